Background: an optimization exercise with open tools, aiming at small area and a short achievable clock period. Do not read the settings as production practice. Function was checked by simulation only, so behaviour that the tests miss may differ from the original. Order is by start time. A run may have started before the one above it ended, and the first run may already hold edits. Some runs may be left out. An edit can pass the tests and still lose a function that they never use.

==> flow/design.v <==
`timescale 1ns / 1ps
module diverge_sq16(
	input  [15:0] a,
	output [27:0] p
	);
	wire signed [15:0] s = a;
	wire signed [31:0] q = s * s;
	assign p = q[27:0];
endmodule
module diverge_sq15(
	input  [14:0] a,
	output [26:0] p
	);
	wire signed [14:0] s = a;
	wire signed [29:0] q = s * s;
	assign p = q[26:0];
endmodule
`timescale 1ns / 1ps
module fractal(
input Clk_100M, reset,
input [15:0]startX,  
input [15:0]startY,
input [15:0]stepX,  
input [15:0]stepY,
output [7:0] divOut,
output [18:0] addr_w,
output wire display,
output wire wea
    );
reg [2:0]  cc;
reg [9:0]  colCount;
reg [8:0]  rowCount;
reg        tempGo;
reg [15:0] xRegTemp;
reg [15:0] yRegTemp;
reg [15:0] xReg1;
reg [15:0] yReg1;
reg [18:0] currAddr;
wire load = (cc == 3'd5);
always @(posedge Clk_100M) begin
	if (reset) begin
		cc       <= 3'd0;
		colCount <= 10'd0;
		rowCount <= 9'd0;
		tempGo   <= 1'b0;
		xRegTemp <= 16'd0;
		yRegTemp <= 16'd0;
		xReg1    <= 16'd0;
		yReg1    <= 16'd0;
		currAddr <= 19'd0;
	end else begin
		cc <= load ? 3'd0 : cc + 3'd1;
		if (load) begin
			xRegTemp <= stepX * colCount;
			yRegTemp <= stepY * rowCount;
			xReg1    <= startX + xRegTemp;
			yReg1    <= startY + yRegTemp;
			currAddr <= {rowCount, 9'd0} + {2'd0, rowCount, 7'd0} + {9'd0, colCount};
			if (colCount == 10'd639) begin
				colCount <= 10'd0;
				tempGo   <= 1'b1;
				rowCount <= (rowCount == 9'd479) ? 9'd0 : rowCount + 9'd1;
			end else begin
				colCount <= colCount + 10'd1;
			end
		end
	end
end
assign addr_w  = currAddr;
assign display = tempGo;
assign wea     = 1'b1;
function inrange;
	input [15:0] v;
	inrange = (v[15:13] == 3'b000) | (v[15:13] == 3'b111) | (v == 16'h2000);
endfunction
reg [15:0] mx, my;
reg        mEsc;
reg [2:0]  mIdx;
wire        first = (cc == 3'd0);
wire [15:0] ux = first ? xReg1 : mx;
wire [15:0] uy = first ? yReg1 : my;
wire        uEsc = first ? 1'b0 : mEsc;
wire [14:0] uX = ux[14:0];
wire [14:0] uY = uy[14:0];
wire [15:0] uT = {uX[14], uX} + {uY[14], uY};
wire [26:0] uX2, uY2;
wire [27:0] uT2;
diverge_sq15 sqx(.a(uX), .p(uX2));
diverge_sq15 sqy(.a(uY), .p(uY2));
diverge_sq16 sqt(.a(uT), .p(uT2));
wire [27:0] uS  = {1'b0, uX2} + {1'b0, uY2};
wire        uOut = ~inrange(ux) | ~inrange(uy) | (uS > 28'h400_0000);
wire [27:0] uDx = {1'b0, uX2} - {1'b0, uY2} + {xReg1, 12'd0};
wire [27:0] uDy = uT2 - uS + {yReg1, 12'd0};
always @(posedge Clk_100M) begin
	mx <= uDx[27:12];
	my <= uDy[27:12];
	if (!uEsc) mIdx <= cc;
	mEsc <= uEsc | uOut;
end
reg [15:0] cxT, cyT;      
reg [15:0] tA;            
reg [15:0] tB;            
reg [15:0] tX;            
reg [27:0] acc;           
reg        tEsc;
reg [2:0]  tIdx;
reg        resEsc;
reg [2:0]  resIdx;
reg        outEsc;
reg [2:0]  outIdx;
reg [15:0] sIn;
always @(*) begin
	case (cc)
		3'd0:    sIn = {mx[14], mx[14:0]};
		3'd1:    sIn = {tA[14], tA[14:0]};
		3'd2:    sIn = tB;
		3'd3:    sIn = {tX[14], tX[14:0]};
		default: sIn = {tA[14], tA[14:0]};
	endcase
end
wire [27:0] sq;
diverge_sq16 sqtail(.a(sIn), .p(sq));
wire [27:0] tS  = acc + sq;                        
wire        tBig = tS > 28'h400_0000;
wire [27:0] tDx = acc - sq + {cxT, 12'd0};         
wire [27:0] tDy = acc + sq;                        
always @(posedge Clk_100M) begin
	if (load) begin
		cxT <= xReg1;
		cyT <= yReg1;
	end
	case (cc)
		3'd0: begin
			acc  <= {1'b0, sq[26:0]};
			tA   <= my;
			tB   <= {mx[14], mx[14:0]} + {my[14], my[14:0]};
			tEsc <= mEsc | ~inrange(mx) | ~inrange(my);
			tIdx <= mEsc ? mIdx : 3'd6;
		end
		3'd1: begin
			tX   <= tDx[27:12];
			acc  <= {cyT, 12'd0} - tS;
			tEsc <= tEsc | tBig;
		end
		3'd2: begin
			tA   <= tDy[27:12];
		end
		3'd3: begin
			acc  <= {1'b0, sq[26:0]};
			if (!tEsc) tIdx <= 3'd7;
			tEsc <= tEsc | ~inrange(tX) | ~inrange(tA);
		end
		3'd4: begin
			resEsc <= tEsc | tBig;
			resIdx <= tIdx;
		end
		default: ;
	endcase
	if (cc == 3'd3) begin
		outEsc <= resEsc;
		outIdx <= resIdx;
	end
end
assign divOut = outEsc ? {5'd0, outIdx} : 8'd100;
endmodule
==> flow/run.sh <==
#!/bin/bash
# synth_recipe.tcl (not shown) runs the flow's synth.tcl, then flattens the netlist and writes it again
# the make line also repeats each setting of config.mk as NAME=value (left out here)
make -C /OpenROAD-flow-scripts/flow DESIGN_CONFIG=/design/flow/config.mk WORK_HOME=/design/flow/orfs CLKGATE_MAP_FILE= SYNTH_SCRIPT=/design/flow/synth_recipe.tcl finish
==> flow/config.mk <==
export PLATFORM = sky130hd
export DESIGN_NAME = fractal
export DESIGN_NICKNAME = fractal
export VERILOG_FILES = /design/flow/design.v
export SDC_FILE = /design/flow/constraint.sdc
export NUM_CORES = 4
export LEC_CHECK = 0
export CAP_MARGIN = 20
export CORE_MARGIN = 2
export CORE_UTILIZATION = 45
export SLEW_MARGIN = 20
==> flow/constraint.sdc <==
create_clock -name core_clock -period 11.0 [get_ports {Clk_100M}]
set_input_delay 2.2000 -clock core_clock [delete_from_list [all_inputs] [get_ports {Clk_100M}]]
set_output_delay 2.2000 -clock core_clock [all_outputs]
set_load 0.01 [all_outputs]
==> run_results.csv, run 1 <==
group,metric,value,unit
outcome,status,"failed layout checks",
outcome,so.violations,"negative setup slack",
timing,period_needed,12.18,ns
timing,whs,0.428,ns
route,wl_per_cell,18.5,µm
finish,multi_input_area,44200,µm²
finish,drive_gt1_share,18.0,%
worst_setup_path,critical_path.top_delay_family,"adder cells",
synth,ys_ff_latch,262,
timing,finalHoldViolCount,0,
worst_setup_path,worst-path-buf-inv,12,
timing,rsz0062_at_grt,"true",
global_route,grt_max_degree,64,
worst_setup_path,path_class,"flip-flop to flip-flop",
timing,finalSetupViolations,10,
synth,yosys.area.top_type,"fa_1",
synth,syn_area,55200,µm²
job,cap_violations,0,
route,drc,0,
clocking,clock_latency,0.62,ns
synth,synth_xor_area_share,5.97,%
synth,synth_edf_count,123,
finish,postLayoutCoreUtil,55.2,%
hold_path,worstHoldPathType,"flip-flop to flip-flop",
route,dr_wl_met2,75.3,mm
timing,drv_slew,0,
clocking,postCtsHoldBufs,0,
clocking,max-clock-path-buffers,3,
timing,fin_tns_setup,-6.67,ns
worst_setup_path,r2r_start,"cc[1]",
timing,fmax,0.0821,GHz
synth,synthAdderAreaFrac,49.4,%
route,wl_met1,71.4,mm
synth,async_flop_share,0,%
clocking,path_clk_slew,0.08,ns
worst_setup_path,critical-path-max-stage-delay,0.52,ns
floorplanning,core.rowCount,128,
worst_setup_path,cp.required,11.55,ns
synth,muxShareOfSynthArea,0.637,%
worst_setup_path,crit_arrival,12.73,ns
worst_setup_path,crit_slowest_cell,"fa_1",
synth,postSynthCellCount,6138,
hold_path,hold_path_end,"outIdx[1]",
floorplanning,pin_count,95,
clocking,clock_tree.root_cell,"clkbuf_16",
worst_setup_path,r2r-end,"my[15]",
finish,n_antenna_cell,0,
timing,post-route-period-util,111,%
timing,worstMarginPinSlew,1.05,ns
worst_setup_path,start_kind,"flip-flop",
clocking,cts-buffers-inserted,29,
route,antenna_left,0,
finish,nFillCells,11200,
finish,nNetsFinal,8640,
synth,synth.distinct_cells,96,
timing,setup_ws,-1.18,ns
timing,clock_skew,0.0299,ns
route,dr.pass1.iters,6,
finish,ff_latch_area,6480,µm²
global_route,antenna_found_initial,5,
synth,synthFlopType,"dfxtp_1",
synth,synth_top_cells_by_area,"fa_1 36%, ha_1 13%, inv_1 9.5%",
route,via_per_inst,5.08,
placement,gp_congestion,0.939,
clocking,cts.sinks,262,
timing,slew_headroom,29.2,%
synth,yosys.area.top_type_share,35.9,%
clocking,cts_tree,"yes",
hold_path,holdCritStartpoint,"resIdx[1]",
floorplanning,die-height,354,µm
route,vias,43900,
floorplanning,start_util,45.4,%
synth,yosysMostFrequentCell,"inv_1",
synth,synth_top_family_by_area,"adder cells",
floorplanning,die_x,354,µm
synth,synthSimpleGateAreaFrac,12.4,%
hold_path,holdPathStages,0,
worst_setup_path,cp-end-kind,"flip-flop",
global_route,grt_usage,25.9,%
route,drt_iter0_markers,2892,
synth,yosysSeqAreaShare,11.7,%
global_route,grt.overflow.total,0,
clocking,htreeDepth,1,
worst_setup_path,ff2ff_path_depth,52,
worst_setup_path,worst_path_most_repeated_cell,"fa_1",
worst_setup_path,worstPathMaxFanout,9,
synth,synth_compound_area_share,8.97,%
route,drt-total-wl,160,mm
synth,synth.avg_cell_area,8.99,µm²
finish,syn2layout_area_growth,21.7,%
route,maxUsedRoutingLayer,"met5",
floorplanning,core_area,122000,µm²
placement,dp_hpwl,136,mm
synth,yosys-top-cells-count,"1400 x inv_1, 991 x fa_1, 667 x nand2_1, 594 x ha_1, 393 x nor2_1",
placement,portBuffers,90,
route,met3_length,9.89,mm
global_route,grt_pass1_vias,46200,
floorplanning,die_area,125000,µm²
global_route,grt_pass1_wl,254,mm
worst_setup_path,r2r_slack,-1.18,ns
placement,place_ws,-1.74,ns
synth,synthesis.yosys.warnings,1,
==> per-stage QoR <==
stage | area [µm²] | instances
floorplan | 55600 | 6140
global placement | 64300 | 8533
detailed placement | 64300 | 8533
CTS | 66400 | 8615
global route | 67200 | 8637
finish | 67200 | 8637
==> cells by family after synthesis <==
| kind of cell | after synthesis |
|---|---|
| other | 2 |
| and+or+nand+nor | 1524 |
| adders and majority gates | 1585 |
| DFF | 262 |
| muxes | 35 |
| xor gates and xnor gates | 370 |
| buffers and inverters | 1596 |
| AOI/OAI and AO/OA | 764 |
==> per-layer routing <==
metal	GRT usage, %	vias to the layer above
li1	-	20700
met1	36.1	22000
met2	42.9	1033
met3	3.90	188
met4	4.93	10
met5	0	-
==> area by class of cell <==
type / count / area share (%)
timing repair inverter: 1 / 0.0242
inverter: 1432 / 8.06
sequential: 262 / 9.64
clock buffer: 37 / 1.22
multi-input combinational: 4282 / 65.8
timing repair buffer: 981 / 11.9
tap: 1625 / 3.03
clock inverter: 17 / 0.303
==> how the worst max path moves through the flow <==
stage,startpoint,endpoint,slack [ns],depth (start not counted)
finish,cc[1],my[15],-1.18,52
global route,cc[1],my[15],-1.66,53
CTS,cc[1],my[15],-1.15,52
detailed placement,cc[0],my[15],-1.74,48
global placement,cc[0],my[15],-1.72,51
floorplan,cc[0],my[15],-0.72,54
==> cells in the final DEF (no fill, tap or decap), types with 121 or more instances in the layout <==
| cell type | instances |
|---|---|
| inv_1 | 1376 |
| fa_1 | 985 |
| buf_4 | 849 |
| nand2_1 | 642 |
| ha_1 | 561 |
| nor2_1 | 373 |
| xnor2_1 | 244 |
| a21oi_1 | 222 |
| dfxtp_1 | 137 |
| and2_1 | 135 |
| edfxtp_1 | 123 |
| o21ai_0 | 121 |
==> state kept, by name, indices dropped and copies added (netlist names), 9 cells and up <==
signal / flops
acc: 28
currAddr: 19
cxT: 16
cyT: 16
mx: 16
my: 16
tA: 16
tB: 16
tX: 16
xReg1: 16
xRegTemp: 16
yReg1: 16
yRegTemp: 16
colCount: 10
rowCount: 9
==> repair_timing <==
| item | 4_1_cts | 5_1_grt |
|---|---|---|
| resized for setup | 159 | 142 |
| endpoints found under the setup margin | 24 | 23 |
| pin swaps | 58 | 78 |
| setup buffers | 24 | 22 |
| cloned | 4 | 1 |
| endpoints found under the hold margin | 0 | 0 |
Power of run 1 is not shown: default switching activity piles up to over one toggle a cycle in this logic, so the estimate is an artifact.
## Run 2: large edit since run 1, in outline
flow/design.v: 166 -> 1761 lines; modules unchanged: 0
  diverge_pipe: new, 1151 lines, shown in part
  diverge_tail: new, 469 lines, not shown
  fractal: edited, 148 -> 139 lines
  removed: diverge_sq16, diverge_sq15
==> module diverge_pipe as of run 2, first 32 of 1151 lines <==
module diverge_pipe(
	input  [14:0] X,
	input  [14:0] Y,
	input  [15:0] cx,
	input  [15:0] cy,
	output        big,
	output [15:0] nx,
	output [15:0] ny
	);
wire [15:0] U = {X[14], X} - {Y[14], Y};
wire s1 = (X[0] & X[11]) ^ (X[1] & X[10]);
wire c2 = (X[0] & X[11]) & (X[1] & X[10]);
wire s3 = (X[0] & X[12]) ^ (X[1] & X[11]);
wire c4 = (X[0] & X[12]) & (X[1] & X[11]);
wire s5 = (X[0] & X[13]) ^ (X[1] & X[12]) ^ (X[2] & X[11]);
wire c6 = ((X[0] & X[13]) & (X[1] & X[12])) | ((X[0] & X[13]) & (X[2] & X[11])) | ((X[1] & X[12]) & (X[2] & X[11]));
wire s7 = (X[3] & X[10]) ^ (X[4] & X[9]);
wire c8 = (X[3] & X[10]) & (X[4] & X[9]);
wire s9 = ~(X[14] & X[0]) ^ (X[1] & X[13]) ^ (X[2] & X[12]);
wire c10 = (~(X[14] & X[0]) & (X[1] & X[13])) | (~(X[14] & X[0]) & (X[2] & X[12])) | ((X[1] & X[13]) & (X[2] & X[12]));
wire s11 = (X[3] & X[11]) ^ (X[4] & X[10]) ^ (X[5] & X[9]);
wire c12 = ((X[3] & X[11]) & (X[4] & X[10])) | ((X[3] & X[11]) & (X[5] & X[9])) | ((X[4] & X[10]) & (X[5] & X[9]));
wire s13 = ~(X[14] & X[1]) ^ (X[2] & X[13]) ^ (X[3] & X[12]);
wire c14 = (~(X[14] & X[1]) & (X[2] & X[13])) | (~(X[14] & X[1]) & (X[3] & X[12])) | ((X[2] & X[13]) & (X[3] & X[12]));
wire s15 = (X[4] & X[11]) ^ (X[5] & X[10]) ^ (X[6] & X[9]);
wire c16 = ((X[4] & X[11]) & (X[5] & X[10])) | ((X[4] & X[11]) & (X[6] & X[9])) | ((X[5] & X[10]) & (X[6] & X[9]));
wire s17 = ~(X[14] & X[2]) ^ (X[3] & X[13]) ^ (X[4] & X[12]);
wire c18 = (~(X[14] & X[2]) & (X[3] & X[13])) | (~(X[14] & X[2]) & (X[4] & X[12])) | ((X[3] & X[13]) & (X[4] & X[12]));
wire s19 = ~(X[14] & X[3]) ^ (X[4] & X[13]) ^ (X[5] & X[12]);
wire c20 = (~(X[14] & X[3]) & (X[4] & X[13])) | (~(X[14] & X[3]) & (X[5] & X[12])) | ((X[4] & X[13]) & (X[5] & X[12]));
wire s21 = (X[0] & X[7]) ^ (X[1] & X[6]);
wire c22 = (X[0] & X[7]) & (X[1] & X[6]);
==> module fractal as of run 2 <==
module fractal(
input Clk_100M, reset,
input [15:0]startX,  
input [15:0]startY,
input [15:0]stepX,  
input [15:0]stepY,
output [7:0] divOut,
output [18:0] addr_w,
output wire display,
output wire wea
    );
reg [2:0]  cc;
reg [9:0]  colCount;
reg [8:0]  rowCount;
reg        tempGo;
reg [15:0] xRegTemp;
reg [15:0] yRegTemp;
reg [15:0] xReg1;
reg [15:0] yReg1;
reg [18:0] currAddr;
wire load = (cc == 3'd5);
always @(posedge Clk_100M) begin
	if (reset) begin
		cc       <= 3'd0;
		colCount <= 10'd0;
		rowCount <= 9'd0;
		tempGo   <= 1'b0;
		xRegTemp <= 16'd0;
		yRegTemp <= 16'd0;
		xReg1    <= 16'd0;
		yReg1    <= 16'd0;
		currAddr <= 19'd0;
	end else begin
		cc <= load ? 3'd0 : cc + 3'd1;
		if (load) begin
			xRegTemp <= stepX * colCount;
			yRegTemp <= stepY * rowCount;
			xReg1    <= startX + xRegTemp;
			yReg1    <= startY + yRegTemp;
			currAddr <= {rowCount, 9'd0} + {2'd0, rowCount, 7'd0} + {9'd0, colCount};
			if (colCount == 10'd639) begin
				colCount <= 10'd0;
				tempGo   <= 1'b1;
				rowCount <= (rowCount == 9'd479) ? 9'd0 : rowCount + 9'd1;
			end else begin
				colCount <= colCount + 10'd1;
			end
		end
	end
end
assign addr_w  = currAddr;
assign display = tempGo;
assign wea     = 1'b1;
function inrange;
	input [15:0] v;
	inrange = (v[15:13] == 3'b000) | (v[15:13] == 3'b111) | (v == 16'h2000);
endfunction
reg [15:0] mx, my;
reg        mEsc;
reg [2:0]  mIdx;
wire        first = (cc == 3'd0);
wire [15:0] ux = first ? xReg1 : mx;
wire [15:0] uy = first ? yReg1 : my;
wire        uEsc = first ? 1'b0 : mEsc;
wire        uBig;
wire [15:0] unx, uny;
diverge_pipe step(.X(ux[14:0]), .Y(uy[14:0]), .cx(xReg1), .cy(yReg1),
	.big(uBig), .nx(unx), .ny(uny));
always @(posedge Clk_100M) begin
	mx <= unx;
	my <= uny;
	if (!uEsc) mIdx <= cc;
	mEsc <= uEsc | uBig | ~inrange(ux) | ~inrange(uy);
end
reg [15:0] cxT, cyT;      
reg [15:0] tA;            
reg [15:0] tB;            
reg [15:0] tX;            
reg [27:0] acc;
reg        tEsc;
reg [2:0]  tIdx;
reg        resEsc;
reg [2:0]  resIdx;
reg        outEsc;
reg [2:0]  outIdx;
reg [15:0] sIn;
always @(*) begin
	case (cc)
		3'd0:    sIn = {mx[14], mx[14:0]};
		3'd2:    sIn = tB;
		3'd3:    sIn = {tX[14], tX[14:0]};
		default: sIn = {tA[14], tA[14:0]};
	endcase
end
wire        accOn = (cc == 3'd1) | (cc == 3'd4);
wire [27:0] e1;
wire [15:0] e2;
diverge_tail tail(.a(sIn), .acc1(accOn ? acc : 28'd0), .acc2(acc),
	.c((cc == 3'd1) ? cxT : cyT), .e1(e1), .e2(e2));
wire        tBig = e1 > 28'h400_0000;
always @(posedge Clk_100M) begin
	if (load) begin
		cxT <= xReg1;
		cyT <= yReg1;
	end
	case (cc)
		3'd0: begin
			acc  <= e1;
			tA   <= my;
			tB   <= {mx[14], mx[14:0]} - {my[14], my[14:0]};
			tEsc <= mEsc | ~inrange(mx) | ~inrange(my);
			tIdx <= mEsc ? mIdx : 3'd6;
		end
		3'd1: begin
			tX   <= e2;
			acc  <= e1;
			tEsc <= tEsc | tBig;
		end
		3'd2: begin
			tA   <= e2;
		end
		3'd3: begin
			acc  <= e1;
			if (!tEsc) tIdx <= 3'd7;
			tEsc <= tEsc | ~inrange(tX) | ~inrange(tA);
		end
		3'd4: begin
			resEsc <= tEsc | tBig;
			resIdx <= tIdx;
		end
		default: ;
	endcase
	if (cc == 3'd3) begin
		outEsc <= resEsc;
		outIdx <= resIdx;
	end
end
assign divOut = outEsc ? {5'd0, outIdx} : 8'd100;
endmodule
==> run 2 against run 1 <==
Now clean on timing, DRC and antenna. Setup slack better by 1.9 ns. Synthesized cell count down 25%. Register-to-register slack better by 1.9 ns. Non-clock buffer count decreased by 808. Worst hold slack got worse by 0.012 ns. Global-route usage is 0.62 points lower. Routed wire length down 28%. Final cell count shrank 32%. Area after synthesis shrank 26%. Fmax is 19% higher. Core utilization shrank 5.9 points.
==> run_results.csv, run 2 <==
group,metric,value,unit
outcome,status,"complete, no violations",
timing,finalSetupViolations,0,
timing,fin_tns_setup,0,ns
synth,syn_area,40800,µm²
synth,synth.distinct_cells,93,
synth,yosys-top-cells-count,"906 x inv_1, 628 x fa_1, 542 x nand2_1, 414 x nor2_1, 372 x ha_1",
route,drc,0,
synth,yosysSeqAreaShare,15.9,%
floorplanning,die-height,305,µm
route,antenna_left,0,
synth,synthesis.yosys.warnings,1,
worst_setup_path,critical-path-max-stage-delay,0.54,ns
synth,synthSimpleGateAreaFrac,15.2,%
synth,synthFlopType,"dfxtp_1",
clocking,clock_tree.root_cell,"clkbuf_16",
route,drt_iter0_markers,2404,
clocking,max-clock-path-buffers,3,
finish,largest_registers,"acc: 28 flops, currAddr: 19 flops",
worst_setup_path,path_class,"flip-flop to flip-flop",
timing,drv_slew,0,
synth,synth.avg_cell_area,8.82,µm²
route,vias,31400,
global_route,antenna_found_initial,7,
clocking,cts-buffers-inserted,34,
global_route,grt_pass1_vias,32200,
clocking,path_clk_slew,0.08,ns
route,dr.pass1.iters,8,
finish,final_cell_mix,"906 x inv_1, 628 x fa_1, 541 x nand2_1",
finish,drive_gt1_share,4.68,%
clocking,postCtsHoldBufs,0,
route,via_per_inst,5.33,
floorplanning,start_util,45.4,%
route,drt-total-wl,115,mm
finish,largest_reg_flops,28,
worst_setup_path,worst_path_most_repeated_cell,"fa_1",
synth,yosys.area.top_type_share,30.8,%
synth,ys_ff_latch,262,
synth,muxShareOfSynthArea,1.35,%
synth,synth_edf_count,123,
worst_setup_path,r2r_start,"cc[0]",
finish,regMostFlops,"acc",
timing,fmax,0.0975,GHz
timing,rsz0062_at_grt,"false",
finish,nFillCells,8779,
timing,finalHoldViolCount,0,
clocking,post_cts_buffers,0,
global_route,grt_usage,25.2,%
clocking,cts.sinks,262,
synth,yosysMostFrequentCell,"inv_1",
timing,clock_skew,0.0214,ns
global_route,grt.overflow.total,0,
synth,synthAdderAreaFrac,42.2,%
finish,multi_input_area,30300,µm²
synth,synth_top_cells_by_area,"fa_1 31%, ha_1 11%, edfxtp_1 9.0%",
floorplanning,core.rowCount,110,
worst_setup_path,endpoint,"my[15]",
timing,slew_headroom,23.1,%
synth,synth_top_family_by_area,"adder cells",
floorplanning,pin_count,95,
worst_setup_path,start_kind,"flip-flop",
placement,gp_congestion,1.01,
timing,worstMarginPinSlew,1.15,ns
worst_setup_path,crit_start,"cc[0]",
worst_setup_path,r2r_slack,0.75,ns
timing,post-route-period-util,93.2,%
worst_setup_path,r2r-end,"my[15]",
synth,postSynthCellCount,4630,
worst_setup_path,cp-end-kind,"flip-flop",
floorplanning,die_x,305,µm
floorplanning,core_area,90000,µm²
hold_path,worstHoldPathType,"flip-flop to flip-flop",
job,cap_violations,0,
finish,syn2layout_area_growth,8.83,%
finish,nNetsFinal,5763,
route,wl_per_cell,19.4,µm
worst_setup_path,worstPathMaxFanout,25,
synth,yosys.area.top_type,"fa_1",
clocking,cts_tree,"yes",
synth,synth_xor_area_share,5.54,%
worst_setup_path,crit_arrival,10.70,ns
worst_setup_path,cp.required,11.45,ns
timing,period_needed,10.25,ns
global_route,grt_pass1_wl,183,mm
clocking,clock_latency,0.56,ns
worst_setup_path,crit_slowest_cell,"fa_1",
finish,ff_latch_area,6480,µm²
synth,async_flop_share,0,%
synth,synth_compound_area_share,9.79,%
clocking,htreeDepth,2,
placement,portBuffers,90,
floorplanning,die_area,93100,µm²
worst_setup_path,ff2ff_path_depth,41,
placement,dp_hpwl,94.9,mm
global_route,grt_max_degree,83,
finish,final_common_cell,"inv_1",
## run 2: changes by cell type after synthesis, sizes merged, moves of 17 or more
cell and change:
a21o -31, a21oi -70, and2 +17, clkbuf -32, fa -363, ha -222, inv -496, mux2 +23
nand2 -123, nor2 +22, nor3 -31, o21ai -27, xnor2 -92, xor2 -26
## run 2: cells by family after synthesis
family | after synthesis
muxes | 49
and+or+nand+nor | 1384
DFF | 262
AOI/OAI and AO/OA | 611
other | 2
xor gates and xnor gates | 252
adders and majority gates | 1000
buffers and inverters | 1070
## run 2: how the worst min path moves through the flow
stage	endpoint	startpoint	slack, ns	cells past startpoint
final	outIdx[0]	resIdx[0]	0.42	0
after floorplan	outEsc	resEsc	0.40	0
after CTS	outIdx[0]	resIdx[0]	0.42	0
after global placement	outIdx[1]	resIdx[1]	0.40	0
after global routing	outIdx[2]	resIdx[2]	0.43	0
after detailed placement	resIdx[1]	tIdx[1]	0.40	0
## run 2: per-stage QoR
step | util [%] | std cells | area, µm² | setup WS, ns | hold WS [ns]
2_1_floorplan | - | 4632 | 40800 | 0.374 | 0.400
3_3_place_gp | 48.0 | 5837 | 43200 | 0.805 | 0.405
3_5_place_dp | 48.0 | 5837 | 43200 | 0.571 | 0.405
4_1_cts | 49.3 | 5899 | 44400 | 0.550 | 0.419
5_1_grt | 49.4 | 5899 | 44400 | 0.0553 | 0.427
6_report | 49.4 | 5900 | 44400 | 0.747 | 0.417
## run 2: worst max-delay path: cells and delay by family, from the launching register on
family / cells / cell delay [ns]
buf+inv: 8 / 0.76
flops: 1 / 0.42
xor+xnor: 2 / 0.50
compound gates: 12 / 2.67
simple gates: 9 / 1.38
fa+ha+maj: 10 / 4.40
## run 2: cell type report
cell class,count,share of cell area (%)
Antenna cell,1,0.00563
Clock buffer,44,2.19
Clock inverter,18,0.434
Inverter,926,7.83
Multi-Input combinational cell,3300,68.2
Sequential cell,262,14.6
Tap cell,1176,3.31
Timing Repair Buffer,173,3.42
## run 2: timing repair
item	4_1_cts	5_1_grt
endpoints found under the setup margin	0	3
resized for setup	0	3
endpoints found under the hold margin	0	0
## run 2: routing by layer
metal	GRT usage [%]	wire length, µm	vias to the layer above
met1	34.4	49300	15600
met2	42.0	54200	992
met5	0	89	-
li1	-	-	14700
met4	6.06	3100	14
met3	4.32	7960	180
Power of run 2 is left out for the same reason.
==> run 3: too many edits to list; what changed since run 2 <==
flow/design.v: 1761 -> 1779 lines; modules unchanged: 0
  diverge_pipe: edited, 1151 -> 1165 lines, shown in part
  diverge_tail: edited, 469 -> 445 lines, not shown
  fractal: edited, 139 -> 167 lines
==> module diverge_pipe as of run 3, first 35 of 1165 lines <==
module diverge_pipe(
	input  [14:0] X,
	input  [14:0] Y,
	input  [15:0] cx,
	input  [15:0] cy,
	output        big,
	output [15:0] nx,
	output [15:0] ny
	);
wire s1 = X[2] ^ (X[0] & X[3]) ^ (X[1] & X[2]);
wire c2 = (X[2] & (X[0] & X[3])) | (X[2] & (X[1] & X[2])) | ((X[0] & X[3]) & (X[1] & X[2]));
wire s3 = (X[0] & X[4]) ^ (X[1] & X[3]) ^ c2;
wire c4 = ((X[0] & X[4]) & (X[1] & X[3])) | ((X[0] & X[4]) & c2) | ((X[1] & X[3]) & c2);
wire s5 = X[3] ^ (X[0] & X[5]) ^ (X[1] & X[4]);
wire c6 = (X[3] & (X[0] & X[5])) | (X[3] & (X[1] & X[4])) | ((X[0] & X[5]) & (X[1] & X[4]));
wire s7 = (X[2] & X[3]) ^ s5 ^ c4;
wire c8 = ((X[2] & X[3]) & s5) | ((X[2] & X[3]) & c4) | (s5 & c4);
wire s9 = (X[0] & X[6]) ^ (X[1] & X[5]) ^ (X[2] & X[4]);
wire c10 = ((X[0] & X[6]) & (X[1] & X[5])) | ((X[0] & X[6]) & (X[2] & X[4])) | ((X[1] & X[5]) & (X[2] & X[4]));
wire s11 = c6 ^ s9 ^ c8;
wire c12 = (c6 & s9) | (c6 & c8) | (s9 & c8);
wire s13 = X[4] ^ (X[0] & X[7]) ^ (X[1] & X[6]);
wire c14 = (X[4] & (X[0] & X[7])) | (X[4] & (X[1] & X[6])) | ((X[0] & X[7]) & (X[1] & X[6]));
wire s15 = (X[2] & X[5]) ^ (X[3] & X[4]) ^ c10;
wire c16 = ((X[2] & X[5]) & (X[3] & X[4])) | ((X[2] & X[5]) & c10) | ((X[3] & X[4]) & c10);
wire s17 = s13 ^ s15 ^ c12;
wire c18 = (s13 & s15) | (s13 & c12) | (s15 & c12);
wire s19 = (X[0] & X[8]) ^ (X[1] & X[7]) ^ (X[2] & X[6]);
wire c20 = ((X[0] & X[8]) & (X[1] & X[7])) | ((X[0] & X[8]) & (X[2] & X[6])) | ((X[1] & X[7]) & (X[2] & X[6]));
wire s21 = (X[3] & X[5]) ^ c14 ^ s19;
wire c22 = ((X[3] & X[5]) & c14) | ((X[3] & X[5]) & s19) | (c14 & s19);
wire s23 = c16 ^ s21 ^ c18;
wire c24 = (c16 & s21) | (c16 & c18) | (s21 & c18);
wire s25 = X[5] ^ (X[0] & X[9]) ^ (X[1] & X[8]);
wire c26 = (X[5] & (X[0] & X[9])) | (X[5] & (X[1] & X[8])) | ((X[0] & X[9]) & (X[1] & X[8]));
==> module fractal as of run 3 <==
module fractal(
input Clk_100M, reset,
input [15:0]startX,  
input [15:0]startY,
input [15:0]stepX,  
input [15:0]stepY,
output [7:0] divOut,
output [18:0] addr_w,
output wire display,
output wire wea
    );
reg [2:0]  cc;
reg [9:0]  colCount;
reg [8:0]  rowCount;
reg        tempGo;
reg [15:0] xRegTemp;      
reg [15:0] yRegTemp;      
reg [15:0] sX, sY;        
reg [15:0] xReg1;         
reg [15:0] yReg1;
reg [18:0] currAddr;
wire load = (cc == 3'd5);
reg [1:0] colBits, rowBits;
always @(*) begin
	case (cc[1:0])
		2'd0:    begin colBits = colCount[3:2]; rowBits = rowCount[3:2]; end
		2'd1:    begin colBits = colCount[5:4]; rowBits = rowCount[5:4]; end
		2'd2:    begin colBits = colCount[7:6]; rowBits = rowCount[7:6]; end
		default: begin colBits = colCount[9:8]; rowBits = {1'b0, rowCount[8]}; end
	endcase
end
wire [15:0] newX = startX + xRegTemp;
wire [15:0] newY = startY + yRegTemp;
always @(posedge Clk_100M) begin
	if (reset) begin
		cc       <= 3'd0;
		colCount <= 10'h3ff;
		rowCount <= 9'd0;
		tempGo   <= 1'b0;
		xRegTemp <= 16'd0;
		yRegTemp <= 16'd0;
		xReg1    <= 16'd0;
		yReg1    <= 16'd0;
		currAddr <= 19'd0;
	end else begin
		cc <= load ? 3'd0 : cc + 3'd1;
		if (load) begin
			xReg1    <= newX;
			yReg1    <= newY;
			xRegTemp <= stepX * colCount[1:0];
			yRegTemp <= stepY * rowCount[1:0];
			currAddr <= (colCount == 10'd0 && rowCount == 9'd0) ? 19'd0 : currAddr + 19'd1;
			if (colCount == 10'd639)
				tempGo <= 1'b1;
		end else if (!cc[2]) begin
			xRegTemp <= xRegTemp + sX * colBits;
			yRegTemp <= yRegTemp + sY * rowBits;
		end
		if (cc == 3'd4) begin
			if (colCount == 10'd639) begin
				colCount <= 10'd0;
				rowCount <= (rowCount == 9'd479) ? 9'd0 : rowCount + 9'd1;
			end else begin
				colCount <= colCount + 10'd1;
			end
		end
	end
end
always @(posedge Clk_100M) begin
	if (reset) begin
		sX <= 16'd0;
		sY <= 16'd0;
	end else begin
		sX <= load ? {stepX[13:0], 2'b00} : {sX[13:0], 2'b00};
		sY <= load ? {stepY[13:0], 2'b00} : {sY[13:0], 2'b00};
	end
end
assign addr_w  = currAddr;
assign display = tempGo;
assign wea     = 1'b1;
function inrange;
	input [15:0] v;
	inrange = (v[15:13] == 3'b000) | (v[15:13] == 3'b111) | (v == 16'h2000);
endfunction
reg [15:0] mx, my;
reg        mEsc;          
reg [2:0]  mIdx;          
wire        uBig;
wire [15:0] unx, uny;
diverge_pipe step(.X(mx[14:0]), .Y(my[14:0]), .cx(xReg1), .cy(yReg1),
	.big(uBig), .nx(unx), .ny(uny));
wire        uOut = uBig | ~inrange(mx) | ~inrange(my);
always @(posedge Clk_100M) begin
	if (load) begin
		mx   <= newX;
		my   <= newY;
		mEsc <= 1'b0;
	end else begin
		mx   <= unx;
		my   <= uny;
		mEsc <= mEsc | uOut;
		if (!mEsc) mIdx <= cc;
	end
end
reg [15:0] cxT, cyT;      
reg [15:0] dIn;
reg [15:0] tA;            
reg [15:0] tX;            
reg [27:0] acc;
reg        tEsc;
reg [2:0]  tIdx;
reg        resEsc;
reg [2:0]  resIdx;
reg        outEsc;
reg [2:0]  outIdx;
wire        accOn = (cc == 3'd1) | (cc == 3'd4);
wire [15:0] sqIn  = {(cc == 3'd2) ? dIn[15] : dIn[14], dIn[14:0]};
wire [27:0] e1;
wire [15:0] e2;
diverge_tail tail(.a(sqIn), .acc1(accOn ? acc : 28'd0), .acc2(acc),
	.c((cc == 3'd1) ? cxT : cyT), .e1(e1), .e2(e2));
wire        tBig = e1 > 28'h400_0000;
always @(posedge Clk_100M) begin
	case (cc)
		3'd5: begin
			cxT  <= xReg1;
			cyT  <= yReg1;
			dIn  <= unx;
			tA   <= uny;
			tEsc <= mEsc | uOut;
			tIdx <= mEsc ? mIdx : 3'd5;
		end
		3'd0: begin
			acc  <= e1;
			dIn  <= tA;
			tA   <= {dIn[14], dIn[14:0]} - {tA[14], tA[14:0]};
			if (!tEsc) tIdx <= 3'd6;
			tEsc <= tEsc | ~inrange(dIn) | ~inrange(tA);
		end
		3'd1: begin
			acc  <= e1;
			dIn  <= tA;
			tX   <= e2;
			tEsc <= tEsc | tBig;
		end
		3'd2: begin
			dIn  <= tX;
			tA   <= e2;
		end
		3'd3: begin
			acc  <= e1;
			dIn  <= tA;
			if (!tEsc) tIdx <= 3'd7;
			tEsc <= tEsc | ~inrange(dIn) | ~inrange(tA);
		end
		default: begin
			resEsc <= tEsc | tBig;
			resIdx <= tIdx;
		end
	endcase
	if (cc == 3'd3) begin
		outEsc <= resEsc;
		outIdx <= resIdx;
	end
end
assign divOut = outEsc ? {5'd0, outIdx} : 8'd100;
endmodule
--- a/flow/config.mk
+++ b/flow/config.mk
@@ -5,7 +5,9 @@
 export SDC_FILE = /design/flow/constraint.sdc
 export NUM_CORES = 4
 export LEC_CHECK = 0
+export ABC_CLOCK_PERIOD_IN_PS = 6000
 export CAP_MARGIN = 20
 export CORE_MARGIN = 2
 export CORE_UTILIZATION = 45
+export SETUP_SLACK_MARGIN = 4.0
 export SLEW_MARGIN = 20
==> run 3 against run 2 <==
Still clean. Synthesized cell count down 6.7%. Register-to-register slack better by 2.6 ns. Routed wire length fell by 7.3%. Critical path depth shrank 8. Global-route usage is 0.47 points lower. Non-clock buffer count is 50 higher. Cell area is 2.5% lower. Clock skew up 0.016 ns.
==> run_results.csv, run 3 <==
group,metric,value,unit
synth,synth.distinct_cells,74,
timing,period_needed,7.64,ns
timing,drv_slew,0,
finish,largest_reg_flops,28,
floorplanning,pin_count,95,
global_route,grt_pass1_vias,30200,
route,drt_iter0_markers,1915,
clocking,cts-buffers-inserted,38,
placement,portBuffers,90,
route,drc,0,
synth,synthesis.yosys.warnings,1,
timing,post-route-period-util,69.5,%
clocking,clock_latency,0.59,ns
clocking,htreeDepth,2,
finish,nFillCells,8102,
synth,postSynthCellCount,4320,
finish,syn2layout_area_growth,12.9,%
hold_path,worstHoldPathType,"flip-flop to flip-flop",
finish,final_common_cell,"inv_1",
outcome,status,"complete, no violations",
synth,yosys.area.top_type,"fa_1",
global_route,grt.overflow.total,0,
synth,yosys.area.top_type_share,30.9,%
floorplanning,die_area,87600,µm²
clocking,max-clock-path-buffers,3,
finish,regMostFlops,"acc",
synth,ys_ff_latch,290,
clocking,clock_tree.root_cell,"clkbuf_16",
job,cap_violations,0,
worst_setup_path,worst_path_most_repeated_cell,"fa_2",
worst_setup_path,start_kind,"flip-flop",
global_route,antenna_found_initial,3,
timing,slew_headroom,28.7,%
floorplanning,die-height,296,µm
clocking,cts_tree,"yes",
global_route,grt_pass1_wl,168,mm
floorplanning,start_util,45.2,%
floorplanning,core.rowCount,107,
synth,synth.avg_cell_area,8.88,µm²
worst_setup_path,crit_slowest_cell,"edfxtp_1",
synth,yosysMostFrequentCell,"inv_1",
synth,synth_top_cells_by_area,"fa_1 31%, edfxtp_1 9.6%, dfxtp_1 8.7%",
synth,synth_edf_count,123,
timing,fmax,0.131,GHz
worst_setup_path,crit_arrival,7.98,ns
worst_setup_path,cp.required,11.34,ns
synth,yosys-top-cells-count,"785 x inv_1, 593 x fa_1, 521 x nand2_1, 290 x and2_1, 266 x ha_1",
worst_setup_path,cp-end-kind,"flip-flop",
floorplanning,core_area,84900,µm²
route,dr.pass1.iters,6,
finish,drive_gt1_share,8.45,%
synth,yosysSeqAreaShare,18.3,%
synth,syn_area,38400,µm²
timing,worstMarginPinSlew,1.07,ns
route,wl_per_cell,19.0,µm
global_route,grt_max_degree,85,
finish,nNetsFinal,5332,
worst_setup_path,path_class,"flip-flop to flip-flop",
route,via_per_inst,5.32,
timing,fin_tns_setup,0,ns
global_route,grt_usage,24.8,%
route,vias,29700,
timing,finalSetupViolations,0,
synth,async_flop_share,0,%
worst_setup_path,worstPathMaxFanout,5,
clocking,cts.sinks,290,
worst_setup_path,critical-path-max-stage-delay,0.47,ns
route,drt-total-wl,106,mm
synth,synthFlopType,"dfxtp_1",
floorplanning,die_x,296,µm
finish,multi_input_area,28400,µm²
route,antenna_left,0,
placement,dp_hpwl,80.8,mm
timing,rsz0062_at_grt,"true",
finish,largest_registers,"acc: 28 flops, currAddr: 19 flops",
clocking,path_clk_slew,0.06,ns
placement,gp_congestion,0.876,
timing,finalHoldViolCount,0,
timing,clock_skew,0.0376,ns
finish,ff_latch_area,7070,µm²
finish,final_cell_mix,"763 x inv_1, 568 x fa_1, 515 x nand2_1",
==> run 3: per-stage QoR <==
step           hold slack (ns)  utilization (%)  worst slack (ns)  cells  instance area [µm²]
3_3_place_gp             0.407             47.7              2.61   5426                40500
2_1_floorplan            0.400                -              3.36   4322                38500
3_5_place_dp             0.405             47.7              2.49   5426                40500
5_1_grt                  0.428             51.0              3.12   5580                43300
6_report                 0.419             51.0              3.36   5582                43300
4_1_cts                  0.420             50.3              3.39   5552                42700
==> run 3: kinds of logic (layout without fill, tap and decap cells) <==
logic type	after synthesis	in the layout	synth area share, %
simple gates	1341	1341	16.7
mux	38	38	1.01
buf+inv	975	1089	9.62
other cells	2	6	0.0196
xor+xnor	201	201	4.59
compound gates	609	609	9.98
flops	290	290	18.3
fa+ha+maj	864	864	39.7
==> run 3: worst paths after layout <==
kind / startpoint / endpoint / slack, ns / cells past startpoint
worst max-delay path: dIn[3] / tEsc / 3.36 / 33
worst min-delay path: resIdx[1] / outIdx[1] / 0.42 / 0
worst max register to register: dIn[3] / tEsc / 3.36 / 33
worst min register to register: resIdx[1] / outIdx[1] / 0.42 / 0
==> run 3: final cells by class <==
| class | count | share of cell area [%] |
|---|---|---|
| Sequential cell | 290 | 16.3 |
| Multi-Input combinational cell | 3057 | 65.6 |
| Clock buffer | 52 | 2.44 |
| Antenna cell | 2 | 0.0116 |
| Tap cell | 1144 | 3.30 |
| Inverter | 797 | 7.06 |
| Timing Repair Buffer | 223 | 4.89 |
| Clock inverter | 17 | 0.402 |
==> run 3: critical path: cells and delay by family, from the launching register on <==
| family | cells | cell delay, ns |
|---|---|---|
| AND/OR/NAND/NOR | 6 | 1.24 |
| adder cells (fa/ha/maj) | 14 | 4.22 |
| flip-flops | 1 | 0.47 |
| AO/OA/AOI/OAI | 5 | 0.89 |
| buffers and inverters | 8 | 0.58 |
==> run 3: layer usage <==
metal	track usage [%]	routed length, µm
met5	0	38
met4	9.00	4290
met3	3.19	6280
met2	42.1	52000
met1	32.4	43700
==> run 3: timing repair <==
item | 4_1_cts | 5_1_grt
pin swaps | 40 | 38
buffers inserted | 54 | 27
cloned | 3 | 1
endpoints found under the setup margin | 74 | 55
resized for setup | 112 | 102
hold buffers | 0 | 0
Power of run 3 is left out for the same reason.
==> run 4: too many edits to list; what changed since run 3 <==
flow/design.v: 1779 -> 1775 lines; modules unchanged: 1
  diverge_pipe: edited, 1165 -> 1161 lines, shown in part
  diverge_tail: edited, 445 -> 445 lines, not shown
==> module diverge_pipe, changes in run 4, first 33 of 1294 lines <==
@@ -9,28 +9,28 @@
 	);
 wire s1 = X[2] ^ (X[0] & X[3]) ^ (X[1] & X[2]);
 wire c2 = (X[2] & (X[0] & X[3])) | (X[2] & (X[1] & X[2])) | ((X[0] & X[3]) & (X[1] & X[2]));
-wire s3 = (X[0] & X[4]) ^ (X[1] & X[3]) ^ c2;
-wire c4 = ((X[0] & X[4]) & (X[1] & X[3])) | ((X[0] & X[4]) & c2) | ((X[1] & X[3]) & c2);
+wire s3 = (X[0] & X[4]) ^ (X[1] & X[3]);
+wire c4 = (X[0] & X[4]) & (X[1] & X[3]);
 wire s5 = X[3] ^ (X[0] & X[5]) ^ (X[1] & X[4]);
 wire c6 = (X[3] & (X[0] & X[5])) | (X[3] & (X[1] & X[4])) | ((X[0] & X[5]) & (X[1] & X[4]));
-wire s7 = (X[2] & X[3]) ^ s5 ^ c4;
-wire c8 = ((X[2] & X[3]) & s5) | ((X[2] & X[3]) & c4) | (s5 & c4);
+wire s7 = (X[2] & X[3]) ^ c4;
+wire c8 = (X[2] & X[3]) & c4;
 wire s9 = (X[0] & X[6]) ^ (X[1] & X[5]) ^ (X[2] & X[4]);
 wire c10 = ((X[0] & X[6]) & (X[1] & X[5])) | ((X[0] & X[6]) & (X[2] & X[4])) | ((X[1] & X[5]) & (X[2] & X[4]));
-wire s11 = c6 ^ s9 ^ c8;
-wire c12 = (c6 & s9) | (c6 & c8) | (s9 & c8);
+wire s11 = c6 ^ c8 ^ s9;
+wire c12 = (c6 & c8) | (c6 & s9) | (c8 & s9);
 wire s13 = X[4] ^ (X[0] & X[7]) ^ (X[1] & X[6]);
 wire c14 = (X[4] & (X[0] & X[7])) | (X[4] & (X[1] & X[6])) | ((X[0] & X[7]) & (X[1] & X[6]));
 wire s15 = (X[2] & X[5]) ^ (X[3] & X[4]) ^ c10;
 wire c16 = ((X[2] & X[5]) & (X[3] & X[4])) | ((X[2] & X[5]) & c10) | ((X[3] & X[4]) & c10);
-wire s17 = s13 ^ s15 ^ c12;
-wire c18 = (s13 & s15) | (s13 & c12) | (s15 & c12);
+wire s17 = s13 ^ c12 ^ s15;
+wire c18 = (s13 & c12) | (s13 & s15) | (c12 & s15);
 wire s19 = (X[0] & X[8]) ^ (X[1] & X[7]) ^ (X[2] & X[6]);
 wire c20 = ((X[0] & X[8]) & (X[1] & X[7])) | ((X[0] & X[8]) & (X[2] & X[6])) | ((X[1] & X[7]) & (X[2] & X[6]));
 wire s21 = (X[3] & X[5]) ^ c14 ^ s19;
 wire c22 = ((X[3] & X[5]) & c14) | ((X[3] & X[5]) & s19) | (c14 & s19);
-wire s23 = c16 ^ s21 ^ c18;
--- a/flow/config.mk
+++ b/flow/config.mk
@@ -5,7 +5,6 @@
 export SDC_FILE = /design/flow/constraint.sdc
 export NUM_CORES = 4
 export LEC_CHECK = 0
-export ABC_CLOCK_PERIOD_IN_PS = 6000
 export CAP_MARGIN = 20
 export CORE_MARGIN = 2
 export CORE_UTILIZATION = 45
==> run 4 against run 3 <==
Count of clock-buffer cells in the layout shrank 7. Non-clock buffer count shrank 47. Worst hold slack gained 0.0032 ns. Critical path type unchanged.
==> run_results.csv, run 4 <==
group,metric,value,unit
outcome,status,"complete, no violations",
floorplanning,core_area,82400,µm²
route,vias,29200,
floorplanning,core.rowCount,105,
clocking,clock_latency,0.57,ns
timing,fin_tns_setup,0,ns
timing,drv_slew,0,
floorplanning,start_util,45.6,%
synth,synthFlopType,"dfxtp_1",
worst_setup_path,critical-path-max-stage-delay,0.53,ns
finish,final_cell_mix,"741 x inv_1, 511 x fa_1, 460 x nand2_1",
route,wl_met1,44.9,mm
clocking,htreeDepth,2,
placement,gp_congestion,0.887,
timing,period_needed,6.77,ns
global_route,grt_pass1_vias,30100,
finish,largest_registers,"acc: 28 flops, currAddr: 19 flops",
timing,finalHoldViolCount,0,
global_route,antenna_found_initial,0,
hold_path,holdCritStartpoint,"resIdx[2]",
clocking,path_clk_slew,0.06,ns
floorplanning,die_area,85700,µm²
worst_setup_path,cp.required,11.32,ns
route,antenna_left,0,
floorplanning,pin_count,95,
synth,synthesis.yosys.warnings,1,
clocking,clock_tree.root_cell,"clkbuf_16",
synth,yosys-top-cells-count,"746 x inv_1, 512 x fa_1, 462 x nand2_1, 295 x ha_1, 227 x nor2_1",
finish,syn2layout_area_growth,10.2,%
global_route,grt.overflow.total,0,
finish,drive_gt1_share,5.49,%
timing,rsz0062_at_grt,"true",
timing,clock_skew,0.0196,ns
clocking,postCtsHoldBufs,0,
route,drt_iter0_markers,2253,
worst_setup_path,worstPathMaxFanout,14,
route,maxUsedRoutingLayer,"met4",
global_route,grt_pass1_wl,168,mm
clocking,cts_tree,"yes",
route,wl_per_cell,19.7,µm
timing,fmax,0.148,GHz
finish,nNetsFinal,5123,
route,met3_length,5.53,mm
synth,yosys.area.top_type_share,27.3,%
job,cap_violations,0,
global_route,grt_max_degree,85,
worst_setup_path,start_kind,"flip-flop",
timing,slew_headroom,19.3,%
timing,whs,0.422,ns
synth,yosysMostFrequentCell,"inv_1",
floorplanning,die_x,293,µm
route,via_per_inst,5.45,
finish,final_common_cell,"inv_1",
synth,syn_area,37500,µm²
synth,ys_ff_latch,290,
route,dr.pass1.iters,6,
timing,finalSetupViolations,0,
clocking,max-clock-path-buffers,3,
timing,worstMarginPinSlew,1.20,ns
synth,synth_top_cells_by_area,"fa_1 27%, edfxtp_1 9.8%, ha_1 9.8%",
finish,regMostFlops,"acc",
worst_setup_path,crit_arrival,7.09,ns
synth,yosys.area.top_type,"fa_1",
worst_setup_path,cp-end-kind,"flip-flop",
route,drc,0,
finish,largest_reg_flops,28,
timing,post-route-period-util,61.6,%
finish,nFillCells,7807,
worst_setup_path,path_class,"flip-flop to flip-flop",
placement,dp_hpwl,81.6,mm
worst_setup_path,path_cells,"buf_6, clkinvlp_4, nor2_1, fa_1, fa_1, inv_1, fa_1, inv_1, ha_1, inv_1, fa_1, inv_1, ha_1, a21o_1, a311oi_4, nand2_2, xor2_1, or4_1, or4_1, nor4_2, nand3_1, a211o_1",
worst_setup_path,r2r_start,"dIn[1]",
global_route,grt_usage,25.1,%
placement,portBuffers,90,
worst_setup_path,crit_start,"dIn[1]",
synth,synth.avg_cell_area,8.89,µm²
finish,final-instance-count-excl-fill,5349,
synth,yosysSeqAreaShare,18.8,%
route,drt-total-wl,105,mm
placement,placed_cells,5244,
synth,synth.distinct_cells,74,
route,dr_wl_met2,52.5,mm
hold_path,worstHoldPathType,"flip-flop to flip-flop",
worst_setup_path,crit_slowest_cell,"fa_1",
synth,postSynthCellCount,4222,
floorplanning,die-height,293,µm
synth,synth_edf_count,123,
clocking,cts-buffers-inserted,36,
clocking,cts.sinks,290,
synth,async_flop_share,0,%
## run 4: layout make-up
type	instances	area, µm²	share of cell area [%]
Inverter	760	2890	6.98
Sequential cell	290	7050	17.1
Tap cell	1070	1340	3.24
Clock inverter	21	373	0.902
Clock buffer	45	1010	2.44
Timing Repair Buffer	176	1610	3.88
Antenna cell	1	2.50	0.00605
Multi-Input combinational cell	2986	27100	65.5
## run 4: cells by family after synthesis
family	after synthesis	synth area share, %
AO/OA/AOI/OAI	707	12.1
XOR/XNOR	308	7.19
adder cells (fa/ha/maj)	807	37.1
buffers and inverters	948	9.57
flip-flops	290	18.8
multiplexers	59	1.62
other	2	0.0200
AND/OR/NAND/NOR	1101	13.6
## run 4: timing repair
| action | 4_1_cts | 5_1_grt |
|---|---|---|
| gates resized for setup | 15 | 39 |
| hold endpoints to repair | 0 | 0 |
| cloned | 1 | 0 |
| setup endpoints to repair | 22 | 27 |
| setup buffers | 3 | 34 |
| pin swaps | 2 | 7 |
## run 4: stage by stage
stage | setup WS [ns] | util [%] | area, µm²
detailed placement | 3.41 | 47.9 | 39400
global route | 3.96 | 50.2 | 41300
finish | 4.23 | 50.2 | 41300
global placement | 3.55 | 47.9 | 39400
floorplan | 4.35 | - | 37500
CTS | 4.00 | 49.7 | 40900
## run 4: final timing paths
check | slack, ns | to | cells past startpoint
worst min register to register | 0.42 | outIdx[2] | 0
worst min-delay path | 0.42 | outIdx[2] | 0
worst max register to register | 4.23 | resEsc | 22
worst max-delay path | 4.23 | resEsc | 22
## run 4: critical path: cells and delay by family, from the launching register on
family                     cells  cell delay, ns
adders and majority gates      6            2.65
and+or+nand+nor                6            1.80
AOI/OAI and AO/OA              3            0.95
buffers and inverters          6            0.60
DFF                            1            0.34
xor gates and xnor gates       1            0.18
## run 4: routing by layer
layer	track usage, %	up-vias
li1	-	13600
met1	32.9	14600
met2	44.1	812
met3	2.88	133
met4	6.24	0
met5	0	-
Power of run 4 is left out for the same reason.
==> run 5: changes to the inputs <==
--- a/flow/design.v
+++ b/flow/design.v
@@ -1713,7 +1713,6 @@
 reg [15:0] cxT, cyT;      
 reg [15:0] dIn;
 reg [15:0] tA;            
-reg [15:0] tX;            
 reg [27:0] acc;
 reg        tEsc;
 reg [2:0]  tIdx;
@@ -1729,42 +1728,39 @@
 	.c((cc == 3'd1) ? cxT : cyT), .e1(e1), .e2(e2));
 wire        tBig = e1 > 28'h400_0000;
 always @(posedge Clk_100M) begin
+	acc <= e1;
+	dIn <= load ? unx : tA;
+	if (load)
+		tA <= uny;
+	else if (cc == 3'd0)
+		tA <= {dIn[14], dIn[14:0]} - {tA[14], tA[14:0]};
+	else
+		tA <= e2;
+	if (load) begin
+		cxT <= xReg1;
+		cyT <= yReg1;
+	end
 	case (cc)
 		3'd5: begin
-			cxT  <= xReg1;
-			cyT  <= yReg1;
-			dIn  <= unx;
-			tA   <= uny;
 			tEsc <= mEsc | uOut;
 			tIdx <= mEsc ? mIdx : 3'd5;
 		end
 		3'd0: begin
-			acc  <= e1;
-			dIn  <= tA;
-			tA   <= {dIn[14], dIn[14:0]} - {tA[14], tA[14:0]};
 			if (!tEsc) tIdx <= 3'd6;
 			tEsc <= tEsc | ~inrange(dIn) | ~inrange(tA);
 		end
 		3'd1: begin
-			acc  <= e1;
-			dIn  <= tA;
-			tX   <= e2;
 			tEsc <= tEsc | tBig;
 		end
-		3'd2: begin
-			dIn  <= tX;
-			tA   <= e2;
-		end
 		3'd3: begin
-			acc  <= e1;
-			dIn  <= tA;
 			if (!tEsc) tIdx <= 3'd7;
 			tEsc <= tEsc | ~inrange(dIn) | ~inrange(tA);
 		end
-		default: begin
+		3'd4: begin
 			resEsc <= tEsc | tBig;
 			resIdx <= tIdx;
 		end
+		default: ;
 	endcase
 	if (cc == 3'd3) begin
 		outEsc <= resEsc;
==> run 5 against run 4 <==
Count of clock-buffer cells in the layout stayed put. Largest cell class unchanged. Non-clock buffer count is 1 lower. First-iteration DRC count is 18% lower. Die area is 2.7% lower. Setup slack worse by 0.13 ns. Core utilization is 0.15 points lower. Via count is 2.2% lower. Fmax is 1.9% lower. Final cell count is 0.37% higher. Global-route usage is 1.1 points lower.
==> run_results.csv, run 5 <==
group,metric,value,unit
outcome,status,"complete, no violations",
floorplanning,die_area,83400,µm²
synth,synthesis.yosys.warnings,1,
synth,synth_edf_count,47,
clocking,clock_tree.root_cell,"clkbuf_16",
worst_setup_path,worstPathMaxFanout,4,
synth,ys_ff_latch,274,
route,dr.pass1.iters,7,
worst_setup_path,cp-end-kind,"flip-flop",
job,cap_violations,0,
synth,synth_xor_area_share,7.03,%
timing,fin_tns_setup,0,ns
synth,synth.distinct_cells,83,
worst_setup_path,crit_slowest_cell,"fa_1",
route,wl_per_cell,18.3,µm
route,via_per_inst,5.31,
worst_setup_path,cp.required,11.31,ns
timing,post-route-period-util,62.8,%
floorplanning,die_x,289,µm
clocking,max-clock-path-buffers,3,
synth,yosys-top-cells-count,"751 x inv_1, 508 x fa_1, 477 x nand2_1, 296 x ha_1, 259 x nor2_1",
worst_setup_path,start_kind,"flip-flop",
route,antenna_left,0,
hold_path,worstHoldPathType,"flip-flop to flip-flop",
timing,finalSetupViolations,0,
synth,postSynthCellCount,4258,
synth,async_flop_share,0,%
global_route,grt_max_degree,87,
placement,place_area,38400,µm²
synth,muxShareOfSynthArea,1.55,%
synth,syn_area,36500,µm²
clocking,cts-buffers-inserted,35,
timing,clock_skew,0.0210,ns
floorplanning,die-height,289,µm
finish,drive_gt1_share,5.99,%
route,drt_iter0_markers,1840,
timing,worstMarginPinSlew,0.990,ns
synth,synth.avg_cell_area,8.58,µm²
clocking,path_clk_slew,0.06,ns
finish,regMostFlops,"acc",
global_route,grt_usage,24.0,%
floorplanning,start_util,45.4,%
floorplanning,core.rowCount,104,
floorplanning,pin_count,95,
worst_setup_path,worst-path-buf-inv,6,
global_route,antenna_found_initial,2,
worst_setup_path,critical_path.top_delay_family,"adder cells",
finish,nNetsFinal,5152,
synth,yosysMostFrequentCell,"inv_1",
worst_setup_path,crit_arrival,7.22,ns
synth,synthAdderAreaFrac,38.0,%
timing,slew_headroom,33.3,%
timing,finalHoldViolCount,0,
route,drc,0,
global_route,grt.overflow.total,0,
timing,fmax,0.145,GHz
global_route,grt_pass1_vias,28600,
finish,final_cell_mix,"732 x inv_1, 506 x fa_1, 475 x nand2_1",
route,drt-total-wl,98.3,mm
clocking,htreeDepth,2,
worst_setup_path,path_class,"flip-flop to flip-flop",
finish,largest_registers,"acc: 28 flops, currAddr: 19 flops",
synth,synthFlopType,"dfxtp_1",
clocking,postCtsHoldBufs,0,
clocking,clock_latency,0.56,ns
route,vias,28500,
finish,final_common_cell,"inv_1",
finish,largest_reg_flops,28,
synth,synth_compound_area_share,12.5,%
synth,synthSimpleGateAreaFrac,14.8,%
timing,drv_slew,0,
synth,synth_top_cells_by_area,"fa_1 28%, dfxtp_1 12%, ha_1 10%",
placement,dp_hpwl,77.3,mm
worst_setup_path,critical-path-max-stage-delay,0.54,ns
finish,stdcell_area,40200,µm²
timing,period_needed,6.91,ns
worst_setup_path,worst_path_most_repeated_cell,"fa_1",
global_route,grt_pass1_wl,157,mm
clocking,cts_tree,"yes",
timing,rsz0062_at_grt,"true",
placement,portBuffers,90,
synth,yosysSeqAreaShare,16.3,%
finish,syn2layout_area_growth,10.2,%
placement,gp_congestion,0.892,
clocking,cts.sinks,274,
synth,yosys.area.top_type,"fa_1",
synth,yosys.area.top_type_share,27.8,%
synth,synth_top_family_by_area,"adder cells",
floorplanning,core_area,80400,µm²
==> run 5: cell types whose count changed after synthesis, moves of 11 or more <==
cell      delta
a22oi_1     -23
dfxtp_1     +60
a21oi_1     +28
and3_1      -13
nand2_1     +15
nor2_1      +32
o21ai_0     +11
edfxtp_1    -76
==> run 5: path summary, 6_finish.rpt <==
path	start	to	slack, ns	cells after the start
worst max-delay path	cc[0]	tEsc	4.09	27
worst min register to register	tIdx[1]	resIdx[1]	0.42	0
worst min-delay path	tIdx[1]	resIdx[1]	0.42	0
worst max register to register	cc[0]	tEsc	4.09	27
==> run 5: layout make-up <==
| class | instances | area [µm²] |
|---|---|---|
| antenna | 1 | 2.50 |
| timing repair buffer | 175 | 1600 |
| sequential | 274 | 6010 |
| clock buffer | 45 | 976 |
| fill | 7797 | 40200 |
| multi-input combinational | 3036 | 27200 |
| inverter | 760 | 2920 |
| clock inverter | 18 | 201 |
| tap | 1060 | 1330 |
==> run 5: per-layer routing <==
layer,track usage [%],vias to the layer above,part of all wire (%),routed length [µm]
met5,0,-,0.010,10
met4,7.80,2,3.5,3410
met3,2.69,134,5.1,5060
met2,40.7,745,48,47300
met1,32.0,14000,43,42400
li1,-,13700,-,-
==> run 5: what timing repair did <==
| action | CTS | global route |
|---|---|---|
| pin swaps | 0 | 20 |
| resized for setup | 23 | 98 |
| hold endpoints to repair | 0 | 0 |
| setup buffers | 1 | 34 |
| endpoints found under the setup margin | 20 | 22 |
==> run 5: cells by family after synthesis <==
kind of cell             count (synthesis)
adder cells (fa/ha/maj)                804
multiplexers                            54
XOR/XNOR                               293
flip-flops                             274
AND/OR/NAND/NOR                       1163
buffers and inverters                  950
other                                    2
AO/OA/AOI/OAI                          718
==> run 5: through the flow <==
stage	utilization [%]	std cells	setup WS (ns)	hold WS, ns
after floorplan	-	4260	4.00	0.400
after global placement	47.8	5270	3.68	0.403
after detailed placement	47.8	5270	3.55	0.408
after CTS	49.3	5334	3.83	0.423
after global routing	50.0	5368	3.90	0.432
final	50.0	5369	4.09	0.424
Power of run 5 is left out for the same reason.
==> run 6: too many edits to list; what changed since run 5 <==
flow/design.v: 1771 -> 1786 lines; modules unchanged: 0
  diverge_pipe: edited, 1161 -> 1165 lines, shown in part
  diverge_tail: edited, 445 -> 449 lines
  fractal: edited, 163 -> 170 lines
==> module diverge_pipe, changes in run 6, first 31 of 2034 lines <==
@@ -41,28 +41,28 @@
 wire c32 = (c22 & s29) | (c22 & c24) | (s29 & c24);
 wire s33 = (X[0] & X[10]) ^ (X[1] & X[9]) ^ (X[2] & X[8]);
 wire c34 = ((X[0] & X[10]) & (X[1] & X[9])) | ((X[0] & X[10]) & (X[2] & X[8])) | ((X[1] & X[9]) & (X[2] & X[8]));
-wire s35 = (X[3] & X[7]) ^ (X[4] & X[6]) ^ c26;
-wire c36 = ((X[3] & X[7]) & (X[4] & X[6])) | ((X[3] & X[7]) & c26) | ((X[4] & X[6]) & c26);
-wire s37 = c28 ^ s33 ^ c30;
-wire c38 = (c28 & s33) | (c28 & c30) | (s33 & c30);
-wire s39 = s35 ^ s37 ^ c32;
-wire c40 = (s35 & s37) | (s35 & c32) | (s37 & c32);
+wire s35 = (X[3] & X[7]) ^ (X[4] & X[6]) ^ cx[0];
+wire c36 = ((X[3] & X[7]) & (X[4] & X[6])) | ((X[3] & X[7]) & cx[0]) | ((X[4] & X[6]) & cx[0]);
+wire s37 = c26 ^ c28 ^ s33;
+wire c38 = (c26 & c28) | (c26 & s33) | (c28 & s33);
+wire s39 = s35 ^ c30 ^ s37;
+wire c40 = (s35 & c30) | (s35 & s37) | (c30 & s37);
 wire s41 = X[6] ^ (X[0] & X[11]) ^ (X[1] & X[10]);
 wire c42 = (X[6] & (X[0] & X[11])) | (X[6] & (X[1] & X[10])) | ((X[0] & X[11]) & (X[1] & X[10]));
 wire s43 = (X[2] & X[9]) ^ (X[3] & X[8]) ^ (X[4] & X[7]);
 wire c44 = ((X[2] & X[9]) & (X[3] & X[8])) | ((X[2] & X[9]) & (X[4] & X[7])) | ((X[3] & X[8]) & (X[4] & X[7]));
-wire s45 = (X[5] & X[6]) ^ cx[0] ^ c34;
-wire c46 = ((X[5] & X[6]) & cx[0]) | ((X[5] & X[6]) & c34) | (cx[0] & c34);
+wire s45 = (X[5] & X[6]) ^ cx[1] ^ c34;
+wire c46 = ((X[5] & X[6]) & cx[1]) | ((X[5] & X[6]) & c34) | (cx[1] & c34);
 wire s47 = s41 ^ s43 ^ c36;
 wire c48 = (s41 & s43) | (s41 & c36) | (s43 & c36);
-wire s49 = s45 ^ c38 ^ s47;
-wire c50 = (s45 & c38) | (s45 & s47) | (c38 & s47);
+wire s49 = c38 ^ s45 ^ s47;
+wire c50 = (c38 & s45) | (c38 & s47) | (s45 & s47);
 wire s51 = (X[0] & X[12]) ^ (X[1] & X[11]) ^ (X[2] & X[10]);
==> module diverge_tail, changes in run 6 <==
@@ -215,18 +215,18 @@
 assign qq_a[25] = c170; assign qq_b[25] = s173;
 assign qq_a[26] = s177; assign qq_b[26] = c174;
 assign qq_a[27] = c178; assign qq_b[27] = s179;
-wire s181 = qq_a[0] ^ qq_b[0] ^ acc1[0];
-wire c182 = (qq_a[0] & qq_b[0]) | (qq_a[0] & acc1[0]) | (qq_b[0] & acc1[0]);
-wire s183 = qq_a[1] ^ qq_b[1] ^ acc1[1];
-wire c184 = (qq_a[1] & qq_b[1]) | (qq_a[1] & acc1[1]) | (qq_b[1] & acc1[1]);
+wire s181 = qq_a[0] ^ qq_b[0];
+wire c182 = qq_a[0] & qq_b[0];
+wire s183 = qq_a[1] ^ qq_b[1] ^ c182;
+wire c184 = (qq_a[1] & qq_b[1]) | (qq_a[1] & c182) | (qq_b[1] & c182);
 wire s185 = qq_a[2] ^ qq_b[2] ^ acc1[2];
 wire c186 = (qq_a[2] & qq_b[2]) | (qq_a[2] & acc1[2]) | (qq_b[2] & acc1[2]);
 wire s187 = qq_b[3] ^ qq_a[3] ^ acc1[3];
 wire c188 = (qq_b[3] & qq_a[3]) | (qq_b[3] & acc1[3]) | (qq_a[3] & acc1[3]);
-wire s189 = qq_b[4] ^ acc1[4] ^ c188;
-wire c190 = (qq_b[4] & acc1[4]) | (qq_b[4] & c188) | (acc1[4] & c188);
-wire s191 = acc1[5] ^ qq_a[5] ^ qq_b[5];
-wire c192 = (acc1[5] & qq_a[5]) | (acc1[5] & qq_b[5]) | (qq_a[5] & qq_b[5]);
+wire s189 = qq_b[4] ^ acc1[4] ^ qq_a[4];
+wire c190 = (qq_b[4] & acc1[4]) | (qq_b[4] & qq_a[4]) | (acc1[4] & qq_a[4]);
+wire s191 = qq_a[5] ^ acc1[5] ^ qq_b[5];
+wire c192 = (qq_a[5] & acc1[5]) | (qq_a[5] & qq_b[5]) | (acc1[5] & qq_b[5]);
 wire s193 = acc1[6] ^ qq_a[6] ^ qq_b[6];
 wire c194 = (acc1[6] & qq_a[6]) | (acc1[6] & qq_b[6]) | (qq_a[6] & qq_b[6]);
 wire s195 = qq_b[7] ^ acc1[7] ^ c194;
@@ -272,11 +272,11 @@
 wire s235 = acc1[27] ^ qq_a[27] ^ qq_b[27];
 wire c236 = (acc1[27] & qq_a[27]) | (acc1[27] & qq_b[27]) | (qq_a[27] & qq_b[27]);
 wire [27:0] e1r_a, e1r_b;
-assign e1r_a[0] = s181; assign e1r_b[0] = 1'b0;
-assign e1r_a[1] = c182; assign e1r_b[1] = s183;
+assign e1r_a[0] = s181; assign e1r_b[0] = acc1[0];
+assign e1r_a[1] = acc1[1]; assign e1r_b[1] = s183;
 assign e1r_a[2] = c184; assign e1r_b[2] = s185;
 assign e1r_a[3] = c186; assign e1r_b[3] = s187;
-assign e1r_a[4] = qq_a[4]; assign e1r_b[4] = s189;
+assign e1r_a[4] = c188; assign e1r_b[4] = s189;
 assign e1r_a[5] = c190; assign e1r_b[5] = s191;
 assign e1r_a[6] = c192; assign e1r_b[6] = s193;
 assign e1r_a[7] = qq_a[7]; assign e1r_b[7] = s195;
@@ -301,22 +301,22 @@
 assign e1r_a[26] = c232; assign e1r_b[26] = s233;
 assign e1r_a[27] = s235; assign e1r_b[27] = c234;
 assign e1 = e1r_a + e1r_b;
-wire s237 = acc2[0] ^ ~qq_a[0] ^ ~qq_b[0];
-wire c238 = (acc2[0] & ~qq_a[0]) | (acc2[0] & ~qq_b[0]) | (~qq_a[0] & ~qq_b[0]);
-wire s239 = acc2[1] ^ ~qq_a[1] ^ ~qq_b[1];
-wire c240 = (acc2[1] & ~qq_a[1]) | (acc2[1] & ~qq_b[1]) | (~qq_a[1] & ~qq_b[1]);
-wire s241 = 1'b1 ^ c238 ^ s239;
-wire c242 = (1'b1 & c238) | (1'b1 & s239) | (c238 & s239);
-wire s243 = acc2[2] ^ ~qq_a[2] ^ ~qq_b[2];
-wire c244 = (acc2[2] & ~qq_a[2]) | (acc2[2] & ~qq_b[2]) | (~qq_a[2] & ~qq_b[2]);
+wire s237 = ~qq_a[0] ^ ~qq_b[0] ^ 1'b1;
+wire c238 = (~qq_a[0] & ~qq_b[0]) | (~qq_a[0] & 1'b1) | (~qq_b[0] & 1'b1);
+wire s239 = ~qq_a[1] ^ ~qq_b[1] ^ 1'b1;
+wire c240 = (~qq_a[1] & ~qq_b[1]) | (~qq_a[1] & 1'b1) | (~qq_b[1] & 1'b1);
+wire s241 = acc2[1] ^ c238 ^ s239;
+wire c242 = (acc2[1] & c238) | (acc2[1] & s239) | (c238 & s239);
+wire s243 = ~qq_a[2] ^ ~qq_b[2] ^ acc2[2];
+wire c244 = (~qq_a[2] & ~qq_b[2]) | (~qq_a[2] & acc2[2]) | (~qq_b[2] & acc2[2]);
 wire s245 = c240 ^ s243 ^ c242;
 wire c246 = (c240 & s243) | (c240 & c242) | (s243 & c242);
-wire s247 = acc2[3] ^ ~qq_b[3] ^ ~qq_a[3];
-wire c248 = (acc2[3] & ~qq_b[3]) | (acc2[3] & ~qq_a[3]) | (~qq_b[3] & ~qq_a[3]);
+wire s247 = ~qq_b[3] ^ ~qq_a[3] ^ acc2[3];
+wire c248 = (~qq_b[3] & ~qq_a[3]) | (~qq_b[3] & acc2[3]) | (~qq_a[3] & acc2[3]);
 wire s249 = c244 ^ s247;
 wire c250 = c244 & s247;
-wire s251 = acc2[4] ^ ~qq_b[4] ^ c248;
-wire c252 = (acc2[4] & ~qq_b[4]) | (acc2[4] & c248) | (~qq_b[4] & c248);
+wire s251 = ~qq_b[4] ^ acc2[4] ^ c248;
+wire c252 = (~qq_b[4] & acc2[4]) | (~qq_b[4] & c248) | (acc2[4] & c248);
 wire s253 = ~qq_a[4] ^ c250 ^ s251;
 wire c254 = (~qq_a[4] & c250) | (~qq_a[4] & s251) | (c250 & s251);
 wire s255 = acc2[5] ^ ~qq_a[5] ^ ~qq_b[5];
@@ -327,40 +327,40 @@
 wire c260 = (acc2[6] & ~qq_a[6]) | (acc2[6] & ~qq_b[6]) | (~qq_a[6] & ~qq_b[6]);
 wire s261 = c256 ^ s259 ^ c258;
 wire c262 = (c256 & s259) | (c256 & c258) | (s259 & c258);
-wire s263 = acc2[7] ^ ~qq_b[7] ^ c260;
-wire c264 = (acc2[7] & ~qq_b[7]) | (acc2[7] & c260) | (~qq_b[7] & c260);
+wire s263 = ~qq_b[7] ^ acc2[7] ^ c260;
+wire c264 = (~qq_b[7] & acc2[7]) | (~qq_b[7] & c260) | (acc2[7] & c260);
 wire s265 = ~qq_a[7] ^ s263 ^ c262;
 wire c266 = (~qq_a[7] & s263) | (~qq_a[7] & c262) | (s263 & c262);
-wire s267 = acc2[8] ^ ~qq_b[8] ^ c264;
-wire c268 = (acc2[8] & ~qq_b[8]) | (acc2[8] & c264) | (~qq_b[8] & c264);
+wire s267 = ~qq_b[8] ^ acc2[8] ^ c264;
+wire c268 = (~qq_b[8] & acc2[8]) | (~qq_b[8] & c264) | (acc2[8] & c264);
 wire s269 = ~qq_a[8] ^ s267 ^ c266;
 wire c270 = (~qq_a[8] & s267) | (~qq_a[8] & c266) | (s267 & c266);
 wire s271 = acc2[9] ^ ~qq_a[9] ^ ~qq_b[9];
 wire c272 = (acc2[9] & ~qq_a[9]) | (acc2[9] & ~qq_b[9]) | (~qq_a[9] & ~qq_b[9]);
 wire s273 = c268 ^ s271;
 wire c274 = c268 & s271;
-wire s275 = acc2[10] ^ ~qq_b[10] ^ ~qq_a[10];
-wire c276 = (acc2[10] & ~qq_b[10]) | (acc2[10] & ~qq_a[10]) | (~qq_b[10] & ~qq_a[10]);
+wire s275 = ~qq_b[10] ^ acc2[10] ^ ~qq_a[10];
+wire c276 = (~qq_b[10] & acc2[10]) | (~qq_b[10] & ~qq_a[10]) | (acc2[10] & ~qq_a[10]);
 wire s277 = c272 ^ c274 ^ s275;
 wire c278 = (c272 & c274) | (c272 & s275) | (c274 & s275);
-wire s279 = acc2[11] ^ ~qq_b[11] ^ ~qq_a[11];
-wire c280 = (acc2[11] & ~qq_b[11]) | (acc2[11] & ~qq_a[11]) | (~qq_b[11] & ~qq_a[11]);
+wire s279 = ~qq_b[11] ^ acc2[11] ^ ~qq_a[11];
+wire c280 = (~qq_b[11] & acc2[11]) | (~qq_b[11] & ~qq_a[11]) | (acc2[11] & ~qq_a[11]);
 wire s281 = c276 ^ c278 ^ s279;
 wire c282 = (c276 & c278) | (c276 & s279) | (c278 & s279);
 wire s283 = acc2[12] ^ c[0] ^ ~qq_a[12];
 wire c284 = (acc2[12] & c[0]) | (acc2[12] & ~qq_a[12]) | (c[0] & ~qq_a[12]);
 wire s285 = ~qq_b[12] ^ s283 ^ c280;
 wire c286 = (~qq_b[12] & s283) | (~qq_b[12] & c280) | (s283 & c280);
-wire s287 = acc2[13] ^ ~qq_b[13] ^ c[1];
-wire c288 = (acc2[13] & ~qq_b[13]) | (acc2[13] & c[1]) | (~qq_b[13] & c[1]);
+wire s287 = ~qq_b[13] ^ acc2[13] ^ c[1];
+wire c288 = (~qq_b[13] & acc2[13]) | (~qq_b[13] & c[1]) | (acc2[13] & c[1]);
 wire s289 = s287 ^ ~qq_a[13] ^ c284;
 wire c290 = (s287 & ~qq_a[13]) | (s287 & c284) | (~qq_a[13] & c284);
 wire s291 = acc2[14] ^ c[2] ^ c288;
 wire c292 = (acc2[14] & c[2]) | (acc2[14] & c288) | (c[2] & c288);
 wire s293 = s291 ^ ~qq_a[14] ^ ~qq_b[14];
 wire c294 = (s291 & ~qq_a[14]) | (s291 & ~qq_b[14]) | (~qq_a[14] & ~qq_b[14]);
-wire s295 = acc2[15] ^ ~qq_b[15] ^ c[3];
-wire c296 = (acc2[15] & ~qq_b[15]) | (acc2[15] & c[3]) | (~qq_b[15] & c[3]);
+wire s295 = ~qq_b[15] ^ acc2[15] ^ c[3];
+wire c296 = (~qq_b[15] & acc2[15]) | (~qq_b[15] & c[3]) | (acc2[15] & c[3]);
 wire s297 = s295 ^ c292 ^ ~qq_a[15];
 wire c298 = (s295 & c292) | (s295 & ~qq_a[15]) | (c292 & ~qq_a[15]);
 wire s299 = acc2[16] ^ c[4] ^ c296;
@@ -373,12 +373,12 @@
 wire c306 = (s303 & ~qq_a[17]) | (s303 & ~qq_b[17]) | (~qq_a[17] & ~qq_b[17]);
 wire s307 = acc2[18] ^ c[6] ^ c304;
 wire c308 = (acc2[18] & c[6]) | (acc2[18] & c304) | (c[6] & c304);
-wire s309 = ~qq_a[18] ^ s307 ^ ~qq_b[18];
-wire c310 = (~qq_a[18] & s307) | (~qq_a[18] & ~qq_b[18]) | (s307 & ~qq_b[18]);
-wire s311 = acc2[19] ^ c[7] ^ c308;
-wire c312 = (acc2[19] & c[7]) | (acc2[19] & c308) | (c[7] & c308);
-wire s313 = ~qq_a[19] ^ ~qq_b[19] ^ s311;
-wire c314 = (~qq_a[19] & ~qq_b[19]) | (~qq_a[19] & s311) | (~qq_b[19] & s311);
+wire s309 = ~qq_a[18] ^ ~qq_b[18] ^ s307;
+wire c310 = (~qq_a[18] & ~qq_b[18]) | (~qq_a[18] & s307) | (~qq_b[18] & s307);
+wire s311 = acc2[19] ^ c[7] ^ ~qq_a[19];
+wire c312 = (acc2[19] & c[7]) | (acc2[19] & ~qq_a[19]) | (c[7] & ~qq_a[19]);
+wire s313 = ~qq_b[19] ^ c308 ^ s311;
+wire c314 = (~qq_b[19] & c308) | (~qq_b[19] & s311) | (c308 & s311);
 wire s315 = acc2[20] ^ c[8] ^ ~qq_a[20];
 wire c316 = (acc2[20] & c[8]) | (acc2[20] & ~qq_a[20]) | (c[8] & ~qq_a[20]);
 wire s317 = ~qq_b[20] ^ c312 ^ s315;
@@ -403,16 +403,20 @@
 wire c336 = (acc2[25] & c[13]) | (acc2[25] & ~qq_a[25]) | (c[13] & ~qq_a[25]);
 wire s337 = ~qq_b[25] ^ c332 ^ s335;
 wire c338 = (~qq_b[25] & c332) | (~qq_b[25] & s335) | (c332 & s335);
-wire s339 = acc2[26] ^ c[14] ^ ~qq_a[26];
-wire c340 = (acc2[26] & c[14]) | (acc2[26] & ~qq_a[26]) | (c[14] & ~qq_a[26]);
-wire s341 = ~qq_b[26] ^ s339 ^ c336;
-wire c342 = (~qq_b[26] & s339) | (~qq_b[26] & c336) | (s339 & c336);
-wire s343 = acc2[27] ^ c[15] ^ ~qq_a[27];
-wire c344 = (acc2[27] & c[15]) | (acc2[27] & ~qq_a[27]) | (c[15] & ~qq_a[27]);
-wire s345 = ~qq_b[27] ^ c340 ^ s343;
-wire c346 = (~qq_b[27] & c340) | (~qq_b[27] & s343) | (c340 & s343);
+wire s339 = 1'b1 ^ acc2[26] ^ c[14];
+wire c340 = (1'b1 & acc2[26]) | (1'b1 & c[14]) | (acc2[26] & c[14]);
+wire s341 = s339 ^ ~qq_a[26] ^ ~qq_b[26];
+wire c342 = (s339 & ~qq_a[26]) | (s339 & ~qq_b[26]) | (~qq_a[26] & ~qq_b[26]);
+wire s343 = c336 ^ s341;
+wire c344 = c336 & s341;
+wire s345 = acc2[27] ^ c[15] ^ c340;
+wire c346 = (acc2[27] & c[15]) | (acc2[27] & c340) | (c[15] & c340);
+wire s347 = ~qq_a[27] ^ ~qq_b[27] ^ s345;
+wire c348 = (~qq_a[27] & ~qq_b[27]) | (~qq_a[27] & s345) | (~qq_b[27] & s345);
+wire s349 = c342 ^ s347 ^ c344;
+wire c350 = (c342 & s347) | (c342 & c344) | (s347 & c344);
 wire [27:0] e2r_a, e2r_b;
-assign e2r_a[0] = s237; assign e2r_b[0] = 1'b0;
+assign e2r_a[0] = acc2[0]; assign e2r_b[0] = s237;
 assign e2r_a[1] = s241; assign e2r_b[1] = 1'b0;
 assign e2r_a[2] = s245; assign e2r_b[2] = 1'b0;
 assign e2r_a[3] = s249; assign e2r_b[3] = c246;
@@ -430,7 +434,7 @@
 assign e2r_a[15] = c294; assign e2r_b[15] = s297;
 assign e2r_a[16] = c298; assign e2r_b[16] = s301;
 assign e2r_a[17] = c302; assign e2r_b[17] = s305;
-assign e2r_a[18] = s309; assign e2r_b[18] = c306;
+assign e2r_a[18] = c306; assign e2r_b[18] = s309;
 assign e2r_a[19] = c310; assign e2r_b[19] = s313;
 assign e2r_a[20] = c314; assign e2r_b[20] = s317;
 assign e2r_a[21] = c318; assign e2r_b[21] = s321;
@@ -438,8 +442,8 @@
 assign e2r_a[23] = c326; assign e2r_b[23] = s329;
 assign e2r_a[24] = s333; assign e2r_b[24] = c330;
 assign e2r_a[25] = c334; assign e2r_b[25] = s337;
-assign e2r_a[26] = c338; assign e2r_b[26] = s341;
-assign e2r_a[27] = s345; assign e2r_b[27] = c342;
+assign e2r_a[26] = s343; assign e2r_b[26] = c338;
+assign e2r_a[27] = s349; assign e2r_b[27] = 1'b0;
 wire [27:0] E2 = e2r_a + e2r_b;
 assign e2 = E2[27:12];
 endmodule
==> module fractal, changes in run 6 <==
@@ -112,13 +112,20 @@
 reg [2:0]  resIdx;
 reg        outEsc;
 reg [2:0]  outIdx;
-wire        accOn = (cc == 3'd1) | (cc == 3'd4);
-wire [15:0] sqIn  = {(cc == 3'd2) ? dIn[15] : dIn[14], dIn[14:0]};
+reg        accOn;         
+reg        selX;          
+reg        selU;          
+always @(posedge Clk_100M) begin
+	accOn <= (cc == 3'd0) | (cc == 3'd3);
+	selX  <= (cc == 3'd0);
+	selU  <= (cc == 3'd1);
+end
+wire [15:0] sqIn  = {selU ? dIn[15] : dIn[14], dIn[14:0]};
 wire [27:0] e1;
 wire [15:0] e2;
-diverge_tail tail(.a(sqIn), .acc1(accOn ? acc : 28'd0), .acc2(acc),
-	.c((cc == 3'd1) ? cxT : cyT), .e1(e1), .e2(e2));
-wire        tBig = e1 > 28'h400_0000;
+diverge_tail tail(.a(sqIn), .acc1(accOn ? acc : 28'hbff_ffff), .acc2(acc),
+	.c(selX ? cxT : cyT), .e1(e1), .e2(e2));
+wire        tBig = ~e1[27];
 always @(posedge Clk_100M) begin
 	acc <= e1;
 	dIn <= load ? unx : tA;
==> run 6 against run 5 <==
Worst hold slack worse by 0.0072 ns. Clock skew up 0.0037 ns. Largest cell class unchanged. Critical path depth shrank 6. Core utilization shrank 1.0 points. Still clean on timing, DRC and antenna. Setup slack improved by 0.20 ns. Sequential share of layout area is 0.15 points lower. Sequential cell count grew 3. Via count grew 0.22%. Count of clock-buffer cells in the layout decreased by 2.
==> run_results.csv, run 6 <==
group,metric,value,unit
finish,final_common_cell,"inv_1",
global_route,grt_use_met2,41.1,%
clocking,path_clk_slew,0.08,ns
job,cap_violations,0,
route,via_per_inst,5.26,
worst_setup_path,start_kind,"flip-flop",
clocking,max-clock-path-buffers,3,
timing,drv_slew,0,
timing,fin_tns_setup,0,ns
floorplanning,start_util,45.2,%
hold_path,hold_path_end,"outIdx[1]",
timing,worstMarginPinSlew,1.02,ns
synth,synth.distinct_cells,81,
finish,largest_reg_flops,28,
timing,finalHoldViolCount,0,
timing,rsz0062_at_grt,"true",
worst_setup_path,path_class,"flip-flop to flip-flop",
synth,async_flop_share,0,%
synth,muxShareOfSynthArea,1.15,%
global_route,met3_usage,3.03,%
synth,synth_top_cells_by_area,"fa_1 32%, dfxtp_1 12%, ha_1 9.9%",
synth,synthFlopType,"dfxtp_1",
timing,finalSetupViolations,0,
global_route,met1_usage,31.2,%
route,drt-total-wl,99.7,mm
finish,final_cell_mix,"793 x inv_1, 595 x fa_1, 529 x nand2_1",
synth,synth_compound_area_share,9.96,%
hold_path,holdPathStages,0,
synth,postSynthCellCount,4317,
global_route,antenna_found_initial,3,
global_route,grt_max_degree,71,
worst_setup_path,r2r_start,"dIn[11]",
worst_setup_path,worstPathMaxFanout,15,
synth,synth_xor_area_share,4.80,%
placement,portBuffers,90,
synth,synth_edf_count,47,
route,vias,28600,
timing,period_needed,6.70,ns
synth,yosys.area.top_type,"fa_1",
global_route,grt_busiest_layer,"met2",
synth,syn_area,37600,µm²
clocking,cts-buffers-inserted,34,
worst_setup_path,ff2ff_path_depth,21,
timing,post-route-period-util,60.9,%
synth,synthAdderAreaFrac,41.6,%
synth,yosys-top-cells-count,"795 x inv_1, 595 x fa_1, 530 x nand2_1, 297 x ha_1, 264 x and2_1",
global_route,grt_pass1_wl,161,mm
route,wl_per_cell,18.4,µm
finish,nNetsFinal,5279,
global_route,grt_usage,23.9,%
worst_setup_path,crit_arrival,7.11,ns
worst_setup_path,cp.required,11.41,ns
synth,synth.avg_cell_area,8.71,µm²
floorplanning,die_area,85900,µm²
synth,synthSimpleGateAreaFrac,16.6,%
finish,regMostFlops,"acc",
floorplanning,core.rowCount,106,
synth,synthesis.yosys.warnings,1,
outcome,status,"complete, no violations",
hold_path,holdCritStartpoint,"resIdx[1]",
finish,nFillCells,7990,
timing,clock_skew,0.0247,ns
finish,syn2layout_area_growth,8.45,%
finish,drive_gt1_share,3.96,%
global_route,grt.overflow.total,0,
clocking,clock_latency,0.56,ns
timing,slew_headroom,30.7,%
synth,yosysMostFrequentCell,"inv_1",
clocking,cts_tree,"yes",
placement,dp_hpwl,77.6,mm
synth,yosysSeqAreaShare,16.0,%
clocking,htreeDepth,2,
worst_setup_path,r2r_slack,4.30,ns
worst_setup_path,cp-end-kind,"flip-flop",
clocking,postCtsHoldBufs,0,
global_route,grt_pass1_vias,29500,
route,dr.pass1.iters,6,
timing,fmax,0.149,GHz
synth,ys_ff_latch,277,
placement,gp_congestion,0.876,
floorplanning,die_x,293,µm
clocking,clock_tree.root_cell,"clkbuf_16",
floorplanning,pin_count,95,
worst_setup_path,r2r-end,"tA[15]",
synth,synth_top_family_by_area,"adder cells",
route,drc,0,
finish,largest_registers,"acc: 28 flops, currAddr: 19 flops",
synth,yosys.area.top_type_share,31.7,%
floorplanning,die-height,293,µm
clocking,cts.sinks,277,
route,antenna_left,0,
finish,postLayoutCoreUtil,49.0,%
route,drt_iter0_markers,1873,
hold_path,worstHoldPathType,"flip-flop to flip-flop",
floorplanning,core_area,83200,µm²
==> run 6: worst max-delay path: stages (launching register included) <==
cell and delay, ns:
dfxtp_1 0.90, inv_1 0.25, nor2_1 0.20, fa_1 0.21, inv_1 0.06, fa_1 0.39
fa_1 0.49, inv_1 0.05, fa_1 0.46, fa_1 0.55, inv_1 0.07, fa_1 0.47
ha_1 0.35, a21o_1 0.18, a21o_1 0.19, a211oi_1 0.27, o21ai_2 0.18, a221o_1 0.43
a211o_1 0.32, a21o_1 0.19, xnor2_1 0.18, o221ai_1 0.13
==> run 6: what timing repair did <==
action,CTS,global route
resized for setup,5,9
endpoints found under the setup margin,17,10
buffers inserted,0,4
cloned,0,0
==> run 6: metrics by stage <==
step	instance area [µm²]	instances	hold WS (ns)	setup WS (ns)
3_3_place_gp	39500	5361	0.403	3.67
3_5_place_dp	39500	5361	0.405	3.52
6_report	40800	5427	0.417	4.30
2_1_floorplan	37600	4319	0.400	4.93
5_1_grt	40800	5426	0.428	3.98
4_1_cts	40700	5422	0.418	4.07
==> run 6: final cells by class <==
cell class	count	area (µm²)	share of cell area [%]
Antenna cell	1	2.50	0.00614
Tap cell	1080	1350	3.31
Sequential cell	277	6020	14.8
Clock buffer	43	946	2.32
Inverter	813	3070	7.53
Clock inverter	18	230	0.565
Timing Repair Buffer	137	1250	3.07
Multi-Input combinational cell	3058	27900	68.4
==> run 6: cells by family (layout without fill, tap and decap cells) <==
kind of cell | after synthesis | in the layout
AND/OR/NAND/NOR | 1313 | 1313
other | 2 | 5
flip-flops | 277 | 277
AO/OA/AOI/OAI | 602 | 602
adder cells (fa/ha/maj) | 892 | 892
multiplexers | 42 | 42
XOR/XNOR | 205 | 205
buffers and inverters | 984 | 1011
==> run 6: how the worst max path moves through the flow <==
| stage | startpoint | to | slack (ns) | cells after the start |
|---|---|---|---|---|
| 2_1_floorplan | mx[0] | mx[15] | 4.93 | 21 |
| 3_3_place_gp | mx[8] | tEsc | 3.67 | 18 |
| 3_5_place_dp | mx[8] | tEsc | 3.52 | 18 |
| 4_1_cts | my[9] | tEsc | 4.07 | 22 |
| 5_1_grt | dIn[11] | tEsc | 3.98 | 19 |
| 6_report | dIn[11] | tA[15] | 4.30 | 21 |
==> run 6: per-layer routing <==
layer	up-vias	routed length [µm]
met3	140	5680
met1	14100	42200
met4	6	3400
met2	763	48400
met5	-	40
li1	13500	-
Power of run 6 is left out for the same reason.
==> run 7: changes to the inputs <==
==> flow/flow/run.sh (new file) <==
#!/bin/bash
# Layout flow: the standard flow (standard.sh) with one change to synthesis.
# Yosys's synth normally runs "abc -fast" before ORFS extracts full adders
# (extract_fa); abc restructures the adder trees first, and the adders it
# leaves are found with mixed polarities, which puts an inverter between many
# pairs of full-adder cells. Here the adders are extracted before "abc -fast".
# Everything else (registers, flattening, renaming, the rest of ORFS) is the
# standard flow.
set -euo pipefail
cd "$(dirname "$0")/.."
{
  cat <<'TCL'
proc synth {args} {
  if {[lsearch -exact $args "fine:"] >= 0} {
    yosys synth -nofsm -noshare -noabc {*}$args
    yosys extract_fa
    yosys abc -fast
    yosys opt -fast
  } else {
    yosys synth -nofsm -noshare {*}$args
  }
}
TCL
  tail -n +2 synth_recipe.tcl
} > flow/fa_synth.tcl
sed "s#$PWD/synth_recipe.tcl#$PWD/flow/fa_synth.tcl#g" standard.sh > flow/fa_standard.sh
grep -q fa_synth.tcl flow/fa_standard.sh
bash flow/fa_standard.sh > flow_make.log 2>&1
==> flow/standard.sh (new file) <==
#!/bin/bash
# synth_recipe.tcl (not shown) runs the flow's synth.tcl, then flattens the netlist and writes it again
# the make line also repeats each setting of config.mk as NAME=value (left out here)
make -C /OpenROAD-flow-scripts/flow DESIGN_CONFIG=/design/flow/config.mk WORK_HOME=/design/flow/orfs CLKGATE_MAP_FILE= SYNTH_SCRIPT=/design/flow/synth_recipe.tcl "${@:-finish}"
removed: flow/run.sh
==> run 7 against run 6 <==
Critical path type unchanged. Sequential share of layout area grew 0.33 points. Synthesized cell count shrank 10%. Worst hold slack gained 0.0027 ns. Clock skew grew 0.0044 ns. Sequential cell count is the same. Global-route usage grew 0.26 points. Via count shrank 6.5%. Largest cell class unchanged. Core utilization grew 0.71 points. Routed wire length shrank 3.0%. Final cell count shrank 7.6%. Critical endpoint is now mx[8]. Highest routed layer is now met4.
==> run_results.csv, run 7 <==
group,metric,value,unit
clocking,max-clock-path-buffers,3,
worst_setup_path,r2r-end,"mx[8]",
synth,synth.distinct_cells,87,
worst_setup_path,start_kind,"flip-flop",
clocking,clock_tree.root_cell,"clkbuf_16",
placement,dp_hpwl,76.5,mm
route,vias,26700,
hold_path,hold_path_end,"outEsc",
route,dr.pass1.iters,7,
worst_setup_path,crit_arrival,7.11,ns
worst_setup_path,path_class,"flip-flop to flip-flop",
timing,clock_skew,0.0291,ns
outcome,status,"complete, no violations",
floorplanning,core.rowCount,104,
floorplanning,die_area,83300,µm²
clocking,cts.sinks,277,
finish,drive_gt1_share,5.64,%
synth,synthesis.yosys.warnings,1,
synth,synth.avg_cell_area,9.39,µm²
global_route,grt_pass1_wl,156,mm
global_route,grt_usage,24.2,%
floorplanning,pin_count,95,
finish,largest_registers,"acc: 28 flops, currAddr: 19 flops",
synth,syn_area,36500,µm²
floorplanning,die-height,289,µm
placement,gp_congestion,0.893,
timing,fmax,0.149,GHz
synth,yosys.area.top_type,"fa_1",
floorplanning,start_util,45.4,%
route,drt-total-wl,96.7,mm
global_route,grt.overflow.total,0,
worst_setup_path,path_cells,"buf_4, clkinvlp_4, buf_4, nor2_1, fa_1, fa_1, fa_1, fa_1, inv_1, fa_1, inv_1, fa_1, inv_1, ha_1, and4_1, and2_1, o2111ai_1, a21oi_1, o31ai_1, xnor2_1, o21ai_0",
global_route,grt_max_degree,74,
hold_path,worstHoldPathType,"flip-flop to flip-flop",
clocking,htreeDepth,2,
finish,syn2layout_area_growth,9.68,%
placement,portBuffers,90,
timing,period_needed,6.70,ns
synth,synthFlopType,"dfxtp_1",
synth,postSynthCellCount,3883,
worst_setup_path,critical_path.top_delay_family,"adder cells",
job,cap_violations,0,
hold_path,holdPathStages,0,
clocking,clock_latency,0.58,ns
global_route,grt_pass1_vias,27800,
synth,yosys-top-cells-count,"600 x fa_1, 411 x and2_1, 386 x inv_1, 333 x nand2_1, 320 x nor2_1",
finish,regMostFlops,"acc",
timing,finalSetupViolations,0,
synth,yosysMostFrequentCell,"fa_1",
hold_path,holdCritStartpoint,"resEsc",
worst_setup_path,r2r_start,"my[12]",
timing,drv_slew,0,
clocking,cts-buffers-inserted,36,
synth,async_flop_share,0,%
clocking,postCtsHoldBufs,0,
worst_setup_path,cp.required,11.42,ns
worst_setup_path,worstPathMaxFanout,18,
finish,final_common_cell,"fa_1",
floorplanning,die_x,289,µm
clocking,path_clk_slew,0.06,ns
route,wl_per_cell,19.3,µm
floorplanning,core_area,80400,µm²
worst_setup_path,ff2ff_path_depth,21,
finish,n_antenna_cell,0,
timing,fin_tns_setup,0,ns
route,drc,0,
route,antenna_left,0,
timing,worstMarginPinSlew,1.02,ns
worst_setup_path,cp-end-kind,"flip-flop",
finish,largest_reg_flops,28,
route,via_per_inst,5.33,
worst_setup_path,r2r_slack,4.30,ns
synth,synth_top_cells_by_area,"fa_1 33%, dfxtp_1 13%, ha_1 10%",
timing,rsz0062_at_grt,"false",
worst_setup_path,worst_path_most_repeated_cell,"fa_1",
synth,synth_edf_count,47,
worst_setup_path,critical-path-max-stage-delay,0.57,ns
worst_setup_path,worst-path-buf-inv,6,
synth,yosysSeqAreaShare,16.5,%
global_route,antenna_found_initial,0,
synth,yosys.area.top_type_share,32.9,%
timing,finalHoldViolCount,0,
synth,ys_ff_latch,277,
finish,nNetsFinal,4891,
timing,post-route-period-util,60.9,%
finish,final_cell_mix,"600 x fa_1, 411 x and2_1, 374 x inv_1",
route,drt_iter0_markers,1662,
timing,slew_headroom,30.0,%
clocking,cts_tree,"yes",
worst_setup_path,crit_slowest_cell,"fa_1",
run 7: cell families after synthesis:
kind of cell	synth area share, %
flip-flops	16.5
multiplexers	1.23
AND/OR/NAND/NOR	18.0
other	0.0206
adder cells (fa/ha/maj)	43.2
buffers and inverters	5.89
AO/OA/AOI/OAI	10.1
XOR/XNOR	5.11
run 7: worst max path at each step:
stage / startpoint / cells after the start / end / slack [ns]
after global placement: my[10] / 20 / tEsc / 3.58
after CTS: my[11] / 21 / dIn[14] / 4.02
final: my[12] / 21 / mx[8] / 4.30
after floorplan: mx[5] / 21 / tEsc / 4.51
after detailed placement: mx[9] / 19 / tEsc / 3.39
after global routing: mx[1] / 20 / dIn[10] / 4.01
run 7: routing by layer:
layer  wire, µm  up-vias  track usage [%]  part of all wire, %
met5          0        -                0                    0
met4       2750        0             6.57                  2.8
met3       4080      117             2.61                  4.2
met2      48500      560             42.8                   50
met1      41400    13300             31.4                   43
li1           -    12700                -                    -
run 7: timing repair:
item | in CTS | in global routing
setup endpoints to repair | 27 | 34
gates cloned | 0 | 1
gates resized for setup | 18 | 27
buffers inserted | 11 | 31
pin swaps | 1 | 0
run 7: worst register-to-register path, delay by kind of cell (launching register included):
kind,cells,cell delay [ns]
xor+xnor,1,0.55
flops,1,0.31
buf+inv,6,0.95
fa+ha+maj,7,3.28
simple gates,3,0.50
compound gates,4,0.95
run 7: layout make-up:
class                      instances  area (µm²)
clock inverter                    21         236
tap                             1060        1330
fill                            7682       40400
multi-input combinational       3044       28400
timing repair inverter             1        5.00
timing repair buffer             165        1490
inverter                         401        1570
clock buffer                      45         986
sequential                       277        6040
run 7: metrics by stage:
stage	instance area, µm²	std cells	hold slack [ns]	utilization, %	worst slack [ns]
2_1_floorplan	36500	3885	0.400	-	4.51
5_1_grt	40000	5014	0.421	49.7	4.01
3_3_place_gp	38300	4905	0.404	47.7	3.58
4_1_cts	39700	4982	0.422	49.3	4.02
6_report	40000	5014	0.419	49.7	4.30
3_5_place_dp	38300	4905	0.407	47.7	3.39
Power of run 7 is left out for the same reason.
==> run 8: changes to the inputs <==
--- a/flow/config.mk
+++ b/flow/config.mk
@@ -8,5 +8,5 @@
 export CAP_MARGIN = 20
 export CORE_MARGIN = 2
 export CORE_UTILIZATION = 45
-export SETUP_SLACK_MARGIN = 4.0
+export SETUP_SLACK_MARGIN = 3.0
 export SLEW_MARGIN = 20
==> run 8 against run 7 <==
Final cell count decreased by 0.86%. Critical endpoint is now tEsc. Sequential share of layout area increased by 0.11 points. Cell area decreased by 1.1%. Sequential cell count unchanged. Synthesized cell count unchanged. Via count decreased by 0.31%.
==> run_results.csv, run 8 <==
group,metric,value,unit
finish,postLayoutCoreUtil,49.2,%
finish,regMostFlops,"acc",
finish,largest_reg_flops,28,
timing,slew_headroom,29.9,%
timing,period_needed,7.60,ns
outcome,status,"complete, no violations",
finish,nFillCells,7719,
clocking,clock_tree.root_cell,"clkbuf_16",
finish,n_antenna_cell,0,
timing,fin_tns_setup,0,ns
floorplanning,die_x,289,µm
floorplanning,die_area,83300,µm²
finish,nNetsFinal,4848,
route,wl_per_cell,19.4,µm
timing,worstMarginPinSlew,1.02,ns
floorplanning,core_area,80400,µm²
synth,synthFlopType,"dfxtp_1",
global_route,antenna_found_initial,0,
finish,largest_registers,"acc: 28 flops, currAddr: 19 flops",
global_route,grt_pass1_wl,156,mm
finish,final_common_cell,"fa_1",
route,drt-total-wl,96.4,mm
worst_setup_path,crit_arrival,7.91,ns
clocking,path_clk_slew,0.06,ns
synth,syn_area,36500,µm²
worst_setup_path,cp-end-kind,"flip-flop",
timing,whs,0.420,ns
synth,async_flop_share,0,%
placement,gp_congestion,0.893,
global_route,grt_use_met2,42.7,%
worst_setup_path,path_class,"flip-flop to flip-flop",
synth,synthesis.yosys.warnings,1,
route,via_per_inst,5.36,
synth,yosysMostFrequentCell,"fa_1",
floorplanning,start_util,45.4,%
clocking,cts_tree,"yes",
clocking,htreeDepth,2,
finish,stdcell_area,39600,µm²
placement,dp_hpwl,76.5,mm
timing,clock_skew,0.0306,ns
floorplanning,core.rowCount,104,
hold_path,worstHoldPathType,"flip-flop to flip-flop",
global_route,grt_busiest_layer,"met2",
synth,yosys.area.top_type_share,32.9,%
finish,drive_gt1_share,3.76,%
floorplanning,die-height,289,µm
synth,postSynthCellCount,3883,
synth,synth.avg_cell_area,9.39,µm²
synth,yosys-top-cells-count,"600 x fa_1, 411 x and2_1, 386 x inv_1, 333 x nand2_1, 320 x nor2_1",
placement,portBuffers,90,
placement,place_area,38300,µm²
worst_setup_path,cp.required,11.31,ns
worst_setup_path,worstPathMaxFanout,17,
synth,synth_top_cells_by_area,"fa_1 33%, dfxtp_1 13%, ha_1 10%",
clocking,postCtsHoldBufs,0,
synth,yosysSeqAreaShare,16.5,%
synth,synth.distinct_cells,87,
global_route,grt_pass1_vias,27800,
global_route,grt_max_degree,74,
route,dr.pass1.iters,7,
route,drc,0,
timing,fmax,0.132,GHz
clocking,clock_latency,0.58,ns
finish,syn2layout_area_growth,8.45,%
job,cap_violations,0,
route,vias,26600,
finish,final_cell_mix,"600 x fa_1, 411 x and2_1, 386 x inv_1",
timing,post-route-period-util,69.1,%
synth,synth_edf_count,47,
synth,ys_ff_latch,277,
global_route,met3_usage,2.47,%
global_route,met1_usage,31.3,%
synth,yosys.area.top_type,"fa_1",
floorplanning,pin_count,95,
timing,finalSetupViolations,0,
timing,finalHoldViolCount,0,
clocking,cts.sinks,277,
worst_setup_path,start_kind,"flip-flop",
timing,drv_slew,0,
route,drt_iter0_markers,1646,
timing,rsz0062_at_grt,"false",
route,antenna_left,0,
global_route,grt_usage,24.1,%
global_route,grt.overflow.total,0,
clocking,cts-buffers-inserted,36,
clocking,max-clock-path-buffers,3,
[run 8: cell types whose count changed in the layout (fill, tap and decap cells not counted), moves of 2 or more]
cell	change
clkinv_1	+4
dfxtp_2	-12
inv_1	+12
dfxtp_4	-2
buf_6	-3
dfxtp_1	+14
inv_4	-2
buf_4	-38
clkinvlp_4	-12
[run 8: critical path, cell delays in order (launching register included)]
cell,delay [ns]
dfxtp_1,0.69
clkinv_1,0.76
fa_1,0.76
inv_1,0.05
fa_1,0.41
fa_1,0.49
fa_1,0.55
fa_1,0.53
inv_1,0.08
fa_1,0.43
ha_1,0.30
a21o_1,0.18
a21o_1,0.17
a21o_1,0.17
a21o_1,0.17
a21oi_1,0.13
o21ai_0,0.12
or4_4,0.56
a2111oi_4,0.62
o221ai_2,0.16
[run 8: worst paths after layout]
kind,slack [ns],start,end,cells after the start
worst max-delay path,3.40,mx[9],tEsc,19
worst min-delay path,0.42,resIdx[0],outIdx[0],0
worst max register to register,3.40,mx[9],tEsc,19
worst min register to register,0.42,resIdx[0],outIdx[0],0
[run 8: cell type report]
class | count | area [µm²] | area share [%]
timing repair buffer | 123 | 1150 | 2.90
inverter | 401 | 1510 | 3.82
sequential | 277 | 6020 | 15.2
tap | 1060 | 1330 | 3.35
clock buffer | 45 | 986 | 2.49
multi-input combinational | 3044 | 28300 | 71.6
clock inverter | 21 | 236 | 0.598
[run 8: cell families (layout without fill, tap and decap cells)]
| kind of cell | Yosys count | in the layout | synth area share, % |
|---|---|---|---|
| buf+inv | 564 | 590 | 5.89 |
| fa+ha+maj | 899 | 899 | 43.2 |
| mux | 43 | 43 | 1.23 |
| compound gates | 560 | 560 | 10.1 |
| simple gates | 1325 | 1325 | 18.0 |
| flops | 277 | 277 | 16.5 |
| xor+xnor | 213 | 213 | 5.11 |
| other cells | 2 | 4 | 0.0206 |
[run 8: repair_timing]
action	CTS	global route
buffers inserted	0	0
gates resized for setup	0	1
endpoints found under the setup margin	0	1
[run 8: per-layer routing]
metal  up-vias  part of all wire, %
met1     13300                   43
met5         -                    0
met3       114                  4.0
met2       546                   50
met4         0                  3.0
li1      12600                    -
[run 8: through the flow]
stage | std cells | setup slack [ns]
2_1_floorplan | 3885 | 4.51
3_3_place_gp | 4905 | 3.58
3_5_place_dp | 4905 | 3.39
4_1_cts | 4971 | 3.39
5_1_grt | 4971 | 3.06
6_report | 4971 | 3.40
Power of run 8 is left out for the same reason.
==> run 9: changes to the inputs <==
--- a/flow/config.mk
+++ b/flow/config.mk
@@ -8,5 +8,5 @@
 export CAP_MARGIN = 20
 export CORE_MARGIN = 2
 export CORE_UTILIZATION = 45
-export SETUP_SLACK_MARGIN = 3.0
+export SETUP_SLACK_MARGIN = 5.0
 export SLEW_MARGIN = 20
==> run 9 against run 8 <==
Setup slack better by 1.5 ns. Largest cell class unchanged. Global-route usage is 1.0 points higher. Sequential cell count stayed put. Critical endpoint unchanged.
==> run_results.csv, run 9 <==
group,metric,value,unit
synth,yosysSeqAreaShare,16.5,%
synth,synth_top_cells_by_area,"fa_1 33%, dfxtp_1 13%, ha_1 10%",
route,vias,27300,
clocking,postCtsHoldBufs,0,
timing,rsz0062_at_grt,"true",
worst_setup_path,worstPathMaxFanout,4,
timing,post-route-period-util,55.8,%
timing,fmax,0.163,GHz
synth,synth.distinct_cells,87,
worst_setup_path,start_kind,"flip-flop",
finish,nNetsFinal,4972,
synth,synthFlopType,"dfxtp_1",
placement,dp_hpwl,77.1,mm
clocking,path_clk_slew,0.06,ns
finish,n_antenna_cell,0,
worst_setup_path,cp.required,11.31,ns
finish,largest_reg_flops,28,
clocking,cts-buffers-inserted,37,
clocking,max-clock-path-buffers,3,
placement,gp_congestion,0.901,
finish,final_cell_mix,"570 x fa_1, 409 x and2_1, 363 x inv_1",
global_route,grt_pass1_vias,28600,
floorplanning,die_area,83300,µm²
timing,finalHoldViolCount,0,
synth,yosys.area.top_type,"fa_1",
floorplanning,die_x,289,µm
synth,yosysMostFrequentCell,"fa_1",
synth,yosys.area.top_type_share,32.9,%
finish,postLayoutCoreUtil,51.7,%
worst_setup_path,path_class,"flip-flop to flip-flop",
synth,synthesis.yosys.warnings,1,
route,antenna_left,0,
synth,ys_ff_latch,277,
timing,fin_tns_setup,0,ns
worst_setup_path,cp-end-kind,"flip-flop",
clocking,clock_tree.root_cell,"clkbuf_16",
timing,worstMarginPinSlew,1.20,ns
outcome,status,"complete, no violations",
global_route,grt_usage,25.1,%
floorplanning,pin_count,95,
route,drt_iter0_markers,1671,
hold_path,worstHoldPathType,"flip-flop to flip-flop",
finish,largest_registers,"acc: 28 flops, currAddr: 19 flops",
floorplanning,core_area,80400,µm²
floorplanning,die-height,289,µm
finish,regMostFlops,"acc",
placement,portBuffers,90,
synth,yosys-top-cells-count,"600 x fa_1, 411 x and2_1, 386 x inv_1, 333 x nand2_1, 320 x nor2_1",
route,drc,0,
floorplanning,start_util,45.4,%
synth,synth_edf_count,47,
timing,drv_slew,0,
global_route,grt.overflow.total,0,
global_route,antenna_found_initial,2,
route,wl_per_cell,19.9,µm
finish,drive_gt1_share,10.6,%
route,via_per_inst,5.37,
worst_setup_path,crit_arrival,6.45,ns
clocking,cts.sinks,277,
timing,period_needed,6.14,ns
synth,async_flop_share,0,%
floorplanning,core.rowCount,104,
finish,syn2layout_area_growth,14.0,%
clocking,cts_tree,"yes",
finish,final_common_cell,"fa_1",
global_route,grt_max_degree,79,
timing,clock_skew,0.0133,ns
timing,finalSetupViolations,0,
synth,syn_area,36500,µm²
synth,synth.avg_cell_area,9.39,µm²
job,cap_violations,0,
clocking,htreeDepth,2,
timing,slew_headroom,19.8,%
route,drt-total-wl,102,mm
synth,postSynthCellCount,3883,
global_route,grt_pass1_wl,161,mm
clocking,clock_latency,0.57,ns
route,dr.pass1.iters,7,
-- run 9: changes by cell type in the layout (fill, tap and decap cells not counted), moves of 8 or more --
cell / before / now
inv_1: 386 / 363
dfxtp_2: 2 / 10
dfxtp_1: 228 / 192
dfxtp_4: 0 / 28
fa_1: 600 / 570
nor2_2: 0 / 12
o21ai_0: 76 / 67
fa_2: 0 / 30
clkinvlp_4: 5 / 16
nor2_1: 320 / 305
buf_4: 34 / 129
buf_12: 0 / 15
-- run 9: cells by family after synthesis --
family	synth area share, %
DFF	16.5
and+or+nand+nor	18.0
adders and majority gates	43.2
buffers and inverters	5.89
xor gates and xnor gates	5.11
AOI/OAI and AO/OA	10.1
muxes	1.23
other	0.0206
-- run 9: worst paths after layout --
check	from	slack, ns	endpoint	depth (start not counted)
worst min-delay path	resIdx[1]	0.42	outIdx[1]	0
worst max register to register	my[9]	4.86	tEsc	23
worst max-delay path	my[9]	4.86	tEsc	23
worst min register to register	resIdx[1]	0.42	outIdx[1]	0
-- run 9: cell type report --
| class | instances | area [µm²] |
|---|---|---|
| clock inverters | 19 | 238 |
| multi-input cells | 3044 | 28800 |
| flip-flops and latches | 277 | 6130 |
| inverters | 401 | 1630 |
| well taps | 1060 | 1330 |
| fillers | 7503 | 38800 |
| repair buffers | 246 | 2410 |
| clock buffers | 48 | 1010 |
-- run 9: critical path, cell delays in order, from the launching register on --
cell	delay (ns)
dfxtp_2	0.35
buf_12	0.13
clkinvlp_4	0.17
buf_12	0.19
fa_1	0.53
inv_2	0.05
fa_2	0.34
fa_1	0.55
fa_2	0.25
inv_2	0.05
fa_1	0.54
inv_2	0.05
fa_1	0.47
ha_1	0.30
a21o_1	0.16
a21o_1	0.14
a21o_1	0.15
a21o_1	0.17
a21oi_2	0.16
o21ai_2	0.07
or4_4	0.50
a2111oi_4	0.31
buf_6	0.18
o221ai_2	0.08
-- run 9: per-stage QoR --
stage,setup WS [ns],instance area [µm²],hold WS (ns),cells
4_1_cts,4.82,41100,0.415,5075
2_1_floorplan,4.96,36600,0.400,3885
5_1_grt,4.67,41600,0.428,5095
6_report,4.86,41600,0.418,5095
3_3_place_gp,3.61,38300,0.403,4903
3_5_place_dp,3.41,38300,0.407,4903
-- run 9: routing by layer --
| layer | track usage [%] | routed length (µm) |
|---|---|---|
| met1 | 32.2 | 42200 |
| met2 | 42.6 | 49100 |
| met3 | 3.63 | 5360 |
| met4 | 10.6 | 4900 |
| met5 | 0 | 9 |
-- run 9: timing repair --
action                                  4_1_cts  5_1_grt
pin swaps                                    58       43
gates resized for setup                     185       71
setup buffers                               101       19
endpoints found under the hold margin         0        0
gates cloned                                  4        1
endpoints found under the setup margin       68       47
Power of run 9 is left out for the same reason.
==> run 10: changes to the inputs <==
--- a/flow/design.v
+++ b/flow/design.v
@@ -2,6 +2,8 @@
 module diverge_pipe(
 	input  [14:0] X,
 	input  [14:0] Y,
+	input  [14:0] Xp,
+	input  [14:0] Yp,
 	input  [15:0] cx,
 	input  [15:0] cy,
 	output        big,
@@ -746,54 +748,54 @@
 assign dx_a[27] = s617; assign dx_b[27] = c612;
 wire [27:0] DX = dx_a + dx_b;
 assign nx = DX[27:12];
-wire s619 = (X[0] & Y[2]) ^ (X[1] & Y[1]) ^ (X[2] & Y[0]);
-wire c620 = ((X[0] & Y[2]) & (X[1] & Y[1])) | ((X[0] & Y[2]) & (X[2] & Y[0])) | ((X[1] & Y[1]) & (X[2] & Y[0]));
-wire s621 = (X[0] & Y[3]) ^ (X[1] & Y[2]) ^ (X[2] & Y[1]);
-wire c622 = ((X[0] & Y[3]) & (X[1] & Y[2])) | ((X[0] & Y[3]) & (X[2] & Y[1])) | ((X[1] & Y[2]) & (X[2] & Y[1]));
-wire s623 = (X[3] & Y[0]) ^ c620 ^ s621;
-wire c624 = ((X[3] & Y[0]) & c620) | ((X[3] & Y[0]) & s621) | (c620 & s621);
-wire s625 = (X[0] & Y[4]) ^ (X[1] & Y[3]) ^ (X[2] & Y[2]);
-wire c626 = ((X[0] & Y[4]) & (X[1] & Y[3])) | ((X[0] & Y[4]) & (X[2] & Y[2])) | ((X[1] & Y[3]) & (X[2] & Y[2]));
-wire s627 = (X[3] & Y[1]) ^ (X[4] & Y[0]) ^ c622;
-wire c628 = ((X[3] & Y[1]) & (X[4] & Y[0])) | ((X[3] & Y[1]) & c622) | ((X[4] & Y[0]) & c622);
+wire s619 = (Xp[0] & Yp[2]) ^ (Xp[1] & Yp[1]) ^ (Xp[2] & Yp[0]);
+wire c620 = ((Xp[0] & Yp[2]) & (Xp[1] & Yp[1])) | ((Xp[0] & Yp[2]) & (Xp[2] & Yp[0])) | ((Xp[1] & Yp[1]) & (Xp[2] & Yp[0]));
+wire s621 = (Xp[0] & Yp[3]) ^ (Xp[1] & Yp[2]) ^ (Xp[2] & Yp[1]);
+wire c622 = ((Xp[0] & Yp[3]) & (Xp[1] & Yp[2])) | ((Xp[0] & Yp[3]) & (Xp[2] & Yp[1])) | ((Xp[1] & Yp[2]) & (Xp[2] & Yp[1]));
+wire s623 = (Xp[3] & Yp[0]) ^ c620 ^ s621;
+wire c624 = ((Xp[3] & Yp[0]) & c620) | ((Xp[3] & Yp[0]) & s621) | (c620 & s621);
+wire s625 = (Xp[0] & Yp[4]) ^ (Xp[1] & Yp[3]) ^ (Xp[2] & Yp[2]);
+wire c626 = ((Xp[0] & Yp[4]) & (Xp[1] & Yp[3])) | ((Xp[0] & Yp[4]) & (Xp[2] & Yp[2])) | ((Xp[1] & Yp[3]) & (Xp[2] & Yp[2]));
+wire s627 = (Xp[3] & Yp[1]) ^ (Xp[4] & Yp[0]) ^ c622;
+wire c628 = ((Xp[3] & Yp[1]) & (Xp[4] & Yp[0])) | ((Xp[3] & Yp[1]) & c622) | ((Xp[4] & Yp[0]) & c622);
 wire s629 = s625 ^ c624 ^ s627;
 wire c630 = (s625 & c624) | (s625 & s627) | (c624 & s627);
-wire s631 = (X[0] & Y[5]) ^ (X[1] & Y[4]) ^ (X[2] & Y[3]);
-wire c632 = ((X[0] & Y[5]) & (X[1] & Y[4])) | ((X[0] & Y[5]) & (X[2] & Y[3])) | ((X[1] & Y[4]) & (X[2] & Y[3]));
-wire s633 = (X[3] & Y[2]) ^ (X[4] & Y[1]) ^ (X[5] & Y[0]);
-wire c634 = ((X[3] & Y[2]) & (X[4] & Y[1])) | ((X[3] & Y[2]) & (X[5] & Y[0])) | ((X[4] & Y[1]) & (X[5] & Y[0]));
+wire s631 = (Xp[0] & Yp[5]) ^ (Xp[1] & Yp[4]) ^ (Xp[2] & Yp[3]);
+wire c632 = ((Xp[0] & Yp[5]) & (Xp[1] & Yp[4])) | ((Xp[0] & Yp[5]) & (Xp[2] & Yp[3])) | ((Xp[1] & Yp[4]) & (Xp[2] & Yp[3]));
+wire s633 = (Xp[3] & Yp[2]) ^ (Xp[4] & Yp[1]) ^ (Xp[5] & Yp[0]);
+wire c634 = ((Xp[3] & Yp[2]) & (Xp[4] & Yp[1])) | ((Xp[3] & Yp[2]) & (Xp[5] & Yp[0])) | ((Xp[4] & Yp[1]) & (Xp[5] & Yp[0]));
 wire s635 = c626 ^ s631 ^ s633;
 wire c636 = (c626 & s631) | (c626 & s633) | (s631 & s633);
 wire s637 = c628 ^ s635;
 wire c638 = c628 & s635;
-wire s639 = (X[0] & Y[6]) ^ (X[1] & Y[5]) ^ (X[2] & Y[4]);
-wire c640 = ((X[0] & Y[6]) & (X[1] & Y[5])) | ((X[0] & Y[6]) & (X[2] & Y[4])) | ((X[1] & Y[5]) & (X[2] & Y[4]));
-wire s641 = (X[3] & Y[3]) ^ (X[4] & Y[2]) ^ (X[5] & Y[1]);
-wire c642 = ((X[3] & Y[3]) & (X[4] & Y[2])) | ((X[3] & Y[3]) & (X[5] & Y[1])) | ((X[4] & Y[2]) & (X[5] & Y[1]));
-wire s643 = (X[6] & Y[0]) ^ c632 ^ c634;
-wire c644 = ((X[6] & Y[0]) & c632) | ((X[6] & Y[0]) & c634) | (c632 & c634);
+wire s639 = (Xp[0] & Yp[6]) ^ (Xp[1] & Yp[5]) ^ (Xp[2] & Yp[4]);
+wire c640 = ((Xp[0] & Yp[6]) & (Xp[1] & Yp[5])) | ((Xp[0] & Yp[6]) & (Xp[2] & Yp[4])) | ((Xp[1] & Yp[5]) & (Xp[2] & Yp[4]));
+wire s641 = (Xp[3] & Yp[3]) ^ (Xp[4] & Yp[2]) ^ (Xp[5] & Yp[1]);
+wire c642 = ((Xp[3] & Yp[3]) & (Xp[4] & Yp[2])) | ((Xp[3] & Yp[3]) & (Xp[5] & Yp[1])) | ((Xp[4] & Yp[2]) & (Xp[5] & Yp[1]));
+wire s643 = (Xp[6] & Yp[0]) ^ c632 ^ c634;
+wire c644 = ((Xp[6] & Yp[0]) & c632) | ((Xp[6] & Yp[0]) & c634) | (c632 & c634);
 wire s645 = s639 ^ s641 ^ c636;
 wire c646 = (s639 & s641) | (s639 & c636) | (s641 & c636);
 wire s647 = s643 ^ c638 ^ s645;
 wire c648 = (s643 & c638) | (s643 & s645) | (c638 & s645);
-wire s649 = (X[0] & Y[7]) ^ (X[1] & Y[6]) ^ (X[2] & Y[5]);
-wire c650 = ((X[0] & Y[7]) & (X[1] & Y[6])) | ((X[0] & Y[7]) & (X[2] & Y[5])) | ((X[1] & Y[6]) & (X[2] & Y[5]));
-wire s651 = (X[3] & Y[4]) ^ (X[4] & Y[3]) ^ (X[5] & Y[2]);
-wire c652 = ((X[3] & Y[4]) & (X[4] & Y[3])) | ((X[3] & Y[4]) & (X[5] & Y[2])) | ((X[4] & Y[3]) & (X[5] & Y[2]));
-wire s653 = (X[6] & Y[1]) ^ (X[7] & Y[0]) ^ c640;
-wire c654 = ((X[6] & Y[1]) & (X[7] & Y[0])) | ((X[6] & Y[1]) & c640) | ((X[7] & Y[0]) & c640);
+wire s649 = (Xp[0] & Yp[7]) ^ (Xp[1] & Yp[6]) ^ (Xp[2] & Yp[5]);
+wire c650 = ((Xp[0] & Yp[7]) & (Xp[1] & Yp[6])) | ((Xp[0] & Yp[7]) & (Xp[2] & Yp[5])) | ((Xp[1] & Yp[6]) & (Xp[2] & Yp[5]));
+wire s651 = (Xp[3] & Yp[4]) ^ (Xp[4] & Yp[3]) ^ (Xp[5] & Yp[2]);
+wire c652 = ((Xp[3] & Yp[4]) & (Xp[4] & Yp[3])) | ((Xp[3] & Yp[4]) & (Xp[5] & Yp[2])) | ((Xp[4] & Yp[3]) & (Xp[5] & Yp[2]));
+wire s653 = (Xp[6] & Yp[1]) ^ (Xp[7] & Yp[0]) ^ c640;
+wire c654 = ((Xp[6] & Yp[1]) & (Xp[7] & Yp[0])) | ((Xp[6] & Yp[1]) & c640) | ((Xp[7] & Yp[0]) & c640);
 wire s655 = c642 ^ s649 ^ s651;
 wire c656 = (c642 & s649) | (c642 & s651) | (s649 & s651);
 wire s657 = c644 ^ s653 ^ s655;
 wire c658 = (c644 & s653) | (c644 & s655) | (s653 & s655);
 wire s659 = c646 ^ s657;
 wire c660 = c646 & s657;
-wire s661 = (X[0] & Y[8]) ^ (X[1] & Y[7]) ^ (X[2] & Y[6]);
-wire c662 = ((X[0] & Y[8]) & (X[1] & Y[7])) | ((X[0] & Y[8]) & (X[2] & Y[6])) | ((X[1] & Y[7]) & (X[2] & Y[6]));
-wire s663 = (X[3] & Y[5]) ^ (X[4] & Y[4]) ^ (X[5] & Y[3]);
-wire c664 = ((X[3] & Y[5]) & (X[4] & Y[4])) | ((X[3] & Y[5]) & (X[5] & Y[3])) | ((X[4] & Y[4]) & (X[5] & Y[3]));
-wire s665 = (X[6] & Y[2]) ^ (X[7] & Y[1]) ^ (X[8] & Y[0]);
-wire c666 = ((X[6] & Y[2]) & (X[7] & Y[1])) | ((X[6] & Y[2]) & (X[8] & Y[0])) | ((X[7] & Y[1]) & (X[8] & Y[0]));
+wire s661 = (Xp[0] & Yp[8]) ^ (Xp[1] & Yp[7]) ^ (Xp[2] & Yp[6]);
+wire c662 = ((Xp[0] & Yp[8]) & (Xp[1] & Yp[7])) | ((Xp[0] & Yp[8]) & (Xp[2] & Yp[6])) | ((Xp[1] & Yp[7]) & (Xp[2] & Yp[6]));
+wire s663 = (Xp[3] & Yp[5]) ^ (Xp[4] & Yp[4]) ^ (Xp[5] & Yp[3]);
+wire c664 = ((Xp[3] & Yp[5]) & (Xp[4] & Yp[4])) | ((Xp[3] & Yp[5]) & (Xp[5] & Yp[3])) | ((Xp[4] & Yp[4]) & (Xp[5] & Yp[3]));
+wire s665 = (Xp[6] & Yp[2]) ^ (Xp[7] & Yp[1]) ^ (Xp[8] & Yp[0]);
+wire c666 = ((Xp[6] & Yp[2]) & (Xp[7] & Yp[1])) | ((Xp[6] & Yp[2]) & (Xp[8] & Yp[0])) | ((Xp[7] & Yp[1]) & (Xp[8] & Yp[0]));
 wire s667 = c650 ^ c652 ^ s661;
 wire c668 = (c650 & c652) | (c650 & s661) | (c652 & s661);
 wire s669 = s663 ^ s665 ^ c654;
@@ -802,14 +804,14 @@
 wire c672 = (c656 & s667) | (c656 & s669) | (s667 & s669);
 wire s673 = c658 ^ c660 ^ s671;
 wire c674 = (c658 & c660) | (c658 & s671) | (c660 & s671);
-wire s675 = (X[0] & Y[9]) ^ (X[1] & Y[8]) ^ (X[2] & Y[7]);
-wire c676 = ((X[0] & Y[9]) & (X[1] & Y[8])) | ((X[0] & Y[9]) & (X[2] & Y[7])) | ((X[1] & Y[8]) & (X[2] & Y[7]));
-wire s677 = (X[3] & Y[6]) ^ (X[4] & Y[5]) ^ (X[5] & Y[4]);
-wire c678 = ((X[3] & Y[6]) & (X[4] & Y[5])) | ((X[3] & Y[6]) & (X[5] & Y[4])) | ((X[4] & Y[5]) & (X[5] & Y[4]));
-wire s679 = (X[6] & Y[3]) ^ (X[7] & Y[2]) ^ (X[8] & Y[1]);
-wire c680 = ((X[6] & Y[3]) & (X[7] & Y[2])) | ((X[6] & Y[3]) & (X[8] & Y[1])) | ((X[7] & Y[2]) & (X[8] & Y[1]));
-wire s681 = (X[9] & Y[0]) ^ c662 ^ c664;
-wire c682 = ((X[9] & Y[0]) & c662) | ((X[9] & Y[0]) & c664) | (c662 & c664);
+wire s675 = (Xp[0] & Yp[9]) ^ (Xp[1] & Yp[8]) ^ (Xp[2] & Yp[7]);
+wire c676 = ((Xp[0] & Yp[9]) & (Xp[1] & Yp[8])) | ((Xp[0] & Yp[9]) & (Xp[2] & Yp[7])) | ((Xp[1] & Yp[8]) & (Xp[2] & Yp[7]));
+wire s677 = (Xp[3] & Yp[6]) ^ (Xp[4] & Yp[5]) ^ (Xp[5] & Yp[4]);
+wire c678 = ((Xp[3] & Yp[6]) & (Xp[4] & Yp[5])) | ((Xp[3] & Yp[6]) & (Xp[5] & Yp[4])) | ((Xp[4] & Yp[5]) & (Xp[5] & Yp[4]));
+wire s679 = (Xp[6] & Yp[3]) ^ (Xp[7] & Yp[2]) ^ (Xp[8] & Yp[1]);
+wire c680 = ((Xp[6] & Yp[3]) & (Xp[7] & Yp[2])) | ((Xp[6] & Yp[3]) & (Xp[8] & Yp[1])) | ((Xp[7] & Yp[2]) & (Xp[8] & Yp[1]));
+wire s681 = (Xp[9] & Yp[0]) ^ c662 ^ c664;
+wire c682 = ((Xp[9] & Yp[0]) & c662) | ((Xp[9] & Yp[0]) & c664) | (c662 & c664);
 wire s683 = c666 ^ s675 ^ s677;
 wire c684 = (c666 & s675) | (c666 & s677) | (s675 & s677);
 wire s685 = s679 ^ c668 ^ s681;
@@ -818,14 +820,14 @@
 wire c688 = (s683 & c670) | (s683 & s685) | (c670 & s685);
 wire s689 = c672 ^ s687;
 wire c690 = c672 & s687;
-wire s691 = (X[0] & Y[10]) ^ (X[1] & Y[9]) ^ (X[2] & Y[8]);
-wire c692 = ((X[0] & Y[10]) & (X[1] & Y[9])) | ((X[0] & Y[10]) & (X[2] & Y[8])) | ((X[1] & Y[9]) & (X[2] & Y[8]));
-wire s693 = (X[3] & Y[7]) ^ (X[4] & Y[6]) ^ (X[5] & Y[5]);
-wire c694 = ((X[3] & Y[7]) & (X[4] & Y[6])) | ((X[3] & Y[7]) & (X[5] & Y[5])) | ((X[4] & Y[6]) & (X[5] & Y[5]));
-wire s695 = (X[6] & Y[4]) ^ (X[7] & Y[3]) ^ (X[8] & Y[2]);
-wire c696 = ((X[6] & Y[4]) & (X[7] & Y[3])) | ((X[6] & Y[4]) & (X[8] & Y[2])) | ((X[7] & Y[3]) & (X[8] & Y[2]));
-wire s697 = (X[9] & Y[1]) ^ (X[10] & Y[0]) ^ c676;
-wire c698 = ((X[9] & Y[1]) & (X[10] & Y[0])) | ((X[9] & Y[1]) & c676) | ((X[10] & Y[0]) & c676);
+wire s691 = (Xp[0] & Yp[10]) ^ (Xp[1] & Yp[9]) ^ (Xp[2] & Yp[8]);
+wire c692 = ((Xp[0] & Yp[10]) & (Xp[1] & Yp[9])) | ((Xp[0] & Yp[10]) & (Xp[2] & Yp[8])) | ((Xp[1] & Yp[9]) & (Xp[2] & Yp[8]));
+wire s693 = (Xp[3] & Yp[7]) ^ (Xp[4] & Yp[6]) ^ (Xp[5] & Yp[5]);
+wire c694 = ((Xp[3] & Yp[7]) & (Xp[4] & Yp[6])) | ((Xp[3] & Yp[7]) & (Xp[5] & Yp[5])) | ((Xp[4] & Yp[6]) & (Xp[5] & Yp[5]));
+wire s695 = (Xp[6] & Yp[4]) ^ (Xp[7] & Yp[3]) ^ (Xp[8] & Yp[2]);
+wire c696 = ((Xp[6] & Yp[4]) & (Xp[7] & Yp[3])) | ((Xp[6] & Yp[4]) & (Xp[8] & Yp[2])) | ((Xp[7] & Yp[3]) & (Xp[8] & Yp[2]));
+wire s697 = (Xp[9] & Yp[1]) ^ (Xp[10] & Yp[0]) ^ c676;
+wire c698 = ((Xp[9] & Yp[1]) & (Xp[10] & Yp[0])) | ((Xp[9] & Yp[1]) & c676) | ((Xp[10] & Yp[0]) & c676);
 wire s699 = c678 ^ c680 ^ s691;
 wire c700 = (c678 & c680) | (c678 & s691) | (c680 & s691);
 wire s701 = s693 ^ s695 ^ c682;
@@ -836,14 +838,14 @@
 wire c706 = (c686 & s701) | (c686 & s703) | (s701 & s703);
 wire s707 = c688 ^ s705 ^ c690;
 wire c708 = (c688 & s705) | (c688 & c690) | (s705 & c690);
-wire s709 = (X[0] & Y[11]) ^ (X[1] & Y[10]) ^ (X[2] & Y[9]);
-wire c710 = ((X[0] & Y[11]) & (X[1] & Y[10])) | ((X[0] & Y[11]) & (X[2] & Y[9])) | ((X[1] & Y[10]) & (X[2] & Y[9]));
-wire s711 = (X[3] & Y[8]) ^ (X[4] & Y[7]) ^ (X[5] & Y[6]);
-wire c712 = ((X[3] & Y[8]) & (X[4] & Y[7])) | ((X[3] & Y[8]) & (X[5] & Y[6])) | ((X[4] & Y[7]) & (X[5] & Y[6]));
-wire s713 = (X[6] & Y[5]) ^ (X[7] & Y[4]) ^ (X[8] & Y[3]);
-wire c714 = ((X[6] & Y[5]) & (X[7] & Y[4])) | ((X[6] & Y[5]) & (X[8] & Y[3])) | ((X[7] & Y[4]) & (X[8] & Y[3]));
-wire s715 = (X[9] & Y[2]) ^ (X[10] & Y[1]) ^ (X[11] & Y[0]);
-wire c716 = ((X[9] & Y[2]) & (X[10] & Y[1])) | ((X[9] & Y[2]) & (X[11] & Y[0])) | ((X[10] & Y[1]) & (X[11] & Y[0]));
+wire s709 = (Xp[0] & Yp[11]) ^ (Xp[1] & Yp[10]) ^ (Xp[2] & Yp[9]);
+wire c710 = ((Xp[0] & Yp[11]) & (Xp[1] & Yp[10])) | ((Xp[0] & Yp[11]) & (Xp[2] & Yp[9])) | ((Xp[1] & Yp[10]) & (Xp[2] & Yp[9]));
+wire s711 = (Xp[3] & Yp[8]) ^ (Xp[4] & Yp[7]) ^ (Xp[5] & Yp[6]);
+wire c712 = ((Xp[3] & Yp[8]) & (Xp[4] & Yp[7])) | ((Xp[3] & Yp[8]) & (Xp[5] & Yp[6])) | ((Xp[4] & Yp[7]) & (Xp[5] & Yp[6]));
+wire s713 = (Xp[6] & Yp[5]) ^ (Xp[7] & Yp[4]) ^ (Xp[8] & Yp[3]);
+wire c714 = ((Xp[6] & Yp[5]) & (Xp[7] & Yp[4])) | ((Xp[6] & Yp[5]) & (Xp[8] & Yp[3])) | ((Xp[7] & Yp[4]) & (Xp[8] & Yp[3]));
+wire s715 = (Xp[9] & Yp[2]) ^ (Xp[10] & Yp[1]) ^ (Xp[11] & Yp[0]);
+wire c716 = ((Xp[9] & Yp[2]) & (Xp[10] & Yp[1])) | ((Xp[9] & Yp[2]) & (Xp[11] & Yp[0])) | ((Xp[10] & Yp[1]) & (Xp[11] & Yp[0]));
 wire s717 = cy[0] ^ c692 ^ c694;
 wire c718 = (cy[0] & c692) | (cy[0] & c694) | (c692 & c694);
 wire s719 = c696 ^ s709 ^ s711;
@@ -856,16 +858,16 @@
 wire c726 = (c702 & s721) | (c702 & c704) | (s721 & c704);
 wire s727 = s723 ^ c706 ^ s725;
 wire c728 = (s723 & c706) | (s723 & s725) | (c706 & s725);
-wire s729 = (X[0] & Y[12]) ^ (X[1] & Y[11]) ^ (X[2] & Y[10]);
-wire c730 = ((X[0] & Y[12]) & (X[1] & Y[11])) | ((X[0] & Y[12]) & (X[2] & Y[10])) | ((X[1] & Y[11]) & (X[2] & Y[10]));
-wire s731 = (X[3] & Y[9]) ^ (X[4] & Y[8]) ^ (X[5] & Y[7]);
-wire c732 = ((X[3] & Y[9]) & (X[4] & Y[8])) | ((X[3] & Y[9]) & (X[5] & Y[7])) | ((X[4] & Y[8]) & (X[5] & Y[7]));
-wire s733 = (X[6] & Y[6]) ^ (X[7] & Y[5]) ^ (X[8] & Y[4]);
-wire c734 = ((X[6] & Y[6]) & (X[7] & Y[5])) | ((X[6] & Y[6]) & (X[8] & Y[4])) | ((X[7] & Y[5]) & (X[8] & Y[4]));
-wire s735 = (X[9] & Y[3]) ^ (X[10] & Y[2]) ^ (X[11] & Y[1]);
-wire c736 = ((X[9] & Y[3]) & (X[10] & Y[2])) | ((X[9] & Y[3]) & (X[11] & Y[1])) | ((X[10] & Y[2]) & (X[11] & Y[1]));
-wire s737 = (X[12] & Y[0]) ^ cy[1] ^ c710;
-wire c738 = ((X[12] & Y[0]) & cy[1]) | ((X[12] & Y[0]) & c710) | (cy[1] & c710);
+wire s729 = (Xp[0] & Yp[12]) ^ (Xp[1] & Yp[11]) ^ (Xp[2] & Yp[10]);
+wire c730 = ((Xp[0] & Yp[12]) & (Xp[1] & Yp[11])) | ((Xp[0] & Yp[12]) & (Xp[2] & Yp[10])) | ((Xp[1] & Yp[11]) & (Xp[2] & Yp[10]));
+wire s731 = (Xp[3] & Yp[9]) ^ (Xp[4] & Yp[8]) ^ (Xp[5] & Yp[7]);
+wire c732 = ((Xp[3] & Yp[9]) & (Xp[4] & Yp[8])) | ((Xp[3] & Yp[9]) & (Xp[5] & Yp[7])) | ((Xp[4] & Yp[8]) & (Xp[5] & Yp[7]));
+wire s733 = (Xp[6] & Yp[6]) ^ (Xp[7] & Yp[5]) ^ (Xp[8] & Yp[4]);
+wire c734 = ((Xp[6] & Yp[6]) & (Xp[7] & Yp[5])) | ((Xp[6] & Yp[6]) & (Xp[8] & Yp[4])) | ((Xp[7] & Yp[5]) & (Xp[8] & Yp[4]));
+wire s735 = (Xp[9] & Yp[3]) ^ (Xp[10] & Yp[2]) ^ (Xp[11] & Yp[1]);
+wire c736 = ((Xp[9] & Yp[3]) & (Xp[10] & Yp[2])) | ((Xp[9] & Yp[3]) & (Xp[11] & Yp[1])) | ((Xp[10] & Yp[2]) & (Xp[11] & Yp[1]));
+wire s737 = (Xp[12] & Yp[0]) ^ cy[1] ^ c710;
+wire c738 = ((Xp[12] & Yp[0]) & cy[1]) | ((Xp[12] & Yp[0]) & c710) | (cy[1] & c710);
 wire s739 = c712 ^ c714 ^ c716;
 wire c740 = (c712 & c714) | (c712 & c716) | (c714 & c716);
 wire s741 = s729 ^ s731 ^ s733;
@@ -878,16 +880,16 @@
 wire c748 = (c722 & c724) | (c722 & s743) | (c724 & s743);
 wire s749 = s745 ^ c726 ^ s747;
 wire c750 = (s745 & c726) | (s745 & s747) | (c726 & s747);
-wire s751 = (X[0] & Y[13]) ^ (X[1] & Y[12]) ^ (X[2] & Y[11]);
-wire c752 = ((X[0] & Y[13]) & (X[1] & Y[12])) | ((X[0] & Y[13]) & (X[2] & Y[11])) | ((X[1] & Y[12]) & (X[2] & Y[11]));
-wire s753 = (X[3] & Y[10]) ^ (X[4] & Y[9]) ^ (X[5] & Y[8]);
-wire c754 = ((X[3] & Y[10]) & (X[4] & Y[9])) | ((X[3] & Y[10]) & (X[5] & Y[8])) | ((X[4] & Y[9]) & (X[5] & Y[8]));
-wire s755 = (X[6] & Y[7]) ^ (X[7] & Y[6]) ^ (X[8] & Y[5]);
-wire c756 = ((X[6] & Y[7]) & (X[7] & Y[6])) | ((X[6] & Y[7]) & (X[8] & Y[5])) | ((X[7] & Y[6]) & (X[8] & Y[5]));
-wire s757 = (X[9] & Y[4]) ^ (X[10] & Y[3]) ^ (X[11] & Y[2]);
-wire c758 = ((X[9] & Y[4]) & (X[10] & Y[3])) | ((X[9] & Y[4]) & (X[11] & Y[2])) | ((X[10] & Y[3]) & (X[11] & Y[2]));
-wire s759 = (X[12] & Y[1]) ^ (X[13] & Y[0]) ^ cy[2];
-wire c760 = ((X[12] & Y[1]) & (X[13] & Y[0])) | ((X[12] & Y[1]) & cy[2]) | ((X[13] & Y[0]) & cy[2]);
+wire s751 = (Xp[0] & Yp[13]) ^ (Xp[1] & Yp[12]) ^ (Xp[2] & Yp[11]);
+wire c752 = ((Xp[0] & Yp[13]) & (Xp[1] & Yp[12])) | ((Xp[0] & Yp[13]) & (Xp[2] & Yp[11])) | ((Xp[1] & Yp[12]) & (Xp[2] & Yp[11]));
+wire s753 = (Xp[3] & Yp[10]) ^ (Xp[4] & Yp[9]) ^ (Xp[5] & Yp[8]);
+wire c754 = ((Xp[3] & Yp[10]) & (Xp[4] & Yp[9])) | ((Xp[3] & Yp[10]) & (Xp[5] & Yp[8])) | ((Xp[4] & Yp[9]) & (Xp[5] & Yp[8]));
+wire s755 = (Xp[6] & Yp[7]) ^ (Xp[7] & Yp[6]) ^ (Xp[8] & Yp[5]);
+wire c756 = ((Xp[6] & Yp[7]) & (Xp[7] & Yp[6])) | ((Xp[6] & Yp[7]) & (Xp[8] & Yp[5])) | ((Xp[7] & Yp[6]) & (Xp[8] & Yp[5]));
+wire s757 = (Xp[9] & Yp[4]) ^ (Xp[10] & Yp[3]) ^ (Xp[11] & Yp[2]);
+wire c758 = ((Xp[9] & Yp[4]) & (Xp[10] & Yp[3])) | ((Xp[9] & Yp[4]) & (Xp[11] & Yp[2])) | ((Xp[10] & Yp[3]) & (Xp[11] & Yp[2]));
+wire s759 = (Xp[12] & Yp[1]) ^ (Xp[13] & Yp[0]) ^ cy[2];
+wire c760 = ((Xp[12] & Yp[1]) & (Xp[13] & Yp[0])) | ((Xp[12] & Yp[1]) & cy[2]) | ((Xp[13] & Yp[0]) & cy[2]);
 wire s761 = c730 ^ c732 ^ c734;
 wire c762 = (c730 & c732) | (c730 & c734) | (c732 & c734);
 wire s763 = c736 ^ s751 ^ s753;
@@ -902,16 +904,16 @@
 wire c772 = (c744 & c746) | (c744 & s767) | (c746 & s767);
 wire s773 = s769 ^ c748 ^ s771;
 wire c774 = (s769 & c748) | (s769 & s771) | (c748 & s771);
-wire s775 = ~(X[14] & Y[0]) ^ ~(Y[14] & X[0]) ^ (X[1] & Y[13]);
-wire c776 = (~(X[14] & Y[0]) & ~(Y[14] & X[0])) | (~(X[14] & Y[0]) & (X[1] & Y[13])) | (~(Y[14] & X[0]) & (X[1] & Y[13]));
-wire s777 = (X[2] & Y[12]) ^ (X[3] & Y[11]) ^ (X[4] & Y[10]);
-wire c778 = ((X[2] & Y[12]) & (X[3] & Y[11])) | ((X[2] & Y[12]) & (X[4] & Y[10])) | ((X[3] & Y[11]) & (X[4] & Y[10]));
-wire s779 = (X[5] & Y[9]) ^ (X[6] & Y[8]) ^ (X[7] & Y[7]);
-wire c780 = ((X[5] & Y[9]) & (X[6] & Y[8])) | ((X[5] & Y[9]) & (X[7] & Y[7])) | ((X[6] & Y[8]) & (X[7] & Y[7]));
-wire s781 = (X[8] & Y[6]) ^ (X[9] & Y[5]) ^ (X[10] & Y[4]);
-wire c782 = ((X[8] & Y[6]) & (X[9] & Y[5])) | ((X[8] & Y[6]) & (X[10] & Y[4])) | ((X[9] & Y[5]) & (X[10] & Y[4]));
-wire s783 = (X[11] & Y[3]) ^ (X[12] & Y[2]) ^ (X[13] & Y[1]);
-wire c784 = ((X[11] & Y[3]) & (X[12] & Y[2])) | ((X[11] & Y[3]) & (X[13] & Y[1])) | ((X[12] & Y[2]) & (X[13] & Y[1]));
+wire s775 = ~(Xp[14] & Yp[0]) ^ ~(Yp[14] & Xp[0]) ^ (Xp[1] & Yp[13]);
+wire c776 = (~(Xp[14] & Yp[0]) & ~(Yp[14] & Xp[0])) | (~(Xp[14] & Yp[0]) & (Xp[1] & Yp[13])) | (~(Yp[14] & Xp[0]) & (Xp[1] & Yp[13]));
+wire s777 = (Xp[2] & Yp[12]) ^ (Xp[3] & Yp[11]) ^ (Xp[4] & Yp[10]);
+wire c778 = ((Xp[2] & Yp[12]) & (Xp[3] & Yp[11])) | ((Xp[2] & Yp[12]) & (Xp[4] & Yp[10])) | ((Xp[3] & Yp[11]) & (Xp[4] & Yp[10]));
+wire s779 = (Xp[5] & Yp[9]) ^ (Xp[6] & Yp[8]) ^ (Xp[7] & Yp[7]);
+wire c780 = ((Xp[5] & Yp[9]) & (Xp[6] & Yp[8])) | ((Xp[5] & Yp[9]) & (Xp[7] & Yp[7])) | ((Xp[6] & Yp[8]) & (Xp[7] & Yp[7]));
+wire s781 = (Xp[8] & Yp[6]) ^ (Xp[9] & Yp[5]) ^ (Xp[10] & Yp[4]);
+wire c782 = ((Xp[8] & Yp[6]) & (Xp[9] & Yp[5])) | ((Xp[8] & Yp[6]) & (Xp[10] & Yp[4])) | ((Xp[9] & Yp[5]) & (Xp[10] & Yp[4]));
+wire s783 = (Xp[11] & Yp[3]) ^ (Xp[12] & Yp[2]) ^ (Xp[13] & Yp[1]);
+wire c784 = ((Xp[11] & Yp[3]) & (Xp[12] & Yp[2])) | ((Xp[11] & Yp[3]) & (Xp[13] & Yp[1])) | ((Xp[12] & Yp[2]) & (Xp[13] & Yp[1]));
 wire s785 = cy[3] ^ c752 ^ c754;
 wire c786 = (cy[3] & c752) | (cy[3] & c754) | (c752 & c754);
 wire s787 = c756 ^ c758 ^ s775;
@@ -928,16 +930,16 @@
 wire c798 = (s791 & s793) | (s791 & c770) | (s793 & c770);
 wire s799 = c772 ^ s795 ^ s797;
 wire c800 = (c772 & s795) | (c772 & s797) | (s795 & s797);
-wire s801 = 1'b1 ^ ~(X[14] & Y[1]) ^ ~(Y[14] & X[1]);
-wire c802 = (1'b1 & ~(X[14] & Y[1])) | (1'b1 & ~(Y[14] & X[1])) | (~(X[14] & Y[1]) & ~(Y[14] & X[1]));
-wire s803 = (X[2] & Y[13]) ^ (X[3] & Y[12]) ^ (X[4] & Y[11]);
-wire c804 = ((X[2] & Y[13]) & (X[3] & Y[12])) | ((X[2] & Y[13]) & (X[4] & Y[11])) | ((X[3] & Y[12]) & (X[4] & Y[11]));
-wire s805 = (X[5] & Y[10]) ^ (X[6] & Y[9]) ^ (X[7] & Y[8]);
-wire c806 = ((X[5] & Y[10]) & (X[6] & Y[9])) | ((X[5] & Y[10]) & (X[7] & Y[8])) | ((X[6] & Y[9]) & (X[7] & Y[8]));
-wire s807 = (X[8] & Y[7]) ^ (X[9] & Y[6]) ^ (X[10] & Y[5]);
-wire c808 = ((X[8] & Y[7]) & (X[9] & Y[6])) | ((X[8] & Y[7]) & (X[10] & Y[5])) | ((X[9] & Y[6]) & (X[10] & Y[5]));
-wire s809 = (X[11] & Y[4]) ^ (X[12] & Y[3]) ^ (X[13] & Y[2]);
-wire c810 = ((X[11] & Y[4]) & (X[12] & Y[3])) | ((X[11] & Y[4]) & (X[13] & Y[2])) | ((X[12] & Y[3]) & (X[13] & Y[2]));
+wire s801 = 1'b1 ^ ~(Xp[14] & Yp[1]) ^ ~(Yp[14] & Xp[1]);
+wire c802 = (1'b1 & ~(Xp[14] & Yp[1])) | (1'b1 & ~(Yp[14] & Xp[1])) | (~(Xp[14] & Yp[1]) & ~(Yp[14] & Xp[1]));
+wire s803 = (Xp[2] & Yp[13]) ^ (Xp[3] & Yp[12]) ^ (Xp[4] & Yp[11]);
+wire c804 = ((Xp[2] & Yp[13]) & (Xp[3] & Yp[12])) | ((Xp[2] & Yp[13]) & (Xp[4] & Yp[11])) | ((Xp[3] & Yp[12]) & (Xp[4] & Yp[11]));
+wire s805 = (Xp[5] & Yp[10]) ^ (Xp[6] & Yp[9]) ^ (Xp[7] & Yp[8]);
+wire c806 = ((Xp[5] & Yp[10]) & (Xp[6] & Yp[9])) | ((Xp[5] & Yp[10]) & (Xp[7] & Yp[8])) | ((Xp[6] & Yp[9]) & (Xp[7] & Yp[8]));
+wire s807 = (Xp[8] & Yp[7]) ^ (Xp[9] & Yp[6]) ^ (Xp[10] & Yp[5]);
+wire c808 = ((Xp[8] & Yp[7]) & (Xp[9] & Yp[6])) | ((Xp[8] & Yp[7]) & (Xp[10] & Yp[5])) | ((Xp[9] & Yp[6]) & (Xp[10] & Yp[5]));
+wire s809 = (Xp[11] & Yp[4]) ^ (Xp[12] & Yp[3]) ^ (Xp[13] & Yp[2]);
+wire c810 = ((Xp[11] & Yp[4]) & (Xp[12] & Yp[3])) | ((Xp[11] & Yp[4]) & (Xp[13] & Yp[2])) | ((Xp[12] & Yp[3]) & (Xp[13] & Yp[2]));
 wire s811 = cy[4] ^ c776 ^ c778;
 wire c812 = (cy[4] & c776) | (cy[4] & c778) | (c776 & c778);
 wire s813 = c780 ^ c782 ^ c784;
@@ -956,16 +958,16 @@
 wire c826 = (c796 & s821) | (c796 & s823) | (s821 & s823);
 wire s827 = c798 ^ s825 ^ c800;
 wire c828 = (c798 & s825) | (c798 & c800) | (s825 & c800);
-wire s829 = ~(X[14] & Y[2]) ^ ~(Y[14] & X[2]) ^ (X[3] & Y[13]);
-wire c830 = (~(X[14] & Y[2]) & ~(Y[14] & X[2])) | (~(X[14] & Y[2]) & (X[3] & Y[13])) | (~(Y[14] & X[2]) & (X[3] & Y[13]));
-wire s831 = (X[4] & Y[12]) ^ (X[5] & Y[11]) ^ (X[6] & Y[10]);
-wire c832 = ((X[4] & Y[12]) & (X[5] & Y[11])) | ((X[4] & Y[12]) & (X[6] & Y[10])) | ((X[5] & Y[11]) & (X[6] & Y[10]));
-wire s833 = (X[7] & Y[9]) ^ (X[8] & Y[8]) ^ (X[9] & Y[7]);
-wire c834 = ((X[7] & Y[9]) & (X[8] & Y[8])) | ((X[7] & Y[9]) & (X[9] & Y[7])) | ((X[8] & Y[8]) & (X[9] & Y[7]));
-wire s835 = (X[10] & Y[6]) ^ (X[11] & Y[5]) ^ (X[12] & Y[4]);
-wire c836 = ((X[10] & Y[6]) & (X[11] & Y[5])) | ((X[10] & Y[6]) & (X[12] & Y[4])) | ((X[11] & Y[5]) & (X[12] & Y[4]));
-wire s837 = (X[13] & Y[3]) ^ cy[5] ^ c802;
-wire c838 = ((X[13] & Y[3]) & cy[5]) | ((X[13] & Y[3]) & c802) | (cy[5] & c802);
+wire s829 = ~(Xp[14] & Yp[2]) ^ ~(Yp[14] & Xp[2]) ^ (Xp[3] & Yp[13]);
+wire c830 = (~(Xp[14] & Yp[2]) & ~(Yp[14] & Xp[2])) | (~(Xp[14] & Yp[2]) & (Xp[3] & Yp[13])) | (~(Yp[14] & Xp[2]) & (Xp[3] & Yp[13]));
+wire s831 = (Xp[4] & Yp[12]) ^ (Xp[5] & Yp[11]) ^ (Xp[6] & Yp[10]);
+wire c832 = ((Xp[4] & Yp[12]) & (Xp[5] & Yp[11])) | ((Xp[4] & Yp[12]) & (Xp[6] & Yp[10])) | ((Xp[5] & Yp[11]) & (Xp[6] & Yp[10]));
+wire s833 = (Xp[7] & Yp[9]) ^ (Xp[8] & Yp[8]) ^ (Xp[9] & Yp[7]);
+wire c834 = ((Xp[7] & Yp[9]) & (Xp[8] & Yp[8])) | ((Xp[7] & Yp[9]) & (Xp[9] & Yp[7])) | ((Xp[8] & Yp[8]) & (Xp[9] & Yp[7]));
+wire s835 = (Xp[10] & Yp[6]) ^ (Xp[11] & Yp[5]) ^ (Xp[12] & Yp[4]);
+wire c836 = ((Xp[10] & Yp[6]) & (Xp[11] & Yp[5])) | ((Xp[10] & Yp[6]) & (Xp[12] & Yp[4])) | ((Xp[11] & Yp[5]) & (Xp[12] & Yp[4]));
+wire s837 = (Xp[13] & Yp[3]) ^ cy[5] ^ c802;
+wire c838 = ((Xp[13] & Yp[3]) & cy[5]) | ((Xp[13] & Yp[3]) & c802) | (cy[5] & c802);
 wire s839 = c804 ^ c806 ^ c808;
 wire c840 = (c804 & c806) | (c804 & c808) | (c806 & c808);
 wire s841 = c810 ^ s829 ^ s831;
@@ -982,14 +984,14 @@
 wire c852 = (c822 & s847) | (c822 & c824) | (s847 & c824);
 wire s853 = s849 ^ c826 ^ s851;
 wire c854 = (s849 & c826) | (s849 & s851) | (c826 & s851);
-wire s855 = ~(X[14] & Y[3]) ^ ~(Y[14] & X[3]) ^ (X[4] & Y[13]);
-wire c856 = (~(X[14] & Y[3]) & ~(Y[14] & X[3])) | (~(X[14] & Y[3]) & (X[4] & Y[13])) | (~(Y[14] & X[3]) & (X[4] & Y[13]));
-wire s857 = (X[5] & Y[12]) ^ (X[6] & Y[11]) ^ (X[7] & Y[10]);
-wire c858 = ((X[5] & Y[12]) & (X[6] & Y[11])) | ((X[5] & Y[12]) & (X[7] & Y[10])) | ((X[6] & Y[11]) & (X[7] & Y[10]));
-wire s859 = (X[8] & Y[9]) ^ (X[9] & Y[8]) ^ (X[10] & Y[7]);
-wire c860 = ((X[8] & Y[9]) & (X[9] & Y[8])) | ((X[8] & Y[9]) & (X[10] & Y[7])) | ((X[9] & Y[8]) & (X[10] & Y[7]));
-wire s861 = (X[11] & Y[6]) ^ (X[12] & Y[5]) ^ (X[13] & Y[4]);
-wire c862 = ((X[11] & Y[6]) & (X[12] & Y[5])) | ((X[11] & Y[6]) & (X[13] & Y[4])) | ((X[12] & Y[5]) & (X[13] & Y[4]));
+wire s855 = ~(Xp[14] & Yp[3]) ^ ~(Yp[14] & Xp[3]) ^ (Xp[4] & Yp[13]);
+wire c856 = (~(Xp[14] & Yp[3]) & ~(Yp[14] & Xp[3])) | (~(Xp[14] & Yp[3]) & (Xp[4] & Yp[13])) | (~(Yp[14] & Xp[3]) & (Xp[4] & Yp[13]));
+wire s857 = (Xp[5] & Yp[12]) ^ (Xp[6] & Yp[11]) ^ (Xp[7] & Yp[10]);
+wire c858 = ((Xp[5] & Yp[12]) & (Xp[6] & Yp[11])) | ((Xp[5] & Yp[12]) & (Xp[7] & Yp[10])) | ((Xp[6] & Yp[11]) & (Xp[7] & Yp[10]));
+wire s859 = (Xp[8] & Yp[9]) ^ (Xp[9] & Yp[8]) ^ (Xp[10] & Yp[7]);
+wire c860 = ((Xp[8] & Yp[9]) & (Xp[9] & Yp[8])) | ((Xp[8] & Yp[9]) & (Xp[10] & Yp[7])) | ((Xp[9] & Yp[8]) & (Xp[10] & Yp[7]));
+wire s861 = (Xp[11] & Yp[6]) ^ (Xp[12] & Yp[5]) ^ (Xp[13] & Yp[4]);
+wire c862 = ((Xp[11] & Yp[6]) & (Xp[12] & Yp[5])) | ((Xp[11] & Yp[6]) & (Xp[13] & Yp[4])) | ((Xp[12] & Yp[5]) & (Xp[13] & Yp[4]));
 wire s863 = cy[6] ^ c830 ^ c832;
 wire c864 = (cy[6] & c830) | (cy[6] & c832) | (c830 & c832);
 wire s865 = c834 ^ c836 ^ s855;
@@ -1006,14 +1008,14 @@
 wire c876 = (s871 & c848) | (s871 & c850) | (c848 & c850);
 wire s877 = s873 ^ c852 ^ s875;
 wire c878 = (s873 & c852) | (s873 & s875) | (c852 & s875);
-wire s879 = ~(X[14] & Y[4]) ^ ~(Y[14] & X[4]) ^ (X[5] & Y[13]);
-wire c880 = (~(X[14] & Y[4]) & ~(Y[14] & X[4])) | (~(X[14] & Y[4]) & (X[5] & Y[13])) | (~(Y[14] & X[4]) & (X[5] & Y[13]));
-wire s881 = (X[6] & Y[12]) ^ (X[7] & Y[11]) ^ (X[8] & Y[10]);
-wire c882 = ((X[6] & Y[12]) & (X[7] & Y[11])) | ((X[6] & Y[12]) & (X[8] & Y[10])) | ((X[7] & Y[11]) & (X[8] & Y[10]));
-wire s883 = (X[9] & Y[9]) ^ (X[10] & Y[8]) ^ (X[11] & Y[7]);
-wire c884 = ((X[9] & Y[9]) & (X[10] & Y[8])) | ((X[9] & Y[9]) & (X[11] & Y[7])) | ((X[10] & Y[8]) & (X[11] & Y[7]));
-wire s885 = (X[12] & Y[6]) ^ (X[13] & Y[5]) ^ cy[7];
-wire c886 = ((X[12] & Y[6]) & (X[13] & Y[5])) | ((X[12] & Y[6]) & cy[7]) | ((X[13] & Y[5]) & cy[7]);
+wire s879 = ~(Xp[14] & Yp[4]) ^ ~(Yp[14] & Xp[4]) ^ (Xp[5] & Yp[13]);
+wire c880 = (~(Xp[14] & Yp[4]) & ~(Yp[14] & Xp[4])) | (~(Xp[14] & Yp[4]) & (Xp[5] & Yp[13])) | (~(Yp[14] & Xp[4]) & (Xp[5] & Yp[13]));
+wire s881 = (Xp[6] & Yp[12]) ^ (Xp[7] & Yp[11]) ^ (Xp[8] & Yp[10]);
+wire c882 = ((Xp[6] & Yp[12]) & (Xp[7] & Yp[11])) | ((Xp[6] & Yp[12]) & (Xp[8] & Yp[10])) | ((Xp[7] & Yp[11]) & (Xp[8] & Yp[10]));
+wire s883 = (Xp[9] & Yp[9]) ^ (Xp[10] & Yp[8]) ^ (Xp[11] & Yp[7]);
+wire c884 = ((Xp[9] & Yp[9]) & (Xp[10] & Yp[8])) | ((Xp[9] & Yp[9]) & (Xp[11] & Yp[7])) | ((Xp[10] & Yp[8]) & (Xp[11] & Yp[7]));
+wire s885 = (Xp[12] & Yp[6]) ^ (Xp[13] & Yp[5]) ^ cy[7];
+wire c886 = ((Xp[12] & Yp[6]) & (Xp[13] & Yp[5])) | ((Xp[12] & Yp[6]) & cy[7]) | ((Xp[13] & Yp[5]) & cy[7]);
 wire s887 = c856 ^ c858 ^ c860;
 wire c888 = (c856 & c858) | (c856 & c860) | (c858 & c860);
 wire s889 = c862 ^ s879 ^ s881;
@@ -1028,14 +1030,14 @@
 wire c898 = (c872 & s893) | (c872 & c874) | (s893 & c874);
 wire s899 = s895 ^ c876 ^ s897;
 wire c900 = (s895 & c876) | (s895 & s897) | (c876 & s897);
-wire s901 = ~(X[14] & Y[5]) ^ ~(Y[14] & X[5]) ^ (X[6] & Y[13]);
-wire c902 = (~(X[14] & Y[5]) & ~(Y[14] & X[5])) | (~(X[14] & Y[5]) & (X[6] & Y[13])) | (~(Y[14] & X[5]) & (X[6] & Y[13]));
-wire s903 = (X[7] & Y[12]) ^ (X[8] & Y[11]) ^ (X[9] & Y[10]);
-wire c904 = ((X[7] & Y[12]) & (X[8] & Y[11])) | ((X[7] & Y[12]) & (X[9] & Y[10])) | ((X[8] & Y[11]) & (X[9] & Y[10]));
-wire s905 = (X[10] & Y[9]) ^ (X[11] & Y[8]) ^ (X[12] & Y[7]);
-wire c906 = ((X[10] & Y[9]) & (X[11] & Y[8])) | ((X[10] & Y[9]) & (X[12] & Y[7])) | ((X[11] & Y[8]) & (X[12] & Y[7]));
-wire s907 = (X[13] & Y[6]) ^ cy[8] ^ c880;
-wire c908 = ((X[13] & Y[6]) & cy[8]) | ((X[13] & Y[6]) & c880) | (cy[8] & c880);
+wire s901 = ~(Xp[14] & Yp[5]) ^ ~(Yp[14] & Xp[5]) ^ (Xp[6] & Yp[13]);
+wire c902 = (~(Xp[14] & Yp[5]) & ~(Yp[14] & Xp[5])) | (~(Xp[14] & Yp[5]) & (Xp[6] & Yp[13])) | (~(Yp[14] & Xp[5]) & (Xp[6] & Yp[13]));
+wire s903 = (Xp[7] & Yp[12]) ^ (Xp[8] & Yp[11]) ^ (Xp[9] & Yp[10]);
+wire c904 = ((Xp[7] & Yp[12]) & (Xp[8] & Yp[11])) | ((Xp[7] & Yp[12]) & (Xp[9] & Yp[10])) | ((Xp[8] & Yp[11]) & (Xp[9] & Yp[10]));
+wire s905 = (Xp[10] & Yp[9]) ^ (Xp[11] & Yp[8]) ^ (Xp[12] & Yp[7]);
+wire c906 = ((Xp[10] & Yp[9]) & (Xp[11] & Yp[8])) | ((Xp[10] & Yp[9]) & (Xp[12] & Yp[7])) | ((Xp[11] & Yp[8]) & (Xp[12] & Yp[7]));
+wire s907 = (Xp[13] & Yp[6]) ^ cy[8] ^ c880;
+wire c908 = ((Xp[13] & Yp[6]) & cy[8]) | ((Xp[13] & Yp[6]) & c880) | (cy[8] & c880);
 wire s909 = c882 ^ c884 ^ s901;
 wire c910 = (c882 & c884) | (c882 & s901) | (c884 & s901);
 wire s911 = s903 ^ s905 ^ c886;
@@ -1048,12 +1050,12 @@
 wire c918 = (c894 & s913) | (c894 & c896) | (s913 & c896);
 wire s919 = s915 ^ c898 ^ s917;
 wire c920 = (s915 & c898) | (s915 & s917) | (c898 & s917);
-wire s921 = ~(X[14] & Y[6]) ^ ~(Y[14] & X[6]) ^ (X[7] & Y[13]);
-wire c922 = (~(X[14] & Y[6]) & ~(Y[14] & X[6])) | (~(X[14] & Y[6]) & (X[7] & Y[13])) | (~(Y[14] & X[6]) & (X[7] & Y[13]));
-wire s923 = (X[8] & Y[12]) ^ (X[9] & Y[11]) ^ (X[10] & Y[10]);
-wire c924 = ((X[8] & Y[12]) & (X[9] & Y[11])) | ((X[8] & Y[12]) & (X[10] & Y[10])) | ((X[9] & Y[11]) & (X[10] & Y[10]));
-wire s925 = (X[11] & Y[9]) ^ (X[12] & Y[8]) ^ (X[13] & Y[7]);
-wire c926 = ((X[11] & Y[9]) & (X[12] & Y[8])) | ((X[11] & Y[9]) & (X[13] & Y[7])) | ((X[12] & Y[8]) & (X[13] & Y[7]));
+wire s921 = ~(Xp[14] & Yp[6]) ^ ~(Yp[14] & Xp[6]) ^ (Xp[7] & Yp[13]);
+wire c922 = (~(Xp[14] & Yp[6]) & ~(Yp[14] & Xp[6])) | (~(Xp[14] & Yp[6]) & (Xp[7] & Yp[13])) | (~(Yp[14] & Xp[6]) & (Xp[7] & Yp[13]));
+wire s923 = (Xp[8] & Yp[12]) ^ (Xp[9] & Yp[11]) ^ (Xp[10] & Yp[10]);
+wire c924 = ((Xp[8] & Yp[12]) & (Xp[9] & Yp[11])) | ((Xp[8] & Yp[12]) & (Xp[10] & Yp[10])) | ((Xp[9] & Yp[11]) & (Xp[10] & Yp[10]));
+wire s925 = (Xp[11] & Yp[9]) ^ (Xp[12] & Yp[8]) ^ (Xp[13] & Yp[7]);
+wire c926 = ((Xp[11] & Yp[9]) & (Xp[12] & Yp[8])) | ((Xp[11] & Yp[9]) & (Xp[13] & Yp[7])) | ((Xp[12] & Yp[8]) & (Xp[13] & Yp[7]));
 wire s927 = cy[9] ^ c902 ^ c904;
 wire c928 = (cy[9] & c902) | (cy[9] & c904) | (c902 & c904);
 wire s929 = c906 ^ s921 ^ s923;
@@ -1066,12 +1068,12 @@
 wire c936 = (c914 & s931) | (c914 & s933) | (s931 & s933);
 wire s937 = c916 ^ s935 ^ c918;
 wire c938 = (c916 & s935) | (c916 & c918) | (s935 & c918);
-wire s939 = ~(X[14] & Y[7]) ^ ~(Y[14] & X[7]) ^ (X[8] & Y[13]);
-wire c940 = (~(X[14] & Y[7]) & ~(Y[14] & X[7])) | (~(X[14] & Y[7]) & (X[8] & Y[13])) | (~(Y[14] & X[7]) & (X[8] & Y[13]));
-wire s941 = (X[9] & Y[12]) ^ (X[10] & Y[11]) ^ (X[11] & Y[10]);
-wire c942 = ((X[9] & Y[12]) & (X[10] & Y[11])) | ((X[9] & Y[12]) & (X[11] & Y[10])) | ((X[10] & Y[11]) & (X[11] & Y[10]));
-wire s943 = (X[12] & Y[9]) ^ (X[13] & Y[8]) ^ cy[10];
-wire c944 = ((X[12] & Y[9]) & (X[13] & Y[8])) | ((X[12] & Y[9]) & cy[10]) | ((X[13] & Y[8]) & cy[10]);
+wire s939 = ~(Xp[14] & Yp[7]) ^ ~(Yp[14] & Xp[7]) ^ (Xp[8] & Yp[13]);
+wire c940 = (~(Xp[14] & Yp[7]) & ~(Yp[14] & Xp[7])) | (~(Xp[14] & Yp[7]) & (Xp[8] & Yp[13])) | (~(Yp[14] & Xp[7]) & (Xp[8] & Yp[13]));
+wire s941 = (Xp[9] & Yp[12]) ^ (Xp[10] & Yp[11]) ^ (Xp[11] & Yp[10]);
+wire c942 = ((Xp[9] & Yp[12]) & (Xp[10] & Yp[11])) | ((Xp[9] & Yp[12]) & (Xp[11] & Yp[10])) | ((Xp[10] & Yp[11]) & (Xp[11] & Yp[10]));
+wire s943 = (Xp[12] & Yp[9]) ^ (Xp[13] & Yp[8]) ^ cy[10];
+wire c944 = ((Xp[12] & Yp[9]) & (Xp[13] & Yp[8])) | ((Xp[12] & Yp[9]) & cy[10]) | ((Xp[13] & Yp[8]) & cy[10]);
 wire s945 = c922 ^ c924 ^ c926;
 wire c946 = (c922 & c924) | (c922 & c926) | (c924 & c926);
 wire s947 = s939 ^ s941 ^ s943;
@@ -1082,12 +1084,12 @@
 wire c952 = (s947 & c932) | (s947 & c934) | (c932 & c934);
 wire s953 = s949 ^ c936 ^ s951;
 wire c954 = (s949 & c936) | (s949 & s951) | (c936 & s951);
-wire s955 = ~(X[14] & Y[8]) ^ ~(Y[14] & X[8]) ^ (X[9] & Y[13]);
-wire c956 = (~(X[14] & Y[8]) & ~(Y[14] & X[8])) | (~(X[14] & Y[8]) & (X[9] & Y[13])) | (~(Y[14] & X[8]) & (X[9] & Y[13]));
-wire s957 = (X[10] & Y[12]) ^ (X[11] & Y[11]) ^ (X[12] & Y[10]);
-wire c958 = ((X[10] & Y[12]) & (X[11] & Y[11])) | ((X[10] & Y[12]) & (X[12] & Y[10])) | ((X[11] & Y[11]) & (X[12] & Y[10]));
-wire s959 = (X[13] & Y[9]) ^ cy[11] ^ c940;
-wire c960 = ((X[13] & Y[9]) & cy[11]) | ((X[13] & Y[9]) & c940) | (cy[11] & c940);
+wire s955 = ~(Xp[14] & Yp[8]) ^ ~(Yp[14] & Xp[8]) ^ (Xp[9] & Yp[13]);
+wire c956 = (~(Xp[14] & Yp[8]) & ~(Yp[14] & Xp[8])) | (~(Xp[14] & Yp[8]) & (Xp[9] & Yp[13])) | (~(Yp[14] & Xp[8]) & (Xp[9] & Yp[13]));
+wire s957 = (Xp[10] & Yp[12]) ^ (Xp[11] & Yp[11]) ^ (Xp[12] & Yp[10]);
+wire c958 = ((Xp[10] & Yp[12]) & (Xp[11] & Yp[11])) | ((Xp[10] & Yp[12]) & (Xp[12] & Yp[10])) | ((Xp[11] & Yp[11]) & (Xp[12] & Yp[10]));
+wire s959 = (Xp[13] & Yp[9]) ^ cy[11] ^ c940;
+wire c960 = ((Xp[13] & Yp[9]) & cy[11]) | ((Xp[13] & Yp[9]) & c940) | (cy[11] & c940);
 wire s961 = c942 ^ s955 ^ s957;
 wire c962 = (c942 & s955) | (c942 & s957) | (s955 & s957);
 wire s963 = c944 ^ c946 ^ s959;
@@ -1096,10 +1098,10 @@
 wire c966 = (s961 & c948) | (s961 & c950) | (c948 & c950);
 wire s967 = s963 ^ c952 ^ s965;
 wire c968 = (s963 & c952) | (s963 & s965) | (c952 & s965);
-wire s969 = ~(X[14] & Y[9]) ^ ~(Y[14] & X[9]) ^ (X[10] & Y[13]);
-wire c970 = (~(X[14] & Y[9]) & ~(Y[14] & X[9])) | (~(X[14] & Y[9]) & (X[10] & Y[13])) | (~(Y[14] & X[9]) & (X[10] & Y[13]));
-wire s971 = (X[11] & Y[12]) ^ (X[12] & Y[11]) ^ (X[13] & Y[10]);
-wire c972 = ((X[11] & Y[12]) & (X[12] & Y[11])) | ((X[11] & Y[12]) & (X[13] & Y[10])) | ((X[12] & Y[11]) & (X[13] & Y[10]));
+wire s969 = ~(Xp[14] & Yp[9]) ^ ~(Yp[14] & Xp[9]) ^ (Xp[10] & Yp[13]);
+wire c970 = (~(Xp[14] & Yp[9]) & ~(Yp[14] & Xp[9])) | (~(Xp[14] & Yp[9]) & (Xp[10] & Yp[13])) | (~(Yp[14] & Xp[9]) & (Xp[10] & Yp[13]));
+wire s971 = (Xp[11] & Yp[12]) ^ (Xp[12] & Yp[11]) ^ (Xp[13] & Yp[10]);
+wire c972 = ((Xp[11] & Yp[12]) & (Xp[12] & Yp[11])) | ((Xp[11] & Yp[12]) & (Xp[13] & Yp[10])) | ((Xp[12] & Yp[11]) & (Xp[13] & Yp[10]));
 wire s973 = cy[12] ^ c956 ^ c958;
 wire c974 = (cy[12] & c956) | (cy[12] & c958) | (c956 & c958);
 wire s975 = s969 ^ s971 ^ c960;
@@ -1108,34 +1110,34 @@
 wire c978 = (c962 & s973) | (c962 & c964) | (s973 & c964);
 wire s979 = s975 ^ c966 ^ s977;
 wire c980 = (s975 & c966) | (s975 & s977) | (c966 & s977);
-wire s981 = ~(X[14] & Y[10]) ^ ~(Y[14] & X[10]) ^ (X[11] & Y[13]);
-wire c982 = (~(X[14] & Y[10]) & ~(Y[14] & X[10])) | (~(X[14] & Y[10]) & (X[11] & Y[13])) | (~(Y[14] & X[10]) & (X[11] & Y[13]));
-wire s983 = (X[12] & Y[12]) ^ (X[13] & Y[11]) ^ cy[13];
-wire c984 = ((X[12] & Y[12]) & (X[13] & Y[11])) | ((X[12] & Y[12]) & cy[13]) | ((X[13] & Y[11]) & cy[13]);
+wire s981 = ~(Xp[14] & Yp[10]) ^ ~(Yp[14] & Xp[10]) ^ (Xp[11] & Yp[13]);
+wire c982 = (~(Xp[14] & Yp[10]) & ~(Yp[14] & Xp[10])) | (~(Xp[14] & Yp[10]) & (Xp[11] & Yp[13])) | (~(Yp[14] & Xp[10]) & (Xp[11] & Yp[13]));
+wire s983 = (Xp[12] & Yp[12]) ^ (Xp[13] & Yp[11]) ^ cy[13];
+wire c984 = ((Xp[12] & Yp[12]) & (Xp[13] & Yp[11])) | ((Xp[12] & Yp[12]) & cy[13]) | ((Xp[13] & Yp[11]) & cy[13]);
 wire s985 = c970 ^ c972 ^ s981;
 wire c986 = (c970 & c972) | (c970 & s981) | (c972 & s981);
 wire s987 = s983 ^ c974 ^ s985;
 wire c988 = (s983 & c974) | (s983 & s985) | (c974 & s985);
 wire s989 = c976 ^ s987 ^ c978;
 wire c990 = (c976 & s987) | (c976 & c978) | (s987 & c978);
-wire s991 = ~(X[14] & Y[11]) ^ ~(Y[14] & X[11]) ^ (X[12] & Y[13]);
-wire c992 = (~(X[14] & Y[11]) & ~(Y[14] & X[11])) | (~(X[14] & Y[11]) & (X[12] & Y[13])) | (~(Y[14] & X[11]) & (X[12] & Y[13]));
-wire s993 = (X[13] & Y[12]) ^ cy[14] ^ c982;
-wire c994 = ((X[13] & Y[12]) & cy[14]) | ((X[13] & Y[12]) & c982) | (cy[14] & c982);
+wire s991 = ~(Xp[14] & Yp[11]) ^ ~(Yp[14] & Xp[11]) ^ (Xp[12] & Yp[13]);
+wire c992 = (~(Xp[14] & Yp[11]) & ~(Yp[14] & Xp[11])) | (~(Xp[14] & Yp[11]) & (Xp[12] & Yp[13])) | (~(Yp[14] & Xp[11]) & (Xp[12] & Yp[13]));
+wire s993 = (Xp[13] & Yp[12]) ^ cy[14] ^ c982;
+wire c994 = ((Xp[13] & Yp[12]) & cy[14]) | ((Xp[13] & Yp[12]) & c982) | (cy[14] & c982);
 wire s995 = s991 ^ c984 ^ c986;
 wire c996 = (s991 & c984) | (s991 & c986) | (c984 & c986);
 wire s997 = s993 ^ c988 ^ s995;
 wire c998 = (s993 & c988) | (s993 & s995) | (c988 & s995);
-wire s999 = ~(X[14] & Y[12]) ^ ~(Y[14] & X[12]) ^ (X[13] & Y[13]);
-wire c1000 = (~(X[14] & Y[12]) & ~(Y[14] & X[12])) | (~(X[14] & Y[12]) & (X[13] & Y[13])) | (~(Y[14] & X[12]) & (X[13] & Y[13]));
+wire s999 = ~(Xp[14] & Yp[12]) ^ ~(Yp[14] & Xp[12]) ^ (Xp[13] & Yp[13]);
+wire c1000 = (~(Xp[14] & Yp[12]) & ~(Yp[14] & Xp[12])) | (~(Xp[14] & Yp[12]) & (Xp[13] & Yp[13])) | (~(Yp[14] & Xp[12]) & (Xp[13] & Yp[13]));
 wire s1001 = cy[15] ^ c992 ^ s999;
 wire c1002 = (cy[15] & c992) | (cy[15] & s999) | (c992 & s999);
 wire s1003 = c994 ^ s1001 ^ c996;
 wire c1004 = (c994 & s1001) | (c994 & c996) | (s1001 & c996);
 wire [27:0] dy_a, dy_b;
 assign dy_a[0] = 1'b0; assign dy_b[0] = 1'b0;
-assign dy_a[1] = (X[0] & Y[0]); assign dy_b[1] = 1'b0;
-assign dy_a[2] = (X[0] & Y[1]); assign dy_b[2] = (X[1] & Y[0]);
+assign dy_a[1] = (Xp[0] & Yp[0]); assign dy_b[1] = 1'b0;
+assign dy_a[2] = (Xp[0] & Yp[1]); assign dy_b[2] = (Xp[1] & Yp[0]);
 assign dy_a[3] = s619; assign dy_b[3] = 1'b0;
 assign dy_a[4] = s623; assign dy_b[4] = 1'b0;
 assign dy_a[5] = s629; assign dy_b[5] = 1'b0;
@@ -1699,21 +1701,26 @@
 	inrange = (v[15:13] == 3'b000) | (v[15:13] == 3'b111) | (v == 16'h2000);
 endfunction
 reg [15:0] mx, my;
+reg [14:0] pxn, pyn;      
 reg        mEsc;          
 reg [2:0]  mIdx;          
 wire        uBig;
 wire [15:0] unx, uny;
-diverge_pipe step(.X(mx[14:0]), .Y(my[14:0]), .cx(xReg1), .cy(yReg1),
+diverge_pipe step(.X(mx[14:0]), .Y(my[14:0]), .Xp(~pxn), .Yp(~pyn), .cx(xReg1), .cy(yReg1),
 	.big(uBig), .nx(unx), .ny(uny));
 wire        uOut = uBig | ~inrange(mx) | ~inrange(my);
 always @(posedge Clk_100M) begin
 	if (load) begin
 		mx   <= newX;
 		my   <= newY;
+		pxn  <= ~newX[14:0];
+		pyn  <= ~newY[14:0];
 		mEsc <= 1'b0;
 	end else begin
 		mx   <= unx;
 		my   <= uny;
+		pxn  <= ~unx[14:0];
+		pyn  <= ~uny[14:0];
 		mEsc <= mEsc | uOut;
 		if (!mEsc) mIdx <= cc;
 	end
==> run 10 against run 9 <==
Die area is 1.4% higher. Final cell count up 1.2%. Critical path depth is 3 lower. Core utilization decreased by 0.61 points. Critical endpoint unchanged. Critical path type unchanged. Still clean on timing, DRC and antenna.
==> run_results.csv, run 10 <==
group,metric,value,unit
timing,period_needed,5.91,ns
finish,postLayoutCoreUtil,51.1,%
finish,largest_registers,"acc: 28 flops, currAddr: 19 flops",
worst_setup_path,start_kind,"flip-flop",
placement,portBuffers,90,
clocking,clock_tree.root_cell,"clkbuf_16",
synth,async_flop_share,0,%
global_route,grt.overflow.total,0,
synth,synth.distinct_cells,93,
timing,clock_skew,0.0244,ns
route,antenna_left,0,
synth,postSynthCellCount,3946,
job,cap_violations,0,
outcome,status,"complete, no violations",
route,dr.pass1.iters,6,
placement,gp_congestion,0.929,
synth,yosysSeqAreaShare,17.9,%
finish,final_common_cell,"fa_1",
worst_setup_path,crit_arrival,6.21,ns
floorplanning,die-height,291,µm
timing,drv_slew,0,
placement,place_area,38900,µm²
synth,yosysMostFrequentCell,"fa_1",
floorplanning,core.rowCount,105,
clocking,htreeDepth,2,
floorplanning,die_x,291,µm
clocking,cts-buffers-inserted,38,
timing,post-route-period-util,53.8,%
synth,synthesis.yosys.warnings,1,
global_route,grt_pass1_vias,28500,
clocking,cts_tree,"yes",
route,wl_met1,43.8,mm
route,wl_per_cell,19.9,µm
route,drt-total-wl,103,mm
route,drc,0,
synth,syn_area,37000,µm²
route,met3_length,5.02,mm
global_route,grt_pass1_wl,162,mm
placement,dp_hpwl,80.7,mm
finish,final_cell_mix,"558 x fa_1, 458 x nor2_1, 387 x inv_1",
finish,n_antenna_cell,0,
finish,drive_gt1_share,10.9,%
finish,stdcell_area,41700,µm²
synth,synth_top_cells_by_area,"fa_1 32%, dfxtp_1 14%, ha_1 10%",
clocking,cts.sinks,307,
worst_setup_path,cp-end-kind,"flip-flop",
route,vias,27700,
synth,synth.avg_cell_area,9.37,µm²
worst_setup_path,path_class,"flip-flop to flip-flop",
synth,ys_ff_latch,307,
timing,fin_tns_setup,0,ns
route,maxUsedRoutingLayer,"met4",
global_route,antenna_found_initial,0,
synth,synthFlopType,"dfxtp_1",
timing,slew_headroom,24.8,%
worst_setup_path,cp.required,11.30,ns
floorplanning,die_area,84500,µm²
clocking,max-clock-path-buffers,3,
global_route,grt_usage,24.6,%
route,via_per_inst,5.38,
clocking,path_clk_slew,0.07,ns
finish,nNetsFinal,5021,
floorplanning,core_area,81700,µm²
timing,fmax,0.169,GHz
finish,regMostFlops,"acc",
timing,finalSetupViolations,0,
synth,synth_edf_count,47,
floorplanning,pin_count,95,
timing,rsz0062_at_grt,"true",
hold_path,holdPathStages,0,
global_route,grt_max_degree,93,
timing,whs,0.417,ns
worst_setup_path,worstPathMaxFanout,8,
finish,largest_reg_flops,28,
synth,yosys.area.top_type_share,32.5,%
route,dr_wl_met2,49.4,mm
clocking,clock_latency,0.58,ns
worst_setup_path,ff2ff_path_depth,20,
route,drt_iter0_markers,1813,
finish,syn2layout_area_growth,12.9,%
timing,worstMarginPinSlew,1.12,ns
finish,nFillCells,7693,
timing,finalHoldViolCount,0,
synth,yosys.area.top_type,"fa_1",
synth,yosys-top-cells-count,"600 x fa_1, 469 x nor2_1, 407 x inv_1, 305 x nand2_1, 299 x ha_1",
floorplanning,start_util,45.3,%
hold_path,worstHoldPathType,"flip-flop to flip-flop",
clocking,postCtsHoldBufs,0,
run 10: cell types whose count changed in the layout (fill, tap and decap cells not counted), moves of 18 or more:
cell	change
nor2_1	+153
and2_1	-126
nand2_1	-27
inv_1	+24
o21ai_1	-24
dfxtp_4	+21
buf_4	-18
run 10: timing repair:
action	in CTS	in global routing
gates resized for setup	162	125
pin swaps	45	84
buffers inserted	65	30
endpoints found under the setup margin	61	50
run 10: area by class of cell:
class,count,area (µm²),area share (%)
Clock buffer,48,1030,2.46
Clock inverter,21,324,0.776
Inverter,427,1700,4.08
Multi-Input combinational cell,3071,28700,68.7
Sequential cell,307,6820,16.3
Tap cell,1070,1340,3.21
Timing Repair Buffer,211,1860,4.45
run 10: routing by layer:
layer  up-vias  GRT usage (%)
li1      13000              -
met1     13800           32.7
met2       704           41.3
met3       156           2.78
met4         0           9.19
met5         -              0
run 10: worst max-delay path, stage by stage (launching register included):
cell,delay [ns]
dfxtp_4,0.38
buf_6,0.14
fa_2,0.39
inv_2,0.07
fa_2,0.18
inv_2,0.04
fa_1,0.55
fa_1,0.46
ha_4,0.29
inv_1,0.05
fa_1,0.54
inv_2,0.06
fa_1,0.50
ha_4,0.29
nand4_1,0.12
or4_1,0.52
a31o_1,0.21
a21oi_2,0.23
o21ai_2,0.11
a2111oi_4,0.38
o311ai_1,0.13
run 10: stage by stage:
| stage | cells | worst slack, ns |
|---|---|---|
| 4_1_cts | 5125 | 5.00 |
| 6_report | 5155 | 5.09 |
| 3_3_place_gp | 4991 | 4.43 |
| 5_1_grt | 5155 | 4.91 |
| 3_5_place_dp | 4991 | 4.31 |
| 2_1_floorplan | 3948 | 5.01 |
run 10: worst paths after layout:
path               endpoint       from  slack (ns)
hold / removal    outIdx[2]  resIdx[2]        0.42
setup / recovery       tEsc      my[6]        5.09
setup reg to reg       tEsc      my[6]        5.09
hold reg to reg   outIdx[2]  resIdx[2]        0.42
run 10: cells by family after synthesis:
family	share of synthesized area, %
other	0.0203
muxes	1.26
and+or+nand+nor	17.2
AOI/OAI and AO/OA	10.2
DFF	17.9
buffers and inverters	5.89
xor gates and xnor gates	4.97
adders and majority gates	42.6
Power of run 10 is left out for the same reason.
==> run 11: changes to the inputs <==
--- a/flow/config.mk
+++ b/flow/config.mk
@@ -7,6 +7,6 @@
 export LEC_CHECK = 0
 export CAP_MARGIN = 20
 export CORE_MARGIN = 2
-export CORE_UTILIZATION = 45
+export CORE_UTILIZATION = 60
 export SETUP_SLACK_MARGIN = 5.0
 export SLEW_MARGIN = 20
==> run 11 against run 10 <==
Highest routed layer is now met5. Via count grew 3.1%. Synthesized cell count is the same. Sequential share of layout area grew 0.075 points. Still clean on timing, DRC and antenna. Routed wire length grew 4.8%. Fmax shrank 0.82%. Area after synthesis is the same. Cell area shrank 0.37%. Clock skew grew 0.010 ns. Critical path type unchanged. Global-route usage grew 9.9 points. Sequential cell count is the same.
==> run_results.csv, run 11 <==
group,metric,value,unit
outcome,status,"complete, no violations",
worst_setup_path,cp-end-kind,"flip-flop",
worst_setup_path,cp.required,11.31,ns
floorplanning,start_util,60.3,%
timing,finalHoldViolCount,0,
clocking,cts.sinks,307,
finish,drive_gt1_share,11.4,%
route,vias,28600,
synth,postSynthCellCount,3946,
timing,drv_slew,0,
global_route,grt_max_degree,73,
floorplanning,die-height,252,µm
floorplanning,die_x,252,µm
synth,yosys.area.top_type,"fa_1",
job,cap_violations,0,
synth,yosysSeqAreaShare,17.9,%
route,dr.pass1.iters,6,
synth,synthesis.yosys.warnings,1,
worst_setup_path,start_kind,"flip-flop",
floorplanning,core_area,61400,µm²
finish,syn2layout_area_growth,12.5,%
route,drt-total-wl,107,mm
route,via_per_inst,5.86,
clocking,clock_tree.root_cell,"clkbuf_16",
finish,nNetsFinal,5022,
finish,final_cell_mix,"557 x fa_1, 456 x nor2_1, 390 x inv_1",
clocking,cts-buffers-inserted,39,
route,antenna_left,0,
placement,dp_hpwl,83.8,mm
route,wl_per_cell,22.0,µm
worst_setup_path,path_class,"flip-flop to flip-flop",
clocking,max-clock-path-buffers,3,
clocking,clock_latency,0.59,ns
global_route,grt_pass1_vias,29700,
timing,fmax,0.168,GHz
synth,yosysMostFrequentCell,"fa_1",
floorplanning,pin_count,95,
clocking,cts_tree,"yes",
finish,final-instance-count-excl-fill,4880,
worst_setup_path,crit_arrival,6.28,ns
placement,portBuffers,90,
synth,synth.distinct_cells,93,
floorplanning,die_area,63600,µm²
route,drc,0,
global_route,grt.overflow.total,0,
hold_path,worstHoldPathType,"flip-flop to flip-flop",
synth,ys_ff_latch,307,
timing,worstMarginPinSlew,1.11,ns
synth,syn_area,37000,µm²
global_route,grt_pass1_wl,169,mm
floorplanning,core.rowCount,91,
synth,synthFlopType,"dfxtp_1",
timing,period_needed,5.96,ns
worst_setup_path,worstPathMaxFanout,8,
synth,synth_edf_count,47,
global_route,antenna_found_initial,7,
finish,largest_registers,"acc: 28 flops, currAddr: 19 flops",
synth,yosys.area.top_type_share,32.5,%
timing,clock_skew,0.0346,ns
synth,yosys-top-cells-count,"600 x fa_1, 469 x nor2_1, 407 x inv_1, 305 x nand2_1, 299 x ha_1",
finish,largest_reg_flops,28,
worst_setup_path,r2r_slack,5.04,ns
timing,rsz0062_at_grt,"true",
synth,async_flop_share,0,%
global_route,grt_usage,34.5,%
synth,synth_top_cells_by_area,"fa_1 32%, dfxtp_1 14%, ha_1 10%",
clocking,path_clk_slew,0.06,ns
route,drt_iter0_markers,2270,
placement,placed_cells,4706,
timing,finalSetupViolations,0,
timing,slew_headroom,25.6,%
timing,post-route-period-util,54.2,%
placement,gp_congestion,1.00,
timing,fin_tns_setup,0,ns
timing,whs,0.434,ns
clocking,htreeDepth,2,
synth,synth.avg_cell_area,9.37,µm²
finish,regMostFlops,"acc",
finish,final_common_cell,"fa_1",
[run 11: cell counts after synthesis]
No cell type changed its count.
[run 11: cell families (layout without fill, tap and decap cells)]
family / after synthesis / count (layout) / synth area share (%)
AND/OR/NAND/NOR: 1339 / 1339 / 17.2
adder cells (fa/ha/maj): 899 / 899 / 42.6
AO/OA/AOI/OAI: 575 / 575 / 10.2
buffers and inverters: 570 / 708 / 5.89
flip-flops: 307 / 307 / 17.9
XOR/XNOR: 209 / 209 / 4.97
multiplexers: 45 / 45 / 1.26
other: 2 / 8 / 0.0203
[run 11: repair_timing]
item                                   4_1_cts  5_1_grt
pin swaps                                   51       58
endpoints found under the hold margin        0        0
setup endpoints to repair                   74       55
hold buffers                                 0        0
resized for setup                          184      115
setup buffers                               58       42
[run 11: stage by stage]
step | worst slack (ns) | area, µm² | util [%]
4_1_cts | 5.00 | 40800 | 66.4
3_3_place_gp | 3.91 | 38500 | 62.7
6_report | 5.04 | 41600 | 67.8
2_1_floorplan | 5.01 | 37000 | -
3_5_place_dp | 4.16 | 38500 | 62.7
5_1_grt | 4.89 | 41600 | 67.8
[run 11: worst max-delay path, cell delays in order (launching register included)]
cell and delay, ns:
dfxtp_4 0.39, and2_1 0.18, fa_1 0.57, fa_1 0.45, fa_1 0.55, fa_1 0.46, buf_4 0.17, fa_1 0.43
fa_1 0.48, ha_1 0.34, nand3_2 0.08, or4_4 0.54, a31o_1 0.22, a21oi_2 0.22, o21ai_2 0.10, a2111oi_4 0.38
o311ai_1 0.13
[run 11: path summary, 6_finish.rpt]
| check | start | end | cells after the start |
|---|---|---|---|
| setup / recovery | mx[9] | tEsc | 16 |
| hold / removal | resIdx[2] | outIdx[2] | 0 |
| setup reg to reg | mx[9] | tEsc | 16 |
| hold reg to reg | resIdx[2] | outIdx[2] | 0 |
[run 11: area by class of cell]
| class | count | area, µm² |
|---|---|---|
| antenna | 4 | 10.0 |
| clock buffer | 49 | 1060 |
| clock inverter | 21 | 330 |
| fill | 4906 | 19800 |
| inverter | 427 | 1690 |
| multi-input combinational | 3071 | 28800 |
| sequential | 307 | 6820 |
| tap | 790 | 988 |
| timing repair buffer | 211 | 1880 |
[run 11: routing by layer]
layer  global-route usage [%]  vias up  wire length, µm
li1                         -    13000                -
met1                     47.1    14300            45100
met2                     55.6      999            50200
met3                     5.79      220             7690
met4                     13.0        4             4460
met5                        0        -               30
Power of run 11 is left out for the same reason.
==> run 12: changes to the inputs <==
--- a/flow/design.v
+++ b/flow/design.v
@@ -1702,26 +1702,31 @@
 endfunction
 reg [15:0] mx, my;
 reg [14:0] pxn, pyn;      
-reg        mEsc;          
+reg        mAcc;          
+reg        eB;            
 reg [2:0]  mIdx;          
+reg        first;         
 wire        uBig;
 wire [15:0] unx, uny;
 diverge_pipe step(.X(mx[14:0]), .Y(my[14:0]), .Xp(~pxn), .Yp(~pyn), .cx(xReg1), .cy(yReg1),
 	.big(uBig), .nx(unx), .ny(uny));
-wire        uOut = uBig | ~inrange(mx) | ~inrange(my);
+wire        mEsc   = mAcc | (eB & ~first);           
+wire        mRange = ~inrange(mx) | ~inrange(my);     
 always @(posedge Clk_100M) begin
+	first <= load;
+	eB    <= uBig;
 	if (load) begin
 		mx   <= newX;
 		my   <= newY;
 		pxn  <= ~newX[14:0];
 		pyn  <= ~newY[14:0];
-		mEsc <= 1'b0;
+		mAcc <= 1'b0;
 	end else begin
 		mx   <= unx;
 		my   <= uny;
 		pxn  <= ~unx[14:0];
 		pyn  <= ~uny[14:0];
-		mEsc <= mEsc | uOut;
+		mAcc <= mEsc | mRange;
 		if (!mEsc) mIdx <= cc;
 	end
 end
@@ -1729,8 +1734,9 @@
 reg [15:0] dIn;
 reg [15:0] tA;            
 reg [27:0] acc;
-reg        tEsc;
+reg        tEsc;          
 reg [2:0]  tIdx;
+reg        bD;            
 reg        resEsc;
 reg [2:0]  resIdx;
 reg        outEsc;
@@ -1762,26 +1768,25 @@
 		cxT <= xReg1;
 		cyT <= yReg1;
 	end
+	bD <= tBig;
 	case (cc)
 		3'd5: begin
-			tEsc <= mEsc | uOut;
-			tIdx <= mEsc ? mIdx : 3'd5;
+			tEsc   <= mEsc | mRange;
+			tIdx   <= mEsc ? mIdx : 3'd5;
+			resEsc <= tEsc | bD;
+			resIdx <= tIdx;
 		end
 		3'd0: begin
-			if (!tEsc) tIdx <= 3'd6;
-			tEsc <= tEsc | ~inrange(dIn) | ~inrange(tA);
+			if (!(tEsc | eB)) tIdx <= 3'd6;
+			tEsc <= tEsc | eB | ~inrange(dIn) | ~inrange(tA);
 		end
-		3'd1: begin
-			tEsc <= tEsc | tBig;
+		3'd2: begin
+			tEsc <= tEsc | bD;
 		end
 		3'd3: begin
 			if (!tEsc) tIdx <= 3'd7;
 			tEsc <= tEsc | ~inrange(dIn) | ~inrange(tA);
 		end
-		3'd4: begin
-			resEsc <= tEsc | tBig;
-			resIdx <= tIdx;
-		end
 		default: ;
 	endcase
 	if (cc == 3'd3) begin
==> flow/flow/run.sh (replaced) <==
#!/bin/bash
set -euo pipefail
MARGIN=6.5
cd "$(dirname "$0")/.."
{
  cat <<'TCL'
proc synth {args} {
  if {[lsearch -exact $args "fine:"] >= 0} {
    yosys synth -nofsm -noshare -noabc {*}$args
    yosys extract_fa
    yosys abc -fast
    yosys opt -fast
  } else {
    yosys synth -nofsm -noshare {*}$args
  }
}
TCL
  tail -n +2 synth_recipe.tcl
} > flow/fa_synth.tcl
sed -e "s#$PWD/synth_recipe.tcl#$PWD/flow/fa_synth.tcl#g" \
    -e "s#SETUP_SLACK_MARGIN=[0-9.]*#SETUP_SLACK_MARGIN=$MARGIN#" standard.sh > flow/fa_standard.sh
grep -q fa_synth.tcl flow/fa_standard.sh
grep -q "SETUP_SLACK_MARGIN=$MARGIN" flow/fa_standard.sh
bash flow/fa_standard.sh > flow_make.log 2>&1
--- a/flow/config.mk
+++ b/flow/config.mk
@@ -7,6 +7,6 @@
 export LEC_CHECK = 0
 export CAP_MARGIN = 20
 export CORE_MARGIN = 2
-export CORE_UTILIZATION = 60
+export CORE_UTILIZATION = 45
 export SETUP_SLACK_MARGIN = 5.0
 export SLEW_MARGIN = 20
==> run 12 against run 11 <==
Clock skew fell by 0.00056 ns. Fmax grew 2.3%. First-iteration DRC count is 34% lower. Sequential cell count rose by 3. Via count shrank 1.9%. Synthesized cell count shrank 0.15%. Critical path type unchanged. Largest cell class unchanged. Highest routed layer unchanged.
==> run_results.csv, run 12 <==
group,metric,value,unit
timing,post-route-period-util,53.0,%
synth,async_flop_share,0,%
worst_setup_path,path_class,"flip-flop to flip-flop",
placement,dp_hpwl,82.2,mm
synth,synthFlopType,"dfxtp_1",
clocking,postCtsHoldBufs,0,
timing,drv_slew,0,
timing,rsz0062_at_grt,"true",
clocking,clock_latency,0.59,ns
synth,synth_top_cells_by_area,"fa_1 33%, dfxtp_1 14%, ha_1 10%",
floorplanning,die-height,290,µm
route,vias,28000,
finish,nFillCells,7213,
timing,finalSetupViolations,0,
synth,yosys.area.top_type_share,32.6,%
timing,worstMarginPinSlew,1.18,ns
finish,largest_reg_flops,28,
finish,final_cell_mix,"517 x fa_1, 427 x nor2_1, 386 x inv_1",
global_route,met3_usage,2.73,%
global_route,grt_use_met2,45.0,%
clocking,path_clk_slew,0.06,ns
timing,slew_headroom,20.9,%
worst_setup_path,cp.required,11.44,ns
outcome,status,"complete, no violations",
placement,portBuffers,90,
global_route,grt_pass1_wl,167,mm
floorplanning,die_x,290,µm
clocking,max-clock-path-buffers,3,
synth,synth.avg_cell_area,9.35,µm²
clocking,cts.sinks,310,
route,via_per_inst,5.39,
worst_setup_path,start_kind,"flip-flop",
route,drc,0,
synth,synth_edf_count,47,
finish,regMostFlops,"acc",
timing,finalHoldViolCount,0,
worst_setup_path,cp-end-kind,"flip-flop",
synth,yosys-top-cells-count,"600 x fa_1, 465 x nor2_1, 422 x inv_1, 314 x nand2_1, 299 x ha_1",
clocking,cts_tree,"yes",
route,wl_per_cell,20.7,µm
finish,largest_registers,"acc: 28 flops, currAddr: 19 flops",
route,dr.pass1.iters,5,
route,antenna_left,0,
global_route,grt.overflow.total,0,
floorplanning,core_area,80800,µm²
global_route,antenna_found_initial,1,
synth,syn_area,36800,µm²
synth,yosysSeqAreaShare,18.1,%
synth,yosys.area.top_type,"fa_1",
floorplanning,pin_count,95,
finish,nNetsFinal,5075,
timing,fmax,0.172,GHz
synth,synth.distinct_cells,80,
timing,period_needed,5.82,ns
timing,clock_skew,0.0340,ns
synth,synthesis.yosys.warnings,1,
floorplanning,die_area,84100,µm²
global_route,grt_pass1_vias,29100,
global_route,grt_busiest_layer,"met2",
clocking,cts-buffers-inserted,40,
synth,ys_ff_latch,310,
global_route,grt_usage,25.5,%
synth,postSynthCellCount,3940,
clocking,clock_tree.root_cell,"clkbuf_16",
global_route,met1_usage,33.4,%
global_route,grt_max_degree,91,
floorplanning,start_util,45.6,%
floorplanning,core.rowCount,104,
finish,drive_gt1_share,18.9,%
worst_setup_path,crit_arrival,6.27,ns
finish,syn2layout_area_growth,19.2,%
route,drt-total-wl,108,mm
job,cap_violations,0,
worst_setup_path,worstPathMaxFanout,6,
route,drt_iter0_markers,1498,
clocking,htreeDepth,2,
hold_path,worstHoldPathType,"flip-flop to flip-flop",
finish,final_common_cell,"fa_1",
synth,yosysMostFrequentCell,"fa_1",
timing,fin_tns_setup,0,ns
placement,gp_congestion,0.892,
==> run 12: what timing repair did <==
action / in CTS / in global routing
resized for setup: 270 / 183
cloned: 0 / 2
buffers inserted: 88 / 78
setup endpoints to repair: 132 / 129
pin swaps: 86 / 136
==> run 12: stage by stage <==
stage / cells / utilization (%) / worst slack (ns) / cell area [µm²] / hold slack (ns)
final: 5202 / 54.3 / 5.18 / 43900 / 0.425
after global routing: 5201 / 54.3 / 4.94 / 43900 / 0.434
after CTS: 5121 / 52.7 / 5.17 / 42600 / 0.425
after detailed placement: 4960 / 49.0 / 4.73 / 39600 / 0.412
after global placement: 4960 / 49.0 / 4.85 / 39600 / 0.410
after floorplan: 3942 / - / 5.41 / 38300 / 0.400
==> run 12: layer usage <==
metal / part of all wire [%] / wire length (µm)
met5: 0.010 / 11
met2: 50 / 54300
met4: 2.6 / 2810
met1: 42 / 45200
met3: 4.9 / 5250
==> run 12: final cells by class <==
type	instances	area [µm²]	share of cell area, %
Tap cell	1060	1330	3.02
Multi-Input combinational cell	3048	30000	68.4
Inverter	438	1810	4.11
Clock inverter	26	302	0.687
Clock buffer	47	1050	2.39
Antenna cell	1	2.50	0.00570
Sequential cell	310	6930	15.8
Timing Repair Buffer	272	2460	5.59
==> run 12: final timing paths <==
path,startpoint,to,slack (ns),cells past startpoint
min reg2reg,resIdx[1],outIdx[1],0.42,0
min,resIdx[1],outIdx[1],0.42,0
max,my[0],dIn[11],5.18,25
max reg2reg,my[0],dIn[11],5.18,25
==> run 12: kinds of logic (layout without fill, tap and decap cells) <==
kind of cell    Yosys count  count (layout)  share of synthesized area [%]
compound gates          563             563                           9.87
xor+xnor                205             205                           4.88
fa+ha+maj               899             899                           42.8
buf+inv                 584             783                           6.01
flops                   310             310                           18.1
mux                      42              42                           1.19
other cells               2               5                         0.0204
simple gates           1335            1335                           17.1
==> run 12: worst max-delay path, stage by stage, from the launching register on <==
cell        delay, ns
dfxtp_4          0.36
clkinvlp_4       0.18
nor2_4           0.13
fa_1             0.19
inv_1            0.06
fa_1             0.35
inv_1            0.08
fa_1             0.45
fa_2             0.42
ha_4             0.28
inv_2            0.04
fa_1             0.55
inv_2            0.06
fa_1             0.50
inv_2            0.05
ha_4             0.23
a21o_1           0.17
a21o_1           0.15
a221o_1          0.34
a21oi_4          0.18
o21ai_4          0.09
buf_4            0.15
a21o_1           0.17
a211o_1          0.28
nand2_1          0.13
o21ai_1          0.08
Power of run 12 is left out for the same reason.
==> run 13: changes to the inputs <==
==> flow/flow/run.sh (replaced) <==
#!/bin/bash
# Layout flow: the standard flow (standard.sh) with one change to synthesis.
# Yosys's synth normally runs "abc -fast" before ORFS extracts full adders
# (extract_fa); abc restructures the adder trees first, and the adders it
# leaves are found with mixed polarities, which puts an inverter between many
# pairs of full-adder cells. Here the adders are extracted before "abc -fast".
# Everything else (registers, flattening, renaming, the rest of ORFS) is the
# standard flow.
set -euo pipefail
cd "$(dirname "$0")/.."
{
  cat <<'TCL'
proc synth {args} {
  if {[lsearch -exact $args "fine:"] >= 0} {
    yosys synth -nofsm -noshare -noabc {*}$args
    yosys extract_fa
    yosys abc -fast
    yosys opt -fast
  } else {
    yosys synth -nofsm -noshare {*}$args
  }
}
TCL
  tail -n +2 synth_recipe.tcl
} > flow/fa_synth.tcl
sed "s#$PWD/synth_recipe.tcl#$PWD/flow/fa_synth.tcl#g" standard.sh > flow/fa_standard.sh
grep -q fa_synth.tcl flow/fa_standard.sh
bash flow/fa_standard.sh > flow_make.log 2>&1
==> run 13 against run 12 <==
Area after synthesis unchanged. Via count fell by 1.4%. Cell area down 5.1%. Critical path depth fell by 4. Die area unchanged. Fmax down 1.8%. Non-clock buffer count decreased by 69. Core utilization is 2.8 points lower. Routed wire length fell by 1.8%. Count of clock-buffer cells in the layout rose by 8. Largest cell class unchanged.
==> run_results.csv, run 13 <==
group,metric,value,unit
timing,rsz0062_at_grt,"true",
global_route,grt_pass1_vias,28800,
floorplanning,die_area,84100,µm²
route,met3_length,5.43,mm
finish,final_common_cell,"fa_1",
clocking,postCtsHoldBufs,0,
clocking,clock_tree.root_cell,"clkbuf_16",
worst_setup_path,worst-path-buf-inv,6,
timing,worstMarginPinSlew,1.01,ns
hold_path,worstHoldPathType,"flip-flop to flip-flop",
global_route,grt.overflow.total,0,
route,drc,0,
clocking,cts.sinks,310,
route,dr.pass1.iters,5,
global_route,antenna_found_initial,0,
worst_setup_path,crit_arrival,6.47,ns
clocking,cts_tree,"yes",
route,dr_wl_met2,51.5,mm
synth,async_flop_share,0,%
worst_setup_path,cp.required,11.54,ns
route,wl_per_cell,20.6,µm
finish,final_cell_mix,"578 x fa_1, 449 x nor2_1, 406 x inv_1",
route,antenna_left,0,
worst_setup_path,worstPathMaxFanout,9,
synth,syn_area,36800,µm²
finish,syn2layout_area_growth,13.2,%
finish,stdcell_area,41700,µm²
finish,largest_reg_flops,28,
finish,largest_registers,"acc: 28 flops, currAddr: 19 flops",
worst_setup_path,path_class,"flip-flop to flip-flop",
timing,period_needed,5.93,ns
placement,place_area,38700,µm²
finish,regMostFlops,"acc",
floorplanning,core.rowCount,104,
job,cap_violations,0,
worst_setup_path,crit_slowest_cell,"fa_1",
worst_setup_path,start_kind,"flip-flop",
floorplanning,pin_count,95,
synth,yosys.area.top_type,"fa_1",
synth,yosys.area.top_type_share,32.6,%
floorplanning,die-height,290,µm
placement,portBuffers,90,
clocking,htreeDepth,2,
placement,dp_hpwl,83.3,mm
synth,yosys-top-cells-count,"600 x fa_1, 465 x nor2_1, 422 x inv_1, 314 x nand2_1, 299 x ha_1",
worst_setup_path,critical_path.top_delay_family,"adder cells",
finish,drive_gt1_share,10.4,%
global_route,grt_pass1_wl,166,mm
timing,fmax,0.169,GHz
placement,gp_congestion,0.902,
outcome,status,"complete, no violations",
route,drt-total-wl,106,mm
route,maxUsedRoutingLayer,"met4",
synth,postSynthCellCount,3940,
synth,yosysSeqAreaShare,18.1,%
floorplanning,core_area,80800,µm²
worst_setup_path,critical-path-max-stage-delay,0.59,ns
timing,clock_skew,0.0294,ns
finish,postLayoutCoreUtil,51.6,%
timing,slew_headroom,32.2,%
clocking,max-clock-path-buffers,3,
synth,synth_top_cells_by_area,"fa_1 33%, dfxtp_1 14%, ha_1 10%",
timing,setup_ws,5.07,ns
clocking,clock_latency,0.61,ns
timing,finalSetupViolations,0,
route,via_per_inst,5.38,
floorplanning,start_util,45.6,%
clocking,path_clk_slew,0.06,ns
synth,synthFlopType,"dfxtp_1",
placement,place_ws,4.21,ns
synth,synth.avg_cell_area,9.35,µm²
synth,yosysMostFrequentCell,"fa_1",
finish,nNetsFinal,5007,
global_route,grt_usage,25.3,%
global_route,grt_max_degree,68,
clocking,cts-buffers-inserted,41,
worst_setup_path,cp-end-kind,"flip-flop",
floorplanning,die_x,290,µm
worst_setup_path,path_cells,"clkinv_8, nor2_2, fa_2, fa_1, fa_1, ha_4, inv_1, fa_1, inv_1, fa_1, inv_1, ha_4, a21oi_4, o21ai_1, o31a_1, a311oi_4, buf_4, xnor2_1, nand2_1, and2_1, inv_1",
synth,synth_edf_count,47,
synth,synth.distinct_cells,80,
finish,nFillCells,7358,
finish,n_antenna_cell,0,
route,wl_met1,45.7,mm
route,vias,27600,
timing,drv_slew,0,
timing,post-route-period-util,53.9,%
timing,finalHoldViolCount,0,
timing,fin_tns_setup,0,ns
route,drt_iter0_markers,1846,
synth,ys_ff_latch,310,
synth,synthesis.yosys.warnings,1,
run 13: worst register-to-register path: cells and delay by family, from the launching register on:
kind,cells,cell delay [ns]
adders and majority gates,7,3.20
DFF,1,0.38
xor gates and xnor gates,1,0.14
and+or+nand+nor,3,0.61
buffers and inverters,6,0.64
AOI/OAI and AO/OA,4,0.92
run 13: cell families (layout without fill, tap and decap cells):
family,Yosys count,in the layout,share of synthesized area [%]
mux,42,42,1.19
xor+xnor,205,205,4.88
other cells,2,4,0.0204
fa+ha+maj,899,899,42.8
flops,310,310,18.1
simple gates,1335,1335,17.1
buf+inv,584,717,6.01
compound gates,563,563,9.87
run 13: final timing paths:
| kind | endpoint | cells past startpoint | slack (ns) | startpoint |
|---|---|---|---|---|
| worst max-delay path | mx[6] | 21 | 5.07 | my[11] |
| worst max register to register | mx[6] | 21 | 5.07 | my[11] |
| worst min register to register | outEsc | 0 | 0.44 | resEsc |
| worst min-delay path | outEsc | 0 | 0.44 | resEsc |
run 13: final cells by class:
cell class / instances / area [µm²] / area share (%)
Multi-Input combinational cell: 3048 / 28500 / 68.4
Sequential cell: 310 / 6880 / 16.5
Inverter: 438 / 1780 / 4.26
Timing Repair Buffer: 203 / 1770 / 4.25
Tap cell: 1060 / 1330 / 3.18
Clock buffer: 55 / 1140 / 2.73
Clock inverter: 21 / 277 / 0.664
run 13: timing repair:
| action | 4_1_cts | 5_1_grt |
|---|---|---|
| pin swaps | 26 | 44 |
| setup buffers | 54 | 32 |
| endpoints found under the setup margin | 72 | 47 |
| gates resized for setup | 177 | 102 |
run 13: metrics by stage:
| step | hold slack [ns] | cells |
|---|---|---|
| floorplan | 0.400 | 3942 |
| global placement | 0.420 | 4973 |
| detailed placement | 0.426 | 4973 |
| CTS | 0.441 | 5103 |
| global route | 0.445 | 5135 |
| finish | 0.439 | 5135 |
run 13: layer usage:
layer	vias to the layer above	track usage (%)
li1	13000	-
met1	13800	33.7
met2	739	43.2
met3	135	3.65
met4	0	7.02
met5	-	0
Power of run 13 is left out for the same reason.
==> run 14: changes to the inputs <==
--- a/flow/design.v
+++ b/flow/design.v
@@ -1640,10 +1640,11 @@
 wire load = (cc == 3'd5);
 reg [1:0] colBits, rowBits;
 always @(*) begin
-	case (cc[1:0])
-		2'd0:    begin colBits = colCount[3:2]; rowBits = rowCount[3:2]; end
-		2'd1:    begin colBits = colCount[5:4]; rowBits = rowCount[5:4]; end
-		2'd2:    begin colBits = colCount[7:6]; rowBits = rowCount[7:6]; end
+	case (cc)
+		3'd0:    begin colBits = colCount[1:0]; rowBits = rowCount[1:0]; end
+		3'd1:    begin colBits = colCount[3:2]; rowBits = rowCount[3:2]; end
+		3'd2:    begin colBits = colCount[5:4]; rowBits = rowCount[5:4]; end
+		3'd3:    begin colBits = colCount[7:6]; rowBits = rowCount[7:6]; end
 		default: begin colBits = colCount[9:8]; rowBits = {1'b0, rowCount[8]}; end
 	endcase
 end
@@ -1665,12 +1666,12 @@
 		if (load) begin
 			xReg1    <= newX;
 			yReg1    <= newY;
-			xRegTemp <= stepX * colCount[1:0];
-			yRegTemp <= stepY * rowCount[1:0];
+			xRegTemp <= 16'd0;
+			yRegTemp <= 16'd0;
 			currAddr <= (colCount == 10'd0 && rowCount == 9'd0) ? 19'd0 : currAddr + 19'd1;
 			if (colCount == 10'd639)
 				tempGo <= 1'b1;
-		end else if (!cc[2]) begin
+		end else begin
 			xRegTemp <= xRegTemp + sX * colBits;
 			yRegTemp <= yRegTemp + sY * rowBits;
 		end
@@ -1689,8 +1690,8 @@
 		sX <= 16'd0;
 		sY <= 16'd0;
 	end else begin
-		sX <= load ? {stepX[13:0], 2'b00} : {sX[13:0], 2'b00};
-		sY <= load ? {stepY[13:0], 2'b00} : {sY[13:0], 2'b00};
+		sX <= load ? stepX : {sX[13:0], 2'b00};
+		sY <= load ? stepY : {sY[13:0], 2'b00};
 	end
 end
 assign addr_w  = currAddr;
==> run 14 against run 13 <==
Die area down 3.4%. Cell area fell by 4.1%. Fmax fell by 0.61%. Count of clock-buffer cells in the layout rose by 4. Sequential share of layout area grew 0.85 points. Sequential cell count is 4 higher. Worst hold slack got worse by 0.019 ns. Setup slack worse by 0.036 ns. Clock skew is 0.0039 ns higher. Critical endpoint is now mx[14].
==> run_results.csv, run 14 <==
group,metric,value,unit
finish,stdcell_area,40000,µm²
timing,finalSetupViolations,0,
synth,ys_ff_latch,314,
route,vias,25900,
finish,drive_gt1_share,9.56,%
synth,muxShareOfSynthArea,0.975,%
timing,slew_headroom,30.4,%
floorplanning,die-height,285,µm
synth,synth_top_cells_by_area,"fa_1 34%, dfxtp_1 15%, ha_1 9.7%",
worst_setup_path,start_kind,"flip-flop",
timing,drv_slew,0,
worst_setup_path,cp.required,11.49,ns
finish,largest_registers,"acc: 28 flops, currAddr: 19 flops",
timing,fin_tns_setup,0,ns
clocking,max-clock-path-buffers,3,
worst_setup_path,cp-end-kind,"flip-flop",
synth,postSynthCellCount,3723,
global_route,grt_pass1_vias,26900,
floorplanning,core_area,78600,µm²
synth,synthFlopType,"dfxtp_1",
floorplanning,pin_count,95,
worst_setup_path,crit_arrival,6.45,ns
synth,async_flop_share,0,%
timing,worstMarginPinSlew,1.04,ns
hold_path,worstHoldPathType,"flip-flop to flip-flop",
global_route,grt.overflow.total,0,
placement,dp_hpwl,75.9,mm
synth,yosys-top-cells-count,"602 x fa_1, 453 x nor2_1, 384 x inv_1, 314 x nand2_1, 276 x ha_1",
timing,setup_ws,5.03,ns
synth,synth_top_family_by_area,"adder cells",
synth,synth_xor_area_share,4.29,%
finish,largest_reg_flops,28,
timing,post-route-period-util,54.2,%
placement,place_area,37500,µm²
synth,synthesis.yosys.warnings,1,
synth,synthAdderAreaFrac,43.6,%
clocking,clock_tree.root_cell,"clkbuf_16",
clocking,htreeDepth,2,
hold_path,holdPathStages,0,
clocking,cts-buffers-inserted,41,
synth,synth_edf_count,47,
route,drt_iter0_markers,1526,
global_route,antenna_found_initial,2,
job,cap_violations,0,
clocking,path_clk_slew,0.06,ns
synth,yosysSeqAreaShare,19.0,%
synth,synth_compound_area_share,8.88,%
global_route,grt_max_degree,107,
placement,place_ws,4.28,ns
finish,regMostFlops,"acc",
synth,synth.distinct_cells,88,
synth,yosys.area.top_type,"fa_1",
finish,nNetsFinal,4742,
finish,final_common_cell,"fa_1",
finish,n_antenna_cell,0,
worst_setup_path,ff2ff_path_depth,22,
placement,portBuffers,90,
timing,clock_skew,0.0333,ns
placement,gp_congestion,0.907,
worst_setup_path,path_class,"flip-flop to flip-flop",
synth,synthSimpleGateAreaFrac,17.5,%
timing,rsz0062_at_grt,"true",
floorplanning,core.rowCount,103,
finish,multi_input_area,27200,µm²
route,drc,0,
finish,syn2layout_area_growth,12.4,%
global_route,grt_usage,23.8,%
timing,fmax,0.168,GHz
finish,nFillCells,7389,
synth,yosys.area.top_type_share,33.9,%
finish,ff_latch_area,6940,µm²
clocking,cts.sinks,314,
floorplanning,die_x,285,µm
timing,finalHoldViolCount,0,
route,wl_per_cell,19.6,µm
clocking,clock_latency,0.60,ns
finish,final_cell_mix,"592 x fa_1, 439 x nor2_1, 369 x inv_1",
clocking,cts_tree,"yes",
route,via_per_inst,5.31,
synth,syn_area,35500,µm²
timing,period_needed,5.97,ns
synth,yosysMostFrequentCell,"fa_1",
worst_setup_path,worstPathMaxFanout,6,
floorplanning,die_area,81200,µm²
route,antenna_left,0,
route,drt-total-wl,95.6,mm
outcome,status,"complete, no violations",
route,dr.pass1.iters,5,
global_route,grt_pass1_wl,151,mm
floorplanning,start_util,45.2,%
synth,synth.avg_cell_area,9.55,µm²
-- run 14: changes by cell type after synthesis, sizes merged, moves of 11 or more --
cell	before	now
xnor2	144	108
inv	426	390
o21a	19	30
nor2	465	453
a21o	65	50
o21ai	100	67
ha	299	276
a211oi	35	14
nor2b	24	35
clkbuf	124	109
a21oi	201	169
and2	288	259
-- run 14: metal layers --
metal,vias to the layer above,global-route usage (%),share of wire [%],wire [µm]
met5,-,0,0,0
met4,0,7.15,3.5,3310
met3,154,3.18,5.1,4910
met2,712,39.8,48,45500
met1,12900,32.4,44,41800
li1,12100,-,-,-
-- run 14: final cells by class --
type	instances	share of cell area [%]
multi-input combinational	2878	68.1
clock inverter	16	0.607
inverter	403	4.03
timing repair buffer	159	3.59
tap	1050	3.29
sequential	314	17.4
timing repair inverter	1	0.0125
clock buffer	59	2.99
-- run 14: logic make-up (layout without fill, tap and decap cells) --
| group | after synthesis | count (layout) |
|---|---|---|
| fa+ha+maj | 878 | 878 |
| flops | 314 | 314 |
| mux | 33 | 33 |
| other cells | 2 | 4 |
| buf+inv | 533 | 638 |
| compound gates | 481 | 481 |
| simple gates | 1308 | 1308 |
| xor+xnor | 174 | 174 |
-- run 14: final timing paths --
path	start	endpoint	slack [ns]
worst min-delay path	resIdx[0]	outIdx[0]	0.42
worst max register to register	my[0]	mx[14]	5.03
worst max-delay path	my[0]	mx[14]	5.03
worst min register to register	resIdx[0]	outIdx[0]	0.42
-- run 14: per-stage QoR --
step	cells	hold slack (ns)	utilization, %
3_3_place_gp	4759	0.413	47.6
5_1_grt	4880	0.435	50.8
3_5_place_dp	4759	0.418	47.6
4_1_cts	4850	0.422	50.0
2_1_floorplan	3725	0.400	-
6_report	4880	0.419	50.8
-- run 14: timing repair --
action | 4_1_cts | 5_1_grt
buffers inserted | 15 | 30
hold buffers | 0 | 0
setup endpoints to repair | 85 | 78
gates resized for setup | 119 | 121
pin swaps | 15 | 37
gates cloned | 1 | 0
-- run 14: critical path, stage by stage, from the launching register on --
cell	delay [ns]
dfxtp_4	0.36
clkinvlp_4	0.16
buf_4	0.17
nor2_2	0.09
fa_1	0.47
fa_1	0.49
fa_1	0.52
ha_4	0.29
inv_2	0.04
fa_1	0.54
inv_2	0.06
fa_1	0.59
inv_2	0.06
ha_4	0.26
a21o_1	0.18
nor3_2	0.10
o21ai_1	0.10
a31oi_2	0.28
a21oi_4	0.13
o211a_4	0.29
nor3_4	0.23
mux2i_2	0.11
or3_1	0.30
Power of run 14 is left out for the same reason.
==> run 15: changes to the inputs <==
==> flow/flow/run.sh (replaced) <==
#!/bin/bash
set -euo pipefail
MARGIN=5.5
cd "$(dirname "$0")/.."
{
  cat <<'TCL'
proc synth {args} {
  if {[lsearch -exact $args "fine:"] >= 0} {
    yosys synth -nofsm -noshare -noabc {*}$args
    yosys extract_fa
    yosys abc -fast
    yosys opt -fast
  } else {
    yosys synth -nofsm -noshare {*}$args
  }
}
TCL
  tail -n +2 synth_recipe.tcl
} > flow/fa_synth.tcl
sed -e "s#$PWD/synth_recipe.tcl#$PWD/flow/fa_synth.tcl#g" \
    -e "s#SETUP_SLACK_MARGIN=[0-9.]*#SETUP_SLACK_MARGIN=$MARGIN#" standard.sh > flow/fa_standard.sh
grep -q fa_synth.tcl flow/fa_standard.sh
grep -q "SETUP_SLACK_MARGIN=$MARGIN" flow/fa_standard.sh
bash flow/fa_standard.sh > flow_make.log 2>&1
==> run 15 against run 14 <==
Still clean on timing, DRC and antenna. Sequential share of layout area fell by 0.58 points. Cell area rose by 4.3%. Core utilization rose by 2.2 points. Worst hold slack got worse by 0.0023 ns. Non-clock buffer count rose by 96. Via count rose by 2.4%. Register-to-register slack got worse by 0.05 ns. Fmax fell by 0.91%. Area after synthesis did not move. Routed wire length rose by 3.1%. Critical path depth rose by 4.
==> run_results.csv, run 15 <==
group,metric,value,unit
synth,synth_top_cells_by_area,"fa_1 34%, dfxtp_1 15%, ha_1 9.7%",
route,dr.pass1.iters,5,
synth,postSynthCellCount,3723,
worst_setup_path,start_kind,"flip-flop",
synth,synth.distinct_cells,88,
synth,synthFlopType,"dfxtp_1",
synth,yosysSeqAreaShare,19.0,%
clocking,path_clk_slew,0.06,ns
clocking,max-clock-path-buffers,3,
finish,syn2layout_area_growth,17.2,%
synth,ys_ff_latch,314,
global_route,grt.overflow.total,0,
timing,fmax,0.166,GHz
placement,portBuffers,90,
worst_setup_path,critical_path.top_delay_family,"adder cells",
timing,post-route-period-util,54.7,%
floorplanning,start_util,45.2,%
finish,n_antenna_cell,0,
floorplanning,die-height,285,µm
worst_setup_path,crit_slowest_cell,"fa_1",
timing,finalSetupViolations,0,
outcome,status,"complete, no violations",
timing,slew_headroom,30.8,%
floorplanning,die_area,81200,µm²
clocking,postCtsHoldBufs,0,
timing,clock_skew,0.0274,ns
synth,yosys.area.top_type,"fa_1",
timing,drv_slew,0,
floorplanning,die_x,285,µm
worst_setup_path,path_class,"flip-flop to flip-flop",
global_route,grt_pass1_wl,154,mm
synth,yosys.area.top_type_share,33.9,%
route,wl_per_cell,19.8,µm
clocking,cts-buffers-inserted,41,
hold_path,holdCritStartpoint,"resEsc",
timing,whs,0.417,ns
job,cap_violations,0,
route,drc,0,
synth,async_flop_share,0,%
route,drt-total-wl,98.5,mm
worst_setup_path,crit_start,"my[0]",
floorplanning,pin_count,95,
timing,finalHoldViolCount,0,
synth,synth_edf_count,47,
route,via_per_inst,5.33,
worst_setup_path,r2r_start,"my[0]",
clocking,cts.sinks,314,
timing,worstMarginPinSlew,1.04,ns
finish,regMostFlops,"acc",
global_route,grt_pass1_vias,27400,
route,antenna_left,0,
finish,final_cell_mix,"553 x fa_1, 429 x nor2_1, 355 x inv_1",
worst_setup_path,crit_arrival,6.50,ns
timing,fin_tns_setup,0,ns
finish,drive_gt1_share,15.4,%
synth,synthesis.yosys.warnings,1,
floorplanning,core_area,78600,µm²
synth,synth.avg_cell_area,9.55,µm²
synth,yosys-top-cells-count,"602 x fa_1, 453 x nor2_1, 384 x inv_1, 314 x nand2_1, 276 x ha_1",
global_route,grt_max_degree,115,
floorplanning,core.rowCount,103,
route,vias,26500,
placement,gp_congestion,0.888,
worst_setup_path,cp-end-kind,"flip-flop",
global_route,antenna_found_initial,1,
timing,rsz0062_at_grt,"true",
finish,largest_registers,"acc: 28 flops, currAddr: 19 flops",
synth,syn_area,35500,µm²
synth,yosysMostFrequentCell,"fa_1",
worst_setup_path,critical-path-max-stage-delay,0.56,ns
clocking,htreeDepth,2,
clocking,clock_latency,0.60,ns
global_route,grt_usage,24.4,%
worst_setup_path,worst-path-buf-inv,8,
worst_setup_path,cp.required,11.47,ns
clocking,clock_tree.root_cell,"clkbuf_16",
timing,period_needed,6.02,ns
clocking,cts_tree,"yes",
worst_setup_path,worst_path_most_repeated_cell,"inv_2",
route,drt_iter0_markers,1502,
finish,nNetsFinal,4838,
finish,final_common_cell,"fa_1",
finish,largest_reg_flops,28,
worst_setup_path,worstPathMaxFanout,5,
hold_path,worstHoldPathType,"flip-flop to flip-flop",
placement,dp_hpwl,76.2,mm
==> run 15: cell counts after synthesis <==
Identical to the previous run, type by type.
==> run 15: layer usage <==
metal / up-vias / wire (µm) / GRT usage [%]
li1: 12300 / - / -
met1: 13400 / 42100 / 32.6
met2: 715 / 48000 / 41.6
met3: 137 / 4920 / 2.82
met4: 0 / 3490 / 7.75
met5: - / 0 / 0
==> run 15: worst paths after layout <==
path	endpoint	slack (ns)	cells after the start
setup / recovery	mx[11]	4.98	26
hold reg to reg	outEsc	0.42	0
setup reg to reg	mx[11]	4.98	26
hold / removal	outEsc	0.42	0
==> run 15: worst register-to-register path, stage by stage, from the launching register on <==
cell	delay, ns
dfxtp_4	0.37
clkinvlp_4	0.16
nor2_4	0.14
fa_2	0.20
inv_2	0.04
fa_2	0.33
inv_2	0.07
fa_1	0.42
fa_1	0.49
ha_4	0.30
inv_2	0.03
fa_1	0.51
inv_2	0.05
fa_1	0.56
inv_2	0.06
ha_4	0.21
a21o_1	0.18
a21o_1	0.20
a21o_4	0.24
a211oi_4	0.31
buf_6	0.16
nor3_4	0.05
or3_4	0.43
xor2_4	0.18
buf_6	0.14
nand2_2	0.05
nand2_1	0.05
==> run 15: layout make-up <==
type                       instances  area [µm²]
fill                            7226       37000
clock inverter                    19         246
sequential                       314        6990
multi-input combinational       2878       28000
clock buffer                      57        1150
inverter                         403        1660
tap                             1050        1310
timing repair inverter             1        5.00
timing repair buffer             255        2340
==> run 15: logic make-up after synthesis <==
| group | share of synthesized area, % |
|---|---|
| buffers and inverters | 5.69 |
| flip-flops | 19.0 |
| multiplexers | 0.975 |
| XOR/XNOR | 4.29 |
| AND/OR/NAND/NOR | 17.5 |
| other | 0.0211 |
| adder cells (fa/ha/maj) | 43.6 |
| AO/OA/AOI/OAI | 8.88 |
==> run 15: what timing repair did <==
item / CTS / global route
resized for setup: 226 / 220
gates cloned: 1 / 0
hold endpoints to repair: 0 / 0
buffers inserted: 81 / 61
pin swaps: 55 / 151
setup endpoints to repair: 101 / 94
==> run 15: through the flow <==
step / cell area [µm²] / setup slack, ns / instances / utilization (%)
after global placement: 37600 / 3.96 / 4758 / 47.8
after global routing: 41700 / 4.81 / 4977 / 53.0
after CTS: 40400 / 5.04 / 4916 / 51.3
after floorplan: 35800 / 5.46 / 3725 / -
final: 41700 / 4.98 / 4977 / 53.0
after detailed placement: 37600 / 3.95 / 4758 / 47.8
Power of run 15 is left out for the same reason.
==> run 16: changes to the inputs <==
==> flow/flow/run.sh (replaced) <==
#!/bin/bash
# Layout flow: the standard flow (standard.sh) with one change to synthesis.
# Yosys's synth normally runs "abc -fast" before ORFS extracts full adders
# (extract_fa); abc restructures the adder trees first, and the adders it
# leaves are found with mixed polarities, which puts an inverter between many
# pairs of full-adder cells. Here the adders are extracted before "abc -fast".
# Everything else (registers, flattening, renaming, the rest of ORFS) is the
# standard flow.
set -euo pipefail
cd "$(dirname "$0")/.."
{
  cat <<'TCL'
proc synth {args} {
  if {[lsearch -exact $args "fine:"] >= 0} {
    yosys synth -nofsm -noshare -noabc {*}$args
    yosys extract_fa
    yosys abc -fast
    yosys opt -fast
  } else {
    yosys synth -nofsm -noshare {*}$args
  }
}
TCL
  tail -n +2 synth_recipe.tcl
} > flow/fa_synth.tcl
sed "s#$PWD/synth_recipe.tcl#$PWD/flow/fa_synth.tcl#g" standard.sh > flow/fa_standard.sh
grep -q fa_synth.tcl flow/fa_standard.sh
bash flow/fa_standard.sh > flow_make.log 2>&1
--- a/flow/config.mk
+++ b/flow/config.mk
@@ -7,6 +7,6 @@
 export LEC_CHECK = 0
 export CAP_MARGIN = 20
 export CORE_MARGIN = 2
-export CORE_UTILIZATION = 45
+export CORE_UTILIZATION = 52
 export SETUP_SLACK_MARGIN = 5.0
 export SLEW_MARGIN = 20
==> run 16 against run 15 <==
Core utilization increased by 6.0 points. Critical path depth decreased by 6. Sequential cell count unchanged. Area after synthesis unchanged. Via count increased by 0.46%. Register-to-register slack improved by 0.13 ns. First-iteration DRC count increased by 0.67%. Clock skew increased by 0.034 ns. Non-clock buffer count decreased by 89. Largest cell class unchanged. Highest routed layer is now met5.
==> run_results.csv, run 16 <==
group,metric,value,unit
outcome,status,"complete, no violations",
synth,async_flop_share,0,%
floorplanning,start_util,52.7,%
synth,syn_area,35500,µm²
timing,clock_skew,0.0614,ns
timing,finalSetupViolations,0,
finish,largest_registers,"acc: 28 flops, currAddr: 19 flops",
global_route,grt.overflow.total,0,
finish,final_cell_mix,"592 x fa_1, 438 x nor2_1, 373 x inv_1",
synth,synth_top_cells_by_area,"fa_1 34%, dfxtp_1 15%, ha_1 9.7%",
timing,rsz0062_at_grt,"true",
route,drt-total-wl,102,mm
worst_setup_path,ff2ff_path_depth,20,
synth,synthFlopType,"dfxtp_1",
route,wl_per_cell,21.6,µm
finish,multi_input_area,27200,µm²
synth,synth.avg_cell_area,9.55,µm²
worst_setup_path,path_class,"flip-flop to flip-flop",
clocking,path_clk_slew,0.07,ns
worst_setup_path,r2r_slack,5.11,ns
hold_path,holdCritStartpoint,"resIdx[1]",
worst_setup_path,cp.required,11.49,ns
timing,fin_tns_setup,0,ns
global_route,met3_usage,4.23,%
floorplanning,core_area,67400,µm²
timing,fmax,0.170,GHz
worst_setup_path,r2r-end,"mx[14]",
job,cap_violations,0,
placement,gp_congestion,0.908,
timing,worstMarginPinSlew,1.08,ns
route,drt_iter0_markers,1512,
global_route,grt_busiest_layer,"met2",
global_route,met1_usage,39.2,%
clocking,cts-buffers-inserted,40,
hold_path,hold_path_end,"outIdx[1]",
clocking,cts.sinks,314,
finish,ff_latch_area,6950,µm²
timing,post-route-period-util,53.6,%
finish,syn2layout_area_growth,11.9,%
finish,n_antenna_cell,0,
synth,yosys-top-cells-count,"602 x fa_1, 453 x nor2_1, 384 x inv_1, 314 x nand2_1, 276 x ha_1",
floorplanning,core.rowCount,95,
clocking,max-clock-path-buffers,3,
worst_setup_path,r2r_start,"my[6]",
synth,yosys.area.top_type,"fa_1",
synth,ys_ff_latch,314,
finish,final_common_cell,"fa_1",
finish,nNetsFinal,4747,
worst_setup_path,worstPathMaxFanout,10,
route,dr.pass1.iters,6,
clocking,clock_tree.root_cell,"clkbuf_16",
timing,slew_headroom,27.3,%
hold_path,worstHoldPathType,"flip-flop to flip-flop",
synth,synth_edf_count,47,
finish,nFillCells,5879,
global_route,grt_pass1_wl,161,mm
global_route,grt_max_degree,105,
floorplanning,die_area,70500,µm²
clocking,htreeDepth,2,
timing,drv_slew,0,
clocking,cts_tree,"yes",
placement,dp_hpwl,80.5,mm
route,vias,26700,
route,drc,0,
finish,regMostFlops,"acc",
global_route,grt_usage,29.7,%
global_route,grt_pass1_vias,28300,
worst_setup_path,crit_arrival,6.38,ns
floorplanning,die-height,265,µm
global_route,antenna_found_initial,3,
finish,largest_reg_flops,28,
synth,yosys.area.top_type_share,33.9,%
worst_setup_path,cp-end-kind,"flip-flop",
timing,period_needed,5.89,ns
synth,yosysSeqAreaShare,19.0,%
synth,postSynthCellCount,3723,
placement,portBuffers,90,
timing,finalHoldViolCount,0,
floorplanning,die_x,265,µm
synth,synthesis.yosys.warnings,1,
finish,drive_gt1_share,9.73,%
route,antenna_left,0,
global_route,grt_use_met2,50.0,%
clocking,clock_latency,0.60,ns
hold_path,holdPathStages,0,
synth,yosysMostFrequentCell,"fa_1",
route,via_per_inst,5.66,
floorplanning,pin_count,95,
worst_setup_path,start_kind,"flip-flop",
synth,synth.distinct_cells,88,
==> run 16: cell counts after synthesis <==
Identical to the previous run, type by type.
==> run 16: area by class of cell <==
type / count / area share, %
sequential: 314 / 17.5
clock inverter: 27 / 0.855
inverter: 403 / 4.06
timing repair buffer: 166 / 3.73
tap: 873 / 2.75
clock buffer: 47 / 2.66
multi-input combinational: 2878 / 68.5
==> run 16: per-layer routing <==
metal | share of wire [%] | wire length (µm)
met5 | 0.011 | 11
met2 | 48 | 49000
met4 | 4.2 | 4270
met3 | 5.8 | 5910
met1 | 42 | 42500
==> run 16: kinds of logic after synthesis <==
| family | synth area share (%) |
|---|---|
| DFF | 19.0 |
| and+or+nand+nor | 17.5 |
| other | 0.0211 |
| AOI/OAI and AO/OA | 8.88 |
| adders and majority gates | 43.6 |
| xor gates and xnor gates | 4.29 |
| buffers and inverters | 5.69 |
| muxes | 0.975 |
==> run 16: worst max-delay path by stage <==
stage / from / endpoint / slack, ns / depth (start not counted)
after global routing: my[6] / mx[14] / 4.91 / 20
final: my[6] / mx[14] / 5.11 / 20
after detailed placement: my[5] / dIn[12] / 4.09 / 20
after global placement: my[4] / dIn[12] / 4.24 / 20
after floorplan: my[1] / mx[14] / 5.01 / 25
after CTS: pxn[5] / my[8] / 5.00 / 17
==> run 16: stage by stage <==
stage / instance area [µm²] / util, % / cells / hold slack (ns) / worst slack, ns
5_1_grt: 39800 / 59.0 / 4708 / 0.430 / 4.91
3_5_place_dp: 37200 / 55.2 / 4579 / 0.410 / 4.09
3_3_place_gp: 37200 / 55.2 / 4579 / 0.410 / 4.24
2_1_floorplan: 35600 / - / 3725 / 0.400 / 5.01
4_1_cts: 39200 / 58.1 / 4676 / 0.424 / 5.00
6_report: 39800 / 59.0 / 4708 / 0.421 / 5.11
==> run 16: what timing repair did <==
| action | in CTS | in global routing |
|---|---|---|
| setup buffers | 23 | 32 |
| setup endpoints to repair | 87 | 75 |
| pin swaps | 10 | 35 |
| resized for setup | 148 | 104 |
| hold buffers | 0 | 0 |
==> run 16: critical path, cell delays in order (launching register included) <==
cell	delay, ns
dfxtp_4	0.36
buf_12	0.14
buf_4	0.14
and2_1	0.16
fa_1	0.46
fa_1	0.46
fa_1	0.44
ha_1	0.23
fa_1	0.60
inv_1	0.08
fa_1	0.48
ha_1	0.39
a21o_1	0.22
a21oi_2	0.21
o21ai_2	0.11
a31oi_4	0.21
a21oi_4	0.11
o211a_4	0.29
nor3_4	0.24
mux2i_1	0.13
or3_1	0.34
Power of run 16 is left out for the same reason.
==> run 17: changes to the inputs <==
==> flow/flow/run.sh (replaced) <==
#!/bin/bash
set -euo pipefail
MARGIN=4.5
cd "$(dirname "$0")/.."
{
  cat <<'TCL'
proc synth {args} {
  if {[lsearch -exact $args "fine:"] >= 0} {
    yosys synth -nofsm -noshare -noabc {*}$args
    yosys extract_fa
    yosys abc -fast
    yosys opt -fast
  } else {
    yosys synth -nofsm -noshare {*}$args
  }
}
TCL
  tail -n +2 synth_recipe.tcl
} > flow/fa_synth.tcl
sed -e "s#$PWD/synth_recipe.tcl#$PWD/flow/fa_synth.tcl#g" \
    -e "s#SETUP_SLACK_MARGIN=[0-9.]*#SETUP_SLACK_MARGIN=$MARGIN#" standard.sh > flow/fa_standard.sh
grep -q fa_synth.tcl flow/fa_standard.sh
grep -q "SETUP_SLACK_MARGIN=$MARGIN" flow/fa_standard.sh
bash flow/fa_standard.sh > flow_make.log 2>&1
--- a/flow/config.mk
+++ b/flow/config.mk
@@ -7,6 +7,6 @@
 export LEC_CHECK = 0
 export CAP_MARGIN = 20
 export CORE_MARGIN = 2
-export CORE_UTILIZATION = 52
+export CORE_UTILIZATION = 45
 export SETUP_SLACK_MARGIN = 5.0
 export SLEW_MARGIN = 20
==> run 17 against run 16 <==
Setup slack worse by 0.36 ns. Still clean. Highest routed layer unchanged. Non-clock buffer count is 46 lower. Synthesized cell count stayed put. Core utilization is 9.4 points lower. Count of clock-buffer cells in the layout is 11 higher. Worst hold slack better by 0.0076 ns. Register-to-register slack worse by 0.36 ns. Die area is 15% higher. Sequential cell count stayed put. Global-route usage is 5.7 points lower. Sequential share of layout area hardly changed.
==> run_results.csv, run 17 <==
group,metric,value,unit
outcome,status,"complete, no violations",
worst_setup_path,path_class,"flip-flop to flip-flop",
synth,synth.avg_cell_area,9.55,µm²
synth,synth_top_cells_by_area,"fa_1 34%, dfxtp_1 15%, ha_1 9.7%",
clocking,cts.sinks,314,
timing,clock_skew,0.0397,ns
floorplanning,die_area,81200,µm²
floorplanning,start_util,45.2,%
finish,final_common_cell,"fa_1",
finish,regMostFlops,"acc",
clocking,clock_tree.root_cell,"clkbuf_16",
synth,synth.distinct_cells,88,
worst_setup_path,crit_slowest_cell,"fa_1",
synth,postSynthCellCount,3723,
floorplanning,core_area,78600,µm²
timing,rsz0062_at_grt,"true",
synth,yosys.area.top_type_share,33.9,%
route,drt_iter0_markers,1447,
worst_setup_path,worst_path_most_repeated_cell,"fa_1",
route,drc,0,
synth,synth_edf_count,47,
worst_setup_path,crit_arrival,6.72,ns
worst_setup_path,worst-path-buf-inv,6,
timing,period_needed,6.25,ns
placement,portBuffers,90,
worst_setup_path,critical-path-max-stage-delay,0.59,ns
finish,largest_registers,"acc: 28 flops, currAddr: 19 flops",
synth,synthesis.yosys.warnings,1,
timing,slew_headroom,25.8,%
route,wl_per_cell,19.6,µm
synth,syn_area,35500,µm²
finish,nNetsFinal,4702,
worst_setup_path,worstPathMaxFanout,7,
global_route,grt_busiest_layer,"met2",
route,dr.pass1.iters,6,
global_route,grt_max_degree,66,
global_route,grt_pass1_vias,27200,
worst_setup_path,crit_start,"my[0]",
finish,syn2layout_area_growth,9.86,%
timing,worstMarginPinSlew,1.11,ns
placement,dp_hpwl,76.3,mm
floorplanning,die_x,285,µm
global_route,grt_usage,24.0,%
global_route,antenna_found_initial,3,
global_route,grt.overflow.total,0,
synth,ys_ff_latch,314,
worst_setup_path,critical_path.top_delay_family,"adder cells",
finish,drive_gt1_share,6.07,%
clocking,path_clk_slew,0.07,ns
synth,async_flop_share,0,%
clocking,postCtsHoldBufs,0,
synth,yosys-top-cells-count,"602 x fa_1, 453 x nor2_1, 384 x inv_1, 314 x nand2_1, 276 x ha_1",
worst_setup_path,start_kind,"flip-flop",
global_route,met3_usage,3.23,%
hold_path,holdCritStartpoint,"tIdx[2]",
job,cap_violations,0,
hold_path,worstHoldPathType,"flip-flop to flip-flop",
route,antenna_left,0,
worst_setup_path,cp.required,11.47,ns
worst_setup_path,cp-end-kind,"flip-flop",
placement,gp_congestion,0.927,
clocking,clock_latency,0.61,ns
timing,fmax,0.160,GHz
synth,yosysMostFrequentCell,"fa_1",
clocking,cts-buffers-inserted,41,
worst_setup_path,path_cells,"clkinvlp_4, nor2_1, fa_1, inv_1, fa_1, inv_1, fa_1, fa_1, ha_4, inv_1, fa_1, inv_1, fa_1, inv_1, ha_1, a21o_1, nor3_1, o21ai_0, a31oi_2, a21oi_4, o211a_1, nor3_4, mux2i_1, or3_1",
timing,post-route-period-util,56.8,%
worst_setup_path,r2r_start,"my[0]",
synth,yosysSeqAreaShare,19.0,%
global_route,grt_pass1_wl,151,mm
route,vias,25700,
timing,fin_tns_setup,0,ns
timing,drv_slew,0,
timing,finalHoldViolCount,0,
floorplanning,pin_count,95,
floorplanning,core.rowCount,103,
route,drt-total-wl,95.0,mm
finish,largest_reg_flops,28,
floorplanning,die-height,285,µm
synth,synthFlopType,"dfxtp_1",
synth,yosys.area.top_type,"fa_1",
route,via_per_inst,5.30,
clocking,htreeDepth,2,
clocking,max-clock-path-buffers,3,
global_route,met1_usage,32.0,%
timing,finalSetupViolations,0,
finish,final_cell_mix,"602 x fa_1, 453 x nor2_1, 381 x inv_1",
global_route,grt_use_met2,40.2,%
clocking,cts_tree,"yes",
[run 17: final cells by class]
type                       instances  area, µm²
multi-input combinational       2878      26800
antenna                            2       5.00
fill                            7470      39600
sequential                       314       6820
clock buffer                      58       1210
clock inverter                    18        175
inverter                         403       1560
timing repair buffer             120       1120
tap                             1050       1310
[run 17: path summary, 6_finish.rpt]
| kind | to | depth (start not counted) | slack, ns |
|---|---|---|---|
| worst max-delay path | mx[14] | 24 | 4.75 |
| worst min-delay path | resIdx[2] | 0 | 0.43 |
| worst max register to register | mx[14] | 24 | 4.75 |
| worst min register to register | resIdx[2] | 0 | 0.43 |
[run 17: logic make-up after synthesis]
logic type                 synth area share, %
muxes                                    0.975
other                                   0.0211
and+or+nand+nor                           17.5
xor gates and xnor gates                  4.29
adders and majority gates                 43.6
DFF                                       19.0
buffers and inverters                     5.69
AOI/OAI and AO/OA                         8.88
[run 17: layer usage]
layer	vias up	part of all wire, %
li1	12000	-
met1	12800	43
met2	660	48
met3	156	5.1
met4	2	3.7
met5	-	0.011
[run 17: what timing repair did]
item / in CTS / in global routing
hold endpoints to repair: 0 / 0
pin swaps: 0 / 5
gates resized for setup: 13 / 60
endpoints found under the setup margin: 23 / 42
buffers inserted: 0 / 7
[run 17: stage by stage]
| stage | setup slack (ns) | instance area, µm² | hold WS, ns | instances | util, % |
|---|---|---|---|---|---|
| after global placement | 4.41 | 37400 | 0.417 | 4758 | 47.6 |
| after detailed placement | 4.23 | 37400 | 0.421 | 4758 | 47.6 |
| after CTS | 4.49 | 38800 | 0.437 | 4834 | 49.4 |
| after floorplan | 4.90 | 35500 | 0.400 | 3725 | - |
| final | 4.75 | 39000 | 0.429 | 4843 | 49.7 |
| after global routing | 4.49 | 39000 | 0.446 | 4841 | 49.7 |
Power of run 17 is left out for the same reason.
==> run 18: changes to the inputs <==
==> flow/flow/run.sh (replaced) <==
#!/bin/bash
# Layout flow: the standard flow (standard.sh) with one change to synthesis.
# Yosys's synth normally runs "abc -fast" before ORFS extracts full adders
# (extract_fa); abc restructures the adder trees first, and the adders it
# leaves are found with mixed polarities, which puts an inverter between many
# pairs of full-adder cells. Here the adders are extracted before "abc -fast".
# Everything else (registers, flattening, renaming, the rest of ORFS) is the
# standard flow.
set -euo pipefail
cd "$(dirname "$0")/.."
{
  cat <<'TCL'
proc synth {args} {
  if {[lsearch -exact $args "fine:"] >= 0} {
    yosys synth -nofsm -noshare -noabc {*}$args
    yosys extract_fa
    yosys abc -fast
    yosys opt -fast
  } else {
    yosys synth -nofsm -noshare {*}$args
  }
}
TCL
  tail -n +2 synth_recipe.tcl
} > flow/fa_synth.tcl
sed "s#$PWD/synth_recipe.tcl#$PWD/flow/fa_synth.tcl#g" standard.sh > flow/fa_standard.sh
grep -q fa_synth.tcl flow/fa_standard.sh
bash flow/fa_standard.sh > flow_make.log 2>&1
--- a/flow/config.mk
+++ b/flow/config.mk
@@ -7,6 +7,7 @@
 export LEC_CHECK = 0
 export CAP_MARGIN = 20
 export CORE_MARGIN = 2
-export CORE_UTILIZATION = 45
+export CORE_UTILIZATION = 52
+export CTS_BUF_LIST = sky130_fd_sc_hd__clkbuf_8
 export SETUP_SLACK_MARGIN = 5.0
 export SLEW_MARGIN = 20
==> run 18 against run 17 <==
Core utilization grew 9.3 points. Non-clock buffer count grew 45. Fmax grew 6.3%. Via count grew 4.0%. Worst hold slack lost 0.0079 ns. Sequential share of layout area is essentially flat. Cell area grew 1.8%. Critical path type unchanged. Critical endpoint is now my[8].
==> run_results.csv, run 18 <==
group,metric,value,unit
outcome,status,"complete, no violations",
clocking,path_clk_slew,0.07,ns
global_route,antenna_found_initial,1,
global_route,grt.overflow.total,0,
clocking,cts_tree,"yes",
floorplanning,core.rowCount,95,
finish,final_cell_mix,"589 x fa_1, 441 x nor2_1, 384 x inv_1",
clocking,htreeDepth,2,
worst_setup_path,ff2ff_path_depth,16,
timing,period_needed,5.88,ns
global_route,grt_pass1_vias,28600,
synth,async_flop_share,0,%
route,dr.pass1.iters,6,
finish,n_antenna_cell,0,
finish,ff_latch_area,6940,µm²
finish,final-instance-count-excl-fill,4743,
finish,nNetsFinal,4764,
clocking,postCtsHoldBufs,0,
clocking,clock_latency,0.72,ns
clocking,cts-buffers-inserted,58,
worst_setup_path,crit_arrival,6.39,ns
floorplanning,core_area,67400,µm²
timing,slew_headroom,38.0,%
clocking,cts.sinks,314,
global_route,grt_pass1_wl,162,mm
placement,placed_cells,4579,
finish,nFillCells,5926,
floorplanning,die_x,265,µm
worst_setup_path,r2r_start,"pxn[1]",
timing,fmax,0.170,GHz
synth,yosys-top-cells-count,"602 x fa_1, 453 x nor2_1, 384 x inv_1, 314 x nand2_1, 276 x ha_1",
synth,syn_area,35500,µm²
timing,finalHoldViolCount,0,
finish,largest_reg_flops,28,
finish,multi_input_area,27200,µm²
route,drt-total-wl,103,mm
synth,synthFlopType,"dfxtp_1",
floorplanning,die_area,70500,µm²
timing,clock_skew,0.0676,ns
placement,place_ws,4.09,ns
route,drc,0,
finish,postLayoutCoreUtil,59.0,%
placement,dp_hpwl,80.5,mm
floorplanning,start_util,52.7,%
job,cap_violations,0,
timing,worstMarginPinSlew,0.930,ns
synth,ys_ff_latch,314,
synth,yosys.area.top_type,"fa_1",
route,wl_per_cell,21.6,µm
clocking,clock_tree.root_cell,"clkbuf_8",
synth,synth_top_cells_by_area,"fa_1 34%, dfxtp_1 15%, ha_1 9.7%",
worst_setup_path,r2r_slack,5.12,ns
floorplanning,pin_count,95,
global_route,grt_max_degree,105,
synth,synth_edf_count,47,
route,vias,26700,
timing,post-route-period-util,53.4,%
worst_setup_path,cp.required,11.51,ns
synth,yosysSeqAreaShare,19.0,%
hold_path,worstHoldPathType,"flip-flop to flip-flop",
global_route,grt_usage,29.9,%
placement,portBuffers,90,
route,drt_iter0_markers,1636,
synth,postSynthCellCount,3723,
floorplanning,die-height,265,µm
route,antenna_left,0,
synth,synth.distinct_cells,88,
worst_setup_path,cp-end-kind,"flip-flop",
synth,synth.avg_cell_area,9.55,µm²
timing,fin_tns_setup,0,ns
worst_setup_path,crit_start,"pxn[1]",
finish,regMostFlops,"acc",
worst_setup_path,worstPathMaxFanout,14,
worst_setup_path,r2r-end,"my[8]",
finish,drive_gt1_share,10.4,%
placement,gp_congestion,0.908,
worst_setup_path,endpoint,"my[8]",
timing,drv_slew,0,
finish,largest_registers,"acc: 28 flops, currAddr: 19 flops",
route,via_per_inst,5.63,
synth,yosys.area.top_type_share,33.9,%
worst_setup_path,start_kind,"flip-flop",
worst_setup_path,path_class,"flip-flop to flip-flop",
timing,setup_ws,5.12,ns
timing,rsz0062_at_grt,"true",
finish,syn2layout_area_growth,11.8,%
synth,yosysMostFrequentCell,"fa_1",
clocking,max-clock-path-buffers,3,
synth,synthesis.yosys.warnings,1,
timing,finalSetupViolations,0,
finish,final_common_cell,"fa_1",
-- run 18: cell counts after synthesis --
Identical to the previous run, type by type.
-- run 18: cell families (layout without fill, tap and decap cells) --
| family | count (synthesis) | after routing | share of synthesized area, % |
|---|---|---|---|
| AOI/OAI and AO/OA | 481 | 481 | 8.88 |
| xor gates and xnor gates | 174 | 174 | 4.29 |
| and+or+nand+nor | 1308 | 1308 | 17.5 |
| other | 2 | 4 | 0.0211 |
| buffers and inverters | 533 | 678 | 5.69 |
| DFF | 314 | 314 | 19.0 |
| muxes | 33 | 33 | 0.975 |
| adders and majority gates | 878 | 878 | 43.6 |
-- run 18: stage by stage --
step	instance area, µm²	hold WS [ns]
after floorplan	35600	0.400
after global placement	37200	0.410
after detailed placement	37200	0.410
after CTS	39100	0.425
after global routing	39700	0.440
final	39700	0.421
-- run 18: final cells by class --
| cell class | instances | share of cell area [%] |
|---|---|---|
| flip-flops and latches | 314 | 17.5 |
| clock inverters | 37 | 0.910 |
| multi-input cells | 2878 | 68.6 |
| repair buffers | 165 | 3.73 |
| well taps | 873 | 2.75 |
| inverters | 403 | 4.04 |
| clock buffers | 73 | 2.53 |
-- run 18: worst min-delay path by stage --
stage               startpoint        end  slack (ns)  depth (start not counted)
CTS                  resIdx[1]  outIdx[1]        0.43                          0
detailed placement   resIdx[1]  outIdx[1]        0.41                          0
finish               resIdx[1]  outIdx[1]        0.42                          0
global placement        resEsc     outEsc        0.41                          0
global route            resEsc     outEsc        0.44                          0
floorplan               resEsc     outEsc        0.40                          0
-- run 18: routing by layer --
metal | share of wire (%) | GRT usage [%] | wire length [µm]
met1 | 42 | 39.4 | 43300
met2 | 48 | 50.1 | 49400
met3 | 5.7 | 4.55 | 5800
met4 | 4.1 | 11.3 | 4200
met5 | 0.013 | 0 | 13
-- run 18: critical path, stage by stage (launching register included) --
cell     delay [ns]
dfxtp_2        0.46
or2_2          0.37
fa_1           0.54
inv_1          0.06
fa_1           0.52
fa_1           0.53
fa_1           0.52
fa_1           0.47
fa_1           0.42
ha_1           0.37
and4_1         0.22
a21oi_1        0.14
o21ai_2        0.14
o21a_1         0.21
nor2_1         0.16
xor2_2         0.35
o21ai_1        0.21
-- run 18: repair_timing --
action                     in CTS  in global routing
pin swaps                      14                 45
gates resized for setup       148                 98
buffers inserted               21                 33
setup endpoints to repair      85                 73
Power of run 18 is left out for the same reason.
==> run 19: changes to the inputs <==
--- a/flow/config.mk
+++ b/flow/config.mk
@@ -8,6 +8,6 @@
 export CAP_MARGIN = 20
 export CORE_MARGIN = 2
 export CORE_UTILIZATION = 52
-export CTS_BUF_LIST = sky130_fd_sc_hd__clkbuf_8
+export CTS_BUF_LIST = sky130_fd_sc_hd__clkbuf_4 sky130_fd_sc_hd__clkbuf_8
 export SETUP_SLACK_MARGIN = 5.0
 export SLEW_MARGIN = 20
==> run 19 against run 18 <==
Still clean. Cell area hardly changed. Non-clock buffer count is 1 lower. Critical path depth stayed put. Clock skew is 0.0099 ns higher. Setup slack worse by 0.0095 ns. Routed wire length hardly changed. Highest routed layer unchanged.
==> run_results.csv, run 19 <==
group,metric,value,unit
timing,drv_slew,0,
clocking,max-clock-path-buffers,3,
finish,drive_gt1_share,10.6,%
timing,fmax,0.170,GHz
finish,nFillCells,5926,
synth,async_flop_share,0,%
route,drt-total-wl,103,mm
finish,final_common_cell,"fa_1",
clocking,cts_tree,"yes",
worst_setup_path,crit_start,"pxn[1]",
synth,postSynthCellCount,3723,
worst_setup_path,critical-path-max-stage-delay,0.54,ns
route,vias,26700,
synth,yosys.area.top_type_share,33.9,%
route,drc,0,
route,dr_wl_met2,49.3,mm
synth,synth.avg_cell_area,9.55,µm²
job,cap_violations,0,
clocking,clock_latency,0.73,ns
route,dr.pass1.iters,6,
worst_setup_path,path_class,"flip-flop to flip-flop",
finish,regMostFlops,"acc",
worst_setup_path,start_kind,"flip-flop",
synth,synth_top_family_by_area,"adder cells",
finish,syn2layout_area_growth,11.8,%
route,via_per_inst,5.64,
global_route,grt_pass1_vias,28600,
floorplanning,die-height,265,µm
worst_setup_path,cp-end-kind,"flip-flop",
route,wl_per_cell,21.7,µm
synth,synthesis.yosys.warnings,1,
synth,yosysMostFrequentCell,"fa_1",
timing,worstMarginPinSlew,1.00,ns
worst_setup_path,critical_path.top_delay_family,"adder cells",
synth,ys_ff_latch,314,
timing,finalHoldViolCount,0,
route,met3_length,5.51,mm
floorplanning,core_area,67400,µm²
global_route,grt_pass1_wl,162,mm
worst_setup_path,path_cells,"or2_2, fa_1, inv_1, fa_1, fa_1, fa_1, fa_1, fa_1, ha_1, and4_1, a21oi_1, o21ai_2, o21a_1, nor2_1, xor2_2, o21ai_1",
timing,clock_skew,0.0775,ns
route,antenna_left,0,
synth,synthSimpleGateAreaFrac,17.5,%
clocking,htreeDepth,2,
synth,yosys-top-cells-count,"602 x fa_1, 453 x nor2_1, 384 x inv_1, 314 x nand2_1, 276 x ha_1",
finish,n_antenna_cell,0,
route,maxUsedRoutingLayer,"met5",
floorplanning,pin_count,95,
timing,slew_headroom,32.7,%
placement,portBuffers,90,
timing,period_needed,5.89,ns
synth,muxShareOfSynthArea,0.975,%
floorplanning,die_x,265,µm
global_route,antenna_found_initial,2,
clocking,cts.sinks,314,
synth,syn_area,35500,µm²
timing,rsz0062_at_grt,"true",
synth,yosysSeqAreaShare,19.0,%
worst_setup_path,worstPathMaxFanout,14,
global_route,grt.overflow.total,0,
floorplanning,die_area,70500,µm²
worst_setup_path,r2r_start,"pxn[1]",
global_route,grt_max_degree,105,
global_route,grt_usage,29.9,%
finish,final_cell_mix,"590 x fa_1, 441 x nor2_1, 372 x inv_1",
synth,synth_top_cells_by_area,"fa_1 34%, dfxtp_1 15%, ha_1 9.7%",
hold_path,worstHoldPathType,"flip-flop to flip-flop",
worst_setup_path,worst-path-buf-inv,1,
worst_setup_path,crit_slowest_cell,"fa_1",
worst_setup_path,cp.required,11.51,ns
finish,largest_reg_flops,28,
synth,synthFlopType,"dfxtp_1",
placement,dp_hpwl,80.5,mm
floorplanning,core.rowCount,95,
clocking,cts-buffers-inserted,58,
synth,yosys.area.top_type,"fa_1",
synth,synth_compound_area_share,8.88,%
worst_setup_path,worst_path_most_repeated_cell,"fa_1",
synth,synth_xor_area_share,4.29,%
hold_path,holdCritStartpoint,"resIdx[1]",
route,wl_met1,43.6,mm
finish,nNetsFinal,4763,
finish,largest_registers,"acc: 28 flops, currAddr: 19 flops",
route,drt_iter0_markers,1653,
timing,post-route-period-util,53.5,%
synth,synth.distinct_cells,88,
outcome,status,"complete, no violations",
timing,fin_tns_setup,0,ns
synth,synthAdderAreaFrac,43.6,%
placement,gp_congestion,0.908,
timing,finalSetupViolations,0,
clocking,clock_tree.root_cell,"clkbuf_8",
floorplanning,start_util,52.7,%
synth,synth_edf_count,47,
clocking,path_clk_slew,0.07,ns
worst_setup_path,crit_arrival,6.40,ns
## run 19: changes by cell type in the layout (fill, tap and decap cells not counted), sizes merged
| cell | delta |
|---|---|
| inv | -12 |
| clkbuf | +12 |
| buf | -1 |
## run 19: area by class of cell
cell class | count | area [µm²] | area share (%)
multi-input combinational | 2878 | 27200 | 68.5
sequential | 314 | 6940 | 17.5
inverter | 403 | 1610 | 4.04
timing repair buffer | 164 | 1460 | 3.68
clock buffer | 85 | 1090 | 2.76
tap | 873 | 1090 | 2.75
clock inverter | 25 | 317 | 0.797
## run 19: stage by stage
| stage | hold slack, ns | utilization [%] | cells | setup slack (ns) | instance area (µm²) |
|---|---|---|---|---|---|
| floorplan | 0.400 | - | 3725 | 5.01 | 35600 |
| global placement | 0.410 | 55.2 | 4579 | 4.24 | 37200 |
| detailed placement | 0.410 | 55.2 | 4579 | 4.09 | 37200 |
| CTS | 0.425 | 58.1 | 4710 | 4.99 | 39200 |
| global route | 0.440 | 59.0 | 4742 | 4.94 | 39700 |
| finish | 0.421 | 59.0 | 4742 | 5.11 | 39700 |
## run 19: per-layer routing
| layer | track usage, % | vias up |
|---|---|---|
| li1 | - | 12200 |
| met1 | 39.4 | 13600 |
| met2 | 50.2 | 763 |
| met3 | 4.52 | 202 |
| met4 | 11.3 | 2 |
| met5 | 0 | - |
## run 19: what timing repair did
action / CTS / global route
resized for setup: 148 / 93
buffers inserted: 21 / 32
hold buffers: 0 / 0
setup endpoints to repair: 84 / 71
pin swaps: 14 / 47
hold endpoints to repair: 0 / 0
## run 19: cells by family after synthesis
group | Yosys count
buf+inv | 533
simple gates | 1308
xor+xnor | 174
other cells | 2
mux | 33
compound gates | 481
fa+ha+maj | 878
flops | 314
## run 19: worst paths after layout
| kind | end | cells past startpoint | slack (ns) |
|---|---|---|---|
| worst min register to register | outIdx[1] | 0 | 0.42 |
| worst max-delay path | my[8] | 16 | 5.11 |
| worst min-delay path | outIdx[1] | 0 | 0.42 |
| worst max register to register | my[8] | 16 | 5.11 |
Power of run 19 is left out for the same reason.
## Run 20: large edit since run 19, in outline
flow/design.v: 1799 -> 1725 lines; modules unchanged: 0
  diverge_pipe: edited, 1167 -> 1119 lines, shown in part
  diverge_tail: edited, 449 -> 425 lines, not shown
  fractal: edited, 181 -> 179 lines
==> module diverge_pipe as of run 20, first 38 of 1119 lines <==
module diverge_pipe(
	input  [14:0] X,
	input  [14:0] Y,
	input  [14:0] Xp,
	input  [14:0] Yp,
	input  [15:0] cx,
	input  [15:0] cy,
	output        big,
	output [15:0] nx,
	output [15:0] ny
	);
wire s1 = X[2] ^ (X[0] & X[3]) ^ (X[1] & X[2]);
wire c2 = (X[2] & (X[0] & X[3])) | (X[2] & (X[1] & X[2])) | ((X[0] & X[3]) & (X[1] & X[2]));
wire s3 = (X[0] & X[4]) ^ (X[1] & X[3]);
wire c4 = (X[0] & X[4]) & (X[1] & X[3]);
wire s5 = X[3] ^ (X[0] & X[5]) ^ (X[1] & X[4]);
wire c6 = (X[3] & (X[0] & X[5])) | (X[3] & (X[1] & X[4])) | ((X[0] & X[5]) & (X[1] & X[4]));
wire s7 = (X[2] & X[3]) ^ c4;
wire c8 = (X[2] & X[3]) & c4;
wire s9 = (X[0] & X[6]) ^ (X[1] & X[5]) ^ (X[2] & X[4]);
wire c10 = ((X[0] & X[6]) & (X[1] & X[5])) | ((X[0] & X[6]) & (X[2] & X[4])) | ((X[1] & X[5]) & (X[2] & X[4]));
wire s11 = c6 ^ c8 ^ s9;
wire c12 = (c6 & c8) | (c6 & s9) | (c8 & s9);
wire s13 = X[4] ^ (X[0] & X[7]) ^ (X[1] & X[6]);
wire c14 = (X[4] & (X[0] & X[7])) | (X[4] & (X[1] & X[6])) | ((X[0] & X[7]) & (X[1] & X[6]));
wire s15 = (X[2] & X[5]) ^ (X[3] & X[4]) ^ c10;
wire c16 = ((X[2] & X[5]) & (X[3] & X[4])) | ((X[2] & X[5]) & c10) | ((X[3] & X[4]) & c10);
wire s17 = s13 ^ c12 ^ s15;
wire c18 = (s13 & c12) | (s13 & s15) | (c12 & s15);
wire s19 = (X[0] & X[8]) ^ (X[1] & X[7]) ^ (X[2] & X[6]);
wire c20 = ((X[0] & X[8]) & (X[1] & X[7])) | ((X[0] & X[8]) & (X[2] & X[6])) | ((X[1] & X[7]) & (X[2] & X[6]));
wire s21 = (X[3] & X[5]) ^ c14 ^ s19;
wire c22 = ((X[3] & X[5]) & c14) | ((X[3] & X[5]) & s19) | (c14 & s19);
wire s23 = c16 ^ s21;
wire c24 = c16 & s21;
wire s25 = X[5] ^ (X[0] & X[9]) ^ (X[1] & X[8]);
wire c26 = (X[5] & (X[0] & X[9])) | (X[5] & (X[1] & X[8])) | ((X[0] & X[9]) & (X[1] & X[8]));
wire s27 = (X[2] & X[7]) ^ (X[3] & X[6]) ^ (X[4] & X[5]);
==> module fractal, changes in run 20 <==
@@ -126,13 +126,11 @@
 reg [2:0]  outIdx;
 reg        accOn;         
 reg        selX;          
-reg        selU;          
 always @(posedge Clk_100M) begin
 	accOn <= (cc == 3'd0) | (cc == 3'd3);
 	selX  <= (cc == 3'd0);
-	selU  <= (cc == 3'd1);
 end
-wire [15:0] sqIn  = {selU ? dIn[15] : dIn[14], dIn[14:0]};
+wire [15:0] sqIn  = dIn;
 wire [27:0] e1;
 wire [15:0] e2;
 diverge_tail tail(.a(sqIn), .acc1(accOn ? acc : 28'hbff_ffff), .acc2(acc),
--- a/flow/config.mk
+++ b/flow/config.mk
@@ -8,6 +8,5 @@
 export CAP_MARGIN = 20
 export CORE_MARGIN = 2
 export CORE_UTILIZATION = 52
-export CTS_BUF_LIST = sky130_fd_sc_hd__clkbuf_4 sky130_fd_sc_hd__clkbuf_8
 export SETUP_SLACK_MARGIN = 5.0
 export SLEW_MARGIN = 20
==> run 20 against run 19 <==
Area after synthesis fell by 3.6%. Synthesized cell count fell by 3.4%. Cell area fell by 2.4%. Critical path type unchanged. Via count fell by 3.4%. Largest cell class unchanged. Core utilization rose by 0.25 points. Die area fell by 3.6%. Still clean.
==> run_results.csv, run 20 <==
group,metric,value,unit
worst_setup_path,r2r_start,"pyn[13]",
floorplanning,die-height,261,µm
finish,nFillCells,5693,
synth,synth_edf_count,47,
worst_setup_path,ff2ff_path_depth,16,
timing,finalSetupViolations,0,
finish,syn2layout_area_growth,13.2,%
synth,postSynthCellCount,3597,
worst_setup_path,r2r-end,"tA[13]",
worst_setup_path,r2r_slack,5.14,ns
synth,yosys.area.top_type,"fa_1",
worst_setup_path,worstPathMaxFanout,5,
clocking,cts-buffers-inserted,40,
floorplanning,die_area,67900,µm²
hold_path,holdPathStages,0,
finish,largest_reg_flops,28,
global_route,grt_usage,29.6,%
hold_path,worstHoldPathType,"flip-flop to flip-flop",
synth,synthesis.yosys.warnings,1,
placement,place_area,35900,µm²
synth,yosys.area.top_type_share,33.4,%
synth,yosysSeqAreaShare,19.7,%
placement,dp_hpwl,76.2,mm
hold_path,holdCritStartpoint,"tIdx[0]",
worst_setup_path,cp-end-kind,"flip-flop",
placement,gp_congestion,0.923,
route,drt_iter0_markers,1721,
clocking,clock_latency,0.61,ns
worst_setup_path,path_class,"flip-flop to flip-flop",
global_route,grt_max_degree,79,
timing,period_needed,5.86,ns
clocking,path_clk_slew,0.06,ns
synth,yosysMostFrequentCell,"fa_1",
worst_setup_path,cp.required,11.42,ns
placement,portBuffers,90,
synth,synth_top_cells_by_area,"fa_1 33%, dfxtp_1 16%, ha_1 10%",
finish,final_common_cell,"fa_1",
timing,fmax,0.171,GHz
clocking,max-clock-path-buffers,3,
finish,final-instance-count-excl-fill,4597,
timing,post-route-period-util,53.3,%
job,cap_violations,0,
synth,yosys-top-cells-count,"571 x fa_1, 453 x nor2_1, 406 x inv_1, 295 x nand2_1, 275 x ha_1",
floorplanning,start_util,52.3,%
timing,slew_headroom,26.3,%
route,wl_per_cell,21.2,µm
finish,regMostFlops,"acc",
clocking,cts_tree,"yes",
floorplanning,die_x,261,µm
route,via_per_inst,5.62,
route,dr.pass1.iters,6,
worst_setup_path,crit_arrival,6.27,ns
synth,synthFlopType,"dfxtp_1",
worst_setup_path,crit_start,"pyn[13]",
finish,final_cell_mix,"546 x fa_1, 439 x nor2_1, 391 x inv_1",
finish,drive_gt1_share,10.6,%
floorplanning,core.rowCount,94,
route,antenna_left,0,
clocking,cts.sinks,313,
floorplanning,pin_count,95,
route,drc,0,
route,drt-total-wl,97.4,mm
finish,stdcell_area,38800,µm²
synth,synth.distinct_cells,81,
placement,placed_cells,4454,
timing,finalHoldViolCount,0,
route,vias,25800,
worst_setup_path,start_kind,"flip-flop",
synth,syn_area,34200,µm²
global_route,grt_pass1_vias,27400,
synth,async_flop_share,0,%
timing,fin_tns_setup,0,ns
clocking,htreeDepth,2,
synth,ys_ff_latch,313,
timing,drv_slew,0,
timing,clock_skew,0.0498,ns
hold_path,hold_path_end,"resIdx[0]",
global_route,grt.overflow.total,0,
finish,largest_registers,"acc: 28 flops, currAddr: 19 flops",
timing,worstMarginPinSlew,1.10,ns
outcome,status,"complete, no violations",
clocking,clock_tree.root_cell,"clkbuf_16",
floorplanning,core_area,65500,µm²
global_route,antenna_found_initial,1,
finish,nNetsFinal,4612,
global_route,grt_pass1_wl,154,mm
synth,synth.avg_cell_area,9.52,µm²
timing,rsz0062_at_grt,"true",
[run 20: through the flow]
step           utilization (%)  hold slack, ns  setup slack, ns
2_1_floorplan                -           0.400             5.13
3_3_place_gp              54.8           0.410             4.07
3_5_place_dp              54.8           0.408             4.00
4_1_cts                   58.1           0.430             4.95
5_1_grt                   59.2           0.428             4.94
6_report                  59.2           0.426             5.14
[run 20: kinds of logic after synthesis]
logic type,share of synthesized area [%]
other cells,0.0219
simple gates,16.5
fa+ha+maj,43.4
mux,0.884
compound gates,8.90
xor+xnor,4.65
flops,19.7
buf+inv,5.96
[run 20: final cells by class]
class,instances,area [µm²],share of cell area (%)
Clock buffer,43,1020,2.64
Tap cell,864,1080,2.79
Sequential cell,313,6940,17.9
Timing Repair Buffer,179,1680,4.34
Clock inverter,31,363,0.936
Multi-Input combinational cell,2748,26000,67.1
Antenna cell,1,2.50,0.00645
Inverter,418,1650,4.26
[run 20: how the worst max path moves through the flow]
stage	slack [ns]	to
after detailed placement	4.00	mx[12]
after global routing	4.94	dIn[14]
final	5.14	tA[13]
after CTS	4.95	bD
after floorplan	5.13	dIn[8]
after global placement	4.07	mx[12]
[run 20: timing repair]
item	in CTS	in global routing
hold buffers	0	0
endpoints found under the setup margin	79	56
pin swaps	21	59
setup buffers	37	31
resized for setup	169	120
[run 20: per-layer routing]
metal	vias up	part of all wire (%)	track usage [%]
li1	11700	-	-
met1	13100	42	38.5
met2	789	48	49.9
met3	198	5.6	4.32
met4	2	4.4	11.7
met5	-	0.013	0
[run 20: worst max-delay path: stages (launching register included)]
cell and delay [ns]:
dfxtp_4 0.39, or2_2 0.30, fa_1 0.53, inv_1 0.05, fa_2 0.37, fa_1 0.51, fa_2 0.42, fa_1 0.52
fa_1 0.58, ha_4 0.22, and4_1 0.15, a221o_1 0.39, o41a_1 0.41, a21o_1 0.25, a21oi_2 0.20, xor2_2 0.27
a21oi_1 0.10
Power of run 20 is left out for the same reason.
==> run 21: changes to the inputs <==
--- a/flow/design.v
+++ b/flow/design.v
@@ -832,16 +832,16 @@
 wire c700 = (c674 & c676) | (c674 & s695) | (c676 & s695);
 wire s701 = s697 ^ c678 ^ s699;
 wire c702 = (s697 & c678) | (s697 & s699) | (c678 & s699);
-wire s703 = (Xp[0] & Yp[13]) ^ (Xp[1] & Yp[12]) ^ (Xp[2] & Yp[11]);
-wire c704 = ((Xp[0] & Yp[13]) & (Xp[1] & Yp[12])) | ((Xp[0] & Yp[13]) & (Xp[2] & Yp[11])) | ((Xp[1] & Yp[12]) & (Xp[2] & Yp[11]));
-wire s705 = (Xp[3] & Yp[10]) ^ (Xp[4] & Yp[9]) ^ (Xp[5] & Yp[8]);
-wire c706 = ((Xp[3] & Yp[10]) & (Xp[4] & Yp[9])) | ((Xp[3] & Yp[10]) & (Xp[5] & Yp[8])) | ((Xp[4] & Yp[9]) & (Xp[5] & Yp[8]));
-wire s707 = (Xp[6] & Yp[7]) ^ (Xp[7] & Yp[6]) ^ (Xp[8] & Yp[5]);
-wire c708 = ((Xp[6] & Yp[7]) & (Xp[7] & Yp[6])) | ((Xp[6] & Yp[7]) & (Xp[8] & Yp[5])) | ((Xp[7] & Yp[6]) & (Xp[8] & Yp[5]));
-wire s709 = (Xp[9] & Yp[4]) ^ (Xp[10] & Yp[3]) ^ (Xp[11] & Yp[2]);
-wire c710 = ((Xp[9] & Yp[4]) & (Xp[10] & Yp[3])) | ((Xp[9] & Yp[4]) & (Xp[11] & Yp[2])) | ((Xp[10] & Yp[3]) & (Xp[11] & Yp[2]));
-wire s711 = (Xp[12] & Yp[1]) ^ (Xp[13] & Yp[0]) ^ cy[2];
-wire c712 = ((Xp[12] & Yp[1]) & (Xp[13] & Yp[0])) | ((Xp[12] & Yp[1]) & cy[2]) | ((Xp[13] & Yp[0]) & cy[2]);
+wire s703 = ~(Xp[13] & Yp[0]) ^ ~(Yp[13] & Xp[0]) ^ (Xp[1] & Yp[12]);
+wire c704 = (~(Xp[13] & Yp[0]) & ~(Yp[13] & Xp[0])) | (~(Xp[13] & Yp[0]) & (Xp[1] & Yp[12])) | (~(Yp[13] & Xp[0]) & (Xp[1] & Yp[12]));
+wire s705 = (Xp[2] & Yp[11]) ^ (Xp[3] & Yp[10]) ^ (Xp[4] & Yp[9]);
+wire c706 = ((Xp[2] & Yp[11]) & (Xp[3] & Yp[10])) | ((Xp[2] & Yp[11]) & (Xp[4] & Yp[9])) | ((Xp[3] & Yp[10]) & (Xp[4] & Yp[9]));
+wire s707 = (Xp[5] & Yp[8]) ^ (Xp[6] & Yp[7]) ^ (Xp[7] & Yp[6]);
+wire c708 = ((Xp[5] & Yp[8]) & (Xp[6] & Yp[7])) | ((Xp[5] & Yp[8]) & (Xp[7] & Yp[6])) | ((Xp[6] & Yp[7]) & (Xp[7] & Yp[6]));
+wire s709 = (Xp[8] & Yp[5]) ^ (Xp[9] & Yp[4]) ^ (Xp[10] & Yp[3]);
+wire c710 = ((Xp[8] & Yp[5]) & (Xp[9] & Yp[4])) | ((Xp[8] & Yp[5]) & (Xp[10] & Yp[3])) | ((Xp[9] & Yp[4]) & (Xp[10] & Yp[3]));
+wire s711 = (Xp[11] & Yp[2]) ^ (Xp[12] & Yp[1]) ^ cy[2];
+wire c712 = ((Xp[11] & Yp[2]) & (Xp[12] & Yp[1])) | ((Xp[11] & Yp[2]) & cy[2]) | ((Xp[12] & Yp[1]) & cy[2]);
 wire s713 = c682 ^ c684 ^ c686;
 wire c714 = (c682 & c684) | (c682 & c686) | (c684 & c686);
 wire s715 = c688 ^ s703 ^ s705;
@@ -856,236 +856,188 @@
 wire c724 = (c696 & c698) | (c696 & s719) | (c698 & s719);
 wire s725 = s721 ^ c700 ^ s723;
 wire c726 = (s721 & c700) | (s721 & s723) | (c700 & s723);
-wire s727 = ~(Xp[14] & Yp[0]) ^ ~(Yp[14] & Xp[0]) ^ (Xp[1] & Yp[13]);
-wire c728 = (~(Xp[14] & Yp[0]) & ~(Yp[14] & Xp[0])) | (~(Xp[14] & Yp[0]) & (Xp[1] & Yp[13])) | (~(Yp[14] & Xp[0]) & (Xp[1] & Yp[13]));
+wire s727 = 1'b1 ^ ~(Xp[13] & Yp[1]) ^ ~(Yp[13] & Xp[1]);
+wire c728 = (1'b1 & ~(Xp[13] & Yp[1])) | (1'b1 & ~(Yp[13] & Xp[1])) | (~(Xp[13] & Yp[1]) & ~(Yp[13] & Xp[1]));
 wire s729 = (Xp[2] & Yp[12]) ^ (Xp[3] & Yp[11]) ^ (Xp[4] & Yp[10]);
 wire c730 = ((Xp[2] & Yp[12]) & (Xp[3] & Yp[11])) | ((Xp[2] & Yp[12]) & (Xp[4] & Yp[10])) | ((Xp[3] & Yp[11]) & (Xp[4] & Yp[10]));
 wire s731 = (Xp[5] & Yp[9]) ^ (Xp[6] & Yp[8]) ^ (Xp[7] & Yp[7]);
 wire c732 = ((Xp[5] & Yp[9]) & (Xp[6] & Yp[8])) | ((Xp[5] & Yp[9]) & (Xp[7] & Yp[7])) | ((Xp[6] & Yp[8]) & (Xp[7] & Yp[7]));
 wire s733 = (Xp[8] & Yp[6]) ^ (Xp[9] & Yp[5]) ^ (Xp[10] & Yp[4]);
 wire c734 = ((Xp[8] & Yp[6]) & (Xp[9] & Yp[5])) | ((Xp[8] & Yp[6]) & (Xp[10] & Yp[4])) | ((Xp[9] & Yp[5]) & (Xp[10] & Yp[4]));
-wire s735 = (Xp[11] & Yp[3]) ^ (Xp[12] & Yp[2]) ^ (Xp[13] & Yp[1]);
-wire c736 = ((Xp[11] & Yp[3]) & (Xp[12] & Yp[2])) | ((Xp[11] & Yp[3]) & (Xp[13] & Yp[1])) | ((Xp[12] & Yp[2]) & (Xp[13] & Yp[1]));
-wire s737 = cy[3] ^ c704 ^ c706;
-wire c738 = (cy[3] & c704) | (cy[3] & c706) | (c704 & c706);
-wire s739 = c708 ^ c710 ^ s727;
-wire c740 = (c708 & c710) | (c708 & s727) | (c710 & s727);
-wire s741 = s729 ^ s731 ^ s733;
-wire c742 = (s729 & s731) | (s729 & s733) | (s731 & s733);
-wire s743 = s735 ^ c712 ^ c714;
-wire c744 = (s735 & c712) | (s735 & c714) | (c712 & c714);
-wire s745 = c716 ^ s737 ^ s739;
-wire c746 = (c716 & s737) | (c716 & s739) | (s737 & s739);
-wire s747 = s741 ^ c718 ^ c720;
-wire c748 = (s741 & c718) | (s741 & c720) | (c718 & c720);
-wire s749 = s743 ^ s745 ^ c722;
-wire c750 = (s743 & s745) | (s743 & c722) | (s745 & c722);
-wire s751 = c724 ^ s747 ^ s749;
-wire c752 = (c724 & s747) | (c724 & s749) | (s747 & s749);
-wire s753 = 1'b1 ^ ~(Xp[14] & Yp[1]) ^ ~(Yp[14] & Xp[1]);
-wire c754 = (1'b1 & ~(Xp[14] & Yp[1])) | (1'b1 & ~(Yp[14] & Xp[1])) | (~(Xp[14] & Yp[1]) & ~(Yp[14] & Xp[1]));
-wire s755 = (Xp[2] & Yp[13]) ^ (Xp[3] & Yp[12]) ^ (Xp[4] & Yp[11]);
-wire c756 = ((Xp[2] & Yp[13]) & (Xp[3] & Yp[12])) | ((Xp[2] & Yp[13]) & (Xp[4] & Yp[11])) | ((Xp[3] & Yp[12]) & (Xp[4] & Yp[11]));
-wire s757 = (Xp[5] & Yp[10]) ^ (Xp[6] & Yp[9]) ^ (Xp[7] & Yp[8]);
-wire c758 = ((Xp[5] & Yp[10]) & (Xp[6] & Yp[9])) | ((Xp[5] & Yp[10]) & (Xp[7] & Yp[8])) | ((Xp[6] & Yp[9]) & (Xp[7] & Yp[8]));
-wire s759 = (Xp[8] & Yp[7]) ^ (Xp[9] & Yp[6]) ^ (Xp[10] & Yp[5]);
-wire c760 = ((Xp[8] & Yp[7]) & (Xp[9] & Yp[6])) | ((Xp[8] & Yp[7]) & (Xp[10] & Yp[5])) | ((Xp[9] & Yp[6]) & (Xp[10] & Yp[5]));
-wire s761 = (Xp[11] & Yp[4]) ^ (Xp[12] & Yp[3]) ^ (Xp[13] & Yp[2]);
-wire c762 = ((Xp[11] & Yp[4]) & (Xp[12] & Yp[3])) | ((Xp[11] & Yp[4]) & (Xp[13] & Yp[2])) | ((Xp[12] & Yp[3]) & (Xp[13] & Yp[2]));
-wire s763 = cy[4] ^ c728 ^ c730;
-wire c764 = (cy[4] & c728) | (cy[4] & c730) | (c728 & c730);
-wire s765 = c732 ^ c734 ^ c736;
-wire c766 = (c732 & c734) | (c732 & c736) | (c734 & c736);
-wire s767 = s753 ^ s755 ^ s757;
-wire c768 = (s753 & s755) | (s753 & s757) | (s755 & s757);
-wire s769 = s759 ^ s761 ^ c738;
-wire c770 = (s759 & s761) | (s759 & c738) | (s761 & c738);
-wire s771 = c740 ^ c742 ^ s763;
-wire c772 = (c740 & c742) | (c740 & s763) | (c742 & s763);
-wire s773 = s765 ^ s767 ^ c744;
-wire c774 = (s765 & s767) | (s765 & c744) | (s767 & c744);
-wire s775 = s769 ^ c746 ^ s771;
-wire c776 = (s769 & c746) | (s769 & s771) | (c746 & s771);
-wire s777 = c748 ^ s773 ^ s775;
-wire c778 = (c748 & s773) | (c748 & s775) | (s773 & s775);
-wire s779 = c750 ^ s777 ^ c752;
-wire c780 = (c750 & s777) | (c750 & c752) | (s777 & c752);
-wire s781 = ~(Xp[14] & Yp[2]) ^ ~(Yp[14] & Xp[2]) ^ (Xp[3] & Yp[13]);
-wire c782 = (~(Xp[14] & Yp[2]) & ~(Yp[14] & Xp[2])) | (~(Xp[14] & Yp[2]) & (Xp[3] & Yp[13])) | (~(Yp[14] & Xp[2]) & (Xp[3] & Yp[13]));
-wire s783 = (Xp[4] & Yp[12]) ^ (Xp[5] & Yp[11]) ^ (Xp[6] & Yp[10]);
-wire c784 = ((Xp[4] & Yp[12]) & (Xp[5] & Yp[11])) | ((Xp[4] & Yp[12]) & (Xp[6] & Yp[10])) | ((Xp[5] & Yp[11]) & (Xp[6] & Yp[10]));
-wire s785 = (Xp[7] & Yp[9]) ^ (Xp[8] & Yp[8]) ^ (Xp[9] & Yp[7]);
-wire c786 = ((Xp[7] & Yp[9]) & (Xp[8] & Yp[8])) | ((Xp[7] & Yp[9]) & (Xp[9] & Yp[7])) | ((Xp[8] & Yp[8]) & (Xp[9] & Yp[7]));
-wire s787 = (Xp[10] & Yp[6]) ^ (Xp[11] & Yp[5]) ^ (Xp[12] & Yp[4]);
-wire c788 = ((Xp[10] & Yp[6]) & (Xp[11] & Yp[5])) | ((Xp[10] & Yp[6]) & (Xp[12] & Yp[4])) | ((Xp[11] & Yp[5]) & (Xp[12] & Yp[4]));
-wire s789 = (Xp[13] & Yp[3]) ^ cy[5] ^ c754;
-wire c790 = ((Xp[13] & Yp[3]) & cy[5]) | ((Xp[13] & Yp[3]) & c754) | (cy[5] & c754);
-wire s791 = c756 ^ c758 ^ c760;
-wire c792 = (c756 & c758) | (c756 & c760) | (c758 & c760);
-wire s793 = c762 ^ s781 ^ s783;
-wire c794 = (c762 & s781) | (c762 & s783) | (s781 & s783);
-wire s795 = s785 ^ s787 ^ c764;
-wire c796 = (s785 & s787) | (s785 & c764) | (s787 & c764);
-wire s797 = c766 ^ c768 ^ s789;
-wire c798 = (c766 & c768) | (c766 & s789) | (c768 & s789);
-wire s799 = s791 ^ s793 ^ c770;
-wire c800 = (s791 & s793) | (s791 & c770) | (s793 & c770);
-wire s801 = c772 ^ s795 ^ s797;
-wire c802 = (c772 & s795) | (c772 & s797) | (s795 & s797);
-wire s803 = c774 ^ s799 ^ c776;
-wire c804 = (c774 & s799) | (c774 & c776) | (s799 & c776);
-wire s805 = s801 ^ c778 ^ s803;
-wire c806 = (s801 & c778) | (s801 & s803) | (c778 & s803);
-wire s807 = ~(Xp[14] & Yp[3]) ^ ~(Yp[14] & Xp[3]) ^ (Xp[4] & Yp[13]);
-wire c808 = (~(Xp[14] & Yp[3]) & ~(Yp[14] & Xp[3])) | (~(Xp[14] & Yp[3]) & (Xp[4] & Yp[13])) | (~(Yp[14] & Xp[3]) & (Xp[4] & Yp[13]));
-wire s809 = (Xp[5] & Yp[12]) ^ (Xp[6] & Yp[11]) ^ (Xp[7] & Yp[10]);
-wire c810 = ((Xp[5] & Yp[12]) & (Xp[6] & Yp[11])) | ((Xp[5] & Yp[12]) & (Xp[7] & Yp[10])) | ((Xp[6] & Yp[11]) & (Xp[7] & Yp[10]));
-wire s811 = (Xp[8] & Yp[9]) ^ (Xp[9] & Yp[8]) ^ (Xp[10] & Yp[7]);
-wire c812 = ((Xp[8] & Yp[9]) & (Xp[9] & Yp[8])) | ((Xp[8] & Yp[9]) & (Xp[10] & Yp[7])) | ((Xp[9] & Yp[8]) & (Xp[10] & Yp[7]));
-wire s813 = (Xp[11] & Yp[6]) ^ (Xp[12] & Yp[5]) ^ (Xp[13] & Yp[4]);
-wire c814 = ((Xp[11] & Yp[6]) & (Xp[12] & Yp[5])) | ((Xp[11] & Yp[6]) & (Xp[13] & Yp[4])) | ((Xp[12] & Yp[5]) & (Xp[13] & Yp[4]));
-wire s815 = cy[6] ^ c782 ^ c784;
-wire c816 = (cy[6] & c782) | (cy[6] & c784) | (c782 & c784);
-wire s817 = c786 ^ c788 ^ s807;
-wire c818 = (c786 & c788) | (c786 & s807) | (c788 & s807);
-wire s819 = s809 ^ s811 ^ s813;
-wire c820 = (s809 & s811) | (s809 & s813) | (s811 & s813);
-wire s821 = c790 ^ c792 ^ c794;
-wire c822 = (c790 & c792) | (c790 & c794) | (c792 & c794);
-wire s823 = s815 ^ s817 ^ s819;
-wire c824 = (s815 & s817) | (s815 & s819) | (s817 & s819);
-wire s825 = c796 ^ c798 ^ s821;
-wire c826 = (c796 & c798) | (c796 & s821) | (c798 & s821);
-wire s827 = s823 ^ c800 ^ c802;
-wire c828 = (s823 & c800) | (s823 & c802) | (c800 & c802);
-wire s829 = s825 ^ c804 ^ s827;
-wire c830 = (s825 & c804) | (s825 & s827) | (c804 & s827);
-wire s831 = ~(Xp[14] & Yp[4]) ^ ~(Yp[14] & Xp[4]) ^ (Xp[5] & Yp[13]);
-wire c832 = (~(Xp[14] & Yp[4]) & ~(Yp[14] & Xp[4])) | (~(Xp[14] & Yp[4]) & (Xp[5] & Yp[13])) | (~(Yp[14] & Xp[4]) & (Xp[5] & Yp[13]));
-wire s833 = (Xp[6] & Yp[12]) ^ (Xp[7] & Yp[11]) ^ (Xp[8] & Yp[10]);
-wire c834 = ((Xp[6] & Yp[12]) & (Xp[7] & Yp[11])) | ((Xp[6] & Yp[12]) & (Xp[8] & Yp[10])) | ((Xp[7] & Yp[11]) & (Xp[8] & Yp[10]));
-wire s835 = (Xp[9] & Yp[9]) ^ (Xp[10] & Yp[8]) ^ (Xp[11] & Yp[7]);
-wire c836 = ((Xp[9] & Yp[9]) & (Xp[10] & Yp[8])) | ((Xp[9] & Yp[9]) & (Xp[11] & Yp[7])) | ((Xp[10] & Yp[8]) & (Xp[11] & Yp[7]));
-wire s837 = (Xp[12] & Yp[6]) ^ (Xp[13] & Yp[5]) ^ cy[7];
-wire c838 = ((Xp[12] & Yp[6]) & (Xp[13] & Yp[5])) | ((Xp[12] & Yp[6]) & cy[7]) | ((Xp[13] & Yp[5]) & cy[7]);
-wire s839 = c808 ^ c810 ^ c812;
-wire c840 = (c808 & c810) | (c808 & c812) | (c810 & c812);
-wire s841 = c814 ^ s831 ^ s833;
-wire c842 = (c814 & s831) | (c814 & s833) | (s831 & s833);
-wire s843 = s835 ^ s837 ^ c816;
-wire c844 = (s835 & s837) | (s835 & c816) | (s837 & c816);
-wire s845 = c818 ^ c820 ^ s839;
-wire c846 = (c818 & c820) | (c818 & s839) | (c820 & s839);
-wire s847 = s841 ^ c822 ^ s843;
-wire c848 = (s841 & c822) | (s841 & s843) | (c822 & s843);
-wire s849 = c824 ^ s845 ^ c826;
-wire c850 = (c824 & s845) | (c824 & c826) | (s845 & c826);
-wire s851 = s847 ^ c828 ^ s849;
-wire c852 = (s847 & c828) | (s847 & s849) | (c828 & s849);
-wire s853 = ~(Xp[14] & Yp[5]) ^ ~(Yp[14] & Xp[5]) ^ (Xp[6] & Yp[13]);
-wire c854 = (~(Xp[14] & Yp[5]) & ~(Yp[14] & Xp[5])) | (~(Xp[14] & Yp[5]) & (Xp[6] & Yp[13])) | (~(Yp[14] & Xp[5]) & (Xp[6] & Yp[13]));
-wire s855 = (Xp[7] & Yp[12]) ^ (Xp[8] & Yp[11]) ^ (Xp[9] & Yp[10]);
-wire c856 = ((Xp[7] & Yp[12]) & (Xp[8] & Yp[11])) | ((Xp[7] & Yp[12]) & (Xp[9] & Yp[10])) | ((Xp[8] & Yp[11]) & (Xp[9] & Yp[10]));
-wire s857 = (Xp[10] & Yp[9]) ^ (Xp[11] & Yp[8]) ^ (Xp[12] & Yp[7]);
-wire c858 = ((Xp[10] & Yp[9]) & (Xp[11] & Yp[8])) | ((Xp[10] & Yp[9]) & (Xp[12] & Yp[7])) | ((Xp[11] & Yp[8]) & (Xp[12] & Yp[7]));
-wire s859 = (Xp[13] & Yp[6]) ^ cy[8] ^ c832;
-wire c860 = ((Xp[13] & Yp[6]) & cy[8]) | ((Xp[13] & Yp[6]) & c832) | (cy[8] & c832);
-wire s861 = c834 ^ c836 ^ s853;
-wire c862 = (c834 & c836) | (c834 & s853) | (c836 & s853);
-wire s863 = s855 ^ s857 ^ c838;
-wire c864 = (s855 & s857) | (s855 & c838) | (s857 & c838);
-wire s865 = c840 ^ c842 ^ s859;
-wire c866 = (c840 & c842) | (c840 & s859) | (c842 & s859);
-wire s867 = s861 ^ s863 ^ c844;
-wire c868 = (s861 & s863) | (s861 & c844) | (s863 & c844);
-wire s869 = c846 ^ s865 ^ c848;
-wire c870 = (c846 & s865) | (c846 & c848) | (s865 & c848);
-wire s871 = s867 ^ c850 ^ s869;
-wire c872 = (s867 & c850) | (s867 & s869) | (c850 & s869);
-wire s873 = ~(Xp[14] & Yp[6]) ^ ~(Yp[14] & Xp[6]) ^ (Xp[7] & Yp[13]);
-wire c874 = (~(Xp[14] & Yp[6]) & ~(Yp[14] & Xp[6])) | (~(Xp[14] & Yp[6]) & (Xp[7] & Yp[13])) | (~(Yp[14] & Xp[6]) & (Xp[7] & Yp[13]));
-wire s875 = (Xp[8] & Yp[12]) ^ (Xp[9] & Yp[11]) ^ (Xp[10] & Yp[10]);
-wire c876 = ((Xp[8] & Yp[12]) & (Xp[9] & Yp[11])) | ((Xp[8] & Yp[12]) & (Xp[10] & Yp[10])) | ((Xp[9] & Yp[11]) & (Xp[10] & Yp[10]));
-wire s877 = (Xp[11] & Yp[9]) ^ (Xp[12] & Yp[8]) ^ (Xp[13] & Yp[7]);
-wire c878 = ((Xp[11] & Yp[9]) & (Xp[12] & Yp[8])) | ((Xp[11] & Yp[9]) & (Xp[13] & Yp[7])) | ((Xp[12] & Yp[8]) & (Xp[13] & Yp[7]));
-wire s879 = cy[9] ^ c854 ^ c856;
-wire c880 = (cy[9] & c854) | (cy[9] & c856) | (c854 & c856);
-wire s881 = c858 ^ s873 ^ s875;
-wire c882 = (c858 & s873) | (c858 & s875) | (s873 & s875);
-wire s883 = s877 ^ c860 ^ c862;
-wire c884 = (s877 & c860) | (s877 & c862) | (c860 & c862);
-wire s885 = s879 ^ c864 ^ s881;
-wire c886 = (s879 & c864) | (s879 & s881) | (c864 & s881);
-wire s887 = c866 ^ s883 ^ s885;
-wire c888 = (c866 & s883) | (c866 & s885) | (s883 & s885);
-wire s889 = c868 ^ s887 ^ c870;
-wire c890 = (c868 & s887) | (c868 & c870) | (s887 & c870);
-wire s891 = ~(Xp[14] & Yp[7]) ^ ~(Yp[14] & Xp[7]) ^ (Xp[8] & Yp[13]);
-wire c892 = (~(Xp[14] & Yp[7]) & ~(Yp[14] & Xp[7])) | (~(Xp[14] & Yp[7]) & (Xp[8] & Yp[13])) | (~(Yp[14] & Xp[7]) & (Xp[8] & Yp[13]));
-wire s893 = (Xp[9] & Yp[12]) ^ (Xp[10] & Yp[11]) ^ (Xp[11] & Yp[10]);
-wire c894 = ((Xp[9] & Yp[12]) & (Xp[10] & Yp[11])) | ((Xp[9] & Yp[12]) & (Xp[11] & Yp[10])) | ((Xp[10] & Yp[11]) & (Xp[11] & Yp[10]));
-wire s895 = (Xp[12] & Yp[9]) ^ (Xp[13] & Yp[8]) ^ cy[10];
-wire c896 = ((Xp[12] & Yp[9]) & (Xp[13] & Yp[8])) | ((Xp[12] & Yp[9]) & cy[10]) | ((Xp[13] & Yp[8]) & cy[10]);
-wire s897 = c874 ^ c876 ^ c878;
-wire c898 = (c874 & c876) | (c874 & c878) | (c876 & c878);
-wire s899 = s891 ^ s893 ^ s895;
-wire c900 = (s891 & s893) | (s891 & s895) | (s893 & s895);
-wire s901 = c880 ^ c882 ^ s897;
-wire c902 = (c880 & c882) | (c880 & s897) | (c882 & s897);
-wire s903 = s899 ^ c884 ^ c886;
-wire c904 = (s899 & c884) | (s899 & c886) | (c884 & c886);
-wire s905 = s901 ^ c888 ^ s903;
-wire c906 = (s901 & c888) | (s901 & s903) | (c888 & s903);
-wire s907 = ~(Xp[14] & Yp[8]) ^ ~(Yp[14] & Xp[8]) ^ (Xp[9] & Yp[13]);
-wire c908 = (~(Xp[14] & Yp[8]) & ~(Yp[14] & Xp[8])) | (~(Xp[14] & Yp[8]) & (Xp[9] & Yp[13])) | (~(Yp[14] & Xp[8]) & (Xp[9] & Yp[13]));
-wire s909 = (Xp[10] & Yp[12]) ^ (Xp[11] & Yp[11]) ^ (Xp[12] & Yp[10]);
-wire c910 = ((Xp[10] & Yp[12]) & (Xp[11] & Yp[11])) | ((Xp[10] & Yp[12]) & (Xp[12] & Yp[10])) | ((Xp[11] & Yp[11]) & (Xp[12] & Yp[10]));
-wire s911 = (Xp[13] & Yp[9]) ^ cy[11] ^ c892;
-wire c912 = ((Xp[13] & Yp[9]) & cy[11]) | ((Xp[13] & Yp[9]) & c892) | (cy[11] & c892);
-wire s913 = c894 ^ s907 ^ s909;
-wire c914 = (c894 & s907) | (c894 & s909) | (s907 & s909);
-wire s915 = c896 ^ c898 ^ s911;
-wire c916 = (c896 & c898) | (c896 & s911) | (c898 & s911);
-wire s917 = s913 ^ c900 ^ c902;
-wire c918 = (s913 & c900) | (s913 & c902) | (c900 & c902);
-wire s919 = s915 ^ c904 ^ s917;
-wire c920 = (s915 & c904) | (s915 & s917) | (c904 & s917);
-wire s921 = ~(Xp[14] & Yp[9]) ^ ~(Yp[14] & Xp[9]) ^ (Xp[10] & Yp[13]);
-wire c922 = (~(Xp[14] & Yp[9]) & ~(Yp[14] & Xp[9])) | (~(Xp[14] & Yp[9]) & (Xp[10] & Yp[13])) | (~(Yp[14] & Xp[9]) & (Xp[10] & Yp[13]));
-wire s923 = (Xp[11] & Yp[12]) ^ (Xp[12] & Yp[11]) ^ (Xp[13] & Yp[10]);
-wire c924 = ((Xp[11] & Yp[12]) & (Xp[12] & Yp[11])) | ((Xp[11] & Yp[12]) & (Xp[13] & Yp[10])) | ((Xp[12] & Yp[11]) & (Xp[13] & Yp[10]));
-wire s925 = cy[12] ^ c908 ^ c910;
-wire c926 = (cy[12] & c908) | (cy[12] & c910) | (c908 & c910);
-wire s927 = s921 ^ s923 ^ c912;
-wire c928 = (s921 & s923) | (s921 & c912) | (s923 & c912);
-wire s929 = c914 ^ s925 ^ c916;
-wire c930 = (c914 & s925) | (c914 & c916) | (s925 & c916);
-wire s931 = s927 ^ c918 ^ s929;
-wire c932 = (s927 & c918) | (s927 & s929) | (c918 & s929);
-wire s933 = ~(Xp[14] & Yp[10]) ^ ~(Yp[14] & Xp[10]) ^ (Xp[11] & Yp[13]);
-wire c934 = (~(Xp[14] & Yp[10]) & ~(Yp[14] & Xp[10])) | (~(Xp[14] & Yp[10]) & (Xp[11] & Yp[13])) | (~(Yp[14] & Xp[10]) & (Xp[11] & Yp[13]));
-wire s935 = (Xp[12] & Yp[12]) ^ (Xp[13] & Yp[11]) ^ cy[13];
-wire c936 = ((Xp[12] & Yp[12]) & (Xp[13] & Yp[11])) | ((Xp[12] & Yp[12]) & cy[13]) | ((Xp[13] & Yp[11]) & cy[13]);
-wire s937 = c922 ^ c924 ^ s933;
-wire c938 = (c922 & c924) | (c922 & s933) | (c924 & s933);
-wire s939 = s935 ^ c926 ^ s937;
-wire c940 = (s935 & c926) | (s935 & s937) | (c926 & s937);
-wire s941 = c928 ^ s939 ^ c930;
-wire c942 = (c928 & s939) | (c928 & c930) | (s939 & c930);
-wire s943 = ~(Xp[14] & Yp[11]) ^ ~(Yp[14] & Xp[11]) ^ (Xp[12] & Yp[13]);
-wire c944 = (~(Xp[14] & Yp[11]) & ~(Yp[14] & Xp[11])) | (~(Xp[14] & Yp[11]) & (Xp[12] & Yp[13])) | (~(Yp[14] & Xp[11]) & (Xp[12] & Yp[13]));
-wire s945 = (Xp[13] & Yp[12]) ^ cy[14] ^ c934;
-wire c946 = ((Xp[13] & Yp[12]) & cy[14]) | ((Xp[13] & Yp[12]) & c934) | (cy[14] & c934);
-wire s947 = s943 ^ c936 ^ c938;
-wire c948 = (s943 & c936) | (s943 & c938) | (c936 & c938);
-wire s949 = s945 ^ c940 ^ s947;
-wire c950 = (s945 & c940) | (s945 & s947) | (c940 & s947);
-wire s951 = ~(Xp[14] & Yp[12]) ^ ~(Yp[14] & Xp[12]) ^ (Xp[13] & Yp[13]);
-wire c952 = (~(Xp[14] & Yp[12]) & ~(Yp[14] & Xp[12])) | (~(Xp[14] & Yp[12]) & (Xp[13] & Yp[13])) | (~(Yp[14] & Xp[12]) & (Xp[13] & Yp[13]));
-wire s953 = cy[15] ^ c944 ^ s951;
-wire c954 = (cy[15] & c944) | (cy[15] & s951) | (c944 & s951);
-wire s955 = c946 ^ s953 ^ c948;
-wire c956 = (c946 & s953) | (c946 & c948) | (s953 & c948);
+wire s735 = (Xp[11] & Yp[3]) ^ (Xp[12] & Yp[2]) ^ cy[3];
+wire c736 = ((Xp[11] & Yp[3]) & (Xp[12] & Yp[2])) | ((Xp[11] & Yp[3]) & cy[3]) | ((Xp[12] & Yp[2]) & cy[3]);
+wire s737 = c704 ^ c706 ^ c708;
+wire c738 = (c704 & c706) | (c704 & c708) | (c706 & c708);
+wire s739 = c710 ^ s727 ^ s729;
+wire c740 = (c710 & s727) | (c710 & s729) | (s727 & s729);
+wire s741 = s731 ^ s733 ^ c712;
+wire c742 = (s731 & s733) | (s731 & c712) | (s733 & c712);
+wire s743 = s735 ^ c714 ^ c716;
+wire c744 = (s735 & c714) | (s735 & c716) | (c714 & c716);
+wire s745 = s737 ^ s739 ^ s741;
+wire c746 = (s737 & s739) | (s737 & s741) | (s739 & s741);
+wire s747 = c718 ^ c720 ^ s743;
+wire c748 = (c718 & c720) | (c718 & s743) | (c720 & s743);
+wire s749 = s745 ^ c722 ^ c724;
+wire c750 = (s745 & c722) | (s745 & c724) | (c722 & c724);
+wire s751 = s747 ^ c726 ^ s749;
+wire c752 = (s747 & c726) | (s747 & s749) | (c726 & s749);
+wire s753 = ~(Xp[13] & Yp[2]) ^ ~(Yp[13] & Xp[2]) ^ (Xp[3] & Yp[12]);
+wire c754 = (~(Xp[13] & Yp[2]) & ~(Yp[13] & Xp[2])) | (~(Xp[13] & Yp[2]) & (Xp[3] & Yp[12])) | (~(Yp[13] & Xp[2]) & (Xp[3] & Yp[12]));
+wire s755 = (Xp[4] & Yp[11]) ^ (Xp[5] & Yp[10]) ^ (Xp[6] & Yp[9]);
+wire c756 = ((Xp[4] & Yp[11]) & (Xp[5] & Yp[10])) | ((Xp[4] & Yp[11]) & (Xp[6] & Yp[9])) | ((Xp[5] & Yp[10]) & (Xp[6] & Yp[9]));
+wire s757 = (Xp[7] & Yp[8]) ^ (Xp[8] & Yp[7]) ^ (Xp[9] & Yp[6]);
+wire c758 = ((Xp[7] & Yp[8]) & (Xp[8] & Yp[7])) | ((Xp[7] & Yp[8]) & (Xp[9] & Yp[6])) | ((Xp[8] & Yp[7]) & (Xp[9] & Yp[6]));
+wire s759 = (Xp[10] & Yp[5]) ^ (Xp[11] & Yp[4]) ^ (Xp[12] & Yp[3]);
+wire c760 = ((Xp[10] & Yp[5]) & (Xp[11] & Yp[4])) | ((Xp[10] & Yp[5]) & (Xp[12] & Yp[3])) | ((Xp[11] & Yp[4]) & (Xp[12] & Yp[3]));
+wire s761 = cy[4] ^ c728 ^ c730;
+wire c762 = (cy[4] & c728) | (cy[4] & c730) | (c728 & c730);
+wire s763 = c732 ^ c734 ^ s753;
+wire c764 = (c732 & c734) | (c732 & s753) | (c734 & s753);
+wire s765 = s755 ^ s757 ^ s759;
+wire c766 = (s755 & s757) | (s755 & s759) | (s757 & s759);
+wire s767 = c736 ^ c738 ^ c740;
+wire c768 = (c736 & c738) | (c736 & c740) | (c738 & c740);
+wire s769 = s761 ^ c742 ^ s763;
+wire c770 = (s761 & c742) | (s761 & s763) | (c742 & s763);
+wire s771 = s765 ^ c744 ^ s767;
+wire c772 = (s765 & c744) | (s765 & s767) | (c744 & s767);
+wire s773 = c746 ^ s769 ^ c748;
+wire c774 = (c746 & s769) | (c746 & c748) | (s769 & c748);
+wire s775 = s771 ^ c750 ^ s773;
+wire c776 = (s771 & c750) | (s771 & s773) | (c750 & s773);
+wire s777 = ~(Xp[13] & Yp[3]) ^ ~(Yp[13] & Xp[3]) ^ (Xp[4] & Yp[12]);
+wire c778 = (~(Xp[13] & Yp[3]) & ~(Yp[13] & Xp[3])) | (~(Xp[13] & Yp[3]) & (Xp[4] & Yp[12])) | (~(Yp[13] & Xp[3]) & (Xp[4] & Yp[12]));
+wire s779 = (Xp[5] & Yp[11]) ^ (Xp[6] & Yp[10]) ^ (Xp[7] & Yp[9]);
+wire c780 = ((Xp[5] & Yp[11]) & (Xp[6] & Yp[10])) | ((Xp[5] & Yp[11]) & (Xp[7] & Yp[9])) | ((Xp[6] & Yp[10]) & (Xp[7] & Yp[9]));
+wire s781 = (Xp[8] & Yp[8]) ^ (Xp[9] & Yp[7]) ^ (Xp[10] & Yp[6]);
+wire c782 = ((Xp[8] & Yp[8]) & (Xp[9] & Yp[7])) | ((Xp[8] & Yp[8]) & (Xp[10] & Yp[6])) | ((Xp[9] & Yp[7]) & (Xp[10] & Yp[6]));
+wire s783 = (Xp[11] & Yp[5]) ^ (Xp[12] & Yp[4]) ^ cy[5];
+wire c784 = ((Xp[11] & Yp[5]) & (Xp[12] & Yp[4])) | ((Xp[11] & Yp[5]) & cy[5]) | ((Xp[12] & Yp[4]) & cy[5]);
+wire s785 = c754 ^ c756 ^ c758;
+wire c786 = (c754 & c756) | (c754 & c758) | (c756 & c758);
+wire s787 = c760 ^ s777 ^ s779;
+wire c788 = (c760 & s777) | (c760 & s779) | (s777 & s779);
+wire s789 = s781 ^ s783 ^ c762;
+wire c790 = (s781 & s783) | (s781 & c762) | (s783 & c762);
+wire s791 = c764 ^ c766 ^ s785;
+wire c792 = (c764 & c766) | (c764 & s785) | (c766 & s785);
+wire s793 = s787 ^ c768 ^ s789;
+wire c794 = (s787 & c768) | (s787 & s789) | (c768 & s789);
+wire s795 = c770 ^ s791 ^ c772;
+wire c796 = (c770 & s791) | (c770 & c772) | (s791 & c772);
+wire s797 = s793 ^ c774 ^ s795;
+wire c798 = (s793 & c774) | (s793 & s795) | (c774 & s795);
+wire s799 = ~(Xp[13] & Yp[4]) ^ ~(Yp[13] & Xp[4]) ^ (Xp[5] & Yp[12]);
+wire c800 = (~(Xp[13] & Yp[4]) & ~(Yp[13] & Xp[4])) | (~(Xp[13] & Yp[4]) & (Xp[5] & Yp[12])) | (~(Yp[13] & Xp[4]) & (Xp[5] & Yp[12]));
+wire s801 = (Xp[6] & Yp[11]) ^ (Xp[7] & Yp[10]) ^ (Xp[8] & Yp[9]);
+wire c802 = ((Xp[6] & Yp[11]) & (Xp[7] & Yp[10])) | ((Xp[6] & Yp[11]) & (Xp[8] & Yp[9])) | ((Xp[7] & Yp[10]) & (Xp[8] & Yp[9]));
+wire s803 = (Xp[9] & Yp[8]) ^ (Xp[10] & Yp[7]) ^ (Xp[11] & Yp[6]);
+wire c804 = ((Xp[9] & Yp[8]) & (Xp[10] & Yp[7])) | ((Xp[9] & Yp[8]) & (Xp[11] & Yp[6])) | ((Xp[10] & Yp[7]) & (Xp[11] & Yp[6]));
+wire s805 = (Xp[12] & Yp[5]) ^ cy[6] ^ c778;
+wire c806 = ((Xp[12] & Yp[5]) & cy[6]) | ((Xp[12] & Yp[5]) & c778) | (cy[6] & c778);
+wire s807 = c780 ^ c782 ^ s799;
+wire c808 = (c780 & c782) | (c780 & s799) | (c782 & s799);
+wire s809 = s801 ^ s803 ^ c784;
+wire c810 = (s801 & s803) | (s801 & c784) | (s803 & c784);
+wire s811 = c786 ^ c788 ^ s805;
+wire c812 = (c786 & c788) | (c786 & s805) | (c788 & s805);
+wire s813 = s807 ^ s809 ^ c790;
+wire c814 = (s807 & s809) | (s807 & c790) | (s809 & c790);
+wire s815 = c792 ^ s811 ^ c794;
+wire c816 = (c792 & s811) | (c792 & c794) | (s811 & c794);
+wire s817 = s813 ^ c796 ^ s815;
+wire c818 = (s813 & c796) | (s813 & s815) | (c796 & s815);
+wire s819 = ~(Xp[13] & Yp[5]) ^ ~(Yp[13] & Xp[5]) ^ (Xp[6] & Yp[12]);
+wire c820 = (~(Xp[13] & Yp[5]) & ~(Yp[13] & Xp[5])) | (~(Xp[13] & Yp[5]) & (Xp[6] & Yp[12])) | (~(Yp[13] & Xp[5]) & (Xp[6] & Yp[12]));
+wire s821 = (Xp[7] & Yp[11]) ^ (Xp[8] & Yp[10]) ^ (Xp[9] & Yp[9]);
+wire c822 = ((Xp[7] & Yp[11]) & (Xp[8] & Yp[10])) | ((Xp[7] & Yp[11]) & (Xp[9] & Yp[9])) | ((Xp[8] & Yp[10]) & (Xp[9] & Yp[9]));
+wire s823 = (Xp[10] & Yp[8]) ^ (Xp[11] & Yp[7]) ^ (Xp[12] & Yp[6]);
+wire c824 = ((Xp[10] & Yp[8]) & (Xp[11] & Yp[7])) | ((Xp[10] & Yp[8]) & (Xp[12] & Yp[6])) | ((Xp[11] & Yp[7]) & (Xp[12] & Yp[6]));
+wire s825 = cy[7] ^ c800 ^ c802;
+wire c826 = (cy[7] & c800) | (cy[7] & c802) | (c800 & c802);
+wire s827 = c804 ^ s819 ^ s821;
+wire c828 = (c804 & s819) | (c804 & s821) | (s819 & s821);
+wire s829 = s823 ^ c806 ^ c808;
+wire c830 = (s823 & c806) | (s823 & c808) | (c806 & c808);
+wire s831 = s825 ^ c810 ^ s827;
+wire c832 = (s825 & c810) | (s825 & s827) | (c810 & s827);
+wire s833 = c812 ^ s829 ^ s831;
+wire c834 = (c812 & s829) | (c812 & s831) | (s829 & s831);
+wire s835 = c814 ^ s833 ^ c816;
+wire c836 = (c814 & s833) | (c814 & c816) | (s833 & c816);
+wire s837 = ~(Xp[13] & Yp[6]) ^ ~(Yp[13] & Xp[6]) ^ (Xp[7] & Yp[12]);
+wire c838 = (~(Xp[13] & Yp[6]) & ~(Yp[13] & Xp[6])) | (~(Xp[13] & Yp[6]) & (Xp[7] & Yp[12])) | (~(Yp[13] & Xp[6]) & (Xp[7] & Yp[12]));
+wire s839 = (Xp[8] & Yp[11]) ^ (Xp[9] & Yp[10]) ^ (Xp[10] & Yp[9]);
+wire c840 = ((Xp[8] & Yp[11]) & (Xp[9] & Yp[10])) | ((Xp[8] & Yp[11]) & (Xp[10] & Yp[9])) | ((Xp[9] & Yp[10]) & (Xp[10] & Yp[9]));
+wire s841 = (Xp[11] & Yp[8]) ^ (Xp[12] & Yp[7]) ^ cy[8];
+wire c842 = ((Xp[11] & Yp[8]) & (Xp[12] & Yp[7])) | ((Xp[11] & Yp[8]) & cy[8]) | ((Xp[12] & Yp[7]) & cy[8]);
+wire s843 = c820 ^ c822 ^ c824;
+wire c844 = (c820 & c822) | (c820 & c824) | (c822 & c824);
+wire s845 = s837 ^ s839 ^ s841;
+wire c846 = (s837 & s839) | (s837 & s841) | (s839 & s841);
+wire s847 = c826 ^ c828 ^ s843;
+wire c848 = (c826 & c828) | (c826 & s843) | (c828 & s843);
+wire s849 = s845 ^ c830 ^ c832;
+wire c850 = (s845 & c830) | (s845 & c832) | (c830 & c832);
+wire s851 = s847 ^ c834 ^ s849;
+wire c852 = (s847 & c834) | (s847 & s849) | (c834 & s849);
+wire s853 = ~(Xp[13] & Yp[7]) ^ ~(Yp[13] & Xp[7]) ^ (Xp[8] & Yp[12]);
+wire c854 = (~(Xp[13] & Yp[7]) & ~(Yp[13] & Xp[7])) | (~(Xp[13] & Yp[7]) & (Xp[8] & Yp[12])) | (~(Yp[13] & Xp[7]) & (Xp[8] & Yp[12]));
+wire s855 = (Xp[9] & Yp[11]) ^ (Xp[10] & Yp[10]) ^ (Xp[11] & Yp[9]);
+wire c856 = ((Xp[9] & Yp[11]) & (Xp[10] & Yp[10])) | ((Xp[9] & Yp[11]) & (Xp[11] & Yp[9])) | ((Xp[10] & Yp[10]) & (Xp[11] & Yp[9]));
+wire s857 = (Xp[12] & Yp[8]) ^ cy[9] ^ c838;
+wire c858 = ((Xp[12] & Yp[8]) & cy[9]) | ((Xp[12] & Yp[8]) & c838) | (cy[9] & c838);
+wire s859 = c840 ^ s853 ^ s855;
+wire c860 = (c840 & s853) | (c840 & s855) | (s853 & s855);
+wire s861 = c842 ^ c844 ^ s857;
+wire c862 = (c842 & c844) | (c842 & s857) | (c844 & s857);
+wire s863 = s859 ^ c846 ^ c848;
+wire c864 = (s859 & c846) | (s859 & c848) | (c846 & c848);
+wire s865 = s861 ^ c850 ^ s863;
+wire c866 = (s861 & c850) | (s861 & s863) | (c850 & s863);
+wire s867 = ~(Xp[13] & Yp[8]) ^ ~(Yp[13] & Xp[8]) ^ (Xp[9] & Yp[12]);
+wire c868 = (~(Xp[13] & Yp[8]) & ~(Yp[13] & Xp[8])) | (~(Xp[13] & Yp[8]) & (Xp[9] & Yp[12])) | (~(Yp[13] & Xp[8]) & (Xp[9] & Yp[12]));
+wire s869 = (Xp[10] & Yp[11]) ^ (Xp[11] & Yp[10]) ^ (Xp[12] & Yp[9]);
+wire c870 = ((Xp[10] & Yp[11]) & (Xp[11] & Yp[10])) | ((Xp[10] & Yp[11]) & (Xp[12] & Yp[9])) | ((Xp[11] & Yp[10]) & (Xp[12] & Yp[9]));
+wire s871 = cy[10] ^ c854 ^ c856;
+wire c872 = (cy[10] & c854) | (cy[10] & c856) | (c854 & c856);
+wire s873 = s867 ^ s869 ^ c858;
+wire c874 = (s867 & s869) | (s867 & c858) | (s869 & c858);
+wire s875 = c860 ^ s871 ^ c862;
+wire c876 = (c860 & s871) | (c860 & c862) | (s871 & c862);
+wire s877 = s873 ^ c864 ^ s875;
+wire c878 = (s873 & c864) | (s873 & s875) | (c864 & s875);
+wire s879 = ~(Xp[13] & Yp[9]) ^ ~(Yp[13] & Xp[9]) ^ (Xp[10] & Yp[12]);
+wire c880 = (~(Xp[13] & Yp[9]) & ~(Yp[13] & Xp[9])) | (~(Xp[13] & Yp[9]) & (Xp[10] & Yp[12])) | (~(Yp[13] & Xp[9]) & (Xp[10] & Yp[12]));
+wire s881 = (Xp[11] & Yp[11]) ^ (Xp[12] & Yp[10]) ^ cy[11];
+wire c882 = ((Xp[11] & Yp[11]) & (Xp[12] & Yp[10])) | ((Xp[11] & Yp[11]) & cy[11]) | ((Xp[12] & Yp[10]) & cy[11]);
+wire s883 = c868 ^ c870 ^ s879;
+wire c884 = (c868 & c870) | (c868 & s879) | (c870 & s879);
+wire s885 = s881 ^ c872 ^ s883;
+wire c886 = (s881 & c872) | (s881 & s883) | (c872 & s883);
+wire s887 = c874 ^ s885 ^ c876;
+wire c888 = (c874 & s885) | (c874 & c876) | (s885 & c876);
+wire s889 = ~(Xp[13] & Yp[10]) ^ ~(Yp[13] & Xp[10]) ^ (Xp[11] & Yp[12]);
+wire c890 = (~(Xp[13] & Yp[10]) & ~(Yp[13] & Xp[10])) | (~(Xp[13] & Yp[10]) & (Xp[11] & Yp[12])) | (~(Yp[13] & Xp[10]) & (Xp[11] & Yp[12]));
+wire s891 = (Xp[12] & Yp[11]) ^ cy[12] ^ c880;
+wire c892 = ((Xp[12] & Yp[11]) & cy[12]) | ((Xp[12] & Yp[11]) & c880) | (cy[12] & c880);
+wire s893 = s889 ^ c882 ^ c884;
+wire c894 = (s889 & c882) | (s889 & c884) | (c882 & c884);
+wire s895 = s891 ^ c886 ^ s893;
+wire c896 = (s891 & c886) | (s891 & s893) | (c886 & s893);
+wire s897 = ~(Xp[13] & Yp[11]) ^ ~(Yp[13] & Xp[11]) ^ (Xp[12] & Yp[12]);
+wire c898 = (~(Xp[13] & Yp[11]) & ~(Yp[13] & Xp[11])) | (~(Xp[13] & Yp[11]) & (Xp[12] & Yp[12])) | (~(Yp[13] & Xp[11]) & (Xp[12] & Yp[12]));
+wire s899 = cy[13] ^ c890 ^ s897;
+wire c900 = (cy[13] & c890) | (cy[13] & s897) | (c890 & s897);
+wire s901 = c892 ^ s899 ^ c894;
+wire c902 = (c892 & s899) | (c892 & c894) | (s899 & c894);
+wire s903 = ~(Xp[13] & Yp[12]) ^ ~(Yp[13] & Xp[12]) ^ cy[14];
+wire c904 = (~(Xp[13] & Yp[12]) & ~(Yp[13] & Xp[12])) | (~(Xp[13] & Yp[12]) & cy[14]) | (~(Yp[13] & Xp[12]) & cy[14]);
+wire s905 = c898 ^ s903 ^ c900;
+wire c906 = (c898 & s903) | (c898 & c900) | (s903 & c900);
+wire s907 = (Xp[13] & Yp[13]) ^ cy[15] ^ c904;
+wire c908 = ((Xp[13] & Yp[13]) & cy[15]) | ((Xp[13] & Yp[13]) & c904) | (cy[15] & c904);
 wire [27:0] dy_a, dy_b;
 assign dy_a[0] = 1'b0; assign dy_b[0] = 1'b0;
 assign dy_a[1] = (Xp[0] & Yp[0]); assign dy_b[1] = 1'b0;
@@ -1102,19 +1054,19 @@
 assign dy_a[12] = s679; assign dy_b[12] = c660;
 assign dy_a[13] = c680; assign dy_b[13] = s701;
 assign dy_a[14] = c702; assign dy_b[14] = s725;
-assign dy_a[15] = c726; assign dy_b[15] = s751;
-assign dy_a[16] = s779; assign dy_b[16] = 1'b0;
-assign dy_a[17] = s805; assign dy_b[17] = c780;
-assign dy_a[18] = c806; assign dy_b[18] = s829;
-assign dy_a[19] = c830; assign dy_b[19] = s851;
-assign dy_a[20] = c852; assign dy_b[20] = s871;
-assign dy_a[21] = c872; assign dy_b[21] = s889;
-assign dy_a[22] = s905; assign dy_b[22] = c890;
-assign dy_a[23] = c906; assign dy_b[23] = s919;
-assign dy_a[24] = c920; assign dy_b[24] = s931;
-assign dy_a[25] = c932; assign dy_b[25] = s941;
-assign dy_a[26] = s949; assign dy_b[26] = c942;
-assign dy_a[27] = c950; assign dy_b[27] = s955;
+assign dy_a[15] = s751; assign dy_b[15] = 1'b0;
+assign dy_a[16] = c752; assign dy_b[16] = s775;
+assign dy_a[17] = c776; assign dy_b[17] = s797;
+assign dy_a[18] = c798; assign dy_b[18] = s817;
+assign dy_a[19] = c818; assign dy_b[19] = s835;
+assign dy_a[20] = s851; assign dy_b[20] = c836;
+assign dy_a[21] = c852; assign dy_b[21] = s865;
+assign dy_a[22] = c866; assign dy_b[22] = s877;
+assign dy_a[23] = c878; assign dy_b[23] = s887;
+assign dy_a[24] = s895; assign dy_b[24] = c888;
+assign dy_a[25] = c896; assign dy_b[25] = s901;
+assign dy_a[26] = s905; assign dy_b[26] = c902;
+assign dy_a[27] = s907; assign dy_b[27] = c906;
 wire [27:0] DY = dy_a + dy_b;
 assign ny = DY[27:12];
 endmodule
@@ -1630,14 +1582,14 @@
 	inrange = (v[15:13] == 3'b000) | (v[15:13] == 3'b111) | (v == 16'h2000);
 endfunction
 reg [15:0] mx, my;
-reg [14:0] pxn, pyn;      
+reg [13:0] pxn, pyn;      
 reg        mAcc;          
 reg        eB;            
 reg [2:0]  mIdx;          
 reg        first;         
 wire        uBig;
 wire [15:0] unx, uny;
-diverge_pipe step(.X(mx[14:0]), .Y(my[14:0]), .Xp(~pxn), .Yp(~pyn), .cx(xReg1), .cy(yReg1),
+diverge_pipe step(.X(mx[14:0]), .Y(my[14:0]), .Xp({1'b0, ~pxn}), .Yp({1'b0, ~pyn}), .cx(xReg1), .cy(yReg1),
 	.big(uBig), .nx(unx), .ny(uny));
 wire        mEsc   = mAcc | (eB & ~first);           
 wire        mRange = ~inrange(mx) | ~inrange(my);     
@@ -1647,14 +1599,14 @@
 	if (load) begin
 		mx   <= newX;
 		my   <= newY;
-		pxn  <= ~newX[14:0];
-		pyn  <= ~newY[14:0];
+		pxn  <= ~newX[13:0];
+		pyn  <= ~newY[13:0];
 		mAcc <= 1'b0;
 	end else begin
 		mx   <= unx;
 		my   <= uny;
-		pxn  <= ~unx[14:0];
-		pyn  <= ~uny[14:0];
+		pxn  <= ~unx[13:0];
+		pyn  <= ~uny[13:0];
 		mAcc <= mEsc | mRange;
 		if (!mEsc) mIdx <= cc;
 	end
==> run 21 against run 20 <==
Register-to-register slack got worse by 0.08 ns. Via count decreased by 3.2%. Sequential cell count decreased by 2. Die area decreased by 1.3%. Area after synthesis decreased by 1.3%. Setup slack got worse by 0.076 ns. Cell area decreased by 2.3%. Worst hold slack got worse by 0.0079 ns. Count of clock-buffer cells in the layout increased by 9. Global-route usage decreased by 2.1 points. Fmax decreased by 1.3%. Critical endpoint is now dIn[14].
==> run_results.csv, run 21 <==
group,metric,value,unit
outcome,status,"complete, no violations",
synth,synth_edf_count,47,
timing,clock_skew,0.0471,ns
finish,drive_gt1_share,9.68,%
synth,yosysSeqAreaShare,19.8,%
clocking,clock_latency,0.59,ns
route,vias,25000,
worst_setup_path,start_kind,"flip-flop",
clocking,cts_tree,"yes",
synth,yosysMostFrequentCell,"fa_1",
synth,yosys.area.top_type_share,32.5,%
route,antenna_left,0,
route,dr.pass1.iters,5,
synth,synthFlopType,"dfxtp_1",
placement,gp_congestion,0.918,
route,drc,0,
clocking,clock_tree.root_cell,"clkbuf_16",
floorplanning,core.rowCount,93,
global_route,antenna_found_initial,0,
timing,worstMarginPinSlew,1.03,ns
hold_path,worstHoldPathType,"flip-flop to flip-flop",
route,drt_iter0_markers,1629,
global_route,grt_max_degree,71,
finish,regMostFlops,"acc",
global_route,grt_usage,27.5,%
worst_setup_path,cp.required,11.48,ns
floorplanning,pin_count,95,
route,wl_met1,38.6,mm
job,cap_violations,0,
finish,nNetsFinal,4525,
clocking,htreeDepth,2,
route,dr_wl_met2,42.4,mm
synth,postSynthCellCount,3560,
worst_setup_path,crit_arrival,6.42,ns
synth,synth.distinct_cells,89,
route,maxUsedRoutingLayer,"met4",
synth,syn_area,33800,µm²
route,wl_per_cell,19.6,µm
worst_setup_path,cp-end-kind,"flip-flop",
finish,final_common_cell,"fa_1",
timing,finalHoldViolCount,0,
placement,place_ws,4.43,ns
synth,synthesis.yosys.warnings,1,
route,drt-total-wl,88.8,mm
floorplanning,core_area,64300,µm²
clocking,cts.sinks,311,
clocking,cts-buffers-inserted,40,
global_route,grt_pass1_vias,26000,
timing,post-route-period-util,54.0,%
timing,fin_tns_setup,0,ns
placement,portBuffers,90,
clocking,max-clock-path-buffers,3,
timing,setup_ws,5.06,ns
finish,syn2layout_area_growth,12.1,%
global_route,grt_pass1_wl,143,mm
route,via_per_inst,5.53,
timing,slew_headroom,31.5,%
finish,final_cell_mix,"532 x fa_1, 399 x nor2_1, 392 x inv_1",
global_route,grt.overflow.total,0,
synth,yosys-top-cells-count,"549 x fa_1, 418 x nor2_1, 410 x inv_1, 296 x nand2_1, 275 x ha_1",
placement,dp_hpwl,72.5,mm
timing,drv_slew,0,
floorplanning,die_area,67000,µm²
worst_setup_path,worstPathMaxFanout,6,
synth,synth.avg_cell_area,9.49,µm²
finish,largest_reg_flops,28,
timing,fmax,0.168,GHz
floorplanning,die_x,259,µm
floorplanning,start_util,52.5,%
worst_setup_path,path_class,"flip-flop to flip-flop",
clocking,path_clk_slew,0.06,ns
synth,synth_top_cells_by_area,"fa_1 33%, dfxtp_1 16%, ha_1 10%",
synth,ys_ff_latch,311,
timing,whs,0.418,ns
floorplanning,die-height,259,µm
synth,yosys.area.top_type,"fa_1",
timing,finalSetupViolations,0,
route,met3_length,4.51,mm
timing,rsz0062_at_grt,"true",
synth,async_flop_share,0,%
finish,largest_registers,"acc: 28 flops, currAddr: 19 flops",
timing,period_needed,5.94,ns
[run 21: final cells by class]
cell class                      count  area [µm²]
Fill cell                        5571       26500
Multi-Input combinational cell   2706       25400
Sequential cell                   311        6870
Inverter                          422        1680
Timing Repair Buffer              154        1410
Clock buffer                       52        1100
Tap cell                          855        1070
Clock inverter                     21         335
Antenna cell                        1        2.50
[run 21: critical path: stages (launching register included)]
cell and delay (ns):
dfxtp_4 0.36, clkinvlp_4 0.18, nor2_2 0.14, fa_1 0.43, fa_1 0.53, fa_1 0.46, ha_4 0.19, fa_2 0.50
fa_2 0.38, fa_1 0.52, inv_2 0.05, ha_4 0.23, or2_4 0.24, a21o_1 0.17, a41o_1 0.26, nand2_2 0.10
o2111ai_4 0.13, a2111o_1 0.44, a31oi_4 0.19, xnor2_2 0.09, mux2_4 0.26
[run 21: metal layers]
metal / track usage, % / vias to the layer above
met2: 45.2 / 708
met4: 10.5 / 0
li1: - / 11600
met5: 0 / -
met3: 3.06 / 140
met1: 37.6 / 12600
[run 21: path summary, 6_finish.rpt]
| kind | start | to | slack [ns] | depth (start not counted) |
|---|---|---|---|---|
| min reg2reg | resIdx[2] | outIdx[2] | 0.42 | 0 |
| max | my[2] | dIn[14] | 5.06 | 20 |
| max reg2reg | my[2] | dIn[14] | 5.06 | 20 |
| min | resIdx[2] | outIdx[2] | 0.42 | 0 |
[run 21: metrics by stage]
stage / area, µm² / util, % / std cells
after floorplan: 33800 / - / 3562
after global placement: 35400 / 55.0 / 4399
after detailed placement: 35400 / 55.0 / 4399
after CTS: 37300 / 58.0 / 4494
after global routing: 37900 / 58.9 / 4521
final: 37900 / 58.9 / 4522
[run 21: what timing repair did]
action,in CTS,in global routing
pin swaps,32,38
setup endpoints to repair,61,64
hold buffers,0,0
gates resized for setup,129,102
setup buffers,22,27
endpoints found under the hold margin,0,0
[run 21: cell families after synthesis]
family / synth area share, %
and+or+nand+nor: 16.1
other: 0.0222
buffers and inverters: 6.13
AOI/OAI and AO/OA: 9.73
xor gates and xnor gates: 4.64
muxes: 0.874
adders and majority gates: 42.7
DFF: 19.8
Power of run 21 is left out for the same reason.
==> run 22: changes to the inputs <==
--- a/flow/config.mk
+++ b/flow/config.mk
@@ -10,3 +10,4 @@
 export CORE_UTILIZATION = 52
 export SETUP_SLACK_MARGIN = 5.0
 export SLEW_MARGIN = 20
+export TNS_END_PERCENT = 5
==> run 22 against run 21 <==
Synthesized cell count did not move. Core utilization is 0.29 points lower. Area after synthesis unchanged. First-iteration DRC count grew 5.6%. Cell area fell by 0.49%. Clock skew about the same. Global-route usage hardly changed. Register-to-register slack hardly changed. Final cell count decreased by 0.24%. Via count decreased by 0.32%. Fmax increased by 0.18%. Critical path depth did not move.
==> run_results.csv, run 22 <==
group,metric,value,unit
placement,dp_hpwl,72.5,mm
synth,synthesis.yosys.warnings,1,
floorplanning,start_util,52.5,%
synth,yosys.area.top_type,"fa_1",
timing,period_needed,5.92,ns
finish,drive_gt1_share,9.05,%
synth,synthAdderAreaFrac,42.7,%
global_route,grt_pass1_vias,26000,
synth,syn_area,33800,µm²
global_route,grt_max_degree,71,
floorplanning,die_area,67000,µm²
clocking,clock_latency,0.59,ns
timing,fmax,0.169,GHz
timing,drv_slew,0,
synth,synthSimpleGateAreaFrac,16.1,%
worst_setup_path,crit_arrival,6.40,ns
synth,synth_compound_area_share,9.73,%
clocking,cts.sinks,311,
worst_setup_path,worst-path-buf-inv,2,
clocking,path_clk_slew,0.06,ns
timing,worstMarginPinSlew,1.03,ns
timing,clock_skew,0.0466,ns
worst_setup_path,cp-end-kind,"flip-flop",
synth,synth_top_cells_by_area,"fa_1 33%, dfxtp_1 16%, ha_1 10%",
worst_setup_path,critical_path.top_delay_family,"adder cells",
finish,stdcell_area,37700,µm²
timing,finalHoldViolCount,0,
clocking,cts_tree,"yes",
clocking,cts-buffers-inserted,40,
global_route,antenna_found_initial,0,
synth,ys_ff_latch,311,
synth,synth.avg_cell_area,9.49,µm²
worst_setup_path,worstPathMaxFanout,6,
route,drt_iter0_markers,1721,
finish,largest_registers,"acc: 28 flops, currAddr: 19 flops",
timing,whs,0.418,ns
outcome,status,"complete, no violations",
worst_setup_path,critical-path-max-stage-delay,0.52,ns
global_route,grt_pass1_wl,143,mm
finish,final-instance-count-excl-fill,4511,
timing,slew_headroom,31.5,%
route,drt-total-wl,88.7,mm
worst_setup_path,path_class,"flip-flop to flip-flop",
clocking,max-clock-path-buffers,3,
synth,synth_xor_area_share,4.64,%
route,dr.pass1.iters,6,
finish,largest_reg_flops,28,
job,cap_violations,0,
floorplanning,pin_count,95,
synth,synth.distinct_cells,89,
finish,final_common_cell,"fa_1",
finish,regMostFlops,"acc",
timing,rsz0062_at_grt,"true",
worst_setup_path,worst_path_most_repeated_cell,"fa_1",
synth,yosys-top-cells-count,"549 x fa_1, 418 x nor2_1, 410 x inv_1, 296 x nand2_1, 275 x ha_1",
hold_path,worstHoldPathType,"flip-flop to flip-flop",
timing,fin_tns_setup,0,ns
route,via_per_inst,5.53,
finish,n_antenna_cell,0,
placement,gp_congestion,0.918,
synth,yosys.area.top_type_share,32.5,%
synth,muxShareOfSynthArea,0.874,%
worst_setup_path,crit_slowest_cell,"fa_1",
synth,synth_top_family_by_area,"adder cells",
timing,post-route-period-util,53.9,%
worst_setup_path,r2r_slack,5.08,ns
floorplanning,die_x,259,µm
worst_setup_path,start_kind,"flip-flop",
placement,portBuffers,90,
route,antenna_left,0,
route,drc,0,
synth,synth_edf_count,47,
floorplanning,core_area,64300,µm²
synth,async_flop_share,0,%
route,vias,24900,
finish,syn2layout_area_growth,11.5,%
floorplanning,die-height,259,µm
clocking,clock_tree.root_cell,"clkbuf_16",
placement,placed_cells,4399,
route,wl_per_cell,19.7,µm
finish,final_cell_mix,"535 x fa_1, 400 x nor2_1, 393 x inv_1",
timing,finalSetupViolations,0,
global_route,grt_usage,27.5,%
worst_setup_path,path_cells,"clkinvlp_4, nor2_2, fa_1, fa_1, fa_1, ha_4, fa_2, fa_2, fa_1, inv_2, ha_4, or2_4, a21o_1, a41o_1, nand2_2, o2111ai_4, a2111o_1, a31oi_4, xnor2_2, mux2_4",
finish,nNetsFinal,4515,
placement,place_area,35400,µm²
finish,nFillCells,5585,
worst_setup_path,cp.required,11.48,ns
clocking,postCtsHoldBufs,0,
global_route,grt.overflow.total,0,
synth,yosysMostFrequentCell,"fa_1",
floorplanning,core.rowCount,93,
synth,yosysSeqAreaShare,19.8,%
clocking,htreeDepth,2,
synth,synthFlopType,"dfxtp_1",
synth,postSynthCellCount,3560,
-- run 22: per-stage QoR --
stage                     utilization, %  worst slack (ns)
final                               58.6              5.08
after global routing                58.6              4.90
after CTS                           58.0              4.93
after detailed placement            55.0              4.43
after global placement              55.0              4.53
after floorplan                        -              5.00
-- run 22: path summary, 6_finish.rpt --
| check | from | end | cells after the start |
|---|---|---|---|
| min reg2reg | resIdx[2] | outIdx[2] | 0 |
| min | resIdx[2] | outIdx[2] | 0 |
| max | my[2] | dIn[14] | 20 |
| max reg2reg | my[2] | dIn[14] | 20 |
-- run 22: what timing repair did --
action | CTS | global route
buffers inserted | 22 | 17
cloned | 0 | 0
pin swaps | 32 | 29
resized for setup | 124 | 83
endpoints found under the setup margin | 61 | 64
endpoints found under the hold margin | 0 | 0
-- run 22: metal layers --
| metal | part of all wire (%) | vias to the layer above | track usage [%] |
|---|---|---|---|
| met1 | 44 | 12600 | 37.6 |
| met3 | 4.5 | 138 | 3.04 |
| met4 | 3.7 | 0 | 10.5 |
| li1 | - | 11600 | - |
| met5 | 0 | - | 0 |
| met2 | 48 | 647 | 45.2 |
-- run 22: area by class of cell --
| cell class | count | area (µm²) | area share, % |
|---|---|---|---|
| clock buffer | 52 | 1100 | 2.91 |
| multi-input combinational | 2706 | 25300 | 67.2 |
| timing repair buffer | 144 | 1310 | 3.49 |
| sequential | 311 | 6860 | 18.2 |
| clock inverter | 21 | 335 | 0.890 |
| inverter | 422 | 1680 | 4.46 |
| tap | 855 | 1070 | 2.84 |
-- run 22: logic make-up after synthesis --
family / count (synthesis)
xor+xnor: 179
compound gates: 510
other cells: 2
buf+inv: 545
flops: 311
fa+ha+maj: 824
simple gates: 1161
mux: 28
Power of run 22 is left out for the same reason.
==> run 23: changes to the inputs <==
--- a/flow/config.mk
+++ b/flow/config.mk
@@ -10,4 +10,4 @@
 export CORE_UTILIZATION = 52
 export SETUP_SLACK_MARGIN = 5.0
 export SLEW_MARGIN = 20
-export TNS_END_PERCENT = 5
+export TNS_END_PERCENT = 0
==> run 23 against run 22 <==
Clock skew is 0.00067 ns lower. Register-to-register slack worse by 0.08 ns. Via count is 0.32% lower. Area after synthesis stayed put. Critical path depth is 1 higher. Cell area is 0.50% lower. Largest cell class unchanged.
==> run_results.csv, run 23 <==
group,metric,value,unit
worst_setup_path,crit_arrival,6.49,ns
finish,regMostFlops,"acc",
synth,syn_area,33800,µm²
timing,worstMarginPinSlew,1.04,ns
floorplanning,core.rowCount,93,
hold_path,worstHoldPathType,"flip-flop to flip-flop",
global_route,grt.overflow.total,0,
route,antenna_left,0,
floorplanning,die_x,259,µm
clocking,htreeDepth,2,
worst_setup_path,cp-end-kind,"flip-flop",
route,vias,24900,
timing,finalSetupViolations,0,
finish,drive_gt1_share,8.34,%
route,drt-total-wl,88.6,mm
worst_setup_path,path_class,"flip-flop to flip-flop",
placement,portBuffers,90,
global_route,antenna_found_initial,0,
clocking,cts_tree,"yes",
clocking,clock_latency,0.60,ns
route,dr.pass1.iters,6,
clocking,cts-buffers-inserted,40,
global_route,grt_max_degree,71,
worst_setup_path,path_cells,"clkinvlp_4, buf_12, nor2_4, fa_2, fa_2, fa_1, ha_2, fa_2, fa_2, fa_1, inv_2, ha_4, or2_4, a21o_1, a41o_1, nand2_2, o2111ai_4, a2111o_1, a31oi_4, xnor2_2, mux2_4",
clocking,cts.sinks,311,
finish,n_antenna_cell,0,
timing,fin_tns_setup,0,ns
finish,syn2layout_area_growth,11.0,%
synth,synth.avg_cell_area,9.49,µm²
timing,post-route-period-util,54.6,%
synth,ys_ff_latch,311,
hold_path,holdCritStartpoint,"resIdx[2]",
placement,dp_hpwl,72.5,mm
route,drc,0,
finish,nNetsFinal,4502,
route,drt_iter0_markers,1625,
finish,final_common_cell,"fa_1",
worst_setup_path,r2r_slack,4.99,ns
finish,final_cell_mix,"536 x fa_1, 404 x nor2_1, 396 x inv_1",
synth,synthFlopType,"dfxtp_1",
timing,clock_skew,0.0460,ns
floorplanning,die-height,259,µm
worst_setup_path,r2r-end,"dIn[14]",
floorplanning,core_area,64300,µm²
synth,yosys-top-cells-count,"549 x fa_1, 418 x nor2_1, 410 x inv_1, 296 x nand2_1, 275 x ha_1",
synth,async_flop_share,0,%
job,cap_violations,0,
synth,synth_top_cells_by_area,"fa_1 33%, dfxtp_1 16%, ha_1 10%",
worst_setup_path,start_kind,"flip-flop",
finish,largest_reg_flops,28,
placement,gp_congestion,0.918,
worst_setup_path,crit_slowest_cell,"fa_2",
synth,synthesis.yosys.warnings,1,
placement,place_area,35400,µm²
clocking,path_clk_slew,0.06,ns
timing,period_needed,6.01,ns
finish,postLayoutCoreUtil,58.3,%
worst_setup_path,r2r_start,"my[2]",
finish,nFillCells,5618,
timing,fmax,0.167,GHz
synth,synth.distinct_cells,89,
timing,drv_slew,0,
global_route,grt_pass1_vias,26000,
synth,yosysMostFrequentCell,"fa_1",
worst_setup_path,worst_path_most_repeated_cell,"fa_2",
timing,rsz0062_at_grt,"true",
global_route,grt_usage,27.5,%
worst_setup_path,critical-path-max-stage-delay,0.57,ns
synth,yosys.area.top_type_share,32.5,%
global_route,grt_pass1_wl,143,mm
synth,yosys.area.top_type,"fa_1",
outcome,status,"complete, no violations",
clocking,clock_tree.root_cell,"clkbuf_16",
worst_setup_path,ff2ff_path_depth,21,
timing,finalHoldViolCount,0,
worst_setup_path,worstPathMaxFanout,5,
clocking,max-clock-path-buffers,3,
finish,largest_registers,"acc: 28 flops, currAddr: 19 flops",
synth,postSynthCellCount,3560,
floorplanning,start_util,52.5,%
timing,slew_headroom,30.4,%
finish,stdcell_area,37500,µm²
synth,synth_edf_count,47,
hold_path,holdPathStages,0,
worst_setup_path,cp.required,11.48,ns
hold_path,hold_path_end,"outIdx[2]",
route,wl_per_cell,19.7,µm
floorplanning,pin_count,95,
synth,yosysSeqAreaShare,19.8,%
route,via_per_inst,5.53,
floorplanning,die_area,67000,µm²
run 23: changes by cell type in the layout (fill, tap and decap cells not counted), sizes merged:
cell	change
clkinv	+1
buf	-13
clkinvlp	-2
inv	+1
run 23: critical path, delay by kind of cell (launching register included):
kind                     cells  cell delay [ns]
flip-flops                   1             0.36
AO/OA/AOI/OAI                5             1.22
multiplexers                 1             0.26
adder cells (fa/ha/maj)      8             3.27
buffers and inverters        3             0.30
XOR/XNOR                     1             0.10
AND/OR/NAND/NOR              3             0.39
run 23: kinds of logic after synthesis:
logic type      after synthesis  share of synthesized area, %
compound gates              510                          9.73
xor+xnor                    179                          4.64
fa+ha+maj                   824                          42.7
buf+inv                     545                          6.13
flops                       311                          19.8
mux                          28                         0.874
other cells                   2                        0.0222
simple gates               1161                          16.1
run 23: what timing repair did:
item / 4_1_cts / 5_1_grt
setup buffers: 18 / 8
pin swaps: 11 / 35
gates resized for setup: 96 / 80
endpoints found under the setup margin: 61 / 68
hold buffers: 0 / 0
run 23: final cells by class:
type                       instances  area (µm²)  area share [%]
sequential                       311        6850            18.3
multi-input combinational       2706       25300            67.4
inverter                         422        1650            4.40
clock buffer                      52        1100            2.92
clock inverter                    21         335           0.894
timing repair buffer             131        1240            3.31
tap                              855        1070            2.85
run 23: layer usage:
metal  up-vias  global-route usage (%)  routed length [µm]  share of wire (%)
met5         -                       0                   0                  0
li1      11600                       -                   -                  -
met1     12500                    37.5               38900                 44
met4         0                    10.1                3290                3.7
met3       136                    3.03                4150                4.7
met2       648                    45.4               42300                 48
run 23: worst max-delay path by stage:
stage,startpoint,end,slack [ns],cells after the start
after global placement,my[5],dIn[15],4.53,20
after detailed placement,my[5],mx[12],4.43,21
final,my[2],dIn[14],4.99,21
after global routing,my[4],dIn[9],4.81,22
after floorplan,my[2],dIn[14],5.00,21
after CTS,my[4],dIn[14],4.91,20
run 23: through the flow:
stage,hold WS [ns],std cells,setup WS (ns)
after detailed placement,0.405,4399,4.43
after CTS,0.420,4490,4.91
after floorplan,0.400,3562,5.00
after global placement,0.401,4399,4.53
final,0.418,4498,4.99
after global routing,0.424,4498,4.81
Power of run 23 is left out for the same reason.
==> run 24: changes to the inputs <==
--- a/flow/config.mk
+++ b/flow/config.mk
@@ -7,7 +7,7 @@
 export LEC_CHECK = 0
 export CAP_MARGIN = 20
 export CORE_MARGIN = 2
-export CORE_UTILIZATION = 52
+export CORE_UTILIZATION = 60
 export SETUP_SLACK_MARGIN = 5.0
 export SLEW_MARGIN = 20
-export TNS_END_PERCENT = 0
+export TNS_END_PERCENT = 5
==> run 24 against run 23 <==
Still clean. Die area is 13% lower. Global-route usage is 5.7 points higher. Synthesized cell count stayed put. Via count is 2.3% higher. First-iteration DRC count is 23% higher. Count of clock-buffer cells in the layout is 1 lower. Worst hold slack better by 0.0076 ns. Clock skew is 0.012 ns higher. Sequential cell count stayed put. Setup slack worse by 0.011 ns. Area after synthesis stayed put. Final cell count is 2.6% lower. Critical endpoint unchanged.
==> run_results.csv, run 24 <==
group,metric,value,unit
outcome,status,"complete, no violations",
finish,final_common_cell,"fa_1",
clocking,clock_latency,0.59,ns
route,drc,0,
finish,syn2layout_area_growth,9.89,%
route,drt-total-wl,93.0,mm
timing,finalSetupViolations,0,
finish,stdcell_area,37100,µm²
floorplanning,core.rowCount,86,
global_route,met3_usage,4.71,%
route,dr.pass1.iters,7,
synth,async_flop_share,0,%
timing,post-route-period-util,54.7,%
finish,regMostFlops,"acc",
finish,nFillCells,4587,
placement,placed_cells,4292,
clocking,htreeDepth,2,
timing,slew_headroom,29.6,%
global_route,grt_max_degree,81,
global_route,met1_usage,42.8,%
clocking,max-clock-path-buffers,3,
synth,synth.avg_cell_area,9.49,µm²
route,wl_per_cell,21.2,µm
finish,final-instance-count-excl-fill,4381,
finish,nNetsFinal,4497,
synth,yosysMostFrequentCell,"fa_1",
worst_setup_path,path_cells,"clkinvlp_4, nor2_2, fa_1, fa_1, fa_1, ha_2, fa_1, fa_2, fa_1, inv_1, ha_4, or2_4, a21o_1, a41o_1, nand2_2, o2111ai_4, a2111o_1, a31oi_4, xnor2_2, mux2_4",
placement,dp_hpwl,74.0,mm
global_route,antenna_found_initial,2,
synth,muxShareOfSynthArea,0.874,%
worst_setup_path,worstPathMaxFanout,4,
floorplanning,die_x,241,µm
global_route,grt_usage,33.2,%
global_route,grt_busiest_layer,"met2",
synth,yosys-top-cells-count,"549 x fa_1, 418 x nor2_1, 410 x inv_1, 296 x nand2_1, 275 x ha_1",
route,via_per_inst,5.80,
synth,synth_top_cells_by_area,"fa_1 33%, dfxtp_1 16%, ha_1 10%",
route,drt_iter0_markers,1995,
timing,worstMarginPinSlew,1.06,ns
synth,postSynthCellCount,3560,
synth,synthFlopType,"dfxtp_1",
clocking,cts-buffers-inserted,36,
floorplanning,die_area,58200,µm²
worst_setup_path,crit_slowest_cell,"fa_1",
floorplanning,start_util,61.0,%
placement,portBuffers,90,
synth,synth_edf_count,47,
clocking,postCtsHoldBufs,0,
worst_setup_path,worst-path-buf-inv,2,
timing,clock_skew,0.0584,ns
synth,synthAdderAreaFrac,42.7,%
hold_path,worstHoldPathType,"flip-flop to flip-flop",
global_route,grt_pass1_wl,147,mm
synth,yosysSeqAreaShare,19.8,%
floorplanning,core_area,55400,µm²
synth,synth_compound_area_share,9.73,%
floorplanning,die-height,241,µm
clocking,clock_tree.root_cell,"clkbuf_16",
synth,synth_xor_area_share,4.64,%
worst_setup_path,critical-path-max-stage-delay,0.54,ns
synth,yosys.area.top_type,"fa_1",
timing,fmax,0.166,GHz
worst_setup_path,cp-end-kind,"flip-flop",
finish,largest_reg_flops,28,
worst_setup_path,start_kind,"flip-flop",
job,cap_violations,0,
synth,synthSimpleGateAreaFrac,16.1,%
placement,gp_congestion,0.934,
finish,n_antenna_cell,0,
synth,ys_ff_latch,311,
finish,final_cell_mix,"541 x fa_1, 404 x nor2_1, 399 x inv_1",
timing,period_needed,6.02,ns
global_route,grt_use_met2,56.6,%
timing,drv_slew,0,
synth,synthesis.yosys.warnings,1,
synth,syn_area,33800,µm²
clocking,path_clk_slew,0.06,ns
finish,largest_registers,"acc: 28 flops, currAddr: 19 flops",
worst_setup_path,crit_arrival,6.49,ns
timing,rsz0062_at_grt,"true",
synth,yosys.area.top_type_share,32.5,%
worst_setup_path,critical_path.top_delay_family,"adder cells",
route,antenna_left,0,
clocking,cts.sinks,311,
global_route,grt.overflow.total,0,
global_route,grt_pass1_vias,26800,
timing,fin_tns_setup,0,ns
placement,place_area,35300,µm²
timing,finalHoldViolCount,0,
synth,synth.distinct_cells,89,
clocking,cts_tree,"yes",
route,vias,25400,
worst_setup_path,path_class,"flip-flop to flip-flop",
worst_setup_path,cp.required,11.47,ns
worst_setup_path,worst_path_most_repeated_cell,"fa_1",
finish,drive_gt1_share,7.76,%
synth,synth_top_family_by_area,"adder cells",
floorplanning,pin_count,95,
## run 24: cell types whose count changed in the layout (fill, tap and decap cells not counted), sizes merged
cell	delta
clkinvlp	-1
buf	-2
bufinv	-3
inv	-1
clkinv	-3
## run 24: logic make-up (layout without fill, tap and decap cells)
family                   count (synthesis)  count (layout)
other                                    2               4
multiplexers                            28              28
AO/OA/AOI/OAI                          510             510
adder cells (fa/ha/maj)                824             824
AND/OR/NAND/NOR                       1161            1161
flip-flops                             311             311
XOR/XNOR                               179             179
buffers and inverters                  545             616
## run 24: final timing paths
path                  start         to  slack (ns)  depth (start not counted)
setup reg to reg     my[11]    dIn[14]        4.98                         20
setup / recovery     my[11]    dIn[14]        4.98                         20
hold / removal    resIdx[1]  outIdx[1]        0.43                          0
hold reg to reg   resIdx[1]  outIdx[1]        0.43                          0
## run 24: per-stage QoR
stage | setup WS [ns] | util [%] | hold WS, ns
global route | 4.82 | 67.0 | 0.441
CTS | 4.92 | 66.5 | 0.426
detailed placement | 4.41 | 63.7 | 0.410
global placement | 4.52 | 63.7 | 0.402
floorplan | 5.00 | - | 0.400
finish | 4.98 | 67.0 | 0.425
## run 24: what timing repair did
item | 4_1_cts | 5_1_grt
gates resized for setup | 95 | 77
endpoints found under the setup margin | 62 | 68
setup buffers | 13 | 11
pin swaps | 7 | 23
## run 24: per-layer routing
layer,vias to the layer above,wire length [µm]
met3,215,6100
met5,-,10
met2,927,45600
li1,11500,-
met4,2,4080
met1,12700,37200
## run 24: final cells by class
cell class,instances,area [µm²],area share [%]
multi-input cells,2706,25300,68.0
flip-flops and latches,311,6860,18.5
inverters,422,1660,4.46
repair buffers,130,1200,3.22
clock buffers,51,1010,2.71
well taps,748,936,2.52
clock inverters,13,221,0.596
Power of run 24 is left out for the same reason.

==> port drivers added, routing unchanged <==
No port has a modelled driver above. Below, the same layouts with a new extraction and two added sets of constraints. Step 1 sets driving cells, clkbuf_16 on the clock port and buf_2 on the other inputs (assumed; they add their load-dependent delay and slew). Step 2 adds t to the input delays and takes it off the output delays; t is the mean of the earliest and latest rising clock arrival at the registers after step 1. Input paths then give back, and output paths get back, about the clock's delay inside the block. Slacks: ideal / step 1 / step 2; pairs: ideal / step 1.
run	t, ns	slack for setup (ns)	latest minus earliest clock arrival (ns)	worst register clock-pin slew, ns	cell pins on the clock port's net
run 1	0.681	-1.177 / -1.177 / -1.177	0.031 / 0.031	0.08 / 0.08	1
run 2	0.615	0.747 / 0.747 / 0.747	0.021 / 0.022	0.08 / 0.08	1
run 3	0.637	3.359 / 3.359 / 3.359	0.038 / 0.038	0.06 / 0.06	1
run 4	0.623	4.228 / 4.228 / 4.228	0.020 / 0.019	0.07 / 0.07	1
run 5	0.609	4.095 / 4.095 / 4.095	0.022 / 0.022	0.06 / 0.06	1
run 6	0.613	4.300 / 4.300 / 4.300	0.025 / 0.025	0.08 / 0.08	1
run 7	0.632	4.302 / 4.302 / 4.302	0.029 / 0.030	0.07 / 0.07	1
run 8	0.627	3.399 / 3.399 / 3.399	0.031 / 0.031	0.07 / 0.07	1
run 9	0.627	4.858 / 4.858 / 4.858	0.013 / 0.013	0.06 / 0.06	1
run 10	0.636	5.087 / 5.087 / 5.087	0.024 / 0.024	0.07 / 0.07	1
run 11	0.633	5.039 / 5.039 / 5.039	0.034 / 0.034	0.07 / 0.07	1
run 12	0.643	5.175 / 5.175 / 5.175	0.036 / 0.036	0.07 / 0.07	1
run 13	0.666	5.070 / 5.070 / 5.070	0.030 / 0.030	0.06 / 0.06	1
run 14	0.655	5.034 / 5.034 / 5.034	0.034 / 0.035	0.06 / 0.06	1
run 15	0.654	4.979 / 4.979 / 4.979	0.028 / 0.028	0.07 / 0.07	1
run 16	0.633	5.107 / 5.107 / 5.107	0.062 / 0.062	0.07 / 0.07	1
run 17	0.654	4.750 / 4.750 / 4.750	0.040 / 0.040	0.07 / 0.07	1
run 18	0.750	5.122 / 5.122 / 5.122	0.068 / 0.069	0.07 / 0.07	1
run 19	0.754	5.113 / 5.113 / 5.113	0.079 / 0.079	0.07 / 0.07	1
run 20	0.645	5.140 / 5.140 / 5.046	0.050 / 0.050	0.08 / 0.08	1
run 21	0.636	5.065 / 5.065 / 5.065	0.047 / 0.048	0.07 / 0.07	1
run 22	0.637	5.076 / 5.076 / 5.076	0.047 / 0.047	0.07 / 0.07	1
run 23	0.639	4.994 / 4.994 / 4.994	0.046 / 0.046	0.07 / 0.07	1
run 24	0.627	4.983 / 4.983 / 4.983	0.059 / 0.059	0.07 / 0.07	1
The setup slack of run 20, which loses most, moves by 0.000 ns with the drivers and by -0.094 ns with both steps.
